What follows belongs to an exercise in optimizing a design on an open flow for small area, a short achievable clock period and few clock cycles; a production flow would make more cautious choices.
Where RTL was checked, it was by simulation tests only, not by an equivalence proof against the original.
Runs are listed by start time; runs that overlapped did not see each other's results, and the first one shown may already differ from the original design.
The series may have gaps, and a smaller design here may also do less where the tests do not look.
The RTL of runs 6 to 11, 14 to 20, 28, 29 and 32 was laid out without a check of its function.

### flow/run.sh
#!/bin/bash
# synth_recipe.tcl (not shown) runs the flow's synth.tcl, then flattens the netlist and writes it again
# the make line also repeats each setting of config.mk as NAME=value (left out here)
make -C /OpenROAD-flow-scripts/flow DESIGN_CONFIG=/design/flow/config.mk WORK_HOME=/design/flow/orfs CLKGATE_MAP_FILE= SYNTH_SCRIPT=/design/flow/synth_recipe.tcl finish
### flow/config.mk
export PLATFORM = sky130hd
export DESIGN_NAME = JAM
export DESIGN_NICKNAME = JAM
export VERILOG_FILES = /design/flow/design.v
export SDC_FILE = /design/flow/constraint.sdc
export NUM_CORES = 4
export LEC_CHECK = 0
export CAP_MARGIN = 20
export CORE_MARGIN = 2
export CORE_UTILIZATION = 40
export SLEW_MARGIN = 20
### flow/constraint.sdc
create_clock -name core_clock -period 5.0 [get_ports {CLK}]
set_input_delay 1.0000 -clock core_clock [delete_from_list [all_inputs] [get_ports {CLK}]]
set_output_delay 1.0000 -clock core_clock [all_outputs]
set_load 0.01 [all_outputs]
### flow/design.v
module JAM (CLK, RST, W,J, Cost,MatchCount,MinCost, Valid );
input CLK;
input RST;
output reg [2:0] W;
output reg [2:0] J;
input [6:0] Cost;
output reg [3:0] MatchCount;
output reg [9:0] MinCost;
output reg Valid ;
reg [3:0] current_state;
reg [3:0] next_state;
parameter INIT = 0;
parameter GET_DATA = 1;
parameter CHECK_MIN = 2;
parameter FIND_PIVOT = 3;
parameter FIND_BIGGER_THAN_MIN = 4;
parameter EXCHANGE = 5;
parameter FLIP_NUMBER = 6;
parameter OUTPUT = 7;
parameter FINISH = 8;
reg [2:0] pivot;
reg [2:0] head;
reg [2:0] tail;
reg [2:0] exchange_point;
reg [2:0] tmp_exchange_point;
reg [9:0] tmp_min;
reg [2:0] buffer [0:7];
reg [3:0] counter;
wire sort_over;
assign sort_over = (buffer[0] == 7 && buffer[1] == 6 && buffer[2] == 5 && buffer[3] == 4 && buffer[4] == 3 && buffer[5] == 2&& buffer[6] == 1&& buffer[7] == 0) ? 1 : 0;
always @(posedge CLK) begin
if(RST)
    current_state <= INIT;
else
    current_state <= next_state;
end
always @(*) begin
    case(current_state)
    INIT:
        next_state = GET_DATA;
    GET_DATA:
        next_state = (counter == 4'd7) ? CHECK_MIN : GET_DATA;
    CHECK_MIN:
        next_state = FIND_PIVOT;
    FIND_PIVOT:
        if(sort_over)
            next_state = OUTPUT;
        else if(buffer[counter] > buffer[counter+1])
            next_state = FIND_PIVOT;
        else
            next_state = FIND_BIGGER_THAN_MIN;
    FIND_BIGGER_THAN_MIN:
        next_state = (tmp_exchange_point == 3'd7 || buffer[tmp_exchange_point] == buffer[pivot] + 1) ? EXCHANGE : FIND_BIGGER_THAN_MIN;
    EXCHANGE:
        next_state = FLIP_NUMBER;
    FLIP_NUMBER:
        next_state = (head < tail) ? FLIP_NUMBER : GET_DATA ;
    OUTPUT:
        next_state = FINISH;
    FINISH:
        next_state = FINISH;
    default:
        next_state = INIT;
    endcase
end
always @(posedge CLK) begin
if(RST)
    counter <= 0;
else if((current_state == INIT || current_state == FLIP_NUMBER) && next_state == GET_DATA)
    counter <= 0;
else if(current_state == CHECK_MIN)
    counter <= 4'd6;
else if(current_state == FIND_PIVOT)
    counter <= counter - 1;
else 
    counter <= counter + 1;
end
always @(posedge CLK) begin
if(RST)
begin
    buffer[0] <= 0;
    buffer[1] <= 1;
    buffer[2] <= 2;
    buffer[3] <= 3;
    buffer[4] <= 4;
    buffer[5] <= 5;
    buffer[6] <= 6;
    buffer[7] <= 7;
    pivot <= 0;
    head <= 0;
    tail <= 0;
    tmp_exchange_point <=0;
    exchange_point <=0;
end
else if(current_state == FIND_PIVOT)
begin
    if(buffer[counter] < buffer[counter +1] )
    begin
        pivot <= counter;
        head <= counter + 1;
        tail <= 3'd7;
        tmp_exchange_point <= counter + 1;
        exchange_point <= counter + 1;
    end
end
else if(current_state == FIND_BIGGER_THAN_MIN)
begin
    if(buffer[tmp_exchange_point] > buffer[pivot] && buffer[tmp_exchange_point] <= buffer[exchange_point])
    begin
        exchange_point <= tmp_exchange_point;
        tmp_exchange_point <= tmp_exchange_point + 1;
    end
    else
        tmp_exchange_point <= tmp_exchange_point + 1;
end
else if(current_state == EXCHANGE) 
begin
    buffer[exchange_point] <= buffer[pivot];
    buffer[pivot] <= buffer[exchange_point];
end
else if(current_state == FLIP_NUMBER)
begin
    if(head < tail)
    begin
        buffer[head] <= buffer[tail];
        buffer[tail] <= buffer[head];
        head <= head + 1;
        tail <= tail - 1;
    end
end
end
always @(posedge CLK) begin
if(RST)
begin
    MinCost <= 10'd1023;
    MatchCount <= 0;
    Valid <= 0;
end
else if(current_state == CHECK_MIN)
begin
    if(tmp_min < MinCost)
    begin
        MinCost <= tmp_min;
        MatchCount <= 1;
    end
    else if(tmp_min == MinCost)
        MatchCount <= MatchCount + 1;
end
else if(next_state == OUTPUT)
    Valid <= 1;
end
always @(posedge CLK) begin
if(RST)
    tmp_min <= 0;
else if(current_state == GET_DATA)
    tmp_min <= tmp_min + Cost;
else if(current_state == CHECK_MIN)
    tmp_min <= 0;
end
always @(posedge CLK) begin
if(RST)
begin
    W <= 0;
    J <= 0;
end
else if(current_state == GET_DATA)
begin
    W <= W + 1;
    J <= buffer[W + 3'd1];
end
else if(current_state == CHECK_MIN)
begin
    W <= 0;
    J <= buffer[0];
end
else if(current_state == FLIP_NUMBER)
    J <= buffer[0];
end
endmodule
==> results by group, run 1 <==
Logic synthesis
  – Number of library cell types mapped by synthesis: 70
  – Yosys warns: 1
  – Top cell type's share of synthesized area: 0.2128
  – Portion of the post-synthesis area used by sequential elements: 0.3238
  – Post-synthesis instance area: 6492 sq um
  – Leading register cell type out of synthesis: sky130_fd_sc_hd__dfxtp_1
  – Seq cells post-synth: just over 90
  – Post-Syn Instances: 640
  – Library cell with the largest summed area after synthesis: sky130_fd_sc_hd__dfxtp_1
  – Syn nets: approximately 690
  – Fraction of synthesis flops using an asynchronous set or reset pin: 0
  – Number of synthesized flops with an enable pin: 24
  – Synthesized area divided by synthesized cell count: 10.14 sq um
  – Synth area leaders: sky130_fd_sc_hd__dfxtp_1, sky130_fd_sc_hd__mux4_2, sky130_fd_sc_hd__edfxtp_1

Global routing
  – Met1 Track Usage GR: 0.2907
  – Total congestion overflow: 0
  – GRT Max-Usage Layer: met2
  – Global-route wire length before repair: a little under 30000 microns
  – Global-route usage over all layers: 0.2151
  – Initial antenna violation count: 0
  – Routing usage on met2: 0.3310
  – Via count of the first global-routing pass: 5197
  – Global routing usage on met3: 0.05440
  – Pin count of the biggest net entering global routing: 68

Min path
  – Class of the tightest hold or removal check: register to register

Floorplan
  – Placeable core region: between 15000 and 20000 sq um
  – Die footprint: between 15000 and 20000 sq um
  – Initial Util: 0.4087
  – Height of the die: between 100 and 150 microns
  – Std-Cell Rows: 46
  – Io pins: 30
  – Horizontal extent of the die: about 130 microns

Clock network
  – Hold bufs inserted after CTS: 0
  – Num CTS Buffers: 9
  – Maximum count of clock buffers along a single path: 2
  – CTS tree: done
  – H-tree levels: 3
  – Clock transition at the register clock pins on the worst setup and hold paths after CTS: roughly 70 ps
  – Insertion delay to the later sink of the worst-skew pair: 360 ps
  – Number of clock sinks: 93
  – Count of instances resized after the clock tree is built: 0
  – Root buffer cell: sky130_fd_sc_hd__clkbuf_16
  – Number of buffers added for setup after CTS: 0

STA
  – Number of hold-slack violations in the final timing report: 0
  – Worst Slack Setup Final: roughly 1100 ps
  – Minimum clock period: between 3000 and 4000 ps
  – Post-route clock period utilization: 0.7873
  – Setup repair after global routing missed its margin: no
  – Actual transition at the worst max-transition pin: around 940 ps
  – Max-Slew Margin vs Limit: 0.3736
  – Highest achievable clock rate: about 250 MHz
  – Final worst clock skew: around 11 ps
  – Final setup violation count: 0
  – Setup tns final: 0 ps
  – Max-slew violation total from the final report: 0

Status
  – Outcome: no timing/DRC/antenna violations

Layout
  – Final Instance Count excl. Fillers: between 800 and 900
  – Inserted Diodes: 0
  – Fillcell total: 1522
  – Total area of multi-input combinational cells: between 4000 and 5000 sq um
  – Commonest cells after routing, fill and taps aside: sky130_fd_sc_hd__nor2_1, sky130_fd_sc_hd__dfxtp_1, sky130_fd_sc_hd__mux2i_1, sky130_fd_sc_hd__mux4_2
  – Number of nets in the finished design: approximately 700
  – Commonest non-fill, non-tap cell in the layout: sky130_fd_sc_hd__nor2_1
  – Share of cells above drive strength 1: 0.1385
  – Seq. cell area: approximately 2100 sq um
  – Growth of design area from synthesis to finish: 11.49%

Setup path
  – Startpoint class of the critical path: register
  – Cell family with the largest share of critical-path delay: compound AO/OA/AOI/OAI gates
  – Most Frequent Cell on Critical Path: sky130_fd_sc_hd__ha_1
  – Critical path capture point type: register
  – CP Data Required Time: 5210 ps
  – Worst setup path category: register to register
  – Worst Path Arrival: between 4000 and 5000 ps
  – Crit-path cells: inv_1 > ha_1 > mux4_2 > mux2i_1 > ha_1 > a21oi_1 > o211ai_1 > o21ai_1 > o21ai_0 > a22oi_1 > nor2_1
  – Critical-path cell with the highest stage delay: sky130_fd_sc_hd__dfxtp_1
  – Max incr delay on CP: approximately 580 ps
  – Crit path max fanout: 10
  – Buffers plus inverters on the worst setup path: 1

Job
  – Max cap viols: 0

Detailed routing
  – Initial DRT Pass Iterations: 7
  – Antenna-violating nets left: 0
  – Detail-routed via count per cell: 6.092
  – Routed wire length per instance: 21.05 microns
  – Routed Wire Length: roughly 18000 microns
  – Remaining routing DRC violations: 0
  – DRC marker count from the first detailed-route iteration: between 500 and 600
  – Via total after detailed routing: 5318

Placed design
  – Post-placement setup slack: about 1200 ps
  – HPWL after detailed placement: around 13000 microns
  – Inst Count DP: 857
  – Number of buffer cells added on primary ports: 29
  – Gpl congestion: between 0.8 and 0.9
## final timing paths
| check | start | end | slack, ps | depth (start not counted) |
|---|---|---|---|---|
| worst max-delay path | counter[1] | head[2] | 1060 | 11 |
| worst min register to register | J[1] | J[1] | 510 | 2 |
| worst max register to register | counter[1] | head[2] | 1060 | 11 |
| worst min-delay path | J[1] | J[1] | 510 | 2 |
## cell usage after synthesis (3+ instances only)
cell type,instances
sky130_fd_sc_hd__a211oi_1,6
sky130_fd_sc_hd__a21o_1,8
sky130_fd_sc_hd__a21oi_1,34
sky130_fd_sc_hd__a22oi_1,9
sky130_fd_sc_hd__a31oi_1,6
sky130_fd_sc_hd__buf_1,3
sky130_fd_sc_hd__buf_2,7
sky130_fd_sc_hd__clkbuf_1,22
sky130_fd_sc_hd__dfxtp_1,69
sky130_fd_sc_hd__edfxtp_1,24
sky130_fd_sc_hd__ha_1,37
sky130_fd_sc_hd__inv_1,27
sky130_fd_sc_hd__mux2_2,14
sky130_fd_sc_hd__mux2i_1,49
sky130_fd_sc_hd__mux4_1,4
sky130_fd_sc_hd__mux4_2,44
sky130_fd_sc_hd__nand2_1,37
sky130_fd_sc_hd__nand2b_1,6
sky130_fd_sc_hd__nand3_1,9
sky130_fd_sc_hd__nor2_1,93
sky130_fd_sc_hd__nor2b_1,11
sky130_fd_sc_hd__nor3_1,19
sky130_fd_sc_hd__nor4_1,3
sky130_fd_sc_hd__nor4b_1,3
sky130_fd_sc_hd__o211ai_1,6
sky130_fd_sc_hd__o21a_1,3
sky130_fd_sc_hd__o21ai_0,9
sky130_fd_sc_hd__o21ai_1,4
sky130_fd_sc_hd__o21bai_1,3
sky130_fd_sc_hd__o41ai_1,3
sky130_fd_sc_hd__or3_1,8
sky130_fd_sc_hd__or4_1,3
sky130_fd_sc_hd__xnor2_1,5
sky130_fd_sc_hd__xor2_1,8
## worst register-to-register path: stages, from the launching register on
cell	delay, ps
sky130_fd_sc_hd__dfxtp_1	580
sky130_fd_sc_hd__inv_1	160
sky130_fd_sc_hd__ha_1	580
sky130_fd_sc_hd__mux4_2	560
sky130_fd_sc_hd__mux2i_1	150
sky130_fd_sc_hd__ha_1	280
sky130_fd_sc_hd__a21oi_1	200
sky130_fd_sc_hd__o211ai_1	350
sky130_fd_sc_hd__o21ai_1	460
sky130_fd_sc_hd__o21ai_0	210
sky130_fd_sc_hd__a22oi_1	180
sky130_fd_sc_hd__nor2_1	80
## per-layer routing
metal	up-vias	share of wire
li1	2442	-
met1	2572	0.43
met2	257	0.45
met3	47	0.084
met4	0	0.032
met5	-	0
## metrics by stage
step / hold WS (ps) / utilization / instance area [sq um]
6_report: 505.3 / 0.4557 / 7238
3_5_place_dp: 486.7 / 0.4379 / 6957
3_3_place_gp: 473.8 / 0.4379 / 6957
4_1_cts: 503.6 / 0.4557 / 7238
5_1_grt: 526.4 / 0.4557 / 7238
2_1_floorplan: 463.4 / - / 6492
## kinds of logic after synthesis
group	share of synthesized area
buffers and inverters	0.03719
AOI/OAI and AO/OA	0.1133
DFF	0.3238
muxes	0.2762
adders and majority gates	0.07439
xor gates and xnor gates	0.02004
and+or+nand+nor	0.1551
## cell type report
class                   instances  area share
clock inverters                 7    0.007779
inverters                      27     0.01400
repair buffers                 34     0.04460
multi-input cells             487      0.5748
flip-flops and latches         93      0.2904
clock buffers                   9     0.03111
well taps                     216     0.03734
Testbench counts, summed over its fixed seeds: cycles 10,748,052.
Power of run 1 is not shown: the default activity estimate is doubtful for this run.
==> run 2: changes to the inputs <==
==> flow/design.v (replaced) <==
module JAM (CLK, RST, W, J, Cost, MatchCount, MinCost, Valid);
input CLK;
input RST;
output reg [2:0] W;
output reg [2:0] J;
input [6:0] Cost;
output reg [3:0] MatchCount;
output reg [9:0] MinCost;
output reg Valid;
localparam S_SCAN = 3'd0, S_UPD = 3'd1, S_AUG = 3'd2, S_DFS = 3'd3,
           S_POP = 3'd4, S_DONE = 3'd5;
reg [2:0] st;
reg [2:0] row;           
reg [6:0] u  [0:7];      
reg [6:0] nv [0:7];      
reg [7:0] minv [0:7];    
reg [3:0] way [0:7];     
reg [2:0] p [0:7];       
reg [7:0] matched;
reg [7:0] used;          
reg [7:0] rowin;         
reg [3:0] j0;            
reg [7:0] delta;
reg [2:0] j1;
reg first;
integer k;
function [3:0] next_after;
    input [7:0] m;
    input [2:0] c;
    integer i;
    begin
        next_after = 4'b1000;
        for (i = 7; i >= 0; i = i - 1)
            if (m[i] && i > c) next_after = i;
    end
endfunction
function [3:0] lowest;
    input [7:0] m;
    integer i;
    begin
        lowest = 4'b1000;
        for (i = 7; i >= 0; i = i - 1)
            if (m[i]) lowest = i;
    end
endfunction
wire [8:0] cur9 = {2'b0, Cost} + {2'b0, nv[J]} - {2'b0, u[W]};
wire [7:0] cur = cur9[7:0];
wire better = first || (cur < minv[J]);
wire [7:0] mnew = better ? cur : minv[J];
wire [3:0] nscan = next_after(~used, J);
wire tight = ({1'b0, Cost} + {1'b0, nv[J]}) == {1'b0, u[W]};
wire [7:0] used_push = used | (8'd1 << J);
wire [3:0] first_push = lowest(~used_push);
wire [2:0] cprev = way[W][2:0];
wire [7:0] used_pop = used & ~(8'd1 << cprev);
wire [3:0] npop = next_after(~used_pop, cprev);
wire [7:0] used_j1 = used | (8'd1 << j1);
wire [3:0] first_j1 = lowest(~used_j1);
wire [3:0] wa = way[j0[2:0]];
always @(posedge CLK) begin
    if (RST) begin
        st <= S_SCAN;
        row <= 3'd0;
        W <= 3'd0;
        J <= 3'd0;
        j0 <= 4'b1000;
        first <= 1'b1;
        delta <= 8'hff;
        used <= 8'd0;
        rowin <= 8'd1;
        matched <= 8'd0;
        MinCost <= 10'd0;
        MatchCount <= 4'd0;
        Valid <= 1'b0;
        for (k = 0; k < 8; k = k + 1) begin
            u[k] <= 7'd0;
            nv[k] <= 7'd0;
        end
    end else begin
        case (st)
        S_SCAN: begin
            if (better) begin
                minv[J] <= cur;
                way[J] <= j0;
            end
            if (mnew < delta) begin
                delta <= mnew;
                j1 <= J;
            end
            if (nscan[3])
                st <= S_UPD;
            else
                J <= nscan[2:0];
        end
        S_UPD: begin
            for (k = 0; k < 8; k = k + 1) begin
                if (used[k])
                    nv[k] <= nv[k] + delta[6:0];
                else
                    minv[k] <= minv[k] - delta;
                if (rowin[k])
                    u[k] <= u[k] + delta[6:0];
            end
            MinCost <= MinCost + {2'b0, delta};
            delta <= 8'hff;
            first <= 1'b0;
            if (matched[j1]) begin
                used <= used_j1;
                rowin[p[j1]] <= 1'b1;
                W <= p[j1];
                J <= first_j1[2:0];
                j0 <= {1'b0, j1};
                st <= S_SCAN;
            end else begin
                j0 <= {1'b0, j1};
                st <= S_AUG;
            end
        end
        S_AUG: begin
            matched[j0[2:0]] <= 1'b1;
            p[j0[2:0]] <= wa[3] ? row : p[wa[2:0]];
            j0 <= wa;
            if (wa[3]) begin
                used <= 8'd0;
                W <= row + 3'd1;
                J <= 3'd0;
                first <= 1'b1;
                if (row == 3'd7) begin
                    W <= 3'd0;
                    st <= S_DFS;
                end else begin
                    row <= row + 3'd1;
                    rowin <= 8'd1 << (row + 3'd1);
                    st <= S_SCAN;
                end
            end
        end
        S_DFS: begin
            if (tight && W != 3'd7) begin
                way[W] <= {1'b0, J};
                used <= used_push;
                W <= W + 3'd1;
                J <= first_push[2:0];
            end else if (!tight && !nscan[3]) begin
                J <= nscan[2:0];
            end else begin
                if (tight)
                    MatchCount <= MatchCount + 4'd1;
                if (W == 3'd0)
                    st <= S_DONE;
                else begin
                    W <= W - 3'd1;
                    st <= S_POP;
                end
            end
        end
        S_POP: begin
            used <= used_pop;
            if (!npop[3]) begin
                J <= npop[2:0];
                st <= S_DFS;
            end else if (W == 3'd0)
                st <= S_DONE;
            else
                W <= W - 3'd1;
        end
        default: begin
            Valid <= 1'b1;
        end
        endcase
    end
end
endmodule
==> run 2 against run 1 <==
Now fails the layout checks on negative setup slack. Non-clock buffer count is 254 higher. Clock-buffer cell count is 45 higher. Global-route usage is 1.9 points higher. Worst setup slack worse by 2500 ps. Register-to-register slack worse by 2500 ps. Synthesized area grew to 3.4 times the previous value. First-iteration DRC count grew to 3.0 times the previous value. Worst hold slack worse by 57 ps. Cell area grew to 3.7 times the previous value.
==> results by group, run 2 <==
Status
  – Outcome: finished with violations
  – Failing Checks: negative setup slack

Global routing
  – Via count of the first global-routing pass: 18786
  – Global-route wire length before repair: approximately 100000 microns
  – Initial antenna violation count: 0
  – Total congestion overflow: 0
  – Global-route usage over all layers: 0.2339
  – Pin count of the biggest net entering global routing: 73

Setup path
  – R2R depth: 32
  – Critical-path cell with the highest stage delay: sky130_fd_sc_hd__or4_4
  – Max incr delay on CP: approximately 490 ps
  – Startpoint class of the critical path: register
  – Critical path capture point type: register
  – Cell family with the largest share of critical-path delay: compound AO/OA/AOI/OAI gates
  – Reg-to-Reg Start: W[0]
  – Worst Path Arrival: slightly below 7000 ps
  – Worst setup path category: register to register
  – Setup slack on the worst flop-to-flop path: -1430 ps
  – CP Data Required Time: 5410 ps
  – Most Frequent Cell on Critical Path: sky130_fd_sc_hd__a21o_1
  – Crit path max fanout: 5
  – Buffers plus inverters on the worst setup path: 4
  – Terminus of the critical flop-to-flop path: delta[4]

STA
  – Actual transition at the worst max-transition pin: around 1000 ps
  – Number of hold-slack violations in the final timing report: 0
  – Highest achievable clock rate: roughly 160 MHz
  – Max-slew violation total from the final report: 0
  – Worst-case hold slack: 447.8 ps
  – Worst Slack Setup Final: -1435 ps
  – Minimum clock period: between 6000 and 7000 ps
  – Final worst clock skew: roughly 15 ps
  – Max-Slew Margin vs Limit: 0.3281
  – Post-route clock period utilization: 1.287
  – Final setup violation count: 110
  – Setup tns final: -115800 ps
  – Setup repair after global routing missed its margin: yes

Floorplan
  – Die footprint: 57550 sq um
  – Std-Cell Rows: 86
  – Placeable core region: ~55000 sq um
  – Initial Util: 0.4040
  – Io pins: 30
  – Horizontal extent of the die: between 200 and 250 microns
  – Height of the die: about 240 microns

Logic synthesis
  – Main combinational cell family by area after synthesis: compound AO/OA/AOI/OAI gates
  – Post-synthesis instance area: 22260 sq um
  – Yosys warns: 3
  – Cell with the most instances after synthesis: sky130_fd_sc_hd__a21oi_1
  – Top cell type's share of synthesized area: 0.1691
  – Complex-gate fraction of the synthesized area: 0.1963
  – Post-Syn Instances: about 2500
  – Synth area leaders: sky130_fd_sc_hd__dfxtp_1, sky130_fd_sc_hd__edfxtp_1, sky130_fd_sc_hd__ha_1
  – Leading register cell type out of synthesis: sky130_fd_sc_hd__dfxtp_1
  – Synthesized area divided by synthesized cell count: roughly 9 sq um
  – Fraction of synthesis flops using an asynchronous set or reset pin: 0
  – XOR/XNOR Fraction of Synth Area: 0.05846
  – Seq cells post-synth: just over 300
  – Syn nets: ~2700
  – Number of synthesized flops with an enable pin: between 100 and 150
  – Portion of the post-synthesis area used by sequential elements: 0.3350
  – Number of library cell types mapped by synthesis: 85
  – Leading post-synthesis cells by instance count: sky130_fd_sc_hd__a21oi_1, sky130_fd_sc_hd__nor2_1, sky130_fd_sc_hd__ha_1, sky130_fd_sc_hd__dfxtp_1, sky130_fd_sc_hd__nand2_1
  – Multiplexer share of the synthesized area: 0.07566
  – Library cell with the largest summed area after synthesis: sky130_fd_sc_hd__dfxtp_1
  – Simple-gate share of the synthesized area: 0.1417
  – Adder and majority cell fraction of the synthesized area: 0.1472

Layout
  – Number of nets in the finished design: 2891
  – Growth of design area from synthesis to finish: 20.66%
  – Number of flip-flops under the largest register name: between 60 and 70
  – Commonest cells after routing, fill and taps aside: sky130_fd_sc_hd__a21oi_1, sky130_fd_sc_hd__nor2_1, sky130_fd_sc_hd__buf_4, sky130_fd_sc_hd__ha_1, sky130_fd_sc_hd__dfxtp_1
  – Fraction of the core area covered by cells at the end of the flow: 0.4875
  – Inserted Diodes: 0
  – Share of cells above drive strength 1: 0.1713
  – Final Instance Count excl. Fillers: ~3400
  – Biggest register: minv
  – Commonest non-fill, non-tap cell in the layout: sky130_fd_sc_hd__a21oi_1
  – Fillcell total: a little over 5000

Min path
  – Class of the tightest hold or removal check: register to register
  – Hold worst-path end: j0[3]
  – Instance count along the most critical hold path: 2
  – Startpoint of the tightest hold check path: j0[3]

Detailed routing
  – DRC marker count from the first detailed-route iteration: about 1700
  – Remaining routing DRC violations: 0
  – Initial DRT Pass Iterations: 6
  – Routed Wire Length: approximately 67000 microns
  – Routed wire length per instance: about 20 microns
  – Via total after detailed routing: around 19000
  – Antenna-violating nets left: 0
  – Detail-routed via count per cell: 5.594

Placed design
  – Gpl congestion: around 0.9
  – Inst Count DP: 3334
  – Number of buffer cells added on primary ports: 29
  – HPWL after detailed placement: a little under 50000 microns

Clock network
  – Hold bufs inserted after CTS: 0
  – CTS tree: done
  – Root buffer cell: sky130_fd_sc_hd__clkbuf_16
  – Insertion delay to the later sink of the worst-skew pair: around 560 ps
  – Num CTS Buffers: 40
  – Clock transition at the register clock pins on the worst setup and hold paths after CTS: ~60 ps
  – Maximum count of clock buffers along a single path: 3
  – Number of clock sinks: 311
  – H-tree levels: 2

Job
  – Max cap viols: 0
[run 2: cell count changes after synthesis, moves of 99 or more]
cell and delta:
sky130_fd_sc_hd__ha_1 +172, sky130_fd_sc_hd__clkbuf_1 +102, sky130_fd_sc_hd__edfxtp_1 +99, sky130_fd_sc_hd__nand2_1 +118, sky130_fd_sc_hd__nor2_1 +154, sky130_fd_sc_hd__dfxtp_1 +119
sky130_fd_sc_hd__a21oi_1 +216, sky130_fd_sc_hd__o21ai_0 +140
[run 2: timing repair]
action                                  in CTS  in global routing
endpoints found under the setup margin     110                122
pin swaps                                   19                  9
cloned                                       0                  1
gates resized for setup                     35                 32
setup buffers                                9                  4
[run 2: worst reg2reg max path, delay by kind of cell (launching register included)]
kind / cells / cell delay [ps]
muxes: 2 / 380
adders and majority gates: 6 / 1570
and+or+nand+nor: 5 / 1050
DFF: 1 / 360
buffers and inverters: 4 / 500
AOI/OAI and AO/OA: 14 / 2310
xor gates and xnor gates: 1 / 160
[run 2: area by class of cell]
type,instances,area [sq um],area share
sequential,311,7468,0.2781
tap,748,935.9,0.03485
multi-input combinational,1875,14290,0.5321
clock buffer,54,1105,0.04113
clock inverter,16,156.4,0.005823
inverter,124,473.0,0.01761
timing repair buffer,288,2427,0.09038
[run 2: cells by family (layout without fill, tap and decap cells)]
logic type / count (synthesis) / count (layout)
and+or+nand+nor: 671 / 671
buffers and inverters: 264 / 482
xor gates and xnor gates: 147 / 147
DFF: 311 / 311
adders and majority gates: 242 / 242
AOI/OAI and AO/OA: 696 / 696
muxes: 119 / 119
[run 2: metal layers]
layer  GRT usage  part of all wire
met3     0.04569             0.071
met4     0.06926             0.027
met2      0.3931              0.47
met5           0                 0
met1      0.3045              0.43
[run 2: per-stage QoR]
stage	setup WS (ps)	instance area, sq um
after floorplan	-1872	22590
after global placement	-1579	25210
after detailed placement	-1676	25210
after CTS	-1326	26670
after global routing	-1675	26860
final	-1435	26860
[run 2: worst max path at each step]
stage          startpoint  endpoint  slack, ps  depth (start not counted)
3_5_place_dp         W[0]  register      -1680                         28
2_1_floorplan        W[2]  register      -1870                         36
5_1_grt              W[0]  register      -1680                         30
3_3_place_gp         W[0]  register      -1580                         28
6_report             W[0]  delta[4]      -1430                         32
4_1_cts              W[0]  register      -1330                         30
Testbench counts for the RTL of run 2, summed over its fixed seeds: cycles 4,555.
Power of run 2 is not shown: the default activity estimate is doubtful for this run.
==> run 3: changes to the inputs <==
==> flow/design.v (replaced) <==
module JAM (CLK, RST, W, J, Cost, MatchCount, MinCost, Valid);
input CLK;
input RST;
output reg [2:0] W;
output reg [2:0] J;
input [6:0] Cost;
output reg [3:0] MatchCount;
output reg [9:0] MinCost;
output reg Valid;
localparam ST_SCAN = 3'd0, ST_WAIT = 3'd1, ST_PEND = 3'd2, ST_READ = 3'd3,
           ST_DFS = 3'd4, ST_DONE = 3'd5;
reg [2:0] st;
reg [2:0] row;           
reg [6:0] u  [0:7];      
reg [6:0] nv [0:7];      
reg [7:0] minv [0:7];    
reg [2:0] way [0:7];     
reg [7:0] vw;            
reg [7:0] vwo;           
reg [2:0] p [0:7];       
reg [7:0] matched;
reg [7:0] used;          
reg [7:0] rowin;         
reg [2:0] j0;            
reg j0v;                 
reg [7:0] delta;
reg [2:0] j1;
reg first;
reg upd;                 
reg aug;                 
reg [2:0] ja;
reg [2:0] arow;
reg [7:0] T [0:7];       
reg fresh;               
reg s1v, s1l;
reg [6:0] s1c;
reg [7:0] s1p, s1m;
reg [2:0] s1j;
reg s2v, s2l;
reg [7:0] s2m;
reg [2:0] s2j;
reg rdv;
reg [6:0] rdc;
reg [7:0] rdt;
reg [5:0] rda;
integer k;
function [3:0] next_after;
    input [7:0] m;
    input [2:0] c;
    integer i;
    begin
        next_after = 4'b1000;
        for (i = 7; i >= 0; i = i - 1)
            if (m[i] && i > c) next_after = i;
    end
endfunction
function [3:0] lowest;
    input [7:0] m;
    integer i;
    begin
        lowest = 4'b1000;
        for (i = 7; i >= 0; i = i - 1)
            if (m[i]) lowest = i;
    end
endfunction
wire [3:0] nscan = next_after(~used, J);
wire [7:0] p0 = {1'b0, nv[J]} - {1'b0, u[W]};
wire [7:0] m0 = first ? 8'hff : (upd ? minv[J] - delta : minv[J]);
wire [7:0] cur = {1'b0, s1c} + s1p;
wire lt = cur < s1m;
wire [7:0] mnew = lt ? cur : s1m;
wire lt2 = s2m < delta;
wire [7:0] dfin = lt2 ? s2m : delta;
wire [2:0] j1f = lt2 ? s2j : j1;
wire [7:0] used_j = used | (8'd1 << j1f);
wire [3:0] first_j = lowest(~used_j);
wire [7:0] tgt = {1'b0, u[W]} - {1'b0, nv[J]};
reg [7:0] avail [0:7];
reg [7:0] blk;
reg dead;
reg [7:0] cand;
always @(*) begin
    blk = 8'd0;
    dead = 1'b0;
    for (k = 0; k < 8; k = k + 1) begin
        avail[k] = T[k] & ~used;
        if (k > W) begin
            if (avail[k] == 8'd0) dead = 1'b1;
            if ((avail[k] & (avail[k] - 8'd1)) == 8'd0) blk = blk | avail[k];
        end
    end
    cand = avail[W] & ~blk & (fresh ? 8'hff : ~((8'd2 << way[W]) - 8'd1));
    if (dead) cand = 8'd0;
end
wire [3:0] cfirst = lowest(cand);
wire [2:0] sprev = way[W - 3'd1];
always @(posedge CLK) begin
    if (RST) begin
        st <= ST_SCAN;
        row <= 3'd0;
        W <= 3'd0;
        J <= 3'd0;
        j0v <= 1'b1;
        first <= 1'b1;
        upd <= 1'b0;
        aug <= 1'b0;
        delta <= 8'hff;
        used <= 8'd0;
        rowin <= 8'd1;
        matched <= 8'd0;
        s1v <= 1'b0;
        s2v <= 1'b0;
        rdv <= 1'b0;
        MinCost <= 10'd0;
        MatchCount <= 4'd0;
        Valid <= 1'b0;
        for (k = 0; k < 8; k = k + 1) begin
            u[k] <= 7'd0;
            nv[k] <= 7'd0;
        end
    end else begin
        upd <= 1'b0;
        if (upd) begin
            for (k = 0; k < 8; k = k + 1) begin
                if (used[k] && (k != j1 || st == ST_PEND))
                    nv[k] <= nv[k] + delta[6:0];
                if (!used[k])
                    minv[k] <= minv[k] - delta;
                if (rowin[k] && (k != W || st == ST_PEND))
                    u[k] <= u[k] + delta[6:0];
            end
            MinCost <= MinCost + {3'd0, delta[6:0]};
            delta <= 8'hff;
        end
        if (aug) begin
            matched[ja] <= 1'b1;
            p[ja] <= vwo[ja] ? arow : p[way[ja]];
            ja <= way[ja];
            if (vwo[ja]) aug <= 1'b0;
        end
        s1v <= (st == ST_SCAN);
        s1l <= nscan[3];
        s1c <= Cost;
        s1p <= p0;
        s1m <= m0;
        s1j <= J;
        s2v <= s1v;
        s2l <= s1l;
        s2m <= mnew;
        s2j <= s1j;
        if (s1v) begin
            minv[s1j] <= mnew;
            if (first)
                vw[s1j] <= 1'b1;
            else if (lt) begin
                vw[s1j] <= j0v;
                way[s1j] <= j0;
            end
        end
        if (s2v) begin
            delta <= dfin;
            j1 <= j1f;
        end
        case (st)
        ST_SCAN: begin
            if (nscan[3])
                st <= ST_WAIT;
            else
                J <= nscan[2:0];
        end
        ST_WAIT: begin
            if (s2v && s2l) begin
                first <= 1'b0;
                upd <= 1'b1;
                if (matched[j1f]) begin
                    used <= used_j;
                    rowin[p[j1f]] <= 1'b1;
                    W <= p[j1f];
                    J <= first_j[2:0];
                    j0 <= j1f;
                    j0v <= 1'b0;
                    st <= ST_SCAN;
                end else begin
                    ja <= j1f;
                    arow <= row;
                    vwo <= vw;
                    st <= ST_PEND;
                end
            end
        end
        ST_PEND: begin
            used <= 8'd0;
            first <= 1'b1;
            j0v <= 1'b1;
            J <= 3'd0;
            if (row == 3'd7) begin
                W <= 3'd0;
                st <= ST_READ;
            end else begin
                aug <= 1'b1;
                row <= row + 3'd1;
                W <= row + 3'd1;
                rowin <= 8'd1 << (row + 3'd1);
                st <= ST_SCAN;
            end
        end
        ST_READ: begin
            {W, J} <= {W, J} + 6'd1;
            if ({W, J} == 6'd63) begin
                W <= 3'd0;
                fresh <= 1'b1;
                st <= ST_DFS;
            end
        end
        ST_DFS: begin
            if (!rdv) begin
                if (cand != 8'd0) begin
                    way[W] <= cfirst[2:0];
                    if (W == 3'd6) begin
                        MatchCount <= MatchCount + 4'd1;
                        fresh <= 1'b0;
                    end else begin
                        used <= used | (8'd1 << cfirst[2:0]);
                        W <= W + 3'd1;
                        fresh <= 1'b1;
                    end
                end else if (W == 3'd0) begin
                    st <= ST_DONE;
                end else begin
                    used <= used & ~(8'd1 << sprev);
                    W <= W - 3'd1;
                    fresh <= 1'b0;
                end
            end
        end
        default: begin
            Valid <= 1'b1;
        end
        endcase
        rdv <= (st == ST_READ);
        rdc <= Cost;
        rdt <= tgt;
        rda <= {W, J};
        if (rdv)
            T[rda[5:3]][rda[2:0]] <= ({1'b0, rdc} == rdt);
    end
end
endmodule
==> run 3 against run 2 <==
Now clean on timing, DRC and antenna. Utilization is 3.3 points lower. Clock skew is 46 ps higher. Via count is 29% higher. Critical endpoint is now used[7]. Highest routed layer unchanged.
==> results by group, run 3 <==
Clock network
  – Maximum count of clock buffers along a single path: 3
  – Clock transition at the register clock pins on the worst setup and hold paths after CTS: about 60 ps
  – Number of buffers added for setup after CTS: 0
  – Num CTS Buffers: 52
  – CTS tree: done
  – Root buffer cell: sky130_fd_sc_hd__clkbuf_16
  – Number of clock sinks: approximately 440
  – Insertion delay to the later sink of the worst-skew pair: 630 ps
  – H-tree levels: 2

Logic synthesis
  – Fraction of synthesis flops using an asynchronous set or reset pin: 0
  – Library cell with the largest summed area after synthesis: sky130_fd_sc_hd__edfxtp_1
  – Top cell type's share of synthesized area: 0.2530
  – Post-synthesis instance area: approximately 30000 sq um
  – Yosys warns: 4
  – Number of synthesized flops with an enable pin: about 250
  – Number of library cell types mapped by synthesis: slightly below 100
  – Post-Syn Instances: 3141
  – Leading register cell type out of synthesis: sky130_fd_sc_hd__edfxtp_1
  – Cell with the most instances after synthesis: sky130_fd_sc_hd__nor2_1
  – Synthesized area divided by synthesized cell count: between 9 and 10 sq um
  – Seq cells post-synth: 441
  – Portion of the post-synthesis area used by sequential elements: 0.3772
  – Synth area leaders: sky130_fd_sc_hd__edfxtp_1, sky130_fd_sc_hd__dfxtp_1, sky130_fd_sc_hd__ha_1
  – Leading post-synthesis cells by instance count: sky130_fd_sc_hd__nor2_1, sky130_fd_sc_hd__edfxtp_1, sky130_fd_sc_hd__ha_1, sky130_fd_sc_hd__nand2_1, sky130_fd_sc_hd__dfxtp_1
  – Syn nets: 3410

Layout
  – Commonest cells after routing, fill and taps aside: sky130_fd_sc_hd__nor2_1, sky130_fd_sc_hd__edfxtp_1, sky130_fd_sc_hd__ha_1, sky130_fd_sc_hd__nand2_1, sky130_fd_sc_hd__dfxtp_1
  – Commonest non-fill, non-tap cell in the layout: sky130_fd_sc_hd__nor2_1
  – Share of cells above drive strength 1: 0.1049
  – Growth of design area from synthesis to finish: 12.46%
  – Number of nets in the finished design: 3476
  – Inserted Diodes: 0

Detailed routing
  – Remaining routing DRC violations: 0
  – Initial DRT Pass Iterations: 8
  – Via total after detailed routing: between 20000 and 25000
  – DRC marker count from the first detailed-route iteration: 2467
  – Routed Wire Length: 95490 microns
  – Detail-routed via count per cell: just under 6
  – Routed wire length per instance: 22.63 microns
  – Antenna-violating nets left: 0

Floorplan
  – Initial Util: 0.4042
  – Placeable core region: 74570 sq um
  – Io pins: 30
  – Height of the die: 278.5 microns
  – Std-Cell Rows: 100
  – Die footprint: 77570 sq um
  – Horizontal extent of the die: roughly 280 microns

Min path
  – Class of the tightest hold or removal check: register to register

STA
  – Final setup violation count: 0
  – Max-Slew Margin vs Limit: 0.2241
  – Actual transition at the worst max-transition pin: 1164 ps
  – Highest achievable clock rate: ~210 MHz
  – Max-slew violation total from the final report: 0
  – Minimum clock period: approximately 4800 ps
  – Post-route clock period utilization: 0.9605
  – Setup repair after global routing missed its margin: no
  – Number of hold-slack violations in the final timing report: 0
  – Final worst clock skew: 61.29 ps
  – Setup tns final: 0 ps

Placed design
  – HPWL after detailed placement: a little over 70000 microns
  – Number of buffer cells added on primary ports: 29
  – Gpl congestion: between 1 and 1.5

Setup path
  – Buffers plus inverters on the worst setup path: 1
  – Cell family with the largest share of critical-path delay: compound AO/OA/AOI/OAI gates
  – Startpoint class of the critical path: register
  – Critical-path cell with the highest stage delay: sky130_fd_sc_hd__a2111oi_0
  – Crit-path cells: inv_1 > ha_1 > a211o_1 > or2_2 > a31o_2 > a21oi_1 > nor2_1 > a2111oi_0 > a22oi_1 > a21oi_1 > nor3_1 > a31o_2 > a221oi_1
  – Max incr delay on CP: between 500 and 600 ps
  – Crit path max fanout: 15
  – Critical path capture point type: register
  – CP Data Required Time: between 5000 and 6000 ps
  – Worst setup path category: register to register
  – Worst Path Arrival: approximately 5300 ps

Global routing
  – Global-route wire length before repair: 145100 microns
  – Via count of the first global-routing pass: around 24000
  – Pin count of the biggest net entering global routing: 76
  – Initial antenna violation count: 2
  – Total congestion overflow: 0
  – Global-route usage over all layers: 0.2426

Job
  – Max cap viols: 0

Status
  – Outcome: no timing/DRC/antenna violations
==> run 3: cell types whose count changed in the layout (fill, tap and decap cells not counted), moves of 30 or more <==
cell,change
sky130_fd_sc_hd__nand2b_1,+53
sky130_fd_sc_hd__edfxtp_1,+131
sky130_fd_sc_hd__ha_1,+30
sky130_fd_sc_hd__a21oi_1,-67
sky130_fd_sc_hd__nand2_1,+50
sky130_fd_sc_hd__buf_4,-120
sky130_fd_sc_hd__nor2b_1,+36
sky130_fd_sc_hd__mux2i_1,+59
sky130_fd_sc_hd__nor2_1,+105
==> run 3: kinds of logic after synthesis <==
kind of cell               count (synthesis)  synth area share
xor gates and xnor gates                 182           0.05288
AOI/OAI and AO/OA                        774            0.1708
and+or+nand+nor                         1007            0.1644
adders and majority gates                263            0.1161
muxes                                    203           0.08389
DFF                                      441            0.3772
buffers and inverters                    271           0.03466
==> run 3: final cells by class <==
type                    instances  area [sq um]
fillers                      7203         40670
multi-input cells            2429         17820
flip-flops and latches        441         11380
clock buffers                  61          1406
well taps                     969          1212
repair buffers                146          1182
inverters                     137         519.2
clock inverters                36         379.1
==> run 3: per-layer routing <==
metal,vias up,global-route usage,wire (microns)
li1,11640,-,-
met1,12001,0.3468,43810
met2,890,0.3794,42300
met3,173,0.03375,6391
met4,0,0.07458,2998
met5,-,0,0
==> run 3: final timing paths <==
check,slack (ps),depth (start not counted),from,end
max reg2reg,200,13,delta[4],used[7]
min reg2reg,420,0,s1l,s2l
max,200,13,delta[4],used[7]
min,420,0,s1l,s2l
==> run 3: per-stage QoR <==
step | utilization | hold WS, ps | instances | instance area [sq um] | worst slack [ps]
floorplan | - | 400.3 | 3141 | 30170 | 14.89
global placement | 0.4300 | 404.8 | 4122 | 32070 | 103.5
detailed placement | 0.4303 | 404.5 | 4122 | 32090 | 46.59
CTS | 0.4542 | 418.9 | 4219 | 33870 | 13.40
global route | 0.4546 | 432.7 | 4219 | 33900 | 49.37
finish | 0.4546 | 420.7 | 4219 | 33900 | 197.6
==> run 3: what timing repair did <==
| action | CTS | global route |
|---|---|---|
| setup endpoints to repair | 0 | 43 |
| resized for setup | 0 | 6 |
| endpoints found under the hold margin | 0 | 0 |
| hold buffers | 0 | 0 |
==> run 3: worst reg2reg max path, delay by kind of cell (launching register included) <==
family | cells | cell delay (ps)
AO/OA/AOI/OAI | 8 | 3000
buffers and inverters | 1 | 210
flip-flops | 1 | 330
AND/OR/NAND/NOR | 3 | 800
adder cells (fa/ha/maj) | 1 | 280
Testbench counts for the RTL of run 3, summed over its fixed seeds: cycles 4,045.
Power of run 3 is not shown: the default activity estimate is doubtful for this run.
==> run 4: changes to the inputs <==
--- a/flow/config.mk
+++ b/flow/config.mk
@@ -7,5 +7,6 @@
 export LEC_CHECK = 0
 export CAP_MARGIN = 20
 export CORE_MARGIN = 2
-export CORE_UTILIZATION = 40
+export CORE_UTILIZATION = 50
+export SETUP_SLACK_MARGIN = 2.0
 export SLEW_MARGIN = 20
==> run 4 against run 3 <==
Still clean on timing, DRC and antenna. Final cell count down 0.78%. Die area down 20%. Sequential share of layout area down 2.8 points. Critical path depth up 4. Via count up 6.8%. Cell area up 9.5%. Synthesized cell count unchanged. Utilization up 16 points. Highest routed layer unchanged.
==> results by group, run 4 <==
Status
  – Outcome: no timing/DRC/antenna violations

Logic synthesis
  – Adder and majority cell fraction of the synthesized area: 0.1161
  – Fraction of synthesis flops using an asynchronous set or reset pin: 0
  – Synth area leaders: sky130_fd_sc_hd__edfxtp_1, sky130_fd_sc_hd__dfxtp_1, sky130_fd_sc_hd__ha_1
  – Post-synthesis instance area: between 30000 and 40000 sq um
  – Top cell type's share of synthesized area: 0.2530
  – Cell with the most instances after synthesis: sky130_fd_sc_hd__nor2_1
  – Synthesized area divided by synthesized cell count: 9.597 sq um
  – Portion of the post-synthesis area used by sequential elements: 0.3772
  – Complex-gate fraction of the synthesized area: 0.1708
  – Multiplexer share of the synthesized area: 0.08389
  – Post-Syn Instances: 3141
  – Main combinational cell family by area after synthesis: compound AO/OA/AOI/OAI gates
  – Leading post-synthesis cells by instance count: sky130_fd_sc_hd__nor2_1, sky130_fd_sc_hd__edfxtp_1, sky130_fd_sc_hd__ha_1, sky130_fd_sc_hd__nand2_1, sky130_fd_sc_hd__dfxtp_1
  – Yosys warns: 4
  – Leading register cell type out of synthesis: sky130_fd_sc_hd__edfxtp_1
  – Simple-gate share of the synthesized area: 0.1644
  – Number of synthesized flops with an enable pin: 254
  – Syn nets: 3410
  – XOR/XNOR Fraction of Synth Area: 0.05288
  – Library cell with the largest summed area after synthesis: sky130_fd_sc_hd__edfxtp_1
  – Number of library cell types mapped by synthesis: 98
  – Seq cells post-synth: between 400 and 500

Detailed routing
  – Detail-routed via count per cell: approximately 6.3
  – Initial DRT Pass Iterations: 8
  – Routed wire length per instance: 25.54 microns
  – Remaining routing DRC violations: 0
  – Antenna-violating nets left: 0
  – Routed Wire Length: between 100000 and 150000 microns
  – Via total after detailed routing: roughly 26000
  – DRC marker count from the first detailed-route iteration: approximately 2800

Clock network
  – Num CTS Buffers: 52
  – CTS tree: done
  – Maximum count of clock buffers along a single path: 3
  – Number of clock sinks: between 400 and 500
  – Root buffer cell: sky130_fd_sc_hd__clkbuf_16
  – Insertion delay to the later sink of the worst-skew pair: about 640 ps
  – H-tree levels: 2
  – Clock transition at the register clock pins on the worst setup and hold paths after CTS: around 70 ps

Setup path
  – Critical path capture point type: register
  – Crit-path cells: ha_4 > ha_4 > a211o_1 > buf_4 > a211oi_4 > buf_6 > buf_4 > nand2_1 > nand4_1 > nand4b_1 > a2111o_1 > nor2_1 > or2_4 > nor2_4 > or4_4 > or3_4 > mux2_4
  – Critical-path cell with the highest stage delay: sky130_fd_sc_hd__or4_4
  – Cell family with the largest share of critical-path delay: simple AND/OR/NAND/NOR gates
  – Crit path max fanout: 6
  – CP Data Required Time: ~5400 ps
  – Buffers plus inverters on the worst setup path: 3
  – Startpoint class of the critical path: register
  – Max incr delay on CP: about 540 ps
  – Worst setup path category: register to register
  – Worst Path Arrival: 4810 ps

Layout
  – Inserted Diodes: 0
  – Share of cells above drive strength 1: 0.2233
  – Fraction of the core area covered by cells at the end of the flow: 0.6183
  – Area of all placed cells without fillers: roughly 37000 sq um
  – Number of nets in the finished design: around 3600
  – Total area of multi-input combinational cells: 19650 sq um
  – Commonest non-fill, non-tap cell in the layout: sky130_fd_sc_hd__nor2_1
  – Seq. cell area: about 11000 sq um
  – Growth of design area from synthesis to finish: 23.11%
  – Commonest cells after routing, fill and taps aside: sky130_fd_sc_hd__nor2_1, sky130_fd_sc_hd__edfxtp_1, sky130_fd_sc_hd__ha_1, sky130_fd_sc_hd__buf_4, sky130_fd_sc_hd__nand2_1
  – Fillcell total: ~5000

STA
  – Minimum clock period: approximately 4400 ps
  – Final setup violation count: 0
  – Actual transition at the worst max-transition pin: about 1300 ps
  – Highest achievable clock rate: around 230 MHz
  – Max-Slew Margin vs Limit: 0.1261
  – Max-slew violation total from the final report: 0
  – Final worst clock skew: 30.07 ps
  – Post-route clock period utilization: 0.8845
  – Setup tns final: 0 ps
  – Number of hold-slack violations in the final timing report: 0
  – Setup repair after global routing missed its margin: yes

Placed design
  – Instance area at placement: 32180 sq um
  – HPWL after detailed placement: a little under 80000 microns
  – Gpl congestion: around 0.95
  – Number of buffer cells added on primary ports: 29

Global routing
  – Pin count of the biggest net entering global routing: 100
  – Global-route usage over all layers: 0.3353
  – Global-route wire length before repair: ~160000 microns
  – Initial antenna violation count: 0
  – Via count of the first global-routing pass: around 26000
  – Total congestion overflow: 0

Floorplan
  – Placeable core region: approximately 60000 sq um
  – Std-Cell Rows: 90
  – Io pins: 30
  – Die footprint: ~62000 sq um
  – Initial Util: 0.5022
  – Horizontal extent of the die: about 250 microns
  – Height of the die: between 200 and 250 microns

Job
  – Max cap viols: 0

Min path
  – Class of the tightest hold or removal check: register to register
-- run 4: cell counts after synthesis --
No cell type changed its count.
-- run 4: worst register-to-register path: stages (launching register included) --
cell                       delay, ps
sky130_fd_sc_hd__dfxtp_4         380
sky130_fd_sc_hd__ha_4            180
sky130_fd_sc_hd__ha_4            160
sky130_fd_sc_hd__a211o_1         290
sky130_fd_sc_hd__buf_4           150
sky130_fd_sc_hd__a211oi_4        220
sky130_fd_sc_hd__buf_6           140
sky130_fd_sc_hd__buf_4           140
sky130_fd_sc_hd__nand2_1          70
sky130_fd_sc_hd__nand4_1         180
sky130_fd_sc_hd__nand4b_1        120
sky130_fd_sc_hd__a2111o_1        500
sky130_fd_sc_hd__nor2_1          170
sky130_fd_sc_hd__or2_4           200
sky130_fd_sc_hd__nor2_4           50
sky130_fd_sc_hd__or4_4           540
sky130_fd_sc_hd__or3_4           390
sky130_fd_sc_hd__mux2_4          310
-- run 4: area by class of cell --
type                    count  area share
inverters                 137     0.01497
well taps                 782     0.02637
multi-input cells        2436      0.5295
flip-flops and latches    441      0.3076
clock buffers              70     0.03935
clock inverters            27    0.007047
repair buffers            293     0.07515
-- run 4: per-stage QoR --
stage	hold slack [ps]	worst slack, ps	std cells
6_report	423.9	577.3	4186
5_1_grt	428.1	500.3	4186
4_1_cts	424.2	626.9	4140
2_1_floorplan	400.3	463.5	3141
3_5_place_dp	410.5	120.9	3925
3_3_place_gp	407.1	237.9	3924
-- run 4: path summary, 6_finish.rpt --
check / from / end / slack [ps] / depth (start not counted)
setup / recovery: W[0] / way[1][1] / 580 / 17
hold / removal: s1l / s2l / 420 / 0
setup reg to reg: W[0] / way[1][1] / 580 / 17
hold reg to reg: s1l / s2l / 420 / 0
-- run 4: metal layers --
| layer | up-vias | wire length (microns) | track usage | share of wire |
|---|---|---|---|---|
| li1 | 11969 | - | - | - |
| met1 | 13009 | 45760 | 0.4575 | 0.43 |
| met2 | 1124 | 49330 | 0.5463 | 0.46 |
| met3 | 279 | 7241 | 0.04360 | 0.068 |
| met4 | 0 | 4574 | 0.1229 | 0.043 |
| met5 | - | 0 | 0 | 0 |
-- run 4: kinds of logic after synthesis --
kind of cell / count (synthesis)
AO/OA/AOI/OAI: 774
XOR/XNOR: 182
adder cells (fa/ha/maj): 263
buffers and inverters: 271
flip-flops: 441
multiplexers: 203
AND/OR/NAND/NOR: 1007
-- run 4: timing repair --
item	CTS	global route
setup endpoints to repair	236	222
hold buffers	0	0
buffers inserted	110	42
resized for setup	258	166
cloned	8	2
pin swaps	71	94
Power of run 4 is not shown: the default activity estimate is doubtful for this run.
==> run 5: changes to the inputs <==
--- a/flow/config.mk
+++ b/flow/config.mk
@@ -5,8 +5,9 @@
 export SDC_FILE = /design/flow/constraint.sdc
 export NUM_CORES = 4
 export LEC_CHECK = 0
+export ABC_CLOCK_PERIOD_IN_PS = 2500
 export CAP_MARGIN = 20
 export CORE_MARGIN = 2
 export CORE_UTILIZATION = 50
-export SETUP_SLACK_MARGIN = 2.0
+export SETUP_SLACK_MARGIN = 2.5
 export SLEW_MARGIN = 20
==> run 5 against run 4 <==
Synthesized cell count stayed put. Worst setup slack lost 39 ps. Critical path type unchanged. Critical endpoint is now way[3][1]. Still clean on timing, DRC and antenna. Register-to-register slack worse by 40 ps.
==> results by group, run 5 <==
Logic synthesis
  – Yosys warns: 4
  – Number of synthesized flops with an enable pin: 254
  – Leading post-synthesis cells by instance count: sky130_fd_sc_hd__nor2_1, sky130_fd_sc_hd__edfxtp_1, sky130_fd_sc_hd__ha_1, sky130_fd_sc_hd__nand2_1, sky130_fd_sc_hd__dfxtp_1
  – Cell with the most instances after synthesis: sky130_fd_sc_hd__nor2_1
  – Post-Syn Instances: between 3000 and 4000
  – Leading register cell type out of synthesis: sky130_fd_sc_hd__edfxtp_1
  – Library cell with the largest summed area after synthesis: sky130_fd_sc_hd__edfxtp_1
  – Synth area leaders: sky130_fd_sc_hd__edfxtp_1, sky130_fd_sc_hd__dfxtp_1, sky130_fd_sc_hd__ha_1
  – Post-synthesis instance area: between 30000 and 40000 sq um
  – Seq cells post-synth: approximately 440
  – Fraction of synthesis flops using an asynchronous set or reset pin: 0
  – Syn nets: between 3000 and 4000
  – Number of library cell types mapped by synthesis: 98
  – Portion of the post-synthesis area used by sequential elements: 0.3772
  – Synthesized area divided by synthesized cell count: 9.597 sq um
  – Top cell type's share of synthesized area: 0.2530

Setup path
  – First element of the critical path: way[7][1]
  – Setup slack on the worst flop-to-flop path: approximately 540 ps
  – Crit path max fanout: 4
  – Terminus of the critical flop-to-flop path: way[3][1]
  – Startpoint class of the critical path: register
  – Worst Path Arrival: slightly below 5000 ps
  – CP Data Required Time: ~5400 ps
  – Critical path capture point type: register
  – Reg-to-Reg Start: way[7][1]
  – Worst setup path category: register to register
  – R2R depth: 18

Detailed routing
  – Antenna-violating nets left: 0
  – Initial DRT Pass Iterations: 7
  – Remaining routing DRC violations: 0
  – Routed wire length per instance: about 26 microns
  – Routed Wire Length: 110600 microns
  – Detail-routed via count per cell: 6.322
  – Via total after detailed routing: ~27000
  – DRC marker count from the first detailed-route iteration: 2541

Layout
  – Growth of design area from synthesis to finish: 25.88%
  – Area of all placed cells without fillers: about 38000 sq um
  – Fillcell total: 4828
  – Fraction of the core area covered by cells at the end of the flow: 0.6322
  – Commonest cells after routing, fill and taps aside: sky130_fd_sc_hd__nor2_1, sky130_fd_sc_hd__edfxtp_1, sky130_fd_sc_hd__buf_4, sky130_fd_sc_hd__ha_1, sky130_fd_sc_hd__nand2_1
  – Share of cells above drive strength 1: 0.2573
  – Commonest non-fill, non-tap cell in the layout: sky130_fd_sc_hd__nor2_1
  – Number of nets in the finished design: 3676
  – Inserted Diodes: 0

Clock network
  – Root buffer cell: sky130_fd_sc_hd__clkbuf_16
  – Insertion delay to the later sink of the worst-skew pair: roughly 640 ps
  – Maximum count of clock buffers along a single path: 3
  – CTS tree: done
  – Clock transition at the register clock pins on the worst setup and hold paths after CTS: roughly 60 ps
  – H-tree levels: 2
  – Num CTS Buffers: 51
  – Number of clock sinks: between 400 and 500

Min path
  – Class of the tightest hold or removal check: register to register
  – Instance count along the most critical hold path: 0
  – Hold worst-path end: s2l
  – Startpoint of the tightest hold check path: s1l

Floorplan
  – Height of the die: around 250 microns
  – Std-Cell Rows: 90
  – Placeable core region: roughly 60000 sq um
  – Die footprint: roughly 62000 sq um
  – Horizontal extent of the die: roughly 250 microns
  – Io pins: 30
  – Initial Util: 0.5022

Placed design
  – Post-placement setup slack: around 52 ps
  – Number of buffer cells added on primary ports: 29
  – Gpl congestion: 0.9500
  – Instance area at placement: about 32000 sq um
  – HPWL after detailed placement: 78750 microns

STA
  – Setup repair after global routing missed its margin: yes
  – Max-slew violation total from the final report: 0
  – Post-route clock period utilization: 0.8923
  – Number of hold-slack violations in the final timing report: 0
  – Setup tns final: 0 ps
  – Max-Slew Margin vs Limit: 0.1841
  – Highest achievable clock rate: roughly 220 MHz
  – Final worst clock skew: about 47 ps
  – Worst Slack Setup Final: approximately 540 ps
  – Minimum clock period: approximately 4500 ps
  – Final setup violation count: 0
  – Actual transition at the worst max-transition pin: 1219 ps

Job
  – Max cap viols: 0

Status
  – Outcome: no timing/DRC/antenna violations

Global routing
  – Initial antenna violation count: 4
  – Global-route wire length before repair: approximately 160000 microns
  – Total congestion overflow: 0
  – Pin count of the biggest net entering global routing: a little over 80
  – Global-route usage over all layers: 0.3437
  – Via count of the first global-routing pass: 26511
## run 5: metal layers
layer  wire (microns)  global-route usage  vias up
li1                 -                   -    12061
met1            46050              0.4599    13226
met2            51050              0.5644     1178
met3             8710             0.05017      274
met4             4811              0.1313        2
met5               13                   0        -
## run 5: how the worst max path moves through the flow
stage                endpoint  slack (ps)  depth (start not counted)
floorplan           way[1][0]         460                         19
global placement    way[6][0]         100                         15
detailed placement  way[6][2]          50                         17
CTS                 way[1][2]         550                         17
global route        way[3][0]         430                         18
finish              way[3][1]         540                         18
## run 5: area by class of cell
cell class	instances	area, sq um	share of cell area
Inverter	137	551.8	0.01454
Clock buffer	65	1386	0.03654
Sequential cell	441	11430	0.3013
Clock inverter	29	360.3	0.009497
Timing Repair Buffer	342	3251	0.08567
Multi-Input combinational cell	2434	19990	0.5267
Tap cell	782	978.4	0.02579
## run 5: kinds of logic (layout without fill, tap and decap cells)
family	count (synthesis)	after routing	share of synthesized area
flip-flops	441	441	0.3772
buffers and inverters	271	573	0.03466
XOR/XNOR	182	182	0.05288
multiplexers	203	207	0.08389
adder cells (fa/ha/maj)	263	263	0.1161
AND/OR/NAND/NOR	1007	1007	0.1644
AO/OA/AOI/OAI	774	775	0.1708
## run 5: repair_timing
action,4_1_cts,5_1_grt
resized for setup,396,216
hold buffers,0,0
pin swaps,105,119
cloned,13,4
setup buffers,114,64
endpoints found under the setup margin,354,295
## run 5: critical path: stages, from the launching register on
cell and delay [ps]:
sky130_fd_sc_hd__edfxtp_1 420, sky130_fd_sc_hd__mux4_2 510, sky130_fd_sc_hd__mux2i_4 210, sky130_fd_sc_hd__and2_4 210, sky130_fd_sc_hd__nand2_4 50, sky130_fd_sc_hd__ha_4 160, sky130_fd_sc_hd__nor2b_4 130, sky130_fd_sc_hd__inv_2 80
sky130_fd_sc_hd__o21bai_4 70, sky130_fd_sc_hd__a311o_1 280, sky130_fd_sc_hd__and4bb_1 300, sky130_fd_sc_hd__o2111ai_4 140, sky130_fd_sc_hd__a21oi_4 200, sky130_fd_sc_hd__or4b_4 170, sky130_fd_sc_hd__nor2_4 40, sky130_fd_sc_hd__or4_4 460
sky130_fd_sc_hd__buf_6 150, sky130_fd_sc_hd__nor3_4 290, sky130_fd_sc_hd__mux2_4 330
## run 5: per-stage QoR
step,cells,hold slack (ps)
2_1_floorplan,3141,400.3
3_3_place_gp,3940,436.2
3_5_place_dp,3941,445.0
4_1_cts,4162,449.8
5_1_grt,4230,457.8
6_report,4230,458.0
Power of run 5 is not shown: the default activity estimate is doubtful for this run.
==> run 6: changes to the inputs <==
==> flow/design.v (replaced) <==
module JAM (CLK, RST, W, J, Cost, MatchCount, MinCost, Valid);
input CLK;
input RST;
output reg [2:0] W;
output reg [2:0] J;
input [6:0] Cost;
output reg [3:0] MatchCount;
output reg [9:0] MinCost;
output reg Valid;
localparam ST_SCAN = 3'd0, ST_WAIT = 3'd1, ST_LAST = 3'd2, ST_READ = 3'd3,
           ST_DFSA = 3'd4, ST_DFSB = 3'd5, ST_DONE = 3'd6;
reg [2:0] st;
reg [2:0] row;           
reg [6:0] u  [0:7];      
reg [6:0] nv [0:7];      
reg [7:0] minv [0:7];    
reg [2:0] way [0:7];     
reg [7:0] vw;            
reg [2:0] p [0:7];       
reg [7:0] matched;
reg [7:0] used;          
reg [7:0] rowin;         
reg [2:0] j0;            
reg [7:0] delta;
reg [2:0] j1;
reg first;               
reg ph;                  
reg upd;                 
reg aug;                 
reg [2:0] ja;
reg [2:0] arow;
reg [7:0] abv;           
reg [7:0] candr;         
reg one;                 
reg s1v, s1l, s1r;
reg [6:0] s1c;
reg [7:0] s1p;
reg [2:0] s1j, s1w;
reg s2v, s2l;
reg [7:0] s2c, s2m;
reg [2:0] s2j;
reg s3v, s3l;
reg [7:0] s3m;
reg [2:0] s3j;
integer k;
function [3:0] next_after;
    input [7:0] m;
    input [2:0] c;
    integer i;
    begin
        next_after = 4'b1000;
        for (i = 7; i >= 0; i = i - 1)
            if (m[i] && i > c) next_after = i;
    end
endfunction
function [3:0] lowest;
    input [7:0] m;
    integer i;
    begin
        lowest = 4'b1000;
        for (i = 7; i >= 0; i = i - 1)
            if (m[i]) lowest = i;
    end
endfunction
function single;
    input [7:0] m;
    integer i, n;
    begin
        n = 0;
        for (i = 0; i < 8; i = i + 1)
            n = n + m[i];
        single = (n < 2);
    end
endfunction
wire [3:0] nscan = next_after(ph ? 8'hff : ~used, J);
wire [7:0] p0 = {1'b0, nv[J]} + (ph ? ((used[J] && upd) ? delta : 8'd0)
                                    : ~{1'b0, u[W]} + 8'd1);
wire [7:0] cur = {1'b0, s1c} + s1p;
wire lt = s2c < s2m;
wire [7:0] mnew = lt ? s2c : s2m;
wire lt3 = s3m < delta;
wire [2:0] j1f = lt3 ? s3j : j1;
wire mf = lt3 ? matched[s3j] : matched[j1];
wire [2:0] pf = lt3 ? p[s3j] : p[j1];
wire [3:0] fa = lowest(~(used | (8'd1 << j1)));
wire [3:0] fb = lowest(~(used | (8'd1 << s3j)));
wire [3:0] ff = lt3 ? fb : fa;
reg [7:0] avail [0:7];
reg [7:0] blk;
reg dead, allone;
reg [7:0] cand;
always @(*) begin
    blk = 8'd0;
    dead = 1'b0;
    allone = 1'b1;
    for (k = 0; k < 8; k = k + 1) begin
        avail[k] = minv[k] & ~used;
        if (!single(avail[k])) allone = 1'b0;
        if (k > W) begin
            if (avail[k] == 8'd0) dead = 1'b1;
            if (single(avail[k])) blk = blk | avail[k];
        end
    end
    cand = dead ? 8'd0 : (avail[W] & ~blk & abv);
end
wire [3:0] cfirst = lowest(candr);
wire [2:0] sprev = way[W - 3'd1];
wire [1:0] pc = {1'b0, candr[0]} + candr[1] + candr[2] + candr[3]
              + candr[4] + candr[5] + candr[6] + candr[7];
always @(posedge CLK) begin
    if (RST) begin
        st <= ST_SCAN;
        row <= 3'd0;
        W <= 3'd0;
        J <= 3'd0;
        first <= 1'b1;
        ph <= 1'b1;
        upd <= 1'b0;
        aug <= 1'b0;
        delta <= 8'hff;
        used <= 8'd0;
        rowin <= 8'd0;
        matched <= 8'd0;
        s1v <= 1'b0;
        s1r <= 1'b0;
        s2v <= 1'b0;
        s3v <= 1'b0;
        MinCost <= 10'd0;
        MatchCount <= 4'd0;
        Valid <= 1'b0;
        for (k = 0; k < 8; k = k + 1) begin
            u[k] <= 7'd0;
            nv[k] <= 7'd0;
        end
    end else begin
        upd <= 1'b0;
        if (upd) begin
            for (k = 0; k < 8; k = k + 1) begin
                if (used[k] && k != j1)
                    nv[k] <= nv[k] + delta[6:0];
                if (!used[k])
                    minv[k] <= minv[k] - delta;
                if (rowin[k] && (k != W || st == ST_LAST))
                    u[k] <= u[k] + delta[6:0];
            end
            MinCost <= MinCost + {3'd0, delta[6:0]};
            delta <= 8'hff;
        end
        if (aug) begin
            matched[ja] <= 1'b1;
            p[ja] <= vw[ja] ? arow : p[way[ja]];
            ja <= way[ja];
            if (vw[ja]) aug <= 1'b0;
        end
        s1v <= (st == ST_SCAN);
        s1r <= (st == ST_READ);
        s1l <= nscan[3];
        s1c <= Cost;
        s1p <= p0;
        s1j <= J;
        s1w <= W;
        s2v <= s1v;
        s2l <= s1l;
        s2c <= cur;
        s2m <= first ? 8'hff : minv[s1j];
        s2j <= s1j;
        if (s1r)
            minv[s1w][s1j] <= (cur == 8'd0);
        s3v <= s2v;
        s3l <= s2l;
        s3m <= mnew;
        s3j <= s2j;
        if (s2v) begin
            minv[s2j] <= mnew;
            if (!first && lt) begin
                vw[s2j] <= 1'b0;
                way[s2j] <= j0;
            end
        end
        if (s3v) begin
            delta <= lt3 ? s3m : delta;
            j1 <= j1f;
        end
        case (st)
        ST_SCAN: begin
            if (ph) begin
                ph <= 1'b0;
                used <= 8'd0;
                rowin <= 8'd1 << row;
            end
            if (nscan[3])
                st <= ST_WAIT;
            else
                J <= nscan[2:0];
        end
        ST_WAIT: begin
            if (s3v && s3l) begin
                first <= 1'b0;
                upd <= 1'b1;
                if (first)
                    vw <= 8'hff;
                if (mf) begin
                    used <= used | (8'd1 << j1f);
                    rowin[pf] <= 1'b1;
                    W <= pf;
                    J <= ff[2:0];
                    j0 <= j1f;
                    st <= ST_SCAN;
                end else begin
                    ja <= j1f;
                    arow <= row;
                    first <= 1'b1;
                    J <= 3'd0;
                    if (row == 3'd7) begin
                        st <= ST_LAST;
                    end else begin
                        aug <= 1'b1;
                        ph <= 1'b1;
                        row <= row + 3'd1;
                        W <= row + 3'd1;
                        st <= ST_SCAN;
                    end
                end
            end
        end
        ST_LAST: begin
            used <= 8'd0;
            W <= 3'd0;
            st <= ST_READ;
        end
        ST_READ: begin
            {W, J} <= {W, J} + 6'd1;
            abv <= 8'hff;
            one <= 1'b1;
            if ({W, J} == 6'd63) begin
                W <= 3'd0;
                st <= ST_DFSA;
            end
        end
        ST_DFSA: begin
            if (!s1r) begin
                candr <= cand;
                one <= one && allone;
                st <= ST_DFSB;
            end
        end
        ST_DFSB: begin
            st <= ST_DFSA;
            one <= 1'b0;
            if (one) begin
                MatchCount <= 4'd1;
                st <= ST_DONE;
            end else if (W == 3'd6) begin
                MatchCount <= MatchCount + {2'b0, pc};
                W <= 3'd5;
                used <= used & ~(8'd1 << sprev);
                abv <= ~((8'd2 << sprev) - 8'd1);
            end else if (candr != 8'd0) begin
                way[W] <= cfirst[2:0];
                used <= used | (8'd1 << cfirst[2:0]);
                W <= W + 3'd1;
                abv <= 8'hff;
            end else if (W == 3'd0) begin
                st <= ST_DONE;
            end else begin
                used <= used & ~(8'd1 << sprev);
                W <= W - 3'd1;
                abv <= ~((8'd2 << sprev) - 8'd1);
            end
        end
        default: begin
            Valid <= 1'b1;
        end
        endcase
    end
end
endmodule
==> flow/config.mk (replaced) <==
export PLATFORM = sky130hd
export DESIGN_NAME = JAM
export DESIGN_NICKNAME = JAM
export VERILOG_FILES = /design/flow/design.v
export SDC_FILE = /design/flow/constraint.sdc
export NUM_CORES = 4
export LEC_CHECK = 0
export CAP_MARGIN = 20
export CORE_MARGIN = 2
export CORE_UTILIZATION = 40
export SLEW_MARGIN = 20
==> run 6 against run 5 <==
Maximum frequency shrank 8.8%. Global-route usage down 7.4 points. Register-to-register slack got worse by 430 ps. Still clean on timing, DRC and antenna. Sequential share of layout area decreased by 1.1 points. Critical path depth down 4. Critical endpoint is now one. Via count grew 1.6%. Utilization shrank 18 points.
==> results by group, run 6 <==
Status
  – Outcome: no timing/DRC/antenna violations

Setup path
  – Worst Path Arrival: about 5300 ps
  – Critical path capture point type: register
  – R2R depth: 14
  – CP Data Required Time: ~5400 ps
  – Crit path max fanout: 5
  – Worst setup path category: register to register
  – Startpoint class of the critical path: register

Clock network
  – CTS tree: done
  – Clock transition at the register clock pins on the worst setup and hold paths after CTS: around 60 ps
  – Number of clock sinks: approximately 390
  – Num CTS Buffers: just under 50
  – Root buffer cell: sky130_fd_sc_hd__clkbuf_16
  – Hold bufs inserted after CTS: 0
  – Insertion delay to the later sink of the worst-skew pair: approximately 640 ps
  – H-tree levels: 2
  – Maximum count of clock buffers along a single path: 3

Detailed routing
  – Routed Wire Length: 107000 microns
  – Routed wire length per instance: ~24 microns
  – DRC marker count from the first detailed-route iteration: roughly 3500
  – Remaining routing DRC violations: 0
  – Via total after detailed routing: around 27000
  – Detail-routed via count per cell: slightly above 6
  – Initial DRT Pass Iterations: 7
  – Antenna-violating nets left: 0

Min path
  – Class of the tightest hold or removal check: register to register
  – Instance count along the most critical hold path: 0

Layout
  – Growth of design area from synthesis to finish: 11.77%
  – Biggest register: minv
  – Commonest non-fill, non-tap cell in the layout: sky130_fd_sc_hd__nand2_1
  – Seq. cell area: around 9900 sq um
  – Share of cells above drive strength 1: 0.08749
  – Total area of multi-input combinational cells: approximately 19000 sq um
  – Number of nets in the finished design: around 3800
  – Inserted Diodes: 0
  – Number of flip-flops under the largest register name: 64
  – Commonest cells after routing, fill and taps aside: sky130_fd_sc_hd__nand2_1, sky130_fd_sc_hd__nor2_1, sky130_fd_sc_hd__inv_1, sky130_fd_sc_hd__a21oi_1, sky130_fd_sc_hd__ha_1
  – Fillcell total: 7332

STA
  – Post-route clock period utilization: 0.9787
  – Actual transition at the worst max-transition pin: approximately 1200 ps
  – Number of hold-slack violations in the final timing report: 0
  – Highest achievable clock rate: approximately 200 MHz
  – Worst Slack Setup Final: ~110 ps
  – Minimum clock period: ~4900 ps
  – Final setup violation count: 0
  – Final worst clock skew: 60.29 ps
  – Max-Slew Margin vs Limit: 0.2002
  – Max-slew violation total from the final report: 0

Placed design
  – Gpl congestion: approximately 0.98
  – Post-placement setup slack: roughly 210 ps
  – Number of buffer cells added on primary ports: 29
  – HPWL after detailed placement: 78850 microns

Floorplan
  – Io pins: 30
  – Initial Util: 0.4022
  – Die footprint: slightly below 80000 sq um
  – Height of the die: 279.7 microns
  – Placeable core region: approximately 76000 sq um
  – Std-Cell Rows: around 100
  – Horizontal extent of the die: around 280 microns

Logic synthesis
  – Leading register cell type out of synthesis: sky130_fd_sc_hd__edfxtp_1
  – Leading post-synthesis cells by instance count: sky130_fd_sc_hd__nand2_1, sky130_fd_sc_hd__nor2_1, sky130_fd_sc_hd__inv_1, sky130_fd_sc_hd__a21oi_1, sky130_fd_sc_hd__ha_1
  – Post-Syn Instances: roughly 3400
  – Syn nets: about 3800
  – Library cell with the largest summed area after synthesis: sky130_fd_sc_hd__edfxtp_1
  – Yosys warns: 4
  – Post-synthesis instance area: a little over 30000 sq um
  – Synth area leaders: sky130_fd_sc_hd__edfxtp_1, sky130_fd_sc_hd__dfxtp_1, sky130_fd_sc_hd__ha_1
  – Fraction of synthesis flops using an asynchronous set or reset pin: 0
  – Cell with the most instances after synthesis: sky130_fd_sc_hd__nand2_1
  – Number of synthesized flops with an enable pin: slightly above 200
  – Seq cells post-synth: 391
  – Top cell type's share of synthesized area: 0.2006
  – Synthesized area divided by synthesized cell count: 8.838 sq um
  – Portion of the post-synthesis area used by sequential elements: 0.3244
  – Number of library cell types mapped by synthesis: 85

Global routing
  – Global-route usage over all layers: 0.2698
  – Pin count of the biggest net entering global routing: just over 80
  – Via count of the first global-routing pass: roughly 26000
  – Initial antenna violation count: 3
  – Global-route wire length before repair: about 160000 microns
  – Total congestion overflow: 0

Job
  – Max cap viols: 0
## run 6: cell count changes in the layout (fill, tap and decap cells not counted), moves of 72 or more
cell | before | now
sky130_fd_sc_hd__buf_6 | 73 | 1
sky130_fd_sc_hd__o21ai_0 | 73 | 146
sky130_fd_sc_hd__a21oi_1 | 112 | 244
sky130_fd_sc_hd__inv_1 | 115 | 256
sky130_fd_sc_hd__buf_4 | 213 | 114
sky130_fd_sc_hd__nand2_1 | 177 | 391
## run 6: final timing paths
path / endpoint / from / slack (ps)
setup / recovery: one / used[1] / 110
setup reg to reg: one / used[1] / 110
hold reg to reg: s3l / s2l / 420
hold / removal: s3l / s2l / 420
## run 6: metal layers
layer	GRT usage	wire [microns]
met5	0	30
met4	0.09310	3717
met3	0.05071	9502
met2	0.4083	46020
met1	0.3844	47770
## run 6: cell families (layout without fill, tap and decap cells)
| kind of cell | count (synthesis) | count (layout) | synth area share |
|---|---|---|---|
| compound gates | 865 | 865 | 0.1858 |
| xor+xnor | 162 | 162 | 0.04668 |
| fa+ha+maj | 307 | 307 | 0.1419 |
| buf+inv | 428 | 498 | 0.05314 |
| flops | 391 | 391 | 0.3244 |
| mux | 194 | 194 | 0.08204 |
| simple gates | 1092 | 1092 | 0.1660 |
## run 6: through the flow
stage	area (sq um)	utilization	hold slack [ps]	TNS, ps	instances
after floorplan	30400	-	400.3	0	3439
after global placement	32190	0.4260	404.2	0	4392
after detailed placement	32200	0.4261	404.5	0	4392
after CTS	33920	0.4489	418.6	0	4484
after global routing	33970	0.4495	437.6	-80.97	4487
final	33970	0.4495	419.3	0	4487
## run 6: layout make-up
cell class,instances,share of cell area
Multi-Input combinational cell,2620,0.5600
Timing Repair Buffer,143,0.03378
Clock inverter,35,0.01267
Sequential cell,391,0.2904
Tap cell,978,0.03602
Inverter,263,0.02924
Clock buffer,57,0.03790
## run 6: worst max-delay path, stage by stage (launching register included)
cell and delay, ps:
sky130_fd_sc_hd__dfxtp_1 330, sky130_fd_sc_hd__inv_1 100, sky130_fd_sc_hd__nand2_1 100, sky130_fd_sc_hd__inv_1 90, sky130_fd_sc_hd__fa_1 500, sky130_fd_sc_hd__inv_1 60, sky130_fd_sc_hd__fa_1 510, sky130_fd_sc_hd__fa_1 470
sky130_fd_sc_hd__or3b_2 480, sky130_fd_sc_hd__fa_1 390, sky130_fd_sc_hd__nor4b_1 300, sky130_fd_sc_hd__o21ai_0 210, sky130_fd_sc_hd__nor3b_1 560, sky130_fd_sc_hd__nand4b_1 300, sky130_fd_sc_hd__o21ai_0 260
## run 6: what timing repair did
item,in CTS,in global routing
buffers inserted,0,3
setup endpoints to repair,0,6
gates resized for setup,0,8
Power of run 6 is not shown: the default activity estimate is doubtful for this run.
==> run 7: changes to the inputs <==
--- a/flow/config.mk
+++ b/flow/config.mk
@@ -5,7 +5,9 @@
 export SDC_FILE = /design/flow/constraint.sdc
 export NUM_CORES = 4
 export LEC_CHECK = 0
+export ABC_CLOCK_PERIOD_IN_PS = 2500
 export CAP_MARGIN = 20
 export CORE_MARGIN = 2
 export CORE_UTILIZATION = 40
+export SETUP_SLACK_MARGIN = 2.5
 export SLEW_MARGIN = 20
==> run 7 against run 6 <==
Critical path depth is the same. Worst setup slack gained 430 ps. Register-to-register slack gained 430 ps. Clock skew shrank 29 ps. Non-clock buffer count grew 233. Sequential share of layout area shrank 4.0 points. Utilization grew 7.5 points. Synthesized cell count is the same.
==> results by group, run 7 <==
Setup path
  – CP Data Required Time: 5370 ps
  – Critical path capture point type: register
  – Worst setup path category: register to register
  – Worst Path Arrival: 4840 ps
  – Crit path max fanout: 7
  – Startpoint class of the critical path: register
  – Setup slack on the worst flop-to-flop path: about 540 ps

Layout
  – Growth of design area from synthesis to finish: 30.48%
  – Commonest non-fill, non-tap cell in the layout: sky130_fd_sc_hd__nand2_1
  – Share of cells above drive strength 1: 0.2685
  – Commonest cells after routing, fill and taps aside: sky130_fd_sc_hd__nand2_1, sky130_fd_sc_hd__nor2_1, sky130_fd_sc_hd__buf_4, sky130_fd_sc_hd__inv_1, sky130_fd_sc_hd__ha_1
  – Number of flip-flops under the largest register name: 64
  – Biggest register: minv
  – Seq. cell area: 9916 sq um
  – Final Instance Count excl. Fillers: about 4700
  – Total area of multi-input combinational cells: around 22000 sq um
  – Number of nets in the finished design: between 4000 and 5000
  – Fillcell total: 6719

Logic synthesis
  – Number of library cell types mapped by synthesis: 85
  – Leading register cell type out of synthesis: sky130_fd_sc_hd__edfxtp_1
  – Library cell with the largest summed area after synthesis: sky130_fd_sc_hd__edfxtp_1
  – Syn nets: between 3000 and 4000
  – Yosys warns: 4
  – Leading post-synthesis cells by instance count: sky130_fd_sc_hd__nand2_1, sky130_fd_sc_hd__nor2_1, sky130_fd_sc_hd__inv_1, sky130_fd_sc_hd__a21oi_1, sky130_fd_sc_hd__ha_1
  – Synth area leaders: sky130_fd_sc_hd__edfxtp_1, sky130_fd_sc_hd__dfxtp_1, sky130_fd_sc_hd__ha_1
  – Number of synthesized flops with an enable pin: between 200 and 250
  – Post-Syn Instances: roughly 3400
  – Fraction of synthesis flops using an asynchronous set or reset pin: 0
  – Post-synthesis instance area: 30390 sq um
  – Top cell type's share of synthesized area: 0.2006
  – Synthesized area divided by synthesized cell count: approximately 9 sq um
  – Cell with the most instances after synthesis: sky130_fd_sc_hd__nand2_1
  – Portion of the post-synthesis area used by sequential elements: 0.3244
  – Seq cells post-synth: a little under 400

STA
  – Setup repair after global routing missed its margin: yes
  – Post-route clock period utilization: 0.8923
  – Final setup violation count: 0
  – Max-slew violation total from the final report: 0
  – Worst-case hold slack: 418.2 ps
  – Number of hold-slack violations in the final timing report: 0
  – Setup tns final: 0 ps
  – Final worst clock skew: about 32 ps
  – Highest achievable clock rate: approximately 220 MHz
  – Minimum clock period: 4462 ps
  – Max-Slew Margin vs Limit: 0.2665
  – Actual transition at the worst max-transition pin: between 1000 and 1500 ps

Detailed routing
  – Detail-routed via count per cell: 6.122
  – Antenna-violating nets left: 0
  – Initial DRT Pass Iterations: 6
  – Routed Wire Length: 119700 microns
  – Routed wire length per instance: between 20 and 30 microns
  – Via total after detailed routing: approximately 29000
  – Remaining routing DRC violations: 0
  – DRC marker count from the first detailed-route iteration: between 3000 and 4000

Global routing
  – GRT Max-Usage Layer: met2
  – Global-route usage over all layers: 0.2899
  – Total congestion overflow: 0
  – Routing usage on met2: 0.4421
  – Via count of the first global-routing pass: about 27000
  – Pin count of the biggest net entering global routing: 148
  – Global-route wire length before repair: 172300 microns
  – Initial antenna violation count: 2
  – Global routing usage on met3: 0.05922
  – Met1 Track Usage GR: 0.4028

Job
  – Max cap viols: 0

Clock network
  – Hold bufs inserted after CTS: 0
  – CTS tree: done
  – Num CTS Buffers: 47
  – Number of clock sinks: ~390
  – Maximum count of clock buffers along a single path: 3
  – Insertion delay to the later sink of the worst-skew pair: about 620 ps
  – Clock transition at the register clock pins on the worst setup and hold paths after CTS: roughly 60 ps
  – Root buffer cell: sky130_fd_sc_hd__clkbuf_16
  – H-tree levels: 2

Floorplan
  – Placeable core region: around 76000 sq um
  – Std-Cell Rows: 101
  – Horizontal extent of the die: about 280 microns
  – Die footprint: slightly below 80000 sq um
  – Initial Util: 0.4022
  – Height of the die: approximately 280 microns
  – Io pins: 30

Placed design
  – Inst Count DP: around 4400
  – Number of buffer cells added on primary ports: 29
  – HPWL after detailed placement: approximately 80000 microns
  – Gpl congestion: 0.9672

Min path
  – Class of the tightest hold or removal check: register to register

Status
  – Outcome: no timing/DRC/antenna violations
run 7: metal layers:
layer | vias to the layer above | part of all wire
li1 | 12968 | -
met1 | 14024 | 0.42
met2 | 1568 | 0.44
met3 | 341 | 0.099
met4 | 0 | 0.047
met5 | - | 0
run 7: cell type report:
cell class                 count  area share
multi-input combinational   2622      0.5521
sequential                   391      0.2500
timing repair buffer         376     0.09913
clock buffer                  66     0.03322
tap                          978     0.03086
inverter                     263     0.02644
clock inverter                21    0.007982
antenna                        4   0.0002524
run 7: worst max-delay path: stages (launching register included):
cell and delay (ps):
sky130_fd_sc_hd__edfxtp_1 440, sky130_fd_sc_hd__nor2b_4 170, sky130_fd_sc_hd__fa_1 620, sky130_fd_sc_hd__inv_1 80, sky130_fd_sc_hd__fa_1 460, sky130_fd_sc_hd__fa_1 480, sky130_fd_sc_hd__or3_4 340, sky130_fd_sc_hd__fa_2 380
sky130_fd_sc_hd__nor2b_4 140, sky130_fd_sc_hd__o21ai_2 200, sky130_fd_sc_hd__nor3_4 60, sky130_fd_sc_hd__buf_6 150, sky130_fd_sc_hd__a222oi_1 210, sky130_fd_sc_hd__nor2_1 100, sky130_fd_sc_hd__a2111oi_0 390
run 7: final timing paths:
kind              cells past startpoint  endpoint       start
setup / recovery                     14  candr[3]  minv[2][3]
hold / removal                        0       s3l         s2l
setup reg to reg                     14  candr[3]  minv[2][3]
hold reg to reg                       0       s3l         s2l
run 7: kinds of logic after synthesis:
group | after synthesis | synth area share
flip-flops | 391 | 0.3244
AO/OA/AOI/OAI | 865 | 0.1858
buffers and inverters | 428 | 0.05314
multiplexers | 194 | 0.08204
XOR/XNOR | 162 | 0.04668
adder cells (fa/ha/maj) | 307 | 0.1419
AND/OR/NAND/NOR | 1092 | 0.1660
run 7: stage by stage:
stage               setup WS (ps)  utilization  cell area, sq um
floorplan                   763.5            -             31630
global placement            380.4       0.4351             32880
detailed placement          324.4       0.4353             32890
CTS                         625.6       0.4936             37300
global route                291.1       0.5247             39650
finish                      538.5       0.5248             39660
run 7: repair_timing:
item,4_1_cts,5_1_grt
endpoints found under the setup margin,385,313
resized for setup,331,314
cloned,14,7
pin swaps,145,223
setup buffers,135,105
Power of run 7 is not shown: the default activity estimate is doubtful for this run.
==> run 8: changes to the inputs <==
--- a/flow/design.v
+++ b/flow/design.v
@@ -7,8 +7,8 @@
 output reg [3:0] MatchCount;
 output reg [9:0] MinCost;
 output reg Valid;
-localparam ST_SCAN = 3'd0, ST_WAIT = 3'd1, ST_LAST = 3'd2, ST_READ = 3'd3,
-           ST_DFSA = 3'd4, ST_DFSB = 3'd5, ST_DONE = 3'd6;
+localparam ST_SCAN = 3'd0, ST_WAIT = 3'd1, ST_LAST = 3'd2, ST_LAST2 = 3'd3,
+           ST_READ = 3'd4, ST_DFSA = 3'd5, ST_DFSB = 3'd6, ST_DONE = 3'd7;
 reg [2:0] st;
 reg [2:0] row;           
 reg [6:0] u  [0:7];      
@@ -20,8 +20,10 @@
 reg [7:0] matched;
 reg [7:0] used;          
 reg [7:0] rowin;         
+reg [7:0] todo;          
+reg [6:0] uW;            
 reg [2:0] j0;            
-reg [7:0] delta;
+reg [7:0] delta;         
 reg [2:0] j1;
 reg first;               
 reg ph;                  
@@ -39,20 +41,8 @@
 reg s2v, s2l;
 reg [7:0] s2c, s2m;
 reg [2:0] s2j;
-reg s3v, s3l;
-reg [7:0] s3m;
-reg [2:0] s3j;
+reg s3l;
 integer k;
-function [3:0] next_after;
-    input [7:0] m;
-    input [2:0] c;
-    integer i;
-    begin
-        next_after = 4'b1000;
-        for (i = 7; i >= 0; i = i - 1)
-            if (m[i] && i > c) next_after = i;
-    end
-endfunction
 function [3:0] lowest;
     input [7:0] m;
     integer i;
@@ -64,27 +54,26 @@
 endfunction
 function single;
     input [7:0] m;
-    integer i, n;
+    reg a, b, ma, mb;
     begin
-        n = 0;
-        for (i = 0; i < 8; i = i + 1)
-            n = n + m[i];
-        single = (n < 2);
+        a = |m[3:0];
+        b = |m[7:4];
+        ma = (m[0] & m[1]) | (m[2] & m[3]) | ((m[0] | m[1]) & (m[2] | m[3]));
+        mb = (m[4] & m[5]) | (m[6] & m[7]) | ((m[4] | m[5]) & (m[6] | m[7]));
+        single = ~(ma | mb | (a & b));
     end
 endfunction
-wire [3:0] nscan = next_after(ph ? 8'hff : ~used, J);
-wire [7:0] p0 = {1'b0, nv[J]} + (ph ? ((used[J] && upd) ? delta : 8'd0)
-                                    : ~{1'b0, u[W]} + 8'd1);
+wire [3:0] nx = lowest(todo);
+wire [7:0] p0 = {1'b0, nv[J]} - {1'b0, uW};
 wire [7:0] cur = {1'b0, s1c} + s1p;
 wire lt = s2c < s2m;
+wire c1 = s2c < delta;
+wire c2 = s2m < delta;
+wire take = lt ? c1 : c2;
 wire [7:0] mnew = lt ? s2c : s2m;
-wire lt3 = s3m < delta;
-wire [2:0] j1f = lt3 ? s3j : j1;
-wire mf = lt3 ? matched[s3j] : matched[j1];
-wire [2:0] pf = lt3 ? p[s3j] : p[j1];
-wire [3:0] fa = lowest(~(used | (8'd1 << j1)));
-wire [3:0] fb = lowest(~(used | (8'd1 << s3j)));
-wire [3:0] ff = lt3 ? fb : fa;
+wire [7:0] used_j = used | (8'd1 << j1);
+wire [3:0] fj = lowest(~used_j);
+wire [2:0] pj = p[j1];
 reg [7:0] avail [0:7];
 reg [7:0] blk;
 reg dead, allone;
@@ -105,14 +94,15 @@
 end
 wire [3:0] cfirst = lowest(candr);
 wire [2:0] sprev = way[W - 3'd1];
-wire [1:0] pc = {1'b0, candr[0]} + candr[1] + candr[2] + candr[3]
-              + candr[4] + candr[5] + candr[6] + candr[7];
+wire [1:0] pc = single(candr) ? {1'b0, |candr} : 2'd2;
 always @(posedge CLK) begin
     if (RST) begin
         st <= ST_SCAN;
         row <= 3'd0;
         W <= 3'd0;
         J <= 3'd0;
+        todo <= 8'hfe;
+        uW <= 7'd0;
         first <= 1'b1;
         ph <= 1'b1;
         upd <= 1'b0;
@@ -124,7 +114,7 @@
         s1v <= 1'b0;
         s1r <= 1'b0;
         s2v <= 1'b0;
-        s3v <= 1'b0;
+        s3l <= 1'b0;
         MinCost <= 10'd0;
         MatchCount <= 4'd0;
         Valid <= 1'b0;
@@ -154,7 +144,7 @@
         end
         s1v <= (st == ST_SCAN);
         s1r <= (st == ST_READ);
-        s1l <= nscan[3];
+        s1l <= (todo == 8'd0);
         s1c <= Cost;
         s1p <= p0;
         s1j <= J;
@@ -166,20 +156,17 @@
         s2j <= s1j;
         if (s1r)
             minv[s1w][s1j] <= (cur == 8'd0);
-        s3v <= s2v;
-        s3l <= s2l;
-        s3m <= mnew;
-        s3j <= s2j;
+        s3l <= s2v && s2l;
         if (s2v) begin
             minv[s2j] <= mnew;
             if (!first && lt) begin
                 vw[s2j] <= 1'b0;
                 way[s2j] <= j0;
             end
-        end
-        if (s3v) begin
-            delta <= lt3 ? s3m : delta;
-            j1 <= j1f;
+            if (take) begin
+                delta <= mnew;
+                j1 <= s2j;
+            end
         end
         case (st)
         ST_SCAN: begin
@@ -188,29 +175,32 @@
                 used <= 8'd0;
                 rowin <= 8'd1 << row;
             end
-            if (nscan[3])
+            if (todo == 8'd0)
                 st <= ST_WAIT;
-            else
-                J <= nscan[2:0];
+            else begin
+                J <= nx[2:0];
+                todo <= todo & ~(8'd1 << nx[2:0]);
+            end
         end
         ST_WAIT: begin
-            if (s3v && s3l) begin
+            if (s3l) begin
                 first <= 1'b0;
                 upd <= 1'b1;
                 if (first)
                     vw <= 8'hff;
-                if (mf) begin
-                    used <= used | (8'd1 << j1f);
-                    rowin[pf] <= 1'b1;
-                    W <= pf;
-                    J <= ff[2:0];
-                    j0 <= j1f;
+                if (matched[j1]) begin
+                    used <= used_j;
+                    rowin[pj] <= 1'b1;
+                    W <= pj;
+                    uW <= u[pj];
+                    J <= fj[2:0];
+                    todo <= ~used_j & ~(8'd1 << fj[2:0]);
+                    j0 <= j1;
                     st <= ST_SCAN;
                 end else begin
-                    ja <= j1f;
+                    ja <= j1;
                     arow <= row;
                     first <= 1'b1;
-                    J <= 3'd0;
                     if (row == 3'd7) begin
                         st <= ST_LAST;
                     end else begin
@@ -218,6 +208,9 @@
                         ph <= 1'b1;
                         row <= row + 3'd1;
                         W <= row + 3'd1;
+                        uW <= 7'd0;
+                        J <= j1;
+                        todo <= ~(8'd1 << j1);
                         st <= ST_SCAN;
                     end
                 end
@@ -226,10 +219,17 @@
         ST_LAST: begin
             used <= 8'd0;
             W <= 3'd0;
+            J <= 3'd0;
+            st <= ST_LAST2;
+        end
+        ST_LAST2: begin
+            uW <= u[0];
             st <= ST_READ;
         end
         ST_READ: begin
             {W, J} <= {W, J} + 6'd1;
+            if (J == 3'd7)
+                uW <= u[W + 3'd1];
             abv <= 8'hff;
             one <= 1'b1;
             if ({W, J} == 6'd63) begin
==> flow/config.mk (replaced) <==
export PLATFORM = sky130hd
export DESIGN_NAME = JAM
export DESIGN_NICKNAME = JAM
export VERILOG_FILES = /design/flow/design.v
export SDC_FILE = /design/flow/constraint.sdc
export NUM_CORES = 4
export LEC_CHECK = 0
export ABC_CLOCK_PERIOD_IN_PS = 3000
export CAP_MARGIN = 20
export CORE_MARGIN = 2
export CORE_UTILIZATION = 40
export SETUP_SLACK_MARGIN = 1.5
export SLEW_MARGIN = 20
==> run 8 against run 7 <==
Still clean on timing, DRC and antenna. Sequential share of layout area rose by 5.2 points. Utilization fell by 8.0 points. Clock skew rose by 6.1 ps. Wire length fell by 15%. Clock-buffer cell count rose by 2. Flip-flop and latch count did not move. Synthesized area fell by 3.8%. First-iteration DRC count barely moved. Cell area fell by 18%. Critical path depth fell by 6. Non-clock buffer count fell by 270. Worst setup slack improved by 1000 ps. Critical endpoint is now candr[6]. Highest routed layer unchanged.
==> results by group, run 8 <==
Status
  – Outcome: no timing/DRC/antenna violations

Setup path
  – Startpoint class of the critical path: register
  – Worst Path Arrival: about 3800 ps
  – Setup slack on the worst flop-to-flop path: approximately 1500 ps
  – Crit path max fanout: 10
  – Crit-path cells: clkinv_1 > a22oi_1 > o211ai_1 > a2111oi_4 > a22oi_1 > nand2_1 > a221oi_1 > o211a_1
  – Worst setup path category: register to register
  – Critical-path cell with the highest stage delay: sky130_fd_sc_hd__a2111oi_4
  – Critical path capture point type: register
  – Most Frequent Cell on Critical Path: sky130_fd_sc_hd__a22oi_1
  – CP Data Required Time: about 5300 ps
  – Max incr delay on CP: between 700 and 800 ps

Layout
  – Commonest cells after routing, fill and taps aside: sky130_fd_sc_hd__nand2_1, sky130_fd_sc_hd__nor2_1, sky130_fd_sc_hd__a21oi_1, sky130_fd_sc_hd__ha_1, sky130_fd_sc_hd__dfxtp_1
  – Final Instance Count excl. Fillers: around 4200
  – Share of cells above drive strength 1: 0.09654
  – Growth of design area from synthesis to finish: 10.60%
  – Inserted Diodes: 0
  – Number of nets in the finished design: 3489
  – Biggest register: minv
  – Number of flip-flops under the largest register name: 64
  – Commonest non-fill, non-tap cell in the layout: sky130_fd_sc_hd__nand2_1

Placed design
  – Inst Count DP: 4116
  – Number of buffer cells added on primary ports: 29
  – Post-placement setup slack: 1370 ps
  – HPWL after detailed placement: between 70000 and 80000 microns
  – Gpl congestion: ~1

Floorplan
  – Initial Util: 0.4023
  – Height of the die: between 200 and 300 microns
  – Std-Cell Rows: roughly 100
  – Io pins: 30
  – Horizontal extent of the die: between 200 and 300 microns
  – Die footprint: ~75000 sq um
  – Placeable core region: between 70000 and 80000 sq um

Clock network
  – H-tree levels: 2
  – Root buffer cell: sky130_fd_sc_hd__clkbuf_16
  – Insertion delay to the later sink of the worst-skew pair: 620 ps
  – Number of clock sinks: slightly below 400
  – Num CTS Buffers: between 40 and 50
  – Maximum count of clock buffers along a single path: 3
  – Clock transition at the register clock pins on the worst setup and hold paths after CTS: around 60 ps
  – CTS tree: done
  – Hold bufs inserted after CTS: 0

STA
  – Highest achievable clock rate: approximately 290 MHz
  – Max-slew violation total from the final report: 0
  – Final worst clock skew: roughly 38 ps
  – Number of hold-slack violations in the final timing report: 0
  – Actual transition at the worst max-transition pin: 1192 ps
  – Worst Slack Setup Final: between 1500 and 2000 ps
  – Setup tns final: 0 ps
  – Setup repair after global routing missed its margin: yes
  – Final setup violation count: 0
  – Post-route clock period utilization: 0.6929
  – Worst-case hold slack: 430.0 ps
  – Minimum clock period: approximately 3500 ps
  – Max-Slew Margin vs Limit: 0.1899

Detailed routing
  – Antenna-violating nets left: 0
  – Routed Wire Length: slightly above 100000 microns
  – Remaining routing DRC violations: 0
  – Routed wire length per instance: ~24 microns
  – Initial DRT Pass Iterations: 10
  – Via total after detailed routing: around 26000
  – Detail-routed via count per cell: a little over 6
  – DRC marker count from the first detailed-route iteration: ~3400

Global routing
  – Global-route usage over all layers: 0.2666
  – Via count of the first global-routing pass: 23984
  – Global-route wire length before repair: approximately 150000 microns
  – Pin count of the biggest net entering global routing: 80
  – Total congestion overflow: 0
  – Initial antenna violation count: 0

Logic synthesis
  – Number of synthesized flops with an enable pin: between 150 and 200
  – Synthesized area divided by synthesized cell count: 9.033 sq um
  – Library cell with the largest summed area after synthesis: sky130_fd_sc_hd__edfxtp_1
  – Cell with the most instances after synthesis: sky130_fd_sc_hd__nand2_1
  – Portion of the post-synthesis area used by sequential elements: 0.3330
  – Fraction of synthesis flops using an asynchronous set or reset pin: 0
  – Post-Syn Instances: between 3000 and 4000
  – Syn nets: around 3500
  – Seq cells post-synth: approximately 390
  – Number of library cell types mapped by synthesis: 96
  – Post-synthesis instance area: 29250 sq um
  – Top cell type's share of synthesized area: 0.1961
  – Synth area leaders: sky130_fd_sc_hd__edfxtp_1, sky130_fd_sc_hd__dfxtp_1, sky130_fd_sc_hd__ha_1
  – Yosys warns: 4
  – Leading post-synthesis cells by instance count: sky130_fd_sc_hd__nand2_1, sky130_fd_sc_hd__nor2_1, sky130_fd_sc_hd__a21oi_1, sky130_fd_sc_hd__ha_1, sky130_fd_sc_hd__dfxtp_1
  – Leading register cell type out of synthesis: sky130_fd_sc_hd__dfxtp_1

Min path
  – Class of the tightest hold or removal check: register to register

Job
  – Max cap viols: 0
[run 8: changes by cell type after synthesis, moves of 23 or more]
| cell | previous run | this run |
|---|---|---|
| sky130_fd_sc_hd__inv_1 | 258 | 143 |
| sky130_fd_sc_hd__buf_2 | 1 | 34 |
| sky130_fd_sc_hd__clkbuf_1 | 144 | 113 |
| sky130_fd_sc_hd__a22o_1 | 3 | 30 |
| sky130_fd_sc_hd__o21a_1 | 27 | 4 |
| sky130_fd_sc_hd__a22oi_1 | 36 | 83 |
| sky130_fd_sc_hd__nand3_1 | 69 | 108 |
| sky130_fd_sc_hd__a211oi_1 | 80 | 29 |
| sky130_fd_sc_hd__fa_1 | 63 | 28 |
| sky130_fd_sc_hd__nand2_1 | 391 | 322 |
[run 8: cells by family (layout without fill, tap and decap cells)]
| kind of cell | after synthesis | after routing | synth area share |
|---|---|---|---|
| AOI/OAI and AO/OA | 845 | 845 | 0.1936 |
| xor gates and xnor gates | 151 | 151 | 0.04522 |
| adders and majority gates | 262 | 262 | 0.1189 |
| buffers and inverters | 325 | 350 | 0.04671 |
| DFF | 391 | 391 | 0.3330 |
| muxes | 221 | 221 | 0.09578 |
| and+or+nand+nor | 1043 | 1043 | 0.1668 |
[run 8: layer usage]
metal / track usage / up-vias / share of wire
met3: 0.06253 / 287 / 0.11
li1: - / 11938 / -
met2: 0.3993 / 1280 / 0.42
met5: 0 / - / 0
met1: 0.3685 / 12247 / 0.43
met4: 0.1088 / 0 / 0.044
[run 8: path summary, 6_finish.rpt]
| kind | from | to | cells after the start |
|---|---|---|---|
| worst max-delay path | used[2] | candr[6] | 8 |
| worst min-delay path | s1l | s2l | 0 |
| worst max register to register | used[2] | candr[6] | 8 |
| worst min register to register | s1l | s2l | 0 |
[run 8: cell type report]
cell class / instances / area [sq um]
Fill cell: 7016 / 40360
Multi-Input combinational cell: 2522 / 18280
Sequential cell: 391 / 9757
Clock buffer: 68 / 1429
Tap cell: 959 / 1200
Timing Repair Buffer: 106 / 873.3
Inverter: 152 / 584.3
Clock inverter: 24 / 230.2
[run 8: timing repair]
| action | in CTS | in global routing |
|---|---|---|
| gates resized for setup | 6 | 21 |
| pin swaps | 0 | 7 |
| setup endpoints to repair | 13 | 96 |
| buffers inserted | 3 | 11 |
[run 8: per-stage QoR]
step / utilization / cell area (sq um)
after floorplan: - / 29260
after global placement: 0.4192 / 30480
after detailed placement: 0.4193 / 30490
after CTS: 0.4427 / 32190
after global routing: 0.4449 / 32350
final: 0.4449 / 32350
[run 8: worst max-delay path: cells and delay by family, from the launching register on]
family          cells  cell delay [ps]
buf+inv             1              590
simple gates        1              100
flops               1              550
compound gates      6             1980
Power of run 8 is not shown: the default activity estimate is doubtful for this run.
==> run 9: changes to the inputs <==
==> flow/config.mk (replaced) <==
export PLATFORM = sky130hd
export DESIGN_NAME = JAM
export DESIGN_NICKNAME = JAM
export VERILOG_FILES = /design/flow/design.v
export SDC_FILE = /design/flow/constraint.sdc
export NUM_CORES = 4
export LEC_CHECK = 0
export ABC_CLOCK_PERIOD_IN_PS = 2500
export CAP_MARGIN = 20
export CORE_MARGIN = 2
export CORE_UTILIZATION = 40
export SETUP_SLACK_MARGIN = 2.2
export SLEW_MARGIN = 20
==> run 9 against run 8 <==
Still clean on timing, DRC and antenna. Via count grew 5.4%. Global-route usage grew 1.1 points. Final cell count grew 3.9%. Cell area grew 10%. Largest cell class unchanged. Highest routed layer is now met5.
==> results by group, run 9 <==
Status
  – Outcome: no timing/DRC/antenna violations

Clock network
  – Hold bufs inserted after CTS: 0
  – H-tree levels: 2
  – Root buffer cell: sky130_fd_sc_hd__clkbuf_16
  – Num CTS Buffers: 49
  – CTS tree: done
  – Clock transition at the register clock pins on the worst setup and hold paths after CTS: roughly 70 ps
  – Maximum count of clock buffers along a single path: 3
  – Number of clock sinks: between 300 and 400
  – Insertion delay to the later sink of the worst-skew pair: around 640 ps

Logic synthesis
  – Yosys warns: 4
  – Fraction of synthesis flops using an asynchronous set or reset pin: 0
  – Synth area leaders: sky130_fd_sc_hd__edfxtp_1, sky130_fd_sc_hd__dfxtp_1, sky130_fd_sc_hd__ha_1
  – Leading register cell type out of synthesis: sky130_fd_sc_hd__dfxtp_1
  – Top cell type's share of synthesized area: 0.1961
  – Portion of the post-synthesis area used by sequential elements: 0.3330
  – Synthesized area divided by synthesized cell count: approximately 9 sq um
  – Number of library cell types mapped by synthesis: 96
  – Post-synthesis instance area: approximately 30000 sq um
  – Seq cells post-synth: slightly below 400
  – Syn nets: about 3500
  – Number of synthesized flops with an enable pin: between 150 and 200
  – Cell with the most instances after synthesis: sky130_fd_sc_hd__nand2_1
  – Library cell with the largest summed area after synthesis: sky130_fd_sc_hd__edfxtp_1
  – Leading post-synthesis cells by instance count: sky130_fd_sc_hd__nand2_1, sky130_fd_sc_hd__nor2_1, sky130_fd_sc_hd__a21oi_1, sky130_fd_sc_hd__ha_1, sky130_fd_sc_hd__dfxtp_1
  – Post-Syn Instances: approximately 3200

Global routing
  – Global-route usage over all layers: 0.2779
  – Via count of the first global-routing pass: around 25000
  – Pin count of the biggest net entering global routing: roughly 120
  – Initial antenna violation count: 4
  – Global-route wire length before repair: ~160000 microns
  – Total congestion overflow: 0

STA
  – Worst Slack Setup Final: about 1900 ps
  – Max-slew violation total from the final report: 0
  – Post-route clock period utilization: 0.6248
  – Number of hold-slack violations in the final timing report: 0
  – Max-Slew Margin vs Limit: 0.3339
  – Setup repair after global routing missed its margin: yes
  – Actual transition at the worst max-transition pin: around 1000 ps
  – Final worst clock skew: 40.16 ps
  – Setup tns final: 0 ps
  – Minimum clock period: approximately 3100 ps
  – Final setup violation count: 0
  – Highest achievable clock rate: 320.1 MHz

Setup path
  – Critical-path cell with the highest stage delay: sky130_fd_sc_hd__or4_4
  – R2R depth: 14
  – Reg-to-Reg Start: candr[1]
  – Max incr delay on CP: 560 ps
  – Crit path max fanout: 2
  – Crit-path cells: or4_4 > maj3_2 > nor2_2 > nor2_1 > nor2_1 > o22ai_2 > nor2_1 > ha_2 > inv_2 > fa_2 > or4_1 > a21oi_2 > a21oi_1 > nor2_1
  – Startpoint class of the critical path: register
  – Terminus of the critical flop-to-flop path: MatchCount[2]
  – Worst Path Arrival: approximately 3700 ps
  – CP Data Required Time: 5540 ps
  – Most Frequent Cell on Critical Path: sky130_fd_sc_hd__nor2_1
  – Critical path capture point type: register
  – Setup slack on the worst flop-to-flop path: between 1500 and 2000 ps
  – Worst setup path category: register to register

Layout
  – Fraction of the core area covered by cells at the end of the flow: 0.4911
  – Commonest non-fill, non-tap cell in the layout: sky130_fd_sc_hd__nand2_1
  – Share of cells above drive strength 1: 0.2114
  – Fillcell total: about 6600
  – Number of flip-flops under the largest register name: 64
  – Number of nets in the finished design: between 3000 and 4000
  – Final Instance Count excl. Fillers: 4385
  – Biggest register: minv
  – Commonest cells after routing, fill and taps aside: sky130_fd_sc_hd__nand2_1, sky130_fd_sc_hd__nor2_1, sky130_fd_sc_hd__a21oi_1, sky130_fd_sc_hd__ha_1, sky130_fd_sc_hd__buf_4
  – Growth of design area from synthesis to finish: 22.10%

Min path
  – Hold worst-path end: s2v
  – Instance count along the most critical hold path: 1
  – Startpoint of the tightest hold check path: s1v
  – Class of the tightest hold or removal check: register to register

Detailed routing
  – Detail-routed via count per cell: around 6.2
  – Routed Wire Length: ~110000 microns
  – Antenna-violating nets left: 0
  – Remaining routing DRC violations: 0
  – Initial DRT Pass Iterations: 9
  – Via total after detailed routing: 27135
  – DRC marker count from the first detailed-route iteration: between 3000 and 4000
  – Routed wire length per instance: about 25 microns

Floorplan
  – Height of the die: around 270 microns
  – Initial Util: 0.4023
  – Die footprint: roughly 75000 sq um
  – Std-Cell Rows: slightly below 100
  – Placeable core region: 72710 sq um
  – Horizontal extent of the die: around 270 microns
  – Io pins: 30

Job
  – Max cap viols: 0

Placed design
  – HPWL after detailed placement: 72390 microns
  – Number of buffer cells added on primary ports: 29
  – Inst Count DP: 4108
  – Gpl congestion: 0.9832
  – Post-placement setup slack: ~1400 ps
==> run 9: changes by cell type in the layout (fill, tap and decap cells not counted), sizes merged, moves of 2 or more <==
cell | before | now
buf | 78 | 241
clkinvlp | 6 | 17
clkbuf | 68 | 59
inv | 146 | 139
bufinv | 3 | 9
clkdlybuf4s50 | 28 | 24
dlygate4sd2 | 0 | 3
clkinv | 21 | 19
==> run 9: how the worst max path moves through the flow <==
stage                     slack (ps)  depth (start not counted)            end     start
after floorplan                 1870                         15  MatchCount[2]  candr[3]
final                           1880                         14  MatchCount[2]  candr[1]
after global placement          1300                         10       candr[7]      W[1]
after detailed placement        1380                         10       candr[7]      W[1]
after CTS                       1920                         14  MatchCount[2]  candr[3]
after global routing            1750                         16         s1p[6]      J[0]
==> run 9: layout make-up <==
cell class / count / area (sq um) / area share
Tap cell: 959 / 1200 / 0.03360
Timing Repair Buffer: 270 / 2522 / 0.07063
Clock buffer: 58 / 1311 / 0.03672
Multi-Input combinational cell: 2522 / 19750 / 0.5529
Antenna cell: 1 / 2.502 / 0.00007007
Inverter: 152 / 646.9 / 0.01811
Clock inverter: 32 / 484.2 / 0.01356
Sequential cell: 391 / 9798 / 0.2744
==> run 9: layer usage <==
| layer | GRT usage | part of all wire |
|---|---|---|
| met5 | 0 | 0.00012 |
| met1 | 0.3781 | 0.41 |
| met3 | 0.07015 | 0.11 |
| met4 | 0.1103 | 0.046 |
| met2 | 0.4210 | 0.43 |
==> run 9: repair_timing <==
item | 4_1_cts | 5_1_grt
pin swaps | 77 | 77
cloned | 8 | 0
buffers inserted | 105 | 73
gates resized for setup | 176 | 176
endpoints found under the setup margin | 259 | 229
==> run 9: through the flow <==
stage	hold slack (ps)	instance area [sq um]
after CTS	433.9	34210
after global placement	421.7	30650
after detailed placement	426.6	30650
after global routing	465.4	35710
final	437.8	35710
after floorplan	400.3	29550
==> run 9: logic make-up after synthesis <==
family          share of synthesized area
compound gates                     0.1936
xor+xnor                          0.04522
fa+ha+maj                          0.1189
buf+inv                           0.04671
flops                              0.3330
mux                               0.09578
simple gates                       0.1668
==> run 9: critical path: cells and delay by family, from the launching register on <==
kind / cells / cell delay, ps
adders and majority gates: 3 / 840
buffers and inverters: 1 / 40
AOI/OAI and AO/OA: 3 / 290
DFF: 1 / 400
and+or+nand+nor: 7 / 1500
Power of run 9 is not shown: the default activity estimate is doubtful for this run.
==> run 10: changes to the inputs <==
--- a/flow/design.v
+++ b/flow/design.v
@@ -128,8 +128,6 @@
             for (k = 0; k < 8; k = k + 1) begin
                 if (used[k] && k != j1)
                     nv[k] <= nv[k] + delta[6:0];
-                if (!used[k])
-                    minv[k] <= minv[k] - delta;
                 if (rowin[k] && (k != W || st == ST_LAST))
                     u[k] <= u[k] + delta[6:0];
             end
@@ -138,36 +136,14 @@
         end
         if (aug) begin
             matched[ja] <= 1'b1;
-            p[ja] <= vw[ja] ? arow : p[way[ja]];
-            ja <= way[ja];
             if (vw[ja]) aug <= 1'b0;
         end
         s1v <= (st == ST_SCAN);
         s1r <= (st == ST_READ);
-        s1l <= (todo == 8'd0);
-        s1c <= Cost;
-        s1p <= p0;
-        s1j <= J;
-        s1w <= W;
         s2v <= s1v;
-        s2l <= s1l;
-        s2c <= cur;
-        s2m <= first ? 8'hff : minv[s1j];
-        s2j <= s1j;
-        if (s1r)
-            minv[s1w][s1j] <= (cur == 8'd0);
         s3l <= s2v && s2l;
-        if (s2v) begin
-            minv[s2j] <= mnew;
-            if (!first && lt) begin
-                vw[s2j] <= 1'b0;
-                way[s2j] <= j0;
-            end
-            if (take) begin
-                delta <= mnew;
-                j1 <= s2j;
-            end
-        end
+        if (s2v && take)
+            delta <= mnew;
         case (st)
         ST_SCAN: begin
             if (ph) begin
@@ -186,8 +162,6 @@
             if (s3l) begin
                 first <= 1'b0;
                 upd <= 1'b1;
-                if (first)
-                    vw <= 8'hff;
                 if (matched[j1]) begin
                     used <= used_j;
                     rowin[pj] <= 1'b1;
@@ -195,11 +169,8 @@
                     uW <= u[pj];
                     J <= fj[2:0];
                     todo <= ~used_j & ~(8'd1 << fj[2:0]);
-                    j0 <= j1;
                     st <= ST_SCAN;
                 end else begin
-                    ja <= j1;
-                    arow <= row;
                     first <= 1'b1;
                     if (row == 3'd7) begin
                         st <= ST_LAST;
@@ -230,23 +201,17 @@
             {W, J} <= {W, J} + 6'd1;
             if (J == 3'd7)
                 uW <= u[W + 3'd1];
-            abv <= 8'hff;
-            one <= 1'b1;
             if ({W, J} == 6'd63) begin
                 W <= 3'd0;
                 st <= ST_DFSA;
             end
         end
         ST_DFSA: begin
-            if (!s1r) begin
-                candr <= cand;
-                one <= one && allone;
+            if (!s1r)
                 st <= ST_DFSB;
-            end
         end
         ST_DFSB: begin
             st <= ST_DFSA;
-            one <= 1'b0;
             if (one) begin
                 MatchCount <= 4'd1;
                 st <= ST_DONE;
@@ -254,18 +219,14 @@
                 MatchCount <= MatchCount + {2'b0, pc};
                 W <= 3'd5;
                 used <= used & ~(8'd1 << sprev);
-                abv <= ~((8'd2 << sprev) - 8'd1);
             end else if (candr != 8'd0) begin
-                way[W] <= cfirst[2:0];
                 used <= used | (8'd1 << cfirst[2:0]);
                 W <= W + 3'd1;
-                abv <= 8'hff;
             end else if (W == 3'd0) begin
                 st <= ST_DONE;
             end else begin
                 used <= used & ~(8'd1 << sprev);
                 W <= W - 3'd1;
-                abv <= ~((8'd2 << sprev) - 8'd1);
             end
         end
         default: begin
@@ -274,4 +235,61 @@
         endcase
     end
 end
+always @(posedge CLK) begin
+    s1l <= (todo == 8'd0);
+    s1c <= Cost;
+    s1p <= p0;
+    s1j <= J;
+    s1w <= W;
+    s2l <= s1l;
+    s2c <= cur;
+    s2m <= first ? 8'hff : minv[s1j];
+    s2j <= s1j;
+    if (s1r)
+        minv[s1w][s1j] <= (cur == 8'd0);
+    if (s2v) begin
+        minv[s2j] <= mnew;
+        if (!first && lt) begin
+            vw[s2j] <= 1'b0;
+            way[s2j] <= j0;
+        end
+        if (take)
+            j1 <= s2j;
+    end
+    if (upd)
+        for (k = 0; k < 8; k = k + 1)
+            if (!used[k])
+                minv[k] <= minv[k] - delta;
+    if (aug) begin
+        p[ja] <= vw[ja] ? arow : p[way[ja]];
+        ja <= way[ja];
+    end
+    if (st == ST_WAIT && s3l) begin
+        if (first)
+            vw <= 8'hff;
+        if (matched[j1])
+            j0 <= j1;
+        else begin
+            ja <= j1;
+            arow <= row;
+        end
+    end
+    if (st == ST_READ) begin
+        abv <= 8'hff;
+        one <= 1'b1;
+    end
+    if (st == ST_DFSA) begin
+        candr <= cand;
+        one <= one && allone;
+    end
+    if (st == ST_DFSB) begin
+        one <= 1'b0;
+        if (W == 3'd6 || candr == 8'd0)
+            abv <= ~((8'd2 << sprev) - 8'd1);
+        else begin
+            way[W] <= cfirst[2:0];
+            abv <= 8'hff;
+        end
+    end
+end
 endmodule
==> run 10 against run 9 <==
Still clean. Via count shrank 4.9%. Global-route usage shrank 1.3 points. Synthesized area shrank 2.8%. Final cell count shrank 4.0%. Maximum frequency shrank 1.5%. Critical path type unchanged. Highest routed layer is now met4.
==> results by group, run 10 <==
Setup path
  – Setup slack on the worst flop-to-flop path: 1830 ps
  – Reg-to-Reg Start: candr[7]
  – Startpoint class of the critical path: register
  – Crit path max fanout: 3
  – Terminus of the critical flop-to-flop path: MatchCount[2]
  – R2R depth: 13
  – Worst setup path category: register to register
  – Critical path capture point type: register
  – Worst Path Arrival: about 3700 ps
  – CP Data Required Time: roughly 5500 ps

Floorplan
  – Height of the die: ~270 microns
  – Die footprint: around 73000 sq um
  – Io pins: 30
  – Placeable core region: ~70000 sq um
  – Std-Cell Rows: 97
  – Initial Util: 0.4052
  – Horizontal extent of the die: around 270 microns

Status
  – Outcome: no timing/DRC/antenna violations

Clock network
  – CTS tree: done
  – Number of clock sinks: 388
  – H-tree levels: 2
  – Num CTS Buffers: 48
  – Maximum count of clock buffers along a single path: 3
  – Root buffer cell: sky130_fd_sc_hd__clkbuf_16
  – Clock transition at the register clock pins on the worst setup and hold paths after CTS: around 60 ps
  – Insertion delay to the later sink of the worst-skew pair: approximately 600 ps

Detailed routing
  – DRC marker count from the first detailed-route iteration: roughly 3100
  – Remaining routing DRC violations: 0
  – Initial DRT Pass Iterations: 14
  – Routed Wire Length: about 100000 microns
  – Routed wire length per instance: 24.12 microns
  – Detail-routed via count per cell: around 6.1
  – Antenna-violating nets left: 0
  – Via total after detailed routing: roughly 26000

STA
  – Setup repair after global routing missed its margin: yes
  – Max-Slew Margin vs Limit: 0.2857
  – Final worst clock skew: between 15 and 20 ps
  – Highest achievable clock rate: 315.2 MHz
  – Max-slew violation total from the final report: 0
  – Actual transition at the worst max-transition pin: 1069 ps
  – Final setup violation count: 0
  – Number of hold-slack violations in the final timing report: 0
  – Setup tns final: 0 ps
  – Minimum clock period: between 3000 and 4000 ps
  – Post-route clock period utilization: 0.6345

Logic synthesis
  – Top cell type's share of synthesized area: 0.1768
  – Synth area leaders: sky130_fd_sc_hd__dfxtp_1, sky130_fd_sc_hd__edfxtp_1, sky130_fd_sc_hd__ha_1
  – Syn nets: 3382
  – Seq cells post-synth: between 300 and 400
  – Library cell with the largest summed area after synthesis: sky130_fd_sc_hd__dfxtp_1
  – Synthesized area divided by synthesized cell count: 9.123 sq um
  – Cell with the most instances after synthesis: sky130_fd_sc_hd__nor2_1
  – Number of library cell types mapped by synthesis: 94
  – Leading post-synthesis cells by instance count: sky130_fd_sc_hd__nor2_1, sky130_fd_sc_hd__dfxtp_1, sky130_fd_sc_hd__ha_1, sky130_fd_sc_hd__a21oi_1
  – Leading register cell type out of synthesis: sky130_fd_sc_hd__dfxtp_1
  – Post-Syn Instances: between 3000 and 4000
  – Number of synthesized flops with an enable pin: 137
  – Fraction of synthesis flops using an asynchronous set or reset pin: 0
  – Portion of the post-synthesis area used by sequential elements: 0.3215
  – Yosys warns: 4
  – Post-synthesis instance area: between 20000 and 30000 sq um

Layout
  – Number of flip-flops under the largest register name: 64
  – Area of all placed cells without fillers: around 34000 sq um
  – Commonest cells after routing, fill and taps aside: sky130_fd_sc_hd__nor2_1, sky130_fd_sc_hd__dfxtp_1, sky130_fd_sc_hd__ha_1, sky130_fd_sc_hd__a21oi_1, sky130_fd_sc_hd__nand2_1
  – Biggest register: minv
  – Commonest non-fill, non-tap cell in the layout: sky130_fd_sc_hd__nor2_1
  – Total area of multi-input combinational cells: approximately 19000 sq um
  – Fillcell total: between 6000 and 7000
  – Share of cells above drive strength 1: 0.1856
  – Seq. cell area: 9201 sq um
  – Growth of design area from synthesis to finish: 18.32%
  – Number of nets in the finished design: 3499

Min path
  – Class of the tightest hold or removal check: register to register
  – Startpoint of the tightest hold check path: s1l
  – Hold worst-path end: s2l
  – Instance count along the most critical hold path: 0

Global routing
  – Via count of the first global-routing pass: roughly 24000
  – Global-route wire length before repair: about 150000 microns
  – Initial antenna violation count: 4
  – Pin count of the biggest net entering global routing: between 90 and 100
  – Total congestion overflow: 0
  – Global-route usage over all layers: 0.2653

Placed design
  – HPWL after detailed placement: 68140 microns
  – Gpl congestion: approximately 0.99
  – Number of buffer cells added on primary ports: 29
  – Instance area at placement: approximately 30000 sq um

Job
  – Max cap viols: 0
## run 10: logic make-up (layout without fill, tap and decap cells)
| logic type | Yosys count | count (layout) | synth area share |
|---|---|---|---|
| muxes | 214 | 216 | 0.09890 |
| buffers and inverters | 301 | 453 | 0.04318 |
| other | 0 | 1 | 0 |
| DFF | 388 | 388 | 0.3215 |
| adders and majority gates | 262 | 262 | 0.1223 |
| xor gates and xnor gates | 155 | 155 | 0.04842 |
| and+or+nand+nor | 877 | 877 | 0.1514 |
| AOI/OAI and AO/OA | 919 | 919 | 0.2143 |
## run 10: repair_timing
action / in CTS / in global routing
pin swaps: 31 / 57
cloned: 2 / 2
setup endpoints to repair: 255 / 195
setup buffers: 74 / 63
hold buffers: 0 / 0
gates resized for setup: 118 / 155
## run 10: per-layer routing
layer | vias to the layer above | track usage | wire length, microns
li1 | 11752 | - | -
met5 | - | 0 | 0
met4 | 0 | 0.1025 | 4428
met3 | 300 | 0.05689 | 9823
met2 | 1320 | 0.4120 | 44460
met1 | 12423 | 0.3600 | 42860
## run 10: critical path, stage by stage, from the launching register on
cell and delay, ps:
sky130_fd_sc_hd__edfxtp_1 420, sky130_fd_sc_hd__or4_4 550, sky130_fd_sc_hd__maj3_2 320, sky130_fd_sc_hd__o21ai_2 130, sky130_fd_sc_hd__a2bb2oi_2 80, sky130_fd_sc_hd__a21oi_2 170, sky130_fd_sc_hd__and2_1 160, sky130_fd_sc_hd__ha_2 190
sky130_fd_sc_hd__inv_2 40, sky130_fd_sc_hd__fa_2 330, sky130_fd_sc_hd__or4_4 480, sky130_fd_sc_hd__a21oi_2 120, sky130_fd_sc_hd__a21oi_1 50, sky130_fd_sc_hd__nor2_1 80
## run 10: metrics by stage
stage | cells | hold slack (ps) | setup slack, ps | util
floorplan | 3116 | 309.6 | 1948 | -
global placement | 3982 | 311.7 | 1430 | 0.4247
detailed placement | 3982 | 320.0 | 1388 | 0.4247
CTS | 4145 | 333.1 | 1814 | 0.4622
global route | 4210 | 353.1 | 1676 | 0.4794
finish | 4211 | 332.8 | 1828 | 0.4795
## run 10: final cells by class
cell class | instances | share of cell area
multi-input cells | 2429 | 0.5697
well taps | 940 | 0.03497
clock inverters | 13 | 0.001711
clock buffers | 74 | 0.04222
repair buffers | 209 | 0.05904
flip-flops and latches | 388 | 0.2736
diodes | 1 | 0.00007440
inverters | 157 | 0.01871
## run 10: how the worst max path moves through the flow
stage / slack [ps] / from / endpoint
final: 1830 / candr[7] / MatchCount[2]
after global placement: 1430 / W[0] / way[3][0]
after detailed placement: 1390 / W[0] / way[3][0]
after CTS: 1810 / candr[7] / MatchCount[2]
after global routing: 1680 / candr[7] / MatchCount[2]
after floorplan: 1950 / candr[4] / MatchCount[2]
Power of run 10 is not shown: the default activity estimate is doubtful for this run.
==> run 11: changes to the inputs <==
==> flow/config.mk (replaced) <==
export PLATFORM = sky130hd
export DESIGN_NAME = JAM
export DESIGN_NICKNAME = JAM
export VERILOG_FILES = /design/flow/design.v
export SDC_FILE = /design/flow/constraint.sdc
export NUM_CORES = 4
export LEC_CHECK = 0
export ABC_CLOCK_PERIOD_IN_PS = 2000
export CAP_MARGIN = 20
export CORE_MARGIN = 2
export CORE_UTILIZATION = 40
export SETUP_SLACK_MARGIN = 2.6
export SLEW_MARGIN = 20
==> run 11 against run 10 <==
Global-route usage rose by 2.5 points. Maximum frequency grew 0.86%. Critical path depth stayed put. Die area unchanged. Worst hold slack better by 26 ps. Via count up 6.3%. Largest cell class unchanged. Clock-buffer cell count fell by 5. Utilization up 5.2 points. Final cell count rose by 5.0%. Cell area is 11% higher.
==> results by group, run 11 <==
Status
  – Outcome: no timing/DRC/antenna violations

STA
  – Number of hold-slack violations in the final timing report: 0
  – Max-slew violation total from the final report: 0
  – Setup repair after global routing missed its margin: yes
  – Post-route clock period utilization: 0.6290
  – Highest achievable clock rate: around 320 MHz
  – Setup tns final: 0 ps
  – Final setup violation count: 0
  – Max-Slew Margin vs Limit: 0.3475
  – Minimum clock period: about 3100 ps
  – Final worst clock skew: 22.67 ps
  – Actual transition at the worst max-transition pin: ~970 ps

Clock network
  – Num CTS Buffers: 47
  – Clock transition at the register clock pins on the worst setup and hold paths after CTS: 60 ps
  – Insertion delay to the later sink of the worst-skew pair: between 600 and 700 ps
  – Number of clock sinks: 388
  – CTS tree: done
  – H-tree levels: 2
  – Maximum count of clock buffers along a single path: 3
  – Root buffer cell: sky130_fd_sc_hd__clkbuf_16

Job
  – Max cap viols: 0

Setup path
  – Startpoint class of the critical path: register
  – Reg-to-Reg Start: candr[7]
  – Critical path capture point type: register
  – Setup slack on the worst flop-to-flop path: around 1900 ps
  – Worst Path Arrival: between 3000 and 4000 ps
  – First element of the critical path: candr[7]
  – Terminus of the critical flop-to-flop path: MatchCount[2]
  – Capturing element of the worst setup path: MatchCount[2]
  – Crit path max fanout: 3
  – Worst setup path category: register to register
  – R2R depth: 13
  – CP Data Required Time: 5540 ps

Layout
  – Number of flip-flops under the largest register name: between 60 and 70
  – Commonest non-fill, non-tap cell in the layout: sky130_fd_sc_hd__nor2_1
  – Total area of multi-input combinational cells: just over 20000 sq um
  – Share of cells above drive strength 1: 0.3020
  – Biggest register: minv
  – Inserted Diodes: 0
  – Growth of design area from synthesis to finish: 31.19%
  – Seq. cell area: a little over 9000 sq um
  – Commonest cells after routing, fill and taps aside: sky130_fd_sc_hd__nor2_1, sky130_fd_sc_hd__buf_4, sky130_fd_sc_hd__dfxtp_1, sky130_fd_sc_hd__ha_1
  – Number of nets in the finished design: between 3000 and 4000
  – Fillcell total: around 6300

Logic synthesis
  – Synth area leaders: sky130_fd_sc_hd__dfxtp_1, sky130_fd_sc_hd__edfxtp_1, sky130_fd_sc_hd__ha_1
  – Top cell type's share of synthesized area: 0.1768
  – Cell with the most instances after synthesis: sky130_fd_sc_hd__nor2_1
  – Synthesized area divided by synthesized cell count: between 9 and 10 sq um
  – Leading register cell type out of synthesis: sky130_fd_sc_hd__dfxtp_1
  – Fraction of synthesis flops using an asynchronous set or reset pin: 0
  – Number of synthesized flops with an enable pin: 137
  – Portion of the post-synthesis area used by sequential elements: 0.3215
  – Post-Syn Instances: ~3100
  – Leading post-synthesis cells by instance count: sky130_fd_sc_hd__nor2_1, sky130_fd_sc_hd__dfxtp_1, sky130_fd_sc_hd__ha_1, sky130_fd_sc_hd__a21oi_1
  – Seq cells post-synth: a little under 400
  – Yosys warns: 4
  – Post-synthesis instance area: about 28000 sq um
  – Library cell with the largest summed area after synthesis: sky130_fd_sc_hd__dfxtp_1
  – Number of library cell types mapped by synthesis: between 90 and 100
  – Syn nets: 3382

Global routing
  – Pin count of the biggest net entering global routing: between 100 and 150
  – Via count of the first global-routing pass: 26090
  – Initial antenna violation count: 2
  – Global-route usage over all layers: 0.2899
  – Total congestion overflow: 0
  – Global-route wire length before repair: roughly 160000 microns

Min path
  – Class of the tightest hold or removal check: register to register

Floorplan
  – Io pins: 30
  – Placeable core region: 70150 sq um
  – Initial Util: 0.4052
  – Height of the die: between 200 and 300 microns
  – Std-Cell Rows: 97
  – Die footprint: between 70000 and 80000 sq um
  – Horizontal extent of the die: between 200 and 300 microns

Detailed routing
  – Remaining routing DRC violations: 0
  – Routed wire length per instance: approximately 25 microns
  – DRC marker count from the first detailed-route iteration: 3109
  – Antenna-violating nets left: 0
  – Via total after detailed routing: 27416
  – Initial DRT Pass Iterations: 9
  – Detail-routed via count per cell: slightly above 6
  – Routed Wire Length: 112500 microns

Placed design
  – Gpl congestion: about 0.97
  – HPWL after detailed placement: roughly 74000 microns
  – Number of buffer cells added on primary ports: 29
[run 11: cell counts after synthesis]
No cell type changed its count.
[run 11: final cells by class]
class,instances,area share
multi-input cells,2428,0.5517
flip-flops and latches,388,0.2478
well taps,940,0.03154
repair buffers,422,0.1093
clock inverters,19,0.005200
inverters,157,0.01788
clock buffers,69,0.03650
[run 11: critical path, stage by stage, from the launching register on]
cell and delay, ps:
sky130_fd_sc_hd__edfxtp_1 390, sky130_fd_sc_hd__or4_4 580, sky130_fd_sc_hd__maj3_2 320, sky130_fd_sc_hd__o21ai_2 150, sky130_fd_sc_hd__a2bb2oi_2 90, sky130_fd_sc_hd__a21oi_2 130, sky130_fd_sc_hd__and2_4 160, sky130_fd_sc_hd__ha_4 130
sky130_fd_sc_hd__inv_2 40, sky130_fd_sc_hd__fa_2 330, sky130_fd_sc_hd__or4_1 490, sky130_fd_sc_hd__a21oi_2 130, sky130_fd_sc_hd__a21oi_1 50, sky130_fd_sc_hd__nor2_1 90
[run 11: worst min path at each step]
stage	from	to	cells past startpoint	slack (ps)
after floorplan	s1l	s2l	0	310
after global placement	s1l	s2l	0	320
after detailed placement	s1l	s2l	0	320
after CTS	s1l	s2l	0	330
after global routing	s1l	s2l	0	360
final	s1l	s2l	0	360
[run 11: metrics by stage]
stage	worst slack [ps]	instance area (sq um)	hold slack (ps)	util	std cells
finish	1855	37290	359.1	0.5316	4423
global route	1686	37290	357.1	0.5316	4423
CTS	1933	34670	327.9	0.4942	4258
detailed placement	1603	30190	321.6	0.4303	3987
global placement	1643	30190	315.1	0.4303	3987
floorplan	1973	29130	309.6	-	3116
[run 11: what timing repair did]
item / in CTS / in global routing
gates resized for setup: 349 / 280
cloned: 2 / 7
pin swaps: 117 / 155
hold buffers: 0 / 0
setup buffers: 181 / 158
setup endpoints to repair: 364 / 300
[run 11: metal layers]
layer  share of wire  GRT usage  wire length (microns)
met3           0.092    0.05050                  10360
met2            0.45     0.4635                  50300
met4           0.058     0.1358                   6473
met1            0.40     0.3807                  45350
met5               0          0                      0
[run 11: kinds of logic after synthesis]
group / count (synthesis) / synth area share
DFF: 388 / 0.3215
buffers and inverters: 301 / 0.04318
adders and majority gates: 262 / 0.1223
AOI/OAI and AO/OA: 919 / 0.2143
muxes: 214 / 0.09890
xor gates and xnor gates: 155 / 0.04842
and+or+nand+nor: 877 / 0.1514
Power of run 11 is not shown: the default activity estimate is doubtful for this run.
==> run 12: changes to the inputs <==
--- a/flow/design.v
+++ b/flow/design.v
@@ -13,7 +13,7 @@
 reg [2:0] row;           
 reg [6:0] u  [0:7];      
 reg [6:0] nv [0:7];      
-reg [7:0] minv [0:7];    
+reg [8:0] minv [0:7];    
 reg [2:0] way [0:7];     
 reg [7:0] vw;            
 reg [2:0] p [0:7];       
@@ -23,7 +23,9 @@
 reg [7:0] todo;          
 reg [6:0] uW;            
 reg [2:0] j0;            
-reg [7:0] delta;         
+reg [8:0] delta;         
+reg [6:0] D;             
+reg [6:0] inc;           
 reg [2:0] j1;
 reg first;               
 reg ph;                  
@@ -39,8 +41,11 @@
 reg [7:0] s1p;
 reg [2:0] s1j, s1w;
 reg s2v, s2l;
-reg [7:0] s2c, s2m;
-reg [2:0] s2j;
+reg [8:0] s2c, s2m;
+reg [2:0] s2j, s2w;
+reg s2r;
+reg pend;                
+reg [1:0] pcr;
 reg s3l;
 integer k;
 function [3:0] lowest;
@@ -64,13 +69,13 @@
     end
 endfunction
 wire [3:0] nx = lowest(todo);
-wire [7:0] p0 = {1'b0, nv[J]} - {1'b0, uW};
-wire [7:0] cur = {1'b0, s1c} + s1p;
+wire [7:0] p0 = {1'b0, nv[J]} + {1'b0, D};
+wire [9:0] cur = {3'b0, s1c} + {2'b0, s1p} - {3'b0, uW};
 wire lt = s2c < s2m;
 wire c1 = s2c < delta;
 wire c2 = s2m < delta;
 wire take = lt ? c1 : c2;
-wire [7:0] mnew = lt ? s2c : s2m;
+wire [8:0] mnew = lt ? s2c : s2m;
 wire [7:0] used_j = used | (8'd1 << j1);
 wire [3:0] fj = lowest(~used_j);
 wire [2:0] pj = p[j1];
@@ -83,7 +88,7 @@
     dead = 1'b0;
     allone = 1'b1;
     for (k = 0; k < 8; k = k + 1) begin
-        avail[k] = minv[k] & ~used;
+        avail[k] = minv[k][7:0] & ~used;
         if (!single(avail[k])) allone = 1'b0;
         if (k > W) begin
             if (avail[k] == 8'd0) dead = 1'b1;
@@ -107,7 +112,8 @@
         ph <= 1'b1;
         upd <= 1'b0;
         aug <= 1'b0;
-        delta <= 8'hff;
+        delta <= 9'h1ff;
+        D <= 7'd0;
         used <= 8'd0;
         rowin <= 8'd0;
         matched <= 8'd0;
@@ -127,12 +133,13 @@
         if (upd) begin
             for (k = 0; k < 8; k = k + 1) begin
                 if (used[k] && k != j1)
-                    nv[k] <= nv[k] + delta[6:0];
+                    nv[k] <= nv[k] + inc;
                 if (rowin[k] && (k != W || st == ST_LAST))
-                    u[k] <= u[k] + delta[6:0];
-            end
-            MinCost <= MinCost + {3'd0, delta[6:0]};
-            delta <= 8'hff;
+                    u[k] <= u[k] + inc;
+            end
+            MinCost <= MinCost + {3'd0, inc};
+            uW <= u[W];
+            delta <= 9'h1ff;
         end
         if (aug) begin
             matched[ja] <= 1'b1;
@@ -144,6 +151,8 @@
         s3l <= s2v && s2l;
         if (s2v && take)
             delta <= mnew;
+        if (s1r && s1j == 3'd7)
+            uW <= u[s1w + 3'd1];
         case (st)
         ST_SCAN: begin
             if (ph) begin
@@ -161,17 +170,19 @@
         ST_WAIT: begin
             if (s3l) begin
                 first <= 1'b0;
+                inc <= delta[6:0] - D;
+                D <= delta[6:0];
                 upd <= 1'b1;
                 if (matched[j1]) begin
                     used <= used_j;
                     rowin[pj] <= 1'b1;
                     W <= pj;
-                    uW <= u[pj];
                     J <= fj[2:0];
                     todo <= ~used_j & ~(8'd1 << fj[2:0]);
                     st <= ST_SCAN;
                 end else begin
                     first <= 1'b1;
+                    D <= 7'd0;
                     if (row == 3'd7) begin
                         st <= ST_LAST;
                     end else begin
@@ -179,7 +190,6 @@
                         ph <= 1'b1;
                         row <= row + 3'd1;
                         W <= row + 3'd1;
-                        uW <= 7'd0;
                         J <= j1;
                         todo <= ~(8'd1 << j1);
                         st <= ST_SCAN;
@@ -199,15 +209,15 @@
         end
         ST_READ: begin
             {W, J} <= {W, J} + 6'd1;
-            if (J == 3'd7)
-                uW <= u[W + 3'd1];
             if ({W, J} == 6'd63) begin
                 W <= 3'd0;
                 st <= ST_DFSA;
             end
         end
         ST_DFSA: begin
-            if (!s1r)
+            if (pend)
+                MatchCount <= MatchCount + {2'b0, pcr};
+            if (!s2r)
                 st <= ST_DFSB;
         end
         ST_DFSB: begin
@@ -216,7 +226,6 @@
                 MatchCount <= 4'd1;
                 st <= ST_DONE;
             end else if (W == 3'd6) begin
-                MatchCount <= MatchCount + {2'b0, pc};
                 W <= 3'd5;
                 used <= used & ~(8'd1 << sprev);
             end else if (candr != 8'd0) begin
@@ -242,11 +251,13 @@
     s1j <= J;
     s1w <= W;
     s2l <= s1l;
-    s2c <= cur;
-    s2m <= first ? 8'hff : minv[s1j];
+    s2c <= cur[8:0];
+    s2m <= first ? 9'h1ff : minv[s1j];
     s2j <= s1j;
-    if (s1r)
-        minv[s1w][s1j] <= (cur == 8'd0);
+    s2w <= s1w;
+    s2r <= s1r;
+    if (s2r)
+        minv[s2w][s2j] <= (s2c == 9'd0);
     if (s2v) begin
         minv[s2j] <= mnew;
         if (!first && lt) begin
@@ -256,10 +267,6 @@
         if (take)
             j1 <= s2j;
     end
-    if (upd)
-        for (k = 0; k < 8; k = k + 1)
-            if (!used[k])
-                minv[k] <= minv[k] - delta;
     if (aug) begin
         p[ja] <= vw[ja] ? arow : p[way[ja]];
         ja <= way[ja];
@@ -278,7 +285,9 @@
         abv <= 8'hff;
         one <= 1'b1;
     end
-    if (st == ST_DFSA) begin
+    pend <= (st == ST_DFSB) && (W == 3'd6);
+    pcr <= pc;
+    if (st == ST_DFSA && !s2r) begin
         candr <= cand;
         one <= one && allone;
     end
==> flow/config.mk (replaced) <==
export PLATFORM = sky130hd
export DESIGN_NAME = JAM
export DESIGN_NICKNAME = JAM
export VERILOG_FILES = /design/flow/design.v
export SDC_FILE = /design/flow/constraint.sdc
export NUM_CORES = 4
export LEC_CHECK = 0
export CAP_MARGIN = 20
export CORE_MARGIN = 2
export CORE_UTILIZATION = 40
export SETUP_SLACK_MARGIN = 2.4
export SLEW_MARGIN = 20
==> run 12 against run 11 <==
Still clean. Wire length shrank 9.2%. Register-to-register slack better by 350 ps. Clock-buffer cell count fell by 5. Final cell count shrank 9.3%. Utilization is 4.3 points lower. Non-clock buffer count fell by 210. Synthesized area fell by 4.0%. Global-route usage down 0.92 points. Cell area fell by 12%. Via count shrank 9.0%. Die area decreased by 3.9%.
==> results by group, run 12 <==
Status
  – Outcome: no timing/DRC/antenna violations

Floorplan
  – Placeable core region: around 67000 sq um
  – Horizontal extent of the die: 265.2 microns
  – Height of the die: between 200 and 300 microns
  – Io pins: 30
  – Initial Util: 0.4049
  – Die footprint: 70330 sq um
  – Std-Cell Rows: 95

Layout
  – Fraction of the core area covered by cells at the end of the flow: 0.4889
  – Total area of multi-input combinational cells: approximately 17000 sq um
  – Fillcell total: slightly above 6000
  – Share of cells above drive strength 1: 0.2066
  – Seq. cell area: 9997 sq um
  – Number of flip-flops under the largest register name: 72
  – Number of nets in the finished design: approximately 3300
  – Commonest cells after routing, fill and taps aside: sky130_fd_sc_hd__nor2_1, sky130_fd_sc_hd__dfxtp_1, sky130_fd_sc_hd__o21ai_0, sky130_fd_sc_hd__inv_1, sky130_fd_sc_hd__nand2_1
  – Commonest non-fill, non-tap cell in the layout: sky130_fd_sc_hd__nor2_1
  – Growth of design area from synthesis to finish: 20.75%
  – Biggest register: minv
  – Area of all placed cells without fillers: approximately 33000 sq um

Detailed routing
  – Detail-routed via count per cell: 6.223
  – Antenna-violating nets left: 0
  – DRC marker count from the first detailed-route iteration: ~2800
  – Via total after detailed routing: 24959
  – Routed wire length per instance: around 25 microns
  – Routed Wire Length: 102100 microns
  – Initial DRT Pass Iterations: 7
  – Remaining routing DRC violations: 0

Logic synthesis
  – Library cell with the largest summed area after synthesis: sky130_fd_sc_hd__dfxtp_1
  – Number of synthesized flops with an enable pin: about 150
  – Syn nets: 3188
  – Seq cells post-synth: 420
  – Yosys warns: 4
  – Leading post-synthesis cells by instance count: sky130_fd_sc_hd__nor2_1, sky130_fd_sc_hd__dfxtp_1, sky130_fd_sc_hd__o21ai_0, sky130_fd_sc_hd__inv_1, sky130_fd_sc_hd__ha_1
  – Post-synthesis instance area: 27290 sq um
  – Top cell type's share of synthesized area: 0.1966
  – Synthesized area divided by synthesized cell count: about 9.2 sq um
  – Post-Syn Instances: between 2000 and 3000
  – Portion of the post-synthesis area used by sequential elements: 0.3639
  – Synth area leaders: sky130_fd_sc_hd__dfxtp_1, sky130_fd_sc_hd__edfxtp_1, sky130_fd_sc_hd__ha_1
  – Fraction of synthesis flops using an asynchronous set or reset pin: 0
  – Cell with the most instances after synthesis: sky130_fd_sc_hd__nor2_1
  – Leading register cell type out of synthesis: sky130_fd_sc_hd__dfxtp_1
  – Number of library cell types mapped by synthesis: 96

Setup path
  – CP Data Required Time: around 5600 ps
  – Max incr delay on CP: around 400 ps
  – Critical-path cell with the highest stage delay: sky130_fd_sc_hd__a222oi_1
  – Cell family with the largest share of critical-path delay: adder cells
  – Buffers plus inverters on the worst setup path: 0
  – Number of cells on the critical path: 12
  – Worst setup path category: register to register
  – Setup slack on the worst flop-to-flop path: roughly 2200 ps
  – R2R depth: 12
  – Critical path capture point type: register
  – Crit path max fanout: 5
  – Crit-path cells: ha_4 > ha_4 > a222oi_1 > a41oi_2 > ha_2 > fa_2 > a21oi_2 > nor2_1 > nor2_1 > o21bai_1 > a21oi_2 > xnor2_1
  – Worst Path Arrival: ~3400 ps
  – Startpoint class of the critical path: register

Global routing
  – Met1 Track Usage GR: 0.3856
  – Pin count of the biggest net entering global routing: between 60 and 70
  – Initial antenna violation count: 1
  – Global-route usage over all layers: 0.2807
  – Global routing usage on met3: 0.05758
  – Via count of the first global-routing pass: 24040
  – GRT Max-Usage Layer: met2
  – Total congestion overflow: 0
  – Global-route wire length before repair: approximately 150000 microns
  – Routing usage on met2: 0.4326

Clock network
  – H-tree levels: 2
  – Insertion delay to the later sink of the worst-skew pair: 620 ps
  – Maximum count of clock buffers along a single path: 3
  – Hold bufs inserted after CTS: 0
  – Number of clock sinks: 420
  – Num CTS Buffers: 52
  – Root buffer cell: sky130_fd_sc_hd__clkbuf_16
  – CTS tree: done
  – Clock transition at the register clock pins on the worst setup and hold paths after CTS: roughly 60 ps

Placed design
  – HPWL after detailed placement: 71430 microns
  – Instance area at placement: between 20000 and 30000 sq um
  – Gpl congestion: ~1.1
  – Number of buffer cells added on primary ports: 29

STA
  – Final setup violation count: 0
  – Actual transition at the worst max-transition pin: about 1000 ps
  – Worst-case hold slack: ~340 ps
  – Setup tns final: 0 ps
  – Number of hold-slack violations in the final timing report: 0
  – Max-Slew Margin vs Limit: 0.3251
  – Max-slew violation total from the final report: 0
  – Final worst clock skew: around 29 ps
  – Post-route clock period utilization: 0.5587
  – Setup repair after global routing missed its margin: yes
  – Minimum clock period: around 2800 ps
  – Highest achievable clock rate: approximately 360 MHz

Min path
  – Class of the tightest hold or removal check: register to register
  – Instance count along the most critical hold path: 0

Job
  – Max cap viols: 0
-- run 12: cell count changes after synthesis, moves of 19 or more --
cell | previous run | this run
sky130_fd_sc_hd__o21ai_1 | 22 | 2
sky130_fd_sc_hd__xnor2_1 | 96 | 64
sky130_fd_sc_hd__o21ai_0 | 196 | 258
sky130_fd_sc_hd__xor2_1 | 58 | 11
sky130_fd_sc_hd__and3_1 | 20 | 39
sky130_fd_sc_hd__a211oi_1 | 81 | 26
sky130_fd_sc_hd__a21o_1 | 101 | 28
sky130_fd_sc_hd__nor2_1 | 313 | 290
sky130_fd_sc_hd__nand3_1 | 46 | 66
sky130_fd_sc_hd__inv_1 | 154 | 204
sky130_fd_sc_hd__nor3_1 | 38 | 76
sky130_fd_sc_hd__a21oi_1 | 216 | 174
sky130_fd_sc_hd__ha_1 | 229 | 183
sky130_fd_sc_hd__nand2b_1 | 76 | 37
-- run 12: cell families after synthesis --
| logic type | count (synthesis) | synth area share |
|---|---|---|
| adder cells (fa/ha/maj) | 213 | 0.1048 |
| AO/OA/AOI/OAI | 797 | 0.1891 |
| buffers and inverters | 351 | 0.05066 |
| XOR/XNOR | 75 | 0.02407 |
| AND/OR/NAND/NOR | 913 | 0.1670 |
| multiplexers | 200 | 0.1005 |
| flip-flops | 420 | 0.3639 |
-- run 12: cell type report --
cell class,instances,share of cell area
timing repair buffer,212,0.06030
inverter,207,0.02400
sequential,420,0.3034
multi-input combinational,2200,0.5276
clock inverter,34,0.01006
tap,873,0.03315
clock buffer,64,0.04146
antenna,1,0.00007594
-- run 12: path summary, 6_finish.rpt --
path	from	to
max	J[1]	s1p[6]
min	s1l	s2l
max reg2reg	J[1]	s1p[6]
min reg2reg	s1l	s2l
-- run 12: per-stage QoR --
step	std cells	worst slack, ps
CTS	3959	2253
global placement	3759	1246
global route	4010	2054
detailed placement	3759	1319
finish	4011	2207
floorplan	2969	2103
-- run 12: what timing repair did --
action,4_1_cts,5_1_grt
pin swaps,53,85
endpoints found under the hold margin,0,0
gates cloned,1,2
buffers inserted,101,49
resized for setup,165,185
endpoints found under the setup margin,314,211
-- run 12: worst register-to-register path: stages, from the launching register on --
cell	delay (ps)
sky130_fd_sc_hd__dfxtp_4	380
sky130_fd_sc_hd__ha_4	210
sky130_fd_sc_hd__ha_4	190
sky130_fd_sc_hd__a222oi_1	410
sky130_fd_sc_hd__a41oi_2	210
sky130_fd_sc_hd__ha_2	250
sky130_fd_sc_hd__fa_2	370
sky130_fd_sc_hd__a21oi_2	150
sky130_fd_sc_hd__nor2_1	50
sky130_fd_sc_hd__nor2_1	120
sky130_fd_sc_hd__o21bai_1	110
sky130_fd_sc_hd__a21oi_2	150
sky130_fd_sc_hd__xnor2_1	120
-- run 12: per-layer routing --
metal  routed length [microns]  up-vias
li1                          -    11207
met1                     43070    12194
met2                     45450     1271
met3                      9604      287
met4                      4004        0
met5                         0        -
Testbench counts for the RTL of run 12, summed over its fixed seeds: cycles 4,482.
Power of run 12 is not shown: the default activity estimate is doubtful for this run.
==> run 13: changes to the inputs <==
--- a/flow/config.mk
+++ b/flow/config.mk
@@ -5,6 +5,7 @@
 export SDC_FILE = /design/flow/constraint.sdc
 export NUM_CORES = 4
 export LEC_CHECK = 0
+export ABC_CLOCK_PERIOD_IN_PS = 2500
 export CAP_MARGIN = 20
 export CORE_MARGIN = 2
 export CORE_UTILIZATION = 40
==> run 13 against run 12 <==
Synthesized area did not move. Worst hold slack did not move. Cell area is the same. Maximum frequency did not move. Synthesized cell count unchanged. Global-route usage stayed put. Critical path depth unchanged. Final cell count unchanged. Clock-buffer cell count unchanged. Non-clock buffer count unchanged. Critical path type unchanged. Highest routed layer unchanged.
==> results by group, run 13 <==
Status
  – Outcome: no timing/DRC/antenna violations

Clock network
  – Hold bufs inserted after CTS: 0
  – CTS tree: done
  – Number of clock sinks: 420
  – Num CTS Buffers: 52
  – Maximum count of clock buffers along a single path: 3
  – H-tree levels: 2
  – Insertion delay to the later sink of the worst-skew pair: just over 600 ps
  – Root buffer cell: sky130_fd_sc_hd__clkbuf_16
  – Clock transition at the register clock pins on the worst setup and hold paths after CTS: around 60 ps

STA
  – Final setup violation count: 0
  – Post-route clock period utilization: 0.5587
  – Highest achievable clock rate: between 300 and 400 MHz
  – Final worst clock skew: 28.69 ps
  – Actual transition at the worst max-transition pin: just over 1000 ps
  – Max-slew violation total from the final report: 0
  – Max-Slew Margin vs Limit: 0.3251
  – Number of hold-slack violations in the final timing report: 0
  – Setup repair after global routing missed its margin: yes
  – Minimum clock period: ~2800 ps
  – Setup tns final: 0 ps

Global routing
  – Via count of the first global-routing pass: about 24000
  – Pin count of the biggest net entering global routing: 64
  – Global-route wire length before repair: approximately 150000 microns
  – Initial antenna violation count: 1
  – Total congestion overflow: 0
  – Global-route usage over all layers: 0.2807

Logic synthesis
  – Leading register cell type out of synthesis: sky130_fd_sc_hd__dfxtp_1
  – Synthesized area divided by synthesized cell count: roughly 9.2 sq um
  – Leading post-synthesis cells by instance count: sky130_fd_sc_hd__nor2_1, sky130_fd_sc_hd__dfxtp_1, sky130_fd_sc_hd__o21ai_0, sky130_fd_sc_hd__inv_1, sky130_fd_sc_hd__ha_1
  – Post-Syn Instances: 2969
  – Syn nets: ~3200
  – Seq cells post-synth: 420
  – Yosys warns: 4
  – Post-synthesis instance area: ~27000 sq um
  – Cell with the most instances after synthesis: sky130_fd_sc_hd__nor2_1
  – Top cell type's share of synthesized area: 0.1966
  – Portion of the post-synthesis area used by sequential elements: 0.3639
  – Fraction of synthesis flops using an asynchronous set or reset pin: 0
  – Library cell with the largest summed area after synthesis: sky130_fd_sc_hd__dfxtp_1
  – Number of synthesized flops with an enable pin: between 150 and 200
  – Number of library cell types mapped by synthesis: 96
  – Synth area leaders: sky130_fd_sc_hd__dfxtp_1, sky130_fd_sc_hd__edfxtp_1, sky130_fd_sc_hd__ha_1

Layout
  – Commonest cells after routing, fill and taps aside: sky130_fd_sc_hd__nor2_1, sky130_fd_sc_hd__dfxtp_1, sky130_fd_sc_hd__o21ai_0, sky130_fd_sc_hd__inv_1, sky130_fd_sc_hd__nand2_1
  – Number of flip-flops under the largest register name: 72
  – Total area of multi-input combinational cells: ~17000 sq um
  – Number of nets in the finished design: 3312
  – Seq. cell area: roughly 10000 sq um
  – Fillcell total: roughly 6200
  – Growth of design area from synthesis to finish: 20.75%
  – Biggest register: minv
  – Share of cells above drive strength 1: 0.2066
  – Commonest non-fill, non-tap cell in the layout: sky130_fd_sc_hd__nor2_1

Setup path
  – CP Data Required Time: 5550 ps
  – Crit-path cells: ha_4 > ha_4 > a222oi_1 > a41oi_2 > ha_2 > fa_2 > a21oi_2 > nor2_1 > nor2_1 > o21bai_1 > a21oi_2 > xnor2_1
  – Max incr delay on CP: 400 ps
  – Cell family with the largest share of critical-path delay: adder cells
  – Critical-path cell with the highest stage delay: sky130_fd_sc_hd__a222oi_1
  – Worst setup path category: register to register
  – Startpoint class of the critical path: register
  – Buffers plus inverters on the worst setup path: 0
  – Critical path capture point type: register
  – Worst Path Arrival: 3350 ps
  – Crit path max fanout: 5

Detailed routing
  – Remaining routing DRC violations: 0
  – Routed wire length per instance: 25.46 microns
  – Via total after detailed routing: between 20000 and 25000
  – Initial DRT Pass Iterations: 7
  – Routed Wire Length: around 100000 microns
  – DRC marker count from the first detailed-route iteration: 2757
  – Antenna-violating nets left: 0
  – Detail-routed via count per cell: between 6 and 7

Floorplan
  – Io pins: 30
  – Std-Cell Rows: between 90 and 100
  – Placeable core region: approximately 67000 sq um
  – Initial Util: 0.4049
  – Horizontal extent of the die: between 200 and 300 microns
  – Die footprint: 70330 sq um
  – Height of the die: between 200 and 300 microns

Job
  – Max cap viols: 0

Placed design
  – Number of buffer cells added on primary ports: 29
  – Gpl congestion: 1.050
  – HPWL after detailed placement: 71430 microns

Min path
  – Class of the tightest hold or removal check: register to register
[run 13: cell counts in the layout (fill, tap and decap cells not counted)]
Identical to the previous run, type by type.
[run 13: path summary, 6_finish.rpt]
check                           from      to  slack, ps  cells past startpoint
worst max-delay path            J[1]  s1p[6]       2210                     12
worst min-delay path             s1l     s2l        340                      0
worst max register to register  J[1]  s1p[6]       2210                     12
worst min register to register   s1l     s2l        340                      0
[run 13: logic make-up (layout without fill, tap and decap cells)]
family	count (synthesis)	after routing	share of synthesized area
fa+ha+maj	213	213	0.1048
mux	200	201	0.1005
buf+inv	351	517	0.05066
flops	420	420	0.3639
compound gates	797	797	0.1891
xor+xnor	75	75	0.02407
simple gates	913	914	0.1670
other cells	0	1	0
[run 13: through the flow]
step           utilization  hold slack [ps]  cells  area, sq um  worst slack, ps
2_1_floorplan            -            309.6   2969        27540             2103
3_3_place_gp        0.4232            320.2   3759        28520             1246
3_5_place_dp        0.4232            320.6   3759        28520             1319
4_1_cts             0.4713            337.9   3959        31770             2253
5_1_grt             0.4889            339.2   4010        32950             2054
6_report            0.4889            338.1   4011        32950             2207
[run 13: what timing repair did]
action,4_1_cts,5_1_grt
resized for setup,165,185
endpoints found under the setup margin,314,211
setup buffers,101,49
pin swaps,53,85
cloned,1,2
[run 13: layout make-up]
type                       count  share of cell area
sequential                   420              0.3034
inverter                     207             0.02400
timing repair buffer         212             0.06030
tap                          873             0.03315
clock buffer                  64             0.04146
antenna                        1          0.00007594
clock inverter                34             0.01006
multi-input combinational   2200              0.5276
[run 13: metal layers]
layer / GRT usage / wire length, microns / up-vias
li1: - / - / 11207
met1: 0.3856 / 43070 / 12194
met2: 0.4326 / 45450 / 1271
met3: 0.05758 / 9604 / 287
met4: 0.1109 / 4004 / 0
met5: 0 / 0 / -
Power of run 13 is not shown: the default activity estimate is doubtful for this run.
==> run 14: changes to the inputs <==
--- a/flow/design.v
+++ b/flow/design.v
@@ -46,7 +46,6 @@
 reg s2r;
 reg pend;                
 reg [1:0] pcr;
-reg s3l;
 integer k;
 function [3:0] lowest;
     input [7:0] m;
@@ -76,9 +75,24 @@
 wire c2 = s2m < delta;
 wire take = lt ? c1 : c2;
 wire [8:0] mnew = lt ? s2c : s2m;
-wire [7:0] used_j = used | (8'd1 << j1);
-wire [3:0] fj = lowest(~used_j);
-wire [2:0] pj = p[j1];
+wire [7:0] used_a = used | (8'd1 << j1);
+wire [7:0] used_b = used | (8'd1 << s2j);
+wire [3:0] fa = lowest(~used_a);
+wire [3:0] fb = lowest(~used_b);
+wire [7:0] todo_a = ~used_a & ~(8'd1 << fa[2:0]);
+wire [7:0] todo_b = ~used_b & ~(8'd1 << fb[2:0]);
+wire [6:0] inc_c = s2c[6:0] - D;
+wire [6:0] inc_m = s2m[6:0] - D;
+wire [6:0] inc_d = delta[6:0] - D;
+wire [2:0] j1f = take ? s2j : j1;
+wire mf = take ? matched[s2j] : matched[j1];
+wire [2:0] pf = take ? p[s2j] : p[j1];
+wire [7:0] usedf = take ? used_b : used_a;
+wire [3:0] ff = take ? fb : fa;
+wire [7:0] todof = take ? todo_b : todo_a;
+wire [6:0] incf = take ? (lt ? inc_c : inc_m) : inc_d;
+wire [6:0] dfin = take ? mnew[6:0] : delta[6:0];
+wire last2 = s2v && s2l;
 reg [7:0] avail [0:7];
 reg [7:0] blk;
 reg dead, allone;
@@ -120,7 +134,6 @@
         s1v <= 1'b0;
         s1r <= 1'b0;
         s2v <= 1'b0;
-        s3l <= 1'b0;
         MinCost <= 10'd0;
         MatchCount <= 4'd0;
         Valid <= 1'b0;
@@ -148,7 +161,6 @@
         s1v <= (st == ST_SCAN);
         s1r <= (st == ST_READ);
         s2v <= s1v;
-        s3l <= s2v && s2l;
         if (s2v && take)
             delta <= mnew;
         if (s1r && s1j == 3'd7)
@@ -168,17 +180,17 @@
             end
         end
         ST_WAIT: begin
-            if (s3l) begin
+            if (last2) begin
                 first <= 1'b0;
-                inc <= delta[6:0] - D;
-                D <= delta[6:0];
+                inc <= incf;
+                D <= dfin;
                 upd <= 1'b1;
-                if (matched[j1]) begin
-                    used <= used_j;
-                    rowin[pj] <= 1'b1;
-                    W <= pj;
-                    J <= fj[2:0];
-                    todo <= ~used_j & ~(8'd1 << fj[2:0]);
+                if (mf) begin
+                    used <= usedf;
+                    rowin[pf] <= 1'b1;
+                    W <= pf;
+                    J <= ff[2:0];
+                    todo <= todof;
                     st <= ST_SCAN;
                 end else begin
                     first <= 1'b1;
@@ -190,8 +202,8 @@
                         ph <= 1'b1;
                         row <= row + 3'd1;
                         W <= row + 3'd1;
-                        J <= j1;
-                        todo <= ~(8'd1 << j1);
+                        J <= j1f;
+                        todo <= ~(8'd1 << j1f);
                         st <= ST_SCAN;
                     end
                 end
@@ -271,13 +283,13 @@
         p[ja] <= vw[ja] ? arow : p[way[ja]];
         ja <= way[ja];
     end
-    if (st == ST_WAIT && s3l) begin
+    if (st == ST_WAIT && last2) begin
         if (first)
             vw <= 8'hff;
-        if (matched[j1])
-            j0 <= j1;
+        if (mf)
+            j0 <= j1f;
         else begin
-            ja <= j1;
+            ja <= j1f;
             arow <= row;
         end
     end
--- a/flow/config.mk
+++ b/flow/config.mk
@@ -5,7 +5,6 @@
 export SDC_FILE = /design/flow/constraint.sdc
 export NUM_CORES = 4
 export LEC_CHECK = 0
-export ABC_CLOCK_PERIOD_IN_PS = 2500
 export CAP_MARGIN = 20
 export CORE_MARGIN = 2
 export CORE_UTILIZATION = 40
==> run 14 against run 13 <==
Sequential share of layout area down 1.4 points. Global-route usage up 0.14 points. Via count is 3.1% higher. Clock skew grew 16 ps. Critical path type unchanged. Register-to-register slack got worse by 730 ps. Maximum frequency decreased by 21%. Flip-flop and latch count fell by 1. Synthesized cell count rose by 1.4%.
==> results by group, run 14 <==
Logic synthesis
  – Number of synthesized flops with an enable pin: between 150 and 200
  – Synth area leaders: sky130_fd_sc_hd__dfxtp_1, sky130_fd_sc_hd__edfxtp_1, sky130_fd_sc_hd__ha_1
  – Synthesized area divided by synthesized cell count: 9.053 sq um
  – Seq cells post-synth: 419
  – Post-synthesis instance area: ~27000 sq um
  – Leading register cell type out of synthesis: sky130_fd_sc_hd__dfxtp_1
  – Post-Syn Instances: 3011
  – Fraction of synthesis flops using an asynchronous set or reset pin: 0
  – Syn nets: ~3200
  – Number of library cell types mapped by synthesis: 81
  – Library cell with the largest summed area after synthesis: sky130_fd_sc_hd__dfxtp_1
  – Portion of the post-synthesis area used by sequential elements: 0.3635
  – Leading post-synthesis cells by instance count: sky130_fd_sc_hd__nor2_1, sky130_fd_sc_hd__dfxtp_1, sky130_fd_sc_hd__o21ai_0, sky130_fd_sc_hd__nand2_1, sky130_fd_sc_hd__a21oi_1
  – Cell with the most instances after synthesis: sky130_fd_sc_hd__nor2_1
  – Top cell type's share of synthesized area: 0.1961
  – Yosys warns: 4

STA
  – Setup repair after global routing missed its margin: yes
  – Final setup violation count: 0
  – Final worst clock skew: approximately 44 ps
  – Highest achievable clock rate: roughly 280 MHz
  – Max-slew violation total from the final report: 0
  – Minimum clock period: approximately 3500 ps
  – Post-route clock period utilization: 0.7038
  – Max-Slew Margin vs Limit: 0.3467
  – Number of hold-slack violations in the final timing report: 0
  – Setup tns final: 0 ps
  – Actual transition at the worst max-transition pin: slightly below 1000 ps

Detailed routing
  – Remaining routing DRC violations: 0
  – Via total after detailed routing: ~26000
  – Antenna-violating nets left: 0
  – Routed Wire Length: between 100000 and 150000 microns
  – DRC marker count from the first detailed-route iteration: ~2900
  – Routed wire length per instance: between 20 and 25 microns
  – Detail-routed via count per cell: between 6 and 7
  – Initial DRT Pass Iterations: 9

Global routing
  – Initial antenna violation count: 1
  – Global-route wire length before repair: around 150000 microns
  – Pin count of the biggest net entering global routing: between 100 and 150
  – Total congestion overflow: 0
  – Via count of the first global-routing pass: 24498
  – Global-route usage over all layers: 0.2821

Setup path
  – CP Data Required Time: between 5000 and 6000 ps
  – Crit path max fanout: 8
  – Setup slack on the worst flop-to-flop path: around 1500 ps
  – Worst setup path category: register to register
  – Startpoint class of the critical path: register
  – Max incr delay on CP: around 390 ps
  – Worst Path Arrival: 4020 ps
  – Critical path capture point type: register
  – Critical-path cell with the highest stage delay: sky130_fd_sc_hd__a2111oi_1
  – Crit-path cells: inv_1 > ha_1 > nand2_1 > nor2_1 > a211oi_2 > o21ai_2 > mux2i_4 > buf_12 > buf_8 > mux2_4 > a2111oi_1 > or2_1 > buf_6 > o22ai_4 > and3_1 > a211o_1

Floorplan
  – Horizontal extent of the die: approximately 270 microns
  – Die footprint: roughly 70000 sq um
  – Initial Util: 0.4052
  – Placeable core region: between 60000 and 70000 sq um
  – Io pins: 30
  – Height of the die: 265.1 microns
  – Std-Cell Rows: 95

Layout
  – Fillcell total: around 6100
  – Number of flip-flops under the largest register name: between 70 and 80
  – Share of cells above drive strength 1: 0.2494
  – Commonest cells after routing, fill and taps aside: sky130_fd_sc_hd__nor2_1, sky130_fd_sc_hd__dfxtp_1, sky130_fd_sc_hd__nand2_1, sky130_fd_sc_hd__o21ai_0, sky130_fd_sc_hd__buf_4
  – Commonest non-fill, non-tap cell in the layout: sky130_fd_sc_hd__nor2_1
  – Number of nets in the finished design: approximately 3400
  – Seq. cell area: 10010 sq um
  – Biggest register: minv
  – Growth of design area from synthesis to finish: 26.85%
  – Total area of multi-input combinational cells: about 18000 sq um

Clock network
  – Insertion delay to the later sink of the worst-skew pair: roughly 630 ps
  – Num CTS Buffers: 50
  – CTS tree: done
  – Root buffer cell: sky130_fd_sc_hd__clkbuf_16
  – Maximum count of clock buffers along a single path: 3
  – Number of clock sinks: between 400 and 500
  – H-tree levels: 2
  – Hold bufs inserted after CTS: 0
  – Clock transition at the register clock pins on the worst setup and hold paths after CTS: around 60 ps

Job
  – Max cap viols: 0

Min path
  – Class of the tightest hold or removal check: register to register

Placed design
  – Number of buffer cells added on primary ports: 29
  – Gpl congestion: slightly below 1
  – HPWL after detailed placement: a little over 70000 microns

Status
  – Outcome: no timing/DRC/antenna violations
-- run 14: cell count changes in the layout (fill, tap and decap cells not counted), sizes merged, moves of 28 or more --
| cell | previous run | this run |
|---|---|---|
| buf | 183 | 258 |
| inv | 206 | 168 |
| and3 | 39 | 11 |
| xor2 | 11 | 59 |
| a21oi | 182 | 211 |
| nor2b | 75 | 41 |
| a21o | 28 | 77 |
| nand2 | 180 | 232 |
-- run 14: cell type report --
type | count | share of cell area
Tap cell | 873 | 0.03159
Clock inverter | 24 | 0.009444
Multi-Input combinational cell | 2265 | 0.5255
Sequential cell | 419 | 0.2894
Timing Repair Buffer | 291 | 0.08109
Antenna cell | 1 | 0.00007237
Clock buffer | 69 | 0.04147
Inverter | 180 | 0.02142
-- run 14: critical path: cells and delay by family, from the launching register on --
family	cells	cell delay (ps)
AOI/OAI and AO/OA	5	1130
adders and majority gates	1	340
buffers and inverters	4	480
DFF	1	370
muxes	2	480
and+or+nand+nor	4	590
-- run 14: path summary, 6_finish.rpt --
kind | startpoint | endpoint | cells past startpoint
setup / recovery | delta[4] | todo[3] | 16
hold / removal | s1l | s2l | 0
setup reg to reg | delta[4] | todo[3] | 16
hold reg to reg | s1l | s2l | 0
-- run 14: metrics by stage --
| step | hold slack, ps | instance area [sq um] | setup WS, ps | std cells | util |
|---|---|---|---|---|---|
| floorplan | 309.6 | 27760 | 1485 | 3011 | - |
| CTS | 328.4 | 33290 | 1607 | 4036 | 0.4948 |
| global placement | 310.5 | 28850 | 1150 | 3819 | 0.4288 |
| global route | 341.9 | 34580 | 1388 | 4121 | 0.5139 |
| detailed placement | 314.7 | 28850 | 1088 | 3819 | 0.4288 |
| finish | 331.1 | 34580 | 1481 | 4122 | 0.5140 |
-- run 14: cells by family (layout without fill, tap and decap cells) --
logic type | count (synthesis) | after routing | synth area share
other cells | 0 | 1 | 0
compound gates | 876 | 876 | 0.2072
xor+xnor | 129 | 129 | 0.04145
buf+inv | 328 | 564 | 0.04540
flops | 419 | 419 | 0.3635
fa+ha+maj | 219 | 219 | 0.1072
mux | 207 | 208 | 0.09759
simple gates | 833 | 833 | 0.1376
-- run 14: routing by layer --
layer / vias to the layer above / track usage / wire (microns)
li1: 11473 / - / -
met1: 12557 / 0.3871 / 42720
met4: 2 / 0.1260 / 5161
met2: 1381 / 0.4394 / 45370
met3: 309 / 0.04425 / 9479
met5: - / 0 / 14
-- run 14: repair_timing --
action	CTS	global route
pin swaps	96	88
setup endpoints to repair	269	241
setup buffers	118	84
cloned	6	1
gates resized for setup	350	161
Power of run 14 is not shown: the default activity estimate is doubtful for this run.
==> run 15: changes to the inputs <==
--- a/flow/design.v
+++ b/flow/design.v
@@ -38,7 +38,7 @@
 reg one;                 
 reg s1v, s1l, s1r;
 reg [6:0] s1c;
-reg [7:0] s1p;
+reg [6:0] s1p;
 reg [2:0] s1j, s1w;
 reg s2v, s2l;
 reg [8:0] s2c, s2m;
@@ -68,8 +68,7 @@
     end
 endfunction
 wire [3:0] nx = lowest(todo);
-wire [7:0] p0 = {1'b0, nv[J]} + {1'b0, D};
-wire [9:0] cur = {3'b0, s1c} + {2'b0, s1p} - {3'b0, uW};
+wire [9:0] cur = {3'b0, s1c} + {3'b0, s1p} + {3'b0, D} - {3'b0, uW};
 wire lt = s2c < s2m;
 wire c1 = s2c < delta;
 wire c2 = s2m < delta;
@@ -84,12 +83,26 @@
 wire [6:0] inc_c = s2c[6:0] - D;
 wire [6:0] inc_m = s2m[6:0] - D;
 wire [6:0] inc_d = delta[6:0] - D;
+wire ma = matched[j1];
+wire mb = matched[s2j];
+wire [2:0] pa = p[j1];
+wire [2:0] pb = p[s2j];
+wire end7 = (row == 3'd7);
+wire [2:0] rowp = row + 3'd1;
+wire [2:0] W_a = ma ? pa : (end7 ? W : rowp);
+wire [2:0] W_b = mb ? pb : (end7 ? W : rowp);
+wire [2:0] J_a = ma ? fa[2:0] : (end7 ? J : j1);
+wire [2:0] J_b = mb ? fb[2:0] : (end7 ? J : s2j);
+wire [7:0] t_a = ma ? todo_a : (end7 ? todo : ~(8'd1 << j1));
+wire [7:0] t_b = mb ? todo_b : (end7 ? todo : ~(8'd1 << s2j));
+wire [7:0] u_a = ma ? used_a : used;
+wire [7:0] u_b = mb ? used_b : used;
+wire [7:0] r_a = ma ? (rowin | (8'd1 << pa)) : rowin;
+wire [7:0] r_b = mb ? (rowin | (8'd1 << pb)) : rowin;
+wire [2:0] st_a = (ma || !end7) ? ST_SCAN : ST_LAST;
+wire [2:0] st_b = (mb || !end7) ? ST_SCAN : ST_LAST;
 wire [2:0] j1f = take ? s2j : j1;
-wire mf = take ? matched[s2j] : matched[j1];
-wire [2:0] pf = take ? p[s2j] : p[j1];
-wire [7:0] usedf = take ? used_b : used_a;
-wire [3:0] ff = take ? fb : fa;
-wire [7:0] todof = take ? todo_b : todo_a;
+wire mf = take ? mb : ma;
 wire [6:0] incf = take ? (lt ? inc_c : inc_m) : inc_d;
 wire [6:0] dfin = take ? mnew[6:0] : delta[6:0];
 wire last2 = s2v && s2l;
@@ -114,6 +127,10 @@
 wire [3:0] cfirst = lowest(candr);
 wire [2:0] sprev = way[W - 3'd1];
 wire [1:0] pc = single(candr) ? {1'b0, |candr} : 2'd2;
+reg [7:0] above;
+always @(*)
+    for (k = 0; k < 8; k = k + 1)
+        above[k] = (k > sprev);
 always @(posedge CLK) begin
     if (RST) begin
         st <= ST_SCAN;
@@ -181,31 +198,20 @@
         end
         ST_WAIT: begin
             if (last2) begin
-                first <= 1'b0;
                 inc <= incf;
-                D <= dfin;
                 upd <= 1'b1;
-                if (mf) begin
-                    used <= usedf;
-                    rowin[pf] <= 1'b1;
-                    W <= pf;
-                    J <= ff[2:0];
-                    todo <= todof;
-                    st <= ST_SCAN;
-                end else begin
-                    first <= 1'b1;
-                    D <= 7'd0;
-                    if (row == 3'd7) begin
-                        st <= ST_LAST;
-                    end else begin
-                        aug <= 1'b1;
-                        ph <= 1'b1;
-                        row <= row + 3'd1;
-                        W <= row + 3'd1;
-                        J <= j1f;
-                        todo <= ~(8'd1 << j1f);
-                        st <= ST_SCAN;
-                    end
+                W <= take ? W_b : W_a;
+                J <= take ? J_b : J_a;
+                todo <= take ? t_b : t_a;
+                used <= take ? u_b : u_a;
+                rowin <= take ? r_b : r_a;
+                st <= take ? st_b : st_a;
+                first <= !mf;
+                D <= mf ? dfin : 7'd0;
+                if (!mf && !end7) begin
+                    aug <= 1'b1;
+                    ph <= 1'b1;
+                    row <= rowp;
                 end
             end
         end
@@ -259,7 +265,7 @@
 always @(posedge CLK) begin
     s1l <= (todo == 8'd0);
     s1c <= Cost;
-    s1p <= p0;
+    s1p <= nv[J];
     s1j <= J;
     s1w <= W;
     s2l <= s1l;
@@ -306,7 +312,7 @@
     if (st == ST_DFSB) begin
         one <= 1'b0;
         if (W == 3'd6 || candr == 8'd0)
-            abv <= ~((8'd2 << sprev) - 8'd1);
+            abv <= above;
         else begin
             way[W] <= cfirst[2:0];
             abv <= 8'hff;
==> run 15 against run 14 <==
Wire length up 2.9%. Utilization is 1.7 points lower. Clock skew rose by 12 ps. Non-clock buffer count shrank 20. Flip-flop and latch count fell by 1. Synthesized area grew 1.6%. Critical path depth rose by 2. Synthesized cell count grew 0.50%. Cell area down 1.5%. Clock-buffer cell count is 5 lower. Largest cell class unchanged. Highest routed layer is now met4.
==> results by group, run 15 <==
Status
  – Outcome: no timing/DRC/antenna violations

Logic synthesis
  – Number of library cell types mapped by synthesis: 94
  – Syn nets: ~3200
  – Synth area leaders: sky130_fd_sc_hd__dfxtp_1, sky130_fd_sc_hd__edfxtp_1, sky130_fd_sc_hd__ha_1
  – Seq cells post-synth: ~420
  – Synthesized area divided by synthesized cell count: around 9.2 sq um
  – Library cell with the largest summed area after synthesis: sky130_fd_sc_hd__dfxtp_1
  – Portion of the post-synthesis area used by sequential elements: 0.3570
  – Number of synthesized flops with an enable pin: 152
  – Cell with the most instances after synthesis: sky130_fd_sc_hd__nor2_1
  – Post-Syn Instances: between 3000 and 4000
  – Yosys warns: 4
  – Leading post-synthesis cells by instance count: sky130_fd_sc_hd__nor2_1, sky130_fd_sc_hd__dfxtp_1, sky130_fd_sc_hd__o21ai_0, sky130_fd_sc_hd__a21oi_1, sky130_fd_sc_hd__nand2_1
  – Top cell type's share of synthesized area: 0.1922
  – Post-synthesis instance area: 27700 sq um
  – Leading register cell type out of synthesis: sky130_fd_sc_hd__dfxtp_1
  – Fraction of synthesis flops using an asynchronous set or reset pin: 0

Setup path
  – Terminus of the critical flop-to-flop path: inc[5]
  – Critical-path cell with the highest stage delay: sky130_fd_sc_hd__a221o_1
  – Worst Path Arrival: about 3800 ps
  – Worst setup path category: register to register
  – Critical path capture point type: register
  – Reg-to-Reg Start: delta[4]
  – Max incr delay on CP: around 330 ps
  – Setup slack on the worst flop-to-flop path: roughly 1600 ps
  – Crit-path cells: inv_2 > ha_4 > a21o_1 > a221o_1 > a32oi_2 > o211ai_1 > buf_4 > nand2_4 > buf_4 > a21o_1 > inv_1 > ha_1 > nor2b_1 > o21ai_1 > nand2b_1 > a21o_1 > a21oi_2 > xnor2_1
  – Crit path max fanout: 4
  – Most Frequent Cell on Critical Path: sky130_fd_sc_hd__a21o_1
  – CP Data Required Time: 5380 ps
  – First element of the critical path: delta[4]
  – Startpoint class of the critical path: register
  – R2R depth: 18

Layout
  – Biggest register: minv
  – Number of flip-flops under the largest register name: around 70
  – Commonest non-fill, non-tap cell in the layout: sky130_fd_sc_hd__nor2_1
  – Commonest cells after routing, fill and taps aside: sky130_fd_sc_hd__nor2_1, sky130_fd_sc_hd__dfxtp_1, sky130_fd_sc_hd__o21ai_0, sky130_fd_sc_hd__buf_4, sky130_fd_sc_hd__nand2_1
  – Share of cells above drive strength 1: 0.2368
  – Fraction of the core area covered by cells at the end of the flow: 0.4967
  – Growth of design area from synthesis to finish: 22.99%
  – Number of nets in the finished design: roughly 3400
  – Area of all placed cells without fillers: about 34000 sq um
  – Fillcell total: ~6300

Placed design
  – HPWL after detailed placement: roughly 73000 microns
  – Gpl congestion: about 0.98
  – Instance area at placement: roughly 29000 sq um
  – Number of buffer cells added on primary ports: 29

STA
  – Actual transition at the worst max-transition pin: roughly 940 ps
  – Max-slew violation total from the final report: 0
  – Max-Slew Margin vs Limit: 0.3720
  – Number of hold-slack violations in the final timing report: 0
  – Setup repair after global routing missed its margin: yes
  – Setup tns final: 0 ps
  – Final worst clock skew: between 50 and 60 ps
  – Worst-case hold slack: roughly 330 ps
  – Post-route clock period utilization: 0.6767
  – Minimum clock period: ~3400 ps
  – Final setup violation count: 0
  – Highest achievable clock rate: between 200 and 300 MHz

Min path
  – Startpoint of the tightest hold check path: s1l
  – Hold worst-path end: s2l
  – Class of the tightest hold or removal check: register to register
  – Instance count along the most critical hold path: 0

Global routing
  – Global-route usage over all layers: 0.2886
  – Global-route wire length before repair: around 160000 microns
  – Initial antenna violation count: 0
  – Total congestion overflow: 0
  – Via count of the first global-routing pass: 25233
  – Pin count of the biggest net entering global routing: 107

Floorplan
  – Placeable core region: roughly 69000 sq um
  – Io pins: 30
  – Horizontal extent of the die: about 270 microns
  – Std-Cell Rows: 96
  – Height of the die: around 270 microns
  – Initial Util: 0.4039
  – Die footprint: 71370 sq um

Detailed routing
  – Remaining routing DRC violations: 0
  – Routed Wire Length: 105700 microns
  – Routed wire length per instance: roughly 25 microns
  – Via total after detailed routing: roughly 26000
  – Antenna-violating nets left: 0
  – Detail-routed via count per cell: 6.261
  – DRC marker count from the first detailed-route iteration: roughly 3200
  – Initial DRT Pass Iterations: 10

Clock network
  – Num CTS Buffers: 50
  – Clock transition at the register clock pins on the worst setup and hold paths after CTS: roughly 60 ps
  – Hold bufs inserted after CTS: 0
  – H-tree levels: 2
  – Insertion delay to the later sink of the worst-skew pair: 630 ps
  – Maximum count of clock buffers along a single path: 3
  – Root buffer cell: sky130_fd_sc_hd__clkbuf_16
  – CTS tree: done
  – Number of clock sinks: 418

Job
  – Max cap viols: 0
[run 15: final cells by class]
| class | instances | area (sq um) | area share |
|---|---|---|---|
| tap | 931 | 1165 | 0.03419 |
| timing repair buffer | 271 | 2454 | 0.07202 |
| antenna | 2 | 5.005 | 0.0001469 |
| sequential | 418 | 9995 | 0.2934 |
| clock buffer | 64 | 1375 | 0.04036 |
| inverter | 174 | 694.4 | 0.02038 |
| clock inverter | 27 | 249.0 | 0.007308 |
| multi-input combinational | 2272 | 18130 | 0.5322 |
[run 15: worst max-delay path by stage]
| stage | to | cells after the start | slack, ps |
|---|---|---|---|
| 2_1_floorplan | inc[6] | 17 | 1680 |
| 3_3_place_gp | inc[6] | 16 | 960 |
| 3_5_place_dp | inc[6] | 17 | 920 |
| 4_1_cts | inc[6] | 19 | 1590 |
| 5_1_grt | inc[5] | 18 | 1420 |
| 6_report | inc[5] | 18 | 1620 |
[run 15: layer usage]
metal | up-vias | routed length [microns] | GRT usage
met5 | - | 0 | 0
met4 | 0 | 6781 | 0.1626
met3 | 389 | 8790 | 0.05250
met2 | 1372 | 47950 | 0.4631
met1 | 12718 | 42190 | 0.3657
li1 | 11561 | - | -
[run 15: cells by family after synthesis]
logic type | Yosys count | share of synthesized area
multiplexers | 200 | 0.09440
AO/OA/AOI/OAI | 917 | 0.2212
AND/OR/NAND/NOR | 855 | 0.1481
adder cells (fa/ha/maj) | 211 | 0.1036
buffers and inverters | 339 | 0.04855
XOR/XNOR | 86 | 0.02719
flip-flops | 418 | 0.3570
[run 15: worst max-delay path: cells and delay by family, from the launching register on]
kind | cells | cell delay [ps]
buffers and inverters | 4 | 500
adder cells (fa/ha/maj) | 2 | 480
XOR/XNOR | 1 | 70
AO/OA/AOI/OAI | 8 | 1450
AND/OR/NAND/NOR | 3 | 320
flip-flops | 1 | 320
[run 15: what timing repair did]
| item | CTS | global route |
|---|---|---|
| setup endpoints to repair | 363 | 244 |
| cloned | 3 | 1 |
| pin swaps | 93 | 102 |
| buffers inserted | 99 | 88 |
| gates resized for setup | 259 | 187 |
[run 15: stage by stage]
step	instances	setup WS [ps]
finish	4159	1616
global route	4157	1421
CTS	4068	1586
detailed placement	3875	916.5
global placement	3874	959.4
floorplan	3026	1678
Power of run 15 is not shown: the default activity estimate is doubtful for this run.
==> run 16: changes to the inputs <==
--- a/flow/design.v
+++ b/flow/design.v
@@ -46,6 +46,7 @@
 reg s2r;
 reg pend;                
 reg [1:0] pcr;
+reg s3l;
 integer k;
 function [3:0] lowest;
     input [7:0] m;
@@ -74,38 +75,9 @@
 wire c2 = s2m < delta;
 wire take = lt ? c1 : c2;
 wire [8:0] mnew = lt ? s2c : s2m;
-wire [7:0] used_a = used | (8'd1 << j1);
-wire [7:0] used_b = used | (8'd1 << s2j);
-wire [3:0] fa = lowest(~used_a);
-wire [3:0] fb = lowest(~used_b);
-wire [7:0] todo_a = ~used_a & ~(8'd1 << fa[2:0]);
-wire [7:0] todo_b = ~used_b & ~(8'd1 << fb[2:0]);
-wire [6:0] inc_c = s2c[6:0] - D;
-wire [6:0] inc_m = s2m[6:0] - D;
-wire [6:0] inc_d = delta[6:0] - D;
-wire ma = matched[j1];
-wire mb = matched[s2j];
-wire [2:0] pa = p[j1];
-wire [2:0] pb = p[s2j];
-wire end7 = (row == 3'd7);
-wire [2:0] rowp = row + 3'd1;
-wire [2:0] W_a = ma ? pa : (end7 ? W : rowp);
-wire [2:0] W_b = mb ? pb : (end7 ? W : rowp);
-wire [2:0] J_a = ma ? fa[2:0] : (end7 ? J : j1);
-wire [2:0] J_b = mb ? fb[2:0] : (end7 ? J : s2j);
-wire [7:0] t_a = ma ? todo_a : (end7 ? todo : ~(8'd1 << j1));
-wire [7:0] t_b = mb ? todo_b : (end7 ? todo : ~(8'd1 << s2j));
-wire [7:0] u_a = ma ? used_a : used;
-wire [7:0] u_b = mb ? used_b : used;
-wire [7:0] r_a = ma ? (rowin | (8'd1 << pa)) : rowin;
-wire [7:0] r_b = mb ? (rowin | (8'd1 << pb)) : rowin;
-wire [2:0] st_a = (ma || !end7) ? ST_SCAN : ST_LAST;
-wire [2:0] st_b = (mb || !end7) ? ST_SCAN : ST_LAST;
-wire [2:0] j1f = take ? s2j : j1;
-wire mf = take ? mb : ma;
-wire [6:0] incf = take ? (lt ? inc_c : inc_m) : inc_d;
-wire [6:0] dfin = take ? mnew[6:0] : delta[6:0];
-wire last2 = s2v && s2l;
+wire [7:0] used_j = used | (8'd1 << j1);
+wire [3:0] fj = lowest(~used_j);
+wire [2:0] pj = p[j1];
 reg [7:0] avail [0:7];
 reg [7:0] blk;
 reg dead, allone;
@@ -151,6 +123,7 @@
         s1v <= 1'b0;
         s1r <= 1'b0;
         s2v <= 1'b0;
+        s3l <= 1'b0;
         MinCost <= 10'd0;
         MatchCount <= 4'd0;
         Valid <= 1'b0;
@@ -178,6 +151,7 @@
         s1v <= (st == ST_SCAN);
         s1r <= (st == ST_READ);
         s2v <= s1v;
+        s3l <= s2v && s2l;
         if (s2v && take)
             delta <= mnew;
         if (s1r && s1j == 3'd7)
@@ -197,21 +171,32 @@
             end
         end
         ST_WAIT: begin
-            if (last2) begin
-                inc <= incf;
+            if (s3l) begin
+                first <= 1'b0;
+                inc <= delta[6:0] - D;
+                D <= delta[6:0];
                 upd <= 1'b1;
-                W <= take ? W_b : W_a;
-                J <= take ? J_b : J_a;
-                todo <= take ? t_b : t_a;
-                used <= take ? u_b : u_a;
-                rowin <= take ? r_b : r_a;
-                st <= take ? st_b : st_a;
-                first <= !mf;
-                D <= mf ? dfin : 7'd0;
-                if (!mf && !end7) begin
-                    aug <= 1'b1;
-                    ph <= 1'b1;
-                    row <= rowp;
+                if (matched[j1]) begin
+                    used <= used_j;
+                    rowin[pj] <= 1'b1;
+                    W <= pj;
+                    J <= fj[2:0];
+                    todo <= ~used_j & ~(8'd1 << fj[2:0]);
+                    st <= ST_SCAN;
+                end else begin
+                    first <= 1'b1;
+                    D <= 7'd0;
+                    if (row == 3'd7) begin
+                        st <= ST_LAST;
+                    end else begin
+                        aug <= 1'b1;
+                        ph <= 1'b1;
+                        row <= row + 3'd1;
+                        W <= row + 3'd1;
+                        J <= j1;
+                        todo <= ~(8'd1 << j1);
+                        st <= ST_SCAN;
+                    end
                 end
             end
         end
@@ -289,13 +274,13 @@
         p[ja] <= vw[ja] ? arow : p[way[ja]];
         ja <= way[ja];
     end
-    if (st == ST_WAIT && last2) begin
+    if (st == ST_WAIT && s3l) begin
         if (first)
             vw <= 8'hff;
-        if (mf)
-            j0 <= j1f;
+        if (matched[j1])
+            j0 <= j1;
         else begin
-            ja <= j1f;
+            ja <= j1;
             arow <= row;
         end
     end
==> run 16 against run 15 <==
Register-to-register slack better by 610 ps. First-iteration DRC count is 1.1% lower. Worst setup slack better by 610 ps. Via count is 5.7% lower. Clock skew is 16 ps lower. Largest cell class unchanged.
==> results by group, run 16 <==
Logic synthesis
  – Fraction of synthesis flops using an asynchronous set or reset pin: 0
  – Post-synthesis instance area: 26950 sq um
  – Cell with the most instances after synthesis: sky130_fd_sc_hd__nor2_1
  – Synthesized area divided by synthesized cell count: about 9.1 sq um
  – Synth area leaders: sky130_fd_sc_hd__dfxtp_1, sky130_fd_sc_hd__edfxtp_1, sky130_fd_sc_hd__ha_1
  – Library cell with the largest summed area after synthesis: sky130_fd_sc_hd__dfxtp_1
  – Post-Syn Instances: ~3000
  – Leading register cell type out of synthesis: sky130_fd_sc_hd__dfxtp_1
  – Leading post-synthesis cells by instance count: sky130_fd_sc_hd__nor2_1, sky130_fd_sc_hd__dfxtp_1, sky130_fd_sc_hd__o21ai_0, sky130_fd_sc_hd__a21oi_1, sky130_fd_sc_hd__nand2_1
  – Portion of the post-synthesis area used by sequential elements: 0.3677
  – Yosys warns: 4
  – Seq cells post-synth: 419
  – Number of library cell types mapped by synthesis: 86
  – Top cell type's share of synthesized area: 0.1983
  – Syn nets: ~3200
  – Number of synthesized flops with an enable pin: about 150

Layout
  – Commonest non-fill, non-tap cell in the layout: sky130_fd_sc_hd__nor2_1
  – Share of cells above drive strength 1: 0.1822
  – Number of nets in the finished design: between 3000 and 4000
  – Commonest cells after routing, fill and taps aside: sky130_fd_sc_hd__nor2_1, sky130_fd_sc_hd__dfxtp_1, sky130_fd_sc_hd__o21ai_0, sky130_fd_sc_hd__nand2_1, sky130_fd_sc_hd__a21oi_1
  – Final Instance Count excl. Fillers: between 3000 and 4000
  – Biggest register: minv
  – Inserted Diodes: 0
  – Seq. cell area: roughly 10000 sq um
  – Fillcell total: 6255
  – Fraction of the core area covered by cells at the end of the flow: 0.4773
  – Total area of multi-input combinational cells: between 15000 and 20000 sq um
  – Growth of design area from synthesis to finish: 18.52%
  – Number of flip-flops under the largest register name: between 70 and 80

STA
  – Minimum clock period: about 2800 ps
  – Final setup violation count: 0
  – Number of hold-slack violations in the final timing report: 0
  – Max-Slew Margin vs Limit: 0.3588
  – Setup tns final: 0 ps
  – Actual transition at the worst max-transition pin: around 960 ps
  – Highest achievable clock rate: roughly 360 MHz
  – Post-route clock period utilization: 0.5554
  – Max-slew violation total from the final report: 0
  – Setup repair after global routing missed its margin: yes
  – Final worst clock skew: 41.10 ps

Floorplan
  – Io pins: 30
  – Std-Cell Rows: 95
  – Horizontal extent of the die: roughly 260 microns
  – Die footprint: around 69000 sq um
  – Initial Util: 0.4028
  – Placeable core region: approximately 67000 sq um
  – Height of the die: approximately 260 microns

Status
  – Outcome: no timing/DRC/antenna violations

Global routing
  – Initial antenna violation count: 3
  – Pin count of the biggest net entering global routing: 77
  – Via count of the first global-routing pass: 23311
  – Global-route wire length before repair: 147900 microns
  – Total congestion overflow: 0
  – Global-route usage over all layers: 0.2793

Clock network
  – Number of clock sinks: 419
  – Clock transition at the register clock pins on the worst setup and hold paths after CTS: about 60 ps
  – Root buffer cell: sky130_fd_sc_hd__clkbuf_16
  – H-tree levels: 2
  – Insertion delay to the later sink of the worst-skew pair: approximately 630 ps
  – Maximum count of clock buffers along a single path: 3
  – CTS tree: done
  – Num CTS Buffers: 50
  – Hold bufs inserted after CTS: 0

Detailed routing
  – Routed Wire Length: 101400 microns
  – Routed wire length per instance: between 20 and 30 microns
  – Remaining routing DRC violations: 0
  – Antenna-violating nets left: 0
  – DRC marker count from the first detailed-route iteration: 3117
  – Initial DRT Pass Iterations: 7
  – Detail-routed via count per cell: between 6 and 7
  – Via total after detailed routing: ~25000

Setup path
  – Crit path max fanout: 2
  – CP Data Required Time: roughly 5500 ps
  – Critical path capture point type: register
  – Startpoint class of the critical path: register
  – Worst setup path category: register to register
  – Worst Path Arrival: 3250 ps

Placed design
  – Gpl congestion: ~1
  – Inst Count DP: between 3000 and 4000
  – Number of buffer cells added on primary ports: 29
  – HPWL after detailed placement: 71440 microns

Job
  – Max cap viols: 0

Min path
  – Class of the tightest hold or removal check: register to register
[run 16: cell types whose count changed in the layout (fill, tap and decap cells not counted), moves of 30 or more]
cell / delta
sky130_fd_sc_hd__buf_4: -59
sky130_fd_sc_hd__a21o_1: -30
sky130_fd_sc_hd__xor2_1: -30
sky130_fd_sc_hd__inv_1: +31
sky130_fd_sc_hd__nor2b_1: +33
sky130_fd_sc_hd__o21ai_0: +33
[run 16: cell type report]
cell class	instances	area share
Timing Repair Buffer	189	0.05444
Tap cell	873	0.03419
Clock buffer	75	0.04551
Multi-Input combinational cell	2192	0.5219
Clock inverter	18	0.008225
Sequential cell	419	0.3125
Inverter	192	0.02319
[run 16: path summary, 6_finish.rpt]
path,from,cells after the start,slack [ps],endpoint
worst min register to register,s1l,0,330,s2l
worst max register to register,s1c[1],13,2220,s2c[7]
worst max-delay path,s1c[1],13,2220,s2c[7]
worst min-delay path,s1l,0,330,s2l
[run 16: metal layers]
metal | up-vias | routed length, microns | track usage
met5 | - | 0 | 0
met4 | 0 | 3878 | 0.1010
met3 | 227 | 9641 | 0.06155
met2 | 1246 | 45180 | 0.4342
met1 | 12058 | 42680 | 0.3810
li1 | 11036 | - | -
[run 16: critical path: stages, from the launching register on]
cell                       delay (ps)
sky130_fd_sc_hd__dfxtp_2          320
sky130_fd_sc_hd__inv_2             40
sky130_fd_sc_hd__fa_1             530
sky130_fd_sc_hd__inv_1             50
sky130_fd_sc_hd__fa_1             490
sky130_fd_sc_hd__ha_2             190
sky130_fd_sc_hd__inv_2             40
sky130_fd_sc_hd__fa_2             360
sky130_fd_sc_hd__inv_2             60
sky130_fd_sc_hd__a21oi_2           50
sky130_fd_sc_hd__o21bai_2         180
sky130_fd_sc_hd__a21o_1           160
sky130_fd_sc_hd__a21oi_2           60
sky130_fd_sc_hd__xnor2_1          130
[run 16: logic make-up (layout without fill, tap and decap cells)]
kind of cell | count (synthesis) | count (layout) | synth area share
simple gates | 901 | 901 | 0.1653
flops | 419 | 419 | 0.3677
compound gates | 823 | 823 | 0.1936
fa+ha+maj | 208 | 208 | 0.1057
mux | 192 | 193 | 0.09823
xor+xnor | 67 | 67 | 0.02177
buf+inv | 336 | 474 | 0.04781
[run 16: repair_timing]
item	in CTS	in global routing
resized for setup	115	138
cloned	0	2
setup endpoints to repair	305	172
pin swaps	28	52
setup buffers	55	65
[run 16: stage by stage]
stage / setup slack, ps / hold slack (ps) / area [sq um]
6_report: 2223 / 332.2 / 31940
5_1_grt: 2122 / 337.3 / 31940
4_1_cts: 2204 / 333.0 / 30870
3_5_place_dp: 1121 / 319.3 / 28200
3_3_place_gp: 1159 / 312.2 / 28190
2_1_floorplan: 2103 / 309.6 / 27110
Power of run 16 is not shown: the default activity estimate is doubtful for this run.
==> run 17: changes to the inputs <==
--- a/flow/config.mk
+++ b/flow/config.mk
@@ -8,5 +8,5 @@
 export CAP_MARGIN = 20
 export CORE_MARGIN = 2
 export CORE_UTILIZATION = 40
-export SETUP_SLACK_MARGIN = 2.4
+export SETUP_SLACK_MARGIN = 2.8
 export SLEW_MARGIN = 20
==> run 17 against run 16 <==
Worst hold slack worse by 4.9 ps. Cell area up 15%. Non-clock buffer count up 237. Maximum frequency up 3.5%. Via count up 7.6%. Utilization up 7.0 points. First-iteration DRC count down 1.5%. Critical path depth down 1. Critical endpoint is now s2c[6]. Synthesized cell count unchanged. Global-route usage up 3.0 points.
==> results by group, run 17 <==
Status
  – Outcome: no timing/DRC/antenna violations

Min path
  – Class of the tightest hold or removal check: register to register

Layout
  – Share of cells above drive strength 1: 0.3498
  – Biggest register: minv
  – Number of flip-flops under the largest register name: around 70
  – Number of nets in the finished design: between 3000 and 4000
  – Seq. cell area: 10040 sq um
  – Fraction of the core area covered by cells at the end of the flow: 0.5478
  – Growth of design area from synthesis to finish: 36.01%
  – Commonest cells after routing, fill and taps aside: sky130_fd_sc_hd__nor2_1, sky130_fd_sc_hd__buf_4, sky130_fd_sc_hd__dfxtp_1, sky130_fd_sc_hd__nand2_1, sky130_fd_sc_hd__inv_1
  – Commonest non-fill, non-tap cell in the layout: sky130_fd_sc_hd__nor2_1
  – Fillcell total: ~5700
  – Total area of multi-input combinational cells: about 19000 sq um

Logic synthesis
  – Synthesized area divided by synthesized cell count: between 9 and 10 sq um
  – Number of library cell types mapped by synthesis: between 80 and 90
  – Syn nets: between 3000 and 4000
  – Cell with the most instances after synthesis: sky130_fd_sc_hd__nor2_1
  – Leading register cell type out of synthesis: sky130_fd_sc_hd__dfxtp_1
  – Post-synthesis instance area: between 20000 and 30000 sq um
  – Top cell type's share of synthesized area: 0.1983
  – Leading post-synthesis cells by instance count: sky130_fd_sc_hd__nor2_1, sky130_fd_sc_hd__dfxtp_1, sky130_fd_sc_hd__o21ai_0, sky130_fd_sc_hd__a21oi_1, sky130_fd_sc_hd__nand2_1
  – Number of synthesized flops with an enable pin: between 150 and 200
  – Portion of the post-synthesis area used by sequential elements: 0.3677
  – Library cell with the largest summed area after synthesis: sky130_fd_sc_hd__dfxtp_1
  – Post-Syn Instances: 2946
  – Seq cells post-synth: between 400 and 500
  – Fraction of synthesis flops using an asynchronous set or reset pin: 0
  – Yosys warns: 4
  – Synth area leaders: sky130_fd_sc_hd__dfxtp_1, sky130_fd_sc_hd__edfxtp_1, sky130_fd_sc_hd__ha_1

STA
  – Minimum clock period: 2683 ps
  – Setup tns final: 0 ps
  – Final worst clock skew: between 15 and 20 ps
  – Final setup violation count: 0
  – Number of hold-slack violations in the final timing report: 0
  – Max-Slew Margin vs Limit: 0.2961
  – Setup repair after global routing missed its margin: yes
  – Post-route clock period utilization: 0.5366
  – Highest achievable clock rate: 372.7 MHz
  – Actual transition at the worst max-transition pin: 1054 ps
  – Max-slew violation total from the final report: 0

Global routing
  – Pin count of the biggest net entering global routing: 64
  – Initial antenna violation count: 10
  – Total congestion overflow: 0
  – Via count of the first global-routing pass: 25489
  – Global-route wire length before repair: between 150000 and 200000 microns
  – Global-route usage over all layers: 0.3088

Clock network
  – H-tree levels: 2
  – Clock transition at the register clock pins on the worst setup and hold paths after CTS: 60 ps
  – Hold bufs inserted after CTS: 0
  – Insertion delay to the later sink of the worst-skew pair: slightly above 600 ps
  – CTS tree: done
  – Number of clock sinks: ~420
  – Num CTS Buffers: 52
  – Maximum count of clock buffers along a single path: 3
  – Root buffer cell: sky130_fd_sc_hd__clkbuf_16

Placed design
  – Number of buffer cells added on primary ports: 29
  – Gpl congestion: ~0.97
  – HPWL after detailed placement: 71390 microns

Detailed routing
  – Routed wire length per instance: approximately 26 microns
  – Antenna-violating nets left: 0
  – Via total after detailed routing: 26440
  – Remaining routing DRC violations: 0
  – DRC marker count from the first detailed-route iteration: around 3100
  – Detail-routed via count per cell: 6.270
  – Routed Wire Length: approximately 110000 microns
  – Initial DRT Pass Iterations: 7

Job
  – Max cap viols: 0

Setup path
  – Critical path capture point type: register
  – Crit path max fanout: 2
  – Startpoint class of the critical path: register
  – Worst setup path category: register to register
  – Critical-path cell with the highest stage delay: sky130_fd_sc_hd__fa_1
  – Worst Path Arrival: about 3200 ps
  – CP Data Required Time: about 5500 ps
  – Max incr delay on CP: approximately 530 ps
  – Crit-path cells: inv_2 > fa_1 > inv_1 > fa_1 > ha_2 > buf_4 > a21o_1 > a21oi_2 > o21bai_1 > a21oi_2 > buf_4 > xnor2_1

Floorplan
  – Die footprint: a little under 70000 sq um
  – Std-Cell Rows: 95
  – Horizontal extent of the die: roughly 260 microns
  – Placeable core region: around 67000 sq um
  – Height of the die: 263.6 microns
  – Initial Util: 0.4028
  – Io pins: 30
## run 17: timing repair
item / CTS / global route
gates resized for setup: 612 / 302
pin swaps: 187 / 164
endpoints found under the setup margin: 446 / 343
gates cloned: 11 / 0
hold endpoints to repair: 0 / 0
setup buffers: 267 / 87
## run 17: metrics by stage
| stage | hold WS, ps | instance area [sq um] | setup slack (ps) | std cells |
|---|---|---|---|---|
| detailed placement | 312.1 | 28460 | 1370 | 3746 |
| floorplan | 309.6 | 27360 | 2103 | 2946 |
| finish | 327.3 | 36660 | 2317 | 4217 |
| CTS | 326.3 | 34820 | 2287 | 4122 |
| global route | 334.3 | 36650 | 2159 | 4211 |
| global placement | 313.5 | 28410 | 1420 | 3743 |
## run 17: logic make-up (layout without fill, tap and decap cells)
group / Yosys count / count (layout) / share of synthesized area
fa+ha+maj: 208 / 208 / 0.1057
buf+inv: 336 / 716 / 0.04781
mux: 192 / 199 / 0.09823
compound gates: 823 / 825 / 0.1936
simple gates: 901 / 902 / 0.1653
xor+xnor: 67 / 67 / 0.02177
flops: 419 / 419 / 0.3677
other cells: 0 / 8 / 0
## run 17: layout make-up
cell class,instances,area share
Multi-Input combinational cell,2201,0.5126
Sequential cell,419,0.2739
Timing Repair Buffer,426,0.1129
Clock buffer,73,0.04208
Tap cell,873,0.02980
Inverter,192,0.02044
Clock inverter,25,0.007713
Antenna cell,8,0.0005461
## run 17: worst paths after layout
check | from | to | slack (ps) | cells past startpoint
setup / recovery | s1c[1] | s2c[6] | 2320 | 12
hold / removal | s1l | s2l | 330 | 0
setup reg to reg | s1c[1] | s2c[6] | 2320 | 12
hold reg to reg | s1l | s2l | 330 | 0
## run 17: critical path: cells and delay by family (launching register included)
kind	cells	cell delay, ps
xor+xnor	1	130
buf+inv	4	360
fa+ha+maj	3	1190
flops	1	320
compound gates	4	600
## run 17: per-layer routing
layer,global-route usage,vias to the layer above,part of all wire
met5,0,-,0.00037
met4,0.1463,4,0.054
met3,0.07923,419,0.11
met2,0.4763,1510,0.44
met1,0.4043,12942,0.40
li1,-,11565,-
Power of run 17 is not shown: the default activity estimate is doubtful for this run.
==> run 18: changes to the inputs <==
--- a/flow/config.mk
+++ b/flow/config.mk
@@ -7,6 +7,6 @@
 export LEC_CHECK = 0
 export CAP_MARGIN = 20
 export CORE_MARGIN = 2
-export CORE_UTILIZATION = 40
-export SETUP_SLACK_MARGIN = 2.8
+export CORE_UTILIZATION = 55
+export SETUP_SLACK_MARGIN = 2.4
 export SLEW_MARGIN = 20
==> run 18 against run 17 <==
Sequential share of layout area is 4.0 points higher. Via count is 5.5% lower. Maximum frequency is 5.8% lower. Cell area is 13% lower. Synthesized cell count stayed put. Register-to-register slack worse by 160 ps. Worst hold slack better by 6.7 ps. Critical path depth is 1 higher. Clock skew is 12 ps higher.
==> results by group, run 18 <==
Logic synthesis
  – Cell with the most instances after synthesis: sky130_fd_sc_hd__nor2_1
  – Leading register cell type out of synthesis: sky130_fd_sc_hd__dfxtp_1
  – Multiplexer share of the synthesized area: 0.09823
  – Post-synthesis instance area: between 20000 and 30000 sq um
  – Top cell type's share of synthesized area: 0.1983
  – Syn nets: 3162
  – Library cell with the largest summed area after synthesis: sky130_fd_sc_hd__dfxtp_1
  – Yosys warns: 4
  – Synth area leaders: sky130_fd_sc_hd__dfxtp_1, sky130_fd_sc_hd__edfxtp_1, sky130_fd_sc_hd__ha_1
  – Adder and majority cell fraction of the synthesized area: 0.1057
  – Number of synthesized flops with an enable pin: roughly 150
  – Complex-gate fraction of the synthesized area: 0.1936
  – Leading post-synthesis cells by instance count: sky130_fd_sc_hd__nor2_1, sky130_fd_sc_hd__dfxtp_1, sky130_fd_sc_hd__o21ai_0, sky130_fd_sc_hd__a21oi_1, sky130_fd_sc_hd__nand2_1
  – Post-Syn Instances: slightly below 3000
  – Fraction of synthesis flops using an asynchronous set or reset pin: 0
  – Main combinational cell family by area after synthesis: compound AO/OA/AOI/OAI gates
  – Simple-gate share of the synthesized area: 0.1653
  – Number of library cell types mapped by synthesis: between 80 and 90
  – XOR/XNOR Fraction of Synth Area: 0.02177
  – Seq cells post-synth: 419
  – Synthesized area divided by synthesized cell count: approximately 9.1 sq um
  – Portion of the post-synthesis area used by sequential elements: 0.3677

Setup path
  – Worst Path Arrival: 3310 ps
  – Setup slack on the worst flop-to-flop path: 2150 ps
  – Crit path max fanout: 2
  – Startpoint class of the critical path: register
  – Reg-to-Reg Start: s1c[1]
  – First element of the critical path: s1c[1]
  – Critical path capture point type: register
  – Worst setup path category: register to register
  – CP Data Required Time: about 5500 ps

Placed design
  – HPWL after detailed placement: approximately 70000 microns
  – Number of buffer cells added on primary ports: 29
  – Gpl congestion: roughly 1.0

Detailed routing
  – Routed wire length per instance: between 20 and 30 microns
  – Antenna-violating nets left: 0
  – Remaining routing DRC violations: 0
  – Initial DRT Pass Iterations: 10
  – Via total after detailed routing: about 25000
  – DRC marker count from the first detailed-route iteration: roughly 3200
  – Detail-routed via count per cell: around 6.7
  – Routed Wire Length: 99710 microns

Floorplan
  – Initial Util: 0.5541
  – Horizontal extent of the die: roughly 230 microns
  – Io pins: 30
  – Die footprint: approximately 51000 sq um
  – Height of the die: approximately 230 microns
  – Std-Cell Rows: 81
  – Placeable core region: 48650 sq um

Layout
  – Fillcell total: 3931
  – Commonest non-fill, non-tap cell in the layout: sky130_fd_sc_hd__nor2_1
  – Total area of multi-input combinational cells: 16800 sq um
  – Number of flip-flops under the largest register name: between 70 and 80
  – Biggest register: minv
  – Growth of design area from synthesis to finish: 18.23%
  – Inserted Diodes: 0
  – Commonest cells after routing, fill and taps aside: sky130_fd_sc_hd__nor2_1, sky130_fd_sc_hd__dfxtp_1, sky130_fd_sc_hd__o21ai_0, sky130_fd_sc_hd__a21oi_1, sky130_fd_sc_hd__nand2_1
  – Fraction of the core area covered by cells at the end of the flow: 0.6551
  – Share of cells above drive strength 1: 0.1928
  – Seq. cell area: ~10000 sq um
  – Number of nets in the finished design: around 3300

STA
  – Max-Slew Margin vs Limit: 0.3478
  – Actual transition at the worst max-transition pin: roughly 980 ps
  – Setup repair after global routing missed its margin: yes
  – Final worst clock skew: 30.82 ps
  – Setup tns final: 0 ps
  – Minimum clock period: between 2000 and 3000 ps
  – Max-slew violation total from the final report: 0
  – Post-route clock period utilization: 0.5694
  – Highest achievable clock rate: 351.3 MHz
  – Number of hold-slack violations in the final timing report: 0
  – Final setup violation count: 0

Global routing
  – Initial antenna violation count: 3
  – Global-route wire length before repair: about 150000 microns
  – Via count of the first global-routing pass: between 20000 and 25000
  – Global-route usage over all layers: 0.3847
  – Total congestion overflow: 0
  – Pin count of the biggest net entering global routing: between 70 and 80

Clock network
  – Hold bufs inserted after CTS: 0
  – Num CTS Buffers: 48
  – Insertion delay to the later sink of the worst-skew pair: ~600 ps
  – H-tree levels: 2
  – Clock transition at the register clock pins on the worst setup and hold paths after CTS: approximately 60 ps
  – Root buffer cell: sky130_fd_sc_hd__clkbuf_16
  – CTS tree: done
  – Number of clock sinks: about 420
  – Maximum count of clock buffers along a single path: 3

Min path
  – Startpoint of the tightest hold check path: s1l
  – Class of the tightest hold or removal check: register to register

Job
  – Max cap viols: 0

Status
  – Outcome: no timing/DRC/antenna violations
==> run 18: metal layers <==
| metal | track usage | wire (microns) | up-vias |
|---|---|---|---|
| met5 | 0 | 15 | - |
| met2 | 0.6002 | 44080 | 1448 |
| met1 | 0.4979 | 38970 | 12127 |
| met3 | 0.09922 | 11270 | 360 |
| met4 | 0.1863 | 5376 | 2 |
| li1 | - | - | 11061 |
==> run 18: area by class of cell <==
type,instances,share of cell area
Multi-Input combinational cell,2193,0.5271
Timing Repair Buffer,207,0.05960
Clock buffer,74,0.04731
Inverter,192,0.02324
Clock inverter,16,0.004868
Tap cell,622,0.02442
Sequential cell,419,0.3134
==> run 18: path summary, 6_finish.rpt <==
| kind | to | cells after the start |
|---|---|---|
| worst max register to register | s2c[7] | 13 |
| worst max-delay path | s2c[7] | 13 |
| worst min-delay path | s2l | 0 |
| worst min register to register | s2l | 0 |
==> run 18: per-stage QoR <==
stage	instances	hold slack, ps	instance area [sq um]	setup slack (ps)
after global placement	3490	311.9	27870	1508
after detailed placement	3490	321.4	27870	1365
after global routing	3723	347.5	31870	2004
after CTS	3651	329.7	30630	2159
after floorplan	2946	309.6	27110	2103
final	3723	334.0	31870	2153
==> run 18: what timing repair did <==
item,4_1_cts,5_1_grt
resized for setup,119,157
buffers inserted,70,68
endpoints found under the setup margin,300,214
pin swaps,21,69
gates cloned,1,4
==> run 18: kinds of logic after synthesis <==
logic type	count (synthesis)
XOR/XNOR	67
buffers and inverters	336
flip-flops	419
multiplexers	192
AND/OR/NAND/NOR	901
adder cells (fa/ha/maj)	208
AO/OA/AOI/OAI	823
==> run 18: critical path: stages (launching register included) <==
cell and delay, ps:
sky130_fd_sc_hd__dfxtp_2 320, sky130_fd_sc_hd__inv_2 40, sky130_fd_sc_hd__fa_1 560, sky130_fd_sc_hd__inv_2 60, sky130_fd_sc_hd__fa_1 540, sky130_fd_sc_hd__ha_2 200
sky130_fd_sc_hd__inv_2 40, sky130_fd_sc_hd__fa_2 340, sky130_fd_sc_hd__inv_2 60, sky130_fd_sc_hd__a21oi_2 40, sky130_fd_sc_hd__o21bai_1 200, sky130_fd_sc_hd__a21o_1 160
sky130_fd_sc_hd__a21oi_2 60, sky130_fd_sc_hd__xnor2_1 130
Power of run 18 is not shown: the default activity estimate is doubtful for this run.
==> run 19: changes to the inputs <==
--- a/flow/design.v
+++ b/flow/design.v
@@ -21,7 +21,7 @@
 reg [7:0] used;          
 reg [7:0] rowin;         
 reg [7:0] todo;          
-reg [6:0] uW;            
+reg [7:0] q;             
 reg [2:0] j0;            
 reg [8:0] delta;         
 reg [6:0] D;             
@@ -69,7 +69,7 @@
     end
 endfunction
 wire [3:0] nx = lowest(todo);
-wire [9:0] cur = {3'b0, s1c} + {3'b0, s1p} + {3'b0, D} - {3'b0, uW};
+wire [9:0] cur = {3'b0, s1c} + {3'b0, s1p} + {{2{q[7]}}, q};
 wire lt = s2c < s2m;
 wire c1 = s2c < delta;
 wire c2 = s2m < delta;
@@ -110,7 +110,7 @@
         W <= 3'd0;
         J <= 3'd0;
         todo <= 8'hfe;
-        uW <= 7'd0;
+        q <= 8'd0;
         first <= 1'b1;
         ph <= 1'b1;
         upd <= 1'b0;
@@ -141,7 +141,7 @@
                     u[k] <= u[k] + inc;
             end
             MinCost <= MinCost + {3'd0, inc};
-            uW <= u[W];
+            q <= {1'b0, D} - {1'b0, u[W]};
             delta <= 9'h1ff;
         end
         if (aug) begin
@@ -155,7 +155,7 @@
         if (s2v && take)
             delta <= mnew;
         if (s1r && s1j == 3'd7)
-            uW <= u[s1w + 3'd1];
+            q <= 8'd0 - {1'b0, u[s1w + 3'd1]};
         case (st)
         ST_SCAN: begin
             if (ph) begin
@@ -207,7 +207,7 @@
             st <= ST_LAST2;
         end
         ST_LAST2: begin
-            uW <= u[0];
+            q <= 8'd0 - {1'b0, u[0]};
             st <= ST_READ;
         end
         ST_READ: begin
--- a/flow/config.mk
+++ b/flow/config.mk
@@ -7,6 +7,6 @@
 export LEC_CHECK = 0
 export CAP_MARGIN = 20
 export CORE_MARGIN = 2
-export CORE_UTILIZATION = 55
-export SETUP_SLACK_MARGIN = 2.4
+export CORE_UTILIZATION = 40
+export SETUP_SLACK_MARGIN = 2.0
 export SLEW_MARGIN = 20
==> run 19 against run 18 <==
Wire length grew 4.5%. Synthesized area is 2.1% higher. Non-clock buffer count shrank 65. Die area up 40%. First-iteration DRC count is 20% lower. Maximum frequency decreased by 9.2%. Global-route usage fell by 9.4 points. Flip-flop and latch count up 1. Sequential share of layout area up 0.16 points. Cell area fell by 0.79%. Synthesized cell count increased by 1.2%.
==> results by group, run 19 <==
Layout
  – Share of cells above drive strength 1: 0.1434
  – Number of flip-flops under the largest register name: between 70 and 80
  – Fillcell total: about 6500
  – Total area of multi-input combinational cells: about 17000 sq um
  – Number of nets in the finished design: roughly 3300
  – Growth of design area from synthesis to finish: 14.91%
  – Fraction of the core area covered by cells at the end of the flow: 0.4626
  – Commonest cells after routing, fill and taps aside: sky130_fd_sc_hd__nor2_1, sky130_fd_sc_hd__dfxtp_1, sky130_fd_sc_hd__o21ai_0, sky130_fd_sc_hd__a21oi_1, sky130_fd_sc_hd__ha_1
  – Seq. cell area: roughly 10000 sq um
  – Commonest non-fill, non-tap cell in the layout: sky130_fd_sc_hd__nor2_1
  – Biggest register: minv

Detailed routing
  – Via total after detailed routing: roughly 25000
  – Routed wire length per instance: around 26 microns
  – DRC marker count from the first detailed-route iteration: roughly 2600
  – Remaining routing DRC violations: 0
  – Routed Wire Length: approximately 100000 microns
  – Detail-routed via count per cell: 6.278
  – Antenna-violating nets left: 0
  – Initial DRT Pass Iterations: 7

STA
  – Setup repair after global routing missed its margin: yes
  – Max-slew violation total from the final report: 0
  – Setup tns final: 0 ps
  – Number of hold-slack violations in the final timing report: 0
  – Minimum clock period: between 3000 and 4000 ps
  – Final setup violation count: 0
  – Worst Slack Setup Final: ~1900 ps
  – Max-Slew Margin vs Limit: 0.2699
  – Final worst clock skew: ~57 ps
  – Actual transition at the worst max-transition pin: approximately 1100 ps
  – Post-route clock period utilization: 0.6271
  – Highest achievable clock rate: 318.9 MHz

Clock network
  – Insertion delay to the later sink of the worst-skew pair: between 600 and 700 ps
  – Clock transition at the register clock pins on the worst setup and hold paths after CTS: around 70 ps
  – Maximum count of clock buffers along a single path: 3
  – CTS tree: done
  – Root buffer cell: sky130_fd_sc_hd__clkbuf_16
  – Num CTS Buffers: 52
  – Number of clock sinks: 420
  – H-tree levels: 2
  – Hold bufs inserted after CTS: 0

Placed design
  – Number of buffer cells added on primary ports: 29
  – Gpl congestion: 0.9892
  – Post-placement setup slack: 1065 ps
  – HPWL after detailed placement: approximately 75000 microns

Logic synthesis
  – Top cell type's share of synthesized area: 0.1950
  – Leading register cell type out of synthesis: sky130_fd_sc_hd__dfxtp_1
  – Syn nets: approximately 3200
  – Synthesized area divided by synthesized cell count: 9.231 sq um
  – Number of library cell types mapped by synthesis: just under 100
  – Leading post-synthesis cells by instance count: sky130_fd_sc_hd__nor2_1, sky130_fd_sc_hd__dfxtp_1, sky130_fd_sc_hd__o21ai_0, sky130_fd_sc_hd__a21oi_1, sky130_fd_sc_hd__ha_1
  – Seq cells post-synth: 420
  – Library cell with the largest summed area after synthesis: sky130_fd_sc_hd__dfxtp_1
  – Fraction of synthesis flops using an asynchronous set or reset pin: 0
  – Portion of the post-synthesis area used by sequential elements: 0.3609
  – Post-synthesis instance area: roughly 28000 sq um
  – Synth area leaders: sky130_fd_sc_hd__dfxtp_1, sky130_fd_sc_hd__edfxtp_1, sky130_fd_sc_hd__ha_1
  – Number of synthesized flops with an enable pin: roughly 150
  – Post-Syn Instances: 2981
  – Cell with the most instances after synthesis: sky130_fd_sc_hd__nor2_1
  – Yosys warns: 4

Setup path
  – Worst setup path category: register to register
  – Reg-to-Reg Start: W[0]
  – Critical-path cell with the highest stage delay: sky130_fd_sc_hd__a222oi_1
  – Crit path max fanout: 6
  – Crit-path cells: buf_12 > clkinvlp_4 > ha_4 > and2_4 > a222oi_1 > a41oi_2 > ha_2 > inv_2 > fa_2 > a21o_1 > a21oi_2 > o21ai_1 > a21oi_2 > xnor2_1 > a31oi_1 > a31oi_1
  – CP Data Required Time: ~5500 ps
  – Critical path capture point type: register
  – Worst Path Arrival: between 3000 and 4000 ps
  – Buffers plus inverters on the worst setup path: 3
  – Terminus of the critical flop-to-flop path: q[6]
  – Cell family with the largest share of critical-path delay: compound AO/OA/AOI/OAI gates
  – Max incr delay on CP: 420 ps
  – Startpoint class of the critical path: register
  – Setup slack on the worst flop-to-flop path: roughly 1900 ps
  – R2R depth: 16

Global routing
  – Via count of the first global-routing pass: 24489
  – Global-route wire length before repair: roughly 160000 microns
  – Global-route usage over all layers: 0.2906
  – Initial antenna violation count: 7
  – Total congestion overflow: 0
  – Pin count of the biggest net entering global routing: 97

Min path
  – Class of the tightest hold or removal check: register to register
  – Instance count along the most critical hold path: 0
  – Startpoint of the tightest hold check path: s1l
  – Hold worst-path end: s2l

Status
  – Outcome: no timing/DRC/antenna violations

Floorplan
  – Die footprint: roughly 71000 sq um
  – Std-Cell Rows: between 90 and 100
  – Height of the die: approximately 270 microns
  – Io pins: 30
  – Initial Util: 0.4026
  – Placeable core region: ~68000 sq um
  – Horizontal extent of the die: 266.3 microns

Job
  – Max cap viols: 0
[run 19: cell count changes in the layout (fill, tap and decap cells not counted), sizes merged, moves of 11 or more]
cell,delta
a21oi,-12
and3,-11
buf,-63
fa,-11
ha,+17
mux2,+16
nand2,-20
nand2b,+13
nor2b,+13
o21ai,-18
xnor2,+14
[run 19: per-stage QoR]
stage | hold WS, ps | area [sq um] | std cells
after floorplan | 309.6 | 27630 | 2981
after global placement | 317.4 | 28770 | 3793
after detailed placement | 313.9 | 28770 | 3793
after CTS | 332.5 | 31280 | 3941
after global routing | 342.8 | 31610 | 3957
final | 333.7 | 31620 | 3959
[run 19: cell families after synthesis]
logic type / after synthesis / synth area share
compound gates: 835 / 0.1961
xor+xnor: 85 / 0.02706
fa+ha+maj: 214 / 0.1032
buf+inv: 328 / 0.04643
flops: 420 / 0.3609
mux: 207 / 0.1034
simple gates: 892 / 0.1629
[run 19: worst max-delay path by stage]
stage                     from    to  slack (ps)  cells past startpoint
after floorplan           W[1]  q[6]        1710                     18
after global placement    W[0]  q[6]        1130                     16
after detailed placement  W[0]  q[6]        1070                     16
after CTS                 W[1]  q[7]        1890                     17
after global routing      W[0]  q[6]        1660                     16
final                     W[0]  q[6]        1860                     16
[run 19: final cells by class]
cell class                      count  area share
Antenna cell                        2   0.0001583
Clock buffer                       67     0.04484
Clock inverter                     30     0.01104
Inverter                          182     0.02208
Multi-Input combinational cell   2234      0.5317
Sequential cell                   420      0.3150
Tap cell                          882     0.03490
Timing Repair Buffer              142     0.04028
[run 19: layer usage]
metal | vias up | part of all wire | track usage | routed length, microns
met5 | - | 0.00019 | 0 | 20
met4 | 4 | 0.045 | 0.1189 | 4652
met3 | 304 | 0.089 | 0.05582 | 9320
met2 | 1205 | 0.45 | 0.4597 | 46500
met1 | 12203 | 0.42 | 0.3895 | 43690
li1 | 11140 | - | - | -
[run 19: timing repair]
item,4_1_cts,5_1_grt
pin swaps,16,26
gates resized for setup,78,50
endpoints found under the setup margin,204,117
gates cloned,2,0
buffers inserted,49,16
Power of run 19 is not shown: the default activity estimate is doubtful for this run.
==> run 20: changes to the inputs <==
--- a/flow/config.mk
+++ b/flow/config.mk
@@ -8,5 +8,5 @@
 export CAP_MARGIN = 20
 export CORE_MARGIN = 2
 export CORE_UTILIZATION = 40
-export SETUP_SLACK_MARGIN = 2.0
+export SETUP_SLACK_MARGIN = 2.4
 export SLEW_MARGIN = 20
==> run 20 against run 19 <==
Still clean on timing, DRC and antenna. Critical endpoint unchanged. Utilization rose by 3.7 points. Die area stayed put. Flip-flop and latch count is the same. Via count up 3.9%. Cell area is 7.9% higher.
==> results by group, run 20 <==
Status
  – Outcome: no timing/DRC/antenna violations

Clock network
  – Root buffer cell: sky130_fd_sc_hd__clkbuf_16
  – Clock transition at the register clock pins on the worst setup and hold paths after CTS: 70 ps
  – CTS tree: done
  – H-tree levels: 2
  – Maximum count of clock buffers along a single path: 3
  – Number of clock sinks: between 400 and 500
  – Num CTS Buffers: 50
  – Insertion delay to the later sink of the worst-skew pair: roughly 640 ps

Detailed routing
  – Remaining routing DRC violations: 0
  – Routed wire length per instance: about 27 microns
  – Routed Wire Length: ~110000 microns
  – Initial DRT Pass Iterations: 10
  – Via total after detailed routing: 25819
  – DRC marker count from the first detailed-route iteration: 3261
  – Antenna-violating nets left: 0
  – Detail-routed via count per cell: ~6.3

Logic synthesis
  – Syn nets: around 3200
  – Top cell type's share of synthesized area: 0.1950
  – Number of library cell types mapped by synthesis: 98
  – Cell with the most instances after synthesis: sky130_fd_sc_hd__nor2_1
  – Synthesized area divided by synthesized cell count: 9.231 sq um
  – Post-synthesis instance area: between 20000 and 30000 sq um
  – Yosys warns: 4
  – Post-Syn Instances: roughly 3000
  – Number of synthesized flops with an enable pin: 152
  – Fraction of synthesis flops using an asynchronous set or reset pin: 0
  – Synth area leaders: sky130_fd_sc_hd__dfxtp_1, sky130_fd_sc_hd__edfxtp_1, sky130_fd_sc_hd__ha_1
  – Leading post-synthesis cells by instance count: sky130_fd_sc_hd__nor2_1, sky130_fd_sc_hd__dfxtp_1, sky130_fd_sc_hd__o21ai_0, sky130_fd_sc_hd__a21oi_1, sky130_fd_sc_hd__ha_1
  – Seq cells post-synth: between 400 and 500
  – Leading register cell type out of synthesis: sky130_fd_sc_hd__dfxtp_1
  – Portion of the post-synthesis area used by sequential elements: 0.3609
  – Library cell with the largest summed area after synthesis: sky130_fd_sc_hd__dfxtp_1

Layout
  – Share of cells above drive strength 1: 0.2396
  – Number of nets in the finished design: between 3000 and 4000
  – Biggest register: minv
  – Seq. cell area: ~10000 sq um
  – Number of flip-flops under the largest register name: just over 70
  – Growth of design area from synthesis to finish: 24.03%
  – Fillcell total: about 6200
  – Inserted Diodes: 0
  – Commonest non-fill, non-tap cell in the layout: sky130_fd_sc_hd__nor2_1
  – Total area of multi-input combinational cells: around 18000 sq um
  – Commonest cells after routing, fill and taps aside: sky130_fd_sc_hd__nor2_1, sky130_fd_sc_hd__dfxtp_1, sky130_fd_sc_hd__o21ai_0, sky130_fd_sc_hd__a21oi_1

STA
  – Minimum clock period: 3040 ps
  – Setup repair after global routing missed its margin: yes
  – Post-route clock period utilization: 0.6079
  – Final setup violation count: 0
  – Setup tns final: 0 ps
  – Max-Slew Margin vs Limit: 0.2504
  – Number of hold-slack violations in the final timing report: 0
  – Max-slew violation total from the final report: 0
  – Actual transition at the worst max-transition pin: between 1000 and 1500 ps
  – Final worst clock skew: about 58 ps
  – Highest achievable clock rate: between 300 and 400 MHz

Placed design
  – HPWL after detailed placement: between 70000 and 80000 microns
  – Gpl congestion: between 1 and 1.5
  – Number of buffer cells added on primary ports: 29

Setup path
  – Worst setup path category: register to register
  – Critical-path cell with the highest stage delay: sky130_fd_sc_hd__or3_4
  – Startpoint class of the critical path: register
  – Crit path max fanout: 4
  – Worst Path Arrival: 3480 ps
  – Cell family with the largest share of critical-path delay: compound AO/OA/AOI/OAI gates
  – Critical path capture point type: register
  – Max incr delay on CP: 400 ps
  – Buffers plus inverters on the worst setup path: 2
  – Crit-path cells: clkinvlp_4 > ha_4 > or3_4 > a41oi_2 > ha_2 > inv_2 > fa_2 > a21o_1 > a21oi_2 > o21ai_1 > a21oi_2 > xnor2_1 > a31oi_1 > a31oi_1
  – CP Data Required Time: 5440 ps

Floorplan
  – Placeable core region: just under 70000 sq um
  – Die footprint: 70910 sq um
  – Io pins: 30
  – Initial Util: 0.4026
  – Height of the die: 266.3 microns
  – Horizontal extent of the die: between 200 and 300 microns
  – Std-Cell Rows: 96

Global routing
  – Total congestion overflow: 0
  – Initial antenna violation count: 3
  – Via count of the first global-routing pass: between 20000 and 25000
  – Pin count of the biggest net entering global routing: 100
  – Global-route usage over all layers: 0.2900
  – Global-route wire length before repair: around 160000 microns

Job
  – Max cap viols: 0

Min path
  – Class of the tightest hold or removal check: register to register
==> run 20: through the flow <==
stage          hold WS, ps  instance area, sq um    util  cells  setup slack [ps]
3_5_place_dp         316.8                 28770  0.4210   3792              1267
2_1_floorplan        309.6                 27640       -   2981              1714
6_report             330.5                 34130  0.4994   4071              1960
5_1_grt              348.0                 34130  0.4994   4071              1773
3_3_place_gp         315.0                 28770  0.4209   3792              1284
4_1_cts              332.4                 32370  0.4737   3999              1987
==> run 20: cells by family (layout without fill, tap and decap cells) <==
kind of cell,count (synthesis),in the layout,share of synthesized area
xor+xnor,85,85,0.02706
compound gates,835,835,0.1961
fa+ha+maj,214,214,0.1032
simple gates,892,893,0.1629
mux,207,208,0.1034
buf+inv,328,534,0.04643
flops,420,420,0.3609
==> run 20: layout make-up <==
class                      count  area share
clock buffer                  66     0.04018
clock inverter                28    0.008615
inverter                     182     0.02049
multi-input combinational   2235      0.5287
sequential                   420      0.2942
tap                          882     0.03233
timing repair buffer         258     0.07548
==> run 20: repair_timing <==
item                       4_1_cts  5_1_grt
pin swaps                       42      120
gates cloned                     2        7
gates resized for setup        244      250
setup endpoints to repair      280      232
setup buffers                  111       65
hold buffers                     0        0
==> run 20: worst paths after layout <==
path | end | cells past startpoint | from | slack [ps]
setup / recovery | q[6] | 14 | W[1] | 1960
hold / removal | s2l | 0 | s1l | 330
setup reg to reg | q[6] | 14 | W[1] | 1960
hold reg to reg | s2l | 0 | s1l | 330
==> run 20: per-layer routing <==
metal / track usage / vias up / routed length, microns
li1: - / 11386 / -
met1: 0.3935 / 12746 / 45100
met2: 0.4579 / 1373 / 48990
met3: 0.05665 / 312 / 9771
met4: 0.1063 / 2 / 4361
met5: 0 / - / 35
Power of run 20 is not shown: the default activity estimate is doubtful for this run.
==> run 21: changes to the inputs <==
--- a/flow/design.v
+++ b/flow/design.v
@@ -7,7 +7,7 @@
 output reg [3:0] MatchCount;
 output reg [9:0] MinCost;
 output reg Valid;
-localparam ST_SCAN = 3'd0, ST_WAIT = 3'd1, ST_LAST = 3'd2, ST_LAST2 = 3'd3,
+localparam ST_SCAN = 3'd0, ST_WAIT = 3'd1, ST_LAST = 3'd2,
            ST_READ = 3'd4, ST_DFSA = 3'd5, ST_DFSB = 3'd6, ST_DONE = 3'd7;
 reg [2:0] st;
 reg [2:0] row;           
@@ -21,7 +21,7 @@
 reg [7:0] used;          
 reg [7:0] rowin;         
 reg [7:0] todo;          
-reg [7:0] q;             
+reg [6:0] uW;            
 reg [2:0] j0;            
 reg [8:0] delta;         
 reg [6:0] D;             
@@ -69,7 +69,7 @@
     end
 endfunction
 wire [3:0] nx = lowest(todo);
-wire [9:0] cur = {3'b0, s1c} + {3'b0, s1p} + {{2{q[7]}}, q};
+wire [9:0] cur = {3'b0, s1c} + {3'b0, s1p} + {3'b0, D} - {3'b0, uW};
 wire lt = s2c < s2m;
 wire c1 = s2c < delta;
 wire c2 = s2m < delta;
@@ -110,7 +110,7 @@
         W <= 3'd0;
         J <= 3'd0;
         todo <= 8'hfe;
-        q <= 8'd0;
+        uW <= 7'd0;
         first <= 1'b1;
         ph <= 1'b1;
         upd <= 1'b0;
@@ -141,7 +141,7 @@
                     u[k] <= u[k] + inc;
             end
             MinCost <= MinCost + {3'd0, inc};
-            q <= {1'b0, D} - {1'b0, u[W]};
+            uW <= u[W];
             delta <= 9'h1ff;
         end
         if (aug) begin
@@ -155,7 +155,7 @@
         if (s2v && take)
             delta <= mnew;
         if (s1r && s1j == 3'd7)
-            q <= 8'd0 - {1'b0, u[s1w + 3'd1]};
+            uW <= u[s1w + 3'd1];
         case (st)
         ST_SCAN: begin
             if (ph) begin
@@ -204,13 +204,11 @@
             used <= 8'd0;
             W <= 3'd0;
             J <= 3'd0;
-            st <= ST_LAST2;
-        end
-        ST_LAST2: begin
-            q <= 8'd0 - {1'b0, u[0]};
             st <= ST_READ;
         end
         ST_READ: begin
+            if ({W, J} == 6'd0)
+                uW <= u[0];
             {W, J} <= {W, J} + 6'd1;
             if ({W, J} == 6'd63) begin
                 W <= 3'd0;
@@ -228,6 +226,7 @@
             if (one) begin
                 MatchCount <= 4'd1;
                 st <= ST_DONE;
+                Valid <= 1'b1;
             end else if (W == 3'd6) begin
                 W <= 3'd5;
                 used <= used & ~(8'd1 << sprev);
@@ -236,6 +235,7 @@
                 W <= W + 3'd1;
             end else if (W == 3'd0) begin
                 st <= ST_DONE;
+                Valid <= 1'b1;
             end else begin
                 used <= used & ~(8'd1 << sprev);
                 W <= W - 3'd1;
==> run 21 against run 20 <==
Still clean. Final cell count decreased by 3.0%. Global-route usage decreased by 0.58 points. Worst setup slack improved by 350 ps.
==> results by group, run 21 <==
Logic synthesis
  – Number of synthesized flops with an enable pin: ~150
  – Leading register cell type out of synthesis: sky130_fd_sc_hd__dfxtp_1
  – Yosys warns: 4
  – Portion of the post-synthesis area used by sequential elements: 0.3655
  – Seq cells post-synth: ~420
  – Top cell type's share of synthesized area: 0.1971
  – Synthesized area divided by synthesized cell count: a little over 9 sq um
  – Leading post-synthesis cells by instance count: sky130_fd_sc_hd__nor2_1, sky130_fd_sc_hd__dfxtp_1, sky130_fd_sc_hd__o21ai_0, sky130_fd_sc_hd__inv_1, sky130_fd_sc_hd__nand2_1
  – Library cell with the largest summed area after synthesis: sky130_fd_sc_hd__dfxtp_1
  – Number of library cell types mapped by synthesis: slightly above 90
  – Post-Syn Instances: between 2000 and 3000
  – Fraction of synthesis flops using an asynchronous set or reset pin: 0
  – Post-synthesis instance area: 27110 sq um
  – Cell with the most instances after synthesis: sky130_fd_sc_hd__nor2_1
  – Syn nets: between 3000 and 4000
  – Synth area leaders: sky130_fd_sc_hd__dfxtp_1, sky130_fd_sc_hd__edfxtp_1, sky130_fd_sc_hd__ha_1

Clock network
  – Maximum count of clock buffers along a single path: 3
  – Num CTS Buffers: 52
  – H-tree levels: 2
  – Root buffer cell: sky130_fd_sc_hd__clkbuf_16
  – Clock transition at the register clock pins on the worst setup and hold paths after CTS: 60 ps
  – Insertion delay to the later sink of the worst-skew pair: approximately 620 ps
  – CTS tree: done
  – Number of clock sinks: roughly 420

Setup path
  – Buffers plus inverters on the worst setup path: 4
  – Most Frequent Cell on Critical Path: sky130_fd_sc_hd__inv_2
  – Worst setup path category: register to register
  – R2R depth: 13
  – Max incr delay on CP: 520 ps
  – Startpoint class of the critical path: register
  – Critical path capture point type: register
  – CP Data Required Time: between 5000 and 6000 ps
  – Crit path max fanout: 2
  – Crit-path cells: inv_2 > fa_1 > inv_1 > fa_1 > ha_2 > inv_2 > fa_2 > inv_2 > a21o_1 > a21oi_2 > o21bai_1 > a21oi_1 > xnor2_1
  – Terminus of the critical flop-to-flop path: s2c[7]
  – Worst Path Arrival: 3190 ps
  – Critical-path cell with the highest stage delay: sky130_fd_sc_hd__fa_1
  – Setup slack on the worst flop-to-flop path: roughly 2300 ps
  – Cell family with the largest share of critical-path delay: adder cells
  – Reg-to-Reg Start: s1c[1]

Floorplan
  – Height of the die: 264.4 microns
  – Die footprint: approximately 70000 sq um
  – Horizontal extent of the die: about 260 microns
  – Placeable core region: ~67000 sq um
  – Std-Cell Rows: 95
  – Initial Util: 0.4037
  – Io pins: 30

STA
  – Minimum clock period: 2689 ps
  – Max-Slew Margin vs Limit: 0.2554
  – Number of hold-slack violations in the final timing report: 0
  – Max-slew violation total from the final report: 0
  – Final worst clock skew: about 18 ps
  – Post-route clock period utilization: 0.5379
  – Final setup violation count: 0
  – Setup tns final: 0 ps
  – Highest achievable clock rate: between 300 and 400 MHz
  – Actual transition at the worst max-transition pin: about 1100 ps
  – Worst-case hold slack: 331.0 ps
  – Setup repair after global routing missed its margin: yes
  – Worst Slack Setup Final: between 2000 and 2500 ps

Min path
  – Class of the tightest hold or removal check: register to register
  – Startpoint of the tightest hold check path: s1l
  – Instance count along the most critical hold path: 0
  – Hold worst-path end: s2l

Detailed routing
  – Routed wire length per instance: 25.98 microns
  – Initial DRT Pass Iterations: 8
  – Via total after detailed routing: 24889
  – Antenna-violating nets left: 0
  – Routed Wire Length: 102600 microns
  – DRC marker count from the first detailed-route iteration: approximately 2700
  – Detail-routed via count per cell: between 6 and 7
  – Remaining routing DRC violations: 0

Layout
  – Share of cells above drive strength 1: 0.1850
  – Seq. cell area: about 10000 sq um
  – Fillcell total: ~6200
  – Growth of design area from synthesis to finish: 18.12%
  – Biggest register: minv
  – Total area of multi-input combinational cells: between 15000 and 20000 sq um
  – Commonest non-fill, non-tap cell in the layout: sky130_fd_sc_hd__nor2_1
  – Commonest cells after routing, fill and taps aside: sky130_fd_sc_hd__nor2_1, sky130_fd_sc_hd__dfxtp_1, sky130_fd_sc_hd__o21ai_0, sky130_fd_sc_hd__inv_1, sky130_fd_sc_hd__nand2_1
  – Area of all placed cells without fillers: roughly 32000 sq um
  – Number of flip-flops under the largest register name: 72
  – Number of nets in the finished design: around 3200

Global routing
  – Global-route wire length before repair: ~150000 microns
  – Via count of the first global-routing pass: approximately 24000
  – Total congestion overflow: 0
  – Global-route usage over all layers: 0.2842
  – Pin count of the biggest net entering global routing: approximately 80
  – Initial antenna violation count: 5

Job
  – Max cap viols: 0

Placed design
  – Number of buffer cells added on primary ports: 29
  – Gpl congestion: roughly 1.0
  – Instance area at placement: between 20000 and 30000 sq um
  – HPWL after detailed placement: 73330 microns
  – Post-placement setup slack: roughly 1400 ps

Status
  – Outcome: no timing/DRC/antenna violations
## run 21: cell count changes in the layout (fill, tap and decap cells not counted), moves of 15 or more
cell,before,now
sky130_fd_sc_hd__nand2_1,170,194
sky130_fd_sc_hd__buf_4,166,104
sky130_fd_sc_hd__inv_1,170,201
sky130_fd_sc_hd__nor2b_1,84,57
sky130_fd_sc_hd__ha_4,21,4
sky130_fd_sc_hd__o21ai_2,35,12
sky130_fd_sc_hd__o21ai_0,176,207
sky130_fd_sc_hd__a22o_1,3,18
## run 21: what timing repair did
item	CTS	global route
hold buffers	0	0
setup buffers	46	53
pin swaps	24	58
resized for setup	158	129
endpoints found under the setup margin	320	234
gates cloned	0	4
## run 21: cell families after synthesis
kind of cell / count (synthesis) / share of synthesized area
and+or+nand+nor: 888 / 0.1605
xor gates and xnor gates: 67 / 0.02164
muxes: 184 / 0.09460
adders and majority gates: 208 / 0.1049
AOI/OAI and AO/OA: 830 / 0.2001
buffers and inverters: 364 / 0.05274
DFF: 419 / 0.3655
## run 21: cell type report
cell class,instances,share of cell area
multi-input cells,2180,0.5238
flip-flops and latches,419,0.3120
repair buffers,165,0.04809
clock buffers,72,0.04688
well taps,873,0.03410
inverters,214,0.02551
clock inverters,25,0.009571
diodes,1,0.00007813
## run 21: worst max path at each step
stage                     startpoint         to  slack [ps]  depth (start not counted)
after floorplan               inc[1]    u[4][6]        2100                          9
after global placement         st[2]  way[5][0]        1350                          6
after CTS                     s1c[1]     s2c[7]        2290                         13
final                         s1c[1]     s2c[7]        2310                         13
after detailed placement       st[2]  way[5][0]        1360                          6
after global routing          s1c[1]     s2c[7]        2180                         13
## run 21: worst reg2reg max path, delay by kind of cell, from the launching register on
kind,cells,cell delay [ps]
AO/OA/AOI/OAI,4,390
buffers and inverters,4,190
adder cells (fa/ha/maj),4,1550
flip-flops,1,320
XOR/XNOR,1,120
## run 21: through the flow
step,cells,utilization
final,3949,0.4769
after global routing,3948,0.4769
after CTS,3891,0.4622
after detailed placement,3748,0.4211
after global placement,3747,0.4209
after floorplan,2960,-
## run 21: metal layers
| layer | track usage | up-vias | wire (microns) |
|---|---|---|---|
| li1 | - | 11050 | - |
| met1 | 0.3904 | 12221 | 43490 |
| met2 | 0.4465 | 1325 | 45230 |
| met3 | 0.05183 | 289 | 9305 |
| met4 | 0.1061 | 4 | 4527 |
| met5 | 0 | - | 24 |
Testbench counts for the RTL of run 21, summed over its fixed seeds: cycles 4,446.
Power of run 21 is not shown: the default activity estimate is doubtful for this run.
==> run 22: changes to the inputs <==
--- a/flow/config.mk
+++ b/flow/config.mk
@@ -8,5 +8,6 @@
 export CAP_MARGIN = 20
 export CORE_MARGIN = 2
 export CORE_UTILIZATION = 40
-export SETUP_SLACK_MARGIN = 2.4
+export SETUP_SLACK_MARGIN = 2.6
 export SLEW_MARGIN = 20
+export TNS_END_PERCENT = 100
==> run 22 against run 21 <==
Cell area rose by 8.2%. First-iteration DRC count rose by 12%. Clock-buffer cell count fell by 8. Register-to-register slack barely moved. Critical path type unchanged. Highest routed layer unchanged. Critical endpoint unchanged. Die area did not move. Wire length rose by 3.7%. Maximum frequency fell by 0.55%.
==> results by group, run 22 <==
Status
  – Outcome: no timing/DRC/antenna violations

STA
  – Final setup violation count: 0
  – Number of hold-slack violations in the final timing report: 0
  – Setup tns final: 0 ps
  – Actual transition at the worst max-transition pin: 1128 ps
  – Max-Slew Margin vs Limit: 0.2478
  – Highest achievable clock rate: ~370 MHz
  – Minimum clock period: about 2700 ps
  – Post-route clock period utilization: 0.5409
  – Setup repair after global routing missed its margin: yes
  – Final worst clock skew: roughly 30 ps
  – Max-slew violation total from the final report: 0

Setup path
  – Crit path max fanout: 2
  – Setup slack on the worst flop-to-flop path: ~2300 ps
  – Critical path capture point type: register
  – Terminus of the critical flop-to-flop path: s2c[7]
  – Worst Path Arrival: about 3200 ps
  – First element of the critical path: s1c[1]
  – R2R depth: 13
  – Startpoint class of the critical path: register
  – CP Data Required Time: 5490 ps
  – Capturing element of the worst setup path: s2c[7]
  – Worst setup path category: register to register
  – Reg-to-Reg Start: s1c[1]

Min path
  – Class of the tightest hold or removal check: register to register

Logic synthesis
  – Portion of the post-synthesis area used by sequential elements: 0.3655
  – Seq cells post-synth: about 420
  – XOR/XNOR Fraction of Synth Area: 0.02164
  – Number of synthesized flops with an enable pin: roughly 150
  – Complex-gate fraction of the synthesized area: 0.2001
  – Number of library cell types mapped by synthesis: ~90
  – Fraction of synthesis flops using an asynchronous set or reset pin: 0
  – Post-synthesis instance area: 27110 sq um
  – Multiplexer share of the synthesized area: 0.09460
  – Synthesized area divided by synthesized cell count: about 9.2 sq um
  – Synth area leaders: sky130_fd_sc_hd__dfxtp_1, sky130_fd_sc_hd__edfxtp_1, sky130_fd_sc_hd__ha_1
  – Syn nets: 3175
  – Yosys warns: 4
  – Post-Syn Instances: around 3000
  – Top cell type's share of synthesized area: 0.1971
  – Adder and majority cell fraction of the synthesized area: 0.1049
  – Simple-gate share of the synthesized area: 0.1605
  – Leading post-synthesis cells by instance count: sky130_fd_sc_hd__nor2_1, sky130_fd_sc_hd__dfxtp_1, sky130_fd_sc_hd__o21ai_0, sky130_fd_sc_hd__inv_1, sky130_fd_sc_hd__nand2_1
  – Main combinational cell family by area after synthesis: compound AO/OA/AOI/OAI gates
  – Leading register cell type out of synthesis: sky130_fd_sc_hd__dfxtp_1
  – Library cell with the largest summed area after synthesis: sky130_fd_sc_hd__dfxtp_1
  – Cell with the most instances after synthesis: sky130_fd_sc_hd__nor2_1

Layout
  – Number of flip-flops under the largest register name: between 70 and 80
  – Commonest non-fill, non-tap cell in the layout: sky130_fd_sc_hd__nor2_1
  – Number of nets in the finished design: around 3400
  – Share of cells above drive strength 1: 0.2703
  – Growth of design area from synthesis to finish: 27.83%
  – Commonest cells after routing, fill and taps aside: sky130_fd_sc_hd__nor2_1, sky130_fd_sc_hd__dfxtp_1, sky130_fd_sc_hd__buf_4, sky130_fd_sc_hd__o21ai_0, sky130_fd_sc_hd__nand2_1
  – Biggest register: minv

Global routing
  – Pin count of the biggest net entering global routing: 95
  – Via count of the first global-routing pass: around 24000
  – Initial antenna violation count: 5
  – Total congestion overflow: 0
  – Global-route wire length before repair: 152200 microns
  – Global-route usage over all layers: 0.2877

Floorplan
  – Die footprint: between 60000 and 70000 sq um
  – Io pins: 30
  – Initial Util: 0.4037
  – Placeable core region: approximately 67000 sq um
  – Horizontal extent of the die: roughly 260 microns
  – Std-Cell Rows: 95
  – Height of the die: between 200 and 300 microns

Clock network
  – H-tree levels: 2
  – Root buffer cell: sky130_fd_sc_hd__clkbuf_16
  – Number of clock sinks: around 420
  – Maximum count of clock buffers along a single path: 3
  – Insertion delay to the later sink of the worst-skew pair: about 630 ps
  – Clock transition at the register clock pins on the worst setup and hold paths after CTS: roughly 60 ps
  – CTS tree: done
  – Num CTS Buffers: 50

Detailed routing
  – Via total after detailed routing: approximately 26000
  – DRC marker count from the first detailed-route iteration: roughly 3000
  – Routed Wire Length: 106300 microns
  – Routed wire length per instance: ~26 microns
  – Antenna-violating nets left: 0
  – Initial DRT Pass Iterations: 6
  – Detail-routed via count per cell: ~6.3
  – Remaining routing DRC violations: 0

Job
  – Max cap viols: 0

Placed design
  – HPWL after detailed placement: roughly 70000 microns
  – Number of buffer cells added on primary ports: 29
  – Gpl congestion: 1.011
==> run 22: cell counts after synthesis <==
Identical to the previous run, type by type.
==> run 22: logic make-up (layout without fill, tap and decap cells) <==
logic type / Yosys count / count (layout)
AOI/OAI and AO/OA: 830 / 830
adders and majority gates: 208 / 208
DFF: 419 / 419
buffers and inverters: 364 / 641
and+or+nand+nor: 888 / 889
muxes: 184 / 187
xor gates and xnor gates: 67 / 67
other: 0 / 4
==> run 22: how the worst min path moves through the flow <==
| stage | startpoint | end | slack (ps) | cells after the start |
|---|---|---|---|---|
| 6_report | s1l | s2l | 350 | 0 |
| 5_1_grt | s1l | s2l | 350 | 0 |
| 4_1_cts | s1l | s2l | 340 | 0 |
| 3_5_place_dp | s1l | s2l | 310 | 0 |
| 3_3_place_gp | s1l | s2l | 320 | 0 |
| 2_1_floorplan | s1l | s2l | 310 | 0 |
==> run 22: timing repair <==
| action | in CTS | in global routing |
|---|---|---|
| pin swaps | 90 | 119 |
| hold buffers | 0 | 0 |
| cloned | 4 | 4 |
| gates resized for setup | 318 | 242 |
| setup buffers | 163 | 100 |
| endpoints found under the setup margin | 370 | 208 |
==> run 22: worst max-delay path: stages (launching register included) <==
cell	delay, ps
sky130_fd_sc_hd__dfxtp_2	320
sky130_fd_sc_hd__inv_2	40
sky130_fd_sc_hd__fa_1	540
sky130_fd_sc_hd__inv_2	40
sky130_fd_sc_hd__fa_1	500
sky130_fd_sc_hd__ha_2	190
sky130_fd_sc_hd__inv_2	40
sky130_fd_sc_hd__fa_2	340
sky130_fd_sc_hd__inv_2	60
sky130_fd_sc_hd__a21o_1	110
sky130_fd_sc_hd__a21oi_2	60
sky130_fd_sc_hd__o21bai_1	120
sky130_fd_sc_hd__a21oi_1	90
sky130_fd_sc_hd__xnor2_1	130
==> run 22: layer usage <==
layer / GRT usage / routed length (microns) / vias up
met1: 0.3917 / 43740 / 12728
met2: 0.4516 / 47740 / 1329
met5: 0 / 21 / -
met4: 0.1101 / 4756 / 4
li1: - / - / 11412
met3: 0.05657 / 10090 / 303
==> run 22: final cells by class <==
cell class                 instances  area (sq um)
fill                            5966         32500
multi-input combinational       2181         17770
sequential                       419         10010
timing repair buffer             333          3176
clock buffer                      64          1354
tap                              873          1092
inverter                         214         827.0
clock inverter                    30         421.7
antenna                            4         10.01
==> run 22: through the flow <==
step | area (sq um) | hold slack, ps | setup WS (ps) | utilization | std cells
detailed placement | 28370 | 313.6 | 1553 | 0.4224 | 3749
floorplan | 27390 | 309.6 | 2104 | - | 2960
global route | 34650 | 354.5 | 2142 | 0.5160 | 4114
global placement | 28370 | 317.3 | 1598 | 0.4224 | 3749
CTS | 32800 | 344.3 | 2257 | 0.4884 | 4010
finish | 34660 | 348.9 | 2296 | 0.5161 | 4118
Power of run 22 is not shown: the default activity estimate is doubtful for this run.
==> run 23: changes to the inputs <==
==> flow/config.mk (replaced) <==
export PLATFORM = sky130hd
export DESIGN_NAME = JAM
export DESIGN_NICKNAME = JAM
export VERILOG_FILES = /design/flow/design.v
export SDC_FILE = /design/flow/constraint.sdc
export NUM_CORES = 4
export LEC_CHECK = 0
export ABC_AREA = 1
export CAP_MARGIN = 20
export CORE_MARGIN = 2
export CORE_UTILIZATION = 40
export SETUP_SLACK_MARGIN = 2.2
export SLEW_MARGIN = 20
==> run 23 against run 22 <==
Still clean. Clock skew is 1.9 ps lower. Via count increased by 2.4%. Critical path depth grew 2. Synthesized cell count is 29% higher. Critical path type unchanged.
==> results by group, run 23 <==
Floorplan
  – Height of the die: 267.0 microns
  – Initial Util: 0.4033
  – Die footprint: between 70000 and 80000 sq um
  – Std-Cell Rows: 96
  – Placeable core region: about 69000 sq um
  – Horizontal extent of the die: between 200 and 300 microns
  – Io pins: 30

Placed design
  – Post-placement setup slack: roughly 1700 ps
  – HPWL after detailed placement: ~74000 microns
  – Gpl congestion: 1.011
  – Number of buffer cells added on primary ports: 29

Logic synthesis
  – Synthesized area divided by synthesized cell count: around 7.3 sq um
  – Syn nets: a little over 4000
  – Library cell with the largest summed area after synthesis: sky130_fd_sc_hd__dfxtp_1
  – Portion of the post-synthesis area used by sequential elements: 0.3582
  – Cell with the most instances after synthesis: sky130_fd_sc_hd__nand2_1
  – Leading register cell type out of synthesis: sky130_fd_sc_hd__dfxtp_1
  – Synth area leaders: sky130_fd_sc_hd__dfxtp_1, sky130_fd_sc_hd__edfxtp_1, sky130_fd_sc_hd__nand2_1
  – Leading post-synthesis cells by instance count: sky130_fd_sc_hd__nand2_1, sky130_fd_sc_hd__inv_1, sky130_fd_sc_hd__o21ai_0, sky130_fd_sc_hd__a21oi_1, sky130_fd_sc_hd__nor2_1
  – Fraction of synthesis flops using an asynchronous set or reset pin: 0
  – Number of synthesized flops with an enable pin: ~150
  – Yosys warns: 4
  – Number of library cell types mapped by synthesis: a little under 60
  – Post-synthesis instance area: roughly 28000 sq um
  – Post-Syn Instances: approximately 3800
  – Top cell type's share of synthesized area: 0.1932
  – Seq cells post-synth: roughly 420

STA
  – Max-slew violation total from the final report: 0
  – Final setup violation count: 0
  – Setup tns final: 0 ps
  – Max-Slew Margin vs Limit: 0.3224
  – Setup repair after global routing missed its margin: yes
  – Minimum clock period: 2751 ps
  – Final worst clock skew: around 27 ps
  – Actual transition at the worst max-transition pin: ~1000 ps
  – Post-route clock period utilization: 0.5501
  – Worst Slack Setup Final: ~2200 ps
  – Number of hold-slack violations in the final timing report: 0
  – Highest achievable clock rate: between 300 and 400 MHz

Setup path
  – Critical path capture point type: register
  – Crit path max fanout: 3
  – CP Data Required Time: between 5000 and 6000 ps
  – First element of the critical path: s1c[3]
  – Worst Path Arrival: about 3300 ps
  – Reg-to-Reg Start: s1c[3]
  – Worst setup path category: register to register
  – Setup slack on the worst flop-to-flop path: about 2200 ps
  – Startpoint class of the critical path: register

Layout
  – Total area of multi-input combinational cells: 15350 sq um
  – Number of nets in the finished design: just over 4000
  – Growth of design area from synthesis to finish: 11.20%
  – Number of flip-flops under the largest register name: slightly above 70
  – Fillcell total: 7079
  – Seq. cell area: just under 10000 sq um
  – Inserted Diodes: 0
  – Commonest cells after routing, fill and taps aside: sky130_fd_sc_hd__nand2_1, sky130_fd_sc_hd__inv_1, sky130_fd_sc_hd__o21ai_0, sky130_fd_sc_hd__a21oi_1, sky130_fd_sc_hd__nor2_1
  – Share of cells above drive strength 1: 0.06403
  – Commonest non-fill, non-tap cell in the layout: sky130_fd_sc_hd__nand2_1
  – Biggest register: minv

Clock network
  – Insertion delay to the later sink of the worst-skew pair: 630 ps
  – Hold bufs inserted after CTS: 0
  – Root buffer cell: sky130_fd_sc_hd__clkbuf_16
  – CTS tree: done
  – Clock transition at the register clock pins on the worst setup and hold paths after CTS: roughly 60 ps
  – Num CTS Buffers: 49
  – H-tree levels: 2
  – Number of clock sinks: about 420
  – Maximum count of clock buffers along a single path: 3

Global routing
  – Pin count of the biggest net entering global routing: 86
  – Total congestion overflow: 0
  – Global-route wire length before repair: around 150000 microns
  – Initial antenna violation count: 3
  – Global-route usage over all layers: 0.2751
  – Via count of the first global-routing pass: 24353

Detailed routing
  – DRC marker count from the first detailed-route iteration: 2651
  – Via total after detailed routing: ~26000
  – Initial DRT Pass Iterations: 6
  – Routed Wire Length: 99080 microns
  – Routed wire length per instance: about 21 microns
  – Antenna-violating nets left: 0
  – Remaining routing DRC violations: 0
  – Detail-routed via count per cell: around 5.5

Job
  – Max cap viols: 0

Status
  – Outcome: no timing/DRC/antenna violations

Min path
  – Startpoint of the tightest hold check path: s1l
  – Class of the tightest hold or removal check: register to register
==> run 23: through the flow <==
stage | hold WS, ps | cell area [sq um] | std cells | utilization
3_3_place_gp | 311.2 | 28730 | 4688 | 0.4189
4_1_cts | 328.9 | 30550 | 4788 | 0.4455
5_1_grt | 341.8 | 30760 | 4804 | 0.4485
3_5_place_dp | 315.1 | 28730 | 4688 | 0.4189
6_report | 328.4 | 30760 | 4804 | 0.4485
2_1_floorplan | 309.6 | 27660 | 3812 | -
==> run 23: repair_timing <==
item,4_1_cts,5_1_grt
resized for setup,35,31
setup buffers,10,15
pin swaps,1,11
cloned,0,1
endpoints found under the setup margin,183,148
endpoints found under the hold margin,0,0
==> run 23: path summary, 6_finish.rpt <==
kind	cells after the start	to
worst min-delay path	0	s2l
worst min register to register	0	s2l
worst max-delay path	15	s2c[8]
worst max register to register	15	s2c[8]
==> run 23: critical path, stage by stage, from the launching register on <==
cell and delay, ps:
sky130_fd_sc_hd__dfxtp_2 320, sky130_fd_sc_hd__inv_2 40, sky130_fd_sc_hd__fa_1 540, sky130_fd_sc_hd__inv_2 40, sky130_fd_sc_hd__fa_1 560, sky130_fd_sc_hd__ha_4 230
sky130_fd_sc_hd__a21oi_2 130, sky130_fd_sc_hd__nand2_1 80, sky130_fd_sc_hd__nand2_1 80, sky130_fd_sc_hd__nand2_2 50, sky130_fd_sc_hd__a21oi_2 160, sky130_fd_sc_hd__nor2_1 60
sky130_fd_sc_hd__o21ai_1 170, sky130_fd_sc_hd__nand2_1 80, sky130_fd_sc_hd__nand2_1 50, sky130_fd_sc_hd__nand2_1 50
==> run 23: logic make-up (layout without fill, tap and decap cells) <==
| logic type | Yosys count | count (layout) | synth area share |
|---|---|---|---|
| AND/OR/NAND/NOR | 1517 | 1518 | 0.2310 |
| XOR/XNOR | 113 | 113 | 0.03646 |
| AO/OA/AOI/OAI | 932 | 932 | 0.1817 |
| buffers and inverters | 625 | 685 | 0.09042 |
| adder cells (fa/ha/maj) | 206 | 206 | 0.1021 |
| flip-flops | 419 | 419 | 0.3582 |
==> run 23: final cells by class <==
cell class | count | area share
flip-flops and latches | 419 | 0.3230
clock inverters | 19 | 0.005857
inverters | 519 | 0.06427
multi-input cells | 2769 | 0.4990
repair buffers | 76 | 0.02282
clock buffers | 71 | 0.04722
well taps | 931 | 0.03787
==> run 23: routing by layer <==
| layer | global-route usage | vias up | routed length, microns |
|---|---|---|---|
| li1 | - | 12763 | - |
| met5 | 0 | - | 8 |
| met1 | 0.3808 | 12326 | 43760 |
| met3 | 0.04899 | 220 | 8444 |
| met4 | 0.09672 | 2 | 3708 |
| met2 | 0.4298 | 1093 | 43160 |
Power of run 23 is not shown: the default activity estimate is doubtful for this run.
==> run 24: changes to the inputs <==
--- a/flow/design.v
+++ b/flow/design.v
@@ -103,6 +103,14 @@
 always @(*)
     for (k = 0; k < 8; k = k + 1)
         above[k] = (k > sprev);
+wire [2:0] sprev2 = way[W - 3'd2];
+reg [7:0] above2;
+always @(*)
+    for (k = 0; k < 8; k = k + 1)
+        above2[k] = (k > sprev2);
+wire rest1 = |(minv[W - 3'd1][7:0] & ~(used & ~(8'd1 << sprev)) & above);
+reg rest1r;
+wire pop2 = !rest1r && (W >= 3'd2);
 always @(posedge CLK) begin
     if (RST) begin
         st <= ST_SCAN;
@@ -227,15 +235,15 @@
                 MatchCount <= 4'd1;
                 st <= ST_DONE;
                 Valid <= 1'b1;
-            end else if (W == 3'd6) begin
-                W <= 3'd5;
-                used <= used & ~(8'd1 << sprev);
-            end else if (candr != 8'd0) begin
+            end else if (candr != 8'd0 && W != 3'd6) begin
                 used <= used | (8'd1 << cfirst[2:0]);
                 W <= W + 3'd1;
-            end else if (W == 3'd0) begin
+            end else if (W == 3'd0 || (W == 3'd1 && !rest1r)) begin
                 st <= ST_DONE;
                 Valid <= 1'b1;
+            end else if (pop2) begin
+                used <= used & ~(8'd1 << sprev) & ~(8'd1 << sprev2);
+                W <= W - 3'd2;
             end else begin
                 used <= used & ~(8'd1 << sprev);
                 W <= W - 3'd1;
@@ -292,11 +300,14 @@
     pcr <= pc;
     if (st == ST_DFSA && !s2r) begin
         candr <= cand;
+        rest1r <= rest1;
         one <= one && allone;
     end
     if (st == ST_DFSB) begin
         one <= 1'b0;
-        if (W == 3'd6 || candr == 8'd0)
+        if (pop2 && (W == 3'd6 || candr == 8'd0))
+            abv <= above2;
+        else if (W == 3'd6 || candr == 8'd0)
             abv <= above;
         else begin
             way[W] <= cfirst[2:0];
--- a/flow/config.mk
+++ b/flow/config.mk
@@ -9,5 +9,5 @@
 export CAP_MARGIN = 20
 export CORE_MARGIN = 2
 export CORE_UTILIZATION = 40
-export SETUP_SLACK_MARGIN = 2.2
+export SETUP_SLACK_MARGIN = 2.4
 export SLEW_MARGIN = 20
==> run 24 against run 23 <==
Maximum frequency shrank 1.5%. Worst setup slack worse by 43 ps. Register-to-register slack worse by 40 ps. Die area rose by 3.2%. Utilization increased by 1.5 points. Clock skew rose by 0.84 ps. Clock-buffer cell count is 1 higher. Critical path depth fell by 4. Cell area rose by 6.0%. First-iteration DRC count is 21% higher. Final cell count rose by 6.3%. Sequential share of layout area shrank 1.7 points. Highest routed layer unchanged.
==> results by group, run 24 <==
Status
  – Outcome: no timing/DRC/antenna violations

Clock network
  – Insertion delay to the later sink of the worst-skew pair: just over 600 ps
  – Root buffer cell: sky130_fd_sc_hd__clkbuf_16
  – Num CTS Buffers: 51
  – Maximum count of clock buffers along a single path: 3
  – H-tree levels: 2
  – Clock transition at the register clock pins on the worst setup and hold paths after CTS: 60 ps
  – CTS tree: done
  – Number of clock sinks: 420

STA
  – Final setup violation count: 0
  – Number of hold-slack violations in the final timing report: 0
  – Final worst clock skew: between 20 and 30 ps
  – Setup repair after global routing missed its margin: yes
  – Actual transition at the worst max-transition pin: 1037 ps
  – Post-route clock period utilization: 0.5587
  – Highest achievable clock rate: about 360 MHz
  – Minimum clock period: 2793 ps
  – Setup tns final: 0 ps
  – Max-slew violation total from the final report: 0
  – Max-Slew Margin vs Limit: 0.3058
  – Worst-case hold slack: between 300 and 400 ps

Placed design
  – Gpl congestion: just over 1
  – Inst Count DP: between 4000 and 5000
  – HPWL after detailed placement: a little over 80000 microns
  – Instance area at placement: a little under 30000 sq um
  – Number of buffer cells added on primary ports: 29

Min path
  – Class of the tightest hold or removal check: register to register
  – Hold worst-path end: s2l
  – Instance count along the most critical hold path: 0
  – Startpoint of the tightest hold check path: s1l

Layout
  – Biggest register: minv
  – Final Instance Count excl. Fillers: a little over 5000
  – Number of nets in the finished design: between 4000 and 5000
  – Fillcell total: roughly 7200
  – Commonest non-fill, non-tap cell in the layout: sky130_fd_sc_hd__nand2_1
  – Share of cells above drive strength 1: 0.08189
  – Area of all placed cells without fillers: approximately 33000 sq um
  – Commonest cells after routing, fill and taps aside: sky130_fd_sc_hd__nand2_1, sky130_fd_sc_hd__inv_1, sky130_fd_sc_hd__o21ai_0, sky130_fd_sc_hd__a21oi_1, sky130_fd_sc_hd__nor2_1
  – Number of flip-flops under the largest register name: between 70 and 80
  – Growth of design area from synthesis to finish: 14.14%

Logic synthesis
  – Library cell with the largest summed area after synthesis: sky130_fd_sc_hd__dfxtp_1
  – Synthesized area divided by synthesized cell count: roughly 7 sq um
  – Top cell type's share of synthesized area: 0.1871
  – Seq cells post-synth: 420
  – Number of synthesized flops with an enable pin: 153
  – Post-synthesis instance area: 28560 sq um
  – Number of library cell types mapped by synthesis: between 50 and 60
  – Fraction of synthesis flops using an asynchronous set or reset pin: 0
  – Leading register cell type out of synthesis: sky130_fd_sc_hd__dfxtp_1
  – Portion of the post-synthesis area used by sequential elements: 0.3480
  – Yosys warns: 4
  – Synth area leaders: sky130_fd_sc_hd__dfxtp_1, sky130_fd_sc_hd__edfxtp_1, sky130_fd_sc_hd__nand2_1
  – Post-Syn Instances: 4070
  – Syn nets: 4293
  – Cell with the most instances after synthesis: sky130_fd_sc_hd__nand2_1
  – Leading post-synthesis cells by instance count: sky130_fd_sc_hd__nand2_1, sky130_fd_sc_hd__inv_1, sky130_fd_sc_hd__o21ai_0, sky130_fd_sc_hd__nor2_1, sky130_fd_sc_hd__a21oi_1

Floorplan
  – Std-Cell Rows: 97
  – Horizontal extent of the die: about 270 microns
  – Placeable core region: 70390 sq um
  – Height of the die: about 270 microns
  – Io pins: 30
  – Initial Util: 0.4058
  – Die footprint: between 70000 and 80000 sq um

Detailed routing
  – Remaining routing DRC violations: 0
  – DRC marker count from the first detailed-route iteration: approximately 3200
  – Routed Wire Length: ~110000 microns
  – Via total after detailed routing: around 29000
  – Routed wire length per instance: roughly 22 microns
  – Detail-routed via count per cell: about 5.6
  – Antenna-violating nets left: 0
  – Initial DRT Pass Iterations: 8

Global routing
  – Global-route wire length before repair: 163500 microns
  – Global-route usage over all layers: 0.2892
  – Total congestion overflow: 0
  – Via count of the first global-routing pass: 26310
  – Pin count of the biggest net entering global routing: 70
  – Initial antenna violation count: 12

Setup path
  – Worst Path Arrival: approximately 3300 ps
  – Reg-to-Reg Start: D[4]
  – Terminus of the critical flop-to-flop path: s2c[5]
  – Startpoint class of the critical path: register
  – Worst setup path category: register to register
  – Setup slack on the worst flop-to-flop path: approximately 2200 ps
  – Crit path max fanout: 4
  – R2R depth: 11
  – Critical path capture point type: register
  – CP Data Required Time: 5490 ps

Job
  – Max cap viols: 0
run 24: cell types whose count changed in the layout (fill, tap and decap cells not counted), moves of 13 or more:
cell                      previous run  this run
sky130_fd_sc_hd__a21oi_1           334       348
sky130_fd_sc_hd__buf_4              42        77
sky130_fd_sc_hd__fa_1               32        15
sky130_fd_sc_hd__fa_2                1        18
sky130_fd_sc_hd__inv_1             479       498
sky130_fd_sc_hd__nand2_1           813       942
sky130_fd_sc_hd__nand3_1           226       251
sky130_fd_sc_hd__nor2_1            334       347
sky130_fd_sc_hd__o21ai_0           428       449
run 24: metrics by stage:
step	setup slack (ps)	util
global route	2096	0.4631
floorplan	2345	-
detailed placement	1481	0.4232
CTS	2099	0.4569
global placement	1544	0.4232
finish	2207	0.4632
run 24: timing repair:
| item | CTS | global route |
|---|---|---|
| gates cloned | 3 | 4 |
| hold buffers | 0 | 0 |
| gates resized for setup | 90 | 77 |
| setup buffers | 33 | 23 |
| pin swaps | 10 | 18 |
| setup endpoints to repair | 340 | 173 |
run 24: worst max path at each step:
stage / to / from / slack (ps)
6_report: s2c[5] / D[4] / 2210
5_1_grt: s2c[7] / uW[1] / 2100
4_1_cts: s2c[7] / uW[1] / 2100
3_5_place_dp: u[6][0] / RST / 1480
3_3_place_gp: u[6][2] / RST / 1540
2_1_floorplan: s2c[7] / D[1] / 2350
run 24: logic make-up after synthesis:
logic type / synth area share
xor gates and xnor gates: 0.03312
adders and majority gates: 0.1024
and+or+nand+nor: 0.2440
AOI/OAI and AO/OA: 0.1812
buffers and inverters: 0.09129
DFF: 0.3480
run 24: layout make-up:
class / instances / area (sq um) / share of cell area
clock buffers: 72 / 1519 / 0.04659
well taps: 940 / 1176 / 0.03607
diodes: 1 / 2.502 / 0.00007675
multi-input cells: 2977 / 16430 / 0.5039
flip-flops and latches: 420 / 9983 / 0.3062
repair buffers: 116 / 1037 / 0.03181
repair inverters: 4 / 25.02 / 0.0007675
inverters: 552 / 2140 / 0.06563
clock inverters: 23 / 291.5 / 0.008942
run 24: layer usage:
| metal | global-route usage | part of all wire | vias to the layer above |
|---|---|---|---|
| li1 | - | - | 13650 |
| met1 | 0.3971 | 0.43 | 13333 |
| met2 | 0.4515 | 0.43 | 1423 |
| met3 | 0.05705 | 0.097 | 311 |
| met4 | 0.1034 | 0.040 | 18 |
| met5 | 0 | 0.0011 | - |
run 24: critical path: stages (launching register included):
cell                      delay (ps)
sky130_fd_sc_hd__dfxtp_1         320
sky130_fd_sc_hd__inv_1            90
sky130_fd_sc_hd__fa_1            620
sky130_fd_sc_hd__inv_1            90
sky130_fd_sc_hd__fa_1            560
sky130_fd_sc_hd__ha_4            230
sky130_fd_sc_hd__a21oi_1         180
sky130_fd_sc_hd__o21ai_2         100
sky130_fd_sc_hd__buf_4           140
sky130_fd_sc_hd__buf_6           100
sky130_fd_sc_hd__buf_6           110
sky130_fd_sc_hd__xor2_4          140
Testbench counts for the RTL of run 24, summed over its fixed seeds: cycles 4,320.
Power of run 24 is not shown: the default activity estimate is doubtful for this run.
==> run 25: changes to the inputs <==
--- a/flow/config.mk
+++ b/flow/config.mk
@@ -9,5 +9,5 @@
 export CAP_MARGIN = 20
 export CORE_MARGIN = 2
 export CORE_UTILIZATION = 40
-export SETUP_SLACK_MARGIN = 2.4
+export SETUP_SLACK_MARGIN = 2.6
 export SLEW_MARGIN = 20
==> run 25 against run 24 <==
Register-to-register slack improved by 100 ps. Critical endpoint is now s2c[7]. Via count rose by 1.5%. Maximum frequency rose by 3.8%. Critical path type unchanged. Synthesized cell count did not move. First-iteration DRC count rose by 9.0%.
==> results by group, run 25 <==
Setup path
  – Crit-path cells: fa_1 > inv_1 > fa_1 > ha_4 > a21oi_2 > o21ai_4 > a21oi_2 > o21ai_2 > xor2_2
  – Crit path max fanout: 4
  – Startpoint class of the critical path: register
  – Cell family with the largest share of critical-path delay: adder cells
  – Worst setup path category: register to register
  – Worst Path Arrival: approximately 3200 ps
  – Critical-path cell with the highest stage delay: sky130_fd_sc_hd__dfxtp_1
  – Critical path capture point type: register
  – Max incr delay on CP: around 500 ps
  – Buffers plus inverters on the worst setup path: 1
  – CP Data Required Time: about 5500 ps

Floorplan
  – Io pins: 30
  – Die footprint: 73560 sq um
  – Horizontal extent of the die: between 200 and 300 microns
  – Height of the die: approximately 270 microns
  – Initial Util: 0.4058
  – Placeable core region: around 70000 sq um
  – Std-Cell Rows: between 90 and 100

Detailed routing
  – Detail-routed via count per cell: roughly 5.6
  – Routed Wire Length: between 100000 and 150000 microns
  – Antenna-violating nets left: 0
  – Remaining routing DRC violations: 0
  – Via total after detailed routing: a little under 30000
  – Initial DRT Pass Iterations: 7
  – Routed wire length per instance: ~21 microns
  – DRC marker count from the first detailed-route iteration: 3505

Logic synthesis
  – Number of library cell types mapped by synthesis: 55
  – Syn nets: 4293
  – Fraction of synthesis flops using an asynchronous set or reset pin: 0
  – Seq cells post-synth: 420
  – Cell with the most instances after synthesis: sky130_fd_sc_hd__nand2_1
  – Post-synthesis instance area: ~29000 sq um
  – Leading register cell type out of synthesis: sky130_fd_sc_hd__dfxtp_1
  – Number of synthesized flops with an enable pin: about 150
  – Library cell with the largest summed area after synthesis: sky130_fd_sc_hd__dfxtp_1
  – Leading post-synthesis cells by instance count: sky130_fd_sc_hd__nand2_1, sky130_fd_sc_hd__inv_1, sky130_fd_sc_hd__o21ai_0, sky130_fd_sc_hd__nor2_1, sky130_fd_sc_hd__a21oi_1
  – Synth area leaders: sky130_fd_sc_hd__dfxtp_1, sky130_fd_sc_hd__edfxtp_1, sky130_fd_sc_hd__nand2_1
  – Portion of the post-synthesis area used by sequential elements: 0.3480
  – Top cell type's share of synthesized area: 0.1871
  – Post-Syn Instances: around 4100
  – Yosys warns: 4
  – Synthesized area divided by synthesized cell count: approximately 7 sq um

Global routing
  – Initial antenna violation count: 4
  – Via count of the first global-routing pass: approximately 26000
  – Global-route wire length before repair: 164100 microns
  – Pin count of the biggest net entering global routing: 69
  – Global-route usage over all layers: 0.2899
  – Total congestion overflow: 0

STA
  – Highest achievable clock rate: 371.7 MHz
  – Setup tns final: 0 ps
  – Final setup violation count: 0
  – Post-route clock period utilization: 0.5381
  – Max-slew violation total from the final report: 0
  – Actual transition at the worst max-transition pin: approximately 1100 ps
  – Number of hold-slack violations in the final timing report: 0
  – Worst Slack Setup Final: between 2000 and 2500 ps
  – Final worst clock skew: 31.86 ps
  – Max-Slew Margin vs Limit: 0.2308
  – Setup repair after global routing missed its margin: yes
  – Minimum clock period: approximately 2700 ps

Clock network
  – Root buffer cell: sky130_fd_sc_hd__clkbuf_16
  – H-tree levels: 2
  – Insertion delay to the later sink of the worst-skew pair: 630 ps
  – Hold bufs inserted after CTS: 0
  – Clock transition at the register clock pins on the worst setup and hold paths after CTS: 60 ps
  – Number of clock sinks: 420
  – CTS tree: done
  – Maximum count of clock buffers along a single path: 3
  – Num CTS Buffers: a little over 50

Placed design
  – Gpl congestion: between 1 and 1.5
  – Inst Count DP: slightly below 5000
  – Number of buffer cells added on primary ports: 29
  – Instance area at placement: 29870 sq um
  – Post-placement setup slack: between 1500 and 2000 ps
  – HPWL after detailed placement: 80920 microns

Layout
  – Share of cells above drive strength 1: 0.1183
  – Final Instance Count excl. Fillers: 5185
  – Biggest register: minv
  – Area of all placed cells without fillers: about 34000 sq um
  – Commonest non-fill, non-tap cell in the layout: sky130_fd_sc_hd__nand2_1
  – Growth of design area from synthesis to finish: 18.47%
  – Commonest cells after routing, fill and taps aside: sky130_fd_sc_hd__nand2_1, sky130_fd_sc_hd__inv_1, sky130_fd_sc_hd__o21ai_0, sky130_fd_sc_hd__a21oi_1, sky130_fd_sc_hd__nor2_1
  – Number of nets in the finished design: 4425
  – Fillcell total: just over 7000
  – Number of flip-flops under the largest register name: 72

Min path
  – Class of the tightest hold or removal check: register to register

Status
  – Outcome: no timing/DRC/antenna violations

Job
  – Max cap viols: 0
## run 25: what timing repair did
item,CTS,global route
setup buffers,80,47
pin swaps,25,33
gates resized for setup,165,139
hold endpoints to repair,0,0
cloned,8,8
endpoints found under the setup margin,387,272
## run 25: per-layer routing
layer | up-vias | wire (microns) | track usage
li1 | 13833 | - | -
met1 | 13616 | 47280 | 0.4076
met2 | 1425 | 47530 | 0.4360
met3 | 278 | 11650 | 0.06015
met4 | 2 | 4421 | 0.1097
met5 | - | 7 | 0
## run 25: final timing paths
| kind | start | endpoint | slack, ps | cells past startpoint |
|---|---|---|---|---|
| setup / recovery | uW[4] | s2c[7] | 2310 | 9 |
| hold / removal | s1l | s2l | 350 | 0 |
| setup reg to reg | uW[4] | s2c[7] | 2310 | 9 |
| hold reg to reg | s1l | s2l | 350 | 0 |
## run 25: kinds of logic (layout without fill, tap and decap cells)
kind of cell	Yosys count	after routing	synth area share
DFF	420	420	0.3480
adders and majority gates	214	214	0.1024
and+or+nand+nor	1684	1690	0.2440
buffers and inverters	674	841	0.09129
xor gates and xnor gates	108	108	0.03312
other	0	2	0
AOI/OAI and AO/OA	970	970	0.1812
## run 25: layout make-up
cell class,instances,area (sq um),area share
Multi-Input combinational cell,2982,16830,0.4975
Tap cell,940,1176,0.03476
Timing Repair Buffer,190,1873,0.05535
Clock inverter,19,145.1,0.004289
Sequential cell,420,10020,0.2960
Timing Repair inverter,5,33.78,0.0009983
Antenna cell,2,5.005,0.0001479
Inverter,552,2215,0.06545
Clock buffer,75,1541,0.04555
## run 25: stage by stage
| step | hold slack [ps] | util |
|---|---|---|
| 6_report | 346.3 | 0.4807 |
| 3_5_place_dp | 319.3 | 0.4244 |
| 2_1_floorplan | 309.6 | - |
| 4_1_cts | 342.0 | 0.4667 |
| 5_1_grt | 344.2 | 0.4806 |
| 3_3_place_gp | 314.5 | 0.4241 |
Power of run 25 is not shown: the default activity estimate is doubtful for this run.
==> run 26: changes to the inputs <==
--- a/flow/design.v
+++ b/flow/design.v
@@ -103,14 +103,6 @@
 always @(*)
     for (k = 0; k < 8; k = k + 1)
         above[k] = (k > sprev);
-wire [2:0] sprev2 = way[W - 3'd2];
-reg [7:0] above2;
-always @(*)
-    for (k = 0; k < 8; k = k + 1)
-        above2[k] = (k > sprev2);
-wire rest1 = |(minv[W - 3'd1][7:0] & ~(used & ~(8'd1 << sprev)) & above);
-reg rest1r;
-wire pop2 = !rest1r && (W >= 3'd2);
 always @(posedge CLK) begin
     if (RST) begin
         st <= ST_SCAN;
@@ -235,15 +227,15 @@
                 MatchCount <= 4'd1;
                 st <= ST_DONE;
                 Valid <= 1'b1;
-            end else if (candr != 8'd0 && W != 3'd6) begin
+            end else if (W == 3'd6) begin
+                W <= 3'd5;
+                used <= used & ~(8'd1 << sprev);
+            end else if (candr != 8'd0) begin
                 used <= used | (8'd1 << cfirst[2:0]);
                 W <= W + 3'd1;
-            end else if (W == 3'd0 || (W == 3'd1 && !rest1r)) begin
+            end else if (W == 3'd0) begin
                 st <= ST_DONE;
                 Valid <= 1'b1;
-            end else if (pop2) begin
-                used <= used & ~(8'd1 << sprev) & ~(8'd1 << sprev2);
-                W <= W - 3'd2;
             end else begin
                 used <= used & ~(8'd1 << sprev);
                 W <= W - 3'd1;
@@ -300,14 +292,11 @@
     pcr <= pc;
     if (st == ST_DFSA && !s2r) begin
         candr <= cand;
-        rest1r <= rest1;
         one <= one && allone;
     end
     if (st == ST_DFSB) begin
         one <= 1'b0;
-        if (pop2 && (W == 3'd6 || candr == 8'd0))
-            abv <= above2;
-        else if (W == 3'd6 || candr == 8'd0)
+        if (W == 3'd6 || candr == 8'd0)
             abv <= above;
         else begin
             way[W] <= cfirst[2:0];
--- a/flow/config.mk
+++ b/flow/config.mk
@@ -9,5 +9,5 @@
 export CAP_MARGIN = 20
 export CORE_MARGIN = 2
 export CORE_UTILIZATION = 40
-export SETUP_SLACK_MARGIN = 2.6
+export SETUP_SLACK_MARGIN = 2.4
 export SLEW_MARGIN = 20
==> run 26 against run 25 <==
Clock skew increased by 3.4 ps. First-iteration DRC count decreased by 18%. Final cell count decreased by 6.9%. Via count decreased by 8.5%. Register-to-register slack about the same. Critical path depth increased by 5. Global-route usage decreased by 1.3 points. Flip-flop and latch count decreased by 1. Sequential share of layout area increased by 2.3 points. Highest routed layer unchanged.
==> results by group, run 26 <==
Status
  – Outcome: no timing/DRC/antenna violations

Setup path
  – Crit path max fanout: 4
  – Worst Path Arrival: 3170 ps
  – Worst setup path category: register to register
  – Buffers plus inverters on the worst setup path: 5
  – Critical path capture point type: register
  – Crit-path cells: inv_2 > fa_1 > inv_2 > fa_1 > ha_4 > nand3_2 > nand2_2 > nand2_1 > nand2_1 > a21oi_2 > buf_4 > buf_6 > buf_6 > xor2_1
  – Max incr delay on CP: 550 ps
  – Startpoint class of the critical path: register
  – CP Data Required Time: roughly 5500 ps
  – Critical-path cell with the highest stage delay: sky130_fd_sc_hd__fa_1
  – Cell family with the largest share of critical-path delay: adder cells

Layout
  – Commonest non-fill, non-tap cell in the layout: sky130_fd_sc_hd__nand2_1
  – Commonest cells after routing, fill and taps aside: sky130_fd_sc_hd__nand2_1, sky130_fd_sc_hd__inv_1, sky130_fd_sc_hd__o21ai_0, sky130_fd_sc_hd__a21oi_1, sky130_fd_sc_hd__nor2_1
  – Growth of design area from synthesis to finish: 12.59%
  – Area of all placed cells without fillers: 31140 sq um
  – Number of flip-flops under the largest register name: between 70 and 80
  – Number of nets in the finished design: around 4100
  – Biggest register: minv
  – Share of cells above drive strength 1: 0.08194

Logic synthesis
  – Top cell type's share of synthesized area: 0.1932
  – Post-Syn Instances: approximately 3800
  – Fraction of synthesis flops using an asynchronous set or reset pin: 0
  – Cell with the most instances after synthesis: sky130_fd_sc_hd__nand2_1
  – Synth area leaders: sky130_fd_sc_hd__dfxtp_1, sky130_fd_sc_hd__edfxtp_1, sky130_fd_sc_hd__nand2_1
  – Leading register cell type out of synthesis: sky130_fd_sc_hd__dfxtp_1
  – Post-synthesis instance area: ~28000 sq um
  – Syn nets: between 4000 and 5000
  – Leading post-synthesis cells by instance count: sky130_fd_sc_hd__nand2_1, sky130_fd_sc_hd__inv_1, sky130_fd_sc_hd__o21ai_0, sky130_fd_sc_hd__a21oi_1, sky130_fd_sc_hd__nor2_1
  – Portion of the post-synthesis area used by sequential elements: 0.3582
  – Synthesized area divided by synthesized cell count: about 7.3 sq um
  – Seq cells post-synth: about 420
  – Yosys warns: 4
  – Number of synthesized flops with an enable pin: around 150
  – Library cell with the largest summed area after synthesis: sky130_fd_sc_hd__dfxtp_1
  – Number of library cell types mapped by synthesis: just under 60

Placed design
  – Post-placement setup slack: 1709 ps
  – Instance area at placement: 28790 sq um
  – Gpl congestion: about 1
  – HPWL after detailed placement: 75160 microns
  – Number of buffer cells added on primary ports: 29

Floorplan
  – Initial Util: 0.4033
  – Placeable core region: 68590 sq um
  – Height of the die: 267.0 microns
  – Horizontal extent of the die: between 200 and 300 microns
  – Die footprint: between 70000 and 80000 sq um
  – Io pins: 30
  – Std-Cell Rows: 96

Global routing
  – Via count of the first global-routing pass: approximately 25000
  – Total congestion overflow: 0
  – Initial antenna violation count: 4
  – Global-route usage over all layers: 0.2770
  – Global-route wire length before repair: approximately 150000 microns
  – Pin count of the biggest net entering global routing: 71

Detailed routing
  – Initial DRT Pass Iterations: 8
  – Remaining routing DRC violations: 0
  – Antenna-violating nets left: 0
  – Routed Wire Length: approximately 100000 microns
  – Detail-routed via count per cell: 5.531
  – Routed wire length per instance: slightly above 20 microns
  – DRC marker count from the first detailed-route iteration: about 2900
  – Via total after detailed routing: ~27000

Clock network
  – Insertion delay to the later sink of the worst-skew pair: 630 ps
  – Root buffer cell: sky130_fd_sc_hd__clkbuf_16
  – H-tree levels: 2
  – Num CTS Buffers: a little over 50
  – Clock transition at the register clock pins on the worst setup and hold paths after CTS: approximately 60 ps
  – Maximum count of clock buffers along a single path: 3
  – CTS tree: done
  – Number of clock sinks: approximately 420

STA
  – Actual transition at the worst max-transition pin: approximately 980 ps
  – Worst Slack Setup Final: roughly 2300 ps
  – Max-Slew Margin vs Limit: 0.3476
  – Setup repair after global routing missed its margin: yes
  – Post-route clock period utilization: 0.5360
  – Setup tns final: 0 ps
  – Number of hold-slack violations in the final timing report: 0
  – Final setup violation count: 0
  – Highest achievable clock rate: 373.1 MHz
  – Max-slew violation total from the final report: 0
  – Final worst clock skew: ~35 ps
  – Minimum clock period: approximately 2700 ps

Min path
  – Class of the tightest hold or removal check: register to register

Job
  – Max cap viols: 0
## run 26: cell types whose count changed after synthesis, sizes merged, moves of 8 or more
cell,previous run,this run
nand2,956,830
o21ai,498,462
inv,536,514
nand3,256,234
clkbuf,67,50
a21oi,352,337
nor2,370,358
clkinv,16,5
o211ai,40,50
ha,181,173
nand4,57,49
## run 26: per-stage QoR
| stage | util | instances | hold WS [ps] |
|---|---|---|---|
| 2_1_floorplan | - | 3812 | 309.6 |
| 3_3_place_gp | 0.4198 | 4689 | 312.6 |
| 3_5_place_dp | 0.4198 | 4689 | 317.8 |
| 4_1_cts | 0.4494 | 4805 | 341.5 |
| 5_1_grt | 0.4541 | 4824 | 346.0 |
| 6_report | 0.4541 | 4825 | 338.1 |
## run 26: repair_timing
action / 4_1_cts / 5_1_grt
pin swaps: 9 / 10
setup buffers: 20 / 18
endpoints found under the setup margin: 273 / 158
cloned: 1 / 1
hold buffers: 0 / 0
resized for setup: 54 / 51
## run 26: cells by family after synthesis
group                      count (synthesis)  synth area share
AOI/OAI and AO/OA                        932            0.1817
xor gates and xnor gates                 113           0.03646
adders and majority gates                206            0.1021
buffers and inverters                    625           0.09042
DFF                                      419            0.3582
and+or+nand+nor                         1517            0.2310
## run 26: worst reg2reg max path, delay by kind of cell, from the launching register on
| family | cells | cell delay, ps |
|---|---|---|
| adders and majority gates | 3 | 1350 |
| buffers and inverters | 5 | 420 |
| DFF | 1 | 330 |
| and+or+nand+nor | 4 | 240 |
| xor gates and xnor gates | 1 | 130 |
| AOI/OAI and AO/OA | 1 | 60 |
## run 26: path summary, 6_finish.rpt
path              startpoint  endpoint  slack, ps  cells after the start
setup reg to reg        D[3]    s2c[6]       2320                     14
hold / removal           s1l       s2l        340                      0
setup / recovery        D[3]    s2c[6]       2320                     14
hold reg to reg          s1l       s2l        340                      0
## run 26: final cells by class
type,count,area (sq um)
Inverter,519,1989
Antenna cell,1,2.502
Timing Repair Buffer,90,783.3
Timing Repair inverter,1,5.005
Sequential cell,419,9938
Tap cell,931,1165
Clock inverter,30,316.6
Clock buffer,65,1445
Multi-Input combinational cell,2769,15500
Fill cell,6961,37440
## run 26: per-layer routing
metal	part of all wire	GRT usage	vias up
met2	0.44	0.4305	1122
met5	0.00015	0	-
li1	-	-	12803
met4	0.032	0.09049	2
met3	0.088	0.04825	184
met1	0.45	0.3886	12575
Testbench counts for the RTL of run 26, summed over its fixed seeds: cycles 4,446.
Power of run 26 is not shown: the default activity estimate is doubtful for this run.
==> run 27: changes to the inputs <==
--- a/flow/design.v
+++ b/flow/design.v
@@ -103,6 +103,14 @@
 always @(*)
     for (k = 0; k < 8; k = k + 1)
         above[k] = (k > sprev);
+wire [2:0] sprev2 = way[W - 3'd2];
+reg [7:0] above2;
+always @(*)
+    for (k = 0; k < 8; k = k + 1)
+        above2[k] = (k > sprev2);
+wire rest1 = |(minv[W - 3'd1][7:0] & ~(used & ~(8'd1 << sprev)) & above);
+reg rest1r;
+wire pop2 = !rest1r && (W >= 3'd2);
 always @(posedge CLK) begin
     if (RST) begin
         st <= ST_SCAN;
@@ -227,15 +235,15 @@
                 MatchCount <= 4'd1;
                 st <= ST_DONE;
                 Valid <= 1'b1;
-            end else if (W == 3'd6) begin
-                W <= 3'd5;
-                used <= used & ~(8'd1 << sprev);
-            end else if (candr != 8'd0) begin
+            end else if (candr != 8'd0 && W != 3'd6) begin
                 used <= used | (8'd1 << cfirst[2:0]);
                 W <= W + 3'd1;
-            end else if (W == 3'd0) begin
+            end else if (W == 3'd0 || (W == 3'd1 && !rest1r)) begin
                 st <= ST_DONE;
                 Valid <= 1'b1;
+            end else if (pop2) begin
+                used <= used & ~(8'd1 << sprev) & ~(8'd1 << sprev2);
+                W <= W - 3'd2;
             end else begin
                 used <= used & ~(8'd1 << sprev);
                 W <= W - 3'd1;
@@ -292,11 +300,14 @@
     pcr <= pc;
     if (st == ST_DFSA && !s2r) begin
         candr <= cand;
+        rest1r <= rest1;
         one <= one && allone;
     end
     if (st == ST_DFSB) begin
         one <= 1'b0;
-        if (W == 3'd6 || candr == 8'd0)
+        if (pop2 && (W == 3'd6 || candr == 8'd0))
+            abv <= above2;
+        else if (W == 3'd6 || candr == 8'd0)
             abv <= above;
         else begin
             way[W] <= cfirst[2:0];
--- a/flow/config.mk
+++ b/flow/config.mk
@@ -8,6 +8,6 @@
 export ABC_AREA = 1
 export CAP_MARGIN = 20
 export CORE_MARGIN = 2
-export CORE_UTILIZATION = 40
+export CORE_UTILIZATION = 45
 export SETUP_SLACK_MARGIN = 2.4
 export SLEW_MARGIN = 20
==> run 27 against run 26 <==
Still clean on timing, DRC and antenna. Clock-buffer cell count fell by 1. Synthesized area rose by 3.3%. First-iteration DRC count rose by 17%. Clock skew fell by 18 ps. Worst setup slack got worse by 130 ps. Critical path depth fell by 3. Global-route usage rose by 3.9 points. Maximum frequency fell by 4.5%. Via count rose by 7.0%. Final cell count rose by 3.6%. Wire length rose by 7.1%. Cell area rose by 4.3%. Critical path type unchanged.
==> results by group, run 27 <==
Detailed routing
  – Routed Wire Length: 107100 microns
  – Initial DRT Pass Iterations: 6
  – DRC marker count from the first detailed-route iteration: ~3300
  – Remaining routing DRC violations: 0
  – Routed wire length per instance: 21.42 microns
  – Detail-routed via count per cell: 5.711
  – Antenna-violating nets left: 0
  – Via total after detailed routing: 28557

Setup path
  – Worst Path Arrival: about 3300 ps
  – Worst setup path category: register to register
  – CP Data Required Time: roughly 5500 ps
  – Setup slack on the worst flop-to-flop path: roughly 2200 ps
  – Critical path capture point type: register
  – Crit path max fanout: 2
  – Critical-path cell with the highest stage delay: sky130_fd_sc_hd__fa_1
  – Startpoint class of the critical path: register
  – R2R depth: 11
  – Reg-to-Reg Start: D[1]
  – Max incr delay on CP: 530 ps
  – Crit-path cells: inv_2 > fa_1 > inv_1 > fa_1 > ha_2 > inv_2 > fa_2 > o21ai_2 > a21oi_2 > o21ai_2 > xor2_2
  – Terminus of the critical flop-to-flop path: s2c[7]

Layout
  – Growth of design area from synthesis to finish: 13.74%
  – Total area of multi-input combinational cells: 16480 sq um
  – Number of flip-flops under the largest register name: 72
  – Commonest cells after routing, fill and taps aside: sky130_fd_sc_hd__nand2_1, sky130_fd_sc_hd__inv_1, sky130_fd_sc_hd__o21ai_0, sky130_fd_sc_hd__a21oi_1, sky130_fd_sc_hd__nor2_1
  – Share of cells above drive strength 1: 0.08281
  – Biggest register: minv
  – Fillcell total: ~6300
  – Seq. cell area: between 9000 and 10000 sq um
  – Inserted Diodes: 0
  – Number of nets in the finished design: 4337
  – Commonest non-fill, non-tap cell in the layout: sky130_fd_sc_hd__nand2_1

Global routing
  – Total congestion overflow: 0
  – Global-route wire length before repair: roughly 160000 microns
  – Global-route usage over all layers: 0.3164
  – Pin count of the biggest net entering global routing: 70
  – Via count of the first global-routing pass: roughly 26000
  – Initial antenna violation count: 4

Clock network
  – Maximum count of clock buffers along a single path: 3
  – Root buffer cell: sky130_fd_sc_hd__clkbuf_16
  – CTS tree: done
  – Num CTS Buffers: 50
  – Clock transition at the register clock pins on the worst setup and hold paths after CTS: 60 ps
  – Insertion delay to the later sink of the worst-skew pair: 610 ps
  – H-tree levels: 2
  – Hold bufs inserted after CTS: 0
  – Number of clock sinks: 420

STA
  – Max-Slew Margin vs Limit: 0.2914
  – Post-route clock period utilization: 0.5612
  – Setup repair after global routing missed its margin: yes
  – Number of hold-slack violations in the final timing report: 0
  – Minimum clock period: between 2000 and 3000 ps
  – Highest achievable clock rate: roughly 360 MHz
  – Setup tns final: 0 ps
  – Max-slew violation total from the final report: 0
  – Final setup violation count: 0
  – Final worst clock skew: about 17 ps
  – Actual transition at the worst max-transition pin: around 1100 ps

Floorplan
  – Io pins: 30
  – Initial Util: 0.4536
  – Horizontal extent of the die: about 260 microns
  – Placeable core region: ~63000 sq um
  – Std-Cell Rows: just over 90
  – Die footprint: 65500 sq um
  – Height of the die: around 260 microns

Logic synthesis
  – Post-Syn Instances: 4070
  – Synth area leaders: sky130_fd_sc_hd__dfxtp_1, sky130_fd_sc_hd__edfxtp_1, sky130_fd_sc_hd__nand2_1
  – Number of synthesized flops with an enable pin: 153
  – Cell with the most instances after synthesis: sky130_fd_sc_hd__nand2_1
  – Portion of the post-synthesis area used by sequential elements: 0.3480
  – Seq cells post-synth: 420
  – Yosys warns: 4
  – Leading register cell type out of synthesis: sky130_fd_sc_hd__dfxtp_1
  – Syn nets: 4293
  – Top cell type's share of synthesized area: 0.1871
  – Library cell with the largest summed area after synthesis: sky130_fd_sc_hd__dfxtp_1
  – Leading post-synthesis cells by instance count: sky130_fd_sc_hd__nand2_1, sky130_fd_sc_hd__inv_1, sky130_fd_sc_hd__o21ai_0, sky130_fd_sc_hd__nor2_1, sky130_fd_sc_hd__a21oi_1
  – Number of library cell types mapped by synthesis: 55
  – Post-synthesis instance area: between 20000 and 30000 sq um
  – Synthesized area divided by synthesized cell count: between 7 and 8 sq um
  – Fraction of synthesis flops using an asynchronous set or reset pin: 0

Placed design
  – HPWL after detailed placement: 78810 microns
  – Number of buffer cells added on primary ports: 29
  – Gpl congestion: roughly 1.0

Min path
  – Class of the tightest hold or removal check: register to register
  – Hold worst-path end: s2l
  – Startpoint of the tightest hold check path: s1l
  – Instance count along the most critical hold path: 0

Job
  – Max cap viols: 0

Status
  – Outcome: no timing/DRC/antenna violations
run 27: worst max-delay path by stage:
stage | cells past startpoint | from | endpoint | slack (ps)
finish | 11 | D[1] | s2c[7] | 2190
global placement | 12 | W[1] | rest1r | 1440
floorplan | 11 | D[1] | s2c[7] | 2350
CTS | 14 | s1c[3] | s2c[8] | 2190
global route | 11 | D[1] | s2c[7] | 2080
detailed placement | 12 | W[1] | rest1r | 1390
run 27: area by class of cell:
class / instances / share of cell area
multi-input combinational: 2977 / 0.5074
timing repair inverter: 3 / 0.0004622
clock buffer: 64 / 0.04425
tap: 846 / 0.03258
sequential: 420 / 0.3071
inverter: 552 / 0.06563
clock inverter: 28 / 0.01159
timing repair buffer: 110 / 0.03100
run 27: worst max-delay path, delay by kind of cell, from the launching register on:
family | cells | cell delay [ps]
compound gates | 3 | 420
xor+xnor | 1 | 250
fa+ha+maj | 4 | 1550
buf+inv | 3 | 150
flops | 1 | 330
run 27: timing repair:
action,4_1_cts,5_1_grt
cloned,2,4
endpoints found under the setup margin,319,187
buffers inserted,32,23
pin swaps,17,21
resized for setup,95,70
run 27: kinds of logic after synthesis:
| logic type | synth area share |
|---|---|
| xor gates and xnor gates | 0.03312 |
| buffers and inverters | 0.09129 |
| AOI/OAI and AO/OA | 0.1812 |
| and+or+nand+nor | 0.2440 |
| DFF | 0.3480 |
| adders and majority gates | 0.1024 |
run 27: per-stage QoR:
step           hold slack (ps)    util  setup slack [ps]  std cells  instance area, sq um
2_1_floorplan            309.6       -              2345       4070                 28640
3_3_place_gp             312.6  0.4708              1438       4847                 29650
3_5_place_dp             314.6  0.4708              1386       4847                 29650
4_1_cts                  328.5  0.5084              2189       4973                 32010
5_1_grt                  331.6  0.5160              2084       5000                 32490
6_report                 328.1  0.5160              2194       5000                 32490
run 27: metal layers:
| layer | routed length [microns] | global-route usage | up-vias | share of wire |
|---|---|---|---|---|
| li1 | - | - | 13632 | - |
| met3 | 10070 | 0.05051 | 286 | 0.094 |
| met1 | 46360 | 0.4452 | 13254 | 0.43 |
| met4 | 4908 | 0.1274 | 0 | 0.046 |
| met2 | 45770 | 0.4838 | 1385 | 0.43 |
| met5 | 0 | 0 | - | 0 |
Testbench counts for the RTL of run 27, summed over its fixed seeds: cycles 4,320.
Power of run 27 is not shown: the default activity estimate is doubtful for this run.
==> run 28: changes to the inputs <==
--- a/flow/design.v
+++ b/flow/design.v
@@ -21,7 +21,6 @@
 reg [7:0] used;          
 reg [7:0] rowin;         
 reg [7:0] todo;          
-reg [6:0] uW;            
 reg [2:0] j0;            
 reg [8:0] delta;         
 reg [6:0] D;             
@@ -36,10 +35,6 @@
 reg [7:0] abv;           
 reg [7:0] candr;         
 reg one;                 
-reg s1v, s1l, s1r;
-reg [6:0] s1c;
-reg [6:0] s1p;
-reg [2:0] s1j, s1w;
 reg s2v, s2l;
 reg [8:0] s2c, s2m;
 reg [2:0] s2j, s2w;
@@ -69,7 +64,7 @@
     end
 endfunction
 wire [3:0] nx = lowest(todo);
-wire [9:0] cur = {3'b0, s1c} + {3'b0, s1p} + {3'b0, D} - {3'b0, uW};
+wire [9:0] cur = {3'b0, Cost} + {3'b0, nv[J]} + {3'b0, D} - {3'b0, u[W]};
 wire lt = s2c < s2m;
 wire c1 = s2c < delta;
 wire c2 = s2m < delta;
@@ -103,14 +98,6 @@
 always @(*)
     for (k = 0; k < 8; k = k + 1)
         above[k] = (k > sprev);
-wire [2:0] sprev2 = way[W - 3'd2];
-reg [7:0] above2;
-always @(*)
-    for (k = 0; k < 8; k = k + 1)
-        above2[k] = (k > sprev2);
-wire rest1 = |(minv[W - 3'd1][7:0] & ~(used & ~(8'd1 << sprev)) & above);
-reg rest1r;
-wire pop2 = !rest1r && (W >= 3'd2);
 always @(posedge CLK) begin
     if (RST) begin
         st <= ST_SCAN;
@@ -118,7 +105,6 @@
         W <= 3'd0;
         J <= 3'd0;
         todo <= 8'hfe;
-        uW <= 7'd0;
         first <= 1'b1;
         ph <= 1'b1;
         upd <= 1'b0;
@@ -128,8 +114,6 @@
         used <= 8'd0;
         rowin <= 8'd0;
         matched <= 8'd0;
-        s1v <= 1'b0;
-        s1r <= 1'b0;
         s2v <= 1'b0;
         s3l <= 1'b0;
         MinCost <= 10'd0;
@@ -149,21 +133,16 @@
                     u[k] <= u[k] + inc;
             end
             MinCost <= MinCost + {3'd0, inc};
-            uW <= u[W];
             delta <= 9'h1ff;
         end
         if (aug) begin
             matched[ja] <= 1'b1;
             if (vw[ja]) aug <= 1'b0;
         end
-        s1v <= (st == ST_SCAN);
-        s1r <= (st == ST_READ);
-        s2v <= s1v;
+        s2v <= (st == ST_SCAN);
         s3l <= s2v && s2l;
         if (s2v && take)
             delta <= mnew;
-        if (s1r && s1j == 3'd7)
-            uW <= u[s1w + 3'd1];
         case (st)
         ST_SCAN: begin
             if (ph) begin
@@ -215,8 +194,6 @@
             st <= ST_READ;
         end
         ST_READ: begin
-            if ({W, J} == 6'd0)
-                uW <= u[0];
             {W, J} <= {W, J} + 6'd1;
             if ({W, J} == 6'd63) begin
                 W <= 3'd0;
@@ -235,15 +212,15 @@
                 MatchCount <= 4'd1;
                 st <= ST_DONE;
                 Valid <= 1'b1;
-            end else if (candr != 8'd0 && W != 3'd6) begin
+            end else if (W == 3'd6) begin
+                W <= 3'd5;
+                used <= used & ~(8'd1 << sprev);
+            end else if (candr != 8'd0) begin
                 used <= used | (8'd1 << cfirst[2:0]);
                 W <= W + 3'd1;
-            end else if (W == 3'd0 || (W == 3'd1 && !rest1r)) begin
+            end else if (W == 3'd0) begin
                 st <= ST_DONE;
                 Valid <= 1'b1;
-            end else if (pop2) begin
-                used <= used & ~(8'd1 << sprev) & ~(8'd1 << sprev2);
-                W <= W - 3'd2;
             end else begin
                 used <= used & ~(8'd1 << sprev);
                 W <= W - 3'd1;
@@ -256,17 +233,12 @@
     end
 end
 always @(posedge CLK) begin
-    s1l <= (todo == 8'd0);
-    s1c <= Cost;
-    s1p <= nv[J];
-    s1j <= J;
-    s1w <= W;
-    s2l <= s1l;
+    s2l <= (todo == 8'd0);
     s2c <= cur[8:0];
-    s2m <= first ? 9'h1ff : minv[s1j];
-    s2j <= s1j;
-    s2w <= s1w;
-    s2r <= s1r;
+    s2m <= first ? 9'h1ff : minv[J];
+    s2j <= J;
+    s2w <= W;
+    s2r <= (st == ST_READ);
     if (s2r)
         minv[s2w][s2j] <= (s2c == 9'd0);
     if (s2v) begin
@@ -300,14 +272,11 @@
     pcr <= pc;
     if (st == ST_DFSA && !s2r) begin
         candr <= cand;
-        rest1r <= rest1;
         one <= one && allone;
     end
     if (st == ST_DFSB) begin
         one <= 1'b0;
-        if (pop2 && (W == 3'd6 || candr == 8'd0))
-            abv <= above2;
-        else if (W == 3'd6 || candr == 8'd0)
+        if (W == 3'd6 || candr == 8'd0)
             abv <= above;
         else begin
             way[W] <= cfirst[2:0];
--- a/flow/config.mk
+++ b/flow/config.mk
@@ -8,6 +8,6 @@
 export ABC_AREA = 1
 export CAP_MARGIN = 20
 export CORE_MARGIN = 2
-export CORE_UTILIZATION = 45
-export SETUP_SLACK_MARGIN = 2.4
+export CORE_UTILIZATION = 40
+export SETUP_SLACK_MARGIN = 2.2
 export SLEW_MARGIN = 20
==> run 28 against run 27 <==
Worst setup slack lost 930 ps. Clock-buffer cell count shrank 5. Synthesized area shrank 7.4%. Maximum frequency shrank 25%. Flip-flop and latch count shrank 31. Final cell count shrank 8.7%. Largest cell class unchanged. Highest routed layer unchanged. Die area grew 4.1%. Critical endpoint is now s2c[8].
==> results by group, run 28 <==
Setup path
  – CP Data Required Time: 5480 ps
  – Crit path max fanout: 13
  – First element of the critical path: W[1]
  – Worst setup path category: register to register
  – Reg-to-Reg Start: W[1]
  – Worst Path Arrival: about 4200 ps
  – Startpoint class of the critical path: register
  – Critical path capture point type: register

Job
  – Max cap viols: 0

STA
  – Post-route clock period utilization: 0.7478
  – Max-Slew Margin vs Limit: 0.2574
  – Highest achievable clock rate: ~270 MHz
  – Setup tns final: 0 ps
  – Number of hold-slack violations in the final timing report: 0
  – Max-slew violation total from the final report: 0
  – Minimum clock period: 3739 ps
  – Final setup violation count: 0
  – Actual transition at the worst max-transition pin: between 1000 and 1500 ps
  – Worst-case hold slack: approximately 450 ps
  – Final worst clock skew: 18.43 ps
  – Setup repair after global routing missed its margin: yes

Global routing
  – Initial antenna violation count: 0
  – Pin count of the biggest net entering global routing: slightly below 90
  – Global-route wire length before repair: 141500 microns
  – Global-route usage over all layers: 0.2716
  – Via count of the first global-routing pass: approximately 23000
  – Total congestion overflow: 0

Layout
  – Biggest register: minv
  – Inserted Diodes: 0
  – Number of nets in the finished design: a little under 4000
  – Commonest non-fill, non-tap cell in the layout: sky130_fd_sc_hd__nand2_1
  – Number of flip-flops under the largest register name: 72
  – Commonest cells after routing, fill and taps aside: sky130_fd_sc_hd__nand2_1, sky130_fd_sc_hd__inv_1, sky130_fd_sc_hd__o21ai_0, sky130_fd_sc_hd__nor2_1, sky130_fd_sc_hd__a21oi_1
  – Fillcell total: 6713
  – Share of cells above drive strength 1: 0.07807
  – Total area of multi-input combinational cells: 15160 sq um
  – Growth of design area from synthesis to finish: 12.67%
  – Seq. cell area: 9320 sq um

Placed design
  – Gpl congestion: between 1 and 1.5
  – HPWL after detailed placement: ~71000 microns
  – Number of buffer cells added on primary ports: 29

Floorplan
  – Initial Util: 0.4031
  – Height of the die: 261.2 microns
  – Placeable core region: 65630 sq um
  – Horizontal extent of the die: approximately 260 microns
  – Std-Cell Rows: 94
  – Io pins: 30
  – Die footprint: 68220 sq um

Logic synthesis
  – Leading post-synthesis cells by instance count: sky130_fd_sc_hd__nand2_1, sky130_fd_sc_hd__inv_1, sky130_fd_sc_hd__o21ai_0, sky130_fd_sc_hd__nor2_1, sky130_fd_sc_hd__a21oi_1
  – Leading register cell type out of synthesis: sky130_fd_sc_hd__dfxtp_1
  – Post-Syn Instances: around 3600
  – Syn nets: between 3000 and 4000
  – Library cell with the largest summed area after synthesis: sky130_fd_sc_hd__dfxtp_1
  – Synth area leaders: sky130_fd_sc_hd__dfxtp_1, sky130_fd_sc_hd__edfxtp_1, sky130_fd_sc_hd__nand2_1
  – Post-synthesis instance area: approximately 26000 sq um
  – Seq cells post-synth: 389
  – Portion of the post-synthesis area used by sequential elements: 0.3518
  – Top cell type's share of synthesized area: 0.1793
  – Synthesized area divided by synthesized cell count: roughly 7.3 sq um
  – Yosys warns: 4
  – Cell with the most instances after synthesis: sky130_fd_sc_hd__nand2_1
  – Number of synthesized flops with an enable pin: between 150 and 200
  – Number of library cell types mapped by synthesis: 65
  – Fraction of synthesis flops using an asynchronous set or reset pin: 0

Detailed routing
  – DRC marker count from the first detailed-route iteration: roughly 2800
  – Detail-routed via count per cell: roughly 5.6
  – Initial DRT Pass Iterations: 8
  – Routed Wire Length: roughly 94000 microns
  – Remaining routing DRC violations: 0
  – Routed wire length per instance: roughly 21 microns
  – Antenna-violating nets left: 0
  – Via total after detailed routing: between 20000 and 30000

Min path
  – Startpoint of the tightest hold check path: s2l
  – Class of the tightest hold or removal check: register to register

Clock network
  – Root buffer cell: sky130_fd_sc_hd__clkbuf_16
  – H-tree levels: 2
  – CTS tree: done
  – Insertion delay to the later sink of the worst-skew pair: about 600 ps
  – Hold bufs inserted after CTS: 0
  – Num CTS Buffers: 45
  – Number of clock sinks: 389
  – Maximum count of clock buffers along a single path: 3
  – Clock transition at the register clock pins on the worst setup and hold paths after CTS: about 60 ps

Status
  – Outcome: no timing/DRC/antenna violations
run 28: changes by cell type in the layout (fill, tap and decap cells not counted), sizes merged, moves of 9 or more:
cell / previous run / this run
nor2: 371 / 332
nand3: 256 / 243
a221oi: 10 / 25
o21ai: 498 / 435
clkinv: 28 / 19
a21oi: 352 / 298
nor3: 34 / 22
nand2: 956 / 806
inv: 529 / 476
dfxtp: 267 / 237
buf: 80 / 69
clkinvlp: 17 / 6
run 28: what timing repair did:
action	in CTS	in global routing
resized for setup	72	20
pin swaps	30	24
setup endpoints to repair	75	67
setup buffers	34	11
gates cloned	1	1
run 28: worst paths after layout:
path	slack, ps	endpoint	cells after the start
worst max-delay path	1260	s2c[8]	20
worst min-delay path	450	s3l	2
worst max register to register	1260	s2c[8]	20
worst min register to register	450	s3l	2
run 28: metal layers:
| metal | track usage | wire (microns) |
|---|---|---|
| met5 | 0 | 0 |
| met4 | 0.09596 | 3298 |
| met3 | 0.04278 | 7510 |
| met2 | 0.4292 | 41570 |
| met1 | 0.3762 | 41430 |
run 28: cell type report:
| class | count | area share |
|---|---|---|
| Multi-Input combinational cell | 2652 | 0.5085 |
| Clock buffer | 59 | 0.04302 |
| Clock inverter | 24 | 0.008101 |
| Timing Repair inverter | 1 | 0.0002938 |
| Inverter | 480 | 0.06225 |
| Timing Repair Buffer | 97 | 0.02892 |
| Tap cell | 864 | 0.03626 |
| Sequential cell | 389 | 0.3127 |
run 28: worst max-delay path, cell delays in order (launching register included):
cell and delay [ps]:
sky130_fd_sc_hd__dfxtp_4 370, sky130_fd_sc_hd__buf_4 170, sky130_fd_sc_hd__ha_4 200, sky130_fd_sc_hd__nand2_8 80, sky130_fd_sc_hd__inv_6 70, sky130_fd_sc_hd__a221oi_4 290
sky130_fd_sc_hd__nand4_1 170, sky130_fd_sc_hd__o21ai_2 140, sky130_fd_sc_hd__fa_1 480, sky130_fd_sc_hd__fa_1 580, sky130_fd_sc_hd__ha_4 230, sky130_fd_sc_hd__a21oi_2 110
sky130_fd_sc_hd__nand2_1 80, sky130_fd_sc_hd__nand2_1 80, sky130_fd_sc_hd__nand2_1 60, sky130_fd_sc_hd__a21oi_2 150, sky130_fd_sc_hd__nor2_1 70, sky130_fd_sc_hd__o21ai_2 140
sky130_fd_sc_hd__nand2_1 70, sky130_fd_sc_hd__nand2_1 50, sky130_fd_sc_hd__nand2_1 40
run 28: cells by family (layout without fill, tap and decap cells):
group / Yosys count / count (layout) / synth area share
adder cells (fa/ha/maj): 207 / 207 / 0.1073
AO/OA/AOI/OAI: 862 / 862 / 0.1777
flip-flops: 389 / 389 / 0.3518
buffers and inverters: 586 / 661 / 0.08801
XOR/XNOR: 115 / 115 / 0.03835
AND/OR/NAND/NOR: 1467 / 1468 / 0.2369
run 28: through the flow:
stage	instances	setup slack, ps	utilization	area [sq um]
3_3_place_gp	4436	659.3	0.4203	27590
3_5_place_dp	4436	699.6	0.4203	27590
5_1_grt	4566	1130	0.4542	29810
4_1_cts	4554	1295	0.4517	29650
6_report	4566	1261	0.4542	29810
2_1_floorplan	3626	1345	-	26590
Power of run 28 is not shown: the default activity estimate is doubtful for this run.
==> run 29: changes to the inputs <==
--- a/flow/config.mk
+++ b/flow/config.mk
@@ -9,5 +9,5 @@
 export CAP_MARGIN = 20
 export CORE_MARGIN = 2
 export CORE_UTILIZATION = 40
-export SETUP_SLACK_MARGIN = 2.2
+export SETUP_SLACK_MARGIN = 2.4
 export SLEW_MARGIN = 20
==> run 29 against run 28 <==
Still clean on timing, DRC and antenna. Worst setup slack better by 21 ps. Synthesized area stayed put. Wire length increased by 1.2%. Cell area rose by 1.5%. Maximum frequency grew 0.57%. Utilization grew 0.68 points. Die area did not move. Clock skew grew 12 ps. Synthesized cell count did not move. Register-to-register slack gained 20 ps. Worst hold slack lost 20 ps. Critical path depth is the same. Critical endpoint unchanged. Largest cell class unchanged. Highest routed layer is now met5.
==> results by group, run 29 <==
Global routing
  – Global-route wire length before repair: around 140000 microns
  – Total congestion overflow: 0
  – Initial antenna violation count: 1
  – Pin count of the biggest net entering global routing: 73
  – Via count of the first global-routing pass: roughly 23000
  – Global-route usage over all layers: 0.2730

Setup path
  – Max incr delay on CP: ~560 ps
  – Cell family with the largest share of critical-path delay: adder cells
  – Critical path capture point type: register
  – Startpoint class of the critical path: register
  – Worst setup path category: register to register
  – First element of the critical path: W[0]
  – Crit-path cells: inv_12 > ha_4 > nand2_8 > inv_8 > a221oi_4 > nand4_1 > o21ai_2 > fa_1 > fa_1 > ha_4 > a21oi_2 > nand2_1 > nand2_1 > nand2_1 > a21oi_2 > nor2_1 > o21ai_1 > nand2_1 > nand2_1 > nand2_1
  – CP Data Required Time: between 5000 and 6000 ps
  – Critical-path cell with the highest stage delay: sky130_fd_sc_hd__fa_1
  – Buffers plus inverters on the worst setup path: 2
  – Most Frequent Cell on Critical Path: sky130_fd_sc_hd__nand2_1
  – Worst Path Arrival: 4210 ps
  – Reg-to-Reg Start: W[0]
  – Crit path max fanout: 13

STA
  – Final setup violation count: 0
  – Setup tns final: 0 ps
  – Setup repair after global routing missed its margin: yes
  – Actual transition at the worst max-transition pin: 932.7 ps
  – Highest achievable clock rate: about 270 MHz
  – Final worst clock skew: about 30 ps
  – Number of hold-slack violations in the final timing report: 0
  – Max-Slew Margin vs Limit: 0.3759
  – Post-route clock period utilization: 0.7436
  – Max-slew violation total from the final report: 0
  – Minimum clock period: around 3700 ps

Min path
  – Class of the tightest hold or removal check: register to register
  – Startpoint of the tightest hold check path: s2l

Detailed routing
  – Remaining routing DRC violations: 0
  – Antenna-violating nets left: 0
  – Initial DRT Pass Iterations: 6
  – Met2 wirelength from detailed routing: roughly 42000 microns
  – DRC marker count from the first detailed-route iteration: about 2700
  – Routed wire length per instance: between 20 and 25 microns
  – Met3 wire length: 8434 microns
  – Routed Wire Length: between 90000 and 100000 microns
  – Via total after detailed routing: roughly 25000
  – Top routing layer in use: met5
  – Detail-routed via count per cell: around 5.5
  – Met1 WL: 41000 microns

Clock network
  – Hold bufs inserted after CTS: 0
  – Root buffer cell: sky130_fd_sc_hd__clkbuf_16
  – CTS tree: done
  – Maximum count of clock buffers along a single path: 3
  – Num CTS Buffers: 46
  – H-tree levels: 2
  – Clock transition at the register clock pins on the worst setup and hold paths after CTS: roughly 60 ps
  – Number of clock sinks: just under 400
  – Insertion delay to the later sink of the worst-skew pair: ~600 ps

Logic synthesis
  – Yosys warns: 4
  – Library cell with the largest summed area after synthesis: sky130_fd_sc_hd__dfxtp_1
  – Leading post-synthesis cells by instance count: sky130_fd_sc_hd__nand2_1, sky130_fd_sc_hd__inv_1, sky130_fd_sc_hd__o21ai_0, sky130_fd_sc_hd__nor2_1, sky130_fd_sc_hd__a21oi_1
  – Number of synthesized flops with an enable pin: between 150 and 200
  – Synthesized area divided by synthesized cell count: ~7.3 sq um
  – Top cell type's share of synthesized area: 0.1793
  – Leading register cell type out of synthesis: sky130_fd_sc_hd__dfxtp_1
  – Cell with the most instances after synthesis: sky130_fd_sc_hd__nand2_1
  – Syn nets: 3842
  – Post-Syn Instances: 3626
  – Post-synthesis instance area: around 26000 sq um
  – Number of library cell types mapped by synthesis: 65
  – Fraction of synthesis flops using an asynchronous set or reset pin: 0
  – Seq cells post-synth: 389
  – Synth area leaders: sky130_fd_sc_hd__dfxtp_1, sky130_fd_sc_hd__edfxtp_1, sky130_fd_sc_hd__nand2_1
  – Portion of the post-synthesis area used by sequential elements: 0.3518

Layout
  – Growth of design area from synthesis to finish: 14.36%
  – Biggest register: minv
  – Total area of multi-input combinational cells: about 15000 sq um
  – Number of flip-flops under the largest register name: 72
  – Commonest non-fill, non-tap cell in the layout: sky130_fd_sc_hd__nand2_1
  – Share of cells above drive strength 1: 0.09267
  – Commonest cells after routing, fill and taps aside: sky130_fd_sc_hd__nand2_1, sky130_fd_sc_hd__inv_1, sky130_fd_sc_hd__o21ai_0, sky130_fd_sc_hd__nor2_1, sky130_fd_sc_hd__a21oi_1
  – Fraction of the core area covered by cells at the end of the flow: 0.4611
  – Number of nets in the finished design: slightly below 4000
  – Inserted Diodes: 0
  – Seq. cell area: between 9000 and 10000 sq um
  – Fillcell total: around 6700

Placed design
  – Gpl congestion: ~1.0
  – Number of buffer cells added on primary ports: 29
  – HPWL after detailed placement: just over 70000 microns

Floorplan
  – Std-Cell Rows: 94
  – Initial Util: 0.4031
  – Die footprint: approximately 70000 sq um
  – Io pins: 30
  – Placeable core region: ~66000 sq um
  – Horizontal extent of the die: 261.2 microns
  – Height of the die: between 200 and 300 microns

Status
  – Outcome: no timing/DRC/antenna violations

Job
  – Max cap viols: 0
[run 29: area by class of cell]
type,count,area share
timing repair buffer,115,0.03651
clock buffer,71,0.04387
clock inverter,14,0.007857
timing repair inverter,1,0.0002895
multi-input combinational,2653,0.5056
tap,864,0.03573
sequential,389,0.3084
inverter,480,0.06165
[run 29: cell families (layout without fill, tap and decap cells)]
family | Yosys count | count (layout) | synth area share
adder cells (fa/ha/maj) | 207 | 207 | 0.1073
flip-flops | 389 | 389 | 0.3518
AND/OR/NAND/NOR | 1467 | 1469 | 0.2369
XOR/XNOR | 115 | 115 | 0.03835
buffers and inverters | 586 | 681 | 0.08801
AO/OA/AOI/OAI | 862 | 862 | 0.1777
[run 29: metal layers]
layer | vias to the layer above | track usage
li1 | 12289 | -
met1 | 11932 | 0.3721
met2 | 1009 | 0.4267
met3 | 205 | 0.05362
met4 | 2 | 0.1045
met5 | - | 0
[run 29: path summary, 6_finish.rpt]
path,to,slack [ps],cells after the start
max,s2c[8],1280,20
min,s3l,430,2
max reg2reg,s2c[8],1280,20
min reg2reg,s3l,430,2
[run 29: what timing repair did]
| action | in CTS | in global routing |
|---|---|---|
| setup endpoints to repair | 208 | 182 |
| gates cloned | 2 | 2 |
| pin swaps | 40 | 19 |
| setup buffers | 48 | 14 |
| gates resized for setup | 113 | 30 |
[run 29: tightest hold or removal path, delay by kind of cell, from the launching register on]
kind          cells  cell delay [ps]
simple gates      2               90
flops             1              300
[run 29: through the flow]
| stage | worst slack (ps) | hold WS [ps] | instance area, sq um | instances |
|---|---|---|---|---|
| finish | 1282 | 427.4 | 30260 | 4587 |
| global route | 1052 | 454.3 | 30260 | 4587 |
| CTS | 1320 | 429.3 | 30030 | 4571 |
| detailed placement | 686.5 | 422.2 | 27660 | 4436 |
| global placement | 647.8 | 408.4 | 27640 | 4435 |
| floorplan | 1345 | 398.7 | 26640 | 3626 |
Power of run 29 is not shown: the default activity estimate is doubtful for this run.
==> run 30: changes to the inputs <==
--- a/flow/design.v
+++ b/flow/design.v
@@ -35,6 +35,10 @@
 reg [7:0] abv;           
 reg [7:0] candr;         
 reg one;                 
+reg s1v, s1l, s1r;
+reg [6:0] s1c;
+reg [7:0] s1p;           
+reg [2:0] s1j, s1w;
 reg s2v, s2l;
 reg [8:0] s2c, s2m;
 reg [2:0] s2j, s2w;
@@ -64,7 +68,7 @@
     end
 endfunction
 wire [3:0] nx = lowest(todo);
-wire [9:0] cur = {3'b0, Cost} + {3'b0, nv[J]} + {3'b0, D} - {3'b0, u[W]};
+wire [9:0] cur = {3'b0, s1c} + {{2{s1p[7]}}, s1p} + {3'b0, D};
 wire lt = s2c < s2m;
 wire c1 = s2c < delta;
 wire c2 = s2m < delta;
@@ -114,6 +118,8 @@
         used <= 8'd0;
         rowin <= 8'd0;
         matched <= 8'd0;
+        s1v <= 1'b0;
+        s1r <= 1'b0;
         s2v <= 1'b0;
         s3l <= 1'b0;
         MinCost <= 10'd0;
@@ -139,7 +145,9 @@
             matched[ja] <= 1'b1;
             if (vw[ja]) aug <= 1'b0;
         end
-        s2v <= (st == ST_SCAN);
+        s1v <= (st == ST_SCAN);
+        s1r <= (st == ST_READ);
+        s2v <= s1v;
         s3l <= s2v && s2l;
         if (s2v && take)
             delta <= mnew;
@@ -233,12 +241,17 @@
     end
 end
 always @(posedge CLK) begin
-    s2l <= (todo == 8'd0);
+    s1l <= (todo == 8'd0);
+    s1c <= Cost;
+    s1p <= {1'b0, nv[J]} - {1'b0, u[W]};
+    s1j <= J;
+    s1w <= W;
+    s2l <= s1l;
     s2c <= cur[8:0];
-    s2m <= first ? 9'h1ff : minv[J];
-    s2j <= J;
-    s2w <= W;
-    s2r <= (st == ST_READ);
+    s2m <= first ? 9'h1ff : minv[s1j];
+    s2j <= s1j;
+    s2w <= s1w;
+    s2r <= s1r;
     if (s2r)
         minv[s2w][s2j] <= (s2c == 9'd0);
     if (s2v) begin
--- a/flow/config.mk
+++ b/flow/config.mk
@@ -9,5 +9,5 @@
 export CAP_MARGIN = 20
 export CORE_MARGIN = 2
 export CORE_UTILIZATION = 40
-export SETUP_SLACK_MARGIN = 2.4
+export SETUP_SLACK_MARGIN = 2.5
 export SLEW_MARGIN = 20
==> run 30 against run 29 <==
Worst setup slack improved by 1000 ps. Final cell count rose by 2.0%. First-iteration DRC count fell by 2.6%. Sequential share of layout area is 0.82 points higher. Synthesized cell count increased by 2.1%. Largest cell class unchanged. Highest routed layer is now met4.
==> results by group, run 30 <==
Layout
  – Biggest register: minv
  – Share of cells above drive strength 1: 0.09955
  – Fraction of the core area covered by cells at the end of the flow: 0.4632
  – Commonest cells after routing, fill and taps aside: sky130_fd_sc_hd__nand2_1, sky130_fd_sc_hd__inv_1, sky130_fd_sc_hd__o21ai_0, sky130_fd_sc_hd__nor2_1, sky130_fd_sc_hd__a21oi_1
  – Number of flip-flops under the largest register name: 72
  – Commonest non-fill, non-tap cell in the layout: sky130_fd_sc_hd__nand2_1
  – Inserted Diodes: 0
  – Number of nets in the finished design: ~4000
  – Growth of design area from synthesis to finish: 14.76%

Clock network
  – Maximum count of clock buffers along a single path: 3
  – Root buffer cell: sky130_fd_sc_hd__clkbuf_16
  – Number of clock sinks: between 400 and 500
  – Num CTS Buffers: between 50 and 60
  – Insertion delay to the later sink of the worst-skew pair: roughly 620 ps
  – H-tree levels: 2
  – Clock transition at the register clock pins on the worst setup and hold paths after CTS: 60 ps
  – Hold bufs inserted after CTS: 0
  – CTS tree: done

Logic synthesis
  – Number of library cell types mapped by synthesis: 58
  – Leading register cell type out of synthesis: sky130_fd_sc_hd__dfxtp_1
  – Synthesized area divided by synthesized cell count: approximately 7.3 sq um
  – Fraction of synthesis flops using an asynchronous set or reset pin: 0
  – Synth area leaders: sky130_fd_sc_hd__dfxtp_1, sky130_fd_sc_hd__edfxtp_1, sky130_fd_sc_hd__nand2_1
  – Number of synthesized flops with an enable pin: between 150 and 200
  – Post-Syn Instances: ~3700
  – Syn nets: 3920
  – Yosys warns: 4
  – Post-synthesis instance area: about 27000 sq um
  – Seq cells post-synth: 413
  – Library cell with the largest summed area after synthesis: sky130_fd_sc_hd__dfxtp_1
  – Portion of the post-synthesis area used by sequential elements: 0.3618
  – Leading post-synthesis cells by instance count: sky130_fd_sc_hd__nand2_1, sky130_fd_sc_hd__inv_1, sky130_fd_sc_hd__o21ai_0, sky130_fd_sc_hd__nor2_1, sky130_fd_sc_hd__a21oi_1
  – Top cell type's share of synthesized area: 0.1931
  – Cell with the most instances after synthesis: sky130_fd_sc_hd__nand2_1

Setup path
  – Critical-path cell with the highest stage delay: sky130_fd_sc_hd__dfxtp_4
  – Worst Path Arrival: about 3200 ps
  – Cell family with the largest share of critical-path delay: compound AO/OA/AOI/OAI gates
  – Buffers plus inverters on the worst setup path: 2
  – CP Data Required Time: approximately 5500 ps
  – Terminus of the critical flop-to-flop path: s1p[6]
  – Reg-to-Reg Start: W[0]
  – Setup slack on the worst flop-to-flop path: between 2000 and 2500 ps
  – Crit path max fanout: 6
  – Startpoint class of the critical path: register
  – Worst setup path category: register to register
  – R2R depth: 13
  – Critical path capture point type: register
  – Crit-path cells: buf_4 > ha_2 > ha_2 > buf_12 > a221oi_1 > nand3_1 > o21ai_0 > ha_4 > a21oi_1 > o21ai_2 > a21oi_2 > o21ai_2 > xor2_1
  – Max incr delay on CP: roughly 380 ps

Floorplan
  – Initial Util: 0.4036
  – Die footprint: 69750 sq um
  – Io pins: 30
  – Std-Cell Rows: 95
  – Height of the die: between 200 and 300 microns
  – Horizontal extent of the die: 264.1 microns
  – Placeable core region: between 60000 and 70000 sq um

Global routing
  – Global-route wire length before repair: around 140000 microns
  – Pin count of the biggest net entering global routing: 78
  – Global-route usage over all layers: 0.2607
  – Via count of the first global-routing pass: ~23000
  – Total congestion overflow: 0
  – Initial antenna violation count: 1

STA
  – Highest achievable clock rate: approximately 370 MHz
  – Final setup violation count: 0
  – Setup repair after global routing missed its margin: yes
  – Max-slew violation total from the final report: 0
  – Number of hold-slack violations in the final timing report: 0
  – Max-Slew Margin vs Limit: 0.3140
  – Final worst clock skew: between 20 and 30 ps
  – Worst-case hold slack: ~320 ps
  – Setup tns final: 0 ps
  – Post-route clock period utilization: 0.5431
  – Minimum clock period: 2715 ps
  – Actual transition at the worst max-transition pin: ~1000 ps

Detailed routing
  – Initial DRT Pass Iterations: 6
  – Detail-routed via count per cell: ~5.5
  – DRC marker count from the first detailed-route iteration: approximately 2600
  – Remaining routing DRC violations: 0
  – Via total after detailed routing: between 20000 and 30000
  – Routed wire length per instance: approximately 20 microns
  – Antenna-violating nets left: 0
  – Routed Wire Length: between 90000 and 100000 microns

Status
  – Outcome: no timing/DRC/antenna violations

Min path
  – Hold worst-path end: s2l
  – Startpoint of the tightest hold check path: s1l
  – Instance count along the most critical hold path: 0
  – Class of the tightest hold or removal check: register to register

Job
  – Max cap viols: 0

Placed design
  – HPWL after detailed placement: approximately 70000 microns
  – Number of buffer cells added on primary ports: 29
  – Gpl congestion: ~0.99
[run 30: changes by cell type in the layout (fill, tap and decap cells not counted), moves of 17 or more]
cell,change
sky130_fd_sc_hd__inv_1,+33
sky130_fd_sc_hd__nand2_1,-27
sky130_fd_sc_hd__buf_4,+21
sky130_fd_sc_hd__dfxtp_1,+19
sky130_fd_sc_hd__nor2_1,+19
sky130_fd_sc_hd__dlygate4sd2_1,+17
[run 30: cell families after synthesis]
logic type                 Yosys count  synth area share
and+or+nand+nor                   1477            0.2319
AOI/OAI and AO/OA                  866            0.1719
buffers and inverters              613           0.08980
DFF                                413            0.3618
adders and majority gates          210            0.1049
xor gates and xnor gates           122           0.03977
[run 30: metal layers]
layer | track usage | vias up | wire length [microns]
met3 | 0.03831 | 164 | 7206
met4 | 0.07632 | 0 | 2562
met5 | 0 | - | 0
met1 | 0.3736 | 12042 | 42610
li1 | - | 12506 | -
met2 | 0.4058 | 1024 | 41100
[run 30: timing repair]
item                       CTS  global route
gates resized for setup    119            52
pin swaps                   21            11
gates cloned                 1             3
setup endpoints to repair  284           205
setup buffers               55            16
[run 30: worst max path at each step]
stage / start / end / cells after the start
after floorplan: W[0] / s1p[6] / 16
after global placement: s2m[4] / way[0][2] / 9
after detailed placement: s2c[6] / way[0][0] / 7
after CTS: W[0] / s1p[6] / 15
after global routing: J[1] / s1p[7] / 14
final: W[0] / s1p[6] / 13
[run 30: through the flow]
step                instance area, sq um  worst slack, ps  std cells
finish                             31050             2285       4680
global route                       31050             2224       4680
CTS                                30710             2376       4661
detailed placement                 28200             1711       4515
global placement                   28200             1746       4515
floorplan                          27250             2440       3701
[run 30: cell type report]
class	instances	area, sq um
fill	6765	35980
multi-input combinational	2678	15420
sequential	413	9834
inverter	505	1956
clock buffer	71	1431
tap	873	1092
timing repair buffer	121	1064
clock inverter	19	257.7
Testbench counts for the RTL of run 30, summed over its fixed seeds: cycles 4,446.
Power of run 30 is not shown: the default activity estimate is doubtful for this run.
==> run 31: changes to the inputs <==
--- a/flow/config.mk
+++ b/flow/config.mk
@@ -9,5 +9,5 @@
 export CAP_MARGIN = 20
 export CORE_MARGIN = 2
 export CORE_UTILIZATION = 40
-export SETUP_SLACK_MARGIN = 2.5
+export SETUP_SLACK_MARGIN = 2.4
 export SLEW_MARGIN = 20
==> run 31 against run 30 <==
Worst setup slack better by 110 ps. Maximum frequency up 4.2%. Via count down 0.79%. Largest cell class unchanged.
==> results by group, run 31 <==
Status
  – Outcome: no timing/DRC/antenna violations

STA
  – Minimum clock period: ~2600 ps
  – Max-Slew Margin vs Limit: 0.3283
  – Final worst clock skew: about 27 ps
  – Setup repair after global routing missed its margin: yes
  – Actual transition at the worst max-transition pin: 1006 ps
  – Final setup violation count: 0
  – Highest achievable clock rate: 383.6 MHz
  – Max-slew violation total from the final report: 0
  – Setup tns final: 0 ps
  – Number of hold-slack violations in the final timing report: 0
  – Post-route clock period utilization: 0.5214
  – Worst Slack Setup Final: about 2400 ps

Setup path
  – Worst setup path category: register to register
  – First element of the critical path: W[0]
  – Setup slack on the worst flop-to-flop path: roughly 2400 ps
  – Worst Path Arrival: about 3200 ps
  – R2R depth: 13
  – Max incr delay on CP: between 300 and 400 ps
  – CP Data Required Time: between 5000 and 6000 ps
  – Terminus of the critical flop-to-flop path: s1p[6]
  – Critical path capture point type: register
  – Critical-path cell with the highest stage delay: sky130_fd_sc_hd__fa_2
  – Crit path max fanout: 6
  – Capturing element of the worst setup path: s1p[6]
  – Startpoint class of the critical path: register
  – Crit-path cells: buf_6 > buf_6 > ha_4 > ha_4 > buf_12 > a221oi_2 > a31oi_1 > ha_2 > fa_2 > o21ai_2 > a21oi_1 > o21ai_1 > xor2_1
  – Reg-to-Reg Start: W[0]

Min path
  – Class of the tightest hold or removal check: register to register

Logic synthesis
  – Library cell with the largest summed area after synthesis: sky130_fd_sc_hd__dfxtp_1
  – Cell with the most instances after synthesis: sky130_fd_sc_hd__nand2_1
  – Leading post-synthesis cells by instance count: sky130_fd_sc_hd__nand2_1, sky130_fd_sc_hd__inv_1, sky130_fd_sc_hd__o21ai_0, sky130_fd_sc_hd__nor2_1, sky130_fd_sc_hd__a21oi_1
  – Syn nets: approximately 3900
  – Yosys warns: 4
  – Synthesized area divided by synthesized cell count: roughly 7.3 sq um
  – Portion of the post-synthesis area used by sequential elements: 0.3618
  – Post-Syn Instances: 3701
  – Top cell type's share of synthesized area: 0.1931
  – Leading register cell type out of synthesis: sky130_fd_sc_hd__dfxtp_1
  – Fraction of synthesis flops using an asynchronous set or reset pin: 0
  – Synth area leaders: sky130_fd_sc_hd__dfxtp_1, sky130_fd_sc_hd__edfxtp_1, sky130_fd_sc_hd__nand2_1
  – Seq cells post-synth: roughly 410
  – Number of library cell types mapped by synthesis: a little under 60
  – Post-synthesis instance area: about 27000 sq um
  – Number of synthesized flops with an enable pin: around 150

Floorplan
  – Horizontal extent of the die: 264.1 microns
  – Initial Util: 0.4036
  – Height of the die: ~260 microns
  – Std-Cell Rows: 95
  – Die footprint: roughly 70000 sq um
  – Placeable core region: between 60000 and 70000 sq um
  – Io pins: 30

Global routing
  – Global-route wire length before repair: about 140000 microns
  – Initial antenna violation count: 0
  – Global routing usage on met3: 0.03468
  – Pin count of the biggest net entering global routing: 68
  – Met1 Track Usage GR: 0.3709
  – Total congestion overflow: 0
  – Routing usage on met2: 0.4092
  – GRT Max-Usage Layer: met2
  – Global-route usage over all layers: 0.2603
  – Via count of the first global-routing pass: ~23000

Placed design
  – HPWL after detailed placement: 69330 microns
  – Gpl congestion: about 0.98
  – Number of buffer cells added on primary ports: 29
  – Inst Count DP: around 4500
  – Post-placement setup slack: between 1500 and 2000 ps

Detailed routing
  – Detail-routed via count per cell: 5.459
  – DRC marker count from the first detailed-route iteration: roughly 2500
  – Antenna-violating nets left: 0
  – Routed Wire Length: about 93000 microns
  – Via total after detailed routing: 25533
  – Routed wire length per instance: 19.91 microns
  – Initial DRT Pass Iterations: 8
  – Remaining routing DRC violations: 0

Layout
  – Number of nets in the finished design: roughly 4000
  – Share of cells above drive strength 1: 0.09753
  – Biggest register: minv
  – Growth of design area from synthesis to finish: 14.50%
  – Fraction of the core area covered by cells at the end of the flow: 0.4622
  – Number of flip-flops under the largest register name: a little over 70
  – Final Instance Count excl. Fillers: roughly 4700
  – Commonest cells after routing, fill and taps aside: sky130_fd_sc_hd__nand2_1, sky130_fd_sc_hd__inv_1, sky130_fd_sc_hd__o21ai_0, sky130_fd_sc_hd__nor2_1, sky130_fd_sc_hd__a21oi_1
  – Commonest non-fill, non-tap cell in the layout: sky130_fd_sc_hd__nand2_1
  – Inserted Diodes: 0

Clock network
  – Insertion delay to the later sink of the worst-skew pair: 620 ps
  – Maximum count of clock buffers along a single path: 3
  – Number of clock sinks: roughly 410
  – H-tree levels: 2
  – Num CTS Buffers: approximately 50
  – CTS tree: done
  – Clock transition at the register clock pins on the worst setup and hold paths after CTS: 60 ps
  – Root buffer cell: sky130_fd_sc_hd__clkbuf_16

Job
  – Max cap viols: 0
run 31: cell counts after synthesis:
No cell type changed its count.
run 31: per-stage QoR:
stage	hold slack [ps]	cell area (sq um)
3_3_place_gp	312.1	28140
3_5_place_dp	313.5	28170
5_1_grt	341.4	30980
2_1_floorplan	309.6	27190
6_report	330.1	30980
4_1_cts	333.1	30490
run 31: final cells by class:
| type | count | area, sq um |
|---|---|---|
| Fill cell | 6899 | 36060 |
| Multi-Input combinational cell | 2676 | 15330 |
| Sequential cell | 413 | 9822 |
| Inverter | 505 | 1966 |
| Clock buffer | 70 | 1510 |
| Tap cell | 873 | 1092 |
| Timing Repair Buffer | 118 | 1067 |
| Clock inverter | 21 | 186.4 |
| Timing Repair inverter | 1 | 8.758 |
run 31: critical path, delay by kind of cell (launching register included):
family          cells  cell delay [ps]
xor+xnor            1              170
buf+inv             3              370
fa+ha+maj           4              890
flops               1              360
compound gates      5              740
run 31: worst min path at each step:
stage          from   to  slack, ps  depth (start not counted)
2_1_floorplan   s1l  s2l        310                          0
3_3_place_gp    s1l  s2l        310                          0
3_5_place_dp    s1r  s2r        310                          0
4_1_cts         s1l  s2l        330                          0
5_1_grt         s1l  s2l        340                          0
6_report        s1l  s2l        330                          0
run 31: routing by layer:
layer,routed length (microns),up-vias
met3,6696,167
met4,2681,0
met2,41390,972
met1,42360,11923
met5,0,-
li1,-,12471
run 31: cell families (layout without fill, tap and decap cells):
group,Yosys count,in the layout,synth area share
compound gates,866,866,0.1719
xor+xnor,122,122,0.03977
fa+ha+maj,210,210,0.1049
buf+inv,613,715,0.08980
flops,413,413,0.3618
simple gates,1477,1478,0.2319
run 31: repair_timing:
item                       in CTS  in global routing
pin swaps                      15                 15
buffers inserted               37                 32
setup endpoints to repair     240                243
cloned                          0                  2
hold buffers                    0                  0
gates resized for setup        96                 61
Power of run 31 is not shown: the default activity estimate is doubtful for this run.
==> run 32: changes to the inputs <==
--- a/flow/design.v
+++ b/flow/design.v
@@ -102,6 +102,14 @@
 always @(*)
     for (k = 0; k < 8; k = k + 1)
         above[k] = (k > sprev);
+wire [2:0] sprev2 = way[W - 3'd2];
+reg [7:0] above2;
+always @(*)
+    for (k = 0; k < 8; k = k + 1)
+        above2[k] = (k > sprev2);
+wire rest1 = |(minv[W - 3'd1][7:0] & ~(used & ~(8'd1 << sprev)) & above);
+reg rest1r;
+wire pop2 = !rest1r && (W >= 3'd2);
 always @(posedge CLK) begin
     if (RST) begin
         st <= ST_SCAN;
@@ -220,15 +228,15 @@
                 MatchCount <= 4'd1;
                 st <= ST_DONE;
                 Valid <= 1'b1;
-            end else if (W == 3'd6) begin
-                W <= 3'd5;
-                used <= used & ~(8'd1 << sprev);
-            end else if (candr != 8'd0) begin
+            end else if (candr != 8'd0 && W != 3'd6) begin
                 used <= used | (8'd1 << cfirst[2:0]);
                 W <= W + 3'd1;
-            end else if (W == 3'd0) begin
+            end else if (W == 3'd0 || (W == 3'd1 && !rest1r)) begin
                 st <= ST_DONE;
                 Valid <= 1'b1;
+            end else if (pop2) begin
+                used <= used & ~(8'd1 << sprev) & ~(8'd1 << sprev2);
+                W <= W - 3'd2;
             end else begin
                 used <= used & ~(8'd1 << sprev);
                 W <= W - 3'd1;
@@ -285,11 +293,14 @@
     pcr <= pc;
     if (st == ST_DFSA && !s2r) begin
         candr <= cand;
+        rest1r <= rest1;
         one <= one && allone;
     end
     if (st == ST_DFSB) begin
         one <= 1'b0;
-        if (W == 3'd6 || candr == 8'd0)
+        if (pop2 && (W == 3'd6 || candr == 8'd0))
+            abv <= above2;
+        else if (W == 3'd6 || candr == 8'd0)
             abv <= above;
         else begin
             way[W] <= cfirst[2:0];
==> run 32 against run 31 <==
Critical path depth up 2. Utilization down 0.23 points. Worst hold slack better by 0.89 ps. Still clean on timing, DRC and antenna.
==> results by group, run 32 <==
Min path
  – Class of the tightest hold or removal check: register to register
  – Hold worst-path end: s2r
  – Instance count along the most critical hold path: 0
  – Startpoint of the tightest hold check path: s1r

Setup path
  – Worst setup path category: register to register
  – Startpoint class of the critical path: register
  – R2R depth: 15
  – Reg-to-Reg Start: W[0]
  – Crit path max fanout: 14
  – CP Data Required Time: 5500 ps
  – Setup slack on the worst flop-to-flop path: 2290 ps
  – Critical path capture point type: register
  – Worst Path Arrival: between 3000 and 4000 ps
  – Terminus of the critical flop-to-flop path: s1p[6]

STA
  – Final worst clock skew: 28.74 ps
  – Max-slew violation total from the final report: 0
  – Minimum clock period: about 2700 ps
  – Final setup violation count: 0
  – Setup repair after global routing missed its margin: yes
  – Actual transition at the worst max-transition pin: roughly 750 ps
  – Post-route clock period utilization: 0.5423
  – Max-Slew Margin vs Limit: 0.4999
  – Setup tns final: 0 ps
  – Highest achievable clock rate: 368.8 MHz
  – Number of hold-slack violations in the final timing report: 0

Logic synthesis
  – Cell with the most instances after synthesis: sky130_fd_sc_hd__nand2_1
  – Leading register cell type out of synthesis: sky130_fd_sc_hd__dfxtp_1
  – Portion of the post-synthesis area used by sequential elements: 0.3495
  – Top cell type's share of synthesized area: 0.1859
  – Number of library cell types mapped by synthesis: between 60 and 70
  – Post-Syn Instances: 3904
  – Library cell with the largest summed area after synthesis: sky130_fd_sc_hd__dfxtp_1
  – Post-synthesis instance area: 28100 sq um
  – Syn nets: 4130
  – Synth area leaders: sky130_fd_sc_hd__dfxtp_1, sky130_fd_sc_hd__edfxtp_1, sky130_fd_sc_hd__nand2_1
  – Number of synthesized flops with an enable pin: about 150
  – Yosys warns: 4
  – Synthesized area divided by synthesized cell count: ~7.2 sq um
  – Leading post-synthesis cells by instance count: sky130_fd_sc_hd__nand2_1, sky130_fd_sc_hd__inv_1, sky130_fd_sc_hd__o21ai_0, sky130_fd_sc_hd__nor2_1, sky130_fd_sc_hd__a21oi_1
  – Fraction of synthesis flops using an asynchronous set or reset pin: 0
  – Seq cells post-synth: around 410

Global routing
  – Initial antenna violation count: 4
  – Total congestion overflow: 0
  – Global-route wire length before repair: 156700 microns
  – Pin count of the biggest net entering global routing: 79
  – Global-route usage over all layers: 0.2874
  – Via count of the first global-routing pass: roughly 25000

Layout
  – Inserted Diodes: 0
  – Growth of design area from synthesis to finish: 14.21%
  – Number of nets in the finished design: between 4000 and 5000
  – Number of flip-flops under the largest register name: 72
  – Commonest cells after routing, fill and taps aside: sky130_fd_sc_hd__nand2_1, sky130_fd_sc_hd__inv_1, sky130_fd_sc_hd__o21ai_0, sky130_fd_sc_hd__nor2_1, sky130_fd_sc_hd__a21oi_1
  – Biggest register: minv
  – Commonest non-fill, non-tap cell in the layout: sky130_fd_sc_hd__nand2_1
  – Share of cells above drive strength 1: 0.09605

Clock network
  – Hold bufs inserted after CTS: 0
  – Insertion delay to the later sink of the worst-skew pair: a little over 600 ps
  – Clock transition at the register clock pins on the worst setup and hold paths after CTS: around 70 ps
  – Root buffer cell: sky130_fd_sc_hd__clkbuf_16
  – Num CTS Buffers: 50
  – H-tree levels: 2
  – CTS tree: done
  – Number of clock sinks: around 410
  – Maximum count of clock buffers along a single path: 3

Placed design
  – Number of buffer cells added on primary ports: 29
  – Gpl congestion: between 1 and 1.5
  – HPWL after detailed placement: approximately 77000 microns

Detailed routing
  – Antenna-violating nets left: 0
  – Initial DRT Pass Iterations: 6
  – Routed wire length per instance: ~21 microns
  – Routed Wire Length: roughly 110000 microns
  – Remaining routing DRC violations: 0
  – DRC marker count from the first detailed-route iteration: 2611
  – Via total after detailed routing: 27394
  – Detail-routed via count per cell: 5.548

Floorplan
  – Io pins: 30
  – Height of the die: about 270 microns
  – Die footprint: roughly 72000 sq um
  – Placeable core region: between 60000 and 70000 sq um
  – Horizontal extent of the die: roughly 270 microns
  – Std-Cell Rows: 97
  – Initial Util: 0.4027

Status
  – Outcome: no timing/DRC/antenna violations

Job
  – Max cap viols: 0
run 32: changes by cell type in the layout (fill, tap and decap cells not counted), moves of 13 or more:
cell	delta
sky130_fd_sc_hd__nand2_1	+129
sky130_fd_sc_hd__a21oi_1	+31
sky130_fd_sc_hd__nand3_1	-23
sky130_fd_sc_hd__nor2_1	+19
sky130_fd_sc_hd__inv_1	-14
sky130_fd_sc_hd__o21ai_1	+13
run 32: stage by stage:
step / cell area, sq um / setup WS [ps] / instances / hold WS, ps / utilization
after floorplan: 28260 / 2368 / 3904 / 309.6 / -
after global placement: 29160 / 1516 / 4766 / 313.0 / 0.4179
after detailed placement: 29170 / 1478 / 4766 / 313.2 / 0.4179
after CTS: 31560 / 2284 / 4911 / 334.6 / 0.4523
after global routing: 32090 / 2174 / 4938 / 346.1 / 0.4599
final: 32090 / 2288 / 4938 / 331.0 / 0.4599
run 32: routing by layer:
metal / vias to the layer above / global-route usage / share of wire
met2: 1165 / 0.4608 / 0.45
met3: 210 / 0.05900 / 0.090
li1: 13114 / - / -
met4: 2 / 0.09399 / 0.035
met5: - / 0 / 0.00012
met1: 12903 / 0.3865 / 0.42
run 32: worst max-delay path, cell delays in order, from the launching register on:
cell	delay, ps
sky130_fd_sc_hd__dfxtp_4	490
sky130_fd_sc_hd__inv_16	70
sky130_fd_sc_hd__ha_4	190
sky130_fd_sc_hd__nand2_8	100
sky130_fd_sc_hd__inv_8	60
sky130_fd_sc_hd__a22o_4	230
sky130_fd_sc_hd__a221oi_4	230
sky130_fd_sc_hd__nand3_1	130
sky130_fd_sc_hd__o21ai_2	80
sky130_fd_sc_hd__ha_1	280
sky130_fd_sc_hd__buf_4	160
sky130_fd_sc_hd__nand2_1	80
sky130_fd_sc_hd__o21ai_2	80
sky130_fd_sc_hd__a21oi_1	140
sky130_fd_sc_hd__o21ai_1	100
sky130_fd_sc_hd__xor2_1	160
run 32: cell type report:
class                           count  area (sq um)
Fill cell                        7096         37690
Multi-Input combinational cell   2873         16290
Sequential cell                   414          9857
Inverter                          494          1931
Clock buffer                       69          1444
Tap cell                          940          1176
Timing Repair Buffer              122          1125
Clock inverter                     23         251.5
Timing Repair inverter              3         22.52
run 32: repair_timing:
action,4_1_cts,5_1_grt
setup buffers,50,25
resized for setup,89,72
pin swaps,12,22
cloned,3,2
endpoints found under the setup margin,245,211
endpoints found under the hold margin,0,0
run 32: kinds of logic after synthesis:
kind of cell,count (synthesis),share of synthesized area
fa+ha+maj,217,0.1041
flops,414,0.3495
compound gates,939,0.1804
xor+xnor,122,0.03869
buf+inv,619,0.09003
simple gates,1593,0.2373
run 32: how the worst max path moves through the flow:
| stage | slack (ps) | startpoint | cells after the start | endpoint |
|---|---|---|---|---|
| final | 2290 | W[0] | 15 | s1p[6] |
| after global routing | 2170 | W[1] | 14 | s1p[6] |
| after CTS | 2280 | W[0] | 16 | s1p[7] |
| after detailed placement | 1480 | W[0] | 11 | rest1r |
| after global placement | 1520 | W[0] | 12 | rest1r |
| after floorplan | 2370 | W[1] | 16 | s1p[6] |
Power of run 32 is not shown: the default activity estimate is doubtful for this run.
==> run 33: changes to the inputs <==
--- a/flow/design.v
+++ b/flow/design.v
@@ -102,14 +102,6 @@
 always @(*)
     for (k = 0; k < 8; k = k + 1)
         above[k] = (k > sprev);
-wire [2:0] sprev2 = way[W - 3'd2];
-reg [7:0] above2;
-always @(*)
-    for (k = 0; k < 8; k = k + 1)
-        above2[k] = (k > sprev2);
-wire rest1 = |(minv[W - 3'd1][7:0] & ~(used & ~(8'd1 << sprev)) & above);
-reg rest1r;
-wire pop2 = !rest1r && (W >= 3'd2);
 always @(posedge CLK) begin
     if (RST) begin
         st <= ST_SCAN;
@@ -228,15 +220,15 @@
                 MatchCount <= 4'd1;
                 st <= ST_DONE;
                 Valid <= 1'b1;
-            end else if (candr != 8'd0 && W != 3'd6) begin
+            end else if (W == 3'd6) begin
+                W <= 3'd5;
+                used <= used & ~(8'd1 << sprev);
+            end else if (candr != 8'd0) begin
                 used <= used | (8'd1 << cfirst[2:0]);
                 W <= W + 3'd1;
-            end else if (W == 3'd0 || (W == 3'd1 && !rest1r)) begin
+            end else if (W == 3'd0) begin
                 st <= ST_DONE;
                 Valid <= 1'b1;
-            end else if (pop2) begin
-                used <= used & ~(8'd1 << sprev) & ~(8'd1 << sprev2);
-                W <= W - 3'd2;
             end else begin
                 used <= used & ~(8'd1 << sprev);
                 W <= W - 3'd1;
@@ -293,14 +285,11 @@
     pcr <= pc;
     if (st == ST_DFSA && !s2r) begin
         candr <= cand;
-        rest1r <= rest1;
         one <= one && allone;
     end
     if (st == ST_DFSB) begin
         one <= 1'b0;
-        if (pop2 && (W == 3'd6 || candr == 8'd0))
-            abv <= above2;
-        else if (W == 3'd6 || candr == 8'd0)
+        if (W == 3'd6 || candr == 8'd0)
             abv <= above;
         else begin
             way[W] <= cfirst[2:0];
--- a/flow/config.mk
+++ b/flow/config.mk
@@ -9,5 +9,5 @@
 export CAP_MARGIN = 20
 export CORE_MARGIN = 2
 export CORE_UTILIZATION = 40
-export SETUP_SLACK_MARGIN = 2.4
+export SETUP_SLACK_MARGIN = 2.3
 export SLEW_MARGIN = 20
==> run 33 against run 32 <==
Still clean. Maximum frequency shrank 0.70%. Non-clock buffer count shrank 11. Synthesized area down 3.7%. Clock-buffer cell count is 8 higher. Utilization is 0.33 points lower. Cell area shrank 4.6%. Via count decreased by 6.9%. Sequential share of layout area rose by 1.4 points. Critical path depth decreased by 1. Register-to-register slack worse by 20 ps. Clock skew up 0.98 ps.
==> results by group, run 33 <==
STA
  – Minimum clock period: roughly 2700 ps
  – Max-Slew Margin vs Limit: 0.2977
  – Final setup violation count: 0
  – Number of hold-slack violations in the final timing report: 0
  – Setup repair after global routing missed its margin: yes
  – Post-route clock period utilization: 0.5461
  – Max-slew violation total from the final report: 0
  – Worst-case hold slack: roughly 330 ps
  – Final worst clock skew: 29.72 ps
  – Setup tns final: 0 ps
  – Actual transition at the worst max-transition pin: 1052 ps
  – Highest achievable clock rate: around 370 MHz

Logic synthesis
  – Number of synthesized flops with an enable pin: 152
  – Library cell with the largest summed area after synthesis: sky130_fd_sc_hd__dfxtp_1
  – Post-synthesis instance area: between 20000 and 30000 sq um
  – Seq cells post-synth: 413
  – Number of library cell types mapped by synthesis: 58
  – Post-Syn Instances: roughly 3700
  – Top cell type's share of synthesized area: 0.1931
  – Yosys warns: 4
  – Cell with the most instances after synthesis: sky130_fd_sc_hd__nand2_1
  – Fraction of synthesis flops using an asynchronous set or reset pin: 0
  – Synth area leaders: sky130_fd_sc_hd__dfxtp_1, sky130_fd_sc_hd__edfxtp_1, sky130_fd_sc_hd__nand2_1
  – Syn nets: 3920
  – Portion of the post-synthesis area used by sequential elements: 0.3618
  – Leading register cell type out of synthesis: sky130_fd_sc_hd__dfxtp_1
  – Synthesized area divided by synthesized cell count: about 7.3 sq um
  – Leading post-synthesis cells by instance count: sky130_fd_sc_hd__nand2_1, sky130_fd_sc_hd__inv_1, sky130_fd_sc_hd__o21ai_0, sky130_fd_sc_hd__nor2_1, sky130_fd_sc_hd__a21oi_1

Placed design
  – Instance area at placement: between 20000 and 30000 sq um
  – HPWL after detailed placement: 69590 microns
  – Number of buffer cells added on primary ports: 29
  – Gpl congestion: roughly 1

Floorplan
  – Placeable core region: between 60000 and 70000 sq um
  – Die footprint: about 70000 sq um
  – Io pins: 30
  – Height of the die: 264.1 microns
  – Std-Cell Rows: 95
  – Horizontal extent of the die: roughly 260 microns
  – Initial Util: 0.4036

Detailed routing
  – Routed wire length per instance: 19.78 microns
  – Initial DRT Pass Iterations: 6
  – DRC marker count from the first detailed-route iteration: 3007
  – Via total after detailed routing: approximately 26000
  – Antenna-violating nets left: 0
  – Routed Wire Length: about 90000 microns
  – Remaining routing DRC violations: 0
  – Detail-routed via count per cell: around 5.5

Layout
  – Inserted Diodes: 0
  – Total area of multi-input combinational cells: ~15000 sq um
  – Share of cells above drive strength 1: 0.08268
  – Area of all placed cells without fillers: 30610 sq um
  – Fraction of the core area covered by cells at the end of the flow: 0.4566
  – Growth of design area from synthesis to finish: 13.11%
  – Commonest cells after routing, fill and taps aside: sky130_fd_sc_hd__nand2_1, sky130_fd_sc_hd__inv_1, sky130_fd_sc_hd__o21ai_0, sky130_fd_sc_hd__nor2_1, sky130_fd_sc_hd__a21oi_1
  – Number of flip-flops under the largest register name: slightly above 70
  – Number of nets in the finished design: approximately 4000
  – Commonest non-fill, non-tap cell in the layout: sky130_fd_sc_hd__nand2_1
  – Biggest register: minv
  – Seq. cell area: ~9800 sq um
  – Fillcell total: roughly 6800

Setup path
  – Critical path capture point type: register
  – Crit path max fanout: 6
  – Worst Path Arrival: around 3300 ps
  – Worst setup path category: register to register
  – Startpoint class of the critical path: register
  – First element of the critical path: W[0]
  – CP Data Required Time: 5530 ps
  – Capturing element of the worst setup path: s1p[6]
  – Terminus of the critical flop-to-flop path: s1p[6]
  – R2R depth: 14
  – Setup slack on the worst flop-to-flop path: ~2300 ps
  – Reg-to-Reg Start: W[0]

Clock network
  – Num CTS Buffers: 50
  – Maximum count of clock buffers along a single path: 3
  – CTS tree: done
  – H-tree levels: 2
  – Number of clock sinks: between 400 and 500
  – Insertion delay to the later sink of the worst-skew pair: about 600 ps
  – Clock transition at the register clock pins on the worst setup and hold paths after CTS: approximately 60 ps
  – Root buffer cell: sky130_fd_sc_hd__clkbuf_16

Global routing
  – Total congestion overflow: 0
  – Global-route wire length before repair: around 140000 microns
  – Global-route usage over all layers: 0.2566
  – Via count of the first global-routing pass: roughly 23000
  – Pin count of the biggest net entering global routing: 53
  – Initial antenna violation count: 1

Status
  – Outcome: no timing/DRC/antenna violations

Job
  – Max cap viols: 0

Min path
  – Startpoint of the tightest hold check path: s1l
  – Class of the tightest hold or removal check: register to register
## run 33: routing by layer
metal	track usage	up-vias	wire (microns)
met3	0.03962	158	7230
met5	0	-	0
met4	0.06572	0	2342
met1	0.3720	11869	42350
met2	0.3974	1015	40480
li1	-	12465	-
## run 33: logic make-up after synthesis
kind of cell | Yosys count | synth area share
compound gates | 866 | 0.1719
fa+ha+maj | 210 | 0.1049
flops | 413 | 0.3618
buf+inv | 613 | 0.08980
simple gates | 1477 | 0.2319
xor+xnor | 122 | 0.03977
## run 33: worst max-delay path, stage by stage (launching register included)
cell                         delay (ps)
sky130_fd_sc_hd__dfxtp_4            430
sky130_fd_sc_hd__clkinv_8            90
sky130_fd_sc_hd__ha_4               180
sky130_fd_sc_hd__nand2_4            120
sky130_fd_sc_hd__clkinvlp_4         160
sky130_fd_sc_hd__nand2_1             90
sky130_fd_sc_hd__nand4_1            110
sky130_fd_sc_hd__a221oi_1           220
sky130_fd_sc_hd__a31oi_1            130
sky130_fd_sc_hd__ha_2               210
sky130_fd_sc_hd__fa_2               370
sky130_fd_sc_hd__o21ai_2            160
sky130_fd_sc_hd__a21oi_1             80
sky130_fd_sc_hd__o21ai_1            150
sky130_fd_sc_hd__xor2_1             160
## run 33: what timing repair did
| action | CTS | global route |
|---|---|---|
| setup buffers | 18 | 44 |
| pin swaps | 1 | 19 |
| setup endpoints to repair | 186 | 241 |
| cloned | 0 | 2 |
| gates resized for setup | 56 | 64 |
| hold buffers | 0 | 0 |
## run 33: how the worst min path moves through the flow
stage | endpoint | slack [ps] | cells after the start
final | s2l | 330 | 0
after global routing | s2r | 330 | 0
after CTS | s2r | 330 | 0
after detailed placement | s2r | 310 | 0
after global placement | s2r | 310 | 0
after floorplan | s2l | 310 | 0
## run 33: cell type report
class	instances	area share
multi-input combinational	2675	0.4942
sequential	413	0.3208
inverter	505	0.06332
clock buffer	77	0.04779
tap	873	0.03569
timing repair buffer	111	0.03364
clock inverter	16	0.004292
timing repair inverter	1	0.0002862
## run 33: through the flow
step                      std cells  setup slack (ps)
after CTS                      4625              2125
after global placement         4514              1661
after detailed placement       4514              1595
final                          4671              2269
after global routing           4671              2086
after floorplan                3701              2252
Testbench counts for the RTL of run 33, summed over its fixed seeds: cycles 4,446.
Power of run 33 is not shown: the default activity estimate is doubtful for this run.
==> run 34: changes to the inputs <==
--- a/flow/config.mk
+++ b/flow/config.mk
@@ -8,6 +8,6 @@
 export ABC_AREA = 1
 export CAP_MARGIN = 20
 export CORE_MARGIN = 2
-export CORE_UTILIZATION = 40
-export SETUP_SLACK_MARGIN = 2.3
+export CORE_UTILIZATION = 50
+export SETUP_SLACK_MARGIN = 2.4
 export SLEW_MARGIN = 20
==> run 34 against run 33 <==
Still clean on timing, DRC and antenna. Register-to-register slack improved by 140 ps. Synthesized cell count unchanged. Utilization increased by 12 points. Clock-buffer cell count decreased by 7. Clock skew decreased by 10 ps. Synthesized area unchanged. Worst hold slack improved by 0.52 ps. Wire length increased by 3.9%. Maximum frequency increased by 3.1%. Worst setup slack improved by 83 ps. Flip-flop and latch count unchanged. Critical path depth decreased by 12.
==> results by group, run 34 <==
Status
  – Outcome: no timing/DRC/antenna violations

Logic synthesis
  – Leading post-synthesis cells by instance count: sky130_fd_sc_hd__nand2_1, sky130_fd_sc_hd__inv_1, sky130_fd_sc_hd__o21ai_0, sky130_fd_sc_hd__nor2_1, sky130_fd_sc_hd__a21oi_1
  – Syn nets: just under 4000
  – Post-synthesis instance area: ~27000 sq um
  – Fraction of synthesis flops using an asynchronous set or reset pin: 0
  – Post-Syn Instances: between 3000 and 4000
  – Yosys warns: 4
  – Number of synthesized flops with an enable pin: 152
  – Synthesized area divided by synthesized cell count: between 7 and 8 sq um
  – Seq cells post-synth: 413
  – Top cell type's share of synthesized area: 0.1931
  – Number of library cell types mapped by synthesis: 58
  – Leading register cell type out of synthesis: sky130_fd_sc_hd__dfxtp_1
  – Cell with the most instances after synthesis: sky130_fd_sc_hd__nand2_1
  – Portion of the post-synthesis area used by sequential elements: 0.3618
  – Library cell with the largest summed area after synthesis: sky130_fd_sc_hd__dfxtp_1
  – Synth area leaders: sky130_fd_sc_hd__dfxtp_1, sky130_fd_sc_hd__edfxtp_1, sky130_fd_sc_hd__nand2_1

Job
  – Max cap viols: 0

Setup path
  – Reg-to-Reg Start: W[0]
  – CP Data Required Time: 4000 ps
  – Critical path capture point type: output port
  – R2R depth: 14
  – Critical-path cell with the highest stage delay: sky130_fd_sc_hd__clkdlybuf4s50_1
  – Crit-path cells: buf_4 > clkdlybuf4s50_1
  – First element of the critical path: J[1]
  – Buffers plus inverters on the worst setup path: 2
  – Worst setup path category: register to output port
  – Number of cells on the critical path: 2
  – Max incr delay on CP: approximately 540 ps
  – Startpoint class of the critical path: register
  – Worst Path Arrival: roughly 1700 ps
  – Cell family with the largest share of critical-path delay: buffers and inverters
  – Crit path max fanout: 6

Placed design
  – Gpl congestion: approximately 0.98
  – HPWL after detailed placement: just over 70000 microns
  – Number of buffer cells added on primary ports: 29

Clock network
  – Root buffer cell: sky130_fd_sc_hd__clkbuf_16
  – Hold bufs inserted after CTS: 0
  – H-tree levels: 2
  – Number of clock sinks: 413
  – Clock transition at the register clock pins on the worst setup and hold paths after CTS: ~60 ps
  – CTS tree: done
  – Num CTS Buffers: 48
  – Maximum count of clock buffers along a single path: 3
  – Insertion delay to the later sink of the worst-skew pair: around 600 ps

Global routing
  – Pin count of the biggest net entering global routing: approximately 110
  – Total congestion overflow: 0
  – Initial antenna violation count: 3
  – Global-route usage over all layers: 0.3337
  – Global-route wire length before repair: about 140000 microns
  – Via count of the first global-routing pass: between 20000 and 25000

Layout
  – Share of cells above drive strength 1: 0.1004
  – Commonest cells after routing, fill and taps aside: sky130_fd_sc_hd__nand2_1, sky130_fd_sc_hd__inv_1, sky130_fd_sc_hd__o21ai_0, sky130_fd_sc_hd__nor2_1, sky130_fd_sc_hd__a21oi_1
  – Biggest register: minv
  – Growth of design area from synthesis to finish: 13.70%
  – Commonest non-fill, non-tap cell in the layout: sky130_fd_sc_hd__nand2_1
  – Number of nets in the finished design: 3989
  – Number of flip-flops under the largest register name: 72

Detailed routing
  – Initial DRT Pass Iterations: 7
  – Via total after detailed routing: ~26000
  – Routed Wire Length: a little under 100000 microns
  – Remaining routing DRC violations: 0
  – DRC marker count from the first detailed-route iteration: approximately 2400
  – Routed wire length per instance: around 21 microns
  – Detail-routed via count per cell: 5.825
  – Antenna-violating nets left: 0

Floorplan
  – Die footprint: 56000 sq um
  – Std-Cell Rows: 85
  – Io pins: 30
  – Horizontal extent of the die: about 240 microns
  – Initial Util: 0.5038
  – Placeable core region: roughly 54000 sq um
  – Height of the die: 236.6 microns

STA
  – Max-Slew Margin vs Limit: 0.2480
  – Setup tns final: 0 ps
  – Final setup violation count: 0
  – Final worst clock skew: around 20 ps
  – Number of hold-slack violations in the final timing report: 0
  – Post-route clock period utilization: 0.5294
  – Highest achievable clock rate: ~380 MHz
  – Setup repair after global routing missed its margin: yes
  – Actual transition at the worst max-transition pin: 1127 ps
  – Minimum clock period: between 2000 and 3000 ps
  – Max-slew violation total from the final report: 0

Min path
  – Startpoint of the tightest hold check path: s1l
  – Instance count along the most critical hold path: 0
  – Class of the tightest hold or removal check: register to register
[run 34: cell counts after synthesis]
Identical to the previous run, type by type.
[run 34: worst reg2reg max path: stages, from the launching register on]
cell                       delay [ps]
sky130_fd_sc_hd__dfxtp_4          410
sky130_fd_sc_hd__clkinv_8         100
sky130_fd_sc_hd__ha_4             200
sky130_fd_sc_hd__nand2_8          120
sky130_fd_sc_hd__clkinv_8          80
sky130_fd_sc_hd__buf_4            130
sky130_fd_sc_hd__a221oi_2         300
sky130_fd_sc_hd__nand3_1          120
sky130_fd_sc_hd__o21ai_0          110
sky130_fd_sc_hd__ha_1             320
sky130_fd_sc_hd__a21oi_2          170
sky130_fd_sc_hd__o21ai_2           90
sky130_fd_sc_hd__a21oi_2          110
sky130_fd_sc_hd__o21ai_1           80
sky130_fd_sc_hd__xor2_1           140
[run 34: what timing repair did]
| item | in CTS | in global routing |
|---|---|---|
| setup endpoints to repair | 236 | 204 |
| cloned | 0 | 1 |
| pin swaps | 13 | 34 |
| buffers inserted | 35 | 42 |
| gates resized for setup | 84 | 91 |
[run 34: final timing paths]
check            to  slack [ps]
max            J[1]        2350
min             s2l         330
max reg2reg  s1p[6]        2410
min reg2reg     s2l         330
[run 34: through the flow]
step,setup slack [ps],instance area [sq um],instances,hold slack (ps),utilization
after global routing,2291,30760,4501,334.1,0.5728
after CTS,2333,30030,4458,325.2,0.5592
after detailed placement,1581,27930,4338,318.6,0.5200
after floorplan,2371,27190,3701,309.6,-
final,2353,30770,4502,325.5,0.5728
after global placement,1614,27930,4338,311.5,0.5200
[run 34: cells by family (layout without fill, tap and decap cells)]
group | Yosys count | after routing | synth area share
buffers and inverters | 613 | 717 | 0.08980
other | 0 | 1 | 0
xor gates and xnor gates | 122 | 122 | 0.03977
AOI/OAI and AO/OA | 866 | 866 | 0.1719
adders and majority gates | 210 | 210 | 0.1049
and+or+nand+nor | 1477 | 1477 | 0.2319
DFF | 413 | 413 | 0.3618
[run 34: layout make-up]
type                            count  area (sq um)
Sequential cell                   413          9828
Tap cell                          696         870.8
Multi-Input combinational cell   2675         15450
Inverter                          505          1959
Clock buffer                       70          1368
Timing Repair Buffer              126          1115
Clock inverter                     15         165.2
Timing Repair inverter              1         8.758
Antenna cell                        1         2.502
Fill cell                        5083         22940
[run 34: metal layers]
layer | up-vias | global-route usage | wire (microns)
met2 | 1135 | 0.5365 | 43170
met1 | 12426 | 0.4591 | 41850
met3 | 217 | 0.04745 | 7381
li1 | 12446 | - | -
met4 | 2 | 0.1187 | 3632
met5 | - | 0 | 11
Power of run 34 is not shown: the default activity estimate is doubtful for this run.

-- static timing again, ports no longer ideal --
How much do the figures lean on ideal ports? The routed layouts below were timed once more, with nothing changed but the port constraints. Step 1, drivers: a clkbuf_16 drives CLK and a buf_2 each remaining input, both assumed. Step 2 times the ports against the registers' clock, not the clock port: input delays grow and output delays shrink by t, the midpoint of the rising clock arrivals with the driver on. Three values: no drivers, after step 1, after step 2; two values: the first two.
run | t, ns | slack for setup (ns) | slew at the worst register clock pin (ns) | worst slew at a driven data input, ns
run 1 | 0.394 | 1.064 / 1.064 / 1.064 | 0.07 / 0.07 | 0.03
run 2 | 0.617 | -1.435 / -1.435 / -1.435 | 0.06 / 0.06 | 0.04
run 3 | 0.669 | 0.198 / 0.198 / 0.198 | 0.07 / 0.07 | 0.05
run 4 | 0.688 | 0.577 / 0.577 / 0.577 | 0.07 / 0.07 | 0.04
run 5 | 0.674 | 0.539 / 0.539 / 0.539 | 0.07 / 0.07 | 0.04
run 6 | 0.671 | 0.106 / 0.106 / 0.106 | 0.07 / 0.07 | 0.04
run 7 | 0.667 | 0.538 / 0.539 / 0.539 | 0.07 / 0.07 | 0.04
run 8 | 0.669 | 1.536 / 1.536 / 1.388 | 0.07 / 0.07 | 0.05
run 9 | 0.678 | 1.876 / 1.876 / 1.521 | 0.07 / 0.07 | 0.07
run 10 | 0.658 | 1.828 / 1.828 / 1.828 | 0.06 / 0.06 | 0.05
run 11 | 0.669 | 1.855 / 1.855 / 1.855 | 0.06 / 0.06 | 0.06
run 12 | 0.673 | 2.207 / 2.207 / 2.174 | 0.06 / 0.06 | 0.05
run 13 | 0.673 | 2.207 / 2.207 / 2.174 | 0.06 / 0.06 | 0.05
run 14 | 0.667 | 1.481 / 1.481 / 1.481 | 0.07 / 0.07 | 0.04
run 15 | 0.665 | 1.616 / 1.616 / 1.616 | 0.07 / 0.07 | 0.05
run 16 | 0.666 | 2.223 / 2.223 / 2.211 | 0.07 / 0.07 | 0.04
run 17 | 0.678 | 2.317 / 2.317 / 2.263 | 0.07 / 0.07 | 0.04
run 18 | 0.655 | 2.153 / 2.153 / 2.153 | 0.07 / 0.07 | 0.11
run 19 | 0.671 | 1.865 / 1.865 / 1.865 | 0.07 / 0.07 | 0.04
run 20 | 0.675 | 1.960 / 1.960 / 1.960 | 0.07 / 0.07 | 0.05
run 21 | 0.672 | 2.311 / 2.311 / 2.311 | 0.07 / 0.07 | 0.04
run 22 | 0.676 | 2.296 / 2.296 / 2.296 | 0.07 / 0.07 | 0.04
run 23 | 0.680 | 2.249 / 2.235 / 1.863 | 0.07 / 0.07 | 0.03
run 24 | 0.662 | 2.207 / 2.207 / 2.035 | 0.07 / 0.07 | 0.03
run 25 | 0.669 | 2.309 / 2.309 / 2.109 | 0.07 / 0.07 | 0.04
run 26 | 0.675 | 2.320 / 2.320 / 2.320 | 0.07 / 0.07 | 0.03
run 27 | 0.673 | 2.194 / 2.194 / 2.194 | 0.07 / 0.07 | 0.03
run 28 | 0.649 | 1.261 / 1.261 / 1.176 | 0.07 / 0.07 | 0.04
run 29 | 0.644 | 1.282 / 1.282 / 1.221 | 0.07 / 0.07 | 0.03
run 30 | 0.664 | 2.285 / 2.285 / 2.061 | 0.06 / 0.06 | 0.03
run 31 | 0.669 | 2.393 / 2.381 / 2.153 | 0.07 / 0.07 | 0.04
run 32 | 0.672 | 2.288 / 2.288 / 2.199 | 0.07 / 0.07 | 0.03
run 33 | 0.652 | 2.269 / 2.269 / 2.256 | 0.06 / 0.06 | 0.04
run 34 | 0.655 | 2.353 / 2.290 / 2.315 | 0.07 / 0.07 | 0.04
For run 23, which loses most, drivers alone change the setup slack by -0.014 ns; drivers and shift together by -0.386 ns.
